Background: an optimization exercise with open tools, aiming at small area and a short achievable clock period. Do not read the settings as production practice.
At most, simulation tests tie the RTL to the original design; equivalence was not proved.
Runs are listed by start time; runs that overlapped did not see each other's results, and the first one shown may already differ from the original design.
Some runs may be left out. An edit can pass the tests and still lose a function that they never use.
For runs 2, 5, 6, 13, 17 and 21, only the layout was checked, not whether the RTL still works.
No activity file was given, so power comes from the tool's default toggle rates.

File: flow/config.mk
export PLATFORM = sky130hd
export DESIGN_NAME = crash_detection
export DESIGN_NICKNAME = crash_detection
export VERILOG_FILES = /design/flow/design.v
export SDC_FILE = /design/flow/constraint.sdc
export NUM_CORES = 4
export LEC_CHECK = 0
export CAP_MARGIN = 20
export CORE_MARGIN = 2
export CORE_UTILIZATION = 45
export PLACE_DENSITY = 0.6
export SLEW_MARGIN = 20
File: flow/constraint.sdc
create_clock -name core_clock -period 50.0 [get_ports {clk}]
set_input_delay 10.0000 -clock core_clock [delete_from_list [all_inputs] [get_ports {clk}]]
set_output_delay 10.0000 -clock core_clock [all_outputs]
set_load 0.01 [all_outputs]
File: flow/run.sh
#!/bin/bash
# synth_recipe.tcl (not shown) runs the flow's synth.tcl, then flattens the netlist and writes it again
# the make line also repeats each setting of config.mk as NAME=value (left out here)
make -C /OpenROAD-flow-scripts/flow DESIGN_CONFIG=/design/flow/config.mk WORK_HOME=/design/flow/orfs CLKGATE_MAP_FILE= SYNTH_SCRIPT=/design/flow/synth_recipe.tcl finish
File: flow/design.v
`timescale 1ns / 1ps
module max_norm_3_axes #(
        parameter int DATA_LEN  = 16,
        parameter int DATA_MSB  = 12
    )(
        input   logic [DATA_LEN-1:0]    i_data_x,
        input   logic [DATA_LEN-1:0]    i_data_y,
        input   logic [DATA_LEN-1:0]    i_data_z,
        output  logic [DATA_MSB-1:0]    o_data_max_norm
    );
    logic signed [DATA_LEN-1:0] sx, sy, sz;
    assign sx = signed'(i_data_x);
    assign sy = signed'(i_data_y);
    assign sz = signed'(i_data_z);
    logic [DATA_MSB-1:0] abs_x, abs_y, abs_z;
    assign abs_x = sx[DATA_LEN-1] ? DATA_MSB'(-sx[DATA_MSB-1:0]) : sx[DATA_MSB-1:0];
    assign abs_y = sy[DATA_LEN-1] ? DATA_MSB'(-sy[DATA_MSB-1:0]) : sy[DATA_MSB-1:0];
    assign abs_z = sz[DATA_LEN-1] ? DATA_MSB'(-sz[DATA_MSB-1:0]) : sz[DATA_MSB-1:0];
    logic [DATA_MSB-1:0] max_norm;
    always_comb begin
        max_norm = abs_x;
        if (abs_y > max_norm) max_norm = abs_y;
        if (abs_z > max_norm) max_norm = abs_z;
    end
    assign o_data_max_norm = max_norm;
endmodule
`timescale 1ns / 1ps
module crash_detection #(
        parameter int HISTORY_LEN = 16  
    )(
        input   logic           clk,
        input   logic           arst_n,
        input   logic           i_state_rst,
        input   logic           i_sensors_valid,
        input   logic [15:0]    i_gps,
        input   logic [15:0]    i_accel_z,
        input   logic [15:0]    i_accel_y,
        input   logic [15:0]    i_accel_x,
        input   logic [15:0]    i_gyro_z,
        input   logic [15:0]    i_gyro_y,
        input   logic [15:0]    i_gyro_x,
        input   logic [15:0]    i_delta,
        input   logic [31:0]    ireg_speed_threshold,
        input   logic [31:0]    ireg_non_fatal_accel_threshold,
        input   logic [31:0]    ireg_fatal_accel_threshold,
        input   logic [31:0]    ireg_angle_threshold,
        input   logic [31:0]    ireg_angle_in_motion_threshold,
        input   logic [31:0]    ireg_angular_speed_threshold,
        output  logic [1:0]     o_state,
        output  logic           o_non_fatal_intr,
        output  logic           o_fatal_intr
    );
    logic [11:0] accel_max_norm;
    logic [15:0] next_accel;
    max_norm_3_axes #(
        .DATA_LEN(16),
        .DATA_MSB(12)
    ) u_accel_max_norm (
        .i_data_x(i_accel_x),
        .i_data_y(i_accel_y),
        .i_data_z(i_accel_z),
        .o_data_max_norm(accel_max_norm)
    );
    assign next_accel = {4'b0, accel_max_norm};
    logic [15:0] gyro_max_norm;
    logic [15:0] next_gyro;
    max_norm_3_axes #(
        .DATA_LEN(16),
        .DATA_MSB(16)
    ) u_gyro_max_norm (
        .i_data_x(i_gyro_x),
        .i_data_y(i_gyro_y),
        .i_data_z(i_gyro_z),
        .o_data_max_norm(gyro_max_norm)
    );
    assign next_gyro = gyro_max_norm;
    logic [HISTORY_LEN:0][15:0] shift_gps;
    logic [HISTORY_LEN-1:0][15:0] shift_delta, shift_accel, shift_gyro;
    always_ff @(posedge clk or negedge arst_n) begin
        if (~arst_n) begin
            shift_gps       <= '0;
            shift_accel     <= '0;
            shift_gyro      <= '0;
            shift_delta     <= '0;
        end else if (i_state_rst) begin
            shift_gps       <= '0;
            shift_accel     <= '0;
            shift_gyro      <= '0;
            shift_delta     <= '0;
        end else if (i_sensors_valid) begin
            shift_gps       <= {shift_gps[HISTORY_LEN-1:0],i_gps};
            shift_accel     <= {shift_accel[HISTORY_LEN-1-1:0],next_accel};
            shift_gyro      <= {shift_gyro[HISTORY_LEN-1-1:0],next_gyro};
            shift_delta     <= {shift_delta[HISTORY_LEN-1-1:0],i_delta};
        end  
    end
    logic [HISTORY_LEN-1+3:0] accel_running_sum, gyro_running_sum, delta_running_sum;
    always_comb begin
        accel_running_sum = '0;
        gyro_running_sum = '0;
        delta_running_sum = '0;
        for (int i =0; i <= HISTORY_LEN-1; i++) begin
            accel_running_sum = accel_running_sum + shift_accel[i];
            gyro_running_sum = gyro_running_sum + shift_gyro[i];
            delta_running_sum = delta_running_sum + shift_delta[i];
        end
    end
    logic [HISTORY_LEN-1:0] avg_accel, avg_gyro;
    assign avg_accel = accel_running_sum >> $clog2(HISTORY_LEN);
    assign avg_gyro = gyro_running_sum >> $clog2(HISTORY_LEN);
    logic [15:0][HISTORY_LEN-1:0] inst_speeds;
    logic [HISTORY_LEN-1+3:0] speed_running_sum;
    logic [HISTORY_LEN-1:0] avg_speed;
    always_comb begin
        for (int i = 0; i < HISTORY_LEN; i++) begin
            if (shift_delta[i] > 0) begin
                inst_speeds[i] = (shift_gps[i] - shift_gps[i+1]) / shift_delta[i];
            end else begin
                inst_speeds[i] = '0;
            end
        end
    end
    always_comb begin
        speed_running_sum = '0;
        for (int i =0; i <= HISTORY_LEN-1; i++) begin
            speed_running_sum = speed_running_sum + inst_speeds[i];
        end
    end
    assign avg_speed = speed_running_sum >> $clog2(HISTORY_LEN);
    typedef enum logic [1:0] {
        SAFE                = 2'b00,
        NON_FATAL           = 2'b01,
        FATAL               = 2'b10
    } crash_state_t;
    crash_state_t state, state_next;
    always_ff @(posedge clk or negedge arst_n) begin
        if (~arst_n) begin
            state       <= SAFE;
        end else if (i_state_rst) begin
            state       <= SAFE;
        end else begin
            state       <= state_next;
        end
    end
    always_comb begin
        state_next = state;
        case(state)
            SAFE: begin
                state_next = SAFE;
                if ((avg_speed >= ireg_speed_threshold) && (
                    (avg_accel > ireg_fatal_accel_threshold) ||
                    (avg_gyro > ireg_angle_threshold)
                )) begin
                    state_next = FATAL;
                end else if ((avg_speed < ireg_speed_threshold) && (
                    (avg_accel > ireg_non_fatal_accel_threshold) ||
                    (avg_gyro > ireg_angle_threshold)
                )) begin
                    state_next = NON_FATAL;
                end
            end
            NON_FATAL: begin
                state_next = NON_FATAL;
                if (i_state_rst) state_next = SAFE;
            end
            FATAL: begin
                state_next = FATAL;
                if (i_state_rst) state_next = SAFE;
            end
            default: state_next = SAFE;
        endcase
    end
    assign o_state = state;
    assign o_non_fatal_intr = (state == NON_FATAL);
    assign o_fatal_intr = (state == FATAL);
endmodule
==> results of run 1 <==
==> kinds of logic after synthesis <==
group                      share of synthesized area, %
AOI/OAI and AO/OA                                  21.9
muxes                                              9.25
and+or+nand+nor                                    19.0
adders and majority gates                          25.4
buffers and inverters                              4.80
xor gates and xnor gates                           5.86
DFF                                                13.7
==> layer usage <==
layer / global-route usage, % / vias up
met5: 0 / -
met4: 7.65 / 4
met3: 2.21 / 623
met2: 44.2 / 3417
met1: 35.8 / 77800
li1: - / 81100
==> cells in the mapped netlist, types with 42 or more instances <==
cell,number
a21o_1,686
and2_1,145
or4_1,61
nand2b_1,239
dfrtp_1,978
buf_1,78
a211oi_1,177
fa_1,617
xor2_1,509
or2_2,177
xnor2_1,683
nor2b_1,250
nor4_1,117
or3_1,242
o21bai_1,89
mux2i_1,1083
o21ai_0,1066
o22ai_1,42
a211o_1,70
nand3b_1,45
nor3b_1,62
o41ai_1,46
a21boi_0,90
a31o_2,71
a21oi_1,1267
o31ai_1,212
o211ai_1,176
clkbuf_1,484
nand4_1,153
nor2_1,2758
and3_1,141
o2111ai_1,84
o211a_1,47
nor3_1,844
a2111oi_0,42
mux2_2,501
a31oi_1,255
o31a_1,98
ha_1,2636
inv_1,1694
nand3_1,393
o21a_1,813
nand2_1,1574
==> through the flow <==
stage / hold WS, ns / instance area, µm² / std cells / utilization [%]
3_5_place_dp: 0.496 / 187000 / 27500 / 47.3
3_3_place_gp: 0.490 / 187000 / 27500 / 47.3
6_report: 0.515 / 191000 / 27800 / 48.4
4_1_cts: 0.519 / 191000 / 27800 / 48.4
5_1_grt: 0.539 / 191000 / 27800 / 48.4
2_1_floorplan: 0.478 / 178000 / 22400 / -
==> sequential cells by signal (all words and copies together), names as in the netlist <==
signal,flops
shift_delta,256
state,2
shift_accel,192
shift_gps,272
shift_gyro,256
==> area by class of cell <==
type	count	area share, %
clock buffer	174	1.84
sequential	978	12.8
antenna	1	0.00131
timing repair buffer	463	2.20
clock inverter	54	0.387
inverter	1698	3.33
multi-input combinational	19200	76.0
tap	5242	3.43
==> tightest hold or removal path, stage by stage (launching register included) <==
cell,delay [ns]
dfrtp_1,0.34
mux2i_1,0.07
nor2_1,0.07
==> worst max-delay path by stage <==
| stage | from | to | cells after the start |
|---|---|---|---|
| after global routing | shift_gps[161]$_DFFE_PN0P_ | state[0]$_DFF_PN0_ | 177 |
| after CTS | shift_gps[33]$_DFFE_PN0P_ | state[0]$_DFF_PN0_ | 161 |
| final | shift_gps[33]$_DFFE_PN0P_ | state[0]$_DFF_PN0_ | 161 |
| after floorplan | shift_gps[49]$_DFFE_PN0P_ | state[0]$_DFF_PN0_ | 174 |
| after detailed placement | shift_gps[49]$_DFFE_PN0P_ | state[0]$_DFF_PN0_ | 162 |
| after global placement | shift_gps[33]$_DFFE_PN0P_ | state[0]$_DFF_PN0_ | 161 |
==> impl_metrics.toml, run 1 <==
[sta]
maxSlewHeadroom_pct = 23.7
finalSetupViolCount = 0
fin_crit_ns = 44.34
hold_viol = 0
fin_worst_skew_ns = 0.0631
rsz0062_at_grt = "false"
report.final.slew_viol_count = 0
tightest_slew_ns = 1.13
max_freq_mhz = 22.6
setup_slack_ns = 5.66
timing.final.crit_share_pct = 88.7
setup-tns-final_ns = 0

[synthesis]
ys_seq_area_share_pct = 13.7
ys_async_sr_fraction_pct = 100
yosysWarnings = 3
synth.top_cell.area_share_pct = 18.5
synth_largest_area_cell = "ha_1"
synth_nets = 26000
syn_area_per_cell_um2 = 7.95
ys_types = 98
synth_ff_type = "dfrtp_1"
synth_edf_count = 0
synth-seq-cells = 978
syn_area_um2 = 178000
postSynthCellCount = 22400
synth_area_leaders = "ha_1 (19%), dfrtp_1 (14%), fa_1 (6.9%)"

[finish]
drive_above_1_share_pct = 5.77
final_common_cell = "nor2_1"
multiInputGateArea_um2 = 145000
n_fill_cell = 39000
ff_latch_area_um2 = 24500
mostFrequentLayoutCells = "nor2_1 (2757), ha_1 (2636), inv_1 (1694)"
finalNetCount = 26000
synthToLayoutAreaGrowth_pct = 7.35

[critical_path]
crit_top_cell = "ha_1"
cp_max_fo = 24
critPathCaptureType = "flip-flop"
worstSetupPathType = "flip-flop to flip-flop"
cp_slowest_cell = "a221o_1"
path_buf_inv = 7
crit_family = "compound AO/OA/AOI/OAI gates"
worst_setup_path_start_kind = "flip-flop"
rr_endpoint = "state[0]$_DFF_PN0_"
rr_worst_depth = 161
cp.arrival_ns = 45.12
timing.rr.start = "shift_gps[33]$_DFFE_PN0P_"
crit_required_ns = 50.78
critical-path-max-stage-delay_ns = 0.83
reg2reg_setup_slack_ns = 5.66

[global_routing]
grt_max_degree = 196
grt_pass1_wl_mm = 855
grt-ovfl-total = 0
antenna_found_initial = 5
grt_pass1_vias = 154000
grt_usage_pct = 26.3

[placed_design]
port-buffer-count = 254
place_congestion = 0.949
dp_hpwl_mm = 438
post-place-ws_ns = 6.47

[clock_tree]
cts_setup_buffers = 0
cts.sinks = 978
cts_tree = "built"
postCtsHoldBufs = 0
clkTransAtPathRegs_ns = 0.06
cts.repair.resized = 0
cts.path.max_buffers = 4
clk_latency_ns = 0.95
cts_buffers = 125
cts.htree.levels = 3
cts_root_buf = "clkbuf_16"

[floorplan]
initial_utilization_pct = 45.1
pin_count = 328
std_cell_rows = 231
die_w_um = 633
dieArea_um2 = 401000
die_y_um = 633
core_area_um2 = 395000

[status]
status = "timing/DRC/antenna clean"

[route]
dr.pass1.iters = 6
viasPerCell = 5.87
wl_met1_mm = 252
via_count = 163000
final_antenna_net_count = 0
drtIter0Drc = 11400
routedWlPerCell_um = 19.5
wirelength_mm = 542
drc_errors = 0
met2_wirelength_mm = 249
dr.max_layer_used = "met5"
dr_wl_met3_mm = 23.8

[worst_hold_path]
whs_path_depth = 2
min_from = "shift_gyro[255]$_DFFE_PN0P_"
hold_end = "shift_gyro[255]$_DFFE_PN0P_"
min_path_type = "flip-flop to flip-flop"

[job]
max_cap_violations = 0
Power of run 1 is not shown: default switching activity piles up to over one toggle a cycle in this logic, so the estimate is an artifact.
==> inputs of run 2 (changes only) <==
==> flow/design.v (replaced) <==
`timescale 1ns / 1ps
module max_norm_3_axes #(
        parameter int DATA_LEN  = 16,
        parameter int DATA_MSB  = 12
    )(
        input   logic [DATA_LEN-1:0]    i_data_x,
        input   logic [DATA_LEN-1:0]    i_data_y,
        input   logic [DATA_LEN-1:0]    i_data_z,
        output  logic [DATA_MSB-1:0]    o_data_max_norm
    );
    logic [DATA_MSB-1:0] abs_x, abs_y, abs_z;
    assign abs_x = i_data_x[DATA_LEN-1] ? DATA_MSB'(-i_data_x[DATA_MSB-1:0]) : i_data_x[DATA_MSB-1:0];
    assign abs_y = i_data_y[DATA_LEN-1] ? DATA_MSB'(-i_data_y[DATA_MSB-1:0]) : i_data_y[DATA_MSB-1:0];
    assign abs_z = i_data_z[DATA_LEN-1] ? DATA_MSB'(-i_data_z[DATA_MSB-1:0]) : i_data_z[DATA_MSB-1:0];
    logic [DATA_MSB-1:0] max_xy;
    assign max_xy = (abs_y > abs_x) ? abs_y : abs_x;
    assign o_data_max_norm = (abs_z > max_xy) ? abs_z : max_xy;
endmodule
module div_row #(
        parameter int K = 1      
    )(
        input   logic [K-1:0]   i_rem,   
        input   logic [15:0]    i_div,
        output  logic           o_q,
        output  logic [K-1:0]   o_rem
    );
    logic [K:0] diff;
    assign diff = {1'b0, i_rem} - {1'b0, i_div[K-1:0]};
    generate
        if (K < 16) begin : g_part
            assign o_q = ~diff[K] & ~|i_div[15:K];
        end else begin : g_full
            assign o_q = ~diff[K];
        end
    endgenerate
    assign o_rem = o_q ? diff[K-1:0] : i_rem;
endmodule
`timescale 1ns / 1ps
module crash_detection #(
        parameter int HISTORY_LEN = 16,  
        parameter int NA = 4             
    )(
        input   logic           clk,
        input   logic           arst_n,
        input   logic           i_state_rst,
        input   logic           i_sensors_valid,
        input   logic [15:0]    i_gps,
        input   logic [15:0]    i_accel_z,
        input   logic [15:0]    i_accel_y,
        input   logic [15:0]    i_accel_x,
        input   logic [15:0]    i_gyro_z,
        input   logic [15:0]    i_gyro_y,
        input   logic [15:0]    i_gyro_x,
        input   logic [15:0]    i_delta,
        input   logic [31:0]    ireg_speed_threshold,
        input   logic [31:0]    ireg_non_fatal_accel_threshold,
        input   logic [31:0]    ireg_fatal_accel_threshold,
        input   logic [31:0]    ireg_angle_threshold,
        input   logic [31:0]    ireg_angle_in_motion_threshold,
        input   logic [31:0]    ireg_angular_speed_threshold,
        output  logic [1:0]     o_state,
        output  logic           o_non_fatal_intr,
        output  logic           o_fatal_intr
    );
    logic [4:0] cnt;
    always_ff @(posedge clk or negedge arst_n) begin
        if (~arst_n)                cnt <= '0;
        else if (i_state_rst)       cnt <= '0;
        else if (i_sensors_valid & ~cnt[4])    cnt <= cnt + 5'd1;
    end
    logic v0, v15;               
    assign v0  = |cnt;
    assign v15 = cnt[4];
    logic [11:0] acc_in;
    logic [15:0] gyr_in;
    max_norm_3_axes #(.DATA_LEN(16), .DATA_MSB(12)) u_accel_max_norm (
        .i_data_x(i_accel_x), .i_data_y(i_accel_y), .i_data_z(i_accel_z),
        .o_data_max_norm(acc_in)
    );
    max_norm_3_axes #(.DATA_LEN(16), .DATA_MSB(16)) u_gyro_max_norm (
        .i_data_x(i_gyro_x), .i_data_y(i_gyro_y), .i_data_z(i_gyro_z),
        .o_data_max_norm(gyr_in)
    );
    logic [15:0] gps0;
    always_ff @(posedge clk or negedge arst_n) begin
        if (~arst_n)                gps0 <= '0;
        else if (i_state_rst)       gps0 <= '0;
        else if (i_sensors_valid)   gps0 <= i_gps;
    end
    logic [15:0] dividend;
    assign dividend = i_gps - gps0;
    logic [15:0] qa;
    logic [15:0] rem_a [0:NA];
    assign rem_a[0] = '0;
    genvar j;
    generate
        for (j = 0; j < NA; j++) begin : g_rows_a
            logic [j:0] rin, rout;
            if (j == 0) begin : g_first
                assign rin = dividend[15];
            end else begin : g_next
                assign rin = {rem_a[j][j-1:0], dividend[15-j]};
            end
            div_row #(.K(j+1)) u_row (.i_rem(rin), .i_div(i_delta), .o_q(qa[15-j]), .o_rem(rout));
            assign rem_a[j+1] = 16'(rout);
        end
    endgenerate
    assign qa[15-NA:0] = '0;
    logic [NA-1:0]      p_q;         
    logic [NA-1:0]      p_rem;       
    logic [15-NA:0]     p_lo;        
    logic [15:0]        p_div;       
    logic               p_zero;      
    always_ff @(posedge clk) begin
        if (i_sensors_valid) begin
            p_q   <= qa[15:16-NA];
            p_rem <= rem_a[NA][NA-1:0];
            p_lo  <= dividend[15-NA:0];
            p_div <= i_delta;
        end
    end
    always_ff @(posedge clk or negedge arst_n) begin
        if (~arst_n)                p_zero <= 1'b1;
        else if (i_state_rst)       p_zero <= 1'b1;
        else if (i_sensors_valid)   p_zero <= ~|i_delta;
    end
    logic [15:0] qb;
    logic [15:0] rem_b [NA:16];
    assign rem_b[NA] = 16'(p_rem);
    generate
        for (j = NA; j < 16; j++) begin : g_rows_b
            logic [j:0] rin, rout;
            assign rin = {rem_b[j][j-1:0], p_lo[15-j]};
            div_row #(.K(j+1)) u_row (.i_rem(rin), .i_div(p_div), .o_q(qb[15-j]), .o_rem(rout));
            assign rem_b[j+1] = 16'(rout);
        end
    endgenerate
    logic [15:0] spd0;
    assign spd0 = p_zero ? 16'd0 : {p_q, qb[15-NA:0]};
    logic [15:0] h_spd [1:15];
    logic [11:0] h_acc [0:15];
    logic [15:0] h_gyr [0:15];
    always_ff @(posedge clk) begin
        if (i_sensors_valid) begin
            h_spd[1] <= spd0;
            h_acc[0] <= acc_in;
            h_gyr[0] <= gyr_in;
            for (int i = 2; i < 16; i++) h_spd[i] <= h_spd[i-1];
            for (int i = 1; i < 16; i++) begin
                h_acc[i] <= h_acc[i-1];
                h_gyr[i] <= h_gyr[i-1];
            end
        end
    end
    logic [11:0] acc0, acc15;
    logic [15:0] gyr0, gyr15, spd15;
    assign acc0  = v0  ? h_acc[0]  : 12'd0;
    assign gyr0  = v0  ? h_gyr[0]  : 16'd0;
    assign acc15 = v15 ? h_acc[15] : 12'd0;
    assign gyr15 = v15 ? h_gyr[15] : 16'd0;
    assign spd15 = v15 ? h_spd[15] : 16'd0;
    logic [18:0] s_acc, s_gyr, s_spd;
    always_ff @(posedge clk or negedge arst_n) begin
        if (~arst_n) begin
            s_acc <= '0;
            s_gyr <= '0;
            s_spd <= '0;
        end else if (i_state_rst) begin
            s_acc <= '0;
            s_gyr <= '0;
            s_spd <= '0;
        end else if (i_sensors_valid) begin
            s_acc <= s_acc + 19'(acc0) - 19'(acc15);
            s_gyr <= s_gyr + 19'(gyr0) - 19'(gyr15);
            s_spd <= s_spd + 19'(spd0) - 19'(spd15);
        end
    end
    logic [18:0] sum_acc, sum_gyr, sum_spd;
    assign sum_acc = s_acc + 19'(acc0);
    assign sum_gyr = s_gyr + 19'(gyr0);
    assign sum_spd = s_spd + 19'(spd0);
    logic [14:0] avg_accel, avg_gyro, avg_speed;
    assign avg_accel = sum_acc[18:4];
    assign avg_gyro  = sum_gyr[18:4];
    assign avg_speed = sum_spd[18:4];
    localparam logic [1:0] SAFE = 2'b00, NON_FATAL = 2'b01, FATAL = 2'b10;
    logic speed_hi, fatal_acc, nonfatal_acc, angle;
    assign speed_hi     = {17'd0, avg_speed} >= ireg_speed_threshold;
    assign fatal_acc    = {17'd0, avg_accel} >  ireg_fatal_accel_threshold;
    assign nonfatal_acc = {17'd0, avg_accel} >  ireg_non_fatal_accel_threshold;
    assign angle        = {17'd0, avg_gyro}  >  ireg_angle_threshold;
    logic [1:0] state, state_next;
    always_comb begin
        state_next = state;
        if (state == SAFE) begin
            if (speed_hi & (fatal_acc | angle))
                state_next = FATAL;
            else if (~speed_hi & (nonfatal_acc | angle))
                state_next = NON_FATAL;
        end
    end
    always_ff @(posedge clk or negedge arst_n) begin
        if (~arst_n)            state <= SAFE;
        else if (i_state_rst)   state <= SAFE;
        else                    state <= state_next;
    end
    assign o_state          = state;
    assign o_non_fatal_intr = state[0];
    assign o_fatal_intr     = state[1];
endmodule
==> impl_metrics.toml, run 2 <==
[status]
status = "timing/DRC/antenna clean"

[sta]
fin_worst_skew_ns = 0.0260
fin_crit_ns = 32.60
tightest_slew_ns = 1.06
rsz0062_at_grt = "false"
finalSetupViolCount = 0
setup-tns-final_ns = 0
timing.final.crit_share_pct = 65.2
report.final.slew_viol_count = 0
whs_ns = 0.397
max_freq_mhz = 30.7
maxSlewHeadroom_pct = 29.1
hold_viol = 0

[clock_tree]
cts_root_buf = "clkbuf_16"
cts_tree = "built"
cts.htree.levels = 3
cts.sinks = 805
cts_buffers = 86
postCtsHoldBufs = 0
cts.repair.resized = 0
clkTransAtPathRegs_ns = 0.06
clk_latency_ns = 0.66
cts_setup_buffers = 0
cts.path.max_buffers = 3

[finish]
drive_above_1_share_pct = 6.16
mostFrequentLayoutCells = "edfxtp_1 (724), ha_1 (361), nor2_1 (271)"
final_common_cell = "edfxtp_1"
synthToLayoutAreaGrowth_pct = 16.1
finalNetCount = 4534
reg.largest.list = "h_gyr (256), h_spd (240), h_acc (192)"
regMostFlops = "h_gyr"
largest_reg_flops = 256
fin_cells = 5165

[synthesis]
syn_area_per_cell_um2 = 12.1
postSynthCellCount = 3522
synth_area_leaders = "edfxtp_1 (51%), ha_1 (11%), dfrtp_1 (4.7%)"
syn_area_um2 = 42800
synth_edf_count = 724
muxShareOfSynthArea_pct = 2.71
ys_types = 87
synth_largest_area_cell = "edfxtp_1"
synth-seq-cells = 805
synth_top_family_by_area = "compound AO/OA/AOI/OAI gates"
synth.most_common_cell = "edfxtp_1"
synth_compound_area_share_pct = 12.0
synth_nets = 4228
ys_async_sr_fraction_pct = 10.1
synthSimpleGateAreaFrac_pct = 10.6
synth-adder-area-share_pct = 11.5
synth_common_cells = "edfxtp_1 (724), ha_1 (361), nor2_1 (272)"
synth.top_cell.area_share_pct = 50.8
synth_ff_type = "edfxtp_1"
synthXorXnorAreaFrac_pct = 4.98
ys_seq_area_share_pct = 55.6
yosysWarnings = 6

[placed_design]
port-buffer-count = 254
place_congestion = 0.871
dp_hpwl_mm = 68.0
placedCellCount = 5004

[global_routing]
grt_pass1_vias = 26600
grt_max_degree = 119
antenna_found_initial = 8
grt_pass1_wl_mm = 145
grt-ovfl-total = 0
grt_usage_pct = 18.8

[route]
final_antenna_net_count = 0
wirelength_mm = 92.6
via_count = 27600
drtIter0Drc = 1877
dr.pass1.iters = 5
routedWlPerCell_um = 17.9
viasPerCell = 5.35
drc_errors = 0

[critical_path]
timing.rr.start = "p_div[1]$_DFFE_PP_"
worst_setup_path_start_kind = "flip-flop"
rr_worst_depth = 118
reg2reg_setup_slack_ns = 17.40
critical-path-max-stage-delay_ns = 0.76
worstSetupPathType = "flip-flop to flip-flop"
cp_max_fo = 16
crit_required_ns = 50.55
cp.arrival_ns = 33.15
cp_slowest_cell = "o21ai_1"
crit_top_cell = "a21oi_1"
critPathCaptureType = "flip-flop"
rr_endpoint = "s_spd[17]$_DFFE_PN0P_"

[floorplan]
dieArea_um2 = 97500
die_w_um = 312
core_area_um2 = 94600
pin_count = 328
std_cell_rows = 113
die_y_um = 312
initial_utilization_pct = 45.2

[power_and_ir_drop]
leakagePower_nw = 19.8
power.total_mw = 2.18
peakVddDrop_mv = 0.0305
power.density_nw_per_um2 = 43.9

[worst_hold_path]
min_from = "h_spd[8][8]$_DFFE_PP_"
hold_end = "h_spd[9][8]$_DFFE_PP_"
min_path_type = "flip-flop to flip-flop"
whs_path_depth = 0

[job]
max_cap_violations = 0
==> run 2: per-layer routing <==
metal	wire (µm)	share of wire [%]	track usage [%]
met1	45100	49	27.6
met2	40700	44	28.8
met3	4830	5.2	3.08
met4	1930	2.1	5.42
met5	68	0.073	0
==> run 2: worst max-delay path by stage <==
stage                                   from               endpoint  slack, ns  depth (start not counted)
after floorplan           p_div[1]$_DFFE_PP_  s_spd[17]$_DFFE_PN0P_      23.79                        123
after global placement    p_div[1]$_DFFE_PP_  s_spd[17]$_DFFE_PN0P_      17.59                        119
after detailed placement  p_div[1]$_DFFE_PP_  s_spd[17]$_DFFE_PN0P_      17.49                        119
after CTS                 p_div[1]$_DFFE_PP_  s_spd[17]$_DFFE_PN0P_      17.36                        119
after global routing      p_div[1]$_DFFE_PP_  s_spd[17]$_DFFE_PN0P_      14.65                        118
final                     p_div[1]$_DFFE_PP_  s_spd[17]$_DFFE_PN0P_      17.40                        118
==> run 2: through the flow <==
step | setup WS, ns | utilization (%) | area (µm²)
after global routing | 14.65 | 52.5 | 49700
final | 17.40 | 52.5 | 49700
after floorplan | 23.79 | - | 42800
after global placement | 17.59 | 49.5 | 46800
after CTS | 17.36 | 52.5 | 49600
after detailed placement | 17.49 | 49.5 | 46800
==> run 2: critical path: cells and delay by family (launching register included) <==
family,cells,cell delay (ns)
AO/OA/AOI/OAI,63,17.75
AND/OR/NAND/NOR,26,5.77
adder cells (fa/ha/maj),15,5.41
buffers and inverters,9,1.29
multiplexers,3,1.28
XOR/XNOR,2,0.55
flip-flops,1,0.35
==> run 2: kinds of logic after synthesis <==
logic type,after synthesis
multiplexers,112
buffers and inverters,291
flip-flops,805
adder cells (fa/ha/maj),382
XOR/XNOR,243
AO/OA/AOI/OAI,769
AND/OR/NAND/NOR,920
==> run 2: layout make-up <==
class	count	area (µm²)
tap	1265	1580
fill	8102	44900
sequential	805	23800
multi-input combinational	2426	17900
inverter	229	860
antenna	1	2.50
clock buffer	103	2250
clock inverter	56	544
timing repair buffer	280	2760
==> run 2: report_power, final <==
part / leakage [nW] / total, mW / internal, mW / switching (mW)
sequential: 8.19 / 0.838 / 0.806 / 0.0320
combinational: 10.2 / 0.723 / 0.322 / 0.401
clock: 1.35 / 0.621 / 0.357 / 0.264
total: 19.8 / 2.18 / 1.48 / 0.697
==> inputs of run 3 (changes only) <==
--- a/flow/design.v
+++ b/flow/design.v
@@ -9,35 +9,72 @@
         output  logic [DATA_MSB-1:0]    o_data_max_norm
     );
-    logic [DATA_MSB-1:0] abs_x, abs_y, abs_z;
-    assign abs_x = i_data_x[DATA_LEN-1] ? DATA_MSB'(-i_data_x[DATA_MSB-1:0]) : i_data_x[DATA_MSB-1:0];
-    assign abs_y = i_data_y[DATA_LEN-1] ? DATA_MSB'(-i_data_y[DATA_MSB-1:0]) : i_data_y[DATA_MSB-1:0];
-    assign abs_z = i_data_z[DATA_LEN-1] ? DATA_MSB'(-i_data_z[DATA_MSB-1:0]) : i_data_z[DATA_MSB-1:0];
-    logic [DATA_MSB-1:0] max_xy;
-    assign max_xy = (abs_y > abs_x) ? abs_y : abs_x;
-    assign o_data_max_norm = (abs_z > max_xy) ? abs_z : max_xy;
+    localparam int N = DATA_MSB;
+    logic [N-1:0] cx, cy, cz;
+    logic nx, ny, nz;
+    assign nx = i_data_x[DATA_LEN-1];
+    assign ny = i_data_y[DATA_LEN-1];
+    assign nz = i_data_z[DATA_LEN-1];
+    assign cx = i_data_x[N-1:0] ^ {N{nx}};
+    assign cy = i_data_y[N-1:0] ^ {N{ny}};
+    assign cz = i_data_z[N-1:0] ^ {N{nz}};
+    logic [N-1:0] abs_x, abs_y, abs_z;
+    assign abs_x = cx + {{(N-1){1'b0}}, nx};
+    assign abs_y = cy + {{(N-1){1'b0}}, ny};
+    assign abs_z = cz + {{(N-1){1'b0}}, nz};
+    logic wx, wy, wz;
+    generate
+        if (N < DATA_LEN) begin : g_wrap
+            assign wx = nx & ~|i_data_x[N-1:0];
+            assign wy = ny & ~|i_data_y[N-1:0];
+            assign wz = nz & ~|i_data_z[N-1:0];
+        end else begin : g_nowrap
+            assign wx = 1'b0;
+            assign wy = 1'b0;
+            assign wz = 1'b0;
+        end
+    endgenerate
+    function automatic logic gt(input logic [N-1:0] ca, input logic na, input logic wa,
+                                input logic [N-1:0] cb, input logic nb, input logic wb);
+        logic [N:0] t;
+        t = {1'b0, ca} + {1'b0, ~cb} + {{N{1'b0}}, na & ~nb};
+        gt = ~wa & (wb | t[N]);
+    endfunction
+    logic y_gt_x, z_gt_x, z_gt_y;
+    assign y_gt_x = gt(cy, ny, wy, cx, nx, wx);
+    assign z_gt_x = gt(cz, nz, wz, cx, nx, wx);
+    assign z_gt_y = gt(cz, nz, wz, cy, ny, wy);
+    logic sel_y, sel_z;
+    assign sel_z = y_gt_x ? z_gt_y : z_gt_x;
+    assign sel_y = y_gt_x & ~z_gt_y;
+    assign o_data_max_norm = sel_z ? abs_z : (sel_y ? abs_y : abs_x);
 endmodule
-module div_row #(
-        parameter int K = 1      
+module div_step4 #(
+        parameter int W = 2      
     )(
-        input   logic [K-1:0]   i_rem,   
-        input   logic [15:0]    i_div,
-        output  logic           o_q,
-        output  logic [K-1:0]   o_rem
-    );
-    logic [K:0] diff;
-    assign diff = {1'b0, i_rem} - {1'b0, i_div[K-1:0]};
-    generate
-        if (K < 16) begin : g_part
-            assign o_q = ~diff[K] & ~|i_div[15:K];
-        end else begin : g_full
-            assign o_q = ~diff[K];
-        end
-    endgenerate
-    assign o_rem = o_q ? diff[K-1:0] : i_rem;
+        input   logic [W-1:0]   i_rem,
+        input   logic [15:0]    i_d1,    
+        input   logic [15:0]    i_d3,    
+        output  logic [1:0]     o_q,
+        output  logic [W-1:0]   o_rem
+    );
+    logic fit1, fit2, fit3;
+    assign fit1 = ({2'b0, i_d1} <  18'(1) << W);
+    assign fit2 = ({2'b0, i_d1} <  18'(1) << (W-1));
+    assign fit3 = ({2'b0, i_d1} <= 18'(((1 << W) - 1) / 3));
+    logic [W:0] df1, df2, df3;
+    assign df1 = {1'b0, i_rem} - {1'b0, i_d1[W-1:0]};
+    assign df2 = {1'b0, i_rem} - {1'b0, i_d1[W-2:0], 1'b0};
+    assign df3 = {1'b0, i_rem} - {1'b0, i_d3[W-1:0]};
+    logic ge1, ge2, ge3;
+    assign ge1 = fit1 & ~df1[W];
+    assign ge2 = fit2 & ~df2[W];
+    assign ge3 = fit3 & ~df3[W];
+    assign o_q   = {ge2, ge3 | (ge1 & ~ge2)};
+    assign o_rem = ge3 ? df3[W-1:0] : ge2 ? df2[W-1:0] : ge1 ? df1[W-1:0] : i_rem;
 endmodule
 `timescale 1ns / 1ps
 module crash_detection #(
         parameter int HISTORY_LEN = 16,  
-        parameter int NA = 4             
+        parameter int NA = 2             
     )(
         input   logic           clk,
@@ -90,4 +127,6 @@
     logic [15:0] dividend;
     assign dividend = i_gps - gps0;
+    logic [17:0] d3_in;
+    assign d3_in = {2'b0, i_delta} + {1'b0, i_delta, 1'b0};
     logic [15:0] qa;
     logic [15:0] rem_a [0:NA];
@@ -95,27 +134,30 @@
     genvar j;
     generate
-        for (j = 0; j < NA; j++) begin : g_rows_a
-            logic [j:0] rin, rout;
+        for (j = 0; j < NA; j++) begin : g_steps_a
+            logic [2*j+1:0] rin, rout;
             if (j == 0) begin : g_first
-                assign rin = dividend[15];
+                assign rin = dividend[15:14];
             end else begin : g_next
-                assign rin = {rem_a[j][j-1:0], dividend[15-j]};
+                assign rin = {rem_a[j][2*j-1:0], dividend[15-2*j -: 2]};
             end
-            div_row #(.K(j+1)) u_row (.i_rem(rin), .i_div(i_delta), .o_q(qa[15-j]), .o_rem(rout));
+            div_step4 #(.W(2*j+2)) u_step (.i_rem(rin), .i_d1(i_delta), .i_d3(d3_in[15:0]),
+                                           .o_q(qa[15-2*j -: 2]), .o_rem(rout));
             assign rem_a[j+1] = 16'(rout);
         end
     endgenerate
-    assign qa[15-NA:0] = '0;
-    logic [NA-1:0]      p_q;         
-    logic [NA-1:0]      p_rem;       
-    logic [15-NA:0]     p_lo;        
+    assign qa[15-2*NA:0] = '0;
+    logic [2*NA-1:0]    p_q;         
+    logic [2*NA-1:0]    p_rem;       
+    logic [15-2*NA:0]   p_lo;        
     logic [15:0]        p_div;       
+    logic [15:0]        p_d3;        
     logic               p_zero;      
     always_ff @(posedge clk) begin
         if (i_sensors_valid) begin
-            p_q   <= qa[15:16-NA];
-            p_rem <= rem_a[NA][NA-1:0];
-            p_lo  <= dividend[15-NA:0];
+            p_q   <= qa[15 -: 2*NA];
+            p_rem <= rem_a[NA][2*NA-1:0];
+            p_lo  <= dividend[15-2*NA:0];
             p_div <= i_delta;
+            p_d3  <= d3_in[15:0];
         end
     end
@@ -126,16 +168,17 @@
     end
     logic [15:0] qb;
-    logic [15:0] rem_b [NA:16];
+    logic [15:0] rem_b [NA:8];
     assign rem_b[NA] = 16'(p_rem);
     generate
-        for (j = NA; j < 16; j++) begin : g_rows_b
-            logic [j:0] rin, rout;
-            assign rin = {rem_b[j][j-1:0], p_lo[15-j]};
-            div_row #(.K(j+1)) u_row (.i_rem(rin), .i_div(p_div), .o_q(qb[15-j]), .o_rem(rout));
+        for (j = NA; j < 8; j++) begin : g_steps_b
+            logic [2*j+1:0] rin, rout;
+            assign rin = {rem_b[j][2*j-1:0], p_lo[15-2*j -: 2]};
+            div_step4 #(.W(2*j+2)) u_step (.i_rem(rin), .i_d1(p_div), .i_d3(p_d3),
+                                           .o_q(qb[15-2*j -: 2]), .o_rem(rout));
             assign rem_b[j+1] = 16'(rout);
         end
     endgenerate
     logic [15:0] spd0;
-    assign spd0 = p_zero ? 16'd0 : {p_q, qb[15-NA:0]};
+    assign spd0 = p_zero ? 16'd0 : {p_q, qb[15-2*NA:0]};
     logic [15:0] h_spd [1:15];
     logic [11:0] h_acc [0:15];
@@ -153,12 +196,19 @@
         end
     end
+    logic v1;                    
+    assign v1 = |cnt[4:1];
     logic [11:0] acc0, acc15;
-    logic [15:0] gyr0, gyr15, spd15;
+    logic [15:0] gyr0, gyr15, spd1, spd15;
     assign acc0  = v0  ? h_acc[0]  : 12'd0;
     assign gyr0  = v0  ? h_gyr[0]  : 16'd0;
+    assign spd1  = v1  ? h_spd[1]  : 16'd0;
     assign acc15 = v15 ? h_acc[15] : 12'd0;
     assign gyr15 = v15 ? h_gyr[15] : 16'd0;
     assign spd15 = v15 ? h_spd[15] : 16'd0;
     logic [18:0] s_acc, s_gyr, s_spd;
+    logic [18:0] sum_acc, sum_gyr, sum_spd1;
+    assign sum_acc  = s_acc + 19'(acc0);
+    assign sum_gyr  = s_gyr + 19'(gyr0);
+    assign sum_spd1 = s_spd + 19'(spd1);      
     always_ff @(posedge clk or negedge arst_n) begin
         if (~arst_n) begin
@@ -171,20 +221,27 @@
             s_spd <= '0;
         end else if (i_sensors_valid) begin
-            s_acc <= s_acc + 19'(acc0) - 19'(acc15);
-            s_gyr <= s_gyr + 19'(gyr0) - 19'(gyr15);
-            s_spd <= s_spd + 19'(spd0) - 19'(spd15);
-        end
-    end
-    logic [18:0] sum_acc, sum_gyr, sum_spd;
-    assign sum_acc = s_acc + 19'(acc0);
-    assign sum_gyr = s_gyr + 19'(gyr0);
-    assign sum_spd = s_spd + 19'(spd0);
-    logic [14:0] avg_accel, avg_gyro, avg_speed;
+            s_acc <= sum_acc  - 19'(acc15);
+            s_gyr <= sum_gyr  - 19'(gyr15);
+            s_spd <= sum_spd1 - 19'(spd15);
+        end
+    end
+    logic [14:0] avg_accel, avg_gyro;
     assign avg_accel = sum_acc[18:4];
     assign avg_gyro  = sum_gyr[18:4];
-    assign avg_speed = sum_spd[18:4];
+    logic [15:0] q_full;
+    assign q_full = {p_q, qb[15-2*NA:0]};
+    logic [14:0] hi, hi1;
+    logic        c4;
+    assign hi  = sum_spd1[18:4] + 15'(q_full[15:4]);
+    assign hi1 = hi + 15'd1;
+    assign c4  = (5'(sum_spd1[3:0]) + 5'(q_full[3:0])) >> 4;
+    logic spd_thr_small, ge_hi, ge_hi1, ge_s;
+    assign spd_thr_small = ~|ireg_speed_threshold[31:15];
+    assign ge_hi  = hi  >= ireg_speed_threshold[14:0];
+    assign ge_hi1 = hi1 >= ireg_speed_threshold[14:0];
+    assign ge_s   = sum_spd1[18:4] >= ireg_speed_threshold[14:0];    
     localparam logic [1:0] SAFE = 2'b00, NON_FATAL = 2'b01, FATAL = 2'b10;
     logic speed_hi, fatal_acc, nonfatal_acc, angle;
-    assign speed_hi     = {17'd0, avg_speed} >= ireg_speed_threshold;
+    assign speed_hi     = spd_thr_small & (p_zero ? ge_s : (c4 ? ge_hi1 : ge_hi));
     assign fatal_acc    = {17'd0, avg_accel} >  ireg_fatal_accel_threshold;
     assign nonfatal_acc = {17'd0, avg_accel} >  ireg_non_fatal_accel_threshold;
==> impl_metrics.toml, run 3 <==
[clock_tree]
cts_buffers = 85
cts.sinks = 820
clkTransAtPathRegs_ns = 0.06
cts_root_buf = "clkbuf_16"
cts.htree.levels = 3
clk_latency_ns = 0.65
cts_setup_buffers = 0
cts.path.max_buffers = 3
postCtsHoldBufs = 0
cts.repair.resized = 0
cts_tree = "built"

[sta]
timing.final.crit_share_pct = 37.4
fin_worst_skew_ns = 0.0300
report.final.slew_viol_count = 0
max_freq_mhz = 53.5
rsz0062_at_grt = "false"
finalSetupViolCount = 0
setup-tns-final_ns = 0
fin_crit_ns = 18.70
maxSlewHeadroom_pct = 28.0
hold_viol = 0
whs_ns = 0.403
tightest_slew_ns = 1.07

[critical_path]
rr_endpoint = "state[1]$_DFFE_PN0P_"
cp.arrival_ns = 19.25
worst_setup_path_start_kind = "flip-flop"
crit_path_end = "state[1]$_DFFE_PN0P_"
reg2reg_setup_slack_ns = 31.30
critPathCaptureType = "flip-flop"
rr_worst_depth = 55
critical-path-max-stage-delay_ns = 0.81
cp_max_fo = 19
cp_slowest_cell = "a211oi_1"
crit_required_ns = 50.55
crit_start = "p_div[3]$_DFFE_PP_"
timing.rr.start = "p_div[3]$_DFFE_PP_"
crit_top_cell = "ha_1"
worstSetupPathType = "flip-flop to flip-flop"

[global_routing]
grt_pass1_vias = 32400
grt_max_degree = 191
antenna_found_initial = 11
grt_usage_pct = 20.3
grt_pass1_wl_mm = 179
grt-ovfl-total = 0

[worst_hold_path]
min_path_type = "flip-flop to flip-flop"

[finish]
finalNetCount = 5485
n_fill_cell = 9537
drive_above_1_share_pct = 4.90
final_common_cell = "edfxtp_1"
reg.largest.list = "h_gyr (256), h_spd (240), h_acc (192)"
synthToLayoutAreaGrowth_pct = 14.2
mostFrequentLayoutCells = "edfxtp_1 (739), ha_1 (526), nor2_1 (339)"
regMostFlops = "h_gyr"
largest_reg_flops = 256

[synthesis]
ys_async_sr_fraction_pct = 9.88
yosysWarnings = 8
synth_common_cells = "edfxtp_1 (739), ha_1 (526), nor2_1 (339)"
synth_area_leaders = "edfxtp_1 (45%), ha_1 (13%), xnor2_1 (4.6%)"
synth_edf_count = 739
ys_types = 90
synth.top_cell.area_share_pct = 45.2
synth-seq-cells = 820
syn_area_per_cell_um2 = 11.4
synth.most_common_cell = "edfxtp_1"
synth_nets = 5186
ys_seq_area_share_pct = 49.3
postSynthCellCount = 4307
synth_largest_area_cell = "edfxtp_1"
synth_ff_type = "edfxtp_1"
syn_area_um2 = 49100

[placed_design]
port-buffer-count = 254
dp_hpwl_mm = 85.6
place_congestion = 0.909

[floorplan]
core_area_um2 = 109000
initial_utilization_pct = 45.2
dieArea_um2 = 112000
pin_count = 328
die_w_um = 334
std_cell_rows = 121
die_y_um = 334

[route]
drtIter0Drc = 2383
final_antenna_net_count = 0
drc_errors = 0
routedWlPerCell_um = 18.9
dr.pass1.iters = 5
viasPerCell = 5.48
via_count = 33400
wirelength_mm = 115

[power_and_ir_drop]
clkPwrFrac_pct = 25.5
power_switching_mw = 0.815
power.density_nw_per_um2 = 42.4
leakagePower_nw = 22.7
peakVddDrop_mv = 0.0256
p_sw_share_pct = 34.3
power.internal_mw = 1.56
comb_power_share_pct = 38.4
seq_power_share_pct = 36.0

[status]
status = "timing/DRC/antenna clean"

[job]
max_cap_violations = 0
==> run 3: cell count changes in the layout (fill, tap and decap cells not counted), sizes merged, moves of 16 or more <==
cell,change
ha,+165
a21oi,+71
o21bai,+16
mux2i,+17
nor2,+67
nand2,+51
inv,+70
mux2,-21
nand3,+31
xor2,+43
o21a,+24
xnor2,+100
==> run 3: layer usage <==
layer  track usage, %  wire, µm
met1             29.3     55000
met2             31.4     50700
met3             3.90      6480
met4             5.20      2570
met5                0        93
==> run 3: worst min-delay path by stage <==
| stage | startpoint | endpoint | slack, ns | depth (start not counted) |
|---|---|---|---|---|
| after detailed placement | h_acc[9][8]$_DFFE_PP_ | h_acc[10][8]$_DFFE_PP_ | 0.40 | 0 |
| after CTS | h_gyr[13][3]$_DFFE_PP_ | h_gyr[14][3]$_DFFE_PP_ | 0.40 | 0 |
| after global placement | h_gyr[7][5]$_DFFE_PP_ | h_gyr[8][5]$_DFFE_PP_ | 0.40 | 0 |
| final | h_spd[8][2]$_DFFE_PP_ | h_spd[9][2]$_DFFE_PP_ | 0.40 | 0 |
| after floorplan | h_acc[9][0]$_DFFE_PP_ | h_acc[10][0]$_DFFE_PP_ | 0.40 | 0 |
| after global routing | h_gyr[13][3]$_DFFE_PP_ | h_gyr[14][3]$_DFFE_PP_ | 0.40 | 0 |
==> run 3: kinds of logic (layout without fill, tap and decap cells) <==
| kind of cell | count (synthesis) | in the layout | share of synthesized area (%) |
|---|---|---|---|
| buffers and inverters | 372 | 740 | 2.91 |
| AND/OR/NAND/NOR | 1111 | 1111 | 11.1 |
| flip-flops | 820 | 820 | 49.3 |
| adder cells (fa/ha/maj) | 555 | 555 | 14.6 |
| XOR/XNOR | 386 | 386 | 6.90 |
| multiplexers | 108 | 108 | 2.23 |
| AO/OA/AOI/OAI | 955 | 955 | 12.9 |
| other | 0 | 2 | 0 |
==> run 3: critical path, delay by kind of cell, from the launching register on <==
kind,cells,cell delay [ns]
flip-flops,1,0.38
buffers and inverters,3,1.07
multiplexers,3,1.60
adder cells (fa/ha/maj),7,2.54
AND/OR/NAND/NOR,12,3.01
AO/OA/AOI/OAI,30,9.99
==> run 3: power by group through the flow <==
stage,registers (mW),clock network (mW),logic (mW)
after floorplan,0.852,0,0.690
after global placement,0.868,0,0.890
after detailed placement,0.870,0,0.902
after CTS,0.857,0.626,0.909
after global routing,0.863,0.651,1.03
final,0.856,0.606,0.913
==> run 3: metrics by stage <==
step	area, µm²	cells	setup WS [ns]	power, mW	util, %
floorplan	49100	4307	34.96	1.54	-
global placement	53300	5933	31.33	1.76	49.1
detailed placement	53300	5933	31.41	1.77	49.1
CTS	56000	6089	31.37	2.39	51.6
global route	56000	6091	30.24	2.55	51.6
finish	56000	6091	31.30	2.38	51.6
==> run 3: cell type report <==
| cell class | count | area (µm²) | area share [%] |
|---|---|---|---|
| flip-flops and latches | 820 | 24200 | 43.2 |
| multi-input cells | 3115 | 23500 | 41.9 |
| repair buffers | 284 | 2780 | 4.96 |
| clock buffers | 108 | 2280 | 4.08 |
| well taps | 1414 | 1770 | 3.16 |
| inverters | 300 | 1130 | 2.01 |
| clock inverters | 48 | 388 | 0.692 |
| diodes | 2 | 5.00 | 0.00893 |
==> inputs of run 4 (changes only) <==
--- a/flow/config.mk
+++ b/flow/config.mk
@@ -8,5 +8,5 @@
 export CAP_MARGIN = 20
 export CORE_MARGIN = 2
-export CORE_UTILIZATION = 45
-export PLACE_DENSITY = 0.6
+export CORE_UTILIZATION = 70
+export PLACE_DENSITY = 0.75
 export SLEW_MARGIN = 20
==> impl_metrics.toml, run 4 <==
[status]
status = "timing/DRC/antenna clean"

[synthesis]
syn_area_um2 = 49100
yosysWarnings = 8
ys_types = 90
syn_area_per_cell_um2 = 11.4
synth.most_common_cell = "edfxtp_1"
synth_nets = 5186
synth_common_cells = "edfxtp_1 (739), ha_1 (526), nor2_1 (339)"
synth_ff_type = "edfxtp_1"
synth-seq-cells = 820
synth_area_leaders = "edfxtp_1 (45%), ha_1 (13%), xnor2_1 (4.6%)"
synth_edf_count = 739
ys_async_sr_fraction_pct = 9.88
synth_largest_area_cell = "edfxtp_1"
ys_seq_area_share_pct = 49.3
synth.top_cell.area_share_pct = 45.2
postSynthCellCount = 4307

[sta]
hold_viol = 0
whs_ns = 0.400
tightest_slew_ns = 1.10
rsz0062_at_grt = "false"
timing.final.crit_share_pct = 37.8
maxSlewHeadroom_pct = 26.9
max_freq_mhz = 52.9
report.final.slew_viol_count = 0
setup_slack_ns = 31.09
setup-tns-final_ns = 0
fin_crit_ns = 18.91
fin_worst_skew_ns = 0.0252
finalSetupViolCount = 0

[placed_design]
dp_hpwl_mm = 83.2
place_congestion = 0.969
port-buffer-count = 254
post-place-ws_ns = 31.56

[critical_path]
crit_required_ns = 50.54
cp.arrival_ns = 19.45
critPathCaptureType = "flip-flop"
crit_top_cell = "ha_1"
worstSetupPathType = "flip-flop to flip-flop"
cp_slowest_cell = "edfxtp_1"
worst_setup_path_start_kind = "flip-flop"
cp_max_fo = 19
critical-path-max-stage-delay_ns = 0.85

[finish]
final_common_cell = "edfxtp_1"
largest_reg_flops = 256
ff_latch_area_um2 = 24200
n_fill_cell = 4240
regMostFlops = "h_gyr"
multiInputGateArea_um2 = 23400
mostFrequentLayoutCells = "edfxtp_1 (739), ha_1 (526), nor2_1 (339)"
drive_above_1_share_pct = 4.92
finalNetCount = 5482
reg.largest.list = "h_gyr (256), h_spd (240), h_acc (192)"
synthToLayoutAreaGrowth_pct = 13.2

[route]
final_antenna_net_count = 0
drc_errors = 0
viasPerCell = 6.26
wirelength_mm = 119
via_count = 35100
dr.pass1.iters = 6
drtIter0Drc = 3531
routedWlPerCell_um = 21.3

[power_and_ir_drop]
leakagePower_nw = 22.8
comb_power_share_pct = 38.7
power.internal_mw = 1.60
seq_power_share_pct = 35.0
power_switching_mw = 0.860
peakVddDrop_mv = 0.0355
clkPwrFrac_pct = 26.2
power.total_mw = 2.46
p_sw_share_pct = 35.0
power.density_nw_per_um2 = 44.2

[job]
max_cap_violations = 0

[global_routing]
grt_pass1_vias = 34800
antenna_found_initial = 3
grt_pass1_wl_mm = 185
grt_max_degree = 145
grt_usage_pct = 33.0
grt-ovfl-total = 0

[clock_tree]
clk_latency_ns = 0.64
cts.htree.levels = 3
cts_buffers = 82
cts.path.max_buffers = 3
clkTransAtPathRegs_ns = 0.06
cts.repair.resized = 0
cts.sinks = 820
postCtsHoldBufs = 0
cts_root_buf = "clkbuf_16"
cts_tree = "built"
cts_setup_buffers = 0

[floorplan]
die_y_um = 269
die_w_um = 269
core_area_um2 = 69700
initial_utilization_pct = 70.4
std_cell_rows = 97
pin_count = 328
dieArea_um2 = 72200

[worst_hold_path]
min_path_type = "flip-flop to flip-flop"
-- run 4: cell counts after synthesis --
No cell type changed its count.
-- run 4: cell families after synthesis --
group | after synthesis | synth area share [%]
compound gates | 955 | 12.9
simple gates | 1111 | 11.1
buf+inv | 372 | 2.91
flops | 820 | 49.3
fa+ha+maj | 555 | 14.6
mux | 108 | 2.23
xor+xnor | 386 | 6.90
-- run 4: final timing paths --
check / slack (ns) / startpoint / endpoint / depth (start not counted)
worst max-delay path: 31.09 / p_div[0]$_DFFE_PP_ / state[1]$_DFFE_PN0P_ / 54
worst min-delay path: 0.40 / h_acc[4][2]$_DFFE_PP_ / h_acc[5][2]$_DFFE_PP_ / 0
worst max register to register: 31.09 / p_div[0]$_DFFE_PP_ / state[1]$_DFFE_PN0P_ / 54
worst min register to register: 0.40 / h_acc[4][2]$_DFFE_PP_ / h_acc[5][2]$_DFFE_PP_ / 0
max in group asynchronous: 39.41 / arst_n / cnt[4]$_DFFE_PN0P_ / 2
min in group asynchronous: 9.33 / arst_n / gps0[15]$_DFFE_PN0P_ / 1
-- run 4: worst max-delay path, delay by kind of cell, from the launching register on --
kind / cells / cell delay (ns)
adder cells (fa/ha/maj): 8 / 3.00
AND/OR/NAND/NOR: 10 / 2.83
flip-flops: 1 / 0.85
buffers and inverters: 2 / 0.32
multiplexers: 3 / 1.47
AO/OA/AOI/OAI: 31 / 10.28
-- run 4: power by group through the flow --
stage | Clock (mW) | Combinational [mW] | Sequential, mW
after global placement | 0 | 0.877 | 0.867
final | 0.644 | 0.951 | 0.860
after CTS | 0.653 | 0.934 | 0.860
after global routing | 0.676 | 1.05 | 0.865
after floorplan | 0 | 0.690 | 0.852
after detailed placement | 0 | 0.908 | 0.871
-- run 4: routing by layer --
layer	vias to the layer above	wire length, µm	GRT usage (%)
met5	-	23	0
met4	4	4860	13.5
met3	343	8810	5.78
met2	1430	56500	54.3
met1	16800	49300	43.7
li1	16500	-	-
-- run 4: area by class of cell --
cell class / count / area share (%)
Sequential cell: 820 / 43.6
Multi-Input combinational cell: 3115 / 42.2
Timing Repair Buffer: 284 / 4.98
Clock buffer: 103 / 4.02
Tap cell: 940 / 2.12
Inverter: 300 / 2.03
Clock inverter: 49 / 1.06
Antenna cell: 6 / 0.0270
-- run 4: stage by stage --
| stage | instances | instance area, µm² | util (%) |
|---|---|---|---|
| 2_1_floorplan | 4307 | 49100 | - |
| 3_3_place_gp | 5459 | 52700 | 75.7 |
| 3_5_place_dp | 5459 | 52700 | 75.7 |
| 4_1_cts | 5611 | 55600 | 79.7 |
| 5_1_grt | 5612 | 55600 | 79.8 |
| 6_report | 5617 | 55600 | 79.8 |
==> inputs of run 5 (changes only) <==
--- a/flow/design.v
+++ b/flow/design.v
@@ -75,6 +75,5 @@
 `timescale 1ns / 1ps
 module crash_detection #(
-        parameter int HISTORY_LEN = 16,  
-        parameter int NA = 2             
+        parameter int HISTORY_LEN = 16   
     )(
         input   logic           clk,
@@ -129,25 +128,10 @@
     logic [17:0] d3_in;
     assign d3_in = {2'b0, i_delta} + {1'b0, i_delta, 1'b0};
-    logic [15:0] qa;
-    logic [15:0] rem_a [0:NA];
-    assign rem_a[0] = '0;
-    genvar j;
-    generate
-        for (j = 0; j < NA; j++) begin : g_steps_a
-            logic [2*j+1:0] rin, rout;
-            if (j == 0) begin : g_first
-                assign rin = dividend[15:14];
-            end else begin : g_next
-                assign rin = {rem_a[j][2*j-1:0], dividend[15-2*j -: 2]};
-            end
-            div_step4 #(.W(2*j+2)) u_step (.i_rem(rin), .i_d1(i_delta), .i_d3(d3_in[15:0]),
-                                           .o_q(qa[15-2*j -: 2]), .o_rem(rout));
-            assign rem_a[j+1] = 16'(rout);
-        end
-    endgenerate
-    assign qa[15-2*NA:0] = '0;
-    logic [2*NA-1:0]    p_q;         
-    logic [2*NA-1:0]    p_rem;       
-    logic [15-2*NA:0]   p_lo;        
+    logic [1:0] q0_in, r0_in;
+    div_step4 #(.W(2)) u_step0 (.i_rem(dividend[15:14]), .i_d1(i_delta), .i_d3(d3_in[15:0]),
+                                .o_q(q0_in), .o_rem(r0_in));
+    logic [1:0]         p_q;         
+    logic [1:0]         p_rem;       
+    logic [13:0]        p_lo;        
     logic [15:0]        p_div;       
     logic [15:0]        p_d3;        
@@ -155,7 +139,7 @@
     always_ff @(posedge clk) begin
         if (i_sensors_valid) begin
-            p_q   <= qa[15 -: 2*NA];
-            p_rem <= rem_a[NA][2*NA-1:0];
-            p_lo  <= dividend[15-2*NA:0];
+            p_q   <= q0_in;
+            p_rem <= r0_in;
+            p_lo  <= dividend[13:0];
             p_div <= i_delta;
             p_d3  <= d3_in[15:0];
@@ -167,27 +151,58 @@
         else if (i_sensors_valid)   p_zero <= ~|i_delta;
     end
-    logic [15:0] qb;
-    logic [15:0] rem_b [NA:8];
-    assign rem_b[NA] = 16'(p_rem);
+    logic [11:0] qhi;            
+    logic [11:0] r5;             
+    logic [15:0] rem_b [1:6];
+    assign rem_b[1] = 16'(p_rem);
+    assign qhi[11:10] = p_q;
+    genvar j;
     generate
-        for (j = NA; j < 8; j++) begin : g_steps_b
+        for (j = 1; j <= 5; j++) begin : g_steps_b
             logic [2*j+1:0] rin, rout;
             assign rin = {rem_b[j][2*j-1:0], p_lo[15-2*j -: 2]};
             div_step4 #(.W(2*j+2)) u_step (.i_rem(rin), .i_d1(p_div), .i_d3(p_d3),
-                                           .o_q(qb[15-2*j -: 2]), .o_rem(rout));
+                                           .o_q(qhi[11-2*j -: 2]), .o_rem(rout));
             assign rem_b[j+1] = 16'(rout);
         end
     endgenerate
-    logic [15:0] spd0;
-    assign spd0 = p_zero ? 16'd0 : {p_q, qb[15-2*NA:0]};
-    logic [15:0] h_spd [1:15];
+    assign r5 = rem_b[6][11:0];
+    logic [11:0]        p2_q;        
+    logic [11:0]        p2_rem;      
+    logic [3:0]         p2_lo;       
+    logic [15:0]        p2_div;      
+    logic               p2_zero;     
+    always_ff @(posedge clk) begin
+        if (i_sensors_valid) begin
+            p2_q   <= qhi;
+            p2_rem <= r5;
+            p2_lo  <= p_lo[3:0];
+            p2_div <= p_div;
+        end
+    end
+    always_ff @(posedge clk or negedge arst_n) begin
+        if (~arst_n)                p2_zero <= 1'b1;
+        else if (i_state_rst)       p2_zero <= 1'b1;
+        else if (i_sensors_valid)   p2_zero <= p_zero;
+    end
+    logic [15:0] p2_d3;
+    assign p2_d3 = p2_div + {p2_div[14:0], 1'b0};
+    logic [1:0]  q6, q7;
+    logic [13:0] r6;
+    logic [15:0] r7;
+    div_step4 #(.W(14)) u_step6 (.i_rem({p2_rem, p2_lo[3:2]}), .i_d1(p2_div), .i_d3(p2_d3),
+                                 .o_q(q6), .o_rem(r6));
+    div_step4 #(.W(16)) u_step7 (.i_rem({r6, p2_lo[1:0]}), .i_d1(p2_div), .i_d3(p2_d3),
+                                 .o_q(q7), .o_rem(r7));
+    logic [15:0] spd1;
+    assign spd1 = p2_zero ? 16'd0 : {p2_q, q6, q7};
+    logic [15:0] h_spd [2:15];
     logic [11:0] h_acc [0:15];
     logic [15:0] h_gyr [0:15];
     always_ff @(posedge clk) begin
         if (i_sensors_valid) begin
-            h_spd[1] <= spd0;
+            h_spd[2] <= spd1;
             h_acc[0] <= acc_in;
             h_gyr[0] <= gyr_in;
-            for (int i = 2; i < 16; i++) h_spd[i] <= h_spd[i-1];
+            for (int i = 3; i < 16; i++) h_spd[i] <= h_spd[i-1];
             for (int i = 1; i < 16; i++) begin
                 h_acc[i] <= h_acc[i-1];
@@ -196,11 +211,8 @@
         end
     end
-    logic v1;                    
-    assign v1 = |cnt[4:1];
     logic [11:0] acc0, acc15;
-    logic [15:0] gyr0, gyr15, spd1, spd15;
+    logic [15:0] gyr0, gyr15, spd15;
     assign acc0  = v0  ? h_acc[0]  : 12'd0;
     assign gyr0  = v0  ? h_gyr[0]  : 16'd0;
-    assign spd1  = v1  ? h_spd[1]  : 16'd0;
     assign acc15 = v15 ? h_acc[15] : 12'd0;
     assign gyr15 = v15 ? h_gyr[15] : 16'd0;
@@ -229,19 +241,36 @@
     assign avg_accel = sum_acc[18:4];
     assign avg_gyro  = sum_gyr[18:4];
-    logic [15:0] q_full;
-    assign q_full = {p_q, qb[15-2*NA:0]};
-    logic [14:0] hi, hi1;
+    logic [14:0] thr;
+    logic        thr_small;
+    assign thr       = ireg_speed_threshold[14:0];
+    assign thr_small = ~|ireg_speed_threshold[31:15];
+    logic [3:0]  k;
+    logic [19:0] kd;
     logic        c4;
-    assign hi  = sum_spd1[18:4] + 15'(q_full[15:4]);
-    assign hi1 = hi + 15'd1;
-    assign c4  = (5'(sum_spd1[3:0]) + 5'(q_full[3:0])) >> 4;
-    logic spd_thr_small, ge_hi, ge_hi1, ge_s;
-    assign spd_thr_small = ~|ireg_speed_threshold[31:15];
-    assign ge_hi  = hi  >= ireg_speed_threshold[14:0];
-    assign ge_hi1 = hi1 >= ireg_speed_threshold[14:0];
-    assign ge_s   = sum_spd1[18:4] >= ireg_speed_threshold[14:0];    
+    assign k  = 4'd0 - sum_spd1[3:0];
+    assign kd = 20'(k) * 20'(p_div);
+    assign c4 = (|sum_spd1[3:0]) & ({4'd0, r5, p_lo[3:0]} >= kd);
+    function automatic logic hi_ge(input logic [14:0] sc, input logic [11:0] q,
+                                   input logic [14:0] t);
+        logic [16:0] bx, by, bz;
+        logic ge_x, lt_y, ge_z;
+        bx = {2'b0, t} - {2'b0, sc};
+        by = 17'h08000 - {2'b0, sc};
+        bz = {2'b0, t} + 17'h08000 - {2'b0, sc};
+        ge_x = bx[16] | (~|bx[15:12] & (q >= bx[11:0]));
+        lt_y = |by[16:12] | (q < by[11:0]);
+        ge_z = ~|bz[16:12] & (q >= bz[11:0]);
+        hi_ge = (ge_x & lt_y) | ge_z;
+    endfunction
+    logic [14:0] s_hi, s_hi1;
+    assign s_hi  = sum_spd1[18:4];
+    assign s_hi1 = s_hi + 15'd1;
+    logic ge_c0, ge_c1, ge_s;
+    assign ge_c0 = hi_ge(s_hi,  qhi, thr);
+    assign ge_c1 = hi_ge(s_hi1, qhi, thr);
+    assign ge_s  = s_hi >= thr;                  
     localparam logic [1:0] SAFE = 2'b00, NON_FATAL = 2'b01, FATAL = 2'b10;
     logic speed_hi, fatal_acc, nonfatal_acc, angle;
-    assign speed_hi     = spd_thr_small & (p_zero ? ge_s : (c4 ? ge_hi1 : ge_hi));
+    assign speed_hi     = thr_small & (p_zero ? ge_s : (c4 ? ge_c1 : ge_c0));
     assign fatal_acc    = {17'd0, avg_accel} >  ireg_fatal_accel_threshold;
     assign nonfatal_acc = {17'd0, avg_accel} >  ireg_non_fatal_accel_threshold;
--- a/flow/config.mk
+++ b/flow/config.mk
@@ -8,5 +8,5 @@
 export CAP_MARGIN = 20
 export CORE_MARGIN = 2
-export CORE_UTILIZATION = 70
-export PLACE_DENSITY = 0.75
+export CORE_UTILIZATION = 45
+export PLACE_DENSITY = 0.6
 export SLEW_MARGIN = 20
==> impl_metrics.toml, run 5 <==
[clock_tree]
cts_buffers = 93
postCtsHoldBufs = 0
clkTransAtPathRegs_ns = 0.07
cts_tree = "built"
cts_setup_buffers = 0
clk_latency_ns = 0.68
cts_root_buf = "clkbuf_16"
cts.path.max_buffers = 3
cts.sinks = 843
cts.repair.resized = 0
cts.htree.levels = 3

[synthesis]
syn_area_per_cell_um2 = 11.1
synth_ff_type = "edfxtp_1"
ys_async_sr_fraction_pct = 9.73
synth-seq-cells = 843
synth_common_cells = "edfxtp_1 (761), ha_1 (600), inv_1 (398)"
synth.top_cell.area_share_pct = 43.3
synth_largest_area_cell = "edfxtp_1"
ys_types = 95
synth_nets = 5727
postSynthCellCount = 4744
synth_edf_count = 761
ys_seq_area_share_pct = 47.1
yosysWarnings = 7
synth_area_leaders = "edfxtp_1 (43%), ha_1 (14%), xnor2_1 (4.3%)"
synth.most_common_cell = "edfxtp_1"
syn_area_um2 = 52800

[critical_path]
rr_worst_depth = 57
cp.arrival_ns = 17.76
reg2reg_setup_slack_ns = 32.80
crit_required_ns = 50.56
worst_setup_path_start_kind = "flip-flop"
cp_slowest_cell = "o21ai_1"
crit_top_cell = "o21ai_0"
rr_endpoint = "state[1]$_DFFE_PN0P_"
critPathCaptureType = "flip-flop"
worstSetupPathType = "flip-flop to flip-flop"
critical-path-max-stage-delay_ns = 0.95
crit_path_end = "state[1]$_DFFE_PN0P_"
timing.rr.start = "p_div[12]$_DFFE_PP_"
crit_start = "p_div[12]$_DFFE_PP_"
cp_max_fo = 13

[global_routing]
grt-ovfl-total = 0
grt_pass1_vias = 35300
grt_max_degree = 191
grt_usage_pct = 20.0
antenna_found_initial = 7
grt_pass1_wl_mm = 191

[sta]
tightest_slew_ns = 1.10
maxSlewHeadroom_pct = 25.9
timing.final.crit_share_pct = 34.4
fin_worst_skew_ns = 0.0210
rsz0062_at_grt = "false"
hold_viol = 0
report.final.slew_viol_count = 0
max_freq_mhz = 58.1
setup-tns-final_ns = 0
finalSetupViolCount = 0
fin_crit_ns = 17.20

[route]
drc_errors = 0
wl_met1_mm = 59.0
dr.max_layer_used = "met5"
dr.pass1.iters = 5
wirelength_mm = 122
final_antenna_net_count = 0
dr_wl_met3_mm = 5.63
drtIter0Drc = 2547
viasPerCell = 5.42
met2_wirelength_mm = 54.0
routedWlPerCell_um = 18.3
via_count = 36000

[power_and_ir_drop]
power.density_nw_per_um2 = 43.0
peakVddDrop_mv = 0.0275
leakagePower_nw = 24.9

[placed_design]
dp_hpwl_mm = 92.6
dpl-instance-area_um2 = 57200
port-buffer-count = 254
place_congestion = 0.899

[finish]
drive_above_1_share_pct = 5.13
regMostFlops = "h_gyr"
n_fill_cell = 10400
synthToLayoutAreaGrowth_pct = 14.3
finalNetCount = 6026
final_common_cell = "edfxtp_1"
largest_reg_flops = 256
fin_area_um2 = 60400
mostFrequentLayoutCells = "edfxtp_1 (761), ha_1 (600), inv_1 (398)"
reg.largest.list = "h_gyr (256), h_spd (224), h_acc (192)"

[job]
max_cap_violations = 0

[floorplan]
die_y_um = 347
pin_count = 328
dieArea_um2 = 120000
std_cell_rows = 125
core_area_um2 = 116000
initial_utilization_pct = 45.4
die_w_um = 347

[status]
status = "timing/DRC/antenna clean"

[worst_hold_path]
min_path_type = "flip-flop to flip-flop"
-- run 5: cell count changes after synthesis, sizes merged, moves of 18 or more --
cell    delta
a21boi    +25
a21o      +45
a21oi     +18
and2      +23
clkbuf    +20
edfxtp    +22
fa        +30
ha        +74
inv      +104
nand2     +49
o21a      -35
o21ai     +49
-- run 5: through the flow --
step / power, mW / util (%) / setup slack (ns) / hold WS [ns] / std cells
after floorplan: 1.65 / - / 35.86 / 0.400 / 4744
after global placement: 1.89 / 49.2 / 32.87 / 0.400 / 6471
after detailed placement: 1.91 / 49.2 / 32.88 / 0.405 / 6471
after CTS: 2.62 / 51.9 / 32.76 / 0.405 / 6646
after global routing: 2.79 / 51.9 / 31.52 / 0.408 / 6648
final: 2.59 / 51.9 / 32.80 / 0.403 / 6649
-- run 5: cell type report --
class	instances	area, µm²	area share [%]
antenna	2	5.00	0.00829
inverter	406	1520	2.52
tap	1524	1910	3.16
clock inverter	67	692	1.15
multi-input combinational	3413	26100	43.2
clock buffer	108	2440	4.05
sequential	843	24900	41.3
timing repair buffer	286	2810	4.65
-- run 5: where the power goes --
group / leakage (nW) / switching [mW] / internal, mW
clock network: 1.52 / 0.285 / 0.405
registers: 8.57 / 0.0379 / 0.846
logic: 14.8 / 0.582 / 0.438
total: 24.9 / 0.905 / 1.69
-- run 5: worst min path at each step --
stage	depth (start not counted)	start	slack, ns	endpoint
final	0	h_acc[8][8]$_DFFE_PP_	0.40	h_acc[9][8]$_DFFE_PP_
after floorplan	0	h_acc[9][0]$_DFFE_PP_	0.40	h_acc[10][0]$_DFFE_PP_
after global placement	0	h_spd[3][12]$_DFFE_PP_	0.40	h_spd[4][12]$_DFFE_PP_
after detailed placement	0	h_acc[9][0]$_DFFE_PP_	0.40	h_acc[10][0]$_DFFE_PP_
after global routing	0	h_spd[2][10]$_DFFE_PP_	0.41	h_spd[3][10]$_DFFE_PP_
after CTS	0	h_acc[10][1]$_DFFE_PP_	0.40	h_acc[11][1]$_DFFE_PP_
-- run 5: cell families after synthesis --
| logic type | Yosys count | share of synthesized area [%] |
|---|---|---|
| AO/OA/AOI/OAI | 1032 | 12.8 |
| XOR/XNOR | 393 | 6.54 |
| adder cells (fa/ha/maj) | 659 | 16.4 |
| buffers and inverters | 488 | 3.49 |
| flip-flops | 843 | 47.1 |
| multiplexers | 122 | 2.34 |
| AND/OR/NAND/NOR | 1207 | 11.3 |
-- run 5: worst max-delay path, delay by kind of cell, from the launching register on --
family | cells | cell delay [ns]
fa+ha+maj | 5 | 1.55
simple gates | 9 | 2.90
compound gates | 36 | 9.92
mux | 2 | 1.03
buf+inv | 5 | 1.12
flops | 1 | 0.56
-- run 5: per-layer routing --
metal  track usage, %  vias up
met5                0        -
met4             5.53        8
met2             31.0      741
li1                 -    18000
met3             3.20      172
met1             29.1    17100
==> inputs of run 6 (changes only) <==
--- a/flow/config.mk
+++ b/flow/config.mk
@@ -9,4 +9,5 @@
 export CORE_MARGIN = 2
 export CORE_UTILIZATION = 45
+export CTS_BUF_LIST = sky130_fd_sc_hd__clkbuf_4
 export PLACE_DENSITY = 0.6
 export SLEW_MARGIN = 20
==> impl_metrics.toml, run 6 <==
[synthesis]
synth_ff_type = "edfxtp_1"
synth_largest_area_cell = "edfxtp_1"
yosysWarnings = 7
ys_async_sr_fraction_pct = 9.73
synth_edf_count = 761
syn_area_um2 = 52800
synth-seq-cells = 843
postSynthCellCount = 4744
syn_area_per_cell_um2 = 11.1
ys_types = 95
synth_area_leaders = "edfxtp_1 (43%), ha_1 (14%), xnor2_1 (4.3%)"
synth.most_common_cell = "edfxtp_1"
synth_nets = 5727
synth.top_cell.area_share_pct = 43.3
ys_seq_area_share_pct = 47.1
synth_common_cells = "edfxtp_1 (761), ha_1 (600), inv_1 (398)"

[finish]
drive_above_1_share_pct = 8.66
final_common_cell = "edfxtp_1"
finalNetCount = 6153
largest_reg_flops = 256
regMostFlops = "h_gyr"
reg.largest.list = "h_gyr (256), h_spd (224), h_acc (192)"
mostFrequentLayoutCells = "edfxtp_1 (761), ha_1 (600), inv_1 (398)"
synthToLayoutAreaGrowth_pct = 14.0

[placed_design]
dp_hpwl_mm = 92.6
post-place-ws_ns = 32.88
port-buffer-count = 254
place_congestion = 0.899

[sta]
finalSetupViolCount = 0
fin_worst_skew_ns = 0.101
hold_viol = 0
timing.final.crit_share_pct = 34.6
fin_crit_ns = 17.31
max_freq_mhz = 57.8
report.final.slew_viol_count = 0
rsz0062_at_grt = "false"
tightest_slew_ns = 1.11
setup_slack_ns = 32.69
maxSlewHeadroom_pct = 25.4
setup-tns-final_ns = 0

[critical_path]
cp.arrival_ns = 18.25
critical-path-max-stage-delay_ns = 0.95
worstSetupPathType = "flip-flop to flip-flop"
crit_required_ns = 50.94
critPathCaptureType = "flip-flop"
crit_top_cell = "o21ai_0"
worst_setup_path_start_kind = "flip-flop"
cp_slowest_cell = "o21ai_1"
cp_max_fo = 13

[clock_tree]
cts_tree = "built"
cts.path.max_buffers = 3
postCtsHoldBufs = 0
cts_setup_buffers = 0
cts_buffers = 220
cts.sinks = 843
cts_root_buf = "clkbuf_4"
cts.repair.resized = 0
clk_latency_ns = 1.13
cts.htree.levels = 4
clkTransAtPathRegs_ns = 0.09

[floorplan]
std_cell_rows = 125
core_area_um2 = 116000
dieArea_um2 = 120000
initial_utilization_pct = 45.4
pin_count = 328
die_y_um = 347
die_w_um = 347

[global_routing]
grt_util_met3_pct = 4.08
grt_pass1_vias = 36400
grt_pass1_wl_mm = 194
grt_util_met1_pct = 29.0
grt_usage_pct = 20.4
grtUsageMet2_pct = 31.4
busiest_layer = "met2"
antenna_found_initial = 10
grt-ovfl-total = 0
grt_max_degree = 191

[route]
drc_errors = 0
final_antenna_net_count = 0
dr.pass1.iters = 5
drtIter0Drc = 2221
routedWlPerCell_um = 17.9
viasPerCell = 5.36
wirelength_mm = 123
via_count = 36900

[status]
status = "timing/DRC/antenna clean"

[power_and_ir_drop]
seq_power_share_pct = 34.9
power.internal_mw = 1.62
power_switching_mw = 0.907
comb_power_share_pct = 40.4
leakagePower_nw = 25.2
p_sw_share_pct = 35.9
peakVddDrop_mv = 0.0228
clkPwrFrac_pct = 24.7
power.density_nw_per_um2 = 42.0

[worst_hold_path]
min_path_type = "flip-flop to flip-flop"

[job]
max_cap_violations = 0
[run 6: final timing paths]
check / startpoint / depth (start not counted) / endpoint / slack (ns)
max in group asynchronous: arst_n / 2 / gps0[12]$_DFFE_PN0P_ / 39.76
setup reg to reg: p_div[12]$_DFFE_PP_ / 57 / state[1]$_DFFE_PN0P_ / 32.69
hold reg to reg: h_spd[5][0]$_DFFE_PP_ / 0 / h_spd[6][0]$_DFFE_PP_ / 0.35
min in group asynchronous: arst_n / 1 / s_spd[10]$_DFFE_PN0P_ / 8.86
hold / removal: h_spd[5][0]$_DFFE_PP_ / 0 / h_spd[6][0]$_DFFE_PP_ / 0.35
setup / recovery: p_div[12]$_DFFE_PP_ / 57 / state[1]$_DFFE_PN0P_ / 32.69
[run 6: logic make-up after synthesis]
group	count (synthesis)	share of synthesized area, %
compound gates	1032	12.8
xor+xnor	393	6.54
fa+ha+maj	659	16.4
buf+inv	488	3.49
flops	843	47.1
mux	122	2.34
simple gates	1207	11.3
[run 6: power groups by stage]
| stage | registers (mW) | clock network [mW] | logic [mW] |
|---|---|---|---|
| 5_1_grt | 0.891 | 0.690 | 1.15 |
| 3_3_place_gp | 0.897 | 0 | 0.994 |
| 3_5_place_dp | 0.898 | 0 | 1.01 |
| 6_report | 0.884 | 0.625 | 1.02 |
| 2_1_floorplan | 0.879 | 0 | 0.775 |
| 4_1_cts | 0.885 | 0.654 | 1.02 |
[run 6: critical path: cells and delay by family (launching register included)]
| kind | cells | cell delay (ns) |
|---|---|---|
| mux | 2 | 1.03 |
| flops | 1 | 0.56 |
| fa+ha+maj | 5 | 1.55 |
| buf+inv | 5 | 1.12 |
| compound gates | 36 | 9.92 |
| simple gates | 9 | 2.92 |
[run 6: cell type report]
type	instances	area, µm²
antenna	6	15.0
clock buffer	322	2420
clock inverter	75	573
fill	10500	56100
inverter	406	1520
multi-input combinational	3413	26100
sequential	843	24900
tap	1524	1910
timing repair buffer	286	2810
[run 6: layer usage]
layer / vias up / part of all wire, %
met1: 17500 / 48
li1: 18400 / -
met2: 815 / 45
met4: 10 / 2.0
met3: 163 / 5.2
met5: - / 0.052
[run 6: metrics by stage]
step / cells / power, mW / util, % / hold WS, ns / area [µm²]
after global placement: 6471 / 1.89 / 49.2 / 0.400 / 57200
final: 6875 / 2.53 / 51.8 / 0.353 / 60200
after floorplan: 4744 / 1.65 / - / 0.400 / 52800
after detailed placement: 6471 / 1.91 / 49.2 / 0.405 / 57200
after global routing: 6874 / 2.74 / 51.8 / 0.387 / 60200
after CTS: 6868 / 2.56 / 51.8 / 0.353 / 60200
==> inputs of run 7 (changes only) <==
--- a/flow/design.v
+++ b/flow/design.v
@@ -55,11 +55,8 @@
         input   logic [15:0]    i_d1,    
         input   logic [15:0]    i_d3,    
+        input   logic [3:1]     i_fit,
         output  logic [1:0]     o_q,
         output  logic [W-1:0]   o_rem
     );
-    logic fit1, fit2, fit3;
-    assign fit1 = ({2'b0, i_d1} <  18'(1) << W);
-    assign fit2 = ({2'b0, i_d1} <  18'(1) << (W-1));
-    assign fit3 = ({2'b0, i_d1} <= 18'(((1 << W) - 1) / 3));
     logic [W:0] df1, df2, df3;
     assign df1 = {1'b0, i_rem} - {1'b0, i_d1[W-1:0]};
@@ -67,10 +64,36 @@
     assign df3 = {1'b0, i_rem} - {1'b0, i_d3[W-1:0]};
     logic ge1, ge2, ge3;
-    assign ge1 = fit1 & ~df1[W];
-    assign ge2 = fit2 & ~df2[W];
-    assign ge3 = fit3 & ~df3[W];
+    assign ge1 = i_fit[1] & ~df1[W];
+    assign ge2 = i_fit[2] & ~df2[W];
+    assign ge3 = i_fit[3] & ~df3[W];
     assign o_q   = {ge2, ge3 | (ge1 & ~ge2)};
     assign o_rem = ge3 ? df3[W-1:0] : ge2 ? df2[W-1:0] : ge1 ? df1[W-1:0] : i_rem;
 endmodule
+module div_fit #(
+        parameter int W = 2
+    )(
+        input   logic [15:0]    i_d1,
+        output  logic [3:1]     o_fit
+    );
+    assign o_fit[1] = {2'b0, i_d1} <  18'(1) << W;
+    assign o_fit[2] = {2'b0, i_d1} <  18'(1) << (W-1);
+    assign o_fit[3] = {2'b0, i_d1} <= 18'(((1 << W) - 1) / 3);
+endmodule
+module div_first2 (
+        input   logic [3:0]     i_top,   
+        input   logic [15:0]    i_d1,    
+        input   logic [3:0]     i_d3,    
+        output  logic [3:0]     o_q,     
+        output  logic [3:0]     o_rem    
+    );
+    logic [1:0] r0;
+    logic [3:1] fit0, fit1;
+    div_fit #(.W(2)) u_fit0 (.i_d1(i_d1), .o_fit(fit0));
+    div_fit #(.W(4)) u_fit1 (.i_d1(i_d1), .o_fit(fit1));
+    div_step4 #(.W(2)) u_step0 (.i_rem(i_top[3:2]), .i_d1(i_d1), .i_d3({12'd0, i_d3}),
+                                .i_fit(fit0), .o_q(o_q[3:2]), .o_rem(r0));
+    div_step4 #(.W(4)) u_step1 (.i_rem({r0, i_top[1:0]}), .i_d1(i_d1), .i_d3({12'd0, i_d3}),
+                                .i_fit(fit1), .o_q(o_q[1:0]), .o_rem(o_rem));
+endmodule
 `timescale 1ns / 1ps
 module crash_detection #(
@@ -124,24 +147,38 @@
         else if (i_sensors_valid)   gps0 <= i_gps;
     end
-    logic [15:0] dividend;
-    assign dividend = i_gps - gps0;
+    logic [12:0] lo_diff;
+    logic        b12;
+    assign lo_diff = {1'b0, i_gps[11:0]} - {1'b0, gps0[11:0]};
+    assign b12     = lo_diff[12];
+    logic [3:0] top_nb, top_b;       
+    assign top_nb = i_gps[15:12] - gps0[15:12];
+    assign top_b  = i_gps[15:12] + ~gps0[15:12];
     logic [17:0] d3_in;
     assign d3_in = {2'b0, i_delta} + {1'b0, i_delta, 1'b0};
-    logic [1:0] q0_in, r0_in;
-    div_step4 #(.W(2)) u_step0 (.i_rem(dividend[15:14]), .i_d1(i_delta), .i_d3(d3_in[15:0]),
-                                .o_q(q0_in), .o_rem(r0_in));
-    logic [1:0]         p_q;         
-    logic [1:0]         p_rem;       
-    logic [13:0]        p_lo;        
+    logic [3:0] qa_nb, qa_b, ra_nb, ra_b;
+    div_first2 u_first_nb (.i_top(top_nb), .i_d1(i_delta), .i_d3(d3_in[3:0]), .o_q(qa_nb), .o_rem(ra_nb));
+    div_first2 u_first_b  (.i_top(top_b),  .i_d1(i_delta), .i_d3(d3_in[3:0]), .o_q(qa_b),  .o_rem(ra_b));
+    logic [3:0]         p_q;         
+    logic [3:0]         p_rem;       
+    logic [11:0]        p_lo;        
     logic [15:0]        p_div;       
-    logic [15:0]        p_d3;        
+    logic [17:0]        p_d3;        
+    logic [3:1]         p_fit [2:5]; 
     logic               p_zero;      
+    logic [3:1] fit_in [2:5];
+    genvar j;
+    generate
+        for (j = 2; j <= 5; j++) begin : g_fit_a
+            div_fit #(.W(2*j+2)) u_fit (.i_d1(i_delta), .o_fit(fit_in[j]));
+        end
+    endgenerate
     always_ff @(posedge clk) begin
         if (i_sensors_valid) begin
-            p_q   <= q0_in;
-            p_rem <= r0_in;
-            p_lo  <= dividend[13:0];
+            p_q   <= b12 ? qa_b : qa_nb;
+            p_rem <= b12 ? ra_b : ra_nb;
+            p_lo  <= lo_diff[11:0];
             p_div <= i_delta;
-            p_d3  <= d3_in[15:0];
+            p_d3  <= d3_in;
+            for (int i = 2; i <= 5; i++) p_fit[i] <= fit_in[i];
         end
     end
@@ -153,14 +190,13 @@
     logic [11:0] qhi;            
     logic [11:0] r5;             
-    logic [15:0] rem_b [1:6];
-    assign rem_b[1] = 16'(p_rem);
-    assign qhi[11:10] = p_q;
-    genvar j;
+    logic [15:0] rem_b [2:6];
+    assign rem_b[2] = 16'(p_rem);
+    assign qhi[11:8] = p_q;
     generate
-        for (j = 1; j <= 5; j++) begin : g_steps_b
+        for (j = 2; j <= 5; j++) begin : g_steps_b
             logic [2*j+1:0] rin, rout;
             assign rin = {rem_b[j][2*j-1:0], p_lo[15-2*j -: 2]};
-            div_step4 #(.W(2*j+2)) u_step (.i_rem(rin), .i_d1(p_div), .i_d3(p_d3),
-                                           .o_q(qhi[11-2*j -: 2]), .o_rem(rout));
+            div_step4 #(.W(2*j+2)) u_step (.i_rem(rin), .i_d1(p_div), .i_d3(p_d3[15:0]),
+                                           .i_fit(p_fit[j]), .o_q(qhi[11-2*j -: 2]), .o_rem(rout));
             assign rem_b[j+1] = 16'(rout);
         end
@@ -187,11 +223,14 @@
     logic [15:0] p2_d3;
     assign p2_d3 = p2_div + {p2_div[14:0], 1'b0};
+    logic [3:1]  fit6, fit7;
+    div_fit #(.W(14)) u_fit6 (.i_d1(p2_div), .o_fit(fit6));
+    div_fit #(.W(16)) u_fit7 (.i_d1(p2_div), .o_fit(fit7));
     logic [1:0]  q6, q7;
     logic [13:0] r6;
     logic [15:0] r7;
     div_step4 #(.W(14)) u_step6 (.i_rem({p2_rem, p2_lo[3:2]}), .i_d1(p2_div), .i_d3(p2_d3),
-                                 .o_q(q6), .o_rem(r6));
+                                 .i_fit(fit6), .o_q(q6), .o_rem(r6));
     div_step4 #(.W(16)) u_step7 (.i_rem({r6, p2_lo[1:0]}), .i_d1(p2_div), .i_d3(p2_d3),
-                                 .o_q(q7), .o_rem(r7));
+                                 .i_fit(fit7), .o_q(q7), .o_rem(r7));
     logic [15:0] spd1;
     assign spd1 = p2_zero ? 16'd0 : {p2_q, q6, q7};
@@ -246,18 +285,34 @@
     assign thr_small = ~|ireg_speed_threshold[31:15];
     logic [3:0]  k;
+    logic [17:0] kd_lo, kd_hi;
     logic [19:0] kd;
     logic        c4;
-    assign k  = 4'd0 - sum_spd1[3:0];
-    assign kd = 20'(k) * 20'(p_div);
+    assign k = 4'd0 - sum_spd1[3:0];
+    always_comb begin
+        case (k[1:0])
+            2'd0: kd_lo = '0;
+            2'd1: kd_lo = {2'b0, p_div};
+            2'd2: kd_lo = {1'b0, p_div, 1'b0};
+            default: kd_lo = p_d3;
+        endcase
+        case (k[3:2])
+            2'd0: kd_hi = '0;
+            2'd1: kd_hi = {2'b0, p_div};
+            2'd2: kd_hi = {1'b0, p_div, 1'b0};
+            default: kd_hi = p_d3;
+        endcase
+    end
+    assign kd = {2'b0, kd_lo} + {kd_hi, 2'b0};
     assign c4 = (|sum_spd1[3:0]) & ({4'd0, r5, p_lo[3:0]} >= kd);
     function automatic logic hi_ge(input logic [14:0] sc, input logic [11:0] q,
                                    input logic [14:0] t);
-        logic [16:0] bx, by, bz;
+        logic [16:0] bx, bz;
+        logic [14:0] nsc;
         logic ge_x, lt_y, ge_z;
         bx = {2'b0, t} - {2'b0, sc};
-        by = 17'h08000 - {2'b0, sc};
-        bz = {2'b0, t} + 17'h08000 - {2'b0, sc};
+        bz = {bx[16:15] + 2'd1, bx[14:0]};
+        nsc = ~sc;
         ge_x = bx[16] | (~|bx[15:12] & (q >= bx[11:0]));
-        lt_y = |by[16:12] | (q < by[11:0]);
+        lt_y = |nsc[14:12] | (q <= nsc[11:0]);
         ge_z = ~|bz[16:12] & (q >= bz[11:0]);
         hi_ge = (ge_x & lt_y) | ge_z;
--- a/flow/config.mk
+++ b/flow/config.mk
@@ -9,5 +9,4 @@
 export CORE_MARGIN = 2
 export CORE_UTILIZATION = 45
-export CTS_BUF_LIST = sky130_fd_sc_hd__clkbuf_4
 export PLACE_DENSITY = 0.6
 export SLEW_MARGIN = 20
==> impl_metrics.toml, run 7 <==
[synthesis]
ys_seq_area_share_pct = 47.3
syn_area_um2 = 53900
yosysWarnings = 14
ys_async_sr_fraction_pct = 9.50
postSynthCellCount = 4817
synth.top_cell.area_share_pct = 43.5
syn_area_per_cell_um2 = 11.2
synth_common_cells = "edfxtp_1 (781), ha_1 (620), nor2_1 (360)"
synth_largest_area_cell = "edfxtp_1"
synth.most_common_cell = "edfxtp_1"
synth_edf_count = 781
synth-seq-cells = 863
synth_nets = 5800
synth_area_leaders = "edfxtp_1 (44%), ha_1 (14%), xnor2_1 (4.0%)"
synth_ff_type = "edfxtp_1"
ys_types = 115

[critical_path]
crit_required_ns = 50.55
cp_slowest_cell = "edfxtp_1"
timing.rr.start = "p_div[1]$_DFFE_PP_"
worst_setup_path_start_kind = "flip-flop"
cp_max_fo = 18
path_buf_inv = 6
critical-path-max-stage-delay_ns = 0.87
worstSetupPathType = "flip-flop to flip-flop"
crit_family = "compound AO/OA/AOI/OAI gates"
critPathCaptureType = "flip-flop"
cp.arrival_ns = 16.26
crit_start = "p_div[1]$_DFFE_PP_"

[sta]
tightest_slew_ns = 1.08
setup_slack_ns = 34.29
timing.final.crit_share_pct = 31.4
maxSlewHeadroom_pct = 28.0
fin_crit_ns = 15.71
rsz0062_at_grt = "false"
whs_ns = 0.404
report.final.slew_viol_count = 0
hold_viol = 0
setup-tns-final_ns = 0
max_freq_mhz = 63.6
fin_worst_skew_ns = 0.0279
finalSetupViolCount = 0

[finish]
reg.largest.list = "h_gyr (256), h_spd (224), h_acc (192)"
n_fill_cell = 10400
final_common_cell = "edfxtp_1"
largest_reg_flops = 256
ff_latch_area_um2 = 25500
drive_above_1_share_pct = 5.14
fin_cells = 6799
mostFrequentLayoutCells = "edfxtp_1 (781), ha_1 (620), nor2_1 (360)"
multiInputGateArea_um2 = 26700
regMostFlops = "h_gyr"
synthToLayoutAreaGrowth_pct = 14.0
finalNetCount = 6100

[placed_design]
dp_hpwl_mm = 96.8
post-place-ws_ns = 34.31
placedCellCount = 6621
place_congestion = 0.906
port-buffer-count = 254

[clock_tree]
cts.sinks = 863
cts.path.max_buffers = 3
cts.htree.levels = 3
cts_setup_buffers = 0
cts_tree = "built"
cts.repair.resized = 0
clk_latency_ns = 0.68
cts_buffers = 94
postCtsHoldBufs = 0
cts_root_buf = "clkbuf_16"
clkTransAtPathRegs_ns = 0.06

[route]
via_count = 36800
final_antenna_net_count = 0
routedWlPerCell_um = 18.8
dr.pass1.iters = 6
viasPerCell = 5.41
drtIter0Drc = 2717
drc_errors = 0
wirelength_mm = 128

[floorplan]
die_y_um = 350
die_w_um = 350
std_cell_rows = 126
initial_utilization_pct = 45.5
dieArea_um2 = 123000
core_area_um2 = 118000
pin_count = 328

[power_and_ir_drop]
peakVddDrop_mv = 0.0607
power.density_nw_per_um2 = 62.4
leakagePower_nw = 25.3

[global_routing]
grt_pass1_vias = 35700
antenna_found_initial = 5
grt_pass1_wl_mm = 198
grt_max_degree = 185
grt-ovfl-total = 0
grt_usage_pct = 20.6

[worst_hold_path]
min_from = "h_acc[11][5]$_DFFE_PP_"
min_path_type = "flip-flop to flip-flop"

[job]
max_cap_violations = 0

[status]
status = "timing/DRC/antenna clean"
run 7: changes by cell type in the layout (fill, tap and decap cells not counted), sizes merged, moves of 22 or more:
cell    delta
inv       -51
a21oi     +31
mux2i     +26
clkbuf   -195
xor2      +23
nor2      +30
and2      -22
clkinv    -34
run 7: kinds of logic (layout without fill, tap and decap cells):
kind of cell | count (synthesis) | count (layout) | synth area share, %
DFF | 863 | 863 | 47.3
other | 0 | 2 | 0
and+or+nand+nor | 1219 | 1219 | 11.1
adders and majority gates | 661 | 661 | 15.9
buffers and inverters | 435 | 815 | 3.11
xor gates and xnor gates | 405 | 405 | 6.62
muxes | 153 | 153 | 2.88
AOI/OAI and AO/OA | 1081 | 1081 | 13.1
run 7: layer usage:
layer	vias to the layer above	global-route usage [%]	share of wire (%)
met5	-	0	0.030
met4	6	7.01	3.3
met3	198	3.41	5.1
met2	815	31.1	43
met1	17400	30.1	49
li1	18300	-	-
run 7: worst register-to-register path, delay by kind of cell (launching register included):
| kind | cells | cell delay [ns] |
|---|---|---|
| AOI/OAI and AO/OA | 33 | 8.18 |
| adders and majority gates | 5 | 1.85 |
| buffers and inverters | 6 | 1.93 |
| DFF | 1 | 0.87 |
| muxes | 1 | 0.56 |
| and+or+nand+nor | 10 | 2.20 |
run 7: final timing paths:
kind / to / slack (ns) / cells past startpoint
max: state[0]$_DFFE_PN0P_ / 34.29 / 55
min: h_acc[12][5]$_DFFE_PP_ / 0.40 / 0
max reg2reg: state[0]$_DFFE_PN0P_ / 34.29 / 55
min reg2reg: h_acc[12][5]$_DFFE_PP_ / 0.40 / 0
max in group asynchronous: cnt[4]$_DFFE_PN0P_ / 39.34 / 2
min in group asynchronous: s_spd[16]$_DFFE_PN0P_ / 9.39 / 1
run 7: cell type report:
class / count / area share (%)
Multi-Input combinational cell: 3519 / 43.5
Clock buffer: 127 / 4.15
Tap cell: 1600 / 3.26
Sequential cell: 863 / 41.5
Timing Repair Buffer: 287 / 4.59
Antenna cell: 2 / 0.00815
Clock inverter: 49 / 0.809
Inverter: 352 / 2.15
run 7: metrics by stage:
stage,utilization [%],power (mW),cell area (µm²)
2_1_floorplan,-,2.59,53900
3_3_place_gp,49.3,3.10,58400
3_5_place_dp,49.3,3.14,58400
4_1_cts,51.9,3.85,61400
5_1_grt,51.9,4.16,61400
6_report,51.9,3.83,61400
run 7: power breakdown:
part,internal (mW),switching [mW]
logic,0.928,1.28
registers,0.894,0.0495
clock network,0.393,0.291
total,2.22,1.62
==> inputs of run 8 (changes only) <==
==> flow/flow/run.sh (new file) <==
#!/bin/bash
# The standard layout, with timing repair asked to leave 35 ns of setup
# slack at the design's 50 ns clock, so that it works on the paths that set
# the achieved period. Clock, constraints and synthesis are unchanged.
set -o pipefail
bash standard.sh SETUP_SLACK_MARGIN=35 finish 2>&1 | tee standard_run.log
==> flow/standard.sh (new file) <==
#!/bin/bash
# synth_recipe.tcl (not shown) runs the flow's synth.tcl, then flattens the netlist and writes it again
# the make line also repeats each setting of config.mk as NAME=value (left out here)
make -C /OpenROAD-flow-scripts/flow DESIGN_CONFIG=/design/flow/config.mk WORK_HOME=/design/flow/orfs CLKGATE_MAP_FILE= SYNTH_SCRIPT=/design/flow/synth_recipe.tcl "${@:-finish}"
removed: flow/run.sh
==> impl_metrics.toml, run 8 <==
[status]
status = "timing/DRC/antenna clean"

[placed_design]
dp_hpwl_mm = 96.8
place_congestion = 0.906
port-buffer-count = 254
post-place-ws_ns = 34.31

[global_routing]
grt_pass1_wl_mm = 198
grt_usage_pct = 20.7
grt_max_degree = 185
grt_pass1_vias = 35700
antenna_found_initial = 5
grt-ovfl-total = 0

[synthesis]
synth_common_cells = "edfxtp_1 (781), ha_1 (620), nor2_1 (360)"
synth.top_cell.area_share_pct = 43.5
syn_area_um2 = 53900
synth_ff_type = "edfxtp_1"
ys_seq_area_share_pct = 47.3
ys_types = 115
synth.most_common_cell = "edfxtp_1"
ys_async_sr_fraction_pct = 9.50
postSynthCellCount = 4817
synth-seq-cells = 863
yosysWarnings = 14
synth_nets = 5800
synth_area_leaders = "edfxtp_1 (44%), ha_1 (14%), xnor2_1 (4.0%)"
synth_largest_area_cell = "edfxtp_1"
syn_area_per_cell_um2 = 11.2
synth_edf_count = 781

[sta]
max_freq_mhz = 68.1
fin_crit_ns = 14.68
fin_worst_skew_ns = 0.0277
rsz0062_at_grt = "true"
setup_slack_ns = 35.32
tightest_slew_ns = 1.06
setup-tns-final_ns = 0
hold_viol = 0
timing.final.crit_share_pct = 29.4
report.final.slew_viol_count = 0
maxSlewHeadroom_pct = 29.1
whs_ns = 0.403
finalSetupViolCount = 0

[power_and_ir_drop]
leakagePower_nw = 25.3
peakVddDrop_mv = 0.0625
power.total_mw = 3.85
power.density_nw_per_um2 = 62.5

[finish]
finalNetCount = 6111
n_fill_cell = 10400
final_common_cell = "edfxtp_1"
synthToLayoutAreaGrowth_pct = 14.3
mostFrequentLayoutCells = "edfxtp_1 (781), ha_1 (620), nor2_1 (359)"
multiInputGateArea_um2 = 26800
final_core_util_pct = 52.0
reg.largest.list = "h_gyr (256), h_spd (224), h_acc (192)"
regMostFlops = "h_gyr"
ff_latch_area_um2 = 25500
largest_reg_flops = 256
drive_above_1_share_pct = 5.57

[clock_tree]
cts_tree = "built"
cts_root_buf = "clkbuf_16"
cts.path.max_buffers = 3
cts_buffers = 94
cts.sinks = 863
clkTransAtPathRegs_ns = 0.06
clk_latency_ns = 0.68
cts.htree.levels = 3

[critical_path]
worst_setup_path_start_kind = "input pin"
timing.rr.start = "p_div[1]$_DFFE_PP_"
worstSetupPathType = "input pin to flip-flop"
critPathCaptureType = "flip-flop"
cp_max_fo = 10
reg2reg_setup_slack_ns = 35.98
crit_start = "i_delta[13]"
cp.arrival_ns = 15.09
rr_endpoint = "state[0]$_DFFE_PN0P_"
crit_path_end = "p_rem[0]$_DFFE_PP_"
crit_required_ns = 50.42
rr_worst_depth = 56

[job]
max_cap_violations = 0

[worst_hold_path]
min_path_type = "flip-flop to flip-flop"

[route]
final_antenna_net_count = 0
wirelength_mm = 128
via_count = 36800
drc_errors = 0
dr.pass1.iters = 6
drtIter0Drc = 2528
viasPerCell = 5.40
routedWlPerCell_um = 18.8

[floorplan]
initial_utilization_pct = 45.5
std_cell_rows = 126
core_area_um2 = 118000
dieArea_um2 = 123000
pin_count = 328
die_y_um = 350
die_w_um = 350
[run 8: worst max-delay path, stage by stage]
cell and delay, ns:
clkdlybuf4s50_1 0.76, inv_1 0.14, ha_1 0.33, and4_1 0.27, a221oi_2 0.40, o21ai_0 0.26, or2_2 0.35, o22ai_1 0.29
mux2i_2 0.49, ha_1 0.34, nor2b_1 0.16, o21a_1 0.17, o21bai_1 0.36, a21boi_0 0.36, mux2i_1 0.12, mux2_2 0.27
[run 8: through the flow]
step	cell area [µm²]	instances
after detailed placement	58400	6621
after global placement	58400	6620
after global routing	61600	6809
after CTS	61400	6798
after floorplan	53900	4817
final	61600	6811
[run 8: final cells by class]
| cell class | instances | area share, % |
|---|---|---|
| multi-input cells | 3519 | 43.5 |
| clock inverters | 49 | 0.807 |
| diodes | 3 | 0.0122 |
| flip-flops and latches | 863 | 41.4 |
| well taps | 1600 | 3.25 |
| clock buffers | 127 | 4.14 |
| inverters | 352 | 2.16 |
| repair buffers | 298 | 4.71 |
[run 8: how the worst min path moves through the flow]
stage	to	startpoint	depth (start not counted)
3_3_place_gp	h_gyr[3][13]$_DFFE_PP_	h_gyr[2][13]$_DFFE_PP_	0
4_1_cts	h_acc[4][7]$_DFFE_PP_	h_acc[3][7]$_DFFE_PP_	0
5_1_grt	h_acc[14][4]$_DFFE_PP_	h_acc[13][4]$_DFFE_PP_	0
6_report	h_acc[12][5]$_DFFE_PP_	h_acc[11][5]$_DFFE_PP_	0
3_5_place_dp	h_acc[10][4]$_DFFE_PP_	h_acc[9][4]$_DFFE_PP_	0
2_1_floorplan	h_acc[10][0]$_DFFE_PP_	h_acc[9][0]$_DFFE_PP_	0
[run 8: report_power, final]
part / total (mW) / switching, mW / internal (mW)
Combinational: 2.23 / 1.29 / 0.936
Clock: 0.683 / 0.290 / 0.393
Sequential: 0.943 / 0.0492 / 0.894
[run 8: timing repair]
action                     in CTS  in global routing
hold buffers                    0                  0
resized for setup               2                 13
setup endpoints to repair       2                  5
buffers inserted                1                 10
[run 8: cells by family after synthesis]
group                    Yosys count  share of synthesized area [%]
AO/OA/AOI/OAI                   1081                           13.1
AND/OR/NAND/NOR                 1219                           11.1
adder cells (fa/ha/maj)          661                           15.9
multiplexers                     153                           2.88
buffers and inverters            435                           3.11
flip-flops                       863                           47.3
XOR/XNOR                         405                           6.62
[run 8: layer usage]
| layer | wire length [µm] | track usage [%] |
|---|---|---|
| met1 | 61700 | 30.1 |
| met2 | 55200 | 31.2 |
| met3 | 6690 | 3.41 |
| met4 | 4290 | 7.01 |
| met5 | 38 | 0 |
==> inputs of run 9 (changes only) <==
==> flow/flow/run.sh (replaced) <==
#!/bin/bash
# The standard layout, with timing repair asked to leave 38 ns of setup
# slack at the design's 50 ns clock, so that it works on the paths that set
# the achieved period. Clock, constraints and synthesis are unchanged.
set -o pipefail
bash standard.sh SETUP_SLACK_MARGIN=38 finish 2>&1 | tee standard_run.log
==> impl_metrics.toml, run 9 <==
[status]
status = "timing/DRC/antenna clean"

[route]
drtIter0Drc = 2167
via_count = 38000
dr_wl_met3_mm = 6.12
dr.pass1.iters = 5
routedWlPerCell_um = 19.0
viasPerCell = 5.43
dr.max_layer_used = "met5"
wl_met1_mm = 63.9
drc_errors = 0
met2_wirelength_mm = 59.6
wirelength_mm = 133
final_antenna_net_count = 0

[finish]
regMostFlops = "h_gyr"
mostFrequentLayoutCells = "edfxtp_1 (781), ha_1 (575), nor2_1 (348)"
drive_above_1_share_pct = 15.0
largest_reg_flops = 256
reg.largest.list = "h_gyr (256), h_spd (224), h_acc (192)"
final_common_cell = "edfxtp_1"
finalNetCount = 6285
synthToLayoutAreaGrowth_pct = 22.5
fin_area_um2 = 66000

[sta]
hold_viol = 0
fin_crit_ns = 13.12
timing.final.crit_share_pct = 26.2
setup-tns-final_ns = 0
maxSlewHeadroom_pct = 40.0
max_freq_mhz = 76.2
rsz0062_at_grt = "true"
report.final.slew_viol_count = 0
tightest_slew_ns = 0.891
finalSetupViolCount = 0
fin_worst_skew_ns = 0.0368

[clock_tree]
cts_buffers = 95
cts_root_buf = "clkbuf_16"
cts.htree.levels = 3
postCtsHoldBufs = 0
clk_latency_ns = 0.69
clkTransAtPathRegs_ns = 0.06
cts.path.max_buffers = 3
cts_tree = "built"
cts.sinks = 863

[power_and_ir_drop]
power.density_nw_per_um2 = 61.2
leakagePower_nw = 27.1
peakVddDrop_mv = 0.0724

[floorplan]
dieArea_um2 = 123000
die_y_um = 350
initial_utilization_pct = 45.5
die_w_um = 350
core_area_um2 = 118000
pin_count = 328
std_cell_rows = 126

[synthesis]
synth_area_leaders = "edfxtp_1 (44%), ha_1 (14%), xnor2_1 (4.0%)"
synth_common_cells = "edfxtp_1 (781), ha_1 (620), nor2_1 (360)"
synth_nets = 5800
syn_area_per_cell_um2 = 11.2
ys_types = 115
synth-seq-cells = 863
postSynthCellCount = 4817
syn_area_um2 = 53900
ys_async_sr_fraction_pct = 9.50
synth.top_cell.area_share_pct = 43.5
synth.most_common_cell = "edfxtp_1"
synth_ff_type = "edfxtp_1"
ys_seq_area_share_pct = 47.3
yosysWarnings = 14
synth_largest_area_cell = "edfxtp_1"
synth_edf_count = 781

[worst_hold_path]
min_from = "h_acc[2][5]$_DFFE_PP_"
whs_path_depth = 0
hold_end = "h_acc[3][5]$_DFFE_PP_"
min_path_type = "flip-flop to flip-flop"

[critical_path]
rr_worst_depth = 55
rr_endpoint = "state[0]$_DFFE_PN0P_"
crit_required_ns = 50.43
worst_setup_path_start_kind = "input pin"
crit_start = "i_gps[12]"
cp_slowest_cell = "fa_2"
critPathCaptureType = "flip-flop"
reg2reg_setup_slack_ns = 37.50
timing.rr.start = "p_div[1]$_DFFE_PP_"
critical-path-max-stage-delay_ns = 0.35
cp.arrival_ns = 13.54
crit_chain = "buf_12 -> inv_12 -> ha_4 -> inv_2 -> fa_2 -> xnor2_2 -> ha_2 -> fa_2 -> or2_4 -> o22ai_4 -> mux2i_4 -> buf_12 -> buf_6 -> ha_4 -> nor2b_4 -> o21a_1 -> o21bai_4 -> a21boi_4 -> mux2i_1 -> mux2_4"
worstSetupPathType = "input pin to flip-flop"
cp_max_fo = 5

[global_routing]
grt-ovfl-total = 0
grt_max_degree = 121
antenna_found_initial = 6
grt_pass1_wl_mm = 206
grt_pass1_vias = 37000
grt_usage_pct = 21.4

[placed_design]
dpl-instance-area_um2 = 59000
place_congestion = 0.897
dp_hpwl_mm = 96.2
port-buffer-count = 254

[job]
max_cap_violations = 0
run 9: cell counts after synthesis:
No cell type changed its count.
run 9: final cells by class:
class                      instances  area, µm²
sequential                       863      25500
tap                             1600       2000
antenna                            1       2.50
timing repair buffer             470       4780
clock buffer                     115       2520
clock inverter                    64        703
fill                           10000      52400
multi-input combinational       3520      29100
inverter                         352       1410
run 9: worst max-delay path by stage:
| stage | cells past startpoint | to |
|---|---|---|
| 2_1_floorplan | 17 | p_rem[0]$_DFFE_PP_ |
| 3_3_place_gp | 55 | state[0]$_DFFE_PN0P_ |
| 3_5_place_dp | 55 | state[0]$_DFFE_PN0P_ |
| 4_1_cts | 20 | p_rem[1]$_DFFE_PP_ |
| 5_1_grt | 57 | state[0]$_DFFE_PN0P_ |
| 6_report | 20 | p_rem[0]$_DFFE_PP_ |
run 9: stage by stage:
| step | total power [mW] | cells | util [%] | worst slack (ns) | hold WS [ns] |
|---|---|---|---|---|---|
| after floorplan | 2.60 | 4817 | - | 36.51 | 0.400 |
| after global placement | 3.12 | 6625 | 49.8 | 34.47 | 0.401 |
| after detailed placement | 3.16 | 6625 | 49.8 | 34.45 | 0.405 |
| after CTS | 4.01 | 6918 | 54.7 | 36.97 | 0.394 |
| after global routing | 4.38 | 6984 | 55.8 | 36.75 | 0.400 |
| final | 4.04 | 6985 | 55.8 | 36.88 | 0.396 |
run 9: worst max-delay path, delay by kind of cell:
kind	cells	cell delay, ns
buf+inv	5	0.44
simple gates	2	0.40
compound gates	4	0.68
xor+xnor	1	0.16
mux	3	0.64
fa+ha+maj	5	1.20
run 9: where the power goes:
group          leakage, nW  switching, mW  total [mW]  internal (mW)
sequential            8.76         0.0474       0.940          0.893
clock                 1.57          0.295       0.716          0.422
combinational         16.7           1.36        2.38           1.03
total                 27.1           1.70        4.04           2.34
run 9: cell families (layout without fill, tap and decap cells):
family	count (synthesis)	count (layout)	share of synthesized area, %
fa+ha+maj	661	661	15.9
mux	153	153	2.88
simple gates	1219	1219	11.1
other cells	0	1	0
flops	863	863	47.3
xor+xnor	405	405	6.62
buf+inv	435	1001	3.11
compound gates	1081	1082	13.1
run 9: timing repair:
item / 4_1_cts / 5_1_grt
endpoints found under the setup margin: 476 / 119
pin swaps: 121 / 100
resized for setup: 422 / 188
gates cloned: 6 / 3
buffers inserted: 108 / 63
run 9: routing by layer:
metal  track usage [%]  up-vias
met5                 0        -
met4              5.67        8
met3              3.22      183
met2              33.5      778
met1              31.0    18300
li1                  -    18700
==> inputs of run 10 (changes only) <==
==> flow/flow/run.sh (replaced) <==
#!/bin/bash
# The standard layout, with timing repair asked to leave 36.5 ns of setup
# slack at the design's 50 ns clock, so that it works on the paths that set
# the achieved period. Clock, constraints and synthesis are unchanged.
set -o pipefail
bash standard.sh SETUP_SLACK_MARGIN=36.5 finish 2>&1 | tee standard_run.log
==> impl_metrics.toml, run 10 <==
[worst_hold_path]
hold_end = "h_spd[15][3]$_DFFE_PP_"
whs_path_depth = 0
min_from = "h_spd[14][3]$_DFFE_PP_"
min_path_type = "flip-flop to flip-flop"

[synthesis]
synth_edf_count = 781
synth_common_cells = "edfxtp_1 (781), ha_1 (620), nor2_1 (360)"
synth_area_leaders = "edfxtp_1 (44%), ha_1 (14%), xnor2_1 (4.0%)"
ys_types = 115
synth.top_cell.area_share_pct = 43.5
yosysWarnings = 14
synth-seq-cells = 863
syn_area_um2 = 53900
synth_top_family_by_area = "adder cells"
ys_seq_area_share_pct = 47.3
synthSimpleGateAreaFrac_pct = 11.1
synth-adder-area-share_pct = 15.9
synthXorXnorAreaFrac_pct = 6.62
postSynthCellCount = 4817
synth_nets = 5800
synth.most_common_cell = "edfxtp_1"
muxShareOfSynthArea_pct = 2.88
synth_ff_type = "edfxtp_1"
ys_async_sr_fraction_pct = 9.50
synth_compound_area_share_pct = 13.1
synth_largest_area_cell = "edfxtp_1"
syn_area_per_cell_um2 = 11.2

[critical_path]
reg2reg_setup_slack_ns = 37.23
crit_required_ns = 50.43
cp.arrival_ns = 13.83
worstSetupPathType = "input pin to flip-flop"
worst_setup_path_start_kind = "input pin"
rr_worst_depth = 51
cp_max_fo = 4
critPathCaptureType = "flip-flop"
rr_endpoint = "state[0]$_DFFE_PN0P_"
timing.rr.start = "p_div[1]$_DFFE_PP_"

[route]
viasPerCell = 5.43
wirelength_mm = 130
dr.pass1.iters = 5
final_antenna_net_count = 0
drc_errors = 0
drtIter0Drc = 2374
via_count = 37200
routedWlPerCell_um = 19.0

[power_and_ir_drop]
peakVddDrop_mv = 0.0670
leakagePower_nw = 25.7
seq_power_share_pct = 23.6
power_switching_mw = 1.67
power.density_nw_per_um2 = 63.7
p_sw_share_pct = 41.9
power.total_mw = 3.99
power.internal_mw = 2.32
comb_power_share_pct = 57.9
clkPwrFrac_pct = 18.4

[sta]
finalSetupViolCount = 0
tightest_slew_ns = 1.06
setup-tns-final_ns = 0
fin_worst_skew_ns = 0.0330
timing.final.crit_share_pct = 26.8
max_freq_mhz = 74.6
hold_viol = 0
fin_crit_ns = 13.40
maxSlewHeadroom_pct = 28.6
whs_ns = 0.402
setup_slack_ns = 36.60
rsz0062_at_grt = "false"
report.final.slew_viol_count = 0

[status]
status = "timing/DRC/antenna clean"

[floorplan]
pin_count = 328
std_cell_rows = 126
die_w_um = 350
die_y_um = 350
dieArea_um2 = 123000
initial_utilization_pct = 45.5
core_area_um2 = 118000

[placed_design]
dp_hpwl_mm = 97.9
place_congestion = 0.952
post-place-ws_ns = 34.35
port-buffer-count = 254

[clock_tree]
cts_root_buf = "clkbuf_16"
cts_tree = "built"
cts.htree.levels = 3
clk_latency_ns = 0.69
cts_buffers = 94
cts.sinks = 863
cts.path.max_buffers = 3
clkTransAtPathRegs_ns = 0.06

[finish]
mostFrequentLayoutCells = "edfxtp_1 (781), ha_1 (610), nor2_1 (353)"
finalNetCount = 6150
synthToLayoutAreaGrowth_pct = 16.3
drive_above_1_share_pct = 8.39
regMostFlops = "h_gyr"
reg.largest.list = "h_gyr (256), h_spd (224), h_acc (192)"
final_common_cell = "edfxtp_1"
largest_reg_flops = 256

[job]
max_cap_violations = 0

[global_routing]
grt_pass1_vias = 36300
grt_usage_pct = 21.1
grt_pass1_wl_mm = 203
grt_max_degree = 160
grt-ovfl-total = 0
antenna_found_initial = 8
run 10: changes by cell type in the layout (fill, tap and decap cells not counted), sizes merged, moves of 2 or more:
cell / change
clkinv: -2
clkbuf: -2
dlymetal6s2s: -11
bufinv: +5
bufbuf: -5
inv: -6
clkdlybuf4s18: -3
buf: -146
clkdlybuf4s15: -3
dlygate4sd2: -15
clkdlybuf4s50: +50
run 10: cell families (layout without fill, tap and decap cells):
logic type               Yosys count  after routing
AO/OA/AOI/OAI                   1081           1081
XOR/XNOR                         405            405
adder cells (fa/ha/maj)          661            661
buffers and inverters            435            864
flip-flops                       863            863
multiplexers                     153            153
other                              0              2
AND/OR/NAND/NOR                 1219           1219
run 10: power by group through the flow:
stage,Combinational [mW],Clock (mW),Sequential (mW)
global placement,2.15,0,0.956
CTS,2.23,0.755,0.944
detailed placement,2.19,0,0.958
floorplan,1.66,0,0.931
finish,2.31,0.735,0.943
global route,2.59,0.783,0.951
run 10: layout make-up:
cell class | instances | area [µm²]
Inverter | 352 | 1360
Antenna cell | 2 | 5.00
Tap cell | 1600 | 2000
Multi-Input combinational cell | 3519 | 27300
Fill cell | 10300 | 55700
Timing Repair Buffer | 337 | 3180
Sequential cell | 863 | 25500
Clock inverter | 62 | 857
Clock buffer | 113 | 2460
run 10: how the worst max path moves through the flow:
stage	start	end
3_5_place_dp	p_div[1]$_DFFE_PP_	state[0]$_DFFE_PN0P_
6_report	i_gps[14]	p_rem[0]$_DFFE_PP_
4_1_cts	p_div[1]$_DFFE_PP_	state[0]$_DFFE_PN0P_
3_3_place_gp	p_div[1]$_DFFE_PP_	state[0]$_DFFE_PN0P_
2_1_floorplan	i_gps[12]	p_rem[0]$_DFFE_PP_
5_1_grt	i_delta[15]	p_rem[1]$_DFFE_PP_
run 10: repair_timing:
action / in CTS / in global routing
pin swaps: 11 / 22
setup endpoints to repair: 40 / 25
hold endpoints to repair: 0 / 0
hold buffers: 0 / 0
gates cloned: 0 / 0
buffers inserted: 25 / 26
resized for setup: 78 / 102
run 10: metrics by stage:
stage | cell area (µm²) | cells | util (%)
6_report | 62700 | 6848 | 52.9
5_1_grt | 62700 | 6848 | 52.9
4_1_cts | 62200 | 6820 | 52.5
3_5_place_dp | 58400 | 6620 | 49.3
3_3_place_gp | 58400 | 6620 | 49.3
2_1_floorplan | 54000 | 4817 | -
run 10: metal layers:
metal  track usage (%)  vias up  wire [µm]
met4              5.65        4       3240
met3              2.69      178       5800
met5                 0        -         32
met1              30.8    17800      63100
li1                  -    18400          -
met2              33.1      755      57800
run 10: critical path, stage by stage:
cell,delay [ns]
clkdlybuf4s50_1,0.50
ha_2,0.32
xnor2_2,0.18
ha_2,0.21
fa_2,0.38
or2_4,0.25
o22ai_4,0.18
mux2i_4,0.38
buf_6,0.15
ha_4,0.20
nor2b_1,0.14
o21a_1,0.22
o21bai_4,0.16
a21boi_4,0.20
mux2i_1,0.09
mux2_2,0.27
==> inputs of run 11 (changes only) <==
==> flow/flow/run.sh (replaced) <==
#!/bin/bash
# The standard layout with two changes to how it is made:
#  - timing repair is asked to leave 38 ns of setup slack at the design's
#    50 ns clock, so that it works on the paths that set the achieved period;
#  - the port buffers that the standard flow inserts are buf_4 cells.
# Clock, constraints and synthesis are unchanged.
set -o pipefail
bash standard.sh SETUP_SLACK_MARGIN=38 "BUFFER_PORTS_ARGS=-buffer_cell sky130_fd_sc_hd__buf_4" finish 2>&1 | tee standard_run.log
==> impl_metrics.toml, run 11 <==
[status]
status = "timing/DRC/antenna clean"

[power_and_ir_drop]
power.density_nw_per_um2 = 62.1
peakVddDrop_mv = 0.0673
leakagePower_nw = 26.8
power.total_mw = 4.01

[worst_hold_path]
whs_path_depth = 0
min_path_type = "flip-flop to flip-flop"

[critical_path]
cp.arrival_ns = 13.54
crit_chain = "buf_12 -> inv_12 -> ha_4 -> inv_2 -> fa_2 -> xnor2_2 -> ha_2 -> fa_2 -> or2_4 -> o22ai_4 -> mux2i_4 -> buf_12 -> ha_4 -> a21o_1 -> a21oi_2 -> nor2_4 -> buf_4 -> o21ai_1 -> mux2i_1 -> a21oi_1 -> a22oi_2"
worst_setup_path_start_kind = "input pin"
critPathCaptureType = "flip-flop"
rr_worst_depth = 54
crit_required_ns = 50.40
cp_slowest_cell = "fa_2"
cp_max_fo = 6
critical-path-max-stage-delay_ns = 0.35
worstSetupPathType = "input pin to flip-flop"

[synthesis]
synth_edf_count = 781
synth_largest_area_cell = "edfxtp_1"
synth_common_cells = "edfxtp_1 (781), ha_1 (620), nor2_1 (360)"
synth-seq-cells = 863
ys_seq_area_share_pct = 47.3
syn_area_per_cell_um2 = 11.2
ys_async_sr_fraction_pct = 9.50
yosysWarnings = 14
syn_area_um2 = 53900
synth_ff_type = "edfxtp_1"
postSynthCellCount = 4817
synth_area_leaders = "edfxtp_1 (44%), ha_1 (14%), xnor2_1 (4.0%)"
synth.top_cell.area_share_pct = 43.5
ys_types = 115
synth_nets = 5800
synth.most_common_cell = "edfxtp_1"

[sta]
finalSetupViolCount = 0
rsz0062_at_grt = "true"
setup-tns-final_ns = 0
fin_crit_ns = 13.14
max_freq_mhz = 76.1
tightest_slew_ns = 1.15
fin_worst_skew_ns = 0.0261
timing.final.crit_share_pct = 26.3
report.final.slew_viol_count = 0
hold_viol = 0
maxSlewHeadroom_pct = 22.7

[placed_design]
dp_hpwl_mm = 96.3
port-buffer-count = 254
place_congestion = 0.923

[floorplan]
std_cell_rows = 126
die_y_um = 350
dieArea_um2 = 123000
die_w_um = 350
initial_utilization_pct = 45.5
core_area_um2 = 118000
pin_count = 328

[global_routing]
grt-ovfl-total = 0
antenna_found_initial = 6
grt_usage_pct = 21.1
grt_pass1_wl_mm = 202
grt_pass1_vias = 36600
grt_max_degree = 103

[route]
wl_met1_mm = 63.4
final_antenna_net_count = 0
viasPerCell = 5.41
dr_wl_met3_mm = 5.77
dr.pass1.iters = 7
routedWlPerCell_um = 18.9
wirelength_mm = 131
via_count = 37600
drtIter0Drc = 2446
met2_wirelength_mm = 59.0
drc_errors = 0
dr.max_layer_used = "met5"

[clock_tree]
cts.htree.levels = 3
cts.sinks = 863
cts.path.max_buffers = 3
cts_tree = "built"
clkTransAtPathRegs_ns = 0.07
cts_root_buf = "clkbuf_16"
postCtsHoldBufs = 0
cts_buffers = 94
clk_latency_ns = 0.67

[finish]
drive_above_1_share_pct = 17.5
finalNetCount = 6248
synthToLayoutAreaGrowth_pct = 19.9
largest_reg_flops = 256
diodes = 0
regMostFlops = "h_gyr"
mostFrequentLayoutCells = "edfxtp_1 (781), ha_1 (586), buf_4 (383)"
final_common_cell = "edfxtp_1"
final_core_util_pct = 54.5
reg.largest.list = "h_gyr (256), h_spd (224), h_acc (192)"

[job]
max_cap_violations = 0
[run 11: cell types whose count changed in the layout (fill, tap and decap cells not counted), moves of 17 or more]
cell	previous run	this run
ha_4	3	29
inv_1	335	316
o21ai_0	207	183
xor2_1	151	130
mux2i_1	130	111
ha_1	610	586
xnor2_1	245	228
xor2_4	0	17
a21oi_1	280	261
buf_4	77	383
clkdlybuf4s50_1	226	0
a21oi_2	16	35
[run 11: layout make-up]
cell class	count	area [µm²]
Fill cell	10100	53800
Multi-Input combinational cell	3519	28700
Sequential cell	863	25500
Timing Repair Buffer	435	3890
Clock buffer	117	2500
Tap cell	1600	2000
Inverter	352	1400
Clock inverter	59	614
[run 11: final timing paths]
check / startpoint / endpoint / slack [ns]
worst max-delay path: i_gps[12] / p_rem[2]$_DFFE_PP_ / 36.86
worst min-delay path: h_spd[3][1]$_DFFE_PP_ / h_spd[4][1]$_DFFE_PP_ / 0.41
worst max register to register: p_div[1]$_DFFE_PP_ / state[0]$_DFFE_PN0P_ / 37.64
worst min register to register: h_spd[3][1]$_DFFE_PP_ / h_spd[4][1]$_DFFE_PP_ / 0.41
min in group asynchronous: arst_n / s_gyr[18]$_DFFE_PN0P_ / 9.37
max in group asynchronous: arst_n / cnt[4]$_DFFE_PN0P_ / 39.32
[run 11: layer usage]
metal / vias to the layer above / GRT usage, %
met1: 18000 / 30.4
met5: - / 0
met4: 8 / 5.21
li1: 18600 / -
met3: 173 / 3.15
met2: 747 / 33.2
[run 11: critical path, delay by kind of cell]
family | cells | cell delay (ns)
XOR/XNOR | 1 | 0.16
AND/OR/NAND/NOR | 2 | 0.34
AO/OA/AOI/OAI | 6 | 0.93
buffers and inverters | 5 | 0.53
adder cells (fa/ha/maj) | 5 | 1.19
multiplexers | 2 | 0.38
[run 11: cells by family after synthesis]
group           share of synthesized area (%)
compound gates                           13.1
buf+inv                                  3.11
simple gates                             11.1
fa+ha+maj                                15.9
flops                                    47.3
mux                                      2.88
xor+xnor                                 6.62
[run 11: repair_timing]
item	CTS	global route
endpoints found under the setup margin	331	49
pin swaps	82	59
resized for setup	222	113
cloned	7	1
setup buffers	102	40
[run 11: power breakdown]
group          switching [mW]  total [mW]  internal (mW)
clock                   0.291       0.693          0.402
combinational            1.36        2.38           1.02
sequential             0.0477       0.941          0.893
[run 11: per-stage QoR]
| stage | instance area [µm²] | setup slack [ns] | hold slack [ns] | std cells |
|---|---|---|---|---|
| final | 64600 | 36.86 | 0.409 | 6945 |
| after global routing | 64600 | 36.75 | 0.413 | 6945 |
| after CTS | 63700 | 36.96 | 0.408 | 6904 |
| after detailed placement | 58400 | 34.50 | 0.405 | 6619 |
| after global placement | 58400 | 34.64 | 0.400 | 6619 |
| after floorplan | 54700 | 36.51 | 0.400 | 4817 |
==> inputs of run 12 (changes only) <==
--- a/flow/design.v
+++ b/flow/design.v
@@ -83,16 +83,263 @@
         input   logic [3:0]     i_top,   
         input   logic [15:0]    i_d1,    
-        input   logic [3:0]     i_d3,    
-        output  logic [3:0]     o_q,     
-        output  logic [3:0]     o_rem    
+        output  logic [3:0]     o_q_nb,  
+        output  logic [3:0]     o_r_nb,  
+        output  logic [3:0]     o_q_b,   
+        output  logic [3:0]     o_r_b
     );
-    logic [1:0] r0;
-    logic [3:1] fit0, fit1;
-    div_fit #(.W(2)) u_fit0 (.i_d1(i_d1), .o_fit(fit0));
-    div_fit #(.W(4)) u_fit1 (.i_d1(i_d1), .o_fit(fit1));
-    div_step4 #(.W(2)) u_step0 (.i_rem(i_top[3:2]), .i_d1(i_d1), .i_d3({12'd0, i_d3}),
-                                .i_fit(fit0), .o_q(o_q[3:2]), .o_rem(r0));
-    div_step4 #(.W(4)) u_step1 (.i_rem({r0, i_top[1:0]}), .i_d1(i_d1), .i_d3({12'd0, i_d3}),
-                                .i_fit(fit1), .o_q(o_q[1:0]), .o_rem(o_rem));
+    function automatic logic [7:0] div4_tab(input logic [3:0] x, input logic [3:0] d);
+        case ({x, d})
+            8'h01: div4_tab = 8'h00;
+            8'h02: div4_tab = 8'h00;
+            8'h03: div4_tab = 8'h00;
+            8'h04: div4_tab = 8'h00;
+            8'h05: div4_tab = 8'h00;
+            8'h06: div4_tab = 8'h00;
+            8'h07: div4_tab = 8'h00;
+            8'h08: div4_tab = 8'h00;
+            8'h09: div4_tab = 8'h00;
+            8'h0a: div4_tab = 8'h00;
+            8'h0b: div4_tab = 8'h00;
+            8'h0c: div4_tab = 8'h00;
+            8'h0d: div4_tab = 8'h00;
+            8'h0e: div4_tab = 8'h00;
+            8'h0f: div4_tab = 8'h00;
+            8'h11: div4_tab = 8'h10;
+            8'h12: div4_tab = 8'h01;
+            8'h13: div4_tab = 8'h01;
+            8'h14: div4_tab = 8'h01;
+            8'h15: div4_tab = 8'h01;
+            8'h16: div4_tab = 8'h01;
+            8'h17: div4_tab = 8'h01;
+            8'h18: div4_tab = 8'h01;
+            8'h19: div4_tab = 8'h01;
+            8'h1a: div4_tab = 8'h01;
+            8'h1b: div4_tab = 8'h01;
+            8'h1c: div4_tab = 8'h01;
+            8'h1d: div4_tab = 8'h01;
+            8'h1e: div4_tab = 8'h01;
+            8'h1f: div4_tab = 8'h01;
+            8'h21: div4_tab = 8'h20;
+            8'h22: div4_tab = 8'h10;
+            8'h23: div4_tab = 8'h02;
+            8'h24: div4_tab = 8'h02;
+            8'h25: div4_tab = 8'h02;
+            8'h26: div4_tab = 8'h02;
+            8'h27: div4_tab = 8'h02;
+            8'h28: div4_tab = 8'h02;
+            8'h29: div4_tab = 8'h02;
+            8'h2a: div4_tab = 8'h02;
+            8'h2b: div4_tab = 8'h02;
+            8'h2c: div4_tab = 8'h02;
+            8'h2d: div4_tab = 8'h02;
+            8'h2e: div4_tab = 8'h02;
+            8'h2f: div4_tab = 8'h02;
+            8'h31: div4_tab = 8'h30;
+            8'h32: div4_tab = 8'h11;
+            8'h33: div4_tab = 8'h10;
+            8'h34: div4_tab = 8'h03;
+            8'h35: div4_tab = 8'h03;
+            8'h36: div4_tab = 8'h03;
+            8'h37: div4_tab = 8'h03;
+            8'h38: div4_tab = 8'h03;
+            8'h39: div4_tab = 8'h03;
+            8'h3a: div4_tab = 8'h03;
+            8'h3b: div4_tab = 8'h03;
+            8'h3c: div4_tab = 8'h03;
+            8'h3d: div4_tab = 8'h03;
+            8'h3e: div4_tab = 8'h03;
+            8'h3f: div4_tab = 8'h03;
+            8'h41: div4_tab = 8'h40;
+            8'h42: div4_tab = 8'h20;
+            8'h43: div4_tab = 8'h11;
+            8'h44: div4_tab = 8'h10;
+            8'h45: div4_tab = 8'h04;
+            8'h46: div4_tab = 8'h04;
+            8'h47: div4_tab = 8'h04;
+            8'h48: div4_tab = 8'h04;
+            8'h49: div4_tab = 8'h04;
+            8'h4a: div4_tab = 8'h04;
+            8'h4b: div4_tab = 8'h04;
+            8'h4c: div4_tab = 8'h04;
+            8'h4d: div4_tab = 8'h04;
+            8'h4e: div4_tab = 8'h04;
+            8'h4f: div4_tab = 8'h04;
+            8'h51: div4_tab = 8'h50;
+            8'h52: div4_tab = 8'h21;
+            8'h53: div4_tab = 8'h12;
+            8'h54: div4_tab = 8'h11;
+            8'h55: div4_tab = 8'h10;
+            8'h56: div4_tab = 8'h05;
+            8'h57: div4_tab = 8'h05;
+            8'h58: div4_tab = 8'h05;
+            8'h59: div4_tab = 8'h05;
+            8'h5a: div4_tab = 8'h05;
+            8'h5b: div4_tab = 8'h05;
+            8'h5c: div4_tab = 8'h05;
+            8'h5d: div4_tab = 8'h05;
+            8'h5e: div4_tab = 8'h05;
+            8'h5f: div4_tab = 8'h05;
+            8'h61: div4_tab = 8'h60;
+            8'h62: div4_tab = 8'h30;
+            8'h63: div4_tab = 8'h20;
+            8'h64: div4_tab = 8'h12;
+            8'h65: div4_tab = 8'h11;
+            8'h66: div4_tab = 8'h10;
+            8'h67: div4_tab = 8'h06;
+            8'h68: div4_tab = 8'h06;
+            8'h69: div4_tab = 8'h06;
+            8'h6a: div4_tab = 8'h06;
+            8'h6b: div4_tab = 8'h06;
+            8'h6c: div4_tab = 8'h06;
+            8'h6d: div4_tab = 8'h06;
+            8'h6e: div4_tab = 8'h06;
+            8'h6f: div4_tab = 8'h06;
+            8'h71: div4_tab = 8'h70;
+            8'h72: div4_tab = 8'h31;
+            8'h73: div4_tab = 8'h21;
+            8'h74: div4_tab = 8'h13;
+            8'h75: div4_tab = 8'h12;
+            8'h76: div4_tab = 8'h11;
+            8'h77: div4_tab = 8'h10;
+            8'h78: div4_tab = 8'h07;
+            8'h79: div4_tab = 8'h07;
+            8'h7a: div4_tab = 8'h07;
+            8'h7b: div4_tab = 8'h07;
+            8'h7c: div4_tab = 8'h07;
+            8'h7d: div4_tab = 8'h07;
+            8'h7e: div4_tab = 8'h07;
+            8'h7f: div4_tab = 8'h07;
+            8'h81: div4_tab = 8'h80;
+            8'h82: div4_tab = 8'h40;
+            8'h83: div4_tab = 8'h22;
+            8'h84: div4_tab = 8'h20;
+            8'h85: div4_tab = 8'h13;
+            8'h86: div4_tab = 8'h12;
+            8'h87: div4_tab = 8'h11;
+            8'h88: div4_tab = 8'h10;
+            8'h89: div4_tab = 8'h08;
+            8'h8a: div4_tab = 8'h08;
+            8'h8b: div4_tab = 8'h08;
+            8'h8c: div4_tab = 8'h08;
+            8'h8d: div4_tab = 8'h08;
+            8'h8e: div4_tab = 8'h08;
+            8'h8f: div4_tab = 8'h08;
+            8'h91: div4_tab = 8'h90;
+            8'h92: div4_tab = 8'h41;
+            8'h93: div4_tab = 8'h30;
+            8'h94: div4_tab = 8'h21;
+            8'h95: div4_tab = 8'h14;
+            8'h96: div4_tab = 8'h13;
+            8'h97: div4_tab = 8'h12;
+            8'h98: div4_tab = 8'h11;
+            8'h99: div4_tab = 8'h10;
+            8'h9a: div4_tab = 8'h09;
+            8'h9b: div4_tab = 8'h09;
+            8'h9c: div4_tab = 8'h09;
+            8'h9d: div4_tab = 8'h09;
+            8'h9e: div4_tab = 8'h09;
+            8'h9f: div4_tab = 8'h09;
+            8'ha1: div4_tab = 8'ha0;
+            8'ha2: div4_tab = 8'h50;
+            8'ha3: div4_tab = 8'h31;
+            8'ha4: div4_tab = 8'h22;
+            8'ha5: div4_tab = 8'h20;
+            8'ha6: div4_tab = 8'h14;
+            8'ha7: div4_tab = 8'h13;
+            8'ha8: div4_tab = 8'h12;
+            8'ha9: div4_tab = 8'h11;
+            8'haa: div4_tab = 8'h10;
+            8'hab: div4_tab = 8'h0a;
+            8'hac: div4_tab = 8'h0a;
+            8'had: div4_tab = 8'h0a;
+            8'hae: div4_tab = 8'h0a;
+            8'haf: div4_tab = 8'h0a;
+            8'hb1: div4_tab = 8'hb0;
+            8'hb2: div4_tab = 8'h51;
+            8'hb3: div4_tab = 8'h32;
+            8'hb4: div4_tab = 8'h23;
+            8'hb5: div4_tab = 8'h21;
+            8'hb6: div4_tab = 8'h15;
+            8'hb7: div4_tab = 8'h14;
+            8'hb8: div4_tab = 8'h13;
+            8'hb9: div4_tab = 8'h12;
+            8'hba: div4_tab = 8'h11;
+            8'hbb: div4_tab = 8'h10;
+            8'hbc: div4_tab = 8'h0b;
+            8'hbd: div4_tab = 8'h0b;
+            8'hbe: div4_tab = 8'h0b;
+            8'hbf: div4_tab = 8'h0b;
+            8'hc1: div4_tab = 8'hc0;
+            8'hc2: div4_tab = 8'h60;
+            8'hc3: div4_tab = 8'h40;
+            8'hc4: div4_tab = 8'h30;
+            8'hc5: div4_tab = 8'h22;
+            8'hc6: div4_tab = 8'h20;
+            8'hc7: div4_tab = 8'h15;
+            8'hc8: div4_tab = 8'h14;
+            8'hc9: div4_tab = 8'h13;
+            8'hca: div4_tab = 8'h12;
+            8'hcb: div4_tab = 8'h11;
+            8'hcc: div4_tab = 8'h10;
+            8'hcd: div4_tab = 8'h0c;
+            8'hce: div4_tab = 8'h0c;
+            8'hcf: div4_tab = 8'h0c;
+            8'hd1: div4_tab = 8'hd0;
+            8'hd2: div4_tab = 8'h61;
+            8'hd3: div4_tab = 8'h41;
+            8'hd4: div4_tab = 8'h31;
+            8'hd5: div4_tab = 8'h23;
+            8'hd6: div4_tab = 8'h21;
+            8'hd7: div4_tab = 8'h16;
+            8'hd8: div4_tab = 8'h15;
+            8'hd9: div4_tab = 8'h14;
+            8'hda: div4_tab = 8'h13;
+            8'hdb: div4_tab = 8'h12;
+            8'hdc: div4_tab = 8'h11;
+            8'hdd: div4_tab = 8'h10;
+            8'hde: div4_tab = 8'h0d;
+            8'hdf: div4_tab = 8'h0d;
+            8'he1: div4_tab = 8'he0;
+            8'he2: div4_tab = 8'h70;
+            8'he3: div4_tab = 8'h42;
+            8'he4: div4_tab = 8'h32;
+            8'he5: div4_tab = 8'h24;
+            8'he6: div4_tab = 8'h22;
+            8'he7: div4_tab = 8'h20;
+            8'he8: div4_tab = 8'h16;
+            8'he9: div4_tab = 8'h15;
+            8'hea: div4_tab = 8'h14;
+            8'heb: div4_tab = 8'h13;
+            8'hec: div4_tab = 8'h12;
+            8'hed: div4_tab = 8'h11;
+            8'hee: div4_tab = 8'h10;
+            8'hef: div4_tab = 8'h0e;
+            8'hf1: div4_tab = 8'hf0;
+            8'hf2: div4_tab = 8'h71;
+            8'hf3: div4_tab = 8'h50;
+            8'hf4: div4_tab = 8'h33;
+            8'hf5: div4_tab = 8'h30;
+            8'hf6: div4_tab = 8'h23;
+            8'hf7: div4_tab = 8'h21;
+            8'hf8: div4_tab = 8'h17;
+            8'hf9: div4_tab = 8'h16;
+            8'hfa: div4_tab = 8'h15;
+            8'hfb: div4_tab = 8'h14;
+            8'hfc: div4_tab = 8'h13;
+            8'hfd: div4_tab = 8'h12;
+            8'hfe: div4_tab = 8'h11;
+            8'hff: div4_tab = 8'h10;
+            default: div4_tab = 8'h00;
+        endcase
+    endfunction
+    logic       big;
+    logic [7:0] t_nb, t_b;
+    assign big  = |i_d1[15:4];
+    assign t_nb = div4_tab(i_top, i_d1[3:0]);
+    assign t_b  = div4_tab(i_top - 4'd1, i_d1[3:0]);
+    assign o_q_nb = big ? 4'd0 : t_nb[7:4];
+    assign o_r_nb = big ? i_top : t_nb[3:0];
+    assign o_q_b  = big ? 4'd0 : t_b[7:4];
+    assign o_r_b  = big ? i_top - 4'd1 : t_b[3:0];
 endmodule
 `timescale 1ns / 1ps
@@ -151,12 +398,11 @@
     assign lo_diff = {1'b0, i_gps[11:0]} - {1'b0, gps0[11:0]};
     assign b12     = lo_diff[12];
-    logic [3:0] top_nb, top_b;       
+    logic [3:0] top_nb;              
     assign top_nb = i_gps[15:12] - gps0[15:12];
-    assign top_b  = i_gps[15:12] + ~gps0[15:12];
     logic [17:0] d3_in;
     assign d3_in = {2'b0, i_delta} + {1'b0, i_delta, 1'b0};
     logic [3:0] qa_nb, qa_b, ra_nb, ra_b;
-    div_first2 u_first_nb (.i_top(top_nb), .i_d1(i_delta), .i_d3(d3_in[3:0]), .o_q(qa_nb), .o_rem(ra_nb));
-    div_first2 u_first_b  (.i_top(top_b),  .i_d1(i_delta), .i_d3(d3_in[3:0]), .o_q(qa_b),  .o_rem(ra_b));
+    div_first2 u_first (.i_top(top_nb), .i_d1(i_delta),
+                        .o_q_nb(qa_nb), .o_r_nb(ra_nb), .o_q_b(qa_b), .o_r_b(ra_b));
     logic [3:0]         p_q;         
     logic [3:0]         p_rem;       
==> flow/flow/run.sh (replaced) <==
#!/bin/bash
# The standard layout with two changes to how it is made:
#  - timing repair is asked to leave 37 ns of setup slack at the design's
#    50 ns clock, so that it works on the paths that set the achieved period;
#  - the port buffers that the standard flow inserts are buf_4 cells.
# Clock, constraints and synthesis are unchanged.
set -o pipefail
bash standard.sh SETUP_SLACK_MARGIN=37 "BUFFER_PORTS_ARGS=-buffer_cell sky130_fd_sc_hd__buf_4" finish 2>&1 | tee standard_run.log
==> impl_metrics.toml, run 12 <==
[status]
status = "timing/DRC/antenna clean"

[synthesis]
synth_edf_count = 781
synth-seq-cells = 863
syn_area_um2 = 54200
syn_area_per_cell_um2 = 11.0
synth_largest_area_cell = "edfxtp_1"
synth.most_common_cell = "edfxtp_1"
ys_async_sr_fraction_pct = 9.50
yosysWarnings = 15
synth_area_leaders = "edfxtp_1 (43%), ha_1 (14%), xnor2_1 (4.2%)"
synth.top_cell.area_share_pct = 43.2
synth_ff_type = "edfxtp_1"
ys_seq_area_share_pct = 47.0
ys_types = 100
synth_common_cells = "edfxtp_1 (781), ha_1 (606), nor2_1 (362)"
synth_nets = 5896
postSynthCellCount = 4938

[route]
drtIter0Drc = 2765
via_count = 37700
viasPerCell = 5.44
wirelength_mm = 126
final_antenna_net_count = 0
drc_errors = 0
routedWlPerCell_um = 18.2
dr.pass1.iters = 5

[clock_tree]
cts_root_buf = "clkbuf_16"
clk_latency_ns = 0.67
clkTransAtPathRegs_ns = 0.06
cts.htree.levels = 3
cts_tree = "built"
cts.path.max_buffers = 3
postCtsHoldBufs = 0
cts.sinks = 863
cts_buffers = 94

[critical_path]
crit_chain = "buf_4 -> inv_16 -> ha_4 -> inv_2 -> fa_2 -> a211oi_2 -> o21bai_1 -> or3_4 -> a31oi_4 -> xor2_1 -> ha_1 -> nor3_1 -> nand2_1 -> a31oi_1 -> o21ai_1 -> nand3_1 -> a2111oi_4 -> maj3_2 -> o22a_4 -> a22o_1"
crit_start = "ireg_speed_threshold[0]"
cp_slowest_cell = "fa_2"
timing.rr.start = "p_lo[10]$_DFFE_PP_"
critPathCaptureType = "flip-flop"
worstSetupPathType = "input pin to flip-flop"
worst_setup_path_start_kind = "input pin"
critical-path-max-stage-delay_ns = 0.36
cp.arrival_ns = 13.56
crit_required_ns = 50.54
cp_max_fo = 3

[sta]
max_freq_mhz = 76.8
fin_worst_skew_ns = 0.0307
fin_crit_ns = 13.02
setup-tns-final_ns = 0
finalSetupViolCount = 0
rsz0062_at_grt = "true"
maxSlewHeadroom_pct = 21.3
tightest_slew_ns = 1.18
timing.final.crit_share_pct = 26.0
setup_slack_ns = 36.98
hold_viol = 0
report.final.slew_viol_count = 0

[finish]
diodes = 0
multiInputGateArea_um2 = 27500
regMostFlops = "h_gyr"
largest_reg_flops = 256
final_core_util_pct = 51.6
final_common_cell = "edfxtp_1"
n_fill_cell = 10700
reg.largest.list = "h_gyr (256), h_spd (224), h_acc (192)"
synthToLayoutAreaGrowth_pct = 13.9
mostFrequentLayoutCells = "edfxtp_1 (781), ha_1 (602), nor2_1 (358)"
drive_above_1_share_pct = 11.8
ff_latch_area_um2 = 25500
fin_area_um2 = 61800
finalNetCount = 6198

[global_routing]
antenna_found_initial = 5
grt-ovfl-total = 0
grt_pass1_vias = 36200
grt_pass1_wl_mm = 197
grt_max_degree = 189
grt_usage_pct = 20.1

[power_and_ir_drop]
leakagePower_nw = 25.5
power.density_nw_per_um2 = 59.4
peakVddDrop_mv = 0.0548

[worst_hold_path]
min_from = "h_acc[3][2]$_DFFE_PP_"
min_path_type = "flip-flop to flip-flop"

[placed_design]
post-place-ws_ns = 34.83
dpl-instance-area_um2 = 58100
port-buffer-count = 254
place_congestion = 0.905
dp_hpwl_mm = 94.4

[job]
max_cap_violations = 0

[floorplan]
pin_count = 328
std_cell_rows = 127
die_y_um = 351
initial_utilization_pct = 45.3
die_w_um = 351
core_area_um2 = 120000
dieArea_um2 = 123000
==> run 12: cell count changes in the layout (fill, tap and decap cells not counted), moves of 19 or more <==
cell | previous run | this run
xnor2_1 | 228 | 259
nor2b_1 | 121 | 142
buf_4 | 383 | 311
ha_4 | 29 | 2
a21oi_2 | 35 | 9
nand2b_1 | 42 | 70
o21a_1 | 58 | 39
o21ai_0 | 183 | 279
a21oi_1 | 261 | 310
o21ai_1 | 38 | 13
nand2_1 | 285 | 340
xnor2_2 | 20 | 1
==> run 12: layer usage <==
metal	global-route usage (%)	wire (µm)	vias up
li1	-	-	18700
met1	29.9	62500	18100
met2	31.2	56300	759
met3	2.88	5370	152
met4	4.13	2010	6
met5	0	46	-
==> run 12: path summary, 6_finish.rpt <==
kind,endpoint,slack (ns),cells after the start
worst max-delay path,state[1]$_DFFE_PN0P_,36.98,20
worst min register to register,h_acc[4][2]$_DFFE_PP_,0.40,0
worst max register to register,state[1]$_DFFE_PN0P_,37.43,56
max in group asynchronous,s_acc[17]$_DFFE_PN0P_,39.37,2
worst min-delay path,h_acc[4][2]$_DFFE_PP_,0.40,0
min in group asynchronous,s_gyr[10]$_DFFE_PN0P_,9.37,1
==> run 12: power breakdown <==
part / internal, mW / leakage, nW / total (mW) / switching, mW
Clock: 0.392 / 1.48 / 0.679 / 0.287
Combinational: 0.881 / 15.3 / 2.05 / 1.17
Sequential: 0.891 / 8.76 / 0.939 / 0.0477
==> run 12: layout make-up <==
cell class                 instances  share of cell area, %
multi-input combinational       3635                   44.5
sequential                       863                   41.3
timing repair buffer             322                   4.01
clock buffer                     118                   4.00
tap                             1612                   3.26
inverter                         324                   2.04
clock inverter                    57                  0.951
==> run 12: logic make-up after synthesis <==
kind of cell | share of synthesized area, %
and+or+nand+nor | 11.8
AOI/OAI and AO/OA | 13.1
DFF | 47.0
adders and majority gates | 15.1
buffers and inverters | 3.08
xor gates and xnor gates | 6.65
muxes | 3.29
==> run 12: what timing repair did <==
action | 4_1_cts | 5_1_grt
hold endpoints to repair | 0 | 0
gates cloned | 0 | 1
gates resized for setup | 42 | 50
setup buffers | 17 | 18
setup endpoints to repair | 17 | 95
pin swaps | 6 | 13
==> run 12: metrics by stage <==
step           std cells  hold slack (ns)  power, mW
6_report            6931            0.396       3.67
5_1_grt             6931            0.404       3.97
4_1_cts             6912            0.392       3.66
3_5_place_dp        6720            0.405       2.93
3_3_place_gp        6720            0.400       2.89
2_1_floorplan       4938            0.400       2.44
==> run 12: worst max-delay path, delay by kind of cell <==
family	cells	cell delay [ns]
AOI/OAI and AO/OA	8	1.30
adders and majority gates	4	1.04
and+or+nand+nor	4	0.84
buffers and inverters	3	0.25
xor gates and xnor gates	1	0.10
==> inputs of run 13 (changes only) <==
--- a/flow/design.v
+++ b/flow/design.v
@@ -530,9 +530,10 @@
     assign thr       = ireg_speed_threshold[14:0];
     assign thr_small = ~|ireg_speed_threshold[31:15];
+    logic [14:0] s_hi;
     logic [3:0]  k;
+    assign s_hi = sum_spd1[18:4];
+    assign k    = 4'd0 - sum_spd1[3:0];
     logic [17:0] kd_lo, kd_hi;
     logic [19:0] kd;
-    logic        c4;
-    assign k = 4'd0 - sum_spd1[3:0];
     always_comb begin
         case (k[1:0])
@@ -550,28 +551,30 @@
     end
     assign kd = {2'b0, kd_lo} + {kd_hi, 2'b0};
-    assign c4 = (|sum_spd1[3:0]) & ({4'd0, r5, p_lo[3:0]} >= kd);
-    function automatic logic hi_ge(input logic [14:0] sc, input logic [11:0] q,
-                                   input logic [14:0] t);
-        logic [16:0] bx, bz;
-        logic [14:0] nsc;
-        logic ge_x, lt_y, ge_z;
-        bx = {2'b0, t} - {2'b0, sc};
-        bz = {bx[16:15] + 2'd1, bx[14:0]};
-        nsc = ~sc;
-        ge_x = bx[16] | (~|bx[15:12] & (q >= bx[11:0]));
-        lt_y = |nsc[14:12] | (q <= nsc[11:0]);
-        ge_z = ~|bz[16:12] & (q >= bz[11:0]);
-        hi_ge = (ge_x & lt_y) | ge_z;
-    endfunction
-    logic [14:0] s_hi, s_hi1;
-    assign s_hi  = sum_spd1[18:4];
-    assign s_hi1 = s_hi + 15'd1;
-    logic ge_c0, ge_c1, ge_s;
-    assign ge_c0 = hi_ge(s_hi,  qhi, thr);
-    assign ge_c1 = hi_ge(s_hi1, qhi, thr);
-    assign ge_s  = s_hi >= thr;                  
+    logic [21:0] kdm [0:3];      
+    assign kdm[0] = 22'(kd);
+    assign kdm[1] = 22'(kd) + {2'b0, p_div, 4'b0};
+    assign kdm[2] = 22'(kd) + {1'b0, p_div, 5'b0};
+    assign kdm[3] = 22'(kd) + {p_d3, 4'b0};
+    logic [15:0] r4x;            
+    assign r4x = {g_steps_b[5].rin, p_lo[3:0]};
+    logic [3:0] c4m;
+    always_comb
+        for (int m = 0; m < 4; m++)
+            c4m[m] = (|sum_spd1[3:0]) & ({6'd0, r4x} >= kdm[m]);
+    logic [14:0] v;
+    assign v = s_hi + {qhi[11:2], 2'b0};
+    logic [4:0] ge_j;            
+    always_comb
+        for (int jj = 0; jj <= 4; jj++)
+            ge_j[jj] = 15'(v + 15'(jj)) >= thr;
+    logic [1:0] m5;
+    logic       c4, ge_q, ge_s;
+    assign m5   = qhi[1:0];
+    assign c4   = c4m[m5];
+    assign ge_q = ge_j[3'(m5) + 3'(c4)];
+    assign ge_s = s_hi >= thr;                   
     localparam logic [1:0] SAFE = 2'b00, NON_FATAL = 2'b01, FATAL = 2'b10;
     logic speed_hi, fatal_acc, nonfatal_acc, angle;
-    assign speed_hi     = thr_small & (p_zero ? ge_s : (c4 ? ge_c1 : ge_c0));
+    assign speed_hi     = thr_small & (p_zero ? ge_s : ge_q);
     assign fatal_acc    = {17'd0, avg_accel} >  ireg_fatal_accel_threshold;
     assign nonfatal_acc = {17'd0, avg_accel} >  ireg_non_fatal_accel_threshold;
==> impl_metrics.toml, run 13 <==
[status]
status = "timing/DRC/antenna clean"

[critical_path]
critical-path-max-stage-delay_ns = 0.56
rr_worst_depth = 68
cp.arrival_ns = 14.33
crit_family = "compound AO/OA/AOI/OAI gates"
reg2reg_setup_slack_ns = 36.31
rr_endpoint = "state[1]$_DFFE_PN0P_"
path_buf_inv = 7
crit_top_cell = "a21oi_2"
crit_required_ns = 50.63
worst_setup_path_start_kind = "flip-flop"
timing.rr.start = "p2_div[1]$_DFFE_PP_"
cp_slowest_cell = "fa_2"
cp_max_fo = 5
critPathCaptureType = "flip-flop"
worstSetupPathType = "flip-flop to flip-flop"

[synthesis]
synth_common_cells = "edfxtp_1 (781), ha_1 (708), nor2_1 (465)"
synth.most_common_cell = "edfxtp_1"
synth_nets = 6480
ys_async_sr_fraction_pct = 9.50
syn_area_per_cell_um2 = 10.7
synth-seq-cells = 863
synth_ff_type = "edfxtp_1"
synth.top_cell.area_share_pct = 40.5
syn_area_um2 = 57900
postSynthCellCount = 5418
synth_area_leaders = "edfxtp_1 (41%), ha_1 (15%), xnor2_1 (4.7%)"
synth_largest_area_cell = "edfxtp_1"
ys_seq_area_share_pct = 44.1
ys_types = 105
synth_edf_count = 781
yosysWarnings = 17

[floorplan]
std_cell_rows = 131
initial_utilization_pct = 45.4
die_w_um = 363
dieArea_um2 = 131000
pin_count = 328
core_area_um2 = 128000
die_y_um = 363

[sta]
fin_worst_skew_ns = 0.0329
timing.final.crit_share_pct = 27.4
report.final.slew_viol_count = 0
hold_viol = 0
tightest_slew_ns = 1.08
finalSetupViolCount = 0
fin_crit_ns = 13.69
setup-tns-final_ns = 0
maxSlewHeadroom_pct = 27.5
rsz0062_at_grt = "true"
max_freq_mhz = 73.0

[route]
viasPerCell = 5.59
final_antenna_net_count = 0
wirelength_mm = 147
via_count = 42100
dr.pass1.iters = 5
drc_errors = 0
routedWlPerCell_um = 19.5
drtIter0Drc = 3026

[finish]
ff_latch_area_um2 = 25500
mostFrequentLayoutCells = "edfxtp_1 (781), ha_1 (685), nor2_1 (459)"
reg.largest.list = "h_gyr (256), h_spd (224), h_acc (192)"
multiInputGateArea_um2 = 31600
synthToLayoutAreaGrowth_pct = 15.7
largest_reg_flops = 256
regMostFlops = "h_gyr"
fin_cells = 7539
finalNetCount = 6862
n_fill_cell = 11300
drive_above_1_share_pct = 13.5
final_common_cell = "edfxtp_1"

[placed_design]
placedCellCount = 7265
place_congestion = 0.927
dp_hpwl_mm = 111
port-buffer-count = 254

[global_routing]
grt_usage_pct = 22.0
antenna_found_initial = 3
grt_pass1_wl_mm = 227
grt_pass1_vias = 40600
grt_max_degree = 178
grt-ovfl-total = 0

[worst_hold_path]
hold_end = "h_acc[7][7]$_DFFE_PP_"
min_from = "h_acc[6][7]$_DFFE_PP_"
whs_path_depth = 0
min_path_type = "flip-flop to flip-flop"

[job]
max_cap_violations = 0

[clock_tree]
clkTransAtPathRegs_ns = 0.06
cts_tree = "built"
cts_buffers = 93
postCtsHoldBufs = 0
clk_latency_ns = 0.70
cts.path.max_buffers = 3
cts_root_buf = "clkbuf_16"
cts.htree.levels = 3
cts.sinks = 863
[run 13: cell count changes after synthesis, moves of 27 or more]
cell and delta:
xnor2_1 +47, nand2_1 -27, ha_1 +102, nand3_1 +44, nor2_1 +103, o21a_1 +54
[run 13: stage by stage]
step | setup slack [ns] | area (µm²) | hold slack [ns] | util (%)
4_1_cts | 36.23 | 66100 | 0.411 | 51.9
5_1_grt | 35.74 | 66900 | 0.411 | 52.5
2_1_floorplan | 36.97 | 57900 | 0.400 | -
3_3_place_gp | 32.42 | 61800 | 0.400 | 48.5
6_report | 36.31 | 66900 | 0.398 | 52.5
3_5_place_dp | 32.56 | 61800 | 0.405 | 48.5
[run 13: how the worst max path moves through the flow]
stage / to / from / depth (start not counted)
after floorplan: p_q[0]$_DFFE_PP_ / i_gps[12] / 12
after CTS: state[1]$_DFFE_PN0P_ / p2_div[0]$_DFFE_PP_ / 71
after global routing: state[1]$_DFFE_PN0P_ / p2_div[1]$_DFFE_PP_ / 68
after detailed placement: state[1]$_DFFE_PN0P_ / p2_div[0]$_DFFE_PP_ / 64
final: state[1]$_DFFE_PN0P_ / p2_div[1]$_DFFE_PP_ / 68
after global placement: state[1]$_DFFE_PN0P_ / p2_div[0]$_DFFE_PP_ / 64
[run 13: cell type report]
cell class | instances | share of cell area [%]
diodes | 1 | 0.00374
repair inverters | 1 | 0.00748
clock buffers | 114 | 3.62
well taps | 1662 | 3.11
inverters | 344 | 1.98
flip-flops and latches | 863 | 38.1
repair buffers | 404 | 4.76
multi-input cells | 4093 | 47.2
clock inverters | 57 | 1.19
[run 13: cells by family after synthesis]
kind of cell	Yosys count	share of synthesized area [%]
multiplexers	146	2.86
flip-flops	863	44.1
adder cells (fa/ha/maj)	739	16.4
buffers and inverters	462	3.07
AND/OR/NAND/NOR	1466	12.3
XOR/XNOR	464	7.09
AO/OA/AOI/OAI	1278	14.3
[run 13: timing repair]
item                                   in CTS  in global routing
setup endpoints to repair                   8                 12
endpoints found under the hold margin       0                  0
setup buffers                              61                 39
gates cloned                                2                  0
pin swaps                                  71                 81
resized for setup                         126                106
[run 13: routing by layer]
layer	global-route usage [%]	part of all wire, %	up-vias
met5	0	0.027	-
met4	4.82	1.9	6
met3	3.02	5.4	192
met2	32.9	43	979
met1	33.7	50	20200
li1	-	-	20700
Power of run 13 is not shown: the default activity estimate is doubtful for this run.
==> inputs of run 14 (changes only) <==
==> flow/design.v: back to that of run 12 <==
==> flow/flow/run.sh (replaced) <==
#!/bin/bash
# The standard layout with changes to how it is made:
#  - timing repair is asked to leave 37 ns of setup slack at the design's
#    50 ns clock, so that it works on the paths that set the achieved period;
#  - the port buffers that the standard flow inserts are buf_2 cells;
#  - the clock tree is built from clkbuf_8 cells.
# Clock, constraints and synthesis are unchanged.
set -o pipefail
bash standard.sh SETUP_SLACK_MARGIN=37 "BUFFER_PORTS_ARGS=-buffer_cell sky130_fd_sc_hd__buf_2" \
    CTS_BUF_LIST=sky130_fd_sc_hd__clkbuf_8 finish 2>&1 | tee standard_run.log
==> impl_metrics.toml, run 14 <==
[status]
status = "timing/DRC/antenna clean"

[clock_tree]
clkTransAtPathRegs_ns = 0.06
clk_latency_ns = 0.82
postCtsHoldBufs = 0
cts.sinks = 863
cts.path.max_buffers = 3
cts.htree.levels = 4
cts_tree = "built"
cts_root_buf = "clkbuf_8"
cts_buffers = 145

[finish]
ff_latch_area_um2 = 25500
final_common_cell = "edfxtp_1"
largest_reg_flops = 256
synthToLayoutAreaGrowth_pct = 12.0
multiInputGateArea_um2 = 27500
fin_cells = 7015
drive_above_1_share_pct = 12.3
mostFrequentLayoutCells = "edfxtp_1 (781), ha_1 (602), nor2_1 (358)"
reg.largest.list = "h_gyr (256), h_spd (224), h_acc (192)"
n_fill_cell = 10900
finalNetCount = 6245
final_core_util_pct = 50.7
regMostFlops = "h_gyr"

[synthesis]
synth.most_common_cell = "edfxtp_1"
synth_largest_area_cell = "edfxtp_1"
synth_area_leaders = "edfxtp_1 (43%), ha_1 (14%), xnor2_1 (4.2%)"
syn_area_um2 = 54200
synth_edf_count = 781
syn_area_per_cell_um2 = 11.0
synth_nets = 5896
synth_common_cells = "edfxtp_1 (781), ha_1 (606), nor2_1 (362)"
ys_async_sr_fraction_pct = 9.50
ys_types = 100
synth_ff_type = "edfxtp_1"
synth.top_cell.area_share_pct = 43.2
postSynthCellCount = 4938
ys_seq_area_share_pct = 47.0
yosysWarnings = 15
synth-seq-cells = 863

[route]
viasPerCell = 5.42
via_count = 38000
dr.pass1.iters = 7
wirelength_mm = 126
drtIter0Drc = 2865
final_antenna_net_count = 0
drc_errors = 0
routedWlPerCell_um = 17.9

[critical_path]
critPathCaptureType = "flip-flop"
worstSetupPathType = "input pin to flip-flop"
crit_required_ns = 50.51
worst_setup_path_start_kind = "input pin"
crit_chain = "buf_2 -> ha_1 -> ha_1 -> nand2_1 -> o21bai_1 -> a21oi_1 -> nor2b_1 -> o21ai_0 -> nand2b_1 -> a21oi_1 -> nor2_1 -> a2111oi_0 -> o311a_1 -> buf_4 -> nor2_2 -> mux2i_1"
cp_slowest_cell = "a2111oi_0"
critical-path-max-stage-delay_ns = 0.57
cp_max_fo = 26
cp.arrival_ns = 13.43

[power_and_ir_drop]
power.density_nw_per_um2 = 58.7
seq_power_share_pct = 26.3
leakagePower_nw = 25.3
clkPwrFrac_pct = 16.3
power.internal_mw = 2.06
p_sw_share_pct = 42.3
power_switching_mw = 1.51
comb_power_share_pct = 57.4
peakVddDrop_mv = 0.0593

[placed_design]
port-buffer-count = 254
dp_hpwl_mm = 94.3
placedCellCount = 6724
place_congestion = 0.906
post-place-ws_ns = 34.55

[floorplan]
initial_utilization_pct = 45.3
std_cell_rows = 127
core_area_um2 = 120000
die_y_um = 351
pin_count = 328
die_w_um = 351
dieArea_um2 = 123000

[sta]
rsz0062_at_grt = "true"
fin_worst_skew_ns = 0.0440
fin_crit_ns = 12.92
report.final.slew_viol_count = 0
setup-tns-final_ns = 0
maxSlewHeadroom_pct = 36.0
finalSetupViolCount = 0
hold_viol = 0
max_freq_mhz = 77.4
setup_slack_ns = 37.08
timing.final.crit_share_pct = 25.8
tightest_slew_ns = 0.959

[global_routing]
grt_usage_pct = 20.3
antenna_found_initial = 10
grt-ovfl-total = 0
grt_max_degree = 152
grt_pass1_vias = 36800
grt_pass1_wl_mm = 198

[worst_hold_path]
min_path_type = "flip-flop to flip-flop"

[job]
max_cap_violations = 0
## run 14: cell count changes after synthesis, moves of 14 or more
cell      delta
nor2_1     -103
ha_1       -102
o21a_1      -54
xnor2_1     -47
nand3_1     -44
nand2_1     +27
a21oi_1     -19
buf_2       -19
inv_1       -19
a211oi_1    -17
clkbuf_1    +17
o21ai_0     -17
nor3_1      -14
## run 14: worst paths after layout
path | start | to | slack [ns] | cells past startpoint
max in group asynchronous | arst_n | gps0[7]$_DFFE_PN0P_ | 39.55 | 2
min | h_gyr[11][3]$_DFFE_PP_ | h_gyr[12][3]$_DFFE_PP_ | 0.37 | 0
max reg2reg | p2_div[1]$_DFFE_PP_ | state[1]$_DFFE_PN0P_ | 37.51 | 61
min in group asynchronous | arst_n | s_gyr[10]$_DFFE_PN0P_ | 9.14 | 1
max | i_gyro_y[15] | h_gyr[0][6]$_DFFE_PP_ | 37.08 | 16
min reg2reg | h_gyr[11][3]$_DFFE_PP_ | h_gyr[12][3]$_DFFE_PP_ | 0.37 | 0
## run 14: what timing repair did
action | 4_1_cts | 5_1_grt
setup endpoints to repair | 74 | 88
buffers inserted | 19 | 8
endpoints found under the hold margin | 0 | 0
pin swaps | 7 | 11
gates resized for setup | 46 | 53
gates cloned | 0 | 1
## run 14: layout make-up
type | instances | share of cell area (%)
multi-input cells | 3635 | 45.2
flip-flops and latches | 863 | 42.0
well taps | 1612 | 3.32
clock buffers | 146 | 3.31
repair buffers | 318 | 3.00
inverters | 324 | 2.08
clock inverters | 113 | 1.11
diodes | 4 | 0.0165
## run 14: critical path: cells and delay by family
family                     cells  cell delay, ns
AOI/OAI and AO/OA              6            1.37
adders and majority gates      2            0.70
buffers and inverters          2            0.73
muxes                          1            0.17
and+or+nand+nor                5            0.45
## run 14: layer usage
metal / wire (µm) / track usage (%)
met1: 62000 / 29.7
met2: 55400 / 31.1
met3: 5580 / 3.13
met4: 2530 / 5.56
met5: 33 / 0
## run 14: cell families after synthesis
family                     after synthesis  share of synthesized area [%]
AOI/OAI and AO/OA                     1119                           13.1
xor gates and xnor gates               409                           6.65
adders and majority gates              637                           15.1
buffers and inverters                  440                           3.08
DFF                                    863                           47.0
muxes                                  158                           3.29
and+or+nand+nor                       1312                           11.8
## run 14: through the flow
stage               cell area [µm²]  total power [mW]  hold slack, ns
finish                        60800              3.57           0.372
global route                  60800              3.88           0.398
CTS                           60500              3.56           0.371
detailed placement            57500              2.92           0.405
global placement              57500              2.88           0.400
floorplan                     54400              2.44           0.400
## run 14: power groups by stage
| stage | clock (mW) | combinational (mW) | sequential [mW] |
|---|---|---|---|
| after CTS | 0.605 | 2.02 | 0.940 |
| after global placement | 0 | 1.93 | 0.952 |
| final | 0.581 | 2.05 | 0.940 |
| after detailed placement | 0 | 1.97 | 0.954 |
| after floorplan | 0 | 1.51 | 0.929 |
| after global routing | 0.638 | 2.30 | 0.948 |
==> inputs of run 15 (changes only) <==
==> flow/flow/run.sh (replaced) <==
#!/bin/bash
# The standard layout with changes to how it is made:
#  - timing repair is asked to leave 37 ns of setup slack at the design's
#    50 ns clock, so that it works on the paths that set the achieved period;
#  - the port buffers that the standard flow inserts are buf_1 cells;
#  - the clock tree is built from clkbuf_4 cells.
# Clock, constraints and synthesis are unchanged.
set -o pipefail
bash standard.sh SETUP_SLACK_MARGIN=37 "BUFFER_PORTS_ARGS=-buffer_cell sky130_fd_sc_hd__buf_1" \
    CTS_BUF_LIST=sky130_fd_sc_hd__clkbuf_4  finish 2>&1 | tee standard_run.log
==> impl_metrics.toml, run 15 <==
[critical_path]
cp_max_fo = 18
cp_slowest_cell = "xnor2_1"
crit_required_ns = 50.95
worst_setup_path_start_kind = "input pin"
crit_chain = "buf_1 -> buf_4 -> xnor2_1 -> ha_1 -> a21o_1 -> a21o_1 -> a21oi_1 -> nor2b_1 -> o21ai_0 -> nand2b_1 -> a21oi_1 -> o21ai_0 -> o311a_2 -> nor2_1 -> mux2i_1"
critical-path-max-stage-delay_ns = 0.65
critPathCaptureType = "flip-flop"
worstSetupPathType = "input pin to flip-flop"
cp.arrival_ns = 13.85

[clock_tree]
clk_latency_ns = 1.15
postCtsHoldBufs = 0
cts_root_buf = "clkbuf_4"
cts.sinks = 863
cts_buffers = 220
cts.path.max_buffers = 3
clkTransAtPathRegs_ns = 0.07
cts_tree = "built"
cts.htree.levels = 4

[finish]
largest_reg_flops = 256
final_common_cell = "edfxtp_1"
mostFrequentLayoutCells = "edfxtp_1 (781), ha_1 (603), nor2_1 (359)"
reg.largest.list = "h_gyr (256), h_spd (224), h_acc (192)"
regMostFlops = "h_gyr"
finalNetCount = 6333
drive_above_1_share_pct = 10.9
final_core_util_pct = 50.7
synthToLayoutAreaGrowth_pct = 12.0

[power_and_ir_drop]
power.density_nw_per_um2 = 59.3
comb_power_share_pct = 57.2
power.internal_mw = 2.08
p_sw_share_pct = 42.3
peakVddDrop_mv = 0.0595
power_switching_mw = 1.52
leakagePower_nw = 24.9
seq_power_share_pct = 26.1
clkPwrFrac_pct = 16.7

[synthesis]
syn_area_um2 = 54200
synth_ff_type = "edfxtp_1"
synth-adder-area-share_pct = 15.1
synth_largest_area_cell = "edfxtp_1"
ys_async_sr_fraction_pct = 9.50
synthSimpleGateAreaFrac_pct = 11.8
synth-seq-cells = 863
synthXorXnorAreaFrac_pct = 6.65
yosysWarnings = 15
synth.top_cell.area_share_pct = 43.2
synth_nets = 5896
postSynthCellCount = 4938
syn_area_per_cell_um2 = 11.0
synth.most_common_cell = "edfxtp_1"
ys_types = 100
ys_seq_area_share_pct = 47.0
synth_common_cells = "edfxtp_1 (781), ha_1 (606), nor2_1 (362)"
muxShareOfSynthArea_pct = 3.29
synth_edf_count = 781
synth_area_leaders = "edfxtp_1 (43%), ha_1 (14%), xnor2_1 (4.2%)"
synth_top_family_by_area = "adder cells"
synth_compound_area_share_pct = 13.1

[route]
final_antenna_net_count = 0
drc_errors = 0
wirelength_mm = 127
viasPerCell = 5.36
dr.pass1.iters = 5
via_count = 38500
routedWlPerCell_um = 17.6
drtIter0Drc = 2596

[floorplan]
std_cell_rows = 127
core_area_um2 = 120000
die_w_um = 351
die_y_um = 351
pin_count = 328
initial_utilization_pct = 45.3
dieArea_um2 = 123000

[sta]
fin_worst_skew_ns = 0.0897
hold_viol = 0
timing.final.crit_share_pct = 25.8
finalSetupViolCount = 0
tightest_slew_ns = 1.15
rsz0062_at_grt = "true"
max_freq_mhz = 77.5
report.final.slew_viol_count = 0
maxSlewHeadroom_pct = 23.1
fin_crit_ns = 12.90
setup-tns-final_ns = 0

[global_routing]
grt_pass1_vias = 37400
grt_max_degree = 191
grt_pass1_wl_mm = 199
grt-ovfl-total = 0
grt_usage_pct = 20.4
antenna_found_initial = 13

[worst_hold_path]
min_path_type = "flip-flop to flip-flop"

[status]
status = "timing/DRC/antenna clean"

[job]
max_cap_violations = 0

[placed_design]
dp_hpwl_mm = 94.3
port-buffer-count = 254
place_congestion = 0.922
## run 15: cell types whose count changed in the layout (fill, tap and decap cells not counted), sizes merged
cell	delta
buf	+5
bufinv	-3
clkbuf	+187
clkdlybuf4s15	+1
clkinv	+22
clkinvlp	-4
diode	+9
inv	-46
o311a	+1
## run 15: area by class of cell
cell class / count / area, µm²
inverters: 324 / 1260
fillers: 10800 / 59100
repair buffers: 330 / 1570
clock inverters: 82 / 458
well taps: 1612 / 2020
flip-flops and latches: 863 / 25500
multi-input cells: 3636 / 27500
diodes: 13 / 32.5
clock buffers: 327 / 2450
## run 15: timing repair
action,4_1_cts,5_1_grt
buffers inserted,14,18
endpoints found under the setup margin,16,21
gates cloned,0,2
pin swaps,6,8
gates resized for setup,40,47
## run 15: per-layer routing
layer  GRT usage, %  vias to the layer above  wire length, µm
met5              0                        -               50
met4           5.34                        8             2070
met3           3.68                      137             6690
met2           31.5                      819            56400
met1           29.7                    18400            61500
li1               -                    19200                -
## run 15: cells by family (layout without fill, tap and decap cells)
| group | Yosys count | count (layout) |
|---|---|---|
| fa+ha+maj | 637 | 637 |
| compound gates | 1119 | 1120 |
| simple gates | 1312 | 1312 |
| mux | 158 | 158 |
| flops | 863 | 863 |
| other cells | 0 | 13 |
| xor+xnor | 409 | 409 |
| buf+inv | 440 | 1063 |
## run 15: power by group through the flow
stage | Combinational [mW] | Sequential [mW] | Clock (mW)
after floorplan | 1.51 | 0.929 | 0
after global placement | 1.94 | 0.953 | 0
after detailed placement | 1.97 | 0.954 | 0
after CTS | 2.02 | 0.939 | 0.630
after global routing | 2.33 | 0.947 | 0.668
final | 2.06 | 0.939 | 0.601
## run 15: stage by stage
| stage | instance area [µm²] | hold WS [ns] | setup slack (ns) | power [mW] | instances |
|---|---|---|---|---|---|
| floorplan | 54400 | 0.400 | 36.93 | 2.44 | 4938 |
| CTS | 60400 | 0.354 | 36.95 | 3.59 | 7153 |
| global route | 60700 | 0.357 | 36.85 | 3.94 | 7183 |
| detailed placement | 57200 | 0.405 | 34.30 | 2.92 | 6730 |
| global placement | 57200 | 0.400 | 34.51 | 2.89 | 6730 |
| finish | 60800 | 0.372 | 37.10 | 3.60 | 7187 |
## run 15: final timing paths
check,endpoint,cells past startpoint,start,slack [ns]
min in group asynchronous,s_gyr[12]$_DFFE_PN0P_,1,arst_n,8.90
worst max register to register,state[1]$_DFFE_PN0P_,55,p_lo[10]$_DFFE_PP_,37.53
worst min register to register,h_spd[14][13]$_DFFE_PP_,0,h_spd[13][13]$_DFFE_PP_,0.37
worst max-delay path,h_gyr[0][15]$_DFFE_PP_,15,i_gyro_x[15],37.10
max in group asynchronous,gps0[14]$_DFFE_PN0P_,2,arst_n,39.84
worst min-delay path,h_spd[14][13]$_DFFE_PP_,0,h_spd[13][13]$_DFFE_PP_,0.37
## run 15: worst max-delay path, delay by kind of cell
| kind | cells | cell delay [ns] |
|---|---|---|
| AO/OA/AOI/OAI | 7 | 1.41 |
| AND/OR/NAND/NOR | 3 | 0.77 |
| XOR/XNOR | 1 | 0.65 |
| multiplexers | 1 | 0.35 |
| adder cells (fa/ha/maj) | 1 | 0.37 |
| buffers and inverters | 2 | 0.28 |
==> inputs of run 16 (changes only) <==
--- a/flow/design.v
+++ b/flow/design.v
@@ -553,14 +553,7 @@
     function automatic logic hi_ge(input logic [14:0] sc, input logic [11:0] q,
                                    input logic [14:0] t);
-        logic [16:0] bx, bz;
-        logic [14:0] nsc;
-        logic ge_x, lt_y, ge_z;
-        bx = {2'b0, t} - {2'b0, sc};
-        bz = {bx[16:15] + 2'd1, bx[14:0]};
-        nsc = ~sc;
-        ge_x = bx[16] | (~|bx[15:12] & (q >= bx[11:0]));
-        lt_y = |nsc[14:12] | (q <= nsc[11:0]);
-        ge_z = ~|bz[16:12] & (q >= bz[11:0]);
-        hi_ge = (ge_x & lt_y) | ge_z;
+        logic [14:0] u;
+        u = sc + {3'b0, q};
+        hi_ge = u >= t;
     endfunction
     logic [14:0] s_hi, s_hi1;
==> flow/flow/run.sh (replaced) <==
#!/bin/bash
# The standard layout with changes to how it is made:
#  - timing repair is asked to leave 37 ns of setup slack at the design's
#    50 ns clock, so that it works on the paths that set the achieved period;
#  - the port buffers that the standard flow inserts are buf_2 cells;
#  - the clock tree is built from clkbuf_8 cells.
# Clock, constraints and synthesis are unchanged.
set -o pipefail
bash standard.sh SETUP_SLACK_MARGIN=37 "BUFFER_PORTS_ARGS=-buffer_cell sky130_fd_sc_hd__buf_2" \
    CTS_BUF_LIST=sky130_fd_sc_hd__clkbuf_8 finish 2>&1 | tee standard_run.log
==> impl_metrics.toml, run 16 <==
[status]
status = "timing/DRC/antenna clean"

[placed_design]
post-place-ws_ns = 34.80
dp_hpwl_mm = 96.9
port-buffer-count = 254
place_congestion = 0.913

[power_and_ir_drop]
power.total_mw = 3.77
power_switching_mw = 1.62
seq_power_share_pct = 25.0
leakagePower_nw = 25.1
comb_power_share_pct = 58.7
clkPwrFrac_pct = 16.3
power.density_nw_per_um2 = 62.7
power.internal_mw = 2.15
p_sw_share_pct = 43.0
peakVddDrop_mv = 0.0681

[route]
final_antenna_net_count = 0
via_count = 37900
routedWlPerCell_um = 19.0
drc_errors = 0
viasPerCell = 5.53
wirelength_mm = 130
drtIter0Drc = 2903
dr.pass1.iters = 5

[global_routing]
grt_pass1_wl_mm = 202
grt_pass1_vias = 36400
grt_usage_pct = 21.1
antenna_found_initial = 9
grt_max_degree = 91
grt-ovfl-total = 0

[synthesis]
synth-seq-cells = 863
synth_top_family_by_area = "adder cells"
synthXorXnorAreaFrac_pct = 6.50
synth_common_cells = "edfxtp_1 (781), ha_1 (584), nor2_1 (362)"
synth_largest_area_cell = "edfxtp_1"
ys_types = 93
yosysWarnings = 15
ys_async_sr_fraction_pct = 9.50
synthSimpleGateAreaFrac_pct = 11.3
synth_edf_count = 781
synth_area_leaders = "edfxtp_1 (44%), ha_1 (14%), xnor2_1 (3.9%)"
synth-adder-area-share_pct = 14.7
syn_area_um2 = 53500
synth_nets = 5773
synth_ff_type = "edfxtp_1"
synth.top_cell.area_share_pct = 43.8
ys_seq_area_share_pct = 47.7
postSynthCellCount = 4837
synth.most_common_cell = "edfxtp_1"
muxShareOfSynthArea_pct = 2.92
syn_area_per_cell_um2 = 11.1
synth_compound_area_share_pct = 13.7

[clock_tree]
clkTransAtPathRegs_ns = 0.08
cts_buffers = 148
cts.htree.levels = 4
cts.sinks = 863
cts_tree = "built"
clk_latency_ns = 0.85
cts_root_buf = "clkbuf_8"
cts.path.max_buffers = 3

[critical_path]
cp.arrival_ns = 13.40
critPathCaptureType = "flip-flop"
cp_max_fo = 18
worst_setup_path_start_kind = "input pin"
crit_required_ns = 50.58
worstSetupPathType = "input pin to flip-flop"

[floorplan]
dieArea_um2 = 122000
std_cell_rows = 126
die_w_um = 349
die_y_um = 349
pin_count = 328
core_area_um2 = 118000
initial_utilization_pct = 45.4

[finish]
reg.largest.list = "h_gyr (256), h_spd (224), h_acc (192)"
mostFrequentLayoutCells = "edfxtp_1 (781), ha_1 (581), nor2_1 (360)"
regMostFlops = "h_gyr"
synthToLayoutAreaGrowth_pct = 12.3
final_common_cell = "edfxtp_1"
largest_reg_flops = 256
finalNetCount = 6132
drive_above_1_share_pct = 12.7
n_fill_cell = 10600

[sta]
setup_slack_ns = 37.18
fin_crit_ns = 12.82
report.final.slew_viol_count = 0
fin_worst_skew_ns = 0.0679
finalSetupViolCount = 0
hold_viol = 0
rsz0062_at_grt = "true"
max_freq_mhz = 78.0
tightest_slew_ns = 1.04
maxSlewHeadroom_pct = 30.6
setup-tns-final_ns = 0
timing.final.crit_share_pct = 25.6

[job]
max_cap_violations = 0

[worst_hold_path]
min_path_type = "flip-flop to flip-flop"
==> run 16: cell types whose count changed after synthesis, sizes merged, moves of 12 or more <==
cell,delta
a21o,-13
buf,+12
ha,-22
mux2i,-18
nand2,-51
nand2b,-19
nor2b,-26
o211ai,+15
o21a,+31
o21ai,-39
xnor2,-22
==> run 16: what timing repair did <==
action / in CTS / in global routing
gates resized for setup: 27 / 57
hold buffers: 0 / 0
endpoints found under the setup margin: 76 / 20
gates cloned: 0 / 2
pin swaps: 2 / 11
buffers inserted: 9 / 22
==> run 16: cell type report <==
class                      count  area [µm²]  share of cell area, %
tap                         1536        1920                   3.20
antenna                        4        10.0                 0.0167
inverter                     326        1250                   2.08
clock buffer                 154        2120                   3.53
clock inverter               117         757                   1.26
sequential                   863       25500                   42.5
multi-input combinational   3533       26600                   44.4
timing repair buffer         324        1860                   3.10
==> run 16: logic make-up (layout without fill, tap and decap cells) <==
kind of cell    after synthesis  after routing
simple gates               1245           1246
compound gates             1135           1136
flops                       863            863
fa+ha+maj                   613            613
buf+inv                     443            921
xor+xnor                    397            397
mux                         141            141
other cells                   0              4
==> run 16: per-layer routing <==
metal / part of all wire (%) / wire length [µm] / track usage (%)
met5: 0.026 / 34 / 0
met3: 5.2 / 6730 / 3.11
met1: 49 / 63300 / 31.2
met4: 2.4 / 3110 / 6.31
met2: 44 / 57000 / 31.9
==> run 16: path summary, 6_finish.rpt <==
| kind | depth (start not counted) | end | slack [ns] | from |
|---|---|---|---|---|
| hold reg to reg | 0 | h_gyr[6][3]$_DFFE_PP_ | 0.38 | h_gyr[5][3]$_DFFE_PP_ |
| setup reg to reg | 56 | state[1]$_DFFE_PN0P_ | 37.58 | p_div[4]$_DFFE_PP_ |
| min in group asynchronous | 1 | s_acc[7]$_DFFE_PN0P_ | 9.15 | arst_n |
| setup / recovery | 15 | h_gyr[0][1]$_DFFE_PP_ | 37.18 | i_gyro_y[15] |
| hold / removal | 0 | h_gyr[6][3]$_DFFE_PP_ | 0.38 | h_gyr[5][3]$_DFFE_PP_ |
| max in group asynchronous | 2 | s_spd[3]$_DFFE_PN0P_ | 39.56 | arst_n |
==> run 16: worst max-delay path, stage by stage <==
cell and delay [ns]:
clkbuf_4 0.25, ha_1 0.43, inv_1 0.07, ha_1 0.26
and3b_1 0.17, o21a_1 0.16, o21ai_0 0.16, a21oi_1 0.11
nor3_1 0.28, nor4_1 0.12, a211oi_2 0.36, o211ai_1 0.15
buf_4 0.26, mux2_2 0.32, mux2_2 0.29
==> run 16: per-stage QoR <==
stage	std cells	hold WS [ns]	utilization, %	area [µm²]
detailed placement	6548	0.405	48.0	56600
global route	6855	0.381	50.9	60100
CTS	6828	0.373	50.5	59600
finish	6857	0.377	50.9	60100
floorplan	4837	0.400	-	53500
global placement	6548	0.400	48.0	56600
==> run 16: power by group through the flow <==
stage,logic (mW),registers (mW),clock network (mW)
3_5_place_dp,2.08,0.955,0
2_1_floorplan,1.59,0.929,0
4_1_cts,2.12,0.941,0.639
6_report,2.21,0.940,0.615
5_1_grt,2.47,0.948,0.670
3_3_place_gp,2.05,0.953,0
==> inputs of run 17 (changes only) <==
--- a/flow/design.v
+++ b/flow/design.v
@@ -400,6 +400,6 @@
     logic [3:0] top_nb;              
     assign top_nb = i_gps[15:12] - gps0[15:12];
-    logic [17:0] d3_in;
-    assign d3_in = {2'b0, i_delta} + {1'b0, i_delta, 1'b0};
+    logic [5:0] d3_lo_in;            
+    assign d3_lo_in = i_delta[5:0] + {i_delta[4:0], 1'b0};
     logic [3:0] qa_nb, qa_b, ra_nb, ra_b;
     div_first2 u_first (.i_top(top_nb), .i_d1(i_delta),
@@ -409,5 +409,5 @@
     logic [11:0]        p_lo;        
     logic [15:0]        p_div;       
-    logic [17:0]        p_d3;        
+    logic [5:0]         p_d3_lo;     
     logic [3:1]         p_fit [2:5]; 
     logic               p_zero;      
@@ -425,5 +425,5 @@
             p_lo  <= lo_diff[11:0];
             p_div <= i_delta;
-            p_d3  <= d3_in;
+            p_d3_lo <= d3_lo_in;
             for (int i = 2; i <= 5; i++) p_fit[i] <= fit_in[i];
         end
@@ -434,4 +434,8 @@
         else if (i_sensors_valid)   p_zero <= ~|i_delta;
     end
+    logic [17:0] p_d3;
+    assign p_d3 = {2'b0, p_div} + {1'b0, p_div, 1'b0};
+    logic [15:0] p_d3_steps;
+    assign p_d3_steps = {p_d3[15:6], p_d3_lo};
     logic [11:0] qhi;            
     logic [11:0] r5;             
@@ -443,5 +447,5 @@
             logic [2*j+1:0] rin, rout;
             assign rin = {rem_b[j][2*j-1:0], p_lo[15-2*j -: 2]};
-            div_step4 #(.W(2*j+2)) u_step (.i_rem(rin), .i_d1(p_div), .i_d3(p_d3[15:0]),
+            div_step4 #(.W(2*j+2)) u_step (.i_rem(rin), .i_d1(p_div), .i_d3(p_d3_steps),
                                            .i_fit(p_fit[j]), .o_q(qhi[11-2*j -: 2]), .o_rem(rout));
             assign rem_b[j+1] = 16'(rout);
==> impl_metrics.toml, run 17 <==
[worst_hold_path]
min_path_type = "flip-flop to flip-flop"

[clock_tree]
clk_latency_ns = 0.85
cts.htree.levels = 4
clkTransAtPathRegs_ns = 0.06
cts_root_buf = "clkbuf_8"
cts.path.max_buffers = 3
cts_buffers = 143
cts.sinks = 851
postCtsHoldBufs = 0
cts_tree = "built"

[sta]
fin_worst_skew_ns = 0.0369
timing.final.crit_share_pct = 25.8
fin_crit_ns = 12.92
tightest_slew_ns = 1.05
hold_viol = 0
maxSlewHeadroom_pct = 29.6
report.final.slew_viol_count = 0
rsz0062_at_grt = "true"
finalSetupViolCount = 0
setup-tns-final_ns = 0
max_freq_mhz = 77.4

[critical_path]
crit_required_ns = 50.63
worstSetupPathType = "input pin to flip-flop"
critPathCaptureType = "flip-flop"
cp_max_fo = 18
critical-path-max-stage-delay_ns = 0.68
worst_setup_path_start_kind = "input pin"
crit_chain = "clkbuf_4 -> xnor2_1 -> inv_1 -> ha_1 -> o21ai_0 -> o21ai_0 -> a221oi_1 -> a211o_1 -> a21oi_4 -> buf_4 -> a211oi_1 -> a21oi_1"
crit_top_cell = "o21ai_0"
cp.arrival_ns = 13.56
cp_slowest_cell = "xnor2_1"

[finish]
finalNetCount = 6119
synthToLayoutAreaGrowth_pct = 12.5
regMostFlops = "h_gyr"
final_core_util_pct = 50.9
largest_reg_flops = 256
mostFrequentLayoutCells = "edfxtp_1 (769), ha_1 (579), nor2_1 (379)"
drive_above_1_share_pct = 12.7
fin_cells = 6846
reg.largest.list = "h_gyr (256), h_spd (224), h_acc (192)"
final_common_cell = "edfxtp_1"

[global_routing]
grt_max_degree = 95
grt_pass1_vias = 36500
antenna_found_initial = 9
grt_usage_pct = 20.6
grt-ovfl-total = 0
grt_pass1_wl_mm = 198

[synthesis]
synth_edf_count = 769
ys_seq_area_share_pct = 47.2
ys_async_sr_fraction_pct = 9.64
synth.top_cell.area_share_pct = 43.3
synth_common_cells = "edfxtp_1 (769), ha_1 (580), nor2_1 (381)"
synth.most_common_cell = "edfxtp_1"
syn_area_um2 = 53300
synth_largest_area_cell = "edfxtp_1"
yosysWarnings = 15
synth_ff_type = "edfxtp_1"
synth_area_leaders = "edfxtp_1 (43%), ha_1 (14%), xnor2_1 (4.3%)"
syn_area_per_cell_um2 = 11.0
synth_nets = 5771
ys_types = 108
synth-seq-cells = 851
postSynthCellCount = 4838

[floorplan]
die_y_um = 348
die_w_um = 348
dieArea_um2 = 121000
pin_count = 328
std_cell_rows = 126
initial_utilization_pct = 45.3
core_area_um2 = 118000

[placed_design]
place_congestion = 0.913
port-buffer-count = 254
placedCellCount = 6538
dp_hpwl_mm = 93.8

[route]
drtIter0Drc = 2837
via_count = 37600
dr.pass1.iters = 6
final_antenna_net_count = 0
drc_errors = 0
wirelength_mm = 126
viasPerCell = 5.49
routedWlPerCell_um = 18.5

[job]
max_cap_violations = 0

[status]
status = "timing/DRC/antenna clean"
## run 17: changes by cell type in the layout (fill, tap and decap cells not counted), moves of 10 or more
cell / change
a211oi_1: +26
a21boi_0: -10
a21o_1: +10
a21oi_1: +10
a31oi_1: -11
clkinv_2: -10
edfxtp_1: -12
inv_1: -31
nand2_1: +33
nor2_1: +19
nor3_1: -18
o21ai_0: -14
xnor2_1: +23
## run 17: timing repair
| item | in CTS | in global routing |
|---|---|---|
| buffers inserted | 8 | 29 |
| gates cloned | 0 | 1 |
| pin swaps | 2 | 7 |
| endpoints found under the setup margin | 96 | 107 |
| hold endpoints to repair | 0 | 0 |
| resized for setup | 28 | 50 |
## run 17: final cells by class
| class | count | area, µm² |
|---|---|---|
| diodes | 6 | 15.0 |
| fillers | 10500 | 57800 |
| inverters | 290 | 1120 |
| flip-flops and latches | 851 | 25100 |
| multi-input cells | 3571 | 26900 |
| clock buffers | 149 | 2050 |
| repair buffers | 329 | 1880 |
| well taps | 1536 | 1920 |
| clock inverters | 114 | 926 |
## run 17: worst paths after layout
path / start / endpoint / slack, ns / cells after the start
setup / recovery: i_gyro_y[15] / h_gyr[0][4]$_DFFE_PP_ / 37.08 / 12
hold / removal: h_spd[4][15]$_DFFE_PP_ / h_spd[5][15]$_DFFE_PP_ / 0.38 / 0
setup reg to reg: p2_div[1]$_DFFE_PP_ / state[0]$_DFFE_PN0P_ / 37.76 / 57
hold reg to reg: h_spd[4][15]$_DFFE_PP_ / h_spd[5][15]$_DFFE_PP_ / 0.38 / 0
max in group asynchronous: arst_n / gps0[11]$_DFFE_PN0P_ / 39.61 / 2
min in group asynchronous: arst_n / s_gyr[18]$_DFFE_PN0P_ / 9.17 / 1
## run 17: cells by family (layout without fill, tap and decap cells)
group	after synthesis	after routing	synth area share (%)
AND/OR/NAND/NOR	1248	1248	11.1
other	0	6	0
flip-flops	851	851	47.2
buffers and inverters	417	882	3.02
AO/OA/AOI/OAI	1166	1167	14.2
adder cells (fa/ha/maj)	611	611	14.7
multiplexers	131	131	2.83
XOR/XNOR	414	414	6.86
## run 17: metal layers
metal	part of all wire [%]	global-route usage, %	vias up
met4	2.4	6.57	8
met3	4.7	3.21	178
li1	-	-	18500
met2	45	31.9	865
met5	0.044	0	-
met1	48	29.6	18000
## run 17: critical path, delay by kind of cell
family | cells | cell delay (ns)
AO/OA/AOI/OAI | 7 | 1.79
XOR/XNOR | 1 | 0.68
adder cells (fa/ha/maj) | 1 | 0.32
buffers and inverters | 3 | 0.75
## run 17: metrics by stage
| step | instance area (µm²) | hold WS, ns | setup WS (ns) |
|---|---|---|---|
| after floorplan | 53400 | 0.400 | 37.00 |
| after global placement | 56300 | 0.400 | 34.65 |
| after detailed placement | 56300 | 0.405 | 34.54 |
| after CTS | 59500 | 0.379 | 36.98 |
| after global routing | 60000 | 0.391 | 36.97 |
| final | 60000 | 0.384 | 37.08 |
Power of run 17 is not shown: the default activity estimate is doubtful for this run.
==> inputs of run 18 (changes only) <==
--- a/flow/design.v
+++ b/flow/design.v
@@ -7,5 +7,5 @@
         input   logic [DATA_LEN-1:0]    i_data_y,
         input   logic [DATA_LEN-1:0]    i_data_z,
-        output  logic [DATA_MSB-1:0]    o_data_max_norm
+        output  logic [DATA_MSB:0]      o_data_max_norm    
     );
     localparam int N = DATA_MSB;
@@ -18,8 +18,4 @@
     assign cy = i_data_y[N-1:0] ^ {N{ny}};
     assign cz = i_data_z[N-1:0] ^ {N{nz}};
-    logic [N-1:0] abs_x, abs_y, abs_z;
-    assign abs_x = cx + {{(N-1){1'b0}}, nx};
-    assign abs_y = cy + {{(N-1){1'b0}}, ny};
-    assign abs_z = cz + {{(N-1){1'b0}}, nz};
     logic wx, wy, wz;
     generate
@@ -47,5 +43,5 @@
     assign sel_z = y_gt_x ? z_gt_y : z_gt_x;
     assign sel_y = y_gt_x & ~z_gt_y;
-    assign o_data_max_norm = sel_z ? abs_z : (sel_y ? abs_y : abs_x);
+    assign o_data_max_norm = sel_z ? {nz, cz} : (sel_y ? {ny, cy} : {nx, cx});
 endmodule
 module div_step4 #(
@@ -378,6 +374,6 @@
     assign v0  = |cnt;
     assign v15 = cnt[4];
-    logic [11:0] acc_in;
-    logic [15:0] gyr_in;
+    logic [12:0] acc_in;
+    logic [16:0] gyr_in;
     max_norm_3_axes #(.DATA_LEN(16), .DATA_MSB(12)) u_accel_max_norm (
         .i_data_x(i_accel_x), .i_data_y(i_accel_y), .i_data_z(i_accel_z),
@@ -486,13 +482,21 @@
     assign spd1 = p2_zero ? 16'd0 : {p2_q, q6, q7};
     logic [15:0] h_spd [2:15];
-    logic [11:0] h_acc [0:15];
-    logic [15:0] h_gyr [0:15];
+    logic [12:0] h_acc0;         
+    logic [16:0] h_gyr0;
+    logic [11:0] h_acc [1:15];
+    logic [15:0] h_gyr [1:15];
+    logic [11:0] acc0_n;         
+    logic [15:0] gyr0_n;
+    assign acc0_n = h_acc0[11:0] + {11'd0, h_acc0[12]};
+    assign gyr0_n = h_gyr0[15:0] + {15'd0, h_gyr0[16]};
     always_ff @(posedge clk) begin
         if (i_sensors_valid) begin
             h_spd[2] <= spd1;
-            h_acc[0] <= acc_in;
-            h_gyr[0] <= gyr_in;
+            h_acc0   <= acc_in;
+            h_gyr0   <= gyr_in;
+            h_acc[1] <= acc0_n;
+            h_gyr[1] <= gyr0_n;
             for (int i = 3; i < 16; i++) h_spd[i] <= h_spd[i-1];
-            for (int i = 1; i < 16; i++) begin
+            for (int i = 2; i < 16; i++) begin
                 h_acc[i] <= h_acc[i-1];
                 h_gyr[i] <= h_gyr[i-1];
@@ -502,6 +506,6 @@
     logic [11:0] acc0, acc15;
     logic [15:0] gyr0, gyr15, spd15;
-    assign acc0  = v0  ? h_acc[0]  : 12'd0;
-    assign gyr0  = v0  ? h_gyr[0]  : 16'd0;
+    assign acc0  = v0  ? acc0_n    : 12'd0;
+    assign gyr0  = v0  ? gyr0_n    : 16'd0;
     assign acc15 = v15 ? h_acc[15] : 12'd0;
     assign gyr15 = v15 ? h_gyr[15] : 16'd0;
==> impl_metrics.toml, run 18 <==
[status]
status = "timing/DRC/antenna clean"

[critical_path]
crit_family = "buffers and inverters"
crit_start = "i_gps[12]"
reg2reg_setup_slack_ns = 37.48
cp_num_cells = 14
crit_chain = "buf_2 -> inv_1 -> ha_1 -> inv_1 -> fa_1 -> buf_4 -> clkinv_2 -> ha_4 -> clkinvlp_4 -> buf_4 -> mux4_2 -> mux4_2 -> mux2i_1 -> nor2_1"
cp_max_fo = 23
critical-path-max-stage-delay_ns = 0.48
crit_path_end = "p_q[0]$_DFFE_PP_"
crit_required_ns = 50.55
critPathCaptureType = "flip-flop"
rr_worst_depth = 54
cp_slowest_cell = "mux4_2"
worstSetupPathType = "input pin to flip-flop"
worst_setup_path_start_kind = "input pin"
path_buf_inv = 7
rr_endpoint = "state[1]$_DFFE_PN0P_"
timing.rr.start = "p_div[3]$_DFFE_PP_"
cp.arrival_ns = 13.33

[synthesis]
synth_nets = 5544
syn_area_per_cell_um2 = 11.3
synth_ff_type = "edfxtp_1"
ys_types = 110
synth_edf_count = 770
ys_seq_area_share_pct = 48.3
postSynthCellCount = 4620
ys_async_sr_fraction_pct = 9.62
synth.top_cell.area_share_pct = 44.4
synth_common_cells = "edfxtp_1 (770), ha_1 (571), nor2_1 (353)"
yosysWarnings = 15
synth-seq-cells = 852
synth_largest_area_cell = "edfxtp_1"
syn_area_um2 = 52100
synth.most_common_cell = "edfxtp_1"
synth_area_leaders = "edfxtp_1 (44%), ha_1 (14%), dfrtp_1 (3.8%)"

[worst_hold_path]
whs_path_depth = 0
min_path_type = "flip-flop to flip-flop"

[sta]
hold_viol = 0
rsz0062_at_grt = "true"
finalSetupViolCount = 0
fin_worst_skew_ns = 0.0486
timing.final.crit_share_pct = 25.6
maxSlewHeadroom_pct = 27.8
fin_crit_ns = 12.78
setup-tns-final_ns = 0
report.final.slew_viol_count = 0
whs_ns = 0.396
tightest_slew_ns = 1.06
max_freq_mhz = 78.2

[finish]
drive_above_1_share_pct = 13.1
finalNetCount = 5905
reg.largest.list = "h_gyr (240), h_spd (224), h_acc (180)"
final_common_cell = "edfxtp_1"
fin_area_um2 = 58700
final_core_util_pct = 51.2
mostFrequentLayoutCells = "edfxtp_1 (770), ha_1 (570), nor2_1 (352)"
synthToLayoutAreaGrowth_pct = 12.6
regMostFlops = "h_gyr"
largest_reg_flops = 240

[clock_tree]
cts_root_buf = "clkbuf_8"
clk_latency_ns = 0.82
postCtsHoldBufs = 0
cts.sinks = 852
cts.htree.levels = 4
cts_buffers = 150
cts.path.max_buffers = 3
clkTransAtPathRegs_ns = 0.06
cts_tree = "built"

[floorplan]
die_w_um = 344
core_area_um2 = 115000
initial_utilization_pct = 45.5
die_y_um = 344
pin_count = 328
dieArea_um2 = 119000
std_cell_rows = 124

[route]
drc_errors = 0
final_antenna_net_count = 0
drtIter0Drc = 2506
via_count = 36000
wirelength_mm = 122
viasPerCell = 5.43
dr.pass1.iters = 8
routedWlPerCell_um = 18.4

[job]
max_cap_violations = 0

[global_routing]
grt_pass1_vias = 34700
antenna_found_initial = 13
grt_usage_pct = 20.3
grt_pass1_wl_mm = 189
grt-ovfl-total = 0
grt_max_degree = 196

[power_and_ir_drop]
clkPwrFrac_pct = 16.2
p_sw_share_pct = 43.2
power.density_nw_per_um2 = 65.2
comb_power_share_pct = 59.6
leakagePower_nw = 24.8
seq_power_share_pct = 24.2
peakVddDrop_mv = 0.0754
power.internal_mw = 2.17
power_switching_mw = 1.65

[placed_design]
dp_hpwl_mm = 90.6
place_congestion = 0.901
dpl-instance-area_um2 = 55200
port-buffer-count = 254
run 18: changes by cell type after synthesis, sizes merged, moves of 11 or more:
cell    before  now
nand2b      60   49
a211oi      59   42
clkbuf      88   77
nor2       382  355
o21ai      254  211
xnor2      264  218
nand2      326  271
o211ai      41   28
run 18: how the worst min path moves through the flow:
stage                                       from                     end
after floorplan            h_acc[9][0]$_DFFE_PP_  h_acc[10][0]$_DFFE_PP_
after global placement    h_gyr[3][13]$_DFFE_PP_  h_gyr[4][13]$_DFFE_PP_
after detailed placement   h_acc[9][1]$_DFFE_PP_  h_acc[10][1]$_DFFE_PP_
after CTS                 h_spd[14][7]$_DFFE_PP_  h_spd[15][7]$_DFFE_PP_
after global routing      h_spd[14][7]$_DFFE_PP_  h_spd[15][7]$_DFFE_PP_
final                     h_spd[14][7]$_DFFE_PP_  h_spd[15][7]$_DFFE_PP_
run 18: cell families after synthesis:
family / share of synthesized area, %
simple gates: 10.7
compound gates: 13.9
fa+ha+maj: 14.8
xor+xnor: 6.20
flops: 48.3
mux: 3.10
buf+inv: 2.98
run 18: cell type report:
class,instances,area (µm²)
tap,1512,1890
timing repair buffer,319,1830
sequential,852,25200
antenna,8,20.0
clock buffer,159,2190
clock inverter,117,752
multi-input combinational,3363,25700
fill,10200,56000
inverter,295,1140
run 18: power groups by stage:
stage / Combinational (mW) / Sequential (mW) / Clock (mW)
after floorplan: 1.68 / 0.921 / 0
after global placement: 2.15 / 0.939 / 0
after detailed placement: 2.19 / 0.942 / 0
after CTS: 2.22 / 0.928 / 0.644
after global routing: 2.55 / 0.935 / 0.675
final: 2.28 / 0.927 / 0.619
run 18: repair_timing:
item / CTS / global route
gates resized for setup: 24 / 47
endpoints found under the hold margin: 0 / 0
endpoints found under the setup margin: 92 / 21
pin swaps: 0 / 6
buffers inserted: 12 / 13
run 18: routing by layer:
layer  GRT usage [%]  share of wire, %  vias up
met4            7.14               2.7        6
met1            30.1                49    17100
met2            29.7                43      795
li1                -                 -    17800
met3            3.70               4.9      174
met5               0             0.030        -
run 18: per-stage QoR:
stage	setup slack (ns)	std cells	total power, mW
2_1_floorplan	37.00	4620	2.60
3_3_place_gp	34.63	6316	3.09
3_5_place_dp	34.57	6316	3.13
4_1_cts	36.96	6604	3.79
5_1_grt	36.89	6621	4.16
6_report	37.22	6625	3.83
run 18: worst register-to-register path: cells and delay by family, from the launching register on:
kind | cells | cell delay, ns
AOI/OAI and AO/OA | 26 | 5.69
xor gates and xnor gates | 1 | 0.14
adders and majority gates | 7 | 2.23
buffers and inverters | 7 | 1.36
DFF | 1 | 0.66
muxes | 6 | 1.51
and+or+nand+nor | 7 | 0.90
==> inputs of run 19 (changes only) <==
==> flow/flow/run.sh (replaced) <==
#!/bin/bash
# The standard layout with changes to how it is made:
#  - timing repair is asked to leave 37 ns of setup slack at the design's
#    50 ns clock, so that it works on the paths that set the achieved period;
#  - the port buffers that the standard flow inserts are buf_2 cells;
#  - the clock tree is built from clkbuf_8 cells, without dummy loads.
# Clock, constraints and synthesis are unchanged.
set -o pipefail
bash standard.sh SETUP_SLACK_MARGIN=37 "BUFFER_PORTS_ARGS=-buffer_cell sky130_fd_sc_hd__buf_2" \
    "CTS_ARGS=-sink_clustering_enable -repair_clock_nets -buf_list sky130_fd_sc_hd__clkbuf_8 -dont_use_dummy_load" \
    finish 2>&1 | tee standard_run.log
==> impl_metrics.toml, run 19 <==
[sta]
timing.final.crit_share_pct = 25.7
tightest_slew_ns = 1.07
finalSetupViolCount = 0
max_freq_mhz = 77.9
report.final.slew_viol_count = 0
maxSlewHeadroom_pct = 27.1
whs_ns = 0.368
fin_worst_skew_ns = 0.0935
hold_viol = 0
rsz0062_at_grt = "true"
fin_crit_ns = 12.84
setup-tns-final_ns = 0

[power_and_ir_drop]
peakVddDrop_mv = 0.0749
power.total_mw = 3.71
power.density_nw_per_um2 = 64.2
leakagePower_nw = 24.2

[placed_design]
port-buffer-count = 254
dp_hpwl_mm = 90.6
place_congestion = 0.901

[critical_path]
critPathCaptureType = "flip-flop"
worstSetupPathType = "input pin to flip-flop"
cp.arrival_ns = 13.33
cp_max_fo = 23
crit_required_ns = 50.49
worst_setup_path_start_kind = "input pin"

[finish]
regMostFlops = "h_gyr"
synthToLayoutAreaGrowth_pct = 11.0
finalNetCount = 5910
n_fill_cell = 10200
drive_above_1_share_pct = 12.6
largest_reg_flops = 240
reg.largest.list = "h_gyr (240), h_spd (224), h_acc (180)"
final_common_cell = "edfxtp_1"
mostFrequentLayoutCells = "edfxtp_1 (770), ha_1 (570), nor2_1 (352)"

[synthesis]
synth_common_cells = "edfxtp_1 (770), ha_1 (571), nor2_1 (353)"
postSynthCellCount = 4620
synth_edf_count = 770
syn_area_um2 = 52100
synth_nets = 5544
ys_types = 110
yosysWarnings = 15
synth.top_cell.area_share_pct = 44.4
ys_async_sr_fraction_pct = 9.62
synth.most_common_cell = "edfxtp_1"
synth_area_leaders = "edfxtp_1 (44%), ha_1 (14%), dfrtp_1 (3.8%)"
synth-seq-cells = 852
ys_seq_area_share_pct = 48.3
synth_largest_area_cell = "edfxtp_1"
synth_ff_type = "edfxtp_1"
syn_area_per_cell_um2 = 11.3

[route]
dr.pass1.iters = 8
drtIter0Drc = 2497
viasPerCell = 5.49
via_count = 35700
wirelength_mm = 121
routedWlPerCell_um = 18.6
final_antenna_net_count = 0
drc_errors = 0

[global_routing]
grt_pass1_wl_mm = 188
grt_pass1_vias = 34400
grt_usage_pct = 20.2
grt_max_degree = 196
grt-ovfl-total = 0
antenna_found_initial = 13

[worst_hold_path]
min_path_type = "flip-flop to flip-flop"

[clock_tree]
cts_buffers = 150
cts_root_buf = "clkbuf_8"
clk_latency_ns = 0.80
clkTransAtPathRegs_ns = 0.06
cts_tree = "built"
cts.sinks = 852
postCtsHoldBufs = 0
cts.htree.levels = 4
cts.path.max_buffers = 3

[floorplan]
die_y_um = 344
initial_utilization_pct = 45.5
std_cell_rows = 124
core_area_um2 = 115000
pin_count = 328
die_w_um = 344
dieArea_um2 = 119000

[job]
max_cap_violations = 0

[status]
status = "timing/DRC/antenna clean"
run 19: cell counts after synthesis:
Identical to the previous run, type by type.
run 19: final timing paths:
check                                        from                      to  slack (ns)  cells after the start
max in group asynchronous                  arst_n     gps0[9]$_DFFE_PN0P_       39.46                      2
min                        h_acc[4][10]$_DFFE_PP_  h_acc[5][10]$_DFFE_PP_        0.37                      0
min reg2reg                h_acc[4][10]$_DFFE_PP_  h_acc[5][10]$_DFFE_PP_        0.37                      0
min in group asynchronous                  arst_n   s_gyr[18]$_DFFE_PN0P_        9.26                      1
max                                     i_gps[12]        p_q[0]$_DFFE_PP_       37.16                     14
max reg2reg                    p_div[1]$_DFFE_PP_    state[1]$_DFFE_PN0P_       37.49                     56
run 19: worst max-delay path, cell delays in order:
cell        delay [ns]
buf_2             0.10
inv_1             0.05
ha_1              0.14
inv_1             0.06
fa_1              0.47
buf_4             0.30
clkinv_2          0.26
ha_4              0.44
clkinvlp_4        0.21
buf_4             0.21
mux4_2            0.41
mux4_2            0.48
mux2i_1           0.14
nor2_1            0.06
run 19: layout make-up:
cell class	instances	area (µm²)	area share, %
Sequential cell	852	25200	43.5
Antenna cell	8	20.0	0.0346
Multi-Input combinational cell	3363	25700	44.4
Timing Repair Buffer	324	1870	3.23
Inverter	295	1140	1.97
Tap cell	1512	1890	3.27
Clock buffer	150	2060	3.57
run 19: kinds of logic after synthesis:
kind of cell    Yosys count  share of synthesized area, %
simple gates           1156                          10.7
compound gates         1099                          13.9
flops                   852                          48.3
fa+ha+maj               601                          14.8
buf+inv                 405                          2.98
xor+xnor                368                          6.20
mux                     139                          3.10
run 19: layer usage:
layer	track usage [%]	wire length (µm)	share of wire [%]
met2	29.6	52000	43
met3	3.61	6260	5.2
met4	6.87	3240	2.7
met1	30.1	59700	49
met5	0	30	0.025
run 19: through the flow:
stage	area (µm²)	util, %	setup slack, ns	instances
after global routing	57800	50.4	36.83	6500
final	57800	50.5	37.16	6504
after floorplan	52200	-	37.00	4620
after CTS	57500	50.1	36.96	6479
after detailed placement	55200	48.2	34.57	6316
after global placement	55200	48.2	34.63	6316
run 19: power by group:
group          internal [mW]  switching [mW]
combinational          0.964            1.32
clock                  0.262           0.241
sequential             0.884          0.0440
run 19: repair_timing:
item / in CTS / in global routing
cloned: 0 / 0
hold endpoints to repair: 0 / 0
pin swaps: 0 / 5
gates resized for setup: 24 / 46
setup buffers: 13 / 17
endpoints found under the setup margin: 93 / 26
==> inputs of run 20 (changes only) <==
==> flow/flow/run.sh (replaced) <==
#!/bin/bash
# The standard layout with changes to how it is made:
#  - timing repair is asked to leave 37 ns of setup slack at the design's
#    50 ns clock, so that it works on the paths that set the achieved period;
#  - the port buffers that the standard flow inserts are buf_2 cells;
#  - the clock tree is built from clkbuf_8 cells, without dummy loads;
#  - repair stops fixing total negative slack after 10% of the endpoints.
# Clock, constraints and synthesis are unchanged.
set -o pipefail
bash standard.sh SETUP_SLACK_MARGIN=37 "BUFFER_PORTS_ARGS=-buffer_cell sky130_fd_sc_hd__buf_2" \
    "CTS_ARGS=-sink_clustering_enable -repair_clock_nets -buf_list sky130_fd_sc_hd__clkbuf_8 -dont_use_dummy_load" \
    TNS_END_PERCENT=10 finish 2>&1 | tee standard_run.log
==> impl_metrics.toml, run 20 <==
[placed_design]
dp_hpwl_mm = 90.9
port-buffer-count = 254
placedCellCount = 6317
place_congestion = 0.897

[synthesis]
synth-seq-cells = 852
synth_nets = 5544
synth.top_cell.area_share_pct = 44.4
ys_async_sr_fraction_pct = 9.62
syn_area_per_cell_um2 = 11.3
synth_ff_type = "edfxtp_1"
syn_area_um2 = 52100
synth_edf_count = 770
ys_types = 110
synth_common_cells = "edfxtp_1 (770), ha_1 (571), nor2_1 (353)"
synth_area_leaders = "edfxtp_1 (44%), ha_1 (14%), dfrtp_1 (3.8%)"
synth.most_common_cell = "edfxtp_1"
yosysWarnings = 15
ys_seq_area_share_pct = 48.3
postSynthCellCount = 4620
synth_largest_area_cell = "edfxtp_1"

[floorplan]
std_cell_rows = 124
initial_utilization_pct = 45.5
core_area_um2 = 115000
die_y_um = 344
pin_count = 328
die_w_um = 344
dieArea_um2 = 119000

[finish]
drive_above_1_share_pct = 12.3
finalNetCount = 5898
reg.largest.list = "h_gyr (240), h_spd (224), h_acc (180)"
multiInputGateArea_um2 = 25700
ff_latch_area_um2 = 25200
synthToLayoutAreaGrowth_pct = 10.8
mostFrequentLayoutCells = "edfxtp_1 (770), ha_1 (570), nor2_1 (351)"
fin_cells = 6492
largest_reg_flops = 240
regMostFlops = "h_gyr"
final_common_cell = "edfxtp_1"
n_fill_cell = 10300

[critical_path]
cp.arrival_ns = 13.32
worstSetupPathType = "input pin to flip-flop"
critPathCaptureType = "flip-flop"
cp_max_fo = 23
worst_setup_path_start_kind = "input pin"
reg2reg_setup_slack_ns = 37.65
crit_required_ns = 50.46

[power_and_ir_drop]
peakVddDrop_mv = 0.0550
leakagePower_nw = 24.2
power.density_nw_per_um2 = 64.3

[sta]
rsz0062_at_grt = "true"
hold_viol = 0
timing.final.crit_share_pct = 25.7
maxSlewHeadroom_pct = 30.6
fin_worst_skew_ns = 0.0765
setup-tns-final_ns = 0
fin_crit_ns = 12.86
max_freq_mhz = 77.8
report.final.slew_viol_count = 0
finalSetupViolCount = 0
tightest_slew_ns = 1.01
whs_ns = 0.362

[job]
max_cap_violations = 0

[clock_tree]
cts_root_buf = "clkbuf_8"
cts.sinks = 852
clk_latency_ns = 0.81
cts.path.max_buffers = 3
cts_tree = "built"
clkTransAtPathRegs_ns = 0.06
postCtsHoldBufs = 0
cts.htree.levels = 4
cts_buffers = 144

[route]
dr.pass1.iters = 5
drtIter0Drc = 2558
viasPerCell = 5.51
routedWlPerCell_um = 18.7
drc_errors = 0
via_count = 35700
wirelength_mm = 122
final_antenna_net_count = 0

[status]
status = "timing/DRC/antenna clean"

[global_routing]
grt_pass1_wl_mm = 189
grt_pass1_vias = 34500
grt_max_degree = 84
antenna_found_initial = 13
grt-ovfl-total = 0
grt_usage_pct = 20.3

[worst_hold_path]
min_path_type = "flip-flop to flip-flop"
run 20: logic make-up (layout without fill, tap and decap cells):
logic type | after synthesis | count (layout) | share of synthesized area [%]
simple gates | 1156 | 1156 | 10.7
compound gates | 1099 | 1099 | 13.9
flops | 852 | 852 | 48.3
fa+ha+maj | 601 | 601 | 14.8
buf+inv | 405 | 757 | 2.98
xor+xnor | 368 | 368 | 6.20
mux | 139 | 139 | 3.10
other cells | 0 | 8 | 0
run 20: final cells by class:
class,instances,area share (%)
inverter,295,1.97
multi-input combinational,3363,44.5
clock buffer,144,3.43
sequential,852,43.6
timing repair buffer,318,3.18
tap,1512,3.28
antenna,8,0.0347
run 20: per-layer routing:
layer / vias to the layer above / track usage (%) / wire length, µm
li1: 17700 / - / -
met1: 17000 / 30.0 / 59700
met2: 803 / 30.2 / 53200
met3: 195 / 3.46 / 5890
met4: 6 / 6.88 / 2950
met5: - / 0 / 38
run 20: critical path, cell delays in order:
cell and delay (ns):
buf_2 0.11, inv_1 0.05, ha_1 0.13, inv_1 0.05
fa_1 0.49, buf_6 0.24, clkinv_2 0.24, ha_4 0.45
clkinvlp_4 0.20, buf_4 0.19, a221oi_1 0.23, a211oi_1 0.08
o21ai_0 0.29, o31ai_1 0.13, a221oi_1 0.32, a21oi_1 0.08
run 20: through the flow:
stage | setup WS (ns) | util [%] | cell area [µm²] | total power, mW
detailed placement | 34.75 | 48.2 | 55200 | 3.13
global placement | 34.88 | 48.2 | 55200 | 3.09
floorplan | 36.96 | - | 52200 | 2.60
global route | 36.91 | 50.4 | 57800 | 4.05
CTS | 36.91 | 50.1 | 57400 | 3.67
finish | 37.14 | 50.4 | 57800 | 3.71
run 20: where the power goes:
part           internal [mW]  leakage [nW]  total [mW]  switching [mW]
clock                  0.252          1.04       0.491           0.239
combinational          0.970          14.5        2.29            1.32
sequential             0.883          8.65       0.927          0.0435
total                   2.11          24.2        3.71            1.61
run 20: path summary, 6_finish.rpt:
check	cells after the start	startpoint	to
worst max-delay path	16	i_gps[12]	p_rem[2]$_DFFE_PP_
worst min-delay path	0	h_gyr[10][15]$_DFFE_PP_	h_gyr[11][15]$_DFFE_PP_
worst max register to register	60	p_div[0]$_DFFE_PP_	state[1]$_DFFE_PN0P_
worst min register to register	0	h_gyr[10][15]$_DFFE_PP_	h_gyr[11][15]$_DFFE_PP_
max in group asynchronous	2	arst_n	gps0[6]$_DFFE_PN0P_
min in group asynchronous	1	arst_n	s_acc[17]$_DFFE_PN0P_
run 20: timing repair:
item | CTS | global route
gates resized for setup | 26 | 44
endpoints found under the hold margin | 0 | 0
pin swaps | 0 | 7
setup buffers | 11 | 12
endpoints found under the setup margin | 80 | 101
==> inputs of run 21 (changes only) <==
--- a/flow/design.v
+++ b/flow/design.v
@@ -78,264 +78,532 @@
 module div_first2 (
         input   logic [3:0]     i_top,   
+        input   logic           i_b,     
         input   logic [15:0]    i_d1,    
-        output  logic [3:0]     o_q_nb,  
-        output  logic [3:0]     o_r_nb,  
-        output  logic [3:0]     o_q_b,   
-        output  logic [3:0]     o_r_b
+        output  logic [3:0]     o_q,     
+        output  logic [3:0]     o_rem    
     );
-    function automatic logic [7:0] div4_tab(input logic [3:0] x, input logic [3:0] d);
-        case ({x, d})
-            8'h01: div4_tab = 8'h00;
-            8'h02: div4_tab = 8'h00;
-            8'h03: div4_tab = 8'h00;
-            8'h04: div4_tab = 8'h00;
-            8'h05: div4_tab = 8'h00;
-            8'h06: div4_tab = 8'h00;
-            8'h07: div4_tab = 8'h00;
-            8'h08: div4_tab = 8'h00;
-            8'h09: div4_tab = 8'h00;
-            8'h0a: div4_tab = 8'h00;
-            8'h0b: div4_tab = 8'h00;
-            8'h0c: div4_tab = 8'h00;
-            8'h0d: div4_tab = 8'h00;
-            8'h0e: div4_tab = 8'h00;
-            8'h0f: div4_tab = 8'h00;
-            8'h11: div4_tab = 8'h10;
-            8'h12: div4_tab = 8'h01;
-            8'h13: div4_tab = 8'h01;
-            8'h14: div4_tab = 8'h01;
-            8'h15: div4_tab = 8'h01;
-            8'h16: div4_tab = 8'h01;
-            8'h17: div4_tab = 8'h01;
-            8'h18: div4_tab = 8'h01;
-            8'h19: div4_tab = 8'h01;
-            8'h1a: div4_tab = 8'h01;
-            8'h1b: div4_tab = 8'h01;
-            8'h1c: div4_tab = 8'h01;
-            8'h1d: div4_tab = 8'h01;
-            8'h1e: div4_tab = 8'h01;
-            8'h1f: div4_tab = 8'h01;
-            8'h21: div4_tab = 8'h20;
-            8'h22: div4_tab = 8'h10;
-            8'h23: div4_tab = 8'h02;
-            8'h24: div4_tab = 8'h02;
-            8'h25: div4_tab = 8'h02;
-            8'h26: div4_tab = 8'h02;
-            8'h27: div4_tab = 8'h02;
-            8'h28: div4_tab = 8'h02;
-            8'h29: div4_tab = 8'h02;
-            8'h2a: div4_tab = 8'h02;
-            8'h2b: div4_tab = 8'h02;
-            8'h2c: div4_tab = 8'h02;
-            8'h2d: div4_tab = 8'h02;
-            8'h2e: div4_tab = 8'h02;
-            8'h2f: div4_tab = 8'h02;
-            8'h31: div4_tab = 8'h30;
-            8'h32: div4_tab = 8'h11;
-            8'h33: div4_tab = 8'h10;
-            8'h34: div4_tab = 8'h03;
-            8'h35: div4_tab = 8'h03;
-            8'h36: div4_tab = 8'h03;
-            8'h37: div4_tab = 8'h03;
-            8'h38: div4_tab = 8'h03;
-            8'h39: div4_tab = 8'h03;
-            8'h3a: div4_tab = 8'h03;
-            8'h3b: div4_tab = 8'h03;
-            8'h3c: div4_tab = 8'h03;
-            8'h3d: div4_tab = 8'h03;
-            8'h3e: div4_tab = 8'h03;
-            8'h3f: div4_tab = 8'h03;
-            8'h41: div4_tab = 8'h40;
-            8'h42: div4_tab = 8'h20;
-            8'h43: div4_tab = 8'h11;
-            8'h44: div4_tab = 8'h10;
-            8'h45: div4_tab = 8'h04;
-            8'h46: div4_tab = 8'h04;
-            8'h47: div4_tab = 8'h04;
-            8'h48: div4_tab = 8'h04;
-            8'h49: div4_tab = 8'h04;
-            8'h4a: div4_tab = 8'h04;
-            8'h4b: div4_tab = 8'h04;
-            8'h4c: div4_tab = 8'h04;
-            8'h4d: div4_tab = 8'h04;
-            8'h4e: div4_tab = 8'h04;
-            8'h4f: div4_tab = 8'h04;
-            8'h51: div4_tab = 8'h50;
-            8'h52: div4_tab = 8'h21;
-            8'h53: div4_tab = 8'h12;
-            8'h54: div4_tab = 8'h11;
-            8'h55: div4_tab = 8'h10;
-            8'h56: div4_tab = 8'h05;
-            8'h57: div4_tab = 8'h05;
-            8'h58: div4_tab = 8'h05;
-            8'h59: div4_tab = 8'h05;
-            8'h5a: div4_tab = 8'h05;
-            8'h5b: div4_tab = 8'h05;
-            8'h5c: div4_tab = 8'h05;
-            8'h5d: div4_tab = 8'h05;
-            8'h5e: div4_tab = 8'h05;
-            8'h5f: div4_tab = 8'h05;
-            8'h61: div4_tab = 8'h60;
-            8'h62: div4_tab = 8'h30;
-            8'h63: div4_tab = 8'h20;
-            8'h64: div4_tab = 8'h12;
-            8'h65: div4_tab = 8'h11;
-            8'h66: div4_tab = 8'h10;
-            8'h67: div4_tab = 8'h06;
-            8'h68: div4_tab = 8'h06;
-            8'h69: div4_tab = 8'h06;
-            8'h6a: div4_tab = 8'h06;
-            8'h6b: div4_tab = 8'h06;
-            8'h6c: div4_tab = 8'h06;
-            8'h6d: div4_tab = 8'h06;
-            8'h6e: div4_tab = 8'h06;
-            8'h6f: div4_tab = 8'h06;
-            8'h71: div4_tab = 8'h70;
-            8'h72: div4_tab = 8'h31;
-            8'h73: div4_tab = 8'h21;
-            8'h74: div4_tab = 8'h13;
-            8'h75: div4_tab = 8'h12;
-            8'h76: div4_tab = 8'h11;
-            8'h77: div4_tab = 8'h10;
-            8'h78: div4_tab = 8'h07;
-            8'h79: div4_tab = 8'h07;
-            8'h7a: div4_tab = 8'h07;
-            8'h7b: div4_tab = 8'h07;
-            8'h7c: div4_tab = 8'h07;
-            8'h7d: div4_tab = 8'h07;
-            8'h7e: div4_tab = 8'h07;
-            8'h7f: div4_tab = 8'h07;
-            8'h81: div4_tab = 8'h80;
-            8'h82: div4_tab = 8'h40;
-            8'h83: div4_tab = 8'h22;
-            8'h84: div4_tab = 8'h20;
-            8'h85: div4_tab = 8'h13;
-            8'h86: div4_tab = 8'h12;
-            8'h87: div4_tab = 8'h11;
-            8'h88: div4_tab = 8'h10;
-            8'h89: div4_tab = 8'h08;
-            8'h8a: div4_tab = 8'h08;
-            8'h8b: div4_tab = 8'h08;
-            8'h8c: div4_tab = 8'h08;
-            8'h8d: div4_tab = 8'h08;
-            8'h8e: div4_tab = 8'h08;
-            8'h8f: div4_tab = 8'h08;
-            8'h91: div4_tab = 8'h90;
-            8'h92: div4_tab = 8'h41;
-            8'h93: div4_tab = 8'h30;
-            8'h94: div4_tab = 8'h21;
-            8'h95: div4_tab = 8'h14;
-            8'h96: div4_tab = 8'h13;
-            8'h97: div4_tab = 8'h12;
-            8'h98: div4_tab = 8'h11;
-            8'h99: div4_tab = 8'h10;
-            8'h9a: div4_tab = 8'h09;
-            8'h9b: div4_tab = 8'h09;
-            8'h9c: div4_tab = 8'h09;
-            8'h9d: div4_tab = 8'h09;
-            8'h9e: div4_tab = 8'h09;
-            8'h9f: div4_tab = 8'h09;
-            8'ha1: div4_tab = 8'ha0;
-            8'ha2: div4_tab = 8'h50;
-            8'ha3: div4_tab = 8'h31;
-            8'ha4: div4_tab = 8'h22;
-            8'ha5: div4_tab = 8'h20;
-            8'ha6: div4_tab = 8'h14;
-            8'ha7: div4_tab = 8'h13;
-            8'ha8: div4_tab = 8'h12;
-            8'ha9: div4_tab = 8'h11;
-            8'haa: div4_tab = 8'h10;
-            8'hab: div4_tab = 8'h0a;
-            8'hac: div4_tab = 8'h0a;
-            8'had: div4_tab = 8'h0a;
-            8'hae: div4_tab = 8'h0a;
-            8'haf: div4_tab = 8'h0a;
-            8'hb1: div4_tab = 8'hb0;
-            8'hb2: div4_tab = 8'h51;
-            8'hb3: div4_tab = 8'h32;
-            8'hb4: div4_tab = 8'h23;
-            8'hb5: div4_tab = 8'h21;
-            8'hb6: div4_tab = 8'h15;
-            8'hb7: div4_tab = 8'h14;
-            8'hb8: div4_tab = 8'h13;
-            8'hb9: div4_tab = 8'h12;
-            8'hba: div4_tab = 8'h11;
-            8'hbb: div4_tab = 8'h10;
-            8'hbc: div4_tab = 8'h0b;
-            8'hbd: div4_tab = 8'h0b;
-            8'hbe: div4_tab = 8'h0b;
-            8'hbf: div4_tab = 8'h0b;
-            8'hc1: div4_tab = 8'hc0;
-            8'hc2: div4_tab = 8'h60;
-            8'hc3: div4_tab = 8'h40;
-            8'hc4: div4_tab = 8'h30;
-            8'hc5: div4_tab = 8'h22;
-            8'hc6: div4_tab = 8'h20;
-            8'hc7: div4_tab = 8'h15;
-            8'hc8: div4_tab = 8'h14;
-            8'hc9: div4_tab = 8'h13;
-            8'hca: div4_tab = 8'h12;
-            8'hcb: div4_tab = 8'h11;
-            8'hcc: div4_tab = 8'h10;
-            8'hcd: div4_tab = 8'h0c;
-            8'hce: div4_tab = 8'h0c;
-            8'hcf: div4_tab = 8'h0c;
-            8'hd1: div4_tab = 8'hd0;
-            8'hd2: div4_tab = 8'h61;
-            8'hd3: div4_tab = 8'h41;
-            8'hd4: div4_tab = 8'h31;
-            8'hd5: div4_tab = 8'h23;
-            8'hd6: div4_tab = 8'h21;
-            8'hd7: div4_tab = 8'h16;
-            8'hd8: div4_tab = 8'h15;
-            8'hd9: div4_tab = 8'h14;
-            8'hda: div4_tab = 8'h13;
-            8'hdb: div4_tab = 8'h12;
-            8'hdc: div4_tab = 8'h11;
-            8'hdd: div4_tab = 8'h10;
-            8'hde: div4_tab = 8'h0d;
-            8'hdf: div4_tab = 8'h0d;
-            8'he1: div4_tab = 8'he0;
-            8'he2: div4_tab = 8'h70;
-            8'he3: div4_tab = 8'h42;
-            8'he4: div4_tab = 8'h32;
-            8'he5: div4_tab = 8'h24;
-            8'he6: div4_tab = 8'h22;
-            8'he7: div4_tab = 8'h20;
-            8'he8: div4_tab = 8'h16;
-            8'he9: div4_tab = 8'h15;
-            8'hea: div4_tab = 8'h14;
-            8'heb: div4_tab = 8'h13;
-            8'hec: div4_tab = 8'h12;
-            8'hed: div4_tab = 8'h11;
-            8'hee: div4_tab = 8'h10;
-            8'hef: div4_tab = 8'h0e;
-            8'hf1: div4_tab = 8'hf0;
-            8'hf2: div4_tab = 8'h71;
-            8'hf3: div4_tab = 8'h50;
-            8'hf4: div4_tab = 8'h33;
-            8'hf5: div4_tab = 8'h30;
-            8'hf6: div4_tab = 8'h23;
-            8'hf7: div4_tab = 8'h21;
-            8'hf8: div4_tab = 8'h17;
-            8'hf9: div4_tab = 8'h16;
-            8'hfa: div4_tab = 8'h15;
-            8'hfb: div4_tab = 8'h14;
-            8'hfc: div4_tab = 8'h13;
-            8'hfd: div4_tab = 8'h12;
-            8'hfe: div4_tab = 8'h11;
-            8'hff: div4_tab = 8'h10;
+    function automatic logic [7:0] div4_tab(input logic [8:0] idx);
+        case (idx)
+            9'h000: div4_tab = 8'h00;
+            9'h001: div4_tab = 8'h00;
+            9'h002: div4_tab = 8'h00;
+            9'h003: div4_tab = 8'h00;
+            9'h004: div4_tab = 8'h00;
+            9'h005: div4_tab = 8'h00;
+            9'h006: div4_tab = 8'h00;
+            9'h007: div4_tab = 8'h00;
+            9'h008: div4_tab = 8'h00;
+            9'h009: div4_tab = 8'h00;
+            9'h00a: div4_tab = 8'h00;
+            9'h00b: div4_tab = 8'h00;
+            9'h00c: div4_tab = 8'h00;
+            9'h00d: div4_tab = 8'h00;
+            9'h00e: div4_tab = 8'h00;
+            9'h00f: div4_tab = 8'h00;
+            9'h010: div4_tab = 8'h01;
+            9'h011: div4_tab = 8'h10;
+            9'h012: div4_tab = 8'h01;
+            9'h013: div4_tab = 8'h01;
+            9'h014: div4_tab = 8'h01;
+            9'h015: div4_tab = 8'h01;
+            9'h016: div4_tab = 8'h01;
+            9'h017: div4_tab = 8'h01;
+            9'h018: div4_tab = 8'h01;
+            9'h019: div4_tab = 8'h01;
+            9'h01a: div4_tab = 8'h01;
+            9'h01b: div4_tab = 8'h01;
+            9'h01c: div4_tab = 8'h01;
+            9'h01d: div4_tab = 8'h01;
+            9'h01e: div4_tab = 8'h01;
+            9'h01f: div4_tab = 8'h01;
+            9'h020: div4_tab = 8'h02;
+            9'h021: div4_tab = 8'h20;
+            9'h022: div4_tab = 8'h10;
+            9'h023: div4_tab = 8'h02;
+            9'h024: div4_tab = 8'h02;
+            9'h025: div4_tab = 8'h02;
+            9'h026: div4_tab = 8'h02;
+            9'h027: div4_tab = 8'h02;
+            9'h028: div4_tab = 8'h02;
+            9'h029: div4_tab = 8'h02;
+            9'h02a: div4_tab = 8'h02;
+            9'h02b: div4_tab = 8'h02;
+            9'h02c: div4_tab = 8'h02;
+            9'h02d: div4_tab = 8'h02;
+            9'h02e: div4_tab = 8'h02;
+            9'h02f: div4_tab = 8'h02;
+            9'h030: div4_tab = 8'h03;
+            9'h031: div4_tab = 8'h30;
+            9'h032: div4_tab = 8'h11;
+            9'h033: div4_tab = 8'h10;
+            9'h034: div4_tab = 8'h03;
+            9'h035: div4_tab = 8'h03;
+            9'h036: div4_tab = 8'h03;
+            9'h037: div4_tab = 8'h03;
+            9'h038: div4_tab = 8'h03;
+            9'h039: div4_tab = 8'h03;
+            9'h03a: div4_tab = 8'h03;
+            9'h03b: div4_tab = 8'h03;
+            9'h03c: div4_tab = 8'h03;
+            9'h03d: div4_tab = 8'h03;
+            9'h03e: div4_tab = 8'h03;
+            9'h03f: div4_tab = 8'h03;
+            9'h040: div4_tab = 8'h04;
+            9'h041: div4_tab = 8'h40;
+            9'h042: div4_tab = 8'h20;
+            9'h043: div4_tab = 8'h11;
+            9'h044: div4_tab = 8'h10;
+            9'h045: div4_tab = 8'h04;
+            9'h046: div4_tab = 8'h04;
+            9'h047: div4_tab = 8'h04;
+            9'h048: div4_tab = 8'h04;
+            9'h049: div4_tab = 8'h04;
+            9'h04a: div4_tab = 8'h04;
+            9'h04b: div4_tab = 8'h04;
+            9'h04c: div4_tab = 8'h04;
+            9'h04d: div4_tab = 8'h04;
+            9'h04e: div4_tab = 8'h04;
+            9'h04f: div4_tab = 8'h04;
+            9'h050: div4_tab = 8'h05;
+            9'h051: div4_tab = 8'h50;
+            9'h052: div4_tab = 8'h21;
+            9'h053: div4_tab = 8'h12;
+            9'h054: div4_tab = 8'h11;
+            9'h055: div4_tab = 8'h10;
+            9'h056: div4_tab = 8'h05;
+            9'h057: div4_tab = 8'h05;
+            9'h058: div4_tab = 8'h05;
+            9'h059: div4_tab = 8'h05;
+            9'h05a: div4_tab = 8'h05;
+            9'h05b: div4_tab = 8'h05;
+            9'h05c: div4_tab = 8'h05;
+            9'h05d: div4_tab = 8'h05;
+            9'h05e: div4_tab = 8'h05;
+            9'h05f: div4_tab = 8'h05;
+            9'h060: div4_tab = 8'h06;
+            9'h061: div4_tab = 8'h60;
+            9'h062: div4_tab = 8'h30;
+            9'h063: div4_tab = 8'h20;
+            9'h064: div4_tab = 8'h12;
+            9'h065: div4_tab = 8'h11;
+            9'h066: div4_tab = 8'h10;
+            9'h067: div4_tab = 8'h06;
+            9'h068: div4_tab = 8'h06;
+            9'h069: div4_tab = 8'h06;
+            9'h06a: div4_tab = 8'h06;
+            9'h06b: div4_tab = 8'h06;
+            9'h06c: div4_tab = 8'h06;
+            9'h06d: div4_tab = 8'h06;
+            9'h06e: div4_tab = 8'h06;
+            9'h06f: div4_tab = 8'h06;
+            9'h070: div4_tab = 8'h07;
+            9'h071: div4_tab = 8'h70;
+            9'h072: div4_tab = 8'h31;
+            9'h073: div4_tab = 8'h21;
+            9'h074: div4_tab = 8'h13;
+            9'h075: div4_tab = 8'h12;
+            9'h076: div4_tab = 8'h11;
+            9'h077: div4_tab = 8'h10;
+            9'h078: div4_tab = 8'h07;
+            9'h079: div4_tab = 8'h07;
+            9'h07a: div4_tab = 8'h07;
+            9'h07b: div4_tab = 8'h07;
+            9'h07c: div4_tab = 8'h07;
+            9'h07d: div4_tab = 8'h07;
+            9'h07e: div4_tab = 8'h07;
+            9'h07f: div4_tab = 8'h07;
+            9'h080: div4_tab = 8'h08;
+            9'h081: div4_tab = 8'h80;
+            9'h082: div4_tab = 8'h40;
+            9'h083: div4_tab = 8'h22;
+            9'h084: div4_tab = 8'h20;
+            9'h085: div4_tab = 8'h13;
+            9'h086: div4_tab = 8'h12;
+            9'h087: div4_tab = 8'h11;
+            9'h088: div4_tab = 8'h10;
+            9'h089: div4_tab = 8'h08;
+            9'h08a: div4_tab = 8'h08;
+            9'h08b: div4_tab = 8'h08;
+            9'h08c: div4_tab = 8'h08;
+            9'h08d: div4_tab = 8'h08;
+            9'h08e: div4_tab = 8'h08;
+            9'h08f: div4_tab = 8'h08;
+            9'h090: div4_tab = 8'h09;
+            9'h091: div4_tab = 8'h90;
+            9'h092: div4_tab = 8'h41;
+            9'h093: div4_tab = 8'h30;
+            9'h094: div4_tab = 8'h21;
+            9'h095: div4_tab = 8'h14;
+            9'h096: div4_tab = 8'h13;
+            9'h097: div4_tab = 8'h12;
+            9'h098: div4_tab = 8'h11;
+            9'h099: div4_tab = 8'h10;
+            9'h09a: div4_tab = 8'h09;
+            9'h09b: div4_tab = 8'h09;
+            9'h09c: div4_tab = 8'h09;
+            9'h09d: div4_tab = 8'h09;
+            9'h09e: div4_tab = 8'h09;
+            9'h09f: div4_tab = 8'h09;
+            9'h0a0: div4_tab = 8'h0a;
+            9'h0a1: div4_tab = 8'ha0;
+            9'h0a2: div4_tab = 8'h50;
+            9'h0a3: div4_tab = 8'h31;
+            9'h0a4: div4_tab = 8'h22;
+            9'h0a5: div4_tab = 8'h20;
+            9'h0a6: div4_tab = 8'h14;
+            9'h0a7: div4_tab = 8'h13;
+            9'h0a8: div4_tab = 8'h12;
+            9'h0a9: div4_tab = 8'h11;
+            9'h0aa: div4_tab = 8'h10;
+            9'h0ab: div4_tab = 8'h0a;
+            9'h0ac: div4_tab = 8'h0a;
+            9'h0ad: div4_tab = 8'h0a;
+            9'h0ae: div4_tab = 8'h0a;
+            9'h0af: div4_tab = 8'h0a;
+            9'h0b0: div4_tab = 8'h0b;
+            9'h0b1: div4_tab = 8'hb0;
+            9'h0b2: div4_tab = 8'h51;
+            9'h0b3: div4_tab = 8'h32;
+            9'h0b4: div4_tab = 8'h23;
+            9'h0b5: div4_tab = 8'h21;
+            9'h0b6: div4_tab = 8'h15;
+            9'h0b7: div4_tab = 8'h14;
+            9'h0b8: div4_tab = 8'h13;
+            9'h0b9: div4_tab = 8'h12;
+            9'h0ba: div4_tab = 8'h11;
+            9'h0bb: div4_tab = 8'h10;
+            9'h0bc: div4_tab = 8'h0b;
+            9'h0bd: div4_tab = 8'h0b;
+            9'h0be: div4_tab = 8'h0b;
+            9'h0bf: div4_tab = 8'h0b;
+            9'h0c0: div4_tab = 8'h0c;
+            9'h0c1: div4_tab = 8'hc0;
+            9'h0c2: div4_tab = 8'h60;
+            9'h0c3: div4_tab = 8'h40;
+            9'h0c4: div4_tab = 8'h30;
+            9'h0c5: div4_tab = 8'h22;
+            9'h0c6: div4_tab = 8'h20;
+            9'h0c7: div4_tab = 8'h15;
+            9'h0c8: div4_tab = 8'h14;
+            9'h0c9: div4_tab = 8'h13;
+            9'h0ca: div4_tab = 8'h12;
+            9'h0cb: div4_tab = 8'h11;
+            9'h0cc: div4_tab = 8'h10;
+            9'h0cd: div4_tab = 8'h0c;
+            9'h0ce: div4_tab = 8'h0c;
+            9'h0cf: div4_tab = 8'h0c;
+            9'h0d0: div4_tab = 8'h0d;
+            9'h0d1: div4_tab = 8'hd0;
+            9'h0d2: div4_tab = 8'h61;
+            9'h0d3: div4_tab = 8'h41;
+            9'h0d4: div4_tab = 8'h31;
+            9'h0d5: div4_tab = 8'h23;
+            9'h0d6: div4_tab = 8'h21;
+            9'h0d7: div4_tab = 8'h16;
+            9'h0d8: div4_tab = 8'h15;
+            9'h0d9: div4_tab = 8'h14;
+            9'h0da: div4_tab = 8'h13;
+            9'h0db: div4_tab = 8'h12;
+            9'h0dc: div4_tab = 8'h11;
+            9'h0dd: div4_tab = 8'h10;
+            9'h0de: div4_tab = 8'h0d;
+            9'h0df: div4_tab = 8'h0d;
+            9'h0e0: div4_tab = 8'h0e;
+            9'h0e1: div4_tab = 8'he0;
+            9'h0e2: div4_tab = 8'h70;
+            9'h0e3: div4_tab = 8'h42;
+            9'h0e4: div4_tab = 8'h32;
+            9'h0e5: div4_tab = 8'h24;
+            9'h0e6: div4_tab = 8'h22;
+            9'h0e7: div4_tab = 8'h20;
+            9'h0e8: div4_tab = 8'h16;
+            9'h0e9: div4_tab = 8'h15;
+            9'h0ea: div4_tab = 8'h14;
+            9'h0eb: div4_tab = 8'h13;
+            9'h0ec: div4_tab = 8'h12;
+            9'h0ed: div4_tab = 8'h11;
+            9'h0ee: div4_tab = 8'h10;
+            9'h0ef: div4_tab = 8'h0e;
+            9'h0f0: div4_tab = 8'h0f;
+            9'h0f1: div4_tab = 8'hf0;
+            9'h0f2: div4_tab = 8'h71;
+            9'h0f3: div4_tab = 8'h50;
+            9'h0f4: div4_tab = 8'h33;
+            9'h0f5: div4_tab = 8'h30;
+            9'h0f6: div4_tab = 8'h23;
+            9'h0f7: div4_tab = 8'h21;
+            9'h0f8: div4_tab = 8'h17;
+            9'h0f9: div4_tab = 8'h16;
+            9'h0fa: div4_tab = 8'h15;
+            9'h0fb: div4_tab = 8'h14;
+            9'h0fc: div4_tab = 8'h13;
+            9'h0fd: div4_tab = 8'h12;
+            9'h0fe: div4_tab = 8'h11;
+            9'h0ff: div4_tab = 8'h10;
+            9'h100: div4_tab = 8'h0f;
+            9'h101: div4_tab = 8'hf0;
+            9'h102: div4_tab = 8'h71;
+            9'h103: div4_tab = 8'h50;
+            9'h104: div4_tab = 8'h33;
+            9'h105: div4_tab = 8'h30;
+            9'h106: div4_tab = 8'h23;
+            9'h107: div4_tab = 8'h21;
+            9'h108: div4_tab = 8'h17;
+            9'h109: div4_tab = 8'h16;
+            9'h10a: div4_tab = 8'h15;
+            9'h10b: div4_tab = 8'h14;
+            9'h10c: div4_tab = 8'h13;
+            9'h10d: div4_tab = 8'h12;
+            9'h10e: div4_tab = 8'h11;
+            9'h10f: div4_tab = 8'h10;
+            9'h110: div4_tab = 8'h00;
+            9'h111: div4_tab = 8'h00;
+            9'h112: div4_tab = 8'h00;
+            9'h113: div4_tab = 8'h00;
+            9'h114: div4_tab = 8'h00;
+            9'h115: div4_tab = 8'h00;
+            9'h116: div4_tab = 8'h00;
+            9'h117: div4_tab = 8'h00;
+            9'h118: div4_tab = 8'h00;
+            9'h119: div4_tab = 8'h00;
+            9'h11a: div4_tab = 8'h00;
+            9'h11b: div4_tab = 8'h00;
+            9'h11c: div4_tab = 8'h00;
+            9'h11d: div4_tab = 8'h00;
+            9'h11e: div4_tab = 8'h00;
+            9'h11f: div4_tab = 8'h00;
+            9'h120: div4_tab = 8'h01;
+            9'h121: div4_tab = 8'h10;
+            9'h122: div4_tab = 8'h01;
+            9'h123: div4_tab = 8'h01;
+            9'h124: div4_tab = 8'h01;
+            9'h125: div4_tab = 8'h01;
+            9'h126: div4_tab = 8'h01;
+            9'h127: div4_tab = 8'h01;
+            9'h128: div4_tab = 8'h01;
+            9'h129: div4_tab = 8'h01;
+            9'h12a: div4_tab = 8'h01;
+            9'h12b: div4_tab = 8'h01;
+            9'h12c: div4_tab = 8'h01;
+            9'h12d: div4_tab = 8'h01;
+            9'h12e: div4_tab = 8'h01;
+            9'h12f: div4_tab = 8'h01;
+            9'h130: div4_tab = 8'h02;
+            9'h131: div4_tab = 8'h20;
+            9'h132: div4_tab = 8'h10;
+            9'h133: div4_tab = 8'h02;
+            9'h134: div4_tab = 8'h02;
+            9'h135: div4_tab = 8'h02;
+            9'h136: div4_tab = 8'h02;
+            9'h137: div4_tab = 8'h02;
+            9'h138: div4_tab = 8'h02;
+            9'h139: div4_tab = 8'h02;
+            9'h13a: div4_tab = 8'h02;
+            9'h13b: div4_tab = 8'h02;
+            9'h13c: div4_tab = 8'h02;
+            9'h13d: div4_tab = 8'h02;
+            9'h13e: div4_tab = 8'h02;
+            9'h13f: div4_tab = 8'h02;
+            9'h140: div4_tab = 8'h03;
+            9'h141: div4_tab = 8'h30;
+            9'h142: div4_tab = 8'h11;
+            9'h143: div4_tab = 8'h10;
+            9'h144: div4_tab = 8'h03;
+            9'h145: div4_tab = 8'h03;
+            9'h146: div4_tab = 8'h03;
+            9'h147: div4_tab = 8'h03;
+            9'h148: div4_tab = 8'h03;
+            9'h149: div4_tab = 8'h03;
+            9'h14a: div4_tab = 8'h03;
+            9'h14b: div4_tab = 8'h03;
+            9'h14c: div4_tab = 8'h03;
+            9'h14d: div4_tab = 8'h03;
+            9'h14e: div4_tab = 8'h03;
+            9'h14f: div4_tab = 8'h03;
+            9'h150: div4_tab = 8'h04;
+            9'h151: div4_tab = 8'h40;
+            9'h152: div4_tab = 8'h20;
+            9'h153: div4_tab = 8'h11;
+            9'h154: div4_tab = 8'h10;
+            9'h155: div4_tab = 8'h04;
+            9'h156: div4_tab = 8'h04;
+            9'h157: div4_tab = 8'h04;
+            9'h158: div4_tab = 8'h04;
+            9'h159: div4_tab = 8'h04;
+            9'h15a: div4_tab = 8'h04;
+            9'h15b: div4_tab = 8'h04;
+            9'h15c: div4_tab = 8'h04;
+            9'h15d: div4_tab = 8'h04;
+            9'h15e: div4_tab = 8'h04;
+            9'h15f: div4_tab = 8'h04;
+            9'h160: div4_tab = 8'h05;
+            9'h161: div4_tab = 8'h50;
+            9'h162: div4_tab = 8'h21;
+            9'h163: div4_tab = 8'h12;
+            9'h164: div4_tab = 8'h11;
+            9'h165: div4_tab = 8'h10;
+            9'h166: div4_tab = 8'h05;
+            9'h167: div4_tab = 8'h05;
+            9'h168: div4_tab = 8'h05;
+            9'h169: div4_tab = 8'h05;
+            9'h16a: div4_tab = 8'h05;
+            9'h16b: div4_tab = 8'h05;
+            9'h16c: div4_tab = 8'h05;
+            9'h16d: div4_tab = 8'h05;
+            9'h16e: div4_tab = 8'h05;
+            9'h16f: div4_tab = 8'h05;
+            9'h170: div4_tab = 8'h06;
+            9'h171: div4_tab = 8'h60;
+            9'h172: div4_tab = 8'h30;
+            9'h173: div4_tab = 8'h20;
+            9'h174: div4_tab = 8'h12;
+            9'h175: div4_tab = 8'h11;
+            9'h176: div4_tab = 8'h10;
+            9'h177: div4_tab = 8'h06;
+            9'h178: div4_tab = 8'h06;
+            9'h179: div4_tab = 8'h06;
+            9'h17a: div4_tab = 8'h06;
+            9'h17b: div4_tab = 8'h06;
+            9'h17c: div4_tab = 8'h06;
+            9'h17d: div4_tab = 8'h06;
+            9'h17e: div4_tab = 8'h06;
+            9'h17f: div4_tab = 8'h06;
+            9'h180: div4_tab = 8'h07;
+            9'h181: div4_tab = 8'h70;
+            9'h182: div4_tab = 8'h31;
+            9'h183: div4_tab = 8'h21;
+            9'h184: div4_tab = 8'h13;
+            9'h185: div4_tab = 8'h12;
+            9'h186: div4_tab = 8'h11;
+            9'h187: div4_tab = 8'h10;
+            9'h188: div4_tab = 8'h07;
+            9'h189: div4_tab = 8'h07;
+            9'h18a: div4_tab = 8'h07;
+            9'h18b: div4_tab = 8'h07;
+            9'h18c: div4_tab = 8'h07;
+            9'h18d: div4_tab = 8'h07;
+            9'h18e: div4_tab = 8'h07;
+            9'h18f: div4_tab = 8'h07;
+            9'h190: div4_tab = 8'h08;
+            9'h191: div4_tab = 8'h80;
+            9'h192: div4_tab = 8'h40;
+            9'h193: div4_tab = 8'h22;
+            9'h194: div4_tab = 8'h20;
+            9'h195: div4_tab = 8'h13;
+            9'h196: div4_tab = 8'h12;
+            9'h197: div4_tab = 8'h11;
+            9'h198: div4_tab = 8'h10;
+            9'h199: div4_tab = 8'h08;
+            9'h19a: div4_tab = 8'h08;
+            9'h19b: div4_tab = 8'h08;
+            9'h19c: div4_tab = 8'h08;
+            9'h19d: div4_tab = 8'h08;
+            9'h19e: div4_tab = 8'h08;
+            9'h19f: div4_tab = 8'h08;
+            9'h1a0: div4_tab = 8'h09;
+            9'h1a1: div4_tab = 8'h90;
+            9'h1a2: div4_tab = 8'h41;
+            9'h1a3: div4_tab = 8'h30;
+            9'h1a4: div4_tab = 8'h21;
+            9'h1a5: div4_tab = 8'h14;
+            9'h1a6: div4_tab = 8'h13;
+            9'h1a7: div4_tab = 8'h12;
+            9'h1a8: div4_tab = 8'h11;
+            9'h1a9: div4_tab = 8'h10;
+            9'h1aa: div4_tab = 8'h09;
+            9'h1ab: div4_tab = 8'h09;
+            9'h1ac: div4_tab = 8'h09;
+            9'h1ad: div4_tab = 8'h09;
+            9'h1ae: div4_tab = 8'h09;
+            9'h1af: div4_tab = 8'h09;
+            9'h1b0: div4_tab = 8'h0a;
+            9'h1b1: div4_tab = 8'ha0;
+            9'h1b2: div4_tab = 8'h50;
+            9'h1b3: div4_tab = 8'h31;
+            9'h1b4: div4_tab = 8'h22;
+            9'h1b5: div4_tab = 8'h20;
+            9'h1b6: div4_tab = 8'h14;
+            9'h1b7: div4_tab = 8'h13;
+            9'h1b8: div4_tab = 8'h12;
+            9'h1b9: div4_tab = 8'h11;
+            9'h1ba: div4_tab = 8'h10;
+            9'h1bb: div4_tab = 8'h0a;
+            9'h1bc: div4_tab = 8'h0a;
+            9'h1bd: div4_tab = 8'h0a;
+            9'h1be: div4_tab = 8'h0a;
+            9'h1bf: div4_tab = 8'h0a;
+            9'h1c0: div4_tab = 8'h0b;
+            9'h1c1: div4_tab = 8'hb0;
+            9'h1c2: div4_tab = 8'h51;
+            9'h1c3: div4_tab = 8'h32;
+            9'h1c4: div4_tab = 8'h23;
+            9'h1c5: div4_tab = 8'h21;
+            9'h1c6: div4_tab = 8'h15;
+            9'h1c7: div4_tab = 8'h14;
+            9'h1c8: div4_tab = 8'h13;
+            9'h1c9: div4_tab = 8'h12;
+            9'h1ca: div4_tab = 8'h11;
+            9'h1cb: div4_tab = 8'h10;
+            9'h1cc: div4_tab = 8'h0b;
+            9'h1cd: div4_tab = 8'h0b;
+            9'h1ce: div4_tab = 8'h0b;
+            9'h1cf: div4_tab = 8'h0b;
+            9'h1d0: div4_tab = 8'h0c;
+            9'h1d1: div4_tab = 8'hc0;
+            9'h1d2: div4_tab = 8'h60;
+            9'h1d3: div4_tab = 8'h40;
+            9'h1d4: div4_tab = 8'h30;
+            9'h1d5: div4_tab = 8'h22;
+            9'h1d6: div4_tab = 8'h20;
+            9'h1d7: div4_tab = 8'h15;
+            9'h1d8: div4_tab = 8'h14;
+            9'h1d9: div4_tab = 8'h13;
+            9'h1da: div4_tab = 8'h12;
+            9'h1db: div4_tab = 8'h11;
+            9'h1dc: div4_tab = 8'h10;
+            9'h1dd: div4_tab = 8'h0c;
+            9'h1de: div4_tab = 8'h0c;
+            9'h1df: div4_tab = 8'h0c;
+            9'h1e0: div4_tab = 8'h0d;
+            9'h1e1: div4_tab = 8'hd0;
+            9'h1e2: div4_tab = 8'h61;
+            9'h1e3: div4_tab = 8'h41;
+            9'h1e4: div4_tab = 8'h31;
+            9'h1e5: div4_tab = 8'h23;
+            9'h1e6: div4_tab = 8'h21;
+            9'h1e7: div4_tab = 8'h16;
+            9'h1e8: div4_tab = 8'h15;
+            9'h1e9: div4_tab = 8'h14;
+            9'h1ea: div4_tab = 8'h13;
+            9'h1eb: div4_tab = 8'h12;
+            9'h1ec: div4_tab = 8'h11;
+            9'h1ed: div4_tab = 8'h10;
+            9'h1ee: div4_tab = 8'h0d;
+            9'h1ef: div4_tab = 8'h0d;
+            9'h1f0: div4_tab = 8'h0e;
+            9'h1f1: div4_tab = 8'he0;
+            9'h1f2: div4_tab = 8'h70;
+            9'h1f3: div4_tab = 8'h42;
+            9'h1f4: div4_tab = 8'h32;
+            9'h1f5: div4_tab = 8'h24;
+            9'h1f6: div4_tab = 8'h22;
+            9'h1f7: div4_tab = 8'h20;
+            9'h1f8: div4_tab = 8'h16;
+            9'h1f9: div4_tab = 8'h15;
+            9'h1fa: div4_tab = 8'h14;
+            9'h1fb: div4_tab = 8'h13;
+            9'h1fc: div4_tab = 8'h12;
+            9'h1fd: div4_tab = 8'h11;
+            9'h1fe: div4_tab = 8'h10;
+            9'h1ff: div4_tab = 8'h0e;
             default: div4_tab = 8'h00;
         endcase
     endfunction
-    logic       big;
-    logic [7:0] t_nb, t_b;
-    assign big  = |i_d1[15:4];
-    assign t_nb = div4_tab(i_top, i_d1[3:0]);
-    assign t_b  = div4_tab(i_top - 4'd1, i_d1[3:0]);
-    assign o_q_nb = big ? 4'd0 : t_nb[7:4];
-    assign o_r_nb = big ? i_top : t_nb[3:0];
-    assign o_q_b  = big ? 4'd0 : t_b[7:4];
-    assign o_r_b  = big ? i_top - 4'd1 : t_b[3:0];
+    logic [3:0] d4;
+    logic [7:0] t;
+    assign d4 = |i_d1[15:4] ? 4'd0 : i_d1[3:0];
+    assign t  = div4_tab({i_b, i_top, d4});
+    assign o_q   = t[7:4];
+    assign o_rem = t[3:0];
 endmodule
 `timescale 1ns / 1ps
@@ -398,7 +666,6 @@
     logic [5:0] d3_lo_in;            
     assign d3_lo_in = i_delta[5:0] + {i_delta[4:0], 1'b0};
-    logic [3:0] qa_nb, qa_b, ra_nb, ra_b;
-    div_first2 u_first (.i_top(top_nb), .i_d1(i_delta),
-                        .o_q_nb(qa_nb), .o_r_nb(ra_nb), .o_q_b(qa_b), .o_r_b(ra_b));
+    logic [3:0] qa, ra;
+    div_first2 u_first (.i_top(top_nb), .i_b(b12), .i_d1(i_delta), .o_q(qa), .o_rem(ra));
     logic [3:0]         p_q;         
     logic [3:0]         p_rem;       
@@ -417,6 +684,6 @@
     always_ff @(posedge clk) begin
         if (i_sensors_valid) begin
-            p_q   <= b12 ? qa_b : qa_nb;
-            p_rem <= b12 ? ra_b : ra_nb;
+            p_q   <= qa;
+            p_rem <= ra;
             p_lo  <= lo_diff[11:0];
             p_div <= i_delta;
--- a/flow/flow/run.sh
+++ b/flow/flow/run.sh
@@ -5,8 +5,9 @@
 #  - the port buffers that the standard flow inserts are buf_2 cells;
 #  - the clock tree is built from clkbuf_8 cells, without dummy loads;
-#  - repair stops fixing total negative slack after 10% of the endpoints.
+#  - the core is filled to 55% and placed at density 0.7.
 # Clock, constraints and synthesis are unchanged.
 set -o pipefail
 bash standard.sh SETUP_SLACK_MARGIN=37 "BUFFER_PORTS_ARGS=-buffer_cell sky130_fd_sc_hd__buf_2" \
     "CTS_ARGS=-sink_clustering_enable -repair_clock_nets -buf_list sky130_fd_sc_hd__clkbuf_8 -dont_use_dummy_load" \
-    TNS_END_PERCENT=10 finish 2>&1 | tee standard_run.log
+    CORE_UTILIZATION=55 PLACE_DENSITY=0.7 \
+    finish 2>&1 | tee standard_run.log
==> impl_metrics.toml, run 21 <==
[critical_path]
crit_family = "simple AND/OR/NAND/NOR gates"
crit_chain = "buf_2 -> or4_4 -> nor3_4 -> and2_4 -> nand2_1 -> inv_1 -> ha_2 -> nor2b_1 -> a21boi_0 -> mux4_2 -> o221ai_1 -> a21oi_1 -> a31oi_1"
cp_max_fo = 13
worst_setup_path_start_kind = "input pin"
crit_required_ns = 50.55
critPathCaptureType = "flip-flop"
cp_slowest_cell = "or4_4"
worstSetupPathType = "input pin to flip-flop"
rr_endpoint = "state[0]$_DFFE_PN0P_"
cp.arrival_ns = 13.50
crit_start = "i_delta[13]"
reg2reg_setup_slack_ns = 37.67
timing.rr.start = "p_div[0]$_DFFE_PP_"
rr_worst_depth = 59
critical-path-max-stage-delay_ns = 0.62
path_buf_inv = 2

[sta]
hold_viol = 0
setup_slack_ns = 37.04
maxSlewHeadroom_pct = 27.4
setup-tns-final_ns = 0
whs_ns = 0.339
max_freq_mhz = 77.2
finalSetupViolCount = 0
fin_worst_skew_ns = 0.101
tightest_slew_ns = 1.08
report.final.slew_viol_count = 0
rsz0062_at_grt = "true"
timing.final.crit_share_pct = 25.9
fin_crit_ns = 12.96

[placed_design]
place_congestion = 0.941
port-buffer-count = 254
dp_hpwl_mm = 89.9
post-place-ws_ns = 34.24

[floorplan]
std_cell_rows = 113
core_area_um2 = 94700
die_w_um = 313
initial_utilization_pct = 55.3
dieArea_um2 = 97800
die_y_um = 313
pin_count = 328

[worst_hold_path]
min_from = "h_acc[6][8]$_DFFE_PP_"
min_path_type = "flip-flop to flip-flop"
hold_end = "h_acc[7][8]$_DFFE_PP_"
whs_path_depth = 0

[synthesis]
synth_common_cells = "edfxtp_1 (770), ha_1 (572), a21oi_1 (329)"
postSynthCellCount = 4760
ys_async_sr_fraction_pct = 9.62
ys_types = 92
synth_ff_type = "edfxtp_1"
synth.top_cell.area_share_pct = 44.1
syn_area_per_cell_um2 = 11.0
synth.most_common_cell = "edfxtp_1"
synth_area_leaders = "edfxtp_1 (44%), ha_1 (14%), xnor2_1 (3.8%)"
synth_nets = 5685
synth_largest_area_cell = "edfxtp_1"
synth_edf_count = 770
yosysWarnings = 15
syn_area_um2 = 52400
ys_seq_area_share_pct = 48.0
synth-seq-cells = 852

[finish]
n_fill_cell = 7758
multiInputGateArea_um2 = 25800
finalNetCount = 6026
mostFrequentLayoutCells = "edfxtp_1 (770), ha_1 (567), a21oi_1 (322)"
final_common_cell = "edfxtp_1"
reg.largest.list = "h_gyr (240), h_spd (224), h_acc (180)"
synthToLayoutAreaGrowth_pct = 10.2
ff_latch_area_um2 = 25200
regMostFlops = "h_gyr"
final_core_util_pct = 61.0
drive_above_1_share_pct = 11.8
largest_reg_flops = 240

[job]
max_cap_violations = 0

[clock_tree]
cts.htree.levels = 4
cts.path.max_buffers = 3
cts.sinks = 852
cts_buffers = 142
cts_root_buf = "clkbuf_8"
cts_tree = "built"
postCtsHoldBufs = 0
clkTransAtPathRegs_ns = 0.05
clk_latency_ns = 0.81

[global_routing]
grt-ovfl-total = 0
grt_pass1_vias = 36300
grt_usage_pct = 24.8
grt_max_degree = 202
antenna_found_initial = 5
grt_pass1_wl_mm = 193

[route]
dr.pass1.iters = 9
drc_errors = 0
routedWlPerCell_um = 19.3
via_count = 37300
wl_met1_mm = 57.4
final_antenna_net_count = 0
dr_wl_met3_mm = 6.71
met2_wirelength_mm = 55.3
wirelength_mm = 123
drtIter0Drc = 3157
viasPerCell = 5.86
dr.max_layer_used = "met5"

[status]
status = "timing/DRC/antenna clean"
## run 21: cell types whose count changed after synthesis, sizes merged, moves of 14 or more
cell and change:
o21ai +54, nor2 -30, clkbuf +30, inv +33
and3 +19, nand2 +31, o211ai +18, xor2 -18
nand3 +14
## run 21: worst max path at each step
stage | end | slack (ns) | depth (start not counted)
after floorplan | h_gyr0[16]$_DFFE_PP_ | 37.01 | 17
after global placement | state[0]$_DFFE_PN0P_ | 34.33 | 59
after detailed placement | state[0]$_DFFE_PN0P_ | 34.24 | 52
after CTS | p_rem[1]$_DFFE_PP_ | 37.01 | 11
after global routing | state[1]$_DFFE_PN0P_ | 36.92 | 59
final | p_rem[0]$_DFFE_PP_ | 37.04 | 13
## run 21: repair_timing
item,in CTS,in global routing
resized for setup,37,51
endpoints found under the setup margin,8,7
buffers inserted,10,29
pin swaps,1,6
## run 21: final cells by class
| type | count | share of cell area, % |
|---|---|---|
| multi-input combinational | 3444 | 44.7 |
| timing repair buffer | 329 | 3.31 |
| antenna | 4 | 0.0173 |
| tap | 1265 | 2.74 |
| clock buffer | 142 | 3.38 |
| sequential | 852 | 43.6 |
| inverter | 332 | 2.23 |
## run 21: cells by family (layout without fill, tap and decap cells)
| group | count (synthesis) | after routing | share of synthesized area, % |
|---|---|---|---|
| adder cells (fa/ha/maj) | 604 | 604 | 14.8 |
| multiplexers | 122 | 122 | 2.42 |
| AND/OR/NAND/NOR | 1204 | 1204 | 11.3 |
| buffers and inverters | 464 | 803 | 3.37 |
| AO/OA/AOI/OAI | 1152 | 1152 | 14.1 |
| other | 0 | 4 | 0 |
| flip-flops | 852 | 852 | 48.0 |
| XOR/XNOR | 362 | 362 | 6.05 |
## run 21: stage by stage
step / std cells / cell area (µm²)
6_report: 6368 / 57700
3_5_place_dp: 6183 / 55100
4_1_cts: 6335 / 57300
2_1_floorplan: 4760 / 52500
5_1_grt: 6368 / 57700
3_3_place_gp: 6183 / 55100
## run 21: metal layers
metal  vias to the layer above  GRT usage (%)
met5                         -              0
met4                         6           8.24
met3                       210           3.61
met2                      1048           38.9
met1                     17900           35.6
li1                      18200              -
Power of run 21 is not shown: the default activity estimate is doubtful for this run.
==> inputs of run 22 (changes only) <==
==> flow/design.v: back to that of run 18 <==
--- a/flow/flow/run.sh
+++ b/flow/flow/run.sh
@@ -5,9 +5,9 @@
 #  - the port buffers that the standard flow inserts are buf_2 cells;
 #  - the clock tree is built from clkbuf_8 cells, without dummy loads;
-#  - the core is filled to 55% and placed at density 0.7.
+#  - the core is filled to 65% and placed at density 0.8.
 # Clock, constraints and synthesis are unchanged.
 set -o pipefail
 bash standard.sh SETUP_SLACK_MARGIN=37 "BUFFER_PORTS_ARGS=-buffer_cell sky130_fd_sc_hd__buf_2" \
     "CTS_ARGS=-sink_clustering_enable -repair_clock_nets -buf_list sky130_fd_sc_hd__clkbuf_8 -dont_use_dummy_load" \
-    CORE_UTILIZATION=55 PLACE_DENSITY=0.7 \
+    CORE_UTILIZATION=65 PLACE_DENSITY=0.8 \
     finish 2>&1 | tee standard_run.log
==> impl_metrics.toml, run 22 <==
[floorplan]
die_y_um = 287
dieArea_um2 = 82500
initial_utilization_pct = 65.9
die_w_um = 287
core_area_um2 = 79100
std_cell_rows = 103
pin_count = 328

[synthesis]
synth.top_cell.area_share_pct = 44.4
ys_types = 110
postSynthCellCount = 4620
synth_common_cells = "edfxtp_1 (770), ha_1 (571), nor2_1 (353)"
yosysWarnings = 15
syn_area_um2 = 52100
synth.most_common_cell = "edfxtp_1"
syn_area_per_cell_um2 = 11.3
ys_seq_area_share_pct = 48.3
ys_async_sr_fraction_pct = 9.62
synth_ff_type = "edfxtp_1"
synth_edf_count = 770
synth-seq-cells = 852
synth_area_leaders = "edfxtp_1 (44%), ha_1 (14%), dfrtp_1 (3.8%)"
synth_nets = 5544
synth_largest_area_cell = "edfxtp_1"

[clock_tree]
cts.path.max_buffers = 3
cts_buffers = 136
cts.htree.levels = 4
clkTransAtPathRegs_ns = 0.06
clk_latency_ns = 0.81
cts_root_buf = "clkbuf_8"
cts_tree = "built"
cts.sinks = 852

[finish]
synthToLayoutAreaGrowth_pct = 9.44
finalNetCount = 5893
fin_area_um2 = 57000
reg.largest.list = "h_gyr (240), h_spd (224), h_acc (180)"
drive_above_1_share_pct = 12.3
n_fill_cell = 5583
largest_reg_flops = 240
final_common_cell = "edfxtp_1"
mostFrequentLayoutCells = "edfxtp_1 (770), ha_1 (570), nor2_1 (351)"
regMostFlops = "h_gyr"

[sta]
tightest_slew_ns = 1.12
setup-tns-final_ns = 0
max_freq_mhz = 77.7
fin_worst_skew_ns = 0.0964
timing.final.crit_share_pct = 25.7
report.final.slew_viol_count = 0
maxSlewHeadroom_pct = 25.7
hold_viol = 0
rsz0062_at_grt = "true"
finalSetupViolCount = 0
fin_crit_ns = 12.87
setup_slack_ns = 37.13

[global_routing]
grt_max_degree = 207
antenna_found_initial = 4
grt_pass1_vias = 35800
grt_usage_pct = 28.6
grt_pass1_wl_mm = 186
grt-ovfl-total = 0

[placed_design]
place_congestion = 0.966
post-place-ws_ns = 34.74
dp_hpwl_mm = 87.4
port-buffer-count = 254
dpl-instance-area_um2 = 54600

[route]
drc_errors = 0
final_antenna_net_count = 0
wirelength_mm = 119
dr.pass1.iters = 6
routedWlPerCell_um = 19.7
drtIter0Drc = 3203
viasPerCell = 6.09
via_count = 36700

[critical_path]
cp_num_cells = 15
rr_endpoint = "state[1]$_DFFE_PN0P_"
crit_top_cell = "mux2_2"
path_buf_inv = 2
critical-path-max-stage-delay_ns = 0.40
cp_max_fo = 18
crit_start = "i_gyro_y[15]"
worstSetupPathType = "input pin to flip-flop"
crit_family = "compound AO/OA/AOI/OAI gates"
crit_path_end = "h_gyr0[16]$_DFFE_PP_"
cp.arrival_ns = 13.34
timing.rr.start = "p2_div[1]$_DFFE_PP_"
reg2reg_setup_slack_ns = 37.72
crit_required_ns = 50.48
cp_slowest_cell = "a211oi_2"
critPathCaptureType = "flip-flop"
crit_chain = "clkbuf_4 -> xnor2_1 -> inv_1 -> ha_1 -> nand2_1 -> o21bai_1 -> a21o_1 -> a21oi_1 -> nor2b_1 -> o21ai_0 -> a2111oi_0 -> a211oi_2 -> nand3_4 -> mux2_2 -> mux2_2"
rr_worst_depth = 54
worst_setup_path_start_kind = "input pin"

[job]
max_cap_violations = 0

[status]
status = "timing/DRC/antenna clean"

[worst_hold_path]
min_path_type = "flip-flop to flip-flop"
## run 22: timing repair
item | 4_1_cts | 5_1_grt
endpoints found under the setup margin | 21 | 20
hold buffers | 0 | 0
buffers inserted | 20 | 13
gates resized for setup | 21 | 46
pin swaps | 1 | 7
## run 22: worst min-delay path by stage
stage | start | slack (ns) | to | depth (start not counted)
finish | h_gyr[7][12]$_DFFE_PP_ | 0.34 | h_gyr[8][12]$_DFFE_PP_ | 0
global route | h_gyr[7][12]$_DFFE_PP_ | 0.35 | h_gyr[8][12]$_DFFE_PP_ | 0
CTS | h_gyr[7][12]$_DFFE_PP_ | 0.34 | h_gyr[8][12]$_DFFE_PP_ | 0
detailed placement | h_acc[10][3]$_DFFE_PP_ | 0.40 | h_acc[11][3]$_DFFE_PP_ | 0
global placement | h_acc[2][5]$_DFFE_PP_ | 0.40 | h_acc[3][5]$_DFFE_PP_ | 0
floorplan | h_acc[9][0]$_DFFE_PP_ | 0.40 | h_acc[10][0]$_DFFE_PP_ | 0
## run 22: per-stage QoR
step           instances  hold slack [ns]  util [%]
2_1_floorplan       4620            0.400         -
3_3_place_gp        5848            0.400      69.0
3_5_place_dp        5848            0.405      69.0
4_1_cts             6004            0.340      71.7
5_1_grt             6018            0.347      72.1
6_report            6020            0.343      72.1
## run 22: metal layers
metal / vias to the layer above / global-route usage [%] / routed length [µm]
met5: - / 0 / 9
met4: 2 / 9.26 / 3370
met3: 239 / 4.55 / 8130
met2: 1232 / 44.2 / 53200
met1: 17500 / 41.7 / 54000
li1: 17700 / - / -
## run 22: kinds of logic (layout without fill, tap and decap cells)
group                    count (synthesis)  count (layout)  synth area share (%)
flip-flops                             852             852                  48.3
XOR/XNOR                               368             368                  6.20
adder cells (fa/ha/maj)                601             601                  14.8
AO/OA/AOI/OAI                         1099            1099                  13.9
AND/OR/NAND/NOR                       1156            1156                  10.7
multiplexers                           139             139                  3.10
other                                    0               3                     0
buffers and inverters                  405             752                  2.98
## run 22: area by class of cell
| type | instances | area [µm²] | area share (%) |
|---|---|---|---|
| Antenna cell | 3 | 7.51 | 0.0132 |
| Clock buffer | 136 | 1870 | 3.28 |
| Inverter | 295 | 1140 | 2.00 |
| Multi-Input combinational cell | 3363 | 25700 | 45.0 |
| Sequential cell | 852 | 25200 | 44.1 |
| Tap cell | 1050 | 1310 | 2.30 |
| Timing Repair Buffer | 321 | 1850 | 3.25 |
Power of run 22 is not shown: the default activity estimate is doubtful for this run.
==> inputs of run 23 (changes only) <==
--- a/flow/flow/run.sh
+++ b/flow/flow/run.sh
@@ -5,9 +5,9 @@
 #  - the port buffers that the standard flow inserts are buf_2 cells;
 #  - the clock tree is built from clkbuf_8 cells, without dummy loads;
-#  - the core is filled to 65% and placed at density 0.8.
+#  - the core is filled to 55% and placed at density 0.7.
 # Clock, constraints and synthesis are unchanged.
 set -o pipefail
 bash standard.sh SETUP_SLACK_MARGIN=37 "BUFFER_PORTS_ARGS=-buffer_cell sky130_fd_sc_hd__buf_2" \
     "CTS_ARGS=-sink_clustering_enable -repair_clock_nets -buf_list sky130_fd_sc_hd__clkbuf_8 -dont_use_dummy_load" \
-    CORE_UTILIZATION=65 PLACE_DENSITY=0.8 \
+    CORE_UTILIZATION=55 PLACE_DENSITY=0.7 \
     finish 2>&1 | tee standard_run.log
==> impl_metrics.toml, run 23 <==
[status]
status = "timing/DRC/antenna clean"

[sta]
rsz0062_at_grt = "true"
finalSetupViolCount = 0
timing.final.crit_share_pct = 25.5
tightest_slew_ns = 1.03
fin_crit_ns = 12.77
setup-tns-final_ns = 0
maxSlewHeadroom_pct = 30.7
fin_worst_skew_ns = 0.0935
max_freq_mhz = 78.3
report.final.slew_viol_count = 0
hold_viol = 0

[clock_tree]
cts.sinks = 852
clkTransAtPathRegs_ns = 0.06
cts.htree.levels = 4
cts_buffers = 138
cts_root_buf = "clkbuf_8"
clk_latency_ns = 0.82
postCtsHoldBufs = 0
cts.path.max_buffers = 3
cts_tree = "built"

[finish]
finalNetCount = 5891
synthToLayoutAreaGrowth_pct = 9.85
mostFrequentLayoutCells = "edfxtp_1 (770), ha_1 (570), nor2_1 (351)"
reg.largest.list = "h_gyr (240), h_spd (224), h_acc (180)"
drive_above_1_share_pct = 12.2
largest_reg_flops = 240
final_common_cell = "edfxtp_1"
regMostFlops = "h_gyr"

[placed_design]
port-buffer-count = 254
place_congestion = 0.932
dp_hpwl_mm = 88.8

[floorplan]
core_area_um2 = 93600
die_w_um = 312
die_y_um = 312
std_cell_rows = 112
pin_count = 328
dieArea_um2 = 97300
initial_utilization_pct = 55.7

[critical_path]
critPathCaptureType = "flip-flop"
crit_top_cell = "a21o_1"
cp_max_fo = 18
path_buf_inv = 3
cp_num_cells = 15
worst_setup_path_start_kind = "input pin"
worstSetupPathType = "input pin to flip-flop"
crit_required_ns = 50.48
critical-path-max-stage-delay_ns = 0.37
cp.arrival_ns = 13.25
crit_family = "compound AO/OA/AOI/OAI gates"
cp_slowest_cell = "a211oi_2"
rr_worst_depth = 57
crit_chain = "clkbuf_4 -> xor2_1 -> inv_1 -> ha_1 -> a21o_1 -> a21o_1 -> a21oi_1 -> nor2b_1 -> o21ai_0 -> nand2b_1 -> a211oi_2 -> a211oi_1 -> o31ai_2 -> buf_4 -> mux2_2"

[synthesis]
ys_async_sr_fraction_pct = 9.62
synth.top_cell.area_share_pct = 44.4
synth.most_common_cell = "edfxtp_1"
ys_seq_area_share_pct = 48.3
synth_nets = 5544
ys_types = 110
synth_edf_count = 770
synth-seq-cells = 852
synth_largest_area_cell = "edfxtp_1"
syn_area_per_cell_um2 = 11.3
synth_ff_type = "edfxtp_1"
postSynthCellCount = 4620
syn_area_um2 = 52100
synth_common_cells = "edfxtp_1 (770), ha_1 (571), nor2_1 (353)"
synth_area_leaders = "edfxtp_1 (44%), ha_1 (14%), dfrtp_1 (3.8%)"
yosysWarnings = 15

[global_routing]
grt_max_degree = 192
grt-ovfl-total = 0
grt_pass1_vias = 34600
grt_usage_pct = 24.1
grt_pass1_wl_mm = 185
antenna_found_initial = 4

[route]
final_antenna_net_count = 0
routedWlPerCell_um = 19.1
drc_errors = 0
viasPerCell = 5.77
wirelength_mm = 119
via_count = 35900
drtIter0Drc = 2841
dr.pass1.iters = 6

[worst_hold_path]
whs_path_depth = 0
min_path_type = "flip-flop to flip-flop"

[job]
max_cap_violations = 0
==> run 23: routing by layer <==
| layer | wire length [µm] | GRT usage (%) | up-vias |
|---|---|---|---|
| li1 | - | - | 17700 |
| met1 | 57700 | 35.9 | 17100 |
| met2 | 51500 | 36.0 | 895 |
| met3 | 7070 | 4.33 | 182 |
| met4 | 2680 | 7.40 | 2 |
| met5 | 12 | 0 | - |
==> run 23: final timing paths <==
path | from | to | slack, ns
worst min register to register | h_gyr[1][11]$_DFFE_PP_ | h_gyr[2][11]$_DFFE_PP_ | 0.36
min in group asynchronous | arst_n | s_gyr[5]$_DFFE_PN0P_ | 9.16
worst max-delay path | i_gyro_x[15] | h_gyr0[16]$_DFFE_PP_ | 37.23
max in group asynchronous | arst_n | s_spd[7]$_DFFE_PN0P_ | 39.49
worst min-delay path | h_gyr[1][11]$_DFFE_PP_ | h_gyr[2][11]$_DFFE_PP_ | 0.36
worst max register to register | p_div[0]$_DFFE_PP_ | state[1]$_DFFE_PN0P_ | 37.71
==> run 23: through the flow <==
| stage | worst slack [ns] | area, µm² | hold WS [ns] | instances | utilization, % |
|---|---|---|---|---|---|
| global placement | 34.93 | 54900 | 0.400 | 6057 | 58.6 |
| finish | 37.23 | 57300 | 0.358 | 6224 | 61.2 |
| floorplan | 37.00 | 52200 | 0.400 | 4620 | - |
| CTS | 36.89 | 57000 | 0.352 | 6208 | 60.9 |
| global route | 36.92 | 57300 | 0.361 | 6224 | 61.2 |
| detailed placement | 34.74 | 54900 | 0.405 | 6057 | 58.6 |
==> run 23: worst reg2reg max path, delay by kind of cell, from the launching register on <==
| kind | cells | cell delay, ns |
|---|---|---|
| compound gates | 29 | 6.48 |
| fa+ha+maj | 8 | 2.27 |
| mux | 6 | 1.38 |
| buf+inv | 6 | 0.95 |
| simple gates | 7 | 0.64 |
| flops | 1 | 0.34 |
| xor+xnor | 1 | 0.16 |
==> run 23: cell families (layout without fill, tap and decap cells) <==
group / Yosys count / after routing / synth area share (%)
muxes: 139 / 139 / 3.10
AOI/OAI and AO/OA: 1099 / 1099 / 13.9
buffers and inverters: 405 / 750 / 2.98
DFF: 852 / 852 / 48.3
adders and majority gates: 601 / 601 / 14.8
other: 0 / 5 / 0
and+or+nand+nor: 1156 / 1156 / 10.7
xor gates and xnor gates: 368 / 368 / 6.20
==> run 23: cell type report <==
cell class	instances	area, µm²
timing repair buffer	317	1790
antenna	5	12.5
clock buffer	138	1900
sequential	852	25200
inverter	295	1140
fill	7703	36300
tap	1254	1570
multi-input combinational	3363	25700
==> run 23: repair_timing <==
| action | 4_1_cts | 5_1_grt |
|---|---|---|
| gates resized for setup | 22 | 42 |
| endpoints found under the setup margin | 9 | 23 |
| buffers inserted | 13 | 11 |
| hold endpoints to repair | 0 | 0 |
| pin swaps | 0 | 5 |
Power of run 23 is not shown: the default activity estimate is doubtful for this run.
==> inputs of run 24 (changes only) <==
==> flow/flow/run.sh (replaced) <==
#!/bin/bash
# The standard layout with changes to how it is made:
#  - timing repair is asked to leave 36.8 ns of setup slack at the design's
#    50 ns clock, so that it works on the paths that set the achieved period;
#  - the port buffers that the standard flow inserts are buf_2 cells;
#  - the clock tree is built from clkbuf_8 cells, without dummy loads;
#  - the core is filled to 55% and placed at density 0.7.
# Clock, constraints and synthesis are unchanged.
set -o pipefail
bash standard.sh SETUP_SLACK_MARGIN=36.8 "BUFFER_PORTS_ARGS=-buffer_cell sky130_fd_sc_hd__buf_2" \
    "CTS_ARGS=-sink_clustering_enable -repair_clock_nets -buf_list sky130_fd_sc_hd__clkbuf_8 -dont_use_dummy_load" \
    CORE_UTILIZATION=55 PLACE_DENSITY=0.7 \
    finish 2>&1 | tee standard_run.log
==> impl_metrics.toml, run 24 <==
[status]
status = "timing/DRC/antenna clean"

[finish]
n_fill_cell = 7610
reg.largest.list = "h_gyr (240), h_spd (224), h_acc (180)"
regMostFlops = "h_gyr"
multiInputGateArea_um2 = 25600
final_core_util_pct = 61.0
drive_above_1_share_pct = 11.9
finalNetCount = 5888
final_common_cell = "edfxtp_1"
fin_cells = 6218
mostFrequentLayoutCells = "edfxtp_1 (770), ha_1 (570), nor2_1 (353)"
synthToLayoutAreaGrowth_pct = 9.59
ff_latch_area_um2 = 25200
largest_reg_flops = 240

[sta]
report.final.slew_viol_count = 0
rsz0062_at_grt = "true"
finalSetupViolCount = 0
fin_worst_skew_ns = 0.109
setup-tns-final_ns = 0
timing.final.crit_share_pct = 26.1
whs_ns = 0.349
hold_viol = 0
maxSlewHeadroom_pct = 29.3
fin_crit_ns = 13.07
tightest_slew_ns = 1.03
max_freq_mhz = 76.5

[floorplan]
dieArea_um2 = 97300
initial_utilization_pct = 55.7
pin_count = 328
die_y_um = 312
std_cell_rows = 112
core_area_um2 = 93600
die_w_um = 312

[critical_path]
cp.arrival_ns = 13.54
critPathCaptureType = "flip-flop"
critical-path-max-stage-delay_ns = 0.53
crit_chain = "buf_2 -> inv_1 -> ha_1 -> inv_1 -> fa_1 -> buf_4 -> clkinvlp_4 -> ha_4 -> clkinvlp_4 -> mux4_2 -> a211oi_1 -> nor3_1 -> a311oi_1 -> a21oi_1"
cp_slowest_cell = "ha_4"
rr_worst_depth = 56
worstSetupPathType = "input pin to flip-flop"
worst_setup_path_start_kind = "input pin"
path_buf_inv = 6
cp_max_fo = 23
crit_required_ns = 50.47
cp_num_cells = 14
crit_family = "buffers and inverters"

[synthesis]
synth_top_family_by_area = "adder cells"
synth-seq-cells = 852
synth.most_common_cell = "edfxtp_1"
synthSimpleGateAreaFrac_pct = 10.7
postSynthCellCount = 4620
syn_area_per_cell_um2 = 11.3
synth_largest_area_cell = "edfxtp_1"
syn_area_um2 = 52100
synth.top_cell.area_share_pct = 44.4
ys_seq_area_share_pct = 48.3
synth_common_cells = "edfxtp_1 (770), ha_1 (571), nor2_1 (353)"
synth_edf_count = 770
yosysWarnings = 15
synth-adder-area-share_pct = 14.8
synth_nets = 5544
synth_area_leaders = "edfxtp_1 (44%), ha_1 (14%), dfrtp_1 (3.8%)"
muxShareOfSynthArea_pct = 3.10
synth_ff_type = "edfxtp_1"
ys_async_sr_fraction_pct = 9.62
ys_types = 110
synthXorXnorAreaFrac_pct = 6.20
synth_compound_area_share_pct = 13.9

[job]
max_cap_violations = 0

[placed_design]
port-buffer-count = 254
placedCellCount = 6060
dp_hpwl_mm = 88.6
place_congestion = 0.942

[worst_hold_path]
min_path_type = "flip-flop to flip-flop"
whs_path_depth = 0

[route]
final_antenna_net_count = 0
via_count = 36200
wirelength_mm = 119
viasPerCell = 5.81
drtIter0Drc = 2815
routedWlPerCell_um = 19.1
dr.pass1.iters = 5
drc_errors = 0

[clock_tree]
cts_tree = "built"
cts_root_buf = "clkbuf_8"
cts.path.max_buffers = 3
postCtsHoldBufs = 0
cts.sinks = 852
cts.htree.levels = 4
cts_buffers = 139
clk_latency_ns = 0.82
clkTransAtPathRegs_ns = 0.06

[global_routing]
grt_pass1_wl_mm = 187
grt-ovfl-total = 0
grt_pass1_vias = 35200
grt_usage_pct = 24.2
antenna_found_initial = 3
grt_max_degree = 182
==> run 24: cell counts after synthesis <==
Identical to the previous run, type by type.
==> run 24: path summary, 6_finish.rpt <==
path                                       startpoint                    end  slack, ns
worst min-delay path            h_gyr[3][0]$_DFFE_PP_  h_gyr[4][0]$_DFFE_PP_       0.35
min in group asynchronous                      arst_n   s_gyr[7]$_DFFE_PN0P_       9.16
worst max register to register     p_div[1]$_DFFE_PP_   state[1]$_DFFE_PN0P_      37.40
max in group asynchronous                      arst_n    gps0[2]$_DFFE_PN0P_      39.45
worst max-delay path                        i_gps[12]     p_rem[0]$_DFFE_PP_      36.93
worst min register to register  h_gyr[3][0]$_DFFE_PP_  h_gyr[4][0]$_DFFE_PP_       0.35
==> run 24: cell families after synthesis <==
logic type,count (synthesis)
adders and majority gates,601
DFF,852
AOI/OAI and AO/OA,1099
buffers and inverters,405
muxes,139
xor gates and xnor gates,368
and+or+nand+nor,1156
==> run 24: worst reg2reg max path, delay by kind of cell, from the launching register on <==
| kind | cells | cell delay [ns] |
|---|---|---|
| and+or+nand+nor | 8 | 1.14 |
| xor gates and xnor gates | 1 | 0.10 |
| buffers and inverters | 7 | 1.27 |
| muxes | 6 | 1.57 |
| AOI/OAI and AO/OA | 27 | 6.06 |
| adders and majority gates | 7 | 2.09 |
| DFF | 1 | 0.32 |
==> run 24: stage by stage <==
| stage | cell area (µm²) | setup WS [ns] |
|---|---|---|
| CTS | 56900 | 36.76 |
| finish | 57100 | 36.93 |
| global placement | 54900 | 35.06 |
| global route | 57100 | 36.61 |
| detailed placement | 54900 | 34.85 |
| floorplan | 52100 | 36.81 |
==> run 24: layout make-up <==
class	count	share of cell area (%)
clock buffer	139	3.35
sequential	852	44.1
antenna	2	0.00876
timing repair buffer	312	3.06
timing repair inverter	1	0.00876
inverter	295	1.99
multi-input combinational	3363	44.8
tap	1254	2.75
==> run 24: timing repair <==
| action | CTS | global route |
|---|---|---|
| pin swaps | 0 | 2 |
| setup buffers | 6 | 10 |
| gates cloned | 0 | 1 |
| gates resized for setup | 22 | 21 |
| setup endpoints to repair | 91 | 100 |
==> run 24: metal layers <==
metal | share of wire, % | vias to the layer above | track usage (%)
li1 | - | 17700 | -
met1 | 48 | 17200 | 36.2
met2 | 44 | 1055 | 36.4
met3 | 5.8 | 203 | 3.46
met4 | 2.6 | 2 | 7.95
met5 | 0.011 | - | 0
Power of run 24 is not shown: the default activity estimate is doubtful for this run.
==> inputs of run 25 (changes only) <==
==> flow/flow/run.sh (replaced) <==
#!/bin/bash
# The standard layout with changes to how it is made:
#  - timing repair is asked to leave 37.3 ns of setup slack at the design's
#    50 ns clock, so that it works on the paths that set the achieved period;
#  - the port buffers that the standard flow inserts are buf_2 cells;
#  - the clock tree is built from clkbuf_8 cells, without dummy loads;
#  - the core is filled to 55% and placed at density 0.7.
# Clock, constraints and synthesis are unchanged.
set -o pipefail
bash standard.sh SETUP_SLACK_MARGIN=37.3 "BUFFER_PORTS_ARGS=-buffer_cell sky130_fd_sc_hd__buf_2" \
    "CTS_ARGS=-sink_clustering_enable -repair_clock_nets -buf_list sky130_fd_sc_hd__clkbuf_8 -dont_use_dummy_load" \
    CORE_UTILIZATION=55 PLACE_DENSITY=0.7 \
    finish 2>&1 | tee standard_run.log
==> impl_metrics.toml, run 25 <==
[job]
max_cap_violations = 0

[clock_tree]
cts_buffers = 139
postCtsHoldBufs = 0
cts.htree.levels = 4
cts_root_buf = "clkbuf_8"
cts.sinks = 852
clkTransAtPathRegs_ns = 0.06
clk_latency_ns = 0.80
cts.path.max_buffers = 3
cts_tree = "built"

[sta]
fin_crit_ns = 12.54
timing.final.crit_share_pct = 25.1
max_freq_mhz = 79.7
maxSlewHeadroom_pct = 32.7
report.final.slew_viol_count = 0
setup-tns-final_ns = 0
hold_viol = 0
fin_worst_skew_ns = 0.0778
tightest_slew_ns = 0.984
finalSetupViolCount = 0
setup_slack_ns = 37.46
rsz0062_at_grt = "true"

[finish]
drive_above_1_share_pct = 12.8
fin_area_um2 = 57600
largest_reg_flops = 240
synthToLayoutAreaGrowth_pct = 10.4
finalNetCount = 5916
mostFrequentLayoutCells = "edfxtp_1 (770), ha_1 (570), nor2_1 (352)"
regMostFlops = "h_gyr"
reg.largest.list = "h_gyr (240), h_spd (224), h_acc (180)"
fin_cells = 6246
n_fill_cell = 7574
final_common_cell = "edfxtp_1"

[floorplan]
core_area_um2 = 93600
pin_count = 328
initial_utilization_pct = 55.7
dieArea_um2 = 97300
die_w_um = 312
std_cell_rows = 112
die_y_um = 312

[synthesis]
synth_common_cells = "edfxtp_1 (770), ha_1 (571), nor2_1 (353)"
yosysWarnings = 15
synth_ff_type = "edfxtp_1"
ys_types = 110
syn_area_per_cell_um2 = 11.3
synth.top_cell.area_share_pct = 44.4
ys_seq_area_share_pct = 48.3
synth_edf_count = 770
synth_area_leaders = "edfxtp_1 (44%), ha_1 (14%), dfrtp_1 (3.8%)"
syn_area_um2 = 52100
synth-seq-cells = 852
ys_async_sr_fraction_pct = 9.62
synth_nets = 5544
synth_largest_area_cell = "edfxtp_1"
postSynthCellCount = 4620
synth.most_common_cell = "edfxtp_1"

[route]
routedWlPerCell_um = 18.8
drtIter0Drc = 2803
via_count = 36000
dr.pass1.iters = 6
final_antenna_net_count = 0
viasPerCell = 5.76
drc_errors = 0
wirelength_mm = 118

[critical_path]
worst_setup_path_start_kind = "input pin"
worstSetupPathType = "input pin to flip-flop"
cp_max_fo = 23
crit_required_ns = 50.47
critPathCaptureType = "flip-flop"
cp.arrival_ns = 13.01

[global_routing]
grt-ovfl-total = 0
grt_pass1_vias = 35100
grt_usage_pct = 24.0
antenna_found_initial = 2
grt_pass1_wl_mm = 186
grt_max_degree = 92

[worst_hold_path]
min_path_type = "flip-flop to flip-flop"

[placed_design]
port-buffer-count = 254
dpl-instance-area_um2 = 55000
post-place-ws_ns = 34.91
placedCellCount = 6058
place_congestion = 0.927
dp_hpwl_mm = 87.9

[status]
status = "timing/DRC/antenna clean"
[run 25: cell counts after synthesis]
No cell type changed its count.
[run 25: per-layer routing]
layer	vias to the layer above	routed length, µm	GRT usage [%]
li1	17700	-	-
met1	17200	57000	35.6
met2	890	51800	36.4
met3	182	6250	3.84
met4	0	2720	7.23
met5	-	0	0
[run 25: final timing paths]
path | startpoint | endpoint | slack [ns] | depth (start not counted)
min reg2reg | h_acc[12][3]$_DFFE_PP_ | h_acc[13][3]$_DFFE_PP_ | 0.35 | 0
min in group asynchronous | arst_n | s_gyr[8]$_DFFE_PN0P_ | 9.23 | 1
max | i_gps[12] | p_rem[0]$_DFFE_PP_ | 37.46 | 14
max in group asynchronous | arst_n | gps0[11]$_DFFE_PN0P_ | 39.47 | 2
min | h_acc[12][3]$_DFFE_PP_ | h_acc[13][3]$_DFFE_PP_ | 0.35 | 0
max reg2reg | p_div[0]$_DFFE_PP_ | state[1]$_DFFE_PN0P_ | 37.95 | 55
[run 25: cell type report]
class                           instances  area (µm²)  area share [%]
Antenna cell                            2        5.00         0.00870
Tap cell                             1254        1570            2.73
Timing Repair Buffer                  341        2000            3.47
Inverter                              295        1140            1.98
Multi-Input combinational cell       3363       25800            44.7
Sequential cell                       852       25200            43.7
Clock buffer                          139        1910            3.32
[run 25: metrics by stage]
step	hold WS, ns	utilization (%)
finish	0.351	61.5
global placement	0.400	58.7
CTS	0.336	61.0
global route	0.344	61.5
detailed placement	0.405	58.7
floorplan	0.400	-
[run 25: worst max-delay path, cell delays in order]
cell	delay, ns
buf_2	0.10
inv_1	0.05
ha_1	0.13
inv_1	0.06
fa_1	0.49
buf_6	0.24
clkinv_4	0.15
ha_4	0.47
inv_6	0.13
mux4_2	0.45
a211oi_1	0.24
nor3_1	0.09
a311oi_2	0.31
a21oi_1	0.07
[run 25: kinds of logic (layout without fill, tap and decap cells)]
kind of cell | Yosys count | count (layout) | share of synthesized area, %
simple gates | 1156 | 1156 | 10.7
buf+inv | 405 | 775 | 2.98
mux | 139 | 139 | 3.10
fa+ha+maj | 601 | 601 | 14.8
compound gates | 1099 | 1099 | 13.9
flops | 852 | 852 | 48.3
other cells | 0 | 2 | 0
xor+xnor | 368 | 368 | 6.20
[run 25: what timing repair did]
item	4_1_cts	5_1_grt
setup buffers	15	32
gates cloned	0	0
endpoints found under the hold margin	0	0
endpoints found under the setup margin	163	18
resized for setup	27	45
pin swaps	0	9
Power of run 25 is not shown: the default activity estimate is doubtful for this run.
==> inputs of run 26 (changes only) <==
==> flow/flow/run.sh (replaced) <==
#!/bin/bash
# The standard layout with changes to how it is made:
#  - timing repair is asked to leave 37.6 ns of setup slack at the design's
#    50 ns clock, so that it works on the paths that set the achieved period;
#  - the port buffers that the standard flow inserts are buf_2 cells;
#  - the clock tree is built from clkbuf_8 cells, without dummy loads;
#  - the core is filled to 55% and placed at density 0.7.
# Clock, constraints and synthesis are unchanged.
set -o pipefail
bash standard.sh SETUP_SLACK_MARGIN=37.6 "BUFFER_PORTS_ARGS=-buffer_cell sky130_fd_sc_hd__buf_2" \
    "CTS_ARGS=-sink_clustering_enable -repair_clock_nets -buf_list sky130_fd_sc_hd__clkbuf_8 -dont_use_dummy_load" \
    CORE_UTILIZATION=55 PLACE_DENSITY=0.7 \
    finish 2>&1 | tee standard_run.log
==> impl_metrics.toml, run 26 <==
[status]
status = "timing/DRC/antenna clean"

[finish]
regMostFlops = "h_gyr"
reg.largest.list = "h_gyr (240), h_spd (224), h_acc (180)"
synthToLayoutAreaGrowth_pct = 11.4
finalNetCount = 5938
mostFrequentLayoutCells = "edfxtp_1 (770), ha_1 (566), nor2_1 (352)"
drive_above_1_share_pct = 13.9
final_common_cell = "edfxtp_1"
n_fill_cell = 7621
largest_reg_flops = 240
final_core_util_pct = 62.0
fin_area_um2 = 58100

[synthesis]
synth_area_leaders = "edfxtp_1 (44%), ha_1 (14%), dfrtp_1 (3.8%)"
ys_seq_area_share_pct = 48.3
synth.top_cell.area_share_pct = 44.4
ys_async_sr_fraction_pct = 9.62
synth_edf_count = 770
syn_area_um2 = 52100
ys_types = 110
synth_largest_area_cell = "edfxtp_1"
synth_common_cells = "edfxtp_1 (770), ha_1 (571), nor2_1 (353)"
syn_area_per_cell_um2 = 11.3
postSynthCellCount = 4620
yosysWarnings = 15
synth_nets = 5544
synth-seq-cells = 852
synth.most_common_cell = "edfxtp_1"
synth_ff_type = "edfxtp_1"

[clock_tree]
cts_buffers = 138
cts.htree.levels = 4
cts.sinks = 852
postCtsHoldBufs = 0
clkTransAtPathRegs_ns = 0.06
cts.path.max_buffers = 3
clk_latency_ns = 0.80
cts_tree = "built"
cts_root_buf = "clkbuf_8"

[route]
wirelength_mm = 118
drc_errors = 0
viasPerCell = 5.78
dr.pass1.iters = 5
drtIter0Drc = 2725
via_count = 36300
final_antenna_net_count = 0
routedWlPerCell_um = 18.8

[global_routing]
grt_usage_pct = 24.0
antenna_found_initial = 3
grt_pass1_wl_mm = 185
grt_pass1_vias = 35000
grt-ovfl-total = 0
grt_max_degree = 182

[critical_path]
cp_slowest_cell = "fa_2"
cp_max_fo = 10
crit_required_ns = 50.49
worstSetupPathType = "input pin to flip-flop"
critPathCaptureType = "flip-flop"
path_buf_inv = 6
crit_family = "adder cells"
crit_chain = "buf_2 -> inv_12 -> ha_4 -> inv_2 -> fa_2 -> buf_12 -> clkinv_8 -> ha_4 -> buf_4 -> nor2_1 -> a32o_1 -> mux4_2 -> mux2i_1 -> nor2_1"
worst_setup_path_start_kind = "input pin"
cp.arrival_ns = 12.78
critical-path-max-stage-delay_ns = 0.57

[floorplan]
initial_utilization_pct = 55.7
die_y_um = 312
core_area_um2 = 93600
std_cell_rows = 112
die_w_um = 312
dieArea_um2 = 97300
pin_count = 328

[placed_design]
dpl-instance-area_um2 = 55000
place_congestion = 0.909
port-buffer-count = 254
dp_hpwl_mm = 87.0

[sta]
maxSlewHeadroom_pct = 26.3
tightest_slew_ns = 1.08
finalSetupViolCount = 0
fin_worst_skew_ns = 0.0858
hold_viol = 0
rsz0062_at_grt = "true"
fin_crit_ns = 12.29
report.final.slew_viol_count = 0
timing.final.crit_share_pct = 24.6
setup-tns-final_ns = 0
max_freq_mhz = 81.4

[worst_hold_path]
min_path_type = "flip-flop to flip-flop"

[job]
max_cap_violations = 0
==> run 26: cell count changes in the layout (fill, tap and decap cells not counted), moves of 6 or more <==
| cell | change |
|---|---|
| diode_2 | +6 |
| a21oi_1 | -6 |
| buf_4 | +22 |
| a21oi_2 | +6 |
==> run 26: cell families (layout without fill, tap and decap cells) <==
logic type	Yosys count	after routing	share of synthesized area (%)
compound gates	1099	1100	13.9
simple gates	1156	1156	10.7
fa+ha+maj	601	601	14.8
mux	139	139	3.10
xor+xnor	368	368	6.20
other cells	0	8	0
flops	852	852	48.3
buf+inv	405	796	2.98
==> run 26: worst paths after layout <==
path | endpoint | cells past startpoint | slack (ns) | start
max | p_q[0]$_DFFE_PP_ | 14 | 37.71 | i_gps[12]
min | h_gyr[9][14]$_DFFE_PP_ | 0 | 0.38 | h_gyr[8][14]$_DFFE_PP_
max reg2reg | state[1]$_DFFE_PN0P_ | 54 | 38.04 | p_div[5]$_DFFE_PP_
min reg2reg | h_gyr[9][14]$_DFFE_PP_ | 0 | 0.38 | h_gyr[8][14]$_DFFE_PP_
max in group asynchronous | gps0[11]$_DFFE_PN0P_ | 2 | 39.43 | arst_n
min in group asynchronous | s_gyr[8]$_DFFE_PN0P_ | 1 | 9.13 | arst_n
==> run 26: layout make-up <==
type | count | area, µm² | share of cell area [%]
Inverter | 295 | 1180 | 2.03
Tap cell | 1254 | 1570 | 2.70
Timing Repair Buffer | 363 | 2240 | 3.85
Antenna cell | 8 | 20.0 | 0.0345
Sequential cell | 852 | 25200 | 43.4
Clock buffer | 138 | 1900 | 3.27
Multi-Input combinational cell | 3364 | 26000 | 44.7
==> run 26: timing repair <==
action                     4_1_cts  5_1_grt
pin swaps                        4       15
buffers inserted                23       50
cloned                           0        2
setup endpoints to repair      100      114
resized for setup               38       81
==> run 26: stage by stage <==
stage          hold WS [ns]  setup slack (ns)  std cells
6_report              0.377             37.71       6274
3_5_place_dp          0.405             34.94       6053
5_1_grt               0.391             37.49       6272
3_3_place_gp          0.400             35.06       6053
4_1_cts               0.377             37.52       6214
2_1_floorplan         0.400             37.27       4620
==> run 26: metal layers <==
metal	wire [µm]	track usage, %
met5	0	0
met4	3220	7.83
met3	6960	4.13
met2	51600	35.9
met1	56300	35.4
Power of run 26 is not shown: the default activity estimate is doubtful for this run.
==> inputs of run 27 (changes only) <==
==> flow/flow/run.sh (replaced) <==
#!/bin/bash
# The standard layout with changes to how it is made:
#  - timing repair is asked to leave 37.9 ns of setup slack at the design's
#    50 ns clock, so that it works on the paths that set the achieved period;
#  - the port buffers that the standard flow inserts are buf_2 cells;
#  - the clock tree is built from clkbuf_8 cells, without dummy loads;
#  - the core is filled to 55% and placed at density 0.7.
# Clock, constraints and synthesis are unchanged.
set -o pipefail
bash standard.sh SETUP_SLACK_MARGIN=37.9 "BUFFER_PORTS_ARGS=-buffer_cell sky130_fd_sc_hd__buf_2" \
    "CTS_ARGS=-sink_clustering_enable -repair_clock_nets -buf_list sky130_fd_sc_hd__clkbuf_8 -dont_use_dummy_load" \
    CORE_UTILIZATION=55 PLACE_DENSITY=0.7 \
    finish 2>&1 | tee standard_run.log
==> impl_metrics.toml, run 27 <==
[synthesis]
postSynthCellCount = 4620
synth.most_common_cell = "edfxtp_1"
ys_seq_area_share_pct = 48.3
synth_ff_type = "edfxtp_1"
syn_area_um2 = 52100
synth_common_cells = "edfxtp_1 (770), ha_1 (571), nor2_1 (353)"
syn_area_per_cell_um2 = 11.3
synth_edf_count = 770
synth_largest_area_cell = "edfxtp_1"
synth-seq-cells = 852
ys_async_sr_fraction_pct = 9.62
yosysWarnings = 15
synth_nets = 5544
ys_types = 110
synth.top_cell.area_share_pct = 44.4
synth_area_leaders = "edfxtp_1 (44%), ha_1 (14%), dfrtp_1 (3.8%)"

[global_routing]
grt-ovfl-total = 0
antenna_found_initial = 3
grt_pass1_wl_mm = 189
grt_pass1_vias = 34900
grt_usage_pct = 24.6
grt_max_degree = 91

[clock_tree]
cts.path.max_buffers = 3
postCtsHoldBufs = 0
clkTransAtPathRegs_ns = 0.06
cts_tree = "built"
cts_root_buf = "clkbuf_8"
cts.sinks = 852
clk_latency_ns = 0.81
cts_buffers = 139
cts.htree.levels = 4

[sta]
hold_viol = 0
finalSetupViolCount = 0
report.final.slew_viol_count = 0
whs_ns = 0.353
max_freq_mhz = 82.4
setup-tns-final_ns = 0
rsz0062_at_grt = "true"
tightest_slew_ns = 1.05
timing.final.crit_share_pct = 24.3
fin_worst_skew_ns = 0.0721
fin_crit_ns = 12.14
maxSlewHeadroom_pct = 29.1

[critical_path]
worstSetupPathType = "input pin to flip-flop"
crit_required_ns = 50.60
cp.arrival_ns = 12.74
cp_max_fo = 3
worst_setup_path_start_kind = "input pin"
reg2reg_setup_slack_ns = 38.29
critPathCaptureType = "flip-flop"

[route]
routedWlPerCell_um = 19.3
via_count = 36600
viasPerCell = 5.79
drtIter0Drc = 3020
drc_errors = 0
wirelength_mm = 122
final_antenna_net_count = 0
dr.pass1.iters = 6

[finish]
regMostFlops = "h_gyr"
largest_reg_flops = 240
drive_above_1_share_pct = 16.0
n_fill_cell = 7467
fin_area_um2 = 59200
final_core_util_pct = 63.2
mostFrequentLayoutCells = "edfxtp_1 (770), ha_1 (558), nor2_1 (349)"
final_common_cell = "edfxtp_1"
reg.largest.list = "h_gyr (240), h_spd (224), h_acc (180)"
finalNetCount = 5987
synthToLayoutAreaGrowth_pct = 13.5

[floorplan]
die_y_um = 312
die_w_um = 312
initial_utilization_pct = 55.7
core_area_um2 = 93600
pin_count = 328
std_cell_rows = 112
dieArea_um2 = 97300

[worst_hold_path]
min_path_type = "flip-flop to flip-flop"

[status]
status = "timing/DRC/antenna clean"

[placed_design]
port-buffer-count = 254
dp_hpwl_mm = 87.7
dpl-instance-area_um2 = 55100
place_congestion = 0.920

[job]
max_cap_violations = 0
[run 27: cell count changes in the layout (fill, tap and decap cells not counted), sizes merged, moves of 2 or more]
cell and delta:
buf +42, diode -6, clkbuf +2, clkinvlp +2
[run 27: layout make-up]
class / instances / area, µm² / area share, %
flip-flops and latches: 852 / 25200 / 42.5
multi-input cells: 3368 / 26500 / 44.8
repair buffers: 407 / 2830 / 4.78
well taps: 1254 / 1570 / 2.65
clock buffers: 139 / 1910 / 3.23
inverters: 295 / 1190 / 2.01
diodes: 2 / 5.00 / 0.00846
[run 27: worst paths after layout]
| check | to | depth (start not counted) | from |
|---|---|---|---|
| min | h_spd[13][12]$_DFFE_PP_ | 0 | h_spd[12][12]$_DFFE_PP_ |
| max reg2reg | state[1]$_DFFE_PN0P_ | 57 | p_div[0]$_DFFE_PP_ |
| min in group asynchronous | s_gyr[7]$_DFFE_PN0P_ | 1 | arst_n |
| max in group asynchronous | s_spd[11]$_DFFE_PN0P_ | 2 | arst_n |
| min reg2reg | h_spd[13][12]$_DFFE_PP_ | 0 | h_spd[12][12]$_DFFE_PP_ |
| max | state[1]$_DFFE_PN0P_ | 13 | ireg_speed_threshold[1] |
[run 27: repair_timing]
| action | 4_1_cts | 5_1_grt |
|---|---|---|
| setup endpoints to repair | 213 | 181 |
| buffers inserted | 42 | 75 |
| cloned | 2 | 7 |
| pin swaps | 18 | 58 |
| gates resized for setup | 90 | 143 |
[run 27: critical path: stages]
cell and delay (ns):
buf_2 0.14, inv_1 0.10, ha_1 0.32, nor2b_1 0.14, o21a_1 0.17, o21ai_0 0.23, a21oi_1 0.11, o2111ai_1 0.34
a311oi_1 0.19, a2111oi_2 0.55, nor3_2 0.20, a31oi_1 0.19, nor2_1 0.05
[run 27: kinds of logic (layout without fill, tap and decap cells)]
logic type / after synthesis / after routing / share of synthesized area, %
DFF: 852 / 852 / 48.3
adders and majority gates: 601 / 601 / 14.8
AOI/OAI and AO/OA: 1099 / 1103 / 13.9
buffers and inverters: 405 / 841 / 2.98
other: 0 / 2 / 0
and+or+nand+nor: 1156 / 1157 / 10.7
muxes: 139 / 139 / 3.10
xor gates and xnor gates: 368 / 368 / 6.20
[run 27: stage by stage]
| step | worst slack (ns) | std cells |
|---|---|---|
| 2_1_floorplan | 37.27 | 4620 |
| 3_3_place_gp | 35.08 | 6050 |
| 3_5_place_dp | 34.96 | 6050 |
| 4_1_cts | 37.87 | 6233 |
| 5_1_grt | 37.80 | 6317 |
| 6_report | 37.86 | 6317 |
[run 27: metal layers]
metal / routed length (µm) / up-vias / global-route usage (%)
met4: 3800 / 0 / 9.09
met5: 0 / - / 0
met2: 53400 / 1016 / 36.5
met1: 58000 / 17500 / 36.2
li1: - / 17900 / -
met3: 6830 / 228 / 4.09
Power of run 27 is not shown: the default activity estimate is doubtful for this run.
==> inputs of run 28 (changes only) <==
==> flow/flow/run.sh (replaced) <==
#!/bin/bash
# The standard layout with changes to how it is made:
#  - timing repair is asked to leave 37.75 ns of setup slack at the design's
#    50 ns clock, so that it works on the paths that set the achieved period;
#  - the port buffers that the standard flow inserts are buf_2 cells;
#  - the clock tree is built from clkbuf_8 cells, without dummy loads;
#  - the core is filled to 55% and placed at density 0.7.
# Clock, constraints and synthesis are unchanged.
set -o pipefail
bash standard.sh SETUP_SLACK_MARGIN=37.75 "BUFFER_PORTS_ARGS=-buffer_cell sky130_fd_sc_hd__buf_2" \
    "CTS_ARGS=-sink_clustering_enable -repair_clock_nets -buf_list sky130_fd_sc_hd__clkbuf_8 -dont_use_dummy_load" \
    CORE_UTILIZATION=55 PLACE_DENSITY=0.7 \
    finish 2>&1 | tee standard_run.log
==> impl_metrics.toml, run 28 <==
[route]
final_antenna_net_count = 0
wirelength_mm = 120
met2_wirelength_mm = 53.4
dr_wl_met3_mm = 6.98
drc_errors = 0
via_count = 36500
dr.pass1.iters = 6
wl_met1_mm = 56.8
drtIter0Drc = 2844
dr.max_layer_used = "met4"
viasPerCell = 5.82
routedWlPerCell_um = 19.1

[synthesis]
muxShareOfSynthArea_pct = 3.10
synth.top_cell.area_share_pct = 44.4
synth-adder-area-share_pct = 14.8
synth.most_common_cell = "edfxtp_1"
synth_edf_count = 770
synth_compound_area_share_pct = 13.9
synth_top_family_by_area = "adder cells"
synth_ff_type = "edfxtp_1"
synthXorXnorAreaFrac_pct = 6.20
synth_nets = 5544
postSynthCellCount = 4620
ys_seq_area_share_pct = 48.3
ys_async_sr_fraction_pct = 9.62
synth_common_cells = "edfxtp_1 (770), ha_1 (571), nor2_1 (353)"
synth-seq-cells = 852
synth_area_leaders = "edfxtp_1 (44%), ha_1 (14%), dfrtp_1 (3.8%)"
syn_area_um2 = 52100
synth_largest_area_cell = "edfxtp_1"
yosysWarnings = 15
synthSimpleGateAreaFrac_pct = 10.7
syn_area_per_cell_um2 = 11.3
ys_types = 110

[floorplan]
die_w_um = 312
dieArea_um2 = 97300
std_cell_rows = 112
pin_count = 328
die_y_um = 312
core_area_um2 = 93600
initial_utilization_pct = 55.7

[critical_path]
worst_setup_path_start_kind = "input pin"
cp_num_cells = 13
crit_path_end = "p_q[0]$_DFFE_PP_"
rr_endpoint = "state[1]$_DFFE_PN0P_"
crit_start = "i_gps[12]"
rr_worst_depth = 59
crit_family = "multiplexers"
reg2reg_setup_slack_ns = 38.18
cp.arrival_ns = 12.78
worstSetupPathType = "input pin to flip-flop"
critical-path-max-stage-delay_ns = 0.58
critPathCaptureType = "flip-flop"
path_buf_inv = 6
timing.rr.start = "p_lo[10]$_DFFE_PP_"
cp_slowest_cell = "fa_2"
crit_chain = "buf_2 -> inv_12 -> ha_4 -> inv_2 -> fa_2 -> buf_12 -> clkinv_8 -> ha_4 -> clkinv_8 -> mux4_2 -> mux4_2 -> mux2i_1 -> nor2_1"
cp_max_fo = 12
crit_required_ns = 50.51

[clock_tree]
clkTransAtPathRegs_ns = 0.06
cts.sinks = 852
cts_tree = "built"
cts_buffers = 140
cts.htree.levels = 4
cts.path.max_buffers = 3
clk_latency_ns = 0.82
cts_root_buf = "clkbuf_8"
postCtsHoldBufs = 0

[finish]
drive_above_1_share_pct = 14.5
synthToLayoutAreaGrowth_pct = 12.0
mostFrequentLayoutCells = "edfxtp_1 (770), ha_1 (565), nor2_1 (348)"
regMostFlops = "h_gyr"
reg.largest.list = "h_gyr (240), h_spd (224), h_acc (180)"
fin_cells = 6279
n_fill_cell = 7559
final_common_cell = "edfxtp_1"
finalNetCount = 5950
largest_reg_flops = 240

[sta]
fin_crit_ns = 12.27
max_freq_mhz = 81.5
hold_viol = 0
report.final.slew_viol_count = 0
finalSetupViolCount = 0
rsz0062_at_grt = "true"
maxSlewHeadroom_pct = 29.5
timing.final.crit_share_pct = 24.5
setup-tns-final_ns = 0
fin_worst_skew_ns = 0.0867
whs_ns = 0.377
tightest_slew_ns = 1.06

[status]
status = "timing/DRC/antenna clean"

[global_routing]
grt-ovfl-total = 0
antenna_found_initial = 2
grt_max_degree = 170
grt_usage_pct = 24.4
grt_pass1_vias = 35200
grt_pass1_wl_mm = 188

[placed_design]
place_congestion = 0.904
placedCellCount = 6050
dp_hpwl_mm = 87.8
port-buffer-count = 254

[worst_hold_path]
min_path_type = "flip-flop to flip-flop"

[job]
max_cap_violations = 0
[run 28: metal layers]
layer  vias up  GRT usage, %
met5         -             0
met4         0          7.45
met3       207          3.69
met2      1053          37.2
met1     17500          35.9
li1      17800             -
[run 28: cells by family after synthesis]
group,count (synthesis)
compound gates,1099
simple gates,1156
mux,139
flops,852
buf+inv,405
xor+xnor,368
fa+ha+maj,601
[run 28: worst reg2reg max path, delay by kind of cell, from the launching register on]
kind                       cells  cell delay [ns]
xor gates and xnor gates       1             0.14
adders and majority gates      8             2.22
muxes                          3             0.61
and+or+nand+nor               12             1.66
buffers and inverters          9             1.29
AOI/OAI and AO/OA             26             5.34
DFF                            1             0.36
[run 28: area by class of cell]
class                   count  area, µm²  share of cell area, %
inverters                 295       1190                   2.05
diodes                      1       2.50                0.00429
well taps                1254       1570                   2.69
multi-input cells        3364      26100                   44.7
repair buffers            373       2420                   4.14
clock buffers             140       1930                   3.30
flip-flops and latches    852      25200                   43.1
[run 28: worst min-delay path by stage]
stage,start,endpoint,slack (ns),cells past startpoint
final,h_gyr[2][8]$_DFFE_PP_,h_gyr[3][8]$_DFFE_PP_,0.38,0
after global routing,h_gyr[2][8]$_DFFE_PP_,h_gyr[3][8]$_DFFE_PP_,0.38,0
after CTS,h_gyr[2][8]$_DFFE_PP_,h_gyr[3][8]$_DFFE_PP_,0.38,0
after detailed placement,h_acc[10][10]$_DFFE_PP_,h_acc[11][10]$_DFFE_PP_,0.40,0
after global placement,h_acc[4][11]$_DFFE_PP_,h_acc[5][11]$_DFFE_PP_,0.40,0
after floorplan,h_acc[9][0]$_DFFE_PP_,h_acc[10][0]$_DFFE_PP_,0.40,0
[run 28: timing repair]
item | 4_1_cts | 5_1_grt
resized for setup | 54 | 90
endpoints found under the setup margin | 124 | 106
cloned | 2 | 1
endpoints found under the hold margin | 0 | 0
pin swaps | 10 | 30
buffers inserted | 25 | 60
[run 28: per-stage QoR]
step                worst slack [ns]  cell area (µm²)  utilization (%)
floorplan                      37.27            52600                -
global placement               35.02            55100             58.9
detailed placement             34.83            55100             58.9
global route                   37.54            58400             62.4
finish                         37.73            58400             62.4
CTS                            37.69            57500             61.5
Power of run 28 is not shown: the default activity estimate is doubtful for this run.
==> inputs of run 29 (changes only) <==
==> flow/flow/run.sh (replaced) <==
#!/bin/bash
# The standard layout with changes to how it is made:
#  - timing repair is asked to leave 37.6 ns of setup slack at the design's
#    50 ns clock, so that it works on the paths that set the achieved period;
#  - the port buffers that the standard flow inserts are buf_2 cells;
#  - the clock tree is built from clkbuf_8 cells, without dummy loads;
#  - the core is filled to 60% and placed at density 0.75.
# Clock, constraints and synthesis are unchanged.
set -o pipefail
bash standard.sh SETUP_SLACK_MARGIN=37.6 "BUFFER_PORTS_ARGS=-buffer_cell sky130_fd_sc_hd__buf_2" \
    "CTS_ARGS=-sink_clustering_enable -repair_clock_nets -buf_list sky130_fd_sc_hd__clkbuf_8 -dont_use_dummy_load" \
    CORE_UTILIZATION=60 PLACE_DENSITY=0.75 \
    finish 2>&1 | tee standard_run.log
==> impl_metrics.toml, run 29 <==
[status]
status = "timing/DRC/antenna clean"

[synthesis]
synth_edf_count = 770
postSynthCellCount = 4620
synth_ff_type = "edfxtp_1"
yosysWarnings = 15
synth_nets = 5544
synth_common_cells = "edfxtp_1 (770), ha_1 (571), nor2_1 (353)"
synth-seq-cells = 852
synth.most_common_cell = "edfxtp_1"
synth.top_cell.area_share_pct = 44.4
syn_area_um2 = 52100
ys_seq_area_share_pct = 48.3
syn_area_per_cell_um2 = 11.3
synth_area_leaders = "edfxtp_1 (44%), ha_1 (14%), dfrtp_1 (3.8%)"
ys_async_sr_fraction_pct = 9.62
ys_types = 110
synth_largest_area_cell = "edfxtp_1"

[finish]
synthToLayoutAreaGrowth_pct = 10.8
mostFrequentLayoutCells = "edfxtp_1 (770), ha_1 (568), nor2_1 (352)"
reg.largest.list = "h_gyr (240), h_spd (224), h_acc (180)"
finalNetCount = 5921
regMostFlops = "h_gyr"
largest_reg_flops = 240
final_common_cell = "edfxtp_1"
fin_area_um2 = 57700
drive_above_1_share_pct = 13.3

[route]
routedWlPerCell_um = 19.1
dr.pass1.iters = 5
final_antenna_net_count = 0
drtIter0Drc = 2837
wirelength_mm = 118
via_count = 36400
viasPerCell = 5.92
drc_errors = 0

[worst_hold_path]
hold_end = "h_gyr[2][0]$_DFFE_PP_"
whs_path_depth = 0
min_from = "h_gyr[1][0]$_DFFE_PP_"
min_path_type = "flip-flop to flip-flop"

[sta]
finalSetupViolCount = 0
fin_crit_ns = 12.35
setup-tns-final_ns = 0
report.final.slew_viol_count = 0
hold_viol = 0
fin_worst_skew_ns = 0.0674
maxSlewHeadroom_pct = 34.7
whs_ns = 0.357
tightest_slew_ns = 0.955
timing.final.crit_share_pct = 24.7
max_freq_mhz = 81.0
rsz0062_at_grt = "true"

[floorplan]
die_w_um = 299
initial_utilization_pct = 60.3
dieArea_um2 = 89300
pin_count = 328
std_cell_rows = 108
die_y_um = 299
core_area_um2 = 86500

[critical_path]
rr_worst_depth = 56
rr_endpoint = "state[1]$_DFFE_PN0P_"
worstSetupPathType = "input pin to flip-flop"
cp.arrival_ns = 12.81
worst_setup_path_start_kind = "input pin"
reg2reg_setup_slack_ns = 37.95
cp_max_fo = 18
critPathCaptureType = "flip-flop"
timing.rr.start = "p_div[3]$_DFFE_PP_"
crit_required_ns = 50.46

[job]
max_cap_violations = 0

[global_routing]
grt_pass1_wl_mm = 184
grt_usage_pct = 26.1
grt-ovfl-total = 0
grt_pass1_vias = 34700
antenna_found_initial = 3
grt_max_degree = 95

[placed_design]
place_congestion = 0.946
dp_hpwl_mm = 87.2
dpl-instance-area_um2 = 54900
port-buffer-count = 254

[clock_tree]
cts.sinks = 852
cts_buffers = 137
cts.path.max_buffers = 3
cts_root_buf = "clkbuf_8"
cts_tree = "built"
cts.htree.levels = 4
clk_latency_ns = 0.78
clkTransAtPathRegs_ns = 0.06
## run 29: cell families after synthesis
| group | after synthesis | synth area share [%] |
|---|---|---|
| AOI/OAI and AO/OA | 1099 | 13.9 |
| xor gates and xnor gates | 368 | 6.20 |
| adders and majority gates | 601 | 14.8 |
| buffers and inverters | 405 | 2.98 |
| DFF | 852 | 48.3 |
| muxes | 139 | 3.10 |
| and+or+nand+nor | 1156 | 10.7 |
## run 29: routing by layer
layer  part of all wire, %  track usage, %  wire (µm)
met1                    48            39.3      56200
met2                    44            39.0      51400
met3                   5.8            3.87       6790
met4                   2.8            8.50       3290
met5                 0.011               0         13
## run 29: how the worst max path moves through the flow
| stage | start | endpoint | slack [ns] |
|---|---|---|---|
| 2_1_floorplan | i_gyro_x[15] | h_gyr0[16]$_DFFE_PP_ | 37.27 |
| 3_3_place_gp | p_div[1]$_DFFE_PP_ | state[1]$_DFFE_PN0P_ | 35.14 |
| 3_5_place_dp | p_div[1]$_DFFE_PP_ | state[1]$_DFFE_PN0P_ | 34.98 |
| 4_1_cts | p_div[0]$_DFFE_PP_ | state[1]$_DFFE_PN0P_ | 37.53 |
| 5_1_grt | p_div[5]$_DFFE_PP_ | state[1]$_DFFE_PN0P_ | 37.44 |
| 6_report | i_gyro_z[15] | h_gyr0[16]$_DFFE_PP_ | 37.65 |
## run 29: repair_timing
item,4_1_cts,5_1_grt
pin swaps,5,14
resized for setup,47,62
setup endpoints to repair,342,210
gates cloned,0,2
setup buffers,27,30
hold buffers,0,0
## run 29: critical path, stage by stage
cell	delay, ns
clkbuf_4	0.29
xor2_1	0.39
ha_1	0.33
a21o_1	0.17
a21o_1	0.18
a21oi_1	0.15
nor2b_1	0.06
o21ai_0	0.18
nand2b_1	0.10
a21oi_1	0.24
nand3_4	0.12
mux2_4	0.32
mux2_4	0.27
## run 29: through the flow
stage / worst slack [ns] / util (%) / cells
2_1_floorplan: 37.27 / - / 4620
3_3_place_gp: 35.14 / 63.5 / 5953
3_5_place_dp: 34.98 / 63.5 / 5953
4_1_cts: 37.53 / 66.1 / 6117
5_1_grt: 37.44 / 66.8 / 6152
6_report: 37.65 / 66.8 / 6152
## run 29: area by class of cell
| type | instances | area [µm²] |
|---|---|---|
| multi-input combinational | 3364 | 25900 |
| timing repair buffer | 347 | 2160 |
| tap | 1155 | 1450 |
| clock buffer | 137 | 1890 |
| inverter | 295 | 1170 |
| sequential | 852 | 25200 |
| antenna | 2 | 5.00 |
| fill | 6572 | 28700 |
Power of run 29 is not shown: the default activity estimate is doubtful for this run.

[afterwards: timing with drivers on the ports]
How much do the figures lean on ideal ports? The routed layouts below were timed once more, with nothing changed but the port constraints. Step 1, drivers: a clkbuf_16 drives clk and a buf_2 each remaining input, both assumed. Step 2, shift: input delay + t, output delay - t, t = (earliest + latest rising clock arrival at the registers) / 2. This alone moves slack from input paths to output paths. Three values: ideal ports, drivers, drivers and shift; two values: the first two.
run	shift t [ns]	setup slack, ns	hold slack, ns	worst setup path at the end	worst register clock-pin slew, ns
run 1	1.009	5.661 / 5.661 / 5.661	0.515 / 0.515 / 0.515	register to register	0.08 / 0.08
run 2	0.715	17.396 / 17.396 / 17.396	0.397 / 0.397 / 0.397	register to register	0.06 / 0.06
run 3	0.708	31.298 / 31.298 / 31.298	0.403 / 0.403 / 0.403	register to register	0.07 / 0.07
run 4	0.690	31.091 / 31.091 / 31.091	0.400 / 0.400 / 0.400	register to register	0.07 / 0.07
run 5	0.746	32.800 / 32.800 / 32.800	0.403 / 0.403 / 0.403	register to register	0.07 / 0.07
run 6	1.156	32.692 / 32.692 / 32.692	0.353 / 0.353 / 0.353	register to register	0.09 / 0.09
run 7	0.743	34.286 / 34.286 / 34.286	0.404 / 0.404 / 0.404	register to register	0.06 / 0.06
run 8	0.744	35.323 / 35.370 / 34.627	0.403 / 0.403 / 0.403	input to register	0.06 / 0.06
run 9	0.746	36.884 / 36.867 / 36.121	0.396 / 0.396 / 0.396	input to register	0.07 / 0.07
run 10	0.754	36.600 / 36.630 / 35.876	0.402 / 0.402 / 0.402	input to register	0.07 / 0.07
run 11	0.742	36.862 / 36.896 / 36.155	0.409 / 0.409 / 0.409	input to register	0.07 / 0.07
run 12	0.728	36.980 / 37.033 / 36.306	0.396 / 0.396 / 0.396	input to register	0.06 / 0.06
run 13	0.753	36.305 / 36.305 / 36.305	0.398 / 0.398 / 0.398	register to register	0.06 / 0.06
run 14	0.879	37.076 / 37.131 / 36.252	0.372 / 0.372 / 0.372	input to register	0.08 / 0.08
run 15	1.184	37.097 / 37.155 / 35.971	0.372 / 0.372 / 0.372	input to register	0.08 / 0.08
run 16	0.886	37.178 / 37.229 / 36.343	0.377 / 0.377 / 0.377	input to register	0.08 / 0.08
run 17	0.904	37.078 / 37.138 / 36.234	0.384 / 0.384 / 0.384	input to register	0.07 / 0.07
run 18	0.868	37.218 / 37.271 / 36.403	0.396 / 0.396 / 0.396	input to register	0.06 / 0.06
run 19	0.835	37.158 / 37.212 / 36.377	0.368 / 0.368 / 0.368	input to register	0.06 / 0.06
run 20	0.837	37.145 / 37.203 / 36.367	0.362 / 0.362 / 0.362	input to register	0.06 / 0.06
run 21	0.837	37.043 / 37.101 / 36.264	0.339 / 0.339 / 0.339	input to register	0.06 / 0.06
run 22	0.841	37.135 / 37.173 / 36.333	0.343 / 0.343 / 0.343	input to register	0.07 / 0.07
run 23	0.854	37.228 / 37.281 / 36.427	0.358 / 0.358 / 0.358	input to register	0.06 / 0.06
run 24	0.839	36.926 / 36.979 / 36.140	0.349 / 0.349 / 0.349	input to register	0.07 / 0.07
run 25	0.827	37.457 / 37.509 / 36.683	0.351 / 0.351 / 0.351	input to register	0.06 / 0.06
run 26	0.838	37.710 / 37.772 / 36.934	0.377 / 0.377 / 0.377	input to register	0.07 / 0.07
run 27	0.832	37.857 / 37.822 / 36.990	0.353 / 0.353 / 0.353	input to register	0.06 / 0.06
run 28	0.842	37.729 / 37.780 / 36.939	0.377 / 0.377 / 0.377	input to register	0.06 / 0.06
run 29	0.825	37.653 / 37.696 / 36.872	0.357 / 0.357 / 0.357	input to register	0.06 / 0.06
After both steps every run listed still meets setup and hold. The setup slack of run 15, which loses most, moves by +0.058 ns with the drivers and by -1.126 ns with both steps.
